This design comes from an exercise in tuning for small area, a short achievable clock period and few clock cycles per item on the open sky130 flow, not from production work.
Function was checked by simulation only, so behaviour that the tests miss may differ from the original.
Order is by start time. A run may have started before the one above it ended, and the first run may already hold edits.
Not every run is shown, and edits may drop behaviour that the tests do not exercise.

==> design/flow/run.sh <==
#!/bin/bash
# synth_recipe.tcl (not shown) runs the flow's synth.tcl, then flattens the netlist and writes it again
# the make line also repeats each setting of config.mk as NAME=value (left out here)
make -C /OpenROAD-flow-scripts/flow DESIGN_CONFIG=/design/flow/config.mk WORK_HOME=/design/flow/orfs CLKGATE_MAP_FILE= SYNTH_SCRIPT=/design/flow/synth_recipe.tcl finish
==> design/flow/config.mk <==
export PLATFORM = sky130hd
export DESIGN_NAME = EC_TOP
export DESIGN_NICKNAME = EC_TOP
export VERILOG_FILES = /design/flow/design.v
export SDC_FILE = /design/flow/constraint.sdc
export NUM_CORES = 4
export LEC_CHECK = 0
export CAP_MARGIN = 20
export CORE_MARGIN = 2
export CORE_UTILIZATION = 40
export SLEW_MARGIN = 20
==> design/flow/constraint.sdc <==
create_clock -name core_clock -period 220.0 [get_ports {clk}]
set_input_delay 44.0000 -clock core_clock [delete_from_list [all_inputs] [get_ports {clk}]]
set_output_delay 44.0000 -clock core_clock [all_outputs]
set_load 0.01 [all_outputs]
==> design/flow/design.v <==
module INV_IP #(parameter IP_WIDTH = 6) (
    IN_1, IN_2,
    OUT_INV
);
input [IP_WIDTH-1:0] IN_1, IN_2;
output [IP_WIDTH-1:0] OUT_INV;
wire signed [IP_WIDTH:0]result;
wire [IP_WIDTH-1:0] IN1,IN2;
genvar i;
generate
	for(i=0; i<9; i=i+1) begin: ASSIGN_AB
		wire[IP_WIDTH-1:0] a,b,idx;
		if(i==0) begin
			assign b=(IN_1>=IN_2)? {1'b0,IN_1}: {1'b0,IN_2};
			assign a=(IN_1>=IN_2)? {1'b0,IN_2}: {1'b0,IN_1};
		end
		else begin
			assign a = ASSIGN_AB[i-1].b;	
			assign b = (ASSIGN_AB[i-1].a)%(ASSIGN_AB[i-1].b);
		end	
	end
endgenerate
genvar j;
generate
	for(j=0; j<9; j=j+1) begin: A_DIV_B
		wire signed [IP_WIDTH:0] div;
		assign div = (ASSIGN_AB[j].a)/(ASSIGN_AB[j].b);	
	end
endgenerate
genvar k;
generate
	for(k=8; k>=0; k=k-1) begin: EE
		wire signed [IP_WIDTH+1:0] s,t;
		if(k==8) begin
			assign s=1;
			assign t=0;
		end
		else if(k==0) begin
 			assign result = (EE[k+1].t+ASSIGN_AB[0].b)%ASSIGN_AB[0].b;
		end
		else begin
			assign s=(ASSIGN_AB[k].b==0)? 1: EE[k+1].t;
			assign t=(ASSIGN_AB[k].b==0)? 0: (EE[k+1].s)-(A_DIV_B[k].div)*EE[k+1].t;
		end
	end
endgenerate
assign OUT_INV = result[IP_WIDTH-1:0];
endmodule
module EC_TOP(
    clk, rst_n, in_valid,
    in_Px, in_Py, in_Qx, in_Qy, in_prime, in_a,
    out_valid, out_Rx, out_Ry
);
input clk, rst_n, in_valid;
input [6-1:0] in_Px, in_Py, in_Qx, in_Qy, in_prime, in_a;
output reg out_valid;
output reg [6-1:0] out_Rx, out_Ry;
reg [6-1:0] px, py, qx, qy, a, xr, yr;
reg [13:0] s_son;
reg [20:0]  s;
reg [6:0] p,s_mom;
reg [2:0] counter;
reg [11:0] first_sub;
wire [5:0] INV_IP6_out;
INV_IP #(.IP_WIDTH(6)) I_INV_IP6 ( .IN_1(p[5:0]), .IN_2(s_mom[5:0]), .OUT_INV(INV_IP6_out));
always@(posedge clk or negedge rst_n)begin
	if(!rst_n) begin
		counter<=0;
	end
	else begin
		if(in_valid==1 && counter<6) counter <= 1;
		else if (counter<6 && counter>0) counter <= counter+1;
		else counter<=0;
	end
end
always@(posedge clk or negedge rst_n)begin
	if(!rst_n) begin
		px <= 0;	
		py <= 0;
		qx <= 0;
		qy <= 0;
		p <= 0;
		a <= 0;
	end
	else begin		
		if (in_valid==1) begin				
			px <= in_Px;	
			py <= in_Py;
			qx <= in_Qx;
			qy <= in_Qy;
			p <= in_prime;
			a <= in_a;
		end	
		else begin
			px <= px;	
			py <= py;
			qx <= qx;
			qy <= qy;
			p <= p;
			a <= a;
		end
	end
end
always@(*)begin
		if ((px!=qx) || (py!=qy))begin
			if ((qy>=py) && (qx>=px))begin
				s_son = qy-py;
				s_mom = qx-px;
			end
			else if ((qy<=py) && (qx>=px))begin
				s_son = qy+p-py;    
				s_mom = qx-px;
			end	
			else if ((qy>=py) && (qx<=px))begin
				s_son = qy-py;    
				s_mom = qx+p-px;
			end
			else begin
				s_son = qy+p-py;    
				s_mom = qx+p-px;
			end
		end
		else begin
			s_son = 3*px*px + a;
			s_mom = (2*py)%p;
		end
end
always@(posedge clk or negedge rst_n)begin
	if(!rst_n) begin
		s <= 0;
	end
	else begin
		s <= (INV_IP6_out*s_son)%p;
	end
end
always@(posedge clk or negedge rst_n)begin
	if(!rst_n) begin
		first_sub <= 0;
	end
	else begin
		if (counter==2) begin
			if (s*s>=px) first_sub<= (s*s)-px;
			else first_sub<= (s*s)+p-px;
		end
		else if (counter==4) begin
			if (px>=xr) first_sub<= s*(px-xr);
			else first_sub<= s*(px+p-xr);
		end
		else first_sub<= first_sub;	
	end
end
always@(posedge clk or negedge rst_n)begin
	if(!rst_n) begin
		xr <= 0;
	end
	else begin
		if (counter==3) begin
			if (first_sub>=qx) xr <= (first_sub-qx)%p;
			else xr <= (first_sub+p-qx)%p;
		end
		else xr<=xr;
	end
end
always@(posedge clk or negedge rst_n)begin
	if(!rst_n) begin
		yr <= 0;
	end
	else begin
		if (counter==5) begin
			if (first_sub>=py) yr <= (first_sub-py)%p;
			else yr <= (first_sub+p-py)%p;
		end
		else yr<=yr;
	end
end		
always@(posedge clk or negedge rst_n)begin
	if(!rst_n) begin
		out_valid <= 0;
		out_Rx <= 0;
		out_Ry <= 0;
	end
	else begin
		if (counter==6) begin
			out_valid <= 1;
			out_Rx <= xr;
			out_Ry <= yr;
		end
		else begin
			out_valid <= 0;
			out_Rx <= 0;
			out_Ry <= 0;
		end
	end
end
endmodule
==> impl_metrics.py, run 1 <==
metrics = {
    "placement": {
        "dp_hpwl_mm": 191.9,
        "placed_area_sq_um": 78320,
        "port_buffers": 51,
        "globalplace.congestion": 0.9579,
    },
    "critical_path": {
        "crit_arrival_ns": 205.78,
        "r2r_slack_ns": 14.48,
        "timing.critical_path.from": "p[2]$_DFFE_PN0P_",
        "critPathMaxFanout": 29,
        "critPathCapture": "s[19]$_DFF_PN0_",
        "regToRegEndpoint": "s[19]$_DFF_PN0_",
        "worst_reg2reg_startpoint": "p[2]$_DFFE_PN0P_",
        "critical_path_required_ns": 220.26,
        "cp-end-kind": "flip-flop",
        "r2r_cells": 1005,
        "setup.worst_path.start_class": "flip-flop",
        "crit_path_max_cell_delay_ns": 0.65,
        "timing_worst_setup_path_type": "flip-flop to flip-flop",
        "critical_path_cell_count": 858,
        "cpMaxStageDelayCell": "sky130_fd_sc_hd__or4_4",
        "cp_top_family": "compound AO/OA/AOI/OAI gates",
        "buffer_and_inverter_count_on_the_worst_path": 58,
        "critical-path-top-cell-by-count": "sky130_fd_sc_hd__o21a_1",
    },
    "die": {
        "floorplan.core_area_sq_um": 185600,
        "overall_die_height_um": 436.6,
        "chipWidth_um": 436.6,
        "floorplan.rows": 158,
        "top_level_ports": 52,
        "initial_core_util_pct": 40.33,
        "design.die.area_sq_um": 190600,
    },
    "routing": {
        "drtAntennaViolNets": 0,
        "drt-total-wl_mm": 236.8,
        "detail_route.first_pass.iterations": 6,
        "drt-initial-drc-count": 5310,
        "drcViolationCount": 0,
        "detail_route.vias_per_cell": 5.920,
        "avgRoutedWirePerCell_um": 18.77,
        "num_vias": 74667,
    },
    "timing": {
        "fin_skew_ns": 0.02033,
        "tightestPinTransition_ns": 1.259,
        "period_share_pct": 93.42,
        "report.final.hold_viol_count": 0,
        "post_route_setup_tns_ns": 0,
        "timing.final.crit_period_ns": 205.52,
        "holdWs_ns": 0.4886,
        "max-slew-margin-rel_pct": 15.16,
        "setup_viol_count_final": 0,
        "final-max-slew-violation-count": 0,
        "max_freq_mhz": 4.866,
    },
    "global_routing": {
        "global_route.peak_usage_layer": "met2",
        "gr-usage-met2_pct": 41.52,
        "grt_pass1_vias": 72555,
        "global_route_wire_length_before_repair_mm": 381.9,
        "grt_antenna_before_repair": 0,
        "met3_usage_pct": 1.805,
        "grt_max_degree": 72,
        "globalRouteTotalUtil_pct": 23.88,
        "grt_remaining_overflow": 0,
        "grtUsageMet1_pct": 32.07,
    },
    "clocking": {
        "clock_tree_root": "sky130_fd_sc_hd__clkbuf_16",
        "cts_num_sinks": 96,
        "tritoncts": "done",
        "cts_buffers": 9,
        "max-clock-path-buffers": 2,
        "cts.reportedPaths.clkPinSlew_ns": 0.09,
        "cts_hold_buffers": 0,
        "htree_levels": 3,
        "worst_skew_pair.late_latency_ns": 0.41,
    },
    "yosys": {
        "yosys_warnings": 1,
        "portion_of_the_post_synthesis_area_used_by_sequential_elements_pct": 3.209,
        "ys_ff_latch": 96,
        "ys.flop_type": "sky130_fd_sc_hd__dfrtp_1",
        "synth_cells": 10085,
        "yosys.area.top_type": "sky130_fd_sc_hd__ha_1",
        "post_synthesis_mean_instance_area_sq_um": 7.423,
        "yosys.cell_types.count": 169,
        "synth-edff-count": 0,
        "synth.cell_area_sq_um": 74870,
        "synth_top_area_share_pct": 18.65,
        "postSynth.asyncResetShare_pct": 100.0,
        "synth_top_cells_by_area": "sky130_fd_sc_hd__ha_1 (19%), sky130_fd_sc_hd__fa_1 (11%), sky130_fd_sc_hd__xnor2_1 (5.3%), sky130_fd_sc_hd__nor2_1 (5.0%), sky130_fd_sc_hd__a21oi_1 (4.5%)",
    },
    "min_path": {
        "timing.hold.worst.class": "flip-flop to flip-flop",
        "whs_path_depth": 2,
        "hold_path_end": "yr[4]$_DFFE_PN0N_",
        "worstHoldStart": "yr[4]$_DFFE_PN0N_",
    },
    "finish": {
        "design.final.nets": 11682,
        "postLayoutCoreUtil_pct": 43.36,
        "finalInstanceArea_sq_um": 80490,
        "syn2layout_area_growth_pct": 7.516,
        "antenna_cells_inserted": 0,
        "layout-drive-gt1-share_pct": 8.369,
    },
    "run_status": {
        "outcome": "timing/DRC/antenna clean",
    },
    "flow_run": {
        "number_of_maximum_capacitance_violations": 0,
    },
}
## cells in the final DEF, fill, tap and decap left out, types with 27 or more instances in the layout
cell type / n
sky130_fd_sc_hd__nand3b_1: 27
sky130_fd_sc_hd__o31ai_1: 126
sky130_fd_sc_hd__clkdlybuf4s50_1: 49
sky130_fd_sc_hd__ha_1: 1116
sky130_fd_sc_hd__a31oi_1: 76
sky130_fd_sc_hd__nand4_1: 94
sky130_fd_sc_hd__and2_1: 202
sky130_fd_sc_hd__xnor2_1: 454
sky130_fd_sc_hd__and3_1: 86
sky130_fd_sc_hd__o21bai_1: 100
sky130_fd_sc_hd__inv_1: 803
sky130_fd_sc_hd__xor2_1: 244
sky130_fd_sc_hd__o211ai_1: 83
sky130_fd_sc_hd__fa_1: 399
sky130_fd_sc_hd__nand2_1: 852
sky130_fd_sc_hd__o22ai_1: 38
sky130_fd_sc_hd__mux2i_1: 108
sky130_fd_sc_hd__or3_1: 99
sky130_fd_sc_hd__a21o_1: 220
sky130_fd_sc_hd__nor2b_1: 131
sky130_fd_sc_hd__nand2b_1: 140
sky130_fd_sc_hd__mux2_2: 141
sky130_fd_sc_hd__buf_4: 194
sky130_fd_sc_hd__or2_2: 93
sky130_fd_sc_hd__a21oi_1: 629
sky130_fd_sc_hd__nor4_1: 51
sky130_fd_sc_hd__nor2_1: 976
sky130_fd_sc_hd__o21a_1: 354
sky130_fd_sc_hd__nand3_1: 169
sky130_fd_sc_hd__and4_1: 30
sky130_fd_sc_hd__o21ai_1: 76
sky130_fd_sc_hd__conb_1: 28
sky130_fd_sc_hd__dfrtp_1: 95
sky130_fd_sc_hd__a211oi_1: 60
sky130_fd_sc_hd__o21ai_0: 456
sky130_fd_sc_hd__a21oi_2: 34
sky130_fd_sc_hd__nor3_1: 391
sky130_fd_sc_hd__o31a_1: 27
## logic make-up (layout without fill, tap and decap cells)
| kind of cell | Yosys count | after routing | share of synthesized area, % |
|---|---|---|---|
| AND/OR/NAND/NOR | 3622 | 3624 | 24.07 |
| AO/OA/AOI/OAI | 2801 | 2801 | 25.31 |
| adder cells (fa/ha/maj) | 1519 | 1519 | 29.38 |
| buffers and inverters | 1069 | 1088 | 5.732 |
| XOR/XNOR | 710 | 710 | 8.438 |
| multiplexers | 267 | 267 | 3.861 |
| flip-flops | 96 | 96 | 3.209 |
| other | 1 | 28 | 0.005009 |
## registers in the layout, indices dropped and copies added (netlist names)
name and count:
a 6, counter 3, p 6, xr 6
qx 6, out_valid 1, first_sub 12, yr 6
py 6, px 6, out_Ry 6, s 20
out_Rx 6, qy 6
## routing by layer
metal	wire length, um	up-vias
li1	-	36444
met1	108200	36016
met2	112400	1883
met3	10560	324
met4	5654	0
met5	0	-
## through the flow
stage	std cells	setup WS, ns
6_report	12613	14.48
5_1_grt	12613	-0.8083
4_1_cts	12536	0.01721
3_5_place_dp	12515	-6.170
3_3_place_gp	12515	0.5416
2_1_floorplan	10112	17.53
## synth_stat cells (all sizes together) (20+ instances only)
library cell and number:
ha 1116, nor2 1003, nand2 865, inv 825
a21oi 676, o21ai 554, xnor2 457, nor3 418
fa 399, o21a 357, xor2 247, a21o 224
and2 206, nand3 181, clkbuf 156, mux2 152
nand2b 144, o31ai 134, nor2b 133, mux2i 115
or2 112, or3 106, o21bai 102, dfrtp 96
nand4 96, and3 92, o211ai 88, buf 87
a31oi 84, nor4 72, a211oi 68, o22ai 43
a21boi 41, a2111oi 36, and4 35, a31o 31
nand3b 28, o31a 28, or4 27, a41o 21
a211o 20, a22oi 20, o211a 20, o311ai 20
## final cells by class
type,count,area (sq um)
Tap cell,2480,3103
Fill cell,18927,105100
Clock buffer,9,225.2
Clock inverter,7,73.82
Multi-Input combinational cell,8949,69580
Sequential cell,96,2404
Timing Repair Buffer,246,1983
Inverter,826,3126
## what timing repair did
action / 4_1_cts / 5_1_grt
resized for setup: 39 / 241
pin swaps: 2 / 30
setup endpoints to repair: 20 / 20
cloned: 0 / 2
setup buffers: 5 / 75
Testbench counts, summed over its fixed seeds: cycles 22,408, items 3,200.
Power of run 1 is not shown: the default activity estimate is doubtful for this run.
==> inputs of run 2 (changes only) <==
==> design/flow/design.v (replaced) <==
module INV_IP(IN_1, IN_2, OUT_INV);
input [5:0] IN_1, IN_2;
output reg [5:0] OUT_INV;
always @* begin
  case ({IN_1[5:1], IN_2[4:0]})
    10'd33: OUT_INV = 6'd1;
    10'd65: OUT_INV = 6'd1;
    10'd66: OUT_INV = 6'd3;
    10'd97: OUT_INV = 6'd1;
    10'd98: OUT_INV = 6'd4;
    10'd99: OUT_INV = 6'd5;
    10'd161: OUT_INV = 6'd1;
    10'd162: OUT_INV = 6'd6;
    10'd163: OUT_INV = 6'd4;
    10'd164: OUT_INV = 6'd3;
    10'd165: OUT_INV = 6'd9;
    10'd193: OUT_INV = 6'd1;
    10'd194: OUT_INV = 6'd7;
    10'd195: OUT_INV = 6'd9;
    10'd196: OUT_INV = 6'd10;
    10'd197: OUT_INV = 6'd8;
    10'd198: OUT_INV = 6'd11;
    10'd257: OUT_INV = 6'd1;
    10'd258: OUT_INV = 6'd9;
    10'd259: OUT_INV = 6'd6;
    10'd260: OUT_INV = 6'd13;
    10'd261: OUT_INV = 6'd7;
    10'd262: OUT_INV = 6'd3;
    10'd263: OUT_INV = 6'd5;
    10'd264: OUT_INV = 6'd15;
    10'd289: OUT_INV = 6'd1;
    10'd290: OUT_INV = 6'd10;
    10'd291: OUT_INV = 6'd13;
    10'd292: OUT_INV = 6'd5;
    10'd293: OUT_INV = 6'd4;
    10'd294: OUT_INV = 6'd16;
    10'd295: OUT_INV = 6'd11;
    10'd296: OUT_INV = 6'd12;
    10'd297: OUT_INV = 6'd17;
    10'd353: OUT_INV = 6'd1;
    10'd354: OUT_INV = 6'd12;
    10'd355: OUT_INV = 6'd8;
    10'd356: OUT_INV = 6'd6;
    10'd357: OUT_INV = 6'd14;
    10'd358: OUT_INV = 6'd4;
    10'd359: OUT_INV = 6'd10;
    10'd360: OUT_INV = 6'd3;
    10'd361: OUT_INV = 6'd18;
    10'd362: OUT_INV = 6'd7;
    10'd363: OUT_INV = 6'd21;
    10'd449: OUT_INV = 6'd1;
    10'd450: OUT_INV = 6'd15;
    10'd451: OUT_INV = 6'd10;
    10'd452: OUT_INV = 6'd22;
    10'd453: OUT_INV = 6'd6;
    10'd454: OUT_INV = 6'd5;
    10'd455: OUT_INV = 6'd25;
    10'd456: OUT_INV = 6'd11;
    10'd457: OUT_INV = 6'd13;
    10'd458: OUT_INV = 6'd3;
    10'd459: OUT_INV = 6'd8;
    10'd460: OUT_INV = 6'd17;
    10'd461: OUT_INV = 6'd9;
    10'd462: OUT_INV = 6'd27;
    10'd481: OUT_INV = 6'd1;
    10'd482: OUT_INV = 6'd16;
    10'd483: OUT_INV = 6'd21;
    10'd484: OUT_INV = 6'd8;
    10'd485: OUT_INV = 6'd25;
    10'd486: OUT_INV = 6'd26;
    10'd487: OUT_INV = 6'd9;
    10'd488: OUT_INV = 6'd4;
    10'd489: OUT_INV = 6'd7;
    10'd490: OUT_INV = 6'd28;
    10'd491: OUT_INV = 6'd17;
    10'd492: OUT_INV = 6'd13;
    10'd493: OUT_INV = 6'd12;
    10'd494: OUT_INV = 6'd20;
    10'd495: OUT_INV = 6'd29;
    10'd577: OUT_INV = 6'd1;
    10'd578: OUT_INV = 6'd19;
    10'd579: OUT_INV = 6'd25;
    10'd580: OUT_INV = 6'd28;
    10'd581: OUT_INV = 6'd15;
    10'd582: OUT_INV = 6'd31;
    10'd583: OUT_INV = 6'd16;
    10'd584: OUT_INV = 6'd14;
    10'd585: OUT_INV = 6'd33;
    10'd586: OUT_INV = 6'd26;
    10'd587: OUT_INV = 6'd27;
    10'd588: OUT_INV = 6'd34;
    10'd589: OUT_INV = 6'd20;
    10'd590: OUT_INV = 6'd8;
    10'd591: OUT_INV = 6'd5;
    10'd592: OUT_INV = 6'd7;
    10'd593: OUT_INV = 6'd24;
    10'd594: OUT_INV = 6'd35;
    10'd641: OUT_INV = 6'd1;
    10'd642: OUT_INV = 6'd21;
    10'd643: OUT_INV = 6'd14;
    10'd644: OUT_INV = 6'd31;
    10'd645: OUT_INV = 6'd33;
    10'd646: OUT_INV = 6'd7;
    10'd647: OUT_INV = 6'd6;
    10'd648: OUT_INV = 6'd36;
    10'd649: OUT_INV = 6'd32;
    10'd650: OUT_INV = 6'd37;
    10'd651: OUT_INV = 6'd15;
    10'd652: OUT_INV = 6'd24;
    10'd653: OUT_INV = 6'd19;
    10'd654: OUT_INV = 6'd3;
    10'd655: OUT_INV = 6'd11;
    10'd656: OUT_INV = 6'd18;
    10'd657: OUT_INV = 6'd29;
    10'd658: OUT_INV = 6'd16;
    10'd659: OUT_INV = 6'd13;
    10'd660: OUT_INV = 6'd39;
    10'd673: OUT_INV = 6'd1;
    10'd674: OUT_INV = 6'd22;
    10'd675: OUT_INV = 6'd29;
    10'd676: OUT_INV = 6'd11;
    10'd677: OUT_INV = 6'd26;
    10'd678: OUT_INV = 6'd36;
    10'd679: OUT_INV = 6'd37;
    10'd680: OUT_INV = 6'd27;
    10'd681: OUT_INV = 6'd24;
    10'd682: OUT_INV = 6'd13;
    10'd683: OUT_INV = 6'd4;
    10'd684: OUT_INV = 6'd18;
    10'd685: OUT_INV = 6'd10;
    10'd686: OUT_INV = 6'd40;
    10'd687: OUT_INV = 6'd23;
    10'd688: OUT_INV = 6'd35;
    10'd689: OUT_INV = 6'd38;
    10'd690: OUT_INV = 6'd12;
    10'd691: OUT_INV = 6'd34;
    10'd692: OUT_INV = 6'd28;
    10'd693: OUT_INV = 6'd41;
    10'd737: OUT_INV = 6'd1;
    10'd738: OUT_INV = 6'd24;
    10'd739: OUT_INV = 6'd16;
    10'd740: OUT_INV = 6'd12;
    10'd741: OUT_INV = 6'd19;
    10'd742: OUT_INV = 6'd8;
    10'd743: OUT_INV = 6'd27;
    10'd744: OUT_INV = 6'd6;
    10'd745: OUT_INV = 6'd21;
    10'd746: OUT_INV = 6'd33;
    10'd747: OUT_INV = 6'd30;
    10'd748: OUT_INV = 6'd4;
    10'd749: OUT_INV = 6'd29;
    10'd750: OUT_INV = 6'd37;
    10'd751: OUT_INV = 6'd22;
    10'd752: OUT_INV = 6'd3;
    10'd753: OUT_INV = 6'd36;
    10'd754: OUT_INV = 6'd34;
    10'd755: OUT_INV = 6'd5;
    10'd756: OUT_INV = 6'd40;
    10'd757: OUT_INV = 6'd9;
    10'd758: OUT_INV = 6'd15;
    10'd759: OUT_INV = 6'd45;
    10'd833: OUT_INV = 6'd1;
    10'd834: OUT_INV = 6'd27;
    10'd835: OUT_INV = 6'd18;
    10'd836: OUT_INV = 6'd40;
    10'd837: OUT_INV = 6'd32;
    10'd838: OUT_INV = 6'd9;
    10'd839: OUT_INV = 6'd38;
    10'd840: OUT_INV = 6'd20;
    10'd841: OUT_INV = 6'd6;
    10'd842: OUT_INV = 6'd16;
    10'd843: OUT_INV = 6'd29;
    10'd844: OUT_INV = 6'd31;
    10'd845: OUT_INV = 6'd49;
    10'd846: OUT_INV = 6'd19;
    10'd847: OUT_INV = 6'd46;
    10'd848: OUT_INV = 6'd10;
    10'd849: OUT_INV = 6'd25;
    10'd850: OUT_INV = 6'd3;
    10'd851: OUT_INV = 6'd14;
    10'd852: OUT_INV = 6'd8;
    10'd853: OUT_INV = 6'd48;
    10'd854: OUT_INV = 6'd41;
    10'd855: OUT_INV = 6'd30;
    10'd856: OUT_INV = 6'd42;
    10'd857: OUT_INV = 6'd17;
    10'd858: OUT_INV = 6'd51;
    10'd929: OUT_INV = 6'd1;
    10'd930: OUT_INV = 6'd30;
    10'd931: OUT_INV = 6'd20;
    10'd932: OUT_INV = 6'd15;
    10'd933: OUT_INV = 6'd12;
    10'd934: OUT_INV = 6'd10;
    10'd935: OUT_INV = 6'd17;
    10'd936: OUT_INV = 6'd37;
    10'd937: OUT_INV = 6'd46;
    10'd938: OUT_INV = 6'd6;
    10'd939: OUT_INV = 6'd43;
    10'd940: OUT_INV = 6'd5;
    10'd941: OUT_INV = 6'd50;
    10'd942: OUT_INV = 6'd38;
    10'd943: OUT_INV = 6'd4;
    10'd944: OUT_INV = 6'd48;
    10'd945: OUT_INV = 6'd7;
    10'd946: OUT_INV = 6'd23;
    10'd947: OUT_INV = 6'd28;
    10'd948: OUT_INV = 6'd3;
    10'd949: OUT_INV = 6'd45;
    10'd950: OUT_INV = 6'd51;
    10'd951: OUT_INV = 6'd18;
    10'd952: OUT_INV = 6'd32;
    10'd953: OUT_INV = 6'd26;
    10'd954: OUT_INV = 6'd25;
    10'd955: OUT_INV = 6'd35;
    10'd956: OUT_INV = 6'd19;
    10'd957: OUT_INV = 6'd57;
    10'd961: OUT_INV = 6'd1;
    10'd962: OUT_INV = 6'd31;
    10'd963: OUT_INV = 6'd41;
    10'd964: OUT_INV = 6'd46;
    10'd965: OUT_INV = 6'd49;
    10'd966: OUT_INV = 6'd51;
    10'd967: OUT_INV = 6'd35;
    10'd968: OUT_INV = 6'd23;
    10'd969: OUT_INV = 6'd34;
    10'd970: OUT_INV = 6'd55;
    10'd971: OUT_INV = 6'd50;
    10'd972: OUT_INV = 6'd56;
    10'd973: OUT_INV = 6'd47;
    10'd974: OUT_INV = 6'd48;
    10'd975: OUT_INV = 6'd57;
    10'd976: OUT_INV = 6'd42;
    10'd977: OUT_INV = 6'd18;
    10'd978: OUT_INV = 6'd17;
    10'd979: OUT_INV = 6'd45;
    10'd980: OUT_INV = 6'd58;
    10'd981: OUT_INV = 6'd32;
    10'd982: OUT_INV = 6'd25;
    10'd983: OUT_INV = 6'd8;
    10'd984: OUT_INV = 6'd28;
    10'd985: OUT_INV = 6'd22;
    10'd986: OUT_INV = 6'd54;
    10'd987: OUT_INV = 6'd52;
    10'd988: OUT_INV = 6'd24;
    10'd989: OUT_INV = 6'd40;
    10'd990: OUT_INV = 6'd59;
    default: OUT_INV = 6'd0;
  endcase
end
endmodule
module EC_TOP(
    clk, rst_n, in_valid,
    in_Px, in_Py, in_Qx, in_Qy, in_prime, in_a,
    out_valid, out_Rx, out_Ry
);
input clk, rst_n, in_valid;
input [5:0] in_Px, in_Py, in_Qx, in_Qy, in_prime, in_a;
output out_valid;
output [5:0] out_Rx, out_Ry;
reg vld;
reg [5:0] s_q, w_q, u_q, pmy_q, p_q;
wire a0 = ~(in_Px[0] ^ in_Qx[0]);
wire a1 = ~(in_Px[1] ^ in_Qx[1]);
wire a2 = ~(in_Px[2] ^ in_Qx[2]);
wire a3 = ~(in_Px[3] ^ in_Qx[3]);
wire a4 = ~(in_Px[4] ^ in_Qx[4]);
wire a5 = ~(in_Px[5] ^ in_Qx[5]);
wire a6 = ~(in_Py[0] ^ in_Qy[0]);
wire a7 = ~(in_Py[1] ^ in_Qy[1]);
wire a8 = ~(in_Py[2] ^ in_Qy[2]);
wire a9 = ~(in_Py[3] ^ in_Qy[3]);
wire a10 = ~(in_Py[4] ^ in_Qy[4]);
wire a11 = ~(in_Py[5] ^ in_Qy[5]);
wire a12 = a0 & a1 & a2 & a3 & a4 & a5 & a6 & a7 & a8 & a9 & a10 & a11;
wire a13 = ~in_Py[0];
wire a14 = in_Qy[0] ^ a13;
wire a15 = ~a14;
wire a16 = in_Qy[0] | a13;
wire a17 = ~in_Py[1];
wire as18, ac18;
EC_FA u_afa18 (.a(in_Qy[1]), .b(a17), .c(a16), .s(as18), .co(ac18));
wire a19 = ~in_Py[2];
wire as20, ac20;
EC_FA u_afa20 (.a(in_Qy[2]), .b(a19), .c(ac18), .s(as20), .co(ac20));
wire a21 = ~in_Py[3];
wire as22, ac22;
EC_FA u_afa22 (.a(in_Qy[3]), .b(a21), .c(ac20), .s(as22), .co(ac22));
wire a23 = ~in_Py[4];
wire as24, ac24;
EC_FA u_afa24 (.a(in_Qy[4]), .b(a23), .c(ac22), .s(as24), .co(ac24));
wire a25 = ~in_Py[5];
wire as26, ac26;
EC_FA u_afa26 (.a(in_Qy[5]), .b(a25), .c(ac24), .s(as26), .co(ac26));
wire a27 = ~ac26;
wire as28, ac28;
EC_HA u_aha28 (.a(a15), .b(in_prime[0]), .s(as28), .co(ac28));
wire as29, ac29;
EC_FA u_afa29 (.a(as18), .b(in_prime[1]), .c(ac28), .s(as29), .co(ac29));
wire as30, ac30;
EC_FA u_afa30 (.a(as20), .b(in_prime[2]), .c(ac29), .s(as30), .co(ac30));
wire as31, ac31;
EC_FA u_afa31 (.a(as22), .b(in_prime[3]), .c(ac30), .s(as31), .co(ac31));
wire as32, ac32;
EC_FA u_afa32 (.a(as24), .b(in_prime[4]), .c(ac31), .s(as32), .co(ac32));
wire as33, ac33;
EC_FA u_afa33 (.a(as26), .b(in_prime[5]), .c(ac32), .s(as33), .co(ac33));
wire a34 = ac26 ? a15 : as28;
wire a35 = ac26 ? as18 : as29;
wire a36 = ac26 ? as20 : as30;
wire a37 = ac26 ? as22 : as31;
wire a38 = ac26 ? as24 : as32;
wire a39 = ac26 ? as26 : as33;
wire a40 = ~in_Px[0];
wire a41 = in_Qx[0] ^ a40;
wire a42 = ~a41;
wire a43 = in_Qx[0] | a40;
wire a44 = ~in_Px[1];
wire as45, ac45;
EC_FA u_afa45 (.a(in_Qx[1]), .b(a44), .c(a43), .s(as45), .co(ac45));
wire a46 = ~in_Px[2];
wire as47, ac47;
EC_FA u_afa47 (.a(in_Qx[2]), .b(a46), .c(ac45), .s(as47), .co(ac47));
wire a48 = ~in_Px[3];
wire as49, ac49;
EC_FA u_afa49 (.a(in_Qx[3]), .b(a48), .c(ac47), .s(as49), .co(ac49));
wire a50 = ~in_Px[4];
wire as51, ac51;
EC_FA u_afa51 (.a(in_Qx[4]), .b(a50), .c(ac49), .s(as51), .co(ac51));
wire a52 = ~in_Px[5];
wire as53, ac53;
EC_FA u_afa53 (.a(in_Qx[5]), .b(a52), .c(ac51), .s(as53), .co(ac53));
wire a54 = ~ac53;
wire as55, ac55;
EC_HA u_aha55 (.a(a42), .b(in_prime[0]), .s(as55), .co(ac55));
wire as56, ac56;
EC_FA u_afa56 (.a(as45), .b(in_prime[1]), .c(ac55), .s(as56), .co(ac56));
wire as57, ac57;
EC_FA u_afa57 (.a(as47), .b(in_prime[2]), .c(ac56), .s(as57), .co(ac57));
wire as58, ac58;
EC_FA u_afa58 (.a(as49), .b(in_prime[3]), .c(ac57), .s(as58), .co(ac58));
wire as59, ac59;
EC_FA u_afa59 (.a(as51), .b(in_prime[4]), .c(ac58), .s(as59), .co(ac59));
wire as60, ac60;
EC_FA u_afa60 (.a(as53), .b(in_prime[5]), .c(ac59), .s(as60), .co(ac60));
wire a61 = ac53 ? a42 : as55;
wire a62 = ac53 ? as45 : as56;
wire a63 = ac53 ? as47 : as57;
wire a64 = ac53 ? as49 : as58;
wire a65 = ac53 ? as51 : as59;
wire a66 = ac53 ? as53 : as60;
wire a67 = ~in_prime[0];
wire a68 = ~a67;
wire a69 = ~in_prime[1];
wire as70, ac70;
EC_FA u_afa70 (.a(in_Py[0]), .b(a69), .c(a67), .s(as70), .co(ac70));
wire a71 = ~in_prime[2];
wire as72, ac72;
EC_FA u_afa72 (.a(in_Py[1]), .b(a71), .c(ac70), .s(as72), .co(ac72));
wire a73 = ~in_prime[3];
wire as74, ac74;
EC_FA u_afa74 (.a(in_Py[2]), .b(a73), .c(ac72), .s(as74), .co(ac74));
wire a75 = ~in_prime[4];
wire as76, ac76;
EC_FA u_afa76 (.a(in_Py[3]), .b(a75), .c(ac74), .s(as76), .co(ac76));
wire a77 = ~in_prime[5];
wire as78, ac78;
EC_FA u_afa78 (.a(in_Py[4]), .b(a77), .c(ac76), .s(as78), .co(ac78));
wire a79 = in_Py[5] ^ ac78;
wire a80 = ~a79;
wire a81 = in_Py[5] | ac78;
wire a82 = a81 & a68;
wire a83 = a81 ? as70 : in_Py[0];
wire a84 = a81 ? as72 : in_Py[1];
wire a85 = a81 ? as74 : in_Py[2];
wire a86 = a81 ? as76 : in_Py[3];
wire a87 = a81 ? as78 : in_Py[4];
wire as88, ac88;
EC_HA u_aha88 (.a(in_Px[1]), .b(in_Px[0]), .s(as88), .co(ac88));
wire as89, ac89;
EC_FA u_afa89 (.a(in_Px[2]), .b(in_Px[1]), .c(ac88), .s(as89), .co(ac89));
wire as90, ac90;
EC_FA u_afa90 (.a(in_Px[3]), .b(in_Px[2]), .c(ac89), .s(as90), .co(ac90));
wire as91, ac91;
EC_FA u_afa91 (.a(in_Px[4]), .b(in_Px[3]), .c(ac90), .s(as91), .co(ac91));
wire as92, ac92;
EC_FA u_afa92 (.a(in_Px[5]), .b(in_Px[4]), .c(ac91), .s(as92), .co(ac92));
wire as93, ac93;
EC_HA u_aha93 (.a(in_Px[5]), .b(ac92), .s(as93), .co(ac93));
wire a94 = ~in_prime[0];
wire a95 = in_Px[0] ^ a94;
wire a96 = ~a95;
wire a97 = in_Px[0] | a94;
wire a98 = ~in_prime[1];
wire as99, ac99;
EC_FA u_afa99 (.a(as88), .b(a98), .c(a97), .s(as99), .co(ac99));
wire a100 = ~in_prime[2];
wire as101, ac101;
EC_FA u_afa101 (.a(as89), .b(a100), .c(ac99), .s(as101), .co(ac101));
wire a102 = ~in_prime[3];
wire as103, ac103;
EC_FA u_afa103 (.a(as90), .b(a102), .c(ac101), .s(as103), .co(ac103));
wire a104 = ~in_prime[4];
wire as105, ac105;
EC_FA u_afa105 (.a(as91), .b(a104), .c(ac103), .s(as105), .co(ac105));
wire a106 = ~in_prime[5];
wire as107, ac107;
EC_FA u_afa107 (.a(as92), .b(a106), .c(ac105), .s(as107), .co(ac107));
wire a108 = as93 ^ ac107;
wire a109 = ~a108;
wire a110 = as93 | ac107;
wire a111 = ac93 ^ a110;
wire a112 = ~a111;
wire a113 = ac93 | a110;
wire a114 = ~in_prime[0];
wire a115 = as88 ^ a114;
wire a116 = ~a115;
wire a117 = as88 | a114;
wire a118 = ~in_prime[1];
wire as119, ac119;
EC_FA u_afa119 (.a(as89), .b(a118), .c(a117), .s(as119), .co(ac119));
wire a120 = ~in_prime[2];
wire as121, ac121;
EC_FA u_afa121 (.a(as90), .b(a120), .c(ac119), .s(as121), .co(ac121));
wire a122 = ~in_prime[3];
wire as123, ac123;
EC_FA u_afa123 (.a(as91), .b(a122), .c(ac121), .s(as123), .co(ac123));
wire a124 = ~in_prime[4];
wire as125, ac125;
EC_FA u_afa125 (.a(as92), .b(a124), .c(ac123), .s(as125), .co(ac125));
wire a126 = ~in_prime[5];
wire as127, ac127;
EC_FA u_afa127 (.a(as93), .b(a126), .c(ac125), .s(as127), .co(ac127));
wire a128 = ac93 ^ ac127;
wire a129 = ~a128;
wire a130 = ac93 | ac127;
wire a131 = a113 ? a96 : in_Px[0];
wire a132 = a113 ? as99 : as88;
wire a133 = a113 ? as101 : as89;
wire a134 = a113 ? as103 : as90;
wire a135 = a113 ? as105 : as91;
wire a136 = a113 ? as107 : as92;
wire a137 = a130 ? in_Px[0] : a131;
wire a138 = a130 ? a116 : a132;
wire a139 = a130 ? as119 : a133;
wire a140 = a130 ? as121 : a134;
wire a141 = a130 ? as123 : a135;
wire a142 = a130 ? as125 : a136;
wire a143 = a12 ? a82 : a61;
wire a144 = a12 ? a83 : a62;
wire a145 = a12 ? a84 : a63;
wire a146 = a12 ? a85 : a64;
wire a147 = a12 ? a86 : a65;
wire a148 = a12 ? a87 : a66;
wire a149 = ~a143;
wire a150 = in_prime[1] ^ a149;
wire a151 = ~a150;
wire a152 = in_prime[1] | a149;
wire a153 = ~a144;
wire a154 = (in_prime[2] & a153) | (in_prime[2] & a152) | (a153 & a152);
wire a155 = ~a145;
wire a156 = (in_prime[3] & a155) | (in_prime[3] & a154) | (a155 & a154);
wire a157 = ~a146;
wire a158 = (in_prime[4] & a157) | (in_prime[4] & a156) | (a157 & a156);
wire a159 = ~a147;
wire a160 = (in_prime[5] & a159) | (in_prime[5] & a158) | (a159 & a158);
wire a161 = ~a148;
wire as162, ac162;
EC_HA u_aha162 (.a(a161), .b(a160), .s(as162), .co(ac162));
wire a163 = ~ac162;
wire a164 = ~a143;
wire a165 = in_prime[0] ^ a164;
wire a166 = ~a165;
wire a167 = in_prime[0] | a164;
wire a168 = ~a144;
wire as169, ac169;
EC_FA u_afa169 (.a(in_prime[1]), .b(a168), .c(a167), .s(as169), .co(ac169));
wire a170 = ~a145;
wire as171, ac171;
EC_FA u_afa171 (.a(in_prime[2]), .b(a170), .c(ac169), .s(as171), .co(ac171));
wire a172 = ~a146;
wire as173, ac173;
EC_FA u_afa173 (.a(in_prime[3]), .b(a172), .c(ac171), .s(as173), .co(ac173));
wire a174 = ~a147;
wire as175, ac175;
EC_FA u_afa175 (.a(in_prime[4]), .b(a174), .c(ac173), .s(as175), .co(ac175));
wire a176 = ~a148;
wire as177, ac177;
EC_FA u_afa177 (.a(in_prime[5]), .b(a176), .c(ac175), .s(as177), .co(ac177));
wire a178 = a163 ? a166 : a143;
wire a179 = a163 ? as169 : a144;
wire a180 = a163 ? as171 : a145;
wire a181 = a163 ? as173 : a146;
wire a182 = a163 ? as175 : a147;
wire [5:0] inv_y;
INV_IP u_inv(.IN_1(in_prime), .IN_2({1'b0, {a182, a181, a180, a179, a178}}), .OUT_INV(inv_y));
wire a183 = ~inv_y[0];
wire a184 = in_prime[0] ^ a183;
wire a185 = ~a184;
wire a186 = in_prime[0] | a183;
wire a187 = ~inv_y[1];
wire as188, ac188;
EC_FA u_afa188 (.a(in_prime[1]), .b(a187), .c(a186), .s(as188), .co(ac188));
wire a189 = ~inv_y[2];
wire as190, ac190;
EC_FA u_afa190 (.a(in_prime[2]), .b(a189), .c(ac188), .s(as190), .co(ac190));
wire a191 = ~inv_y[3];
wire as192, ac192;
EC_FA u_afa192 (.a(in_prime[3]), .b(a191), .c(ac190), .s(as192), .co(ac192));
wire a193 = ~inv_y[4];
wire as194, ac194;
EC_FA u_afa194 (.a(in_prime[4]), .b(a193), .c(ac192), .s(as194), .co(ac194));
wire a195 = ~inv_y[5];
wire as196, ac196;
EC_FA u_afa196 (.a(in_prime[5]), .b(a195), .c(ac194), .s(as196), .co(ac196));
wire a197 = a163 ? a185 : inv_y[0];
wire a198 = a163 ? as188 : inv_y[1];
wire a199 = a163 ? as190 : inv_y[2];
wire a200 = a163 ? as192 : inv_y[3];
wire a201 = a163 ? as194 : inv_y[4];
wire a202 = a163 ? as196 : inv_y[5];
wire a203 = a12 & a137;
wire a204 = a12 & a138;
wire a205 = a12 & a139;
wire a206 = a12 & a140;
wire a207 = a12 & a141;
wire a208 = a12 & a142;
wire a209 = a12 ? in_a[0] : a34;
wire a210 = a12 ? in_a[1] : a35;
wire a211 = a12 ? in_a[2] : a36;
wire a212 = a12 ? in_a[3] : a37;
wire a213 = a12 ? in_a[4] : a38;
wire a214 = a12 ? in_a[5] : a39;
wire a215 = a203 & in_Px[0];
wire a216 = a203 & in_Px[1];
wire a217 = a203 & in_Px[2];
wire a218 = a203 & in_Px[3];
wire a219 = a203 & in_Px[4];
wire a220 = a203 & in_Px[5];
wire a221 = a204 & in_Px[0];
wire a222 = a204 & in_Px[1];
wire a223 = a204 & in_Px[2];
wire a224 = a204 & in_Px[3];
wire a225 = a204 & in_Px[4];
wire a226 = a204 & in_Px[5];
wire a227 = a205 & in_Px[0];
wire a228 = a205 & in_Px[1];
wire a229 = a205 & in_Px[2];
wire a230 = a205 & in_Px[3];
wire a231 = a205 & in_Px[4];
wire a232 = a205 & in_Px[5];
wire a233 = a206 & in_Px[0];
wire a234 = a206 & in_Px[1];
wire a235 = a206 & in_Px[2];
wire a236 = a206 & in_Px[3];
wire a237 = a206 & in_Px[4];
wire a238 = a206 & in_Px[5];
wire a239 = a207 & in_Px[0];
wire a240 = a207 & in_Px[1];
wire a241 = a207 & in_Px[2];
wire a242 = a207 & in_Px[3];
wire a243 = a207 & in_Px[4];
wire a244 = a207 & in_Px[5];
wire a245 = a208 & in_Px[0];
wire a246 = a208 & in_Px[1];
wire a247 = a208 & in_Px[2];
wire a248 = a208 & in_Px[3];
wire a249 = a208 & in_Px[4];
wire a250 = a208 & in_Px[5];
wire as251, ac251;
EC_HA u_aha251 (.a(a209), .b(a215), .s(as251), .co(ac251));
wire as252, ac252;
EC_FA u_afa252 (.a(a210), .b(a216), .c(a221), .s(as252), .co(ac252));
wire as253, ac253;
EC_HA u_aha253 (.a(ac251), .b(as252), .s(as253), .co(ac253));
wire as254, ac254;
EC_FA u_afa254 (.a(a211), .b(a217), .c(a222), .s(as254), .co(ac254));
wire as255, ac255;
EC_FA u_afa255 (.a(a227), .b(ac252), .c(as254), .s(as255), .co(ac255));
wire as256, ac256;
EC_HA u_aha256 (.a(ac253), .b(as255), .s(as256), .co(ac256));
wire as257, ac257;
EC_FA u_afa257 (.a(a212), .b(a218), .c(a223), .s(as257), .co(ac257));
wire as258, ac258;
EC_FA u_afa258 (.a(a228), .b(a233), .c(ac254), .s(as258), .co(ac258));
wire as259, ac259;
EC_FA u_afa259 (.a(as257), .b(as258), .c(ac255), .s(as259), .co(ac259));
wire as260, ac260;
EC_HA u_aha260 (.a(ac256), .b(as259), .s(as260), .co(ac260));
wire as261, ac261;
EC_FA u_afa261 (.a(a213), .b(a219), .c(a224), .s(as261), .co(ac261));
wire as262, ac262;
EC_FA u_afa262 (.a(a229), .b(a234), .c(a239), .s(as262), .co(ac262));
wire as263, ac263;
EC_FA u_afa263 (.a(ac257), .b(as261), .c(as262), .s(as263), .co(ac263));
wire as264, ac264;
EC_FA u_afa264 (.a(ac258), .b(as263), .c(ac259), .s(as264), .co(ac264));
wire as265, ac265;
EC_HA u_aha265 (.a(ac260), .b(as264), .s(as265), .co(ac265));
wire as266, ac266;
EC_FA u_afa266 (.a(a214), .b(a220), .c(a225), .s(as266), .co(ac266));
wire as267, ac267;
EC_FA u_afa267 (.a(a230), .b(a235), .c(a240), .s(as267), .co(ac267));
wire as268, ac268;
EC_FA u_afa268 (.a(a245), .b(ac261), .c(ac262), .s(as268), .co(ac268));
wire as269, ac269;
EC_FA u_afa269 (.a(as266), .b(as267), .c(as268), .s(as269), .co(ac269));
wire as270, ac270;
EC_FA u_afa270 (.a(ac263), .b(as269), .c(ac264), .s(as270), .co(ac270));
wire as271, ac271;
EC_HA u_aha271 (.a(ac265), .b(as270), .s(as271), .co(ac271));
wire as272, ac272;
EC_FA u_afa272 (.a(a226), .b(a231), .c(a236), .s(as272), .co(ac272));
wire as273, ac273;
EC_FA u_afa273 (.a(a241), .b(a246), .c(ac266), .s(as273), .co(ac273));
wire as274, ac274;
EC_FA u_afa274 (.a(ac267), .b(as272), .c(ac268), .s(as274), .co(ac274));
wire as275, ac275;
EC_FA u_afa275 (.a(as273), .b(ac269), .c(as274), .s(as275), .co(ac275));
wire as276, ac276;
EC_FA u_afa276 (.a(as275), .b(ac270), .c(ac271), .s(as276), .co(ac276));
wire as277, ac277;
EC_FA u_afa277 (.a(a232), .b(a237), .c(a242), .s(as277), .co(ac277));
wire as278, ac278;
EC_FA u_afa278 (.a(a247), .b(ac272), .c(as277), .s(as278), .co(ac278));
wire as279, ac279;
EC_FA u_afa279 (.a(ac273), .b(as278), .c(ac274), .s(as279), .co(ac279));
wire as280, ac280;
EC_FA u_afa280 (.a(ac275), .b(as279), .c(ac276), .s(as280), .co(ac280));
wire as281, ac281;
EC_FA u_afa281 (.a(a238), .b(a243), .c(a248), .s(as281), .co(ac281));
wire as282, ac282;
EC_FA u_afa282 (.a(ac277), .b(as281), .c(ac278), .s(as282), .co(ac282));
wire as283, ac283;
EC_FA u_afa283 (.a(as282), .b(ac279), .c(ac280), .s(as283), .co(ac283));
wire as284, ac284;
EC_FA u_afa284 (.a(a244), .b(a249), .c(ac281), .s(as284), .co(ac284));
wire as285, ac285;
EC_FA u_afa285 (.a(as284), .b(ac282), .c(ac283), .s(as285), .co(ac285));
wire as286, ac286;
EC_FA u_afa286 (.a(a250), .b(ac284), .c(ac285), .s(as286), .co(ac286));
wire a287 = ~in_prime[0];
wire a288 = as271 ^ a287;
wire a289 = ~a288;
wire a290 = as271 | a287;
wire a291 = ~in_prime[1];
wire as292, ac292;
EC_FA u_afa292 (.a(as276), .b(a291), .c(a290), .s(as292), .co(ac292));
wire a293 = ~in_prime[2];
wire as294, ac294;
EC_FA u_afa294 (.a(as280), .b(a293), .c(ac292), .s(as294), .co(ac294));
wire a295 = ~in_prime[3];
wire as296, ac296;
EC_FA u_afa296 (.a(as283), .b(a295), .c(ac294), .s(as296), .co(ac296));
wire a297 = ~in_prime[4];
wire as298, ac298;
EC_FA u_afa298 (.a(as285), .b(a297), .c(ac296), .s(as298), .co(ac298));
wire a299 = ~in_prime[5];
wire as300, ac300;
EC_FA u_afa300 (.a(as286), .b(a299), .c(ac298), .s(as300), .co(ac300));
wire a301 = ac286 ^ ac300;
wire a302 = ~a301;
wire a303 = ac286 | ac300;
wire a304 = a303 ? a289 : as271;
wire a305 = a303 ? as292 : as276;
wire a306 = a303 ? as294 : as280;
wire a307 = a303 ? as296 : as283;
wire a308 = a303 ? as298 : as285;
wire a309 = a303 ? as300 : as286;
wire a310 = ~in_prime[0];
wire a311 = as265 ^ a310;
wire a312 = ~a311;
wire a313 = as265 | a310;
wire a314 = ~in_prime[1];
wire as315, ac315;
EC_FA u_afa315 (.a(a304), .b(a314), .c(a313), .s(as315), .co(ac315));
wire a316 = ~in_prime[2];
wire as317, ac317;
EC_FA u_afa317 (.a(a305), .b(a316), .c(ac315), .s(as317), .co(ac317));
wire a318 = ~in_prime[3];
wire as319, ac319;
EC_FA u_afa319 (.a(a306), .b(a318), .c(ac317), .s(as319), .co(ac319));
wire a320 = ~in_prime[4];
wire as321, ac321;
EC_FA u_afa321 (.a(a307), .b(a320), .c(ac319), .s(as321), .co(ac321));
wire a322 = ~in_prime[5];
wire as323, ac323;
EC_FA u_afa323 (.a(a308), .b(a322), .c(ac321), .s(as323), .co(ac323));
wire a324 = a309 ^ ac323;
wire a325 = ~a324;
wire a326 = a309 | ac323;
wire a327 = a326 ? a312 : as265;
wire a328 = a326 ? as315 : a304;
wire a329 = a326 ? as317 : a305;
wire a330 = a326 ? as319 : a306;
wire a331 = a326 ? as321 : a307;
wire a332 = a326 ? as323 : a308;
wire a333 = ~in_prime[0];
wire a334 = as260 ^ a333;
wire a335 = ~a334;
wire a336 = as260 | a333;
wire a337 = ~in_prime[1];
wire as338, ac338;
EC_FA u_afa338 (.a(a327), .b(a337), .c(a336), .s(as338), .co(ac338));
wire a339 = ~in_prime[2];
wire as340, ac340;
EC_FA u_afa340 (.a(a328), .b(a339), .c(ac338), .s(as340), .co(ac340));
wire a341 = ~in_prime[3];
wire as342, ac342;
EC_FA u_afa342 (.a(a329), .b(a341), .c(ac340), .s(as342), .co(ac342));
wire a343 = ~in_prime[4];
wire as344, ac344;
EC_FA u_afa344 (.a(a330), .b(a343), .c(ac342), .s(as344), .co(ac344));
wire a345 = ~in_prime[5];
wire as346, ac346;
EC_FA u_afa346 (.a(a331), .b(a345), .c(ac344), .s(as346), .co(ac346));
wire a347 = a332 ^ ac346;
wire a348 = ~a347;
wire a349 = a332 | ac346;
wire a350 = a349 ? a335 : as260;
wire a351 = a349 ? as338 : a327;
wire a352 = a349 ? as340 : a328;
wire a353 = a349 ? as342 : a329;
wire a354 = a349 ? as344 : a330;
wire a355 = a349 ? as346 : a331;
wire a356 = ~in_prime[0];
wire a357 = as256 ^ a356;
wire a358 = ~a357;
wire a359 = as256 | a356;
wire a360 = ~in_prime[1];
wire as361, ac361;
EC_FA u_afa361 (.a(a350), .b(a360), .c(a359), .s(as361), .co(ac361));
wire a362 = ~in_prime[2];
wire as363, ac363;
EC_FA u_afa363 (.a(a351), .b(a362), .c(ac361), .s(as363), .co(ac363));
wire a364 = ~in_prime[3];
wire as365, ac365;
EC_FA u_afa365 (.a(a352), .b(a364), .c(ac363), .s(as365), .co(ac365));
wire a366 = ~in_prime[4];
wire as367, ac367;
EC_FA u_afa367 (.a(a353), .b(a366), .c(ac365), .s(as367), .co(ac367));
wire a368 = ~in_prime[5];
wire as369, ac369;
EC_FA u_afa369 (.a(a354), .b(a368), .c(ac367), .s(as369), .co(ac369));
wire a370 = a355 ^ ac369;
wire a371 = ~a370;
wire a372 = a355 | ac369;
wire a373 = a372 ? a358 : as256;
wire a374 = a372 ? as361 : a350;
wire a375 = a372 ? as363 : a351;
wire a376 = a372 ? as365 : a352;
wire a377 = a372 ? as367 : a353;
wire a378 = a372 ? as369 : a354;
wire a379 = ~in_prime[0];
wire a380 = as253 ^ a379;
wire a381 = ~a380;
wire a382 = as253 | a379;
wire a383 = ~in_prime[1];
wire as384, ac384;
EC_FA u_afa384 (.a(a373), .b(a383), .c(a382), .s(as384), .co(ac384));
wire a385 = ~in_prime[2];
wire as386, ac386;
EC_FA u_afa386 (.a(a374), .b(a385), .c(ac384), .s(as386), .co(ac386));
wire a387 = ~in_prime[3];
wire as388, ac388;
EC_FA u_afa388 (.a(a375), .b(a387), .c(ac386), .s(as388), .co(ac388));
wire a389 = ~in_prime[4];
wire as390, ac390;
EC_FA u_afa390 (.a(a376), .b(a389), .c(ac388), .s(as390), .co(ac390));
wire a391 = ~in_prime[5];
wire as392, ac392;
EC_FA u_afa392 (.a(a377), .b(a391), .c(ac390), .s(as392), .co(ac392));
wire a393 = a378 ^ ac392;
wire a394 = ~a393;
wire a395 = a378 | ac392;
wire a396 = a395 ? a381 : as253;
wire a397 = a395 ? as384 : a373;
wire a398 = a395 ? as386 : a374;
wire a399 = a395 ? as388 : a375;
wire a400 = a395 ? as390 : a376;
wire a401 = a395 ? as392 : a377;
wire a402 = ~in_prime[0];
wire a403 = as251 ^ a402;
wire a404 = ~a403;
wire a405 = as251 | a402;
wire a406 = ~in_prime[1];
wire as407, ac407;
EC_FA u_afa407 (.a(a396), .b(a406), .c(a405), .s(as407), .co(ac407));
wire a408 = ~in_prime[2];
wire as409, ac409;
EC_FA u_afa409 (.a(a397), .b(a408), .c(ac407), .s(as409), .co(ac409));
wire a410 = ~in_prime[3];
wire as411, ac411;
EC_FA u_afa411 (.a(a398), .b(a410), .c(ac409), .s(as411), .co(ac411));
wire a412 = ~in_prime[4];
wire as413, ac413;
EC_FA u_afa413 (.a(a399), .b(a412), .c(ac411), .s(as413), .co(ac413));
wire a414 = ~in_prime[5];
wire as415, ac415;
EC_FA u_afa415 (.a(a400), .b(a414), .c(ac413), .s(as415), .co(ac415));
wire a416 = a401 ^ ac415;
wire a417 = ~a416;
wire a418 = a401 | ac415;
wire a419 = a418 ? a404 : as251;
wire a420 = a418 ? as407 : a396;
wire a421 = a418 ? as409 : a397;
wire a422 = a418 ? as411 : a398;
wire a423 = a418 ? as413 : a399;
wire a424 = a418 ? as415 : a400;
wire a425 = a419 & a197;
wire a426 = a419 & a198;
wire a427 = a419 & a199;
wire a428 = a419 & a200;
wire a429 = a419 & a201;
wire a430 = a419 & a202;
wire a431 = a420 & a197;
wire a432 = a420 & a198;
wire a433 = a420 & a199;
wire a434 = a420 & a200;
wire a435 = a420 & a201;
wire a436 = a420 & a202;
wire a437 = a421 & a197;
wire a438 = a421 & a198;
wire a439 = a421 & a199;
wire a440 = a421 & a200;
wire a441 = a421 & a201;
wire a442 = a421 & a202;
wire a443 = a422 & a197;
wire a444 = a422 & a198;
wire a445 = a422 & a199;
wire a446 = a422 & a200;
wire a447 = a422 & a201;
wire a448 = a422 & a202;
wire a449 = a423 & a197;
wire a450 = a423 & a198;
wire a451 = a423 & a199;
wire a452 = a423 & a200;
wire a453 = a423 & a201;
wire a454 = a423 & a202;
wire a455 = a424 & a197;
wire a456 = a424 & a198;
wire a457 = a424 & a199;
wire a458 = a424 & a200;
wire a459 = a424 & a201;
wire a460 = a424 & a202;
wire as461, ac461;
EC_HA u_aha461 (.a(a426), .b(a431), .s(as461), .co(ac461));
wire as462, ac462;
EC_FA u_afa462 (.a(a427), .b(a432), .c(a437), .s(as462), .co(ac462));
wire as463, ac463;
EC_HA u_aha463 (.a(ac461), .b(as462), .s(as463), .co(ac463));
wire as464, ac464;
EC_FA u_afa464 (.a(a428), .b(a433), .c(a438), .s(as464), .co(ac464));
wire as465, ac465;
EC_FA u_afa465 (.a(a443), .b(ac462), .c(as464), .s(as465), .co(ac465));
wire as466, ac466;
EC_HA u_aha466 (.a(ac463), .b(as465), .s(as466), .co(ac466));
wire as467, ac467;
EC_FA u_afa467 (.a(a429), .b(a434), .c(a439), .s(as467), .co(ac467));
wire as468, ac468;
EC_FA u_afa468 (.a(a444), .b(a449), .c(ac464), .s(as468), .co(ac468));
wire as469, ac469;
EC_FA u_afa469 (.a(as467), .b(ac465), .c(as468), .s(as469), .co(ac469));
wire as470, ac470;
EC_HA u_aha470 (.a(ac466), .b(as469), .s(as470), .co(ac470));
wire as471, ac471;
EC_FA u_afa471 (.a(a430), .b(a435), .c(a440), .s(as471), .co(ac471));
wire as472, ac472;
EC_FA u_afa472 (.a(a445), .b(a450), .c(a455), .s(as472), .co(ac472));
wire as473, ac473;
EC_FA u_afa473 (.a(ac467), .b(as471), .c(as472), .s(as473), .co(ac473));
wire as474, ac474;
EC_FA u_afa474 (.a(ac468), .b(as473), .c(ac469), .s(as474), .co(ac474));
wire as475, ac475;
EC_HA u_aha475 (.a(ac470), .b(as474), .s(as475), .co(ac475));
wire as476, ac476;
EC_FA u_afa476 (.a(a436), .b(a441), .c(a446), .s(as476), .co(ac476));
wire as477, ac477;
EC_FA u_afa477 (.a(a451), .b(a456), .c(ac471), .s(as477), .co(ac477));
wire as478, ac478;
EC_FA u_afa478 (.a(ac472), .b(as476), .c(ac473), .s(as478), .co(ac478));
wire as479, ac479;
EC_FA u_afa479 (.a(as477), .b(as478), .c(ac474), .s(as479), .co(ac479));
wire as480, ac480;
EC_HA u_aha480 (.a(ac475), .b(as479), .s(as480), .co(ac480));
wire as481, ac481;
EC_FA u_afa481 (.a(a442), .b(a447), .c(a452), .s(as481), .co(ac481));
wire as482, ac482;
EC_FA u_afa482 (.a(a457), .b(ac476), .c(as481), .s(as482), .co(ac482));
wire as483, ac483;
EC_FA u_afa483 (.a(ac477), .b(as482), .c(ac478), .s(as483), .co(ac483));
wire as484, ac484;
EC_FA u_afa484 (.a(as483), .b(ac479), .c(ac480), .s(as484), .co(ac484));
wire as485, ac485;
EC_FA u_afa485 (.a(a448), .b(a453), .c(a458), .s(as485), .co(ac485));
wire as486, ac486;
EC_FA u_afa486 (.a(ac481), .b(as485), .c(ac482), .s(as486), .co(ac486));
wire as487, ac487;
EC_FA u_afa487 (.a(as486), .b(ac483), .c(ac484), .s(as487), .co(ac487));
wire as488, ac488;
EC_FA u_afa488 (.a(a454), .b(a459), .c(ac485), .s(as488), .co(ac488));
wire as489, ac489;
EC_FA u_afa489 (.a(as488), .b(ac486), .c(ac487), .s(as489), .co(ac489));
wire as490, ac490;
EC_FA u_afa490 (.a(a460), .b(ac488), .c(ac489), .s(as490), .co(ac490));
wire a491 = ~in_prime[0];
wire a492 = as475 ^ a491;
wire a493 = ~a492;
wire a494 = as475 | a491;
wire a495 = ~in_prime[1];
wire as496, ac496;
EC_FA u_afa496 (.a(as480), .b(a495), .c(a494), .s(as496), .co(ac496));
wire a497 = ~in_prime[2];
wire as498, ac498;
EC_FA u_afa498 (.a(as484), .b(a497), .c(ac496), .s(as498), .co(ac498));
wire a499 = ~in_prime[3];
wire as500, ac500;
EC_FA u_afa500 (.a(as487), .b(a499), .c(ac498), .s(as500), .co(ac500));
wire a501 = ~in_prime[4];
wire as502, ac502;
EC_FA u_afa502 (.a(as489), .b(a501), .c(ac500), .s(as502), .co(ac502));
wire a503 = ~in_prime[5];
wire as504, ac504;
EC_FA u_afa504 (.a(as490), .b(a503), .c(ac502), .s(as504), .co(ac504));
wire a505 = ac490 ^ ac504;
wire a506 = ~a505;
wire a507 = ac490 | ac504;
wire a508 = a507 ? a493 : as475;
wire a509 = a507 ? as496 : as480;
wire a510 = a507 ? as498 : as484;
wire a511 = a507 ? as500 : as487;
wire a512 = a507 ? as502 : as489;
wire a513 = a507 ? as504 : as490;
wire a514 = ~in_prime[0];
wire a515 = as470 ^ a514;
wire a516 = ~a515;
wire a517 = as470 | a514;
wire a518 = ~in_prime[1];
wire as519, ac519;
EC_FA u_afa519 (.a(a508), .b(a518), .c(a517), .s(as519), .co(ac519));
wire a520 = ~in_prime[2];
wire as521, ac521;
EC_FA u_afa521 (.a(a509), .b(a520), .c(ac519), .s(as521), .co(ac521));
wire a522 = ~in_prime[3];
wire as523, ac523;
EC_FA u_afa523 (.a(a510), .b(a522), .c(ac521), .s(as523), .co(ac523));
wire a524 = ~in_prime[4];
wire as525, ac525;
EC_FA u_afa525 (.a(a511), .b(a524), .c(ac523), .s(as525), .co(ac525));
wire a526 = ~in_prime[5];
wire as527, ac527;
EC_FA u_afa527 (.a(a512), .b(a526), .c(ac525), .s(as527), .co(ac527));
wire a528 = a513 ^ ac527;
wire a529 = ~a528;
wire a530 = a513 | ac527;
wire a531 = a530 ? a516 : as470;
wire a532 = a530 ? as519 : a508;
wire a533 = a530 ? as521 : a509;
wire a534 = a530 ? as523 : a510;
wire a535 = a530 ? as525 : a511;
wire a536 = a530 ? as527 : a512;
wire a537 = ~in_prime[0];
wire a538 = as466 ^ a537;
wire a539 = ~a538;
wire a540 = as466 | a537;
wire a541 = ~in_prime[1];
wire as542, ac542;
EC_FA u_afa542 (.a(a531), .b(a541), .c(a540), .s(as542), .co(ac542));
wire a543 = ~in_prime[2];
wire as544, ac544;
EC_FA u_afa544 (.a(a532), .b(a543), .c(ac542), .s(as544), .co(ac544));
wire a545 = ~in_prime[3];
wire as546, ac546;
EC_FA u_afa546 (.a(a533), .b(a545), .c(ac544), .s(as546), .co(ac546));
wire a547 = ~in_prime[4];
wire as548, ac548;
EC_FA u_afa548 (.a(a534), .b(a547), .c(ac546), .s(as548), .co(ac548));
wire a549 = ~in_prime[5];
wire as550, ac550;
EC_FA u_afa550 (.a(a535), .b(a549), .c(ac548), .s(as550), .co(ac550));
wire a551 = a536 ^ ac550;
wire a552 = ~a551;
wire a553 = a536 | ac550;
wire a554 = a553 ? a539 : as466;
wire a555 = a553 ? as542 : a531;
wire a556 = a553 ? as544 : a532;
wire a557 = a553 ? as546 : a533;
wire a558 = a553 ? as548 : a534;
wire a559 = a553 ? as550 : a535;
wire a560 = ~in_prime[0];
wire a561 = as463 ^ a560;
wire a562 = ~a561;
wire a563 = as463 | a560;
wire a564 = ~in_prime[1];
wire as565, ac565;
EC_FA u_afa565 (.a(a554), .b(a564), .c(a563), .s(as565), .co(ac565));
wire a566 = ~in_prime[2];
wire as567, ac567;
EC_FA u_afa567 (.a(a555), .b(a566), .c(ac565), .s(as567), .co(ac567));
wire a568 = ~in_prime[3];
wire as569, ac569;
EC_FA u_afa569 (.a(a556), .b(a568), .c(ac567), .s(as569), .co(ac569));
wire a570 = ~in_prime[4];
wire as571, ac571;
EC_FA u_afa571 (.a(a557), .b(a570), .c(ac569), .s(as571), .co(ac571));
wire a572 = ~in_prime[5];
wire as573, ac573;
EC_FA u_afa573 (.a(a558), .b(a572), .c(ac571), .s(as573), .co(ac573));
wire a574 = a559 ^ ac573;
wire a575 = ~a574;
wire a576 = a559 | ac573;
wire a577 = a576 ? a562 : as463;
wire a578 = a576 ? as565 : a554;
wire a579 = a576 ? as567 : a555;
wire a580 = a576 ? as569 : a556;
wire a581 = a576 ? as571 : a557;
wire a582 = a576 ? as573 : a558;
wire a583 = ~in_prime[0];
wire a584 = as461 ^ a583;
wire a585 = ~a584;
wire a586 = as461 | a583;
wire a587 = ~in_prime[1];
wire as588, ac588;
EC_FA u_afa588 (.a(a577), .b(a587), .c(a586), .s(as588), .co(ac588));
wire a589 = ~in_prime[2];
wire as590, ac590;
EC_FA u_afa590 (.a(a578), .b(a589), .c(ac588), .s(as590), .co(ac590));
wire a591 = ~in_prime[3];
wire as592, ac592;
EC_FA u_afa592 (.a(a579), .b(a591), .c(ac590), .s(as592), .co(ac592));
wire a593 = ~in_prime[4];
wire as594, ac594;
EC_FA u_afa594 (.a(a580), .b(a593), .c(ac592), .s(as594), .co(ac594));
wire a595 = ~in_prime[5];
wire as596, ac596;
EC_FA u_afa596 (.a(a581), .b(a595), .c(ac594), .s(as596), .co(ac596));
wire a597 = a582 ^ ac596;
wire a598 = ~a597;
wire a599 = a582 | ac596;
wire a600 = a599 ? a585 : as461;
wire a601 = a599 ? as588 : a577;
wire a602 = a599 ? as590 : a578;
wire a603 = a599 ? as592 : a579;
wire a604 = a599 ? as594 : a580;
wire a605 = a599 ? as596 : a581;
wire a606 = ~in_prime[0];
wire a607 = a425 ^ a606;
wire a608 = ~a607;
wire a609 = a425 | a606;
wire a610 = ~in_prime[1];
wire as611, ac611;
EC_FA u_afa611 (.a(a600), .b(a610), .c(a609), .s(as611), .co(ac611));
wire a612 = ~in_prime[2];
wire as613, ac613;
EC_FA u_afa613 (.a(a601), .b(a612), .c(ac611), .s(as613), .co(ac613));
wire a614 = ~in_prime[3];
wire as615, ac615;
EC_FA u_afa615 (.a(a602), .b(a614), .c(ac613), .s(as615), .co(ac615));
wire a616 = ~in_prime[4];
wire as617, ac617;
EC_FA u_afa617 (.a(a603), .b(a616), .c(ac615), .s(as617), .co(ac617));
wire a618 = ~in_prime[5];
wire as619, ac619;
EC_FA u_afa619 (.a(a604), .b(a618), .c(ac617), .s(as619), .co(ac619));
wire a620 = a605 ^ ac619;
wire a621 = ~a620;
wire a622 = a605 | ac619;
wire a623 = a622 ? a608 : a425;
wire a624 = a622 ? as611 : a600;
wire a625 = a622 ? as613 : a601;
wire a626 = a622 ? as615 : a602;
wire a627 = a622 ? as617 : a603;
wire a628 = a622 ? as619 : a604;
wire as629, ac629;
EC_HA u_aha629 (.a(in_Px[0]), .b(in_Qx[1]), .s(as629), .co(ac629));
wire as630, ac630;
EC_FA u_afa630 (.a(in_Px[1]), .b(in_Qx[2]), .c(ac629), .s(as630), .co(ac630));
wire as631, ac631;
EC_FA u_afa631 (.a(in_Px[2]), .b(in_Qx[3]), .c(ac630), .s(as631), .co(ac631));
wire as632, ac632;
EC_FA u_afa632 (.a(in_Px[3]), .b(in_Qx[4]), .c(ac631), .s(as632), .co(ac632));
wire as633, ac633;
EC_FA u_afa633 (.a(in_Px[4]), .b(in_Qx[5]), .c(ac632), .s(as633), .co(ac633));
wire as634, ac634;
EC_HA u_aha634 (.a(in_Px[5]), .b(ac633), .s(as634), .co(ac634));
wire a635 = ~in_prime[0];
wire a636 = in_Qx[0] ^ a635;
wire a637 = ~a636;
wire a638 = in_Qx[0] | a635;
wire a639 = ~in_prime[1];
wire as640, ac640;
EC_FA u_afa640 (.a(as629), .b(a639), .c(a638), .s(as640), .co(ac640));
wire a641 = ~in_prime[2];
wire as642, ac642;
EC_FA u_afa642 (.a(as630), .b(a641), .c(ac640), .s(as642), .co(ac642));
wire a643 = ~in_prime[3];
wire as644, ac644;
EC_FA u_afa644 (.a(as631), .b(a643), .c(ac642), .s(as644), .co(ac644));
wire a645 = ~in_prime[4];
wire as646, ac646;
EC_FA u_afa646 (.a(as632), .b(a645), .c(ac644), .s(as646), .co(ac646));
wire a647 = ~in_prime[5];
wire as648, ac648;
EC_FA u_afa648 (.a(as633), .b(a647), .c(ac646), .s(as648), .co(ac648));
wire a649 = as634 ^ ac648;
wire a650 = ~a649;
wire a651 = as634 | ac648;
wire a652 = ac634 ^ a651;
wire a653 = ~a652;
wire a654 = ac634 | a651;
wire a655 = ~in_prime[0];
wire a656 = as629 ^ a655;
wire a657 = ~a656;
wire a658 = as629 | a655;
wire a659 = ~in_prime[1];
wire as660, ac660;
EC_FA u_afa660 (.a(as630), .b(a659), .c(a658), .s(as660), .co(ac660));
wire a661 = ~in_prime[2];
wire as662, ac662;
EC_FA u_afa662 (.a(as631), .b(a661), .c(ac660), .s(as662), .co(ac662));
wire a663 = ~in_prime[3];
wire as664, ac664;
EC_FA u_afa664 (.a(as632), .b(a663), .c(ac662), .s(as664), .co(ac664));
wire a665 = ~in_prime[4];
wire as666, ac666;
EC_FA u_afa666 (.a(as633), .b(a665), .c(ac664), .s(as666), .co(ac666));
wire a667 = ~in_prime[5];
wire as668, ac668;
EC_FA u_afa668 (.a(as634), .b(a667), .c(ac666), .s(as668), .co(ac668));
wire a669 = ac634 ^ ac668;
wire a670 = ~a669;
wire a671 = ac634 | ac668;
wire a672 = a654 ? a637 : in_Qx[0];
wire a673 = a654 ? as640 : as629;
wire a674 = a654 ? as642 : as630;
wire a675 = a654 ? as644 : as631;
wire a676 = a654 ? as646 : as632;
wire a677 = a654 ? as648 : as633;
wire a678 = a671 ? in_Qx[0] : a672;
wire a679 = a671 ? a657 : a673;
wire a680 = a671 ? as660 : a674;
wire a681 = a671 ? as662 : a675;
wire a682 = a671 ? as664 : a676;
wire a683 = a671 ? as666 : a677;
wire as684, ac684;
EC_HA u_aha684 (.a(in_Px[0]), .b(in_Qx[0]), .s(as684), .co(ac684));
wire as685, ac685;
EC_FA u_afa685 (.a(in_Px[1]), .b(in_Qx[1]), .c(ac684), .s(as685), .co(ac685));
wire as686, ac686;
EC_FA u_afa686 (.a(in_Px[2]), .b(in_Qx[2]), .c(ac685), .s(as686), .co(ac686));
wire as687, ac687;
EC_FA u_afa687 (.a(in_Px[3]), .b(in_Qx[3]), .c(ac686), .s(as687), .co(ac687));
wire as688, ac688;
EC_FA u_afa688 (.a(in_Px[4]), .b(in_Qx[4]), .c(ac687), .s(as688), .co(ac688));
wire as689, ac689;
EC_FA u_afa689 (.a(in_Px[5]), .b(in_Qx[5]), .c(ac688), .s(as689), .co(ac689));
wire a690 = ~in_prime[0];
wire a691 = as684 ^ a690;
wire a692 = ~a691;
wire a693 = as684 | a690;
wire a694 = ~in_prime[1];
wire as695, ac695;
EC_FA u_afa695 (.a(as685), .b(a694), .c(a693), .s(as695), .co(ac695));
wire a696 = ~in_prime[2];
wire as697, ac697;
EC_FA u_afa697 (.a(as686), .b(a696), .c(ac695), .s(as697), .co(ac697));
wire a698 = ~in_prime[3];
wire as699, ac699;
EC_FA u_afa699 (.a(as687), .b(a698), .c(ac697), .s(as699), .co(ac699));
wire a700 = ~in_prime[4];
wire as701, ac701;
EC_FA u_afa701 (.a(as688), .b(a700), .c(ac699), .s(as701), .co(ac701));
wire a702 = ~in_prime[5];
wire as703, ac703;
EC_FA u_afa703 (.a(as689), .b(a702), .c(ac701), .s(as703), .co(ac703));
wire a704 = ac689 ^ ac703;
wire a705 = ~a704;
wire a706 = ac689 | ac703;
wire a707 = a706 ? a692 : as684;
wire a708 = a706 ? as695 : as685;
wire a709 = a706 ? as697 : as686;
wire a710 = a706 ? as699 : as687;
wire a711 = a706 ? as701 : as688;
wire a712 = a706 ? as703 : as689;
wire a713 = ~in_Py[0];
wire a714 = in_prime[0] ^ a713;
wire a715 = ~a714;
wire a716 = in_prime[0] | a713;
wire a717 = ~in_Py[1];
wire as718, ac718;
EC_FA u_afa718 (.a(in_prime[1]), .b(a717), .c(a716), .s(as718), .co(ac718));
wire a719 = ~in_Py[2];
wire as720, ac720;
EC_FA u_afa720 (.a(in_prime[2]), .b(a719), .c(ac718), .s(as720), .co(ac720));
wire a721 = ~in_Py[3];
wire as722, ac722;
EC_FA u_afa722 (.a(in_prime[3]), .b(a721), .c(ac720), .s(as722), .co(ac722));
wire a723 = ~in_Py[4];
wire as724, ac724;
EC_FA u_afa724 (.a(in_prime[4]), .b(a723), .c(ac722), .s(as724), .co(ac724));
wire a725 = ~in_Py[5];
wire as726, ac726;
EC_FA u_afa726 (.a(in_prime[5]), .b(a725), .c(ac724), .s(as726), .co(ac726));
always @(posedge clk or negedge rst_n)
    if (!rst_n) vld <= 1'b0;
    else vld <= in_valid;
always @(posedge clk) begin
    s_q   <= {a628, a627, a626, a625, a624, a623};
    w_q   <= {a683, a682, a681, a680, a679, a678};
    u_q   <= {a712, a711, a710, a709, a708, a707};
    pmy_q <= {as726, as724, as722, as720, as718, a715};
    p_q   <= in_prime;
end
wire b0 = s_q[0] & s_q[1];
wire b1 = s_q[0] & s_q[2];
wire b2 = s_q[0] & s_q[3];
wire b3 = s_q[0] & s_q[4];
wire b4 = s_q[0] & s_q[5];
wire b5 = s_q[1] & s_q[2];
wire b6 = s_q[1] & s_q[3];
wire b7 = s_q[1] & s_q[4];
wire b8 = s_q[1] & s_q[5];
wire b9 = s_q[2] & s_q[3];
wire b10 = s_q[2] & s_q[4];
wire b11 = s_q[2] & s_q[5];
wire b12 = s_q[3] & s_q[4];
wire b13 = s_q[3] & s_q[5];
wire b14 = s_q[4] & s_q[5];
wire bs15, bc15;
EC_HA u_bha15 (.a(s_q[1]), .b(b0), .s(bs15), .co(bc15));
wire bs16, bc16;
EC_HA u_bha16 (.a(b1), .b(bc15), .s(bs16), .co(bc16));
wire bs17, bc17;
EC_FA u_bfa17 (.a(s_q[2]), .b(b2), .c(b5), .s(bs17), .co(bc17));
wire bs18, bc18;
EC_HA u_bha18 (.a(bc16), .b(bs17), .s(bs18), .co(bc18));
wire bs19, bc19;
EC_FA u_bfa19 (.a(b3), .b(b6), .c(bc17), .s(bs19), .co(bc19));
wire bs20, bc20;
EC_HA u_bha20 (.a(bc18), .b(bs19), .s(bs20), .co(bc20));
wire bs21, bc21;
EC_FA u_bfa21 (.a(s_q[3]), .b(b4), .c(b7), .s(bs21), .co(bc21));
wire bs22, bc22;
EC_FA u_bfa22 (.a(b9), .b(bs21), .c(bc19), .s(bs22), .co(bc22));
wire bs23, bc23;
EC_HA u_bha23 (.a(bc20), .b(bs22), .s(bs23), .co(bc23));
wire bs24, bc24;
EC_FA u_bfa24 (.a(b8), .b(b10), .c(bc21), .s(bs24), .co(bc24));
wire bs25, bc25;
EC_FA u_bfa25 (.a(bs24), .b(bc22), .c(bc23), .s(bs25), .co(bc25));
wire bs26, bc26;
EC_FA u_bfa26 (.a(s_q[4]), .b(b11), .c(b12), .s(bs26), .co(bc26));
wire bs27, bc27;
EC_FA u_bfa27 (.a(bs26), .b(bc24), .c(bc25), .s(bs27), .co(bc27));
wire bs28, bc28;
EC_FA u_bfa28 (.a(b13), .b(bc26), .c(bc27), .s(bs28), .co(bc28));
wire bs29, bc29;
EC_FA u_bfa29 (.a(s_q[5]), .b(b14), .c(bc28), .s(bs29), .co(bc29));
wire b30 = ~p_q[0];
wire b31 = bs20 ^ b30;
wire b32 = ~b31;
wire b33 = bs20 | b30;
wire b34 = ~p_q[1];
wire bs35, bc35;
EC_FA u_bfa35 (.a(bs23), .b(b34), .c(b33), .s(bs35), .co(bc35));
wire b36 = ~p_q[2];
wire bs37, bc37;
EC_FA u_bfa37 (.a(bs25), .b(b36), .c(bc35), .s(bs37), .co(bc37));
wire b38 = ~p_q[3];
wire bs39, bc39;
EC_FA u_bfa39 (.a(bs27), .b(b38), .c(bc37), .s(bs39), .co(bc39));
wire b40 = ~p_q[4];
wire bs41, bc41;
EC_FA u_bfa41 (.a(bs28), .b(b40), .c(bc39), .s(bs41), .co(bc41));
wire b42 = ~p_q[5];
wire bs43, bc43;
EC_FA u_bfa43 (.a(bs29), .b(b42), .c(bc41), .s(bs43), .co(bc43));
wire b44 = bc29 ^ bc43;
wire b45 = ~b44;
wire b46 = bc29 | bc43;
wire b47 = b46 ? b32 : bs20;
wire b48 = b46 ? bs35 : bs23;
wire b49 = b46 ? bs37 : bs25;
wire b50 = b46 ? bs39 : bs27;
wire b51 = b46 ? bs41 : bs28;
wire b52 = b46 ? bs43 : bs29;
wire b53 = ~p_q[0];
wire b54 = bs18 ^ b53;
wire b55 = ~b54;
wire b56 = bs18 | b53;
wire b57 = ~p_q[1];
wire bs58, bc58;
EC_FA u_bfa58 (.a(b47), .b(b57), .c(b56), .s(bs58), .co(bc58));
wire b59 = ~p_q[2];
wire bs60, bc60;
EC_FA u_bfa60 (.a(b48), .b(b59), .c(bc58), .s(bs60), .co(bc60));
wire b61 = ~p_q[3];
wire bs62, bc62;
EC_FA u_bfa62 (.a(b49), .b(b61), .c(bc60), .s(bs62), .co(bc62));
wire b63 = ~p_q[4];
wire bs64, bc64;
EC_FA u_bfa64 (.a(b50), .b(b63), .c(bc62), .s(bs64), .co(bc64));
wire b65 = ~p_q[5];
wire bs66, bc66;
EC_FA u_bfa66 (.a(b51), .b(b65), .c(bc64), .s(bs66), .co(bc66));
wire b67 = b52 ^ bc66;
wire b68 = ~b67;
wire b69 = b52 | bc66;
wire b70 = b69 ? b55 : bs18;
wire b71 = b69 ? bs58 : b47;
wire b72 = b69 ? bs60 : b48;
wire b73 = b69 ? bs62 : b49;
wire b74 = b69 ? bs64 : b50;
wire b75 = b69 ? bs66 : b51;
wire b76 = ~p_q[0];
wire b77 = bs16 ^ b76;
wire b78 = ~b77;
wire b79 = bs16 | b76;
wire b80 = ~p_q[1];
wire bs81, bc81;
EC_FA u_bfa81 (.a(b70), .b(b80), .c(b79), .s(bs81), .co(bc81));
wire b82 = ~p_q[2];
wire bs83, bc83;
EC_FA u_bfa83 (.a(b71), .b(b82), .c(bc81), .s(bs83), .co(bc83));
wire b84 = ~p_q[3];
wire bs85, bc85;
EC_FA u_bfa85 (.a(b72), .b(b84), .c(bc83), .s(bs85), .co(bc85));
wire b86 = ~p_q[4];
wire bs87, bc87;
EC_FA u_bfa87 (.a(b73), .b(b86), .c(bc85), .s(bs87), .co(bc87));
wire b88 = ~p_q[5];
wire bs89, bc89;
EC_FA u_bfa89 (.a(b74), .b(b88), .c(bc87), .s(bs89), .co(bc89));
wire b90 = b75 ^ bc89;
wire b91 = ~b90;
wire b92 = b75 | bc89;
wire b93 = b92 ? b78 : bs16;
wire b94 = b92 ? bs81 : b70;
wire b95 = b92 ? bs83 : b71;
wire b96 = b92 ? bs85 : b72;
wire b97 = b92 ? bs87 : b73;
wire b98 = b92 ? bs89 : b74;
wire b99 = ~p_q[0];
wire b100 = bs15 ^ b99;
wire b101 = ~b100;
wire b102 = bs15 | b99;
wire b103 = ~p_q[1];
wire bs104, bc104;
EC_FA u_bfa104 (.a(b93), .b(b103), .c(b102), .s(bs104), .co(bc104));
wire b105 = ~p_q[2];
wire bs106, bc106;
EC_FA u_bfa106 (.a(b94), .b(b105), .c(bc104), .s(bs106), .co(bc106));
wire b107 = ~p_q[3];
wire bs108, bc108;
EC_FA u_bfa108 (.a(b95), .b(b107), .c(bc106), .s(bs108), .co(bc108));
wire b109 = ~p_q[4];
wire bs110, bc110;
EC_FA u_bfa110 (.a(b96), .b(b109), .c(bc108), .s(bs110), .co(bc110));
wire b111 = ~p_q[5];
wire bs112, bc112;
EC_FA u_bfa112 (.a(b97), .b(b111), .c(bc110), .s(bs112), .co(bc112));
wire b113 = b98 ^ bc112;
wire b114 = ~b113;
wire b115 = b98 | bc112;
wire b116 = b115 ? b101 : bs15;
wire b117 = b115 ? bs104 : b93;
wire b118 = b115 ? bs106 : b94;
wire b119 = b115 ? bs108 : b95;
wire b120 = b115 ? bs110 : b96;
wire b121 = b115 ? bs112 : b97;
wire b122 = ~p_q[0];
wire b123 = ~b122;
wire b124 = ~p_q[1];
wire bs125, bc125;
EC_FA u_bfa125 (.a(b116), .b(b124), .c(b122), .s(bs125), .co(bc125));
wire b126 = ~p_q[2];
wire bs127, bc127;
EC_FA u_bfa127 (.a(b117), .b(b126), .c(bc125), .s(bs127), .co(bc127));
wire b128 = ~p_q[3];
wire bs129, bc129;
EC_FA u_bfa129 (.a(b118), .b(b128), .c(bc127), .s(bs129), .co(bc129));
wire b130 = ~p_q[4];
wire bs131, bc131;
EC_FA u_bfa131 (.a(b119), .b(b130), .c(bc129), .s(bs131), .co(bc131));
wire b132 = ~p_q[5];
wire bs133, bc133;
EC_FA u_bfa133 (.a(b120), .b(b132), .c(bc131), .s(bs133), .co(bc133));
wire b134 = b121 ^ bc133;
wire b135 = ~b134;
wire b136 = b121 | bc133;
wire b137 = b136 & b123;
wire b138 = b136 ? bs125 : b116;
wire b139 = b136 ? bs127 : b117;
wire b140 = b136 ? bs129 : b118;
wire b141 = b136 ? bs131 : b119;
wire b142 = b136 ? bs133 : b120;
wire b143 = ~p_q[0];
wire b144 = s_q[0] ^ b143;
wire b145 = ~b144;
wire b146 = s_q[0] | b143;
wire b147 = ~p_q[1];
wire bs148, bc148;
EC_FA u_bfa148 (.a(b137), .b(b147), .c(b146), .s(bs148), .co(bc148));
wire b149 = ~p_q[2];
wire bs150, bc150;
EC_FA u_bfa150 (.a(b138), .b(b149), .c(bc148), .s(bs150), .co(bc150));
wire b151 = ~p_q[3];
wire bs152, bc152;
EC_FA u_bfa152 (.a(b139), .b(b151), .c(bc150), .s(bs152), .co(bc152));
wire b153 = ~p_q[4];
wire bs154, bc154;
EC_FA u_bfa154 (.a(b140), .b(b153), .c(bc152), .s(bs154), .co(bc154));
wire b155 = ~p_q[5];
wire bs156, bc156;
EC_FA u_bfa156 (.a(b141), .b(b155), .c(bc154), .s(bs156), .co(bc156));
wire b157 = b142 ^ bc156;
wire b158 = ~b157;
wire b159 = b142 | bc156;
wire b160 = b159 ? b145 : s_q[0];
wire b161 = b159 ? bs148 : b137;
wire b162 = b159 ? bs150 : b138;
wire b163 = b159 ? bs152 : b139;
wire b164 = b159 ? bs154 : b140;
wire b165 = b159 ? bs156 : b141;
wire b166 = ~u_q[0];
wire b167 = b160 ^ b166;
wire b168 = ~b167;
wire b169 = b160 | b166;
wire b170 = ~u_q[1];
wire bs171, bc171;
EC_FA u_bfa171 (.a(b161), .b(b170), .c(b169), .s(bs171), .co(bc171));
wire b172 = ~u_q[2];
wire bs173, bc173;
EC_FA u_bfa173 (.a(b162), .b(b172), .c(bc171), .s(bs173), .co(bc173));
wire b174 = ~u_q[3];
wire bs175, bc175;
EC_FA u_bfa175 (.a(b163), .b(b174), .c(bc173), .s(bs175), .co(bc175));
wire b176 = ~u_q[4];
wire bs177, bc177;
EC_FA u_bfa177 (.a(b164), .b(b176), .c(bc175), .s(bs177), .co(bc177));
wire b178 = ~u_q[5];
wire bs179, bc179;
EC_FA u_bfa179 (.a(b165), .b(b178), .c(bc177), .s(bs179), .co(bc179));
wire b180 = ~bc179;
wire bs181, bc181;
EC_HA u_bha181 (.a(b168), .b(p_q[0]), .s(bs181), .co(bc181));
wire bs182, bc182;
EC_FA u_bfa182 (.a(bs171), .b(p_q[1]), .c(bc181), .s(bs182), .co(bc182));
wire bs183, bc183;
EC_FA u_bfa183 (.a(bs173), .b(p_q[2]), .c(bc182), .s(bs183), .co(bc183));
wire bs184, bc184;
EC_FA u_bfa184 (.a(bs175), .b(p_q[3]), .c(bc183), .s(bs184), .co(bc184));
wire bs185, bc185;
EC_FA u_bfa185 (.a(bs177), .b(p_q[4]), .c(bc184), .s(bs185), .co(bc185));
wire bs186, bc186;
EC_FA u_bfa186 (.a(bs179), .b(p_q[5]), .c(bc185), .s(bs186), .co(bc186));
wire b187 = bc179 ? b168 : bs181;
wire b188 = bc179 ? bs171 : bs182;
wire b189 = bc179 ? bs173 : bs183;
wire b190 = bc179 ? bs175 : bs184;
wire b191 = bc179 ? bs177 : bs185;
wire b192 = bc179 ? bs179 : bs186;
wire b193 = ~b160;
wire b194 = w_q[0] ^ b193;
wire b195 = ~b194;
wire b196 = w_q[0] | b193;
wire b197 = ~b161;
wire bs198, bc198;
EC_FA u_bfa198 (.a(w_q[1]), .b(b197), .c(b196), .s(bs198), .co(bc198));
wire b199 = ~b162;
wire bs200, bc200;
EC_FA u_bfa200 (.a(w_q[2]), .b(b199), .c(bc198), .s(bs200), .co(bc200));
wire b201 = ~b163;
wire bs202, bc202;
EC_FA u_bfa202 (.a(w_q[3]), .b(b201), .c(bc200), .s(bs202), .co(bc202));
wire b203 = ~b164;
wire bs204, bc204;
EC_FA u_bfa204 (.a(w_q[4]), .b(b203), .c(bc202), .s(bs204), .co(bc204));
wire b205 = ~b165;
wire bs206, bc206;
EC_FA u_bfa206 (.a(w_q[5]), .b(b205), .c(bc204), .s(bs206), .co(bc206));
wire b207 = ~bc206;
wire bs208, bc208;
EC_HA u_bha208 (.a(b195), .b(p_q[0]), .s(bs208), .co(bc208));
wire bs209, bc209;
EC_FA u_bfa209 (.a(bs198), .b(p_q[1]), .c(bc208), .s(bs209), .co(bc209));
wire bs210, bc210;
EC_FA u_bfa210 (.a(bs200), .b(p_q[2]), .c(bc209), .s(bs210), .co(bc210));
wire bs211, bc211;
EC_FA u_bfa211 (.a(bs202), .b(p_q[3]), .c(bc210), .s(bs211), .co(bc211));
wire bs212, bc212;
EC_FA u_bfa212 (.a(bs204), .b(p_q[4]), .c(bc211), .s(bs212), .co(bc212));
wire bs213, bc213;
EC_FA u_bfa213 (.a(bs206), .b(p_q[5]), .c(bc212), .s(bs213), .co(bc213));
wire b214 = bc206 ? b195 : bs208;
wire b215 = bc206 ? bs198 : bs209;
wire b216 = bc206 ? bs200 : bs210;
wire b217 = bc206 ? bs202 : bs211;
wire b218 = bc206 ? bs204 : bs212;
wire b219 = bc206 ? bs206 : bs213;
wire b220 = s_q[0] & b214;
wire b221 = s_q[0] & b215;
wire b222 = s_q[0] & b216;
wire b223 = s_q[0] & b217;
wire b224 = s_q[0] & b218;
wire b225 = s_q[0] & b219;
wire b226 = s_q[1] & b214;
wire b227 = s_q[1] & b215;
wire b228 = s_q[1] & b216;
wire b229 = s_q[1] & b217;
wire b230 = s_q[1] & b218;
wire b231 = s_q[1] & b219;
wire b232 = s_q[2] & b214;
wire b233 = s_q[2] & b215;
wire b234 = s_q[2] & b216;
wire b235 = s_q[2] & b217;
wire b236 = s_q[2] & b218;
wire b237 = s_q[2] & b219;
wire b238 = s_q[3] & b214;
wire b239 = s_q[3] & b215;
wire b240 = s_q[3] & b216;
wire b241 = s_q[3] & b217;
wire b242 = s_q[3] & b218;
wire b243 = s_q[3] & b219;
wire b244 = s_q[4] & b214;
wire b245 = s_q[4] & b215;
wire b246 = s_q[4] & b216;
wire b247 = s_q[4] & b217;
wire b248 = s_q[4] & b218;
wire b249 = s_q[4] & b219;
wire b250 = s_q[5] & b214;
wire b251 = s_q[5] & b215;
wire b252 = s_q[5] & b216;
wire b253 = s_q[5] & b217;
wire b254 = s_q[5] & b218;
wire b255 = s_q[5] & b219;
wire bs256, bc256;
EC_HA u_bha256 (.a(pmy_q[0]), .b(b220), .s(bs256), .co(bc256));
wire bs257, bc257;
EC_FA u_bfa257 (.a(pmy_q[1]), .b(b221), .c(b226), .s(bs257), .co(bc257));
wire bs258, bc258;
EC_HA u_bha258 (.a(bc256), .b(bs257), .s(bs258), .co(bc258));
wire bs259, bc259;
EC_FA u_bfa259 (.a(pmy_q[2]), .b(b222), .c(b227), .s(bs259), .co(bc259));
wire bs260, bc260;
EC_FA u_bfa260 (.a(b232), .b(bc257), .c(bs259), .s(bs260), .co(bc260));
wire bs261, bc261;
EC_HA u_bha261 (.a(bc258), .b(bs260), .s(bs261), .co(bc261));
wire bs262, bc262;
EC_FA u_bfa262 (.a(pmy_q[3]), .b(b223), .c(b228), .s(bs262), .co(bc262));
wire bs263, bc263;
EC_FA u_bfa263 (.a(b233), .b(b238), .c(bc259), .s(bs263), .co(bc263));
wire bs264, bc264;
EC_FA u_bfa264 (.a(bs262), .b(bc260), .c(bs263), .s(bs264), .co(bc264));
wire bs265, bc265;
EC_HA u_bha265 (.a(bc261), .b(bs264), .s(bs265), .co(bc265));
wire bs266, bc266;
EC_FA u_bfa266 (.a(pmy_q[4]), .b(b229), .c(b234), .s(bs266), .co(bc266));
wire bs267, bc267;
EC_FA u_bfa267 (.a(b239), .b(b244), .c(b224), .s(bs267), .co(bc267));
wire bs268, bc268;
EC_FA u_bfa268 (.a(bc262), .b(bs266), .c(bs267), .s(bs268), .co(bc268));
wire bs269, bc269;
EC_FA u_bfa269 (.a(bc263), .b(bs268), .c(bc264), .s(bs269), .co(bc269));
wire bs270, bc270;
EC_HA u_bha270 (.a(bc265), .b(bs269), .s(bs270), .co(bc270));
wire bs271, bc271;
EC_FA u_bfa271 (.a(pmy_q[5]), .b(b235), .c(b240), .s(bs271), .co(bc271));
wire bs272, bc272;
EC_FA u_bfa272 (.a(b245), .b(b250), .c(b230), .s(bs272), .co(bc272));
wire bs273, bc273;
EC_FA u_bfa273 (.a(bc266), .b(bs271), .c(b225), .s(bs273), .co(bc273));
wire bs274, bc274;
EC_FA u_bfa274 (.a(bc267), .b(bs272), .c(bc268), .s(bs274), .co(bc274));
wire bs275, bc275;
EC_FA u_bfa275 (.a(bs273), .b(bs274), .c(bc269), .s(bs275), .co(bc275));
wire bs276, bc276;
EC_HA u_bha276 (.a(bc270), .b(bs275), .s(bs276), .co(bc276));
wire bs277, bc277;
EC_FA u_bfa277 (.a(b241), .b(b246), .c(b251), .s(bs277), .co(bc277));
wire bs278, bc278;
EC_FA u_bfa278 (.a(b236), .b(bc271), .c(bs277), .s(bs278), .co(bc278));
wire bs279, bc279;
EC_FA u_bfa279 (.a(b231), .b(bc272), .c(bc273), .s(bs279), .co(bc279));
wire bs280, bc280;
EC_FA u_bfa280 (.a(bs278), .b(bc274), .c(bs279), .s(bs280), .co(bc280));
wire bs281, bc281;
EC_FA u_bfa281 (.a(bs280), .b(bc275), .c(bc276), .s(bs281), .co(bc281));
wire bs282, bc282;
EC_FA u_bfa282 (.a(b247), .b(b252), .c(b242), .s(bs282), .co(bc282));
wire bs283, bc283;
EC_FA u_bfa283 (.a(bc277), .b(b237), .c(bs282), .s(bs283), .co(bc283));
wire bs284, bc284;
EC_FA u_bfa284 (.a(bc278), .b(bs283), .c(bc279), .s(bs284), .co(bc284));
wire bs285, bc285;
EC_FA u_bfa285 (.a(bc280), .b(bs284), .c(bc281), .s(bs285), .co(bc285));
wire bs286, bc286;
EC_FA u_bfa286 (.a(b253), .b(b248), .c(b243), .s(bs286), .co(bc286));
wire bs287, bc287;
EC_FA u_bfa287 (.a(bc282), .b(bc283), .c(bs286), .s(bs287), .co(bc287));
wire bs288, bc288;
EC_FA u_bfa288 (.a(bs287), .b(bc284), .c(bc285), .s(bs288), .co(bc288));
wire bs289, bc289;
EC_FA u_bfa289 (.a(b254), .b(b249), .c(bc286), .s(bs289), .co(bc289));
wire bs290, bc290;
EC_FA u_bfa290 (.a(bc287), .b(bs289), .c(bc288), .s(bs290), .co(bc290));
wire bs291, bc291;
EC_FA u_bfa291 (.a(b255), .b(bc289), .c(bc290), .s(bs291), .co(bc291));
wire b292 = ~p_q[0];
wire b293 = bs276 ^ b292;
wire b294 = ~b293;
wire b295 = bs276 | b292;
wire b296 = ~p_q[1];
wire bs297, bc297;
EC_FA u_bfa297 (.a(bs281), .b(b296), .c(b295), .s(bs297), .co(bc297));
wire b298 = ~p_q[2];
wire bs299, bc299;
EC_FA u_bfa299 (.a(bs285), .b(b298), .c(bc297), .s(bs299), .co(bc299));
wire b300 = ~p_q[3];
wire bs301, bc301;
EC_FA u_bfa301 (.a(bs288), .b(b300), .c(bc299), .s(bs301), .co(bc301));
wire b302 = ~p_q[4];
wire bs303, bc303;
EC_FA u_bfa303 (.a(bs290), .b(b302), .c(bc301), .s(bs303), .co(bc303));
wire b304 = ~p_q[5];
wire bs305, bc305;
EC_FA u_bfa305 (.a(bs291), .b(b304), .c(bc303), .s(bs305), .co(bc305));
wire b306 = bc291 ^ bc305;
wire b307 = ~b306;
wire b308 = bc291 | bc305;
wire b309 = b308 ? b294 : bs276;
wire b310 = b308 ? bs297 : bs281;
wire b311 = b308 ? bs299 : bs285;
wire b312 = b308 ? bs301 : bs288;
wire b313 = b308 ? bs303 : bs290;
wire b314 = b308 ? bs305 : bs291;
wire b315 = ~p_q[0];
wire b316 = bs270 ^ b315;
wire b317 = ~b316;
wire b318 = bs270 | b315;
wire b319 = ~p_q[1];
wire bs320, bc320;
EC_FA u_bfa320 (.a(b309), .b(b319), .c(b318), .s(bs320), .co(bc320));
wire b321 = ~p_q[2];
wire bs322, bc322;
EC_FA u_bfa322 (.a(b310), .b(b321), .c(bc320), .s(bs322), .co(bc322));
wire b323 = ~p_q[3];
wire bs324, bc324;
EC_FA u_bfa324 (.a(b311), .b(b323), .c(bc322), .s(bs324), .co(bc324));
wire b325 = ~p_q[4];
wire bs326, bc326;
EC_FA u_bfa326 (.a(b312), .b(b325), .c(bc324), .s(bs326), .co(bc326));
wire b327 = ~p_q[5];
wire bs328, bc328;
EC_FA u_bfa328 (.a(b313), .b(b327), .c(bc326), .s(bs328), .co(bc328));
wire b329 = b314 ^ bc328;
wire b330 = ~b329;
wire b331 = b314 | bc328;
wire b332 = b331 ? b317 : bs270;
wire b333 = b331 ? bs320 : b309;
wire b334 = b331 ? bs322 : b310;
wire b335 = b331 ? bs324 : b311;
wire b336 = b331 ? bs326 : b312;
wire b337 = b331 ? bs328 : b313;
wire b338 = ~p_q[0];
wire b339 = bs265 ^ b338;
wire b340 = ~b339;
wire b341 = bs265 | b338;
wire b342 = ~p_q[1];
wire bs343, bc343;
EC_FA u_bfa343 (.a(b332), .b(b342), .c(b341), .s(bs343), .co(bc343));
wire b344 = ~p_q[2];
wire bs345, bc345;
EC_FA u_bfa345 (.a(b333), .b(b344), .c(bc343), .s(bs345), .co(bc345));
wire b346 = ~p_q[3];
wire bs347, bc347;
EC_FA u_bfa347 (.a(b334), .b(b346), .c(bc345), .s(bs347), .co(bc347));
wire b348 = ~p_q[4];
wire bs349, bc349;
EC_FA u_bfa349 (.a(b335), .b(b348), .c(bc347), .s(bs349), .co(bc349));
wire b350 = ~p_q[5];
wire bs351, bc351;
EC_FA u_bfa351 (.a(b336), .b(b350), .c(bc349), .s(bs351), .co(bc351));
wire b352 = b337 ^ bc351;
wire b353 = ~b352;
wire b354 = b337 | bc351;
wire b355 = b354 ? b340 : bs265;
wire b356 = b354 ? bs343 : b332;
wire b357 = b354 ? bs345 : b333;
wire b358 = b354 ? bs347 : b334;
wire b359 = b354 ? bs349 : b335;
wire b360 = b354 ? bs351 : b336;
wire b361 = ~p_q[0];
wire b362 = bs261 ^ b361;
wire b363 = ~b362;
wire b364 = bs261 | b361;
wire b365 = ~p_q[1];
wire bs366, bc366;
EC_FA u_bfa366 (.a(b355), .b(b365), .c(b364), .s(bs366), .co(bc366));
wire b367 = ~p_q[2];
wire bs368, bc368;
EC_FA u_bfa368 (.a(b356), .b(b367), .c(bc366), .s(bs368), .co(bc368));
wire b369 = ~p_q[3];
wire bs370, bc370;
EC_FA u_bfa370 (.a(b357), .b(b369), .c(bc368), .s(bs370), .co(bc370));
wire b371 = ~p_q[4];
wire bs372, bc372;
EC_FA u_bfa372 (.a(b358), .b(b371), .c(bc370), .s(bs372), .co(bc372));
wire b373 = ~p_q[5];
wire bs374, bc374;
EC_FA u_bfa374 (.a(b359), .b(b373), .c(bc372), .s(bs374), .co(bc374));
wire b375 = b360 ^ bc374;
wire b376 = ~b375;
wire b377 = b360 | bc374;
wire b378 = b377 ? b363 : bs261;
wire b379 = b377 ? bs366 : b355;
wire b380 = b377 ? bs368 : b356;
wire b381 = b377 ? bs370 : b357;
wire b382 = b377 ? bs372 : b358;
wire b383 = b377 ? bs374 : b359;
wire b384 = ~p_q[0];
wire b385 = bs258 ^ b384;
wire b386 = ~b385;
wire b387 = bs258 | b384;
wire b388 = ~p_q[1];
wire bs389, bc389;
EC_FA u_bfa389 (.a(b378), .b(b388), .c(b387), .s(bs389), .co(bc389));
wire b390 = ~p_q[2];
wire bs391, bc391;
EC_FA u_bfa391 (.a(b379), .b(b390), .c(bc389), .s(bs391), .co(bc391));
wire b392 = ~p_q[3];
wire bs393, bc393;
EC_FA u_bfa393 (.a(b380), .b(b392), .c(bc391), .s(bs393), .co(bc393));
wire b394 = ~p_q[4];
wire bs395, bc395;
EC_FA u_bfa395 (.a(b381), .b(b394), .c(bc393), .s(bs395), .co(bc395));
wire b396 = ~p_q[5];
wire bs397, bc397;
EC_FA u_bfa397 (.a(b382), .b(b396), .c(bc395), .s(bs397), .co(bc397));
wire b398 = b383 ^ bc397;
wire b399 = ~b398;
wire b400 = b383 | bc397;
wire b401 = b400 ? b386 : bs258;
wire b402 = b400 ? bs389 : b378;
wire b403 = b400 ? bs391 : b379;
wire b404 = b400 ? bs393 : b380;
wire b405 = b400 ? bs395 : b381;
wire b406 = b400 ? bs397 : b382;
wire b407 = ~p_q[0];
wire b408 = bs256 ^ b407;
wire b409 = ~b408;
wire b410 = bs256 | b407;
wire b411 = ~p_q[1];
wire bs412, bc412;
EC_FA u_bfa412 (.a(b401), .b(b411), .c(b410), .s(bs412), .co(bc412));
wire b413 = ~p_q[2];
wire bs414, bc414;
EC_FA u_bfa414 (.a(b402), .b(b413), .c(bc412), .s(bs414), .co(bc414));
wire b415 = ~p_q[3];
wire bs416, bc416;
EC_FA u_bfa416 (.a(b403), .b(b415), .c(bc414), .s(bs416), .co(bc416));
wire b417 = ~p_q[4];
wire bs418, bc418;
EC_FA u_bfa418 (.a(b404), .b(b417), .c(bc416), .s(bs418), .co(bc418));
wire b419 = ~p_q[5];
wire bs420, bc420;
EC_FA u_bfa420 (.a(b405), .b(b419), .c(bc418), .s(bs420), .co(bc420));
wire b421 = b406 ^ bc420;
wire b422 = ~b421;
wire b423 = b406 | bc420;
wire b424 = b423 ? b409 : bs256;
wire b425 = b423 ? bs412 : b401;
wire b426 = b423 ? bs414 : b402;
wire b427 = b423 ? bs416 : b403;
wire b428 = b423 ? bs418 : b404;
wire b429 = b423 ? bs420 : b405;
assign out_valid = vld;
assign out_Rx = {b192, b191, b190, b189, b188, b187} & {6{vld}};
assign out_Ry = {b429, b428, b427, b426, b425, b424} & {6{vld}};
endmodule
module EC_FA(a, b, c, s, co);
input a, b, c;
output s, co;
assign s = a ^ b ^ c;
assign co = (a & b) | (a & c) | (b & c);
endmodule
module EC_HA(a, b, s, co);
input a, b;
output s, co;
assign s = a ^ b;
assign co = a & b;
endmodule
--- a/design/flow/config.mk
+++ b/design/flow/config.mk
@@ -10,2 +10,4 @@
 export CORE_UTILIZATION = 40
 export SLEW_MARGIN = 20
+export SYNTH_HIERARCHICAL = 1
+export SYNTH_MEMORY_MAX_BITS = 16384
==> impl_metrics.py, run 2 <==
metrics = {
    "run_status": {
        "outcome": "timing/DRC/antenna clean",
    },
    "global_routing": {
        "grt_antenna_before_repair": 0,
        "grt_pass1_vias": 12743,
        "global_route_wire_length_before_repair_mm": 68.50,
        "grt_max_degree": 74,
        "grt_remaining_overflow": 0,
        "globalRouteTotalUtil_pct": 21.94,
    },
    "clocking": {
        "clock_tree_root": "sky130_fd_sc_hd__clkbuf_16",
        "cts_buffers": 5,
        "postCtsResizedCells": 0,
        "post_cts.repair.setup_buffers": 0,
        "htree_levels": 2,
        "max-clock-path-buffers": 2,
        "cts_hold_buffers": 0,
        "tritoncts": "done",
        "cts.reportedPaths.clkPinSlew_ns": 0.05,
        "cts_num_sinks": 31,
    },
    "yosys": {
        "synth.cell_area_sq_um": 15120,
        "synth_cells": 1584,
        "post_synthesis_mean_instance_area_sq_um": 9.546,
        "yosys_warnings": 8,
    },
    "finish": {
        "postLayoutCoreUtil_pct": 43.09,
        "antenna_cells_inserted": 0,
        "finalInstanceArea_sq_um": 16150,
        "final.fill_count": 3724,
        "final_common_cell": "sky130_fd_sc_hd__fa_1",
        "final_cell_mix": "sky130_fd_sc_hd__fa_1 (311), sky130_fd_sc_hd__inv_1 (137), sky130_fd_sc_hd__nor2_1 (132), sky130_fd_sc_hd__nand2_1 (86), sky130_fd_sc_hd__ha_1 (85)",
        "design.final.nets": 2016,
        "syn2layout_area_growth_pct": 6.835,
        "layout-drive-gt1-share_pct": 7.459,
    },
    "critical_path": {
        "cpMaxStageDelayCell": "sky130_fd_sc_hd__clkdlybuf4s50_1",
        "critical_path_required_ns": 220.16,
        "crit_path_max_cell_delay_ns": 0.71,
        "setup.worst_path.start_class": "input port",
        "cp-end-kind": "flip-flop",
        "crit_arrival_ns": 88.61,
        "timing.critical_path.from": "in_Px[1]",
        "critical-path-top-cell-by-count": "sky130_fd_sc_hd__fa_1",
        "timing_worst_setup_path_type": "input port to flip-flop",
        "critPathMaxFanout": 16,
    },
    "die": {
        "floorplan.core_area_sq_um": 37490,
        "chipWidth_um": 198.4,
        "design.die.area_sq_um": 39370,
        "top_level_ports": 52,
        "floorplan.rows": 71,
        "initial_core_util_pct": 40.33,
        "overall_die_height_um": 198.4,
    },
    "placement": {
        "dp_hpwl_mm": 32.41,
        "placed_area_sq_um": 15990,
        "port_buffers": 51,
        "globalplace.congestion": 0.9870,
    },
    "timing": {
        "final-max-slew-violation-count": 0,
        "post_route_setup_tns_ns": 0,
        "tightestPinTransition_ns": 0.9255,
        "grt_setup_unrepaired": "no",
        "report.final.hold_viol_count": 0,
        "period_share_pct": 40.20,
        "timing.final.crit_period_ns": 88.45,
        "setup_viol_count_final": 0,
        "max_freq_mhz": 11.31,
        "max-slew-margin-rel_pct": 38.17,
    },
    "routing": {
        "drt-initial-drc-count": 1179,
        "drt-total-wl_mm": 40.86,
        "detail_route.first_pass.iterations": 6,
        "drcViolationCount": 0,
        "num_vias": 11994,
        "drtAntennaViolNets": 0,
        "avgRoutedWirePerCell_um": 19.52,
        "detail_route.vias_per_cell": 5.731,
    },
    "flow_run": {
        "number_of_maximum_capacitance_violations": 0,
    },
    "min_path": {
        "timing.hold.worst.class": "input port to asynchronous set/reset pin",
    },
}
## run 2: worst paths after layout
check	slack, ns	end
max	131.55	s_q[1]$_DFF_P_
min	43.90	vld$_DFF_PN0_
max in group asynchronous	175.97	vld$_DFF_PN0_
min in group core_clock	44.25	vld$_DFF_PN0_
## run 2: area by class of cell
type | count | area [sq um] | area share (%)
Multi-Input combinational cell | 1332 | 13550 | 83.89
Tap cell | 511 | 639.4 | 3.958
Timing Repair Buffer | 69 | 635.6 | 3.935
Sequential cell | 31 | 625.6 | 3.873
Inverter | 142 | 533.0 | 3.300
Clock buffer | 5 | 125.1 | 0.7745
Clock inverter | 3 | 43.79 | 0.2711
## run 2: metal layers
metal	part of all wire, %	track usage (%)
met4	2.8	6.799
met2	47	35.96
met1	44	31.26
met3	5.9	1.356
met5	0	0
## run 2: stage by stage
stage | hold WS, ns | instances | setup WS (ns)
6_report | 43.90 | 2093 | 131.55
5_1_grt | 43.90 | 2093 | 129.17
4_1_cts | 43.89 | 2093 | 131.61
3_5_place_dp | 44.19 | 2085 | 131.29
3_3_place_gp | 44.19 | 2085 | 132.21
2_1_floorplan | 43.70 | 1584 | 134.67
## run 2: critical path, delay by kind of cell
kind	cells	cell delay, ns
adder cells (fa/ha/maj)	80	32.62
AO/OA/AOI/OAI	17	4.44
AND/OR/NAND/NOR	16	4.79
buffers and inverters	2	0.78
multiplexers	7	1.93
Testbench counts for the RTL of run 2, summed over its fixed seeds: cycles 3,208, items 3,200.
Power of run 2 is not shown: default switching activity piles up to over one toggle a cycle in this logic, so the estimate is an artifact.
## Run 3: large edit since run 2, in outline
design/flow/design.v: 1791 -> 1729 lines; modules unchanged: 3
  EC_TOP: edited, 1529 -> 1467 lines, shown in part
==> module EC_TOP, changes in run 3, first 52 of 1674 lines <==
@@ -23,23 +23,23 @@
 wire a11 = ~(in_Py[5] ^ in_Qy[5]);
 wire a12 = a0 & a1 & a2 & a3 & a4 & a5 & a6 & a7 & a8 & a9 & a10 & a11;
-wire a13 = ~in_Py[0];
-wire a14 = in_Qy[0] ^ a13;
+wire a13 = ~in_Px[0];
+wire a14 = in_Qx[0] ^ a13;
 wire a15 = ~a14;
-wire a16 = in_Qy[0] | a13;
-wire a17 = ~in_Py[1];
+wire a16 = in_Qx[0] | a13;
+wire a17 = ~in_Px[1];
 wire as18, ac18;
-EC_FA u_afa18 (.a(in_Qy[1]), .b(a17), .c(a16), .s(as18), .co(ac18));
-wire a19 = ~in_Py[2];
+EC_FA u_afa18 (.a(in_Qx[1]), .b(a17), .c(a16), .s(as18), .co(ac18));
+wire a19 = ~in_Px[2];
 wire as20, ac20;
-EC_FA u_afa20 (.a(in_Qy[2]), .b(a19), .c(ac18), .s(as20), .co(ac20));
-wire a21 = ~in_Py[3];
+EC_FA u_afa20 (.a(in_Qx[2]), .b(a19), .c(ac18), .s(as20), .co(ac20));
+wire a21 = ~in_Px[3];
 wire as22, ac22;
-EC_FA u_afa22 (.a(in_Qy[3]), .b(a21), .c(ac20), .s(as22), .co(ac22));
-wire a23 = ~in_Py[4];
+EC_FA u_afa22 (.a(in_Qx[3]), .b(a21), .c(ac20), .s(as22), .co(ac22));
+wire a23 = ~in_Px[4];
 wire as24, ac24;
-EC_FA u_afa24 (.a(in_Qy[4]), .b(a23), .c(ac22), .s(as24), .co(ac24));
-wire a25 = ~in_Py[5];
+EC_FA u_afa24 (.a(in_Qx[4]), .b(a23), .c(ac22), .s(as24), .co(ac24));
+wire a25 = ~in_Px[5];
 wire as26, ac26;
-EC_FA u_afa26 (.a(in_Qy[5]), .b(a25), .c(ac24), .s(as26), .co(ac26));
+EC_FA u_afa26 (.a(in_Qx[5]), .b(a25), .c(ac24), .s(as26), .co(ac26));
 wire a27 = ~ac26;
 wire as28, ac28;
@@ -61,902 +61,840 @@
 wire a38 = ac26 ? as24 : as32;
 wire a39 = ac26 ? as26 : as33;
-wire a40 = ~in_Px[0];
-wire a41 = in_Qx[0] ^ a40;
+wire a40 = ~in_Py[0];
+wire a41 = in_prime[0] ^ a40;
 wire a42 = ~a41;
-wire a43 = in_Qx[0] | a40;
-wire a44 = ~in_Px[1];
+wire a43 = in_prime[0] | a40;
+wire a44 = ~in_Py[1];
 wire as45, ac45;
-EC_FA u_afa45 (.a(in_Qx[1]), .b(a44), .c(a43), .s(as45), .co(ac45));
-wire a46 = ~in_Px[2];
--- a/design/flow/config.mk
+++ b/design/flow/config.mk
@@ -6,4 +6,5 @@
 export NUM_CORES = 4
 export LEC_CHECK = 0
+export ABC_AREA = 1
 export CAP_MARGIN = 20
 export CORE_MARGIN = 2
==> impl_metrics.py, run 3 <==
metrics = {
    "min_path": {
        "timing.hold.worst.class": "input port to asynchronous set/reset pin",
    },
    "critical_path": {
        "crit_arrival_ns": 84.39,
        "critical-path-top-cell-by-count": "sky130_fd_sc_hd__fa_1",
        "timing_worst_setup_path_type": "input port to flip-flop",
        "crit_path_max_cell_delay_ns": 0.60,
        "cp-end-kind": "flip-flop",
        "critical_path_required_ns": 220.16,
        "cpMaxStageDelayCell": "sky130_fd_sc_hd__clkdlybuf4s50_1",
        "setup.worst_path.start_class": "input port",
        "critPathMaxFanout": 12,
        "critPathCapture": "s_q[0]$_DFF_P_",
        "timing.critical_path.from": "in_Px[1]",
    },
    "die": {
        "overall_die_height_um": 194.6,
        "initial_core_util_pct": 40.74,
        "floorplan.core_area_sq_um": 35660,
        "design.die.area_sq_um": 37860,
        "top_level_ports": 52,
        "chipWidth_um": 194.6,
        "floorplan.rows": 69,
    },
    "finish": {
        "antenna_cells_inserted": 0,
        "design.final.nets": 2364,
        "layout-drive-gt1-share_pct": 6.674,
        "ff_latch_area_sq_um": 625.6,
        "syn2layout_area_growth_pct": 8.294,
        "layoutNonFillerInstCount": 2409,
        "final_common_cell": "sky130_fd_sc_hd__nand2_1",
        "multiInputGateArea_sq_um": 12610,
        "final.fill_count": 3662,
        "postLayoutCoreUtil_pct": 44.12,
        "final_cell_mix": "sky130_fd_sc_hd__nand2_1 (511), sky130_fd_sc_hd__fa_1 (303), sky130_fd_sc_hd__inv_1 (259), sky130_fd_sc_hd__nor2_1 (215), sky130_fd_sc_hd__nand3_1 (106)",
    },
    "routing": {
        "drtAntennaViolNets": 0,
        "detail_route.first_pass.iterations": 6,
        "avgRoutedWirePerCell_um": 17.03,
        "drcViolationCount": 0,
        "detail_route.vias_per_cell": 5.337,
        "num_vias": 12858,
        "drt-initial-drc-count": 994,
        "drt-total-wl_mm": 41.03,
    },
    "global_routing": {
        "global_route_wire_length_before_repair_mm": 69.27,
        "globalRouteTotalUtil_pct": 22.56,
        "grt_pass1_vias": 13261,
        "grt_antenna_before_repair": 0,
        "grt_remaining_overflow": 0,
        "grt_max_degree": 50,
    },
    "clocking": {
        "cts_num_sinks": 31,
        "cts_hold_buffers": 0,
        "tritoncts": "done",
        "htree_levels": 2,
        "max-clock-path-buffers": 2,
        "clock_tree_root": "sky130_fd_sc_hd__clkbuf_16",
        "post_cts.repair.setup_buffers": 0,
        "postCtsResizedCells": 0,
        "cts_buffers": 5,
        "cts.reportedPaths.clkPinSlew_ns": 0.05,
    },
    "timing": {
        "final-max-slew-violation-count": 0,
        "grt_setup_unrepaired": "no",
        "setup_viol_count_final": 0,
        "post_route_setup_tns_ns": 0,
        "timing.final.ws_setup_ns": 135.78,
        "report.final.hold_viol_count": 0,
        "tightestPinTransition_ns": 0.7803,
        "max_freq_mhz": 11.87,
        "timing.final.crit_period_ns": 84.22,
        "max-slew-margin-rel_pct": 47.91,
        "period_share_pct": 38.28,
    },
    "yosys": {
        "post_synthesis_mean_instance_area_sq_um": 7.621,
        "synth.cell_area_sq_um": 14530,
        "synth_cells": 1906,
        "yosys_warnings": 8,
    },
    "placement": {
        "placement.setup.worst_slack_ns": 135.38,
        "placedCellCount": 2401,
        "dp_hpwl_mm": 33.28,
        "port_buffers": 51,
        "globalplace.congestion": 0.9676,
    },
    "run_status": {
        "outcome": "timing/DRC/antenna clean",
    },
    "flow_run": {
        "number_of_maximum_capacitance_violations": 0,
    },
}
run 3: stage by stage:
stage / hold slack, ns / cell area, sq um
floorplan: 43.70 / 14530
global placement: 44.15 / 15540
detailed placement: 44.15 / 15540
CTS: 43.86 / 15730
global route: 43.86 / 15730
finish: 43.86 / 15730
run 3: area by class of cell:
| type | instances | share of cell area (%) |
|---|---|---|
| multi-input cells | 1557 | 80.18 |
| inverters | 278 | 6.633 |
| repair buffers | 74 | 4.343 |
| flip-flops and latches | 31 | 3.977 |
| well taps | 461 | 3.667 |
| clock buffers | 6 | 0.8192 |
| clock inverters | 2 | 0.3818 |
run 3: per-layer routing:
layer,global-route usage [%],vias to the layer above,part of all wire [%]
met4,6.638,0,2.8
li1,-,6045,-
met1,31.61,6151,44
met5,0,-,0
met2,37.18,562,47
met3,2.134,100,6.6
run 3: how the worst min path moves through the flow:
stage,start,to,slack [ns],depth (start not counted)
after global routing,rst_n,vld$_DFF_PN0_,43.86,1
after floorplan,rst_n,vld$_DFF_PN0_,43.70,0
after detailed placement,rst_n,vld$_DFF_PN0_,44.15,1
after global placement,rst_n,vld$_DFF_PN0_,44.15,1
after CTS,rst_n,vld$_DFF_PN0_,43.86,1
final,rst_n,vld$_DFF_PN0_,43.86,1
run 3: worst max-delay path, delay by kind of cell:
family | cells | cell delay (ns)
compound gates | 14 | 2.32
simple gates | 22 | 3.60
buf+inv | 13 | 1.85
fa+ha+maj | 80 | 32.57
Testbench counts for the RTL of run 3, summed over its fixed seeds: cycles 3,208, items 3,200.
Power of run 3 is left out for the same reason.
## Run 4: large edit since run 3, in outline
design/flow/design.v: 1729 -> 1659 lines; modules unchanged: 3
  EC_TOP: edited, 1467 -> 1397 lines, shown in part
==> module EC_TOP as of run 4, first 51 of 1397 lines <==
module EC_TOP(
    clk, rst_n, in_valid,
    in_Px, in_Py, in_Qx, in_Qy, in_prime, in_a,
    out_valid, out_Rx, out_Ry
);
input clk, rst_n, in_valid;
input [5:0] in_Px, in_Py, in_Qx, in_Qy, in_prime, in_a;
output out_valid;
output [5:0] out_Rx, out_Ry;
reg vld;
reg [5:0] s_q, w_q, u_q, pmy_q, p_q;
wire a0 = ~(in_Px[0] ^ in_Qx[0]);
wire a1 = ~(in_Px[1] ^ in_Qx[1]);
wire a2 = ~(in_Px[2] ^ in_Qx[2]);
wire a3 = ~(in_Px[3] ^ in_Qx[3]);
wire a4 = ~(in_Px[4] ^ in_Qx[4]);
wire a5 = ~(in_Px[5] ^ in_Qx[5]);
wire a6 = ~(in_Py[0] ^ in_Qy[0]);
wire a7 = ~(in_Py[1] ^ in_Qy[1]);
wire a8 = ~(in_Py[2] ^ in_Qy[2]);
wire a9 = ~(in_Py[3] ^ in_Qy[3]);
wire a10 = ~(in_Py[4] ^ in_Qy[4]);
wire a11 = ~(in_Py[5] ^ in_Qy[5]);
wire a12 = a0 & a1 & a2 & a3 & a4 & a5 & a6 & a7 & a8 & a9 & a10 & a11;
wire a13 = ~in_Px[0];
wire a14 = in_Qx[0] ^ a13;
wire a15 = ~a14;
wire a16 = in_Qx[0] | a13;
wire a17 = ~in_Px[1];
wire a18 = in_Qx[1] ^ a17 ^ a16;
wire a19 = (in_Qx[1] & a17) | (in_Qx[1] & a16) | (a17 & a16);
wire a20 = ~in_Px[2];
wire a21 = in_Qx[2] ^ a20 ^ a19;
wire a22 = (in_Qx[2] & a20) | (in_Qx[2] & a19) | (a20 & a19);
wire a23 = ~in_Px[3];
wire a24 = in_Qx[3] ^ a23 ^ a22;
wire a25 = (in_Qx[3] & a23) | (in_Qx[3] & a22) | (a23 & a22);
wire a26 = ~in_Px[4];
wire a27 = in_Qx[4] ^ a26 ^ a25;
wire a28 = (in_Qx[4] & a26) | (in_Qx[4] & a25) | (a26 & a25);
wire a29 = ~in_Px[5];
wire a30 = in_Qx[5] ^ a29 ^ a28;
wire a31 = (in_Qx[5] & a29) | (in_Qx[5] & a28) | (a29 & a28);
wire a32 = ~a31;
wire a33 = a15 ^ in_prime[0];
wire a34 = a15 & in_prime[0];
wire a35 = a18 ^ in_prime[1] ^ a34;
wire a36 = (a18 & in_prime[1]) | (a18 & a34) | (in_prime[1] & a34);
wire a37 = a21 ^ in_prime[2] ^ a36;
wire a38 = (a21 & in_prime[2]) | (a21 & a36) | (in_prime[2] & a36);
wire a39 = a24 ^ in_prime[3] ^ a38;
removed: design/flow/run.sh
==> design/flow/flow/run.sh (new file) <==
#!/bin/bash
# Own layout flow:
#  1. the standard synthesis (standard.sh synth), unchanged;
#  2. an area-oriented re-mapping (ABC amap) of the combinational standard
#     cells only: flip-flops, full/half adders and tie cells stay as they are,
#     so the registers keep their names and cell types;
#  3. the standard layout from floorplan to finish, with buf_1 port buffers.
# Each tool writes its full output to a log file in the work folder.
set -euo pipefail
W="$PWD"
RES="$W/orfs/results/$FLOW_PLATFORM/EC_TOP/base"
bash standard.sh synth > "$W/synth.log" 2>&1
cp "$RES/1_2_yosys.v" "$W/1_2_yosys_standard.v"
REMAP_IN="$W/1_2_yosys_standard.v" REMAP_OUT="$RES/1_2_yosys.v" \
  yosys -c flow/remap.tcl > "$W/remap.log" 2>&1
rm -f "$RES/1_synth.odb"
export BUFFER_PORTS_ARGS="-buffer_cell sky130_fd_sc_hd__buf_1"
bash standard.sh > "$W/layout.log" 2>&1
==> design/flow/flow/amap.abc (new file) <==
strash
dch
amap
topo
stime -c
==> design/flow/flow/remap.tcl (new file) <==
# Re-map the combinational cells of the standard synthesis for area.
# Flip-flops, full/half adders and tie cells are kept as they are.
yosys -import
set lib $::env(FLOW_HOME)/platforms/$::env(FLOW_PLATFORM)/lib/sky130_fd_sc_hd__tt_025C_1v80.lib
set top $::env(FLOW_TOP)
set flat $::env(PWD)/remap_flat.v
# 1. the other cells as their logic functions
read_liberty -ignore_miss_func $lib
read_verilog $::env(REMAP_IN)
hierarchy -check -top $top
blackbox sky130_fd_sc_hd__df* sky130_fd_sc_hd__fa_* sky130_fd_sc_hd__ha_* sky130_fd_sc_hd__conb_*
flatten
opt_clean -purge
select $top
write_verilog -noattr -selected $flat
select -clear
design -reset
# 2. map that logic again
read_liberty -lib $lib
read_verilog $flat
hierarchy -check -top $top
techmap
opt -fast
set dont {}
foreach c {probe_p_8 probec_p_8 lpflow_*} { lappend dont -dont_use sky130_fd_sc_hd__$c }
abc -liberty $lib {*}$dont -script [file dirname [info script]]/amap.abc
opt_clean -purge
setundef -zero
hilomap -singleton -hicell sky130_fd_sc_hd__conb_1 HI -locell sky130_fd_sc_hd__conb_1 LO
insbuf -buf sky130_fd_sc_hd__buf_4 A X
opt_clean -purge
check -assert
tee -o $::env(PWD)/remap_stat.txt stat -liberty $lib
write_verilog -noattr -nohex -nodec $::env(REMAP_OUT)
==> design/flow/standard.sh (new file) <==
#!/bin/bash
# synth_recipe.tcl (not shown) runs the flow's synth.tcl, then flattens the netlist and writes it again
# the make line also repeats each setting of config.mk as NAME=value (left out here)
make -C /OpenROAD-flow-scripts/flow DESIGN_CONFIG=/design/flow/config.mk WORK_HOME=/design/flow/orfs CLKGATE_MAP_FILE= SYNTH_SCRIPT=/design/flow/synth_recipe.tcl "${@:-finish}"
==> impl_metrics.py, run 4 <==
metrics = {
    "run_status": {
        "outcome": "timing/DRC/antenna clean",
    },
    "critical_path": {
        "cp-end-kind": "flip-flop",
        "critPathMaxFanout": 10,
        "timing.critical_path.from": "in_Px[2]",
        "crit_path_max_cell_delay_ns": 0.68,
        "critical-path-top-cell-by-count": "sky130_fd_sc_hd__fa_1",
        "cpMaxStageDelayCell": "sky130_fd_sc_hd__o21ai_0",
        "timing_worst_setup_path_type": "input port to flip-flop",
        "crit_arrival_ns": 85.02,
        "setup.worst_path.start_class": "input port",
        "critical_path_required_ns": 220.16,
    },
    "timing": {
        "timing.final.ws_setup_ns": 135.14,
        "tightestPinTransition_ns": 0.9090,
        "max_freq_mhz": 11.78,
        "max-slew-margin-rel_pct": 38.61,
        "setup_viol_count_final": 0,
        "post_route_setup_tns_ns": 0,
        "final-max-slew-violation-count": 0,
        "period_share_pct": 38.57,
        "timing.final.crit_period_ns": 84.86,
        "report.final.hold_viol_count": 0,
        "grt_setup_unrepaired": "no",
    },
    "routing": {
        "avgRoutedWirePerCell_um": 19.61,
        "drt-total-wl_mm": 38.30,
        "num_vias": 11684,
        "drt-initial-drc-count": 1277,
        "detail_route.first_pass.iterations": 6,
        "drcViolationCount": 0,
        "detail_route.vias_per_cell": 5.983,
        "drtAntennaViolNets": 0,
    },
    "die": {
        "design.die.area_sq_um": 33560,
        "top_level_ports": 52,
        "initial_core_util_pct": 40.70,
        "floorplan.core_area_sq_um": 31560,
        "overall_die_height_um": 183.2,
        "chipWidth_um": 183.2,
        "floorplan.rows": 65,
    },
    "clocking": {
        "max-clock-path-buffers": 2,
        "postCtsResizedCells": 0,
        "cts_buffers": 5,
        "cts_hold_buffers": 0,
        "tritoncts": "done",
        "cts.reportedPaths.clkPinSlew_ns": 0.05,
        "cts_num_sinks": 31,
        "post_cts.repair.setup_buffers": 0,
        "htree_levels": 2,
        "clock_tree_root": "sky130_fd_sc_hd__clkbuf_16",
    },
    "yosys": {
        "yosys_warnings": 8,
        "synth.cell_area_sq_um": 12840,
        "post_synthesis_mean_instance_area_sq_um": 8.690,
        "synth_cells": 1478,
    },
    "placement": {
        "dp_hpwl_mm": 30.69,
        "placement.setup.worst_slack_ns": 135.14,
        "placedCellCount": 1945,
        "port_buffers": 51,
        "globalplace.congestion": 0.9856,
    },
    "finish": {
        "design.final.nets": 1960,
        "antenna_cells_inserted": 0,
        "layout-drive-gt1-share_pct": 2.708,
        "final_cell_mix": "sky130_fd_sc_hd__nor2_1 (313), sky130_fd_sc_hd__fa_1 (288), sky130_fd_sc_hd__clkinv_1 (242), sky130_fd_sc_hd__o22ai_1 (97), sky130_fd_sc_hd__ha_1 (83)",
        "final_common_cell": "sky130_fd_sc_hd__nor2_1",
        "layoutNonFillerInstCount": 1953,
        "syn2layout_area_growth_pct": 7.550,
    },
    "global_routing": {
        "global_route_wire_length_before_repair_mm": 63.05,
        "grt_remaining_overflow": 0,
        "grt_max_degree": 41,
        "grt_antenna_before_repair": 0,
        "globalRouteTotalUtil_pct": 23.64,
        "grt_pass1_vias": 12023,
    },
    "flow_run": {
        "number_of_maximum_capacitance_violations": 0,
    },
    "min_path": {
        "timing.hold.worst.class": "input port to asynchronous set/reset pin",
    },
}
## run 4: final timing paths
check | end | slack (ns) | cells past startpoint
min | vld$_DFF_PN0_ | 43.47 | 1
max | s_q[3]$_DFF_P_ | 135.14 | 141
min in group core_clock | vld$_DFF_PN0_ | 43.82 | 1
max in group asynchronous | vld$_DFF_PN0_ | 176.43 | 1
## run 4: cell type report
class | count | area, sq um
Clock inverter | 3 | 20.02
Fill cell | 3148 | 17740
Sequential cell | 31 | 625.6
Inverter | 242 | 908.4
Multi-Input combinational cell | 1193 | 11240
Timing Repair Buffer | 77 | 391.6
Clock buffer | 5 | 125.1
Tap cell | 402 | 503.0
## run 4: layer usage
metal	global-route usage [%]	wire length (um)	vias to the layer above	share of wire (%)
met1	31.22	15660	5730	41
met2	40.74	18520	545	48
li1	-	-	5275	-
met4	8.832	1544	0	4.0
met3	1.827	2573	134	6.7
met5	0	0	-	0
## run 4: worst max-delay path, delay by kind of cell
family	cells	cell delay, ns
adders and majority gates	74	24.55
buffers and inverters	31	5.72
AOI/OAI and AO/OA	23	8.19
and+or+nand+nor	13	2.50
## run 4: through the flow
stage | cell area, sq um | hold slack (ns) | util [%]
2_1_floorplan | 12840 | 43.70 | -
3_3_place_gp | 13670 | 43.76 | 43.31
6_report | 13810 | 43.47 | 43.77
4_1_cts | 13810 | 43.46 | 43.77
5_1_grt | 13810 | 43.46 | 43.77
3_5_place_dp | 13670 | 43.76 | 43.31
Testbench counts for the RTL of run 4, summed over its fixed seeds: cycles 3,208, items 3,200.
Power of run 4 is left out for the same reason.
==> inputs of run 5 (changes only) <==
--- a/design/flow/flow/remap.tcl
+++ b/design/flow/flow/remap.tcl
@@ -9,5 +9,5 @@
 read_verilog $::env(REMAP_IN)
 hierarchy -check -top $top
-blackbox sky130_fd_sc_hd__df* sky130_fd_sc_hd__fa_* sky130_fd_sc_hd__ha_* sky130_fd_sc_hd__conb_*
+blackbox sky130_fd_sc_hd__df* sky130_fd_sc_hd__fa_* sky130_fd_sc_hd__ha_* sky130_fd_sc_hd__conb_* {*}[expr {[info exists ::env(REMAP_KEEP)] ? $::env(REMAP_KEEP) : ""}]
 flatten
 opt_clean -purge
==> impl_metrics.py, run 5 <==
metrics = {
    "routing": {
        "detail_route.first_pass.iterations": 6,
        "avgRoutedWirePerCell_um": 19.61,
        "detail_route.vias_per_cell": 5.983,
        "drt-initial-drc-count": 1277,
        "drt-total-wl_mm": 38.30,
        "num_vias": 11684,
        "drtAntennaViolNets": 0,
        "drcViolationCount": 0,
    },
    "critical_path": {
        "setup.worst_path.start_class": "input port",
        "critical_path_required_ns": 220.16,
        "crit_path_max_cell_delay_ns": 0.68,
        "critical-path-top-cell-by-count": "sky130_fd_sc_hd__fa_1",
        "cp-end-kind": "flip-flop",
        "timing.critical_path.from": "in_Px[2]",
        "critPathMaxFanout": 10,
        "crit_arrival_ns": 85.02,
        "timing_worst_setup_path_type": "input port to flip-flop",
        "buffer_and_inverter_count_on_the_worst_path": 31,
        "cp_top_family": "adder cells",
        "cpMaxStageDelayCell": "sky130_fd_sc_hd__o21ai_0",
    },
    "flow_run": {
        "number_of_maximum_capacitance_violations": 0,
    },
    "finish": {
        "antenna_cells_inserted": 0,
        "design.final.nets": 1960,
        "syn2layout_area_growth_pct": 7.550,
        "final_cell_mix": "sky130_fd_sc_hd__nor2_1 (313), sky130_fd_sc_hd__fa_1 (288), sky130_fd_sc_hd__clkinv_1 (242), sky130_fd_sc_hd__o22ai_1 (97), sky130_fd_sc_hd__ha_1 (83)",
        "layout-drive-gt1-share_pct": 2.708,
        "final_common_cell": "sky130_fd_sc_hd__nor2_1",
    },
    "die": {
        "floorplan.core_area_sq_um": 31560,
        "design.die.area_sq_um": 33560,
        "top_level_ports": 52,
        "overall_die_height_um": 183.2,
        "initial_core_util_pct": 40.70,
        "floorplan.rows": 65,
        "chipWidth_um": 183.2,
    },
    "timing": {
        "report.final.hold_viol_count": 0,
        "timing.final.crit_period_ns": 84.86,
        "period_share_pct": 38.57,
        "max-slew-margin-rel_pct": 38.61,
        "setup_viol_count_final": 0,
        "max_freq_mhz": 11.78,
        "final-max-slew-violation-count": 0,
        "grt_setup_unrepaired": "no",
        "post_route_setup_tns_ns": 0,
        "tightestPinTransition_ns": 0.9090,
    },
    "yosys": {
        "post_synthesis_mean_instance_area_sq_um": 8.690,
        "yosys_warnings": 8,
        "synth_cells": 1478,
        "synth.cell_area_sq_um": 12840,
    },
    "clocking": {
        "post_cts.repair.setup_buffers": 0,
        "max-clock-path-buffers": 2,
        "tritoncts": "done",
        "cts_num_sinks": 31,
        "clock_tree_root": "sky130_fd_sc_hd__clkbuf_16",
        "cts.reportedPaths.clkPinSlew_ns": 0.05,
        "cts_buffers": 5,
        "postCtsResizedCells": 0,
        "cts_hold_buffers": 0,
        "htree_levels": 2,
    },
    "min_path": {
        "timing.hold.worst.class": "input port to asynchronous set/reset pin",
    },
    "placement": {
        "globalplace.congestion": 0.9856,
        "dp_hpwl_mm": 30.69,
        "port_buffers": 51,
    },
    "global_routing": {
        "grt_pass1_vias": 12023,
        "global_route_wire_length_before_repair_mm": 63.05,
        "grt_antenna_before_repair": 0,
        "grt_max_degree": 41,
        "grt_remaining_overflow": 0,
        "globalRouteTotalUtil_pct": 23.64,
    },
    "run_status": {
        "outcome": "timing/DRC/antenna clean",
    },
}
==> run 5: cell counts in the layout (fill, tap and decap cells not counted) <==
No cell type changed its count.
==> run 5: metal layers <==
layer  up-vias  share of wire [%]  global-route usage (%)
met1      5730                 41                   31.22
met3       134                6.7                   1.827
met4         0                4.0                   8.832
met2       545                 48                   40.74
met5         -                  0                       0
li1       5275                  -                       -
==> run 5: per-stage QoR <==
| stage | util [%] | worst slack (ns) | cells | hold slack (ns) | cell area [sq um] |
|---|---|---|---|---|---|
| finish | 43.77 | 135.14 | 1953 | 43.47 | 13810 |
| detailed placement | 43.31 | 135.14 | 1945 | 43.76 | 13670 |
| global placement | 43.31 | 136.36 | 1945 | 43.76 | 13670 |
| CTS | 43.77 | 135.43 | 1953 | 43.46 | 13810 |
| floorplan | - | 139.10 | 1478 | 43.70 | 12840 |
| global route | 43.77 | 131.91 | 1953 | 43.46 | 13810 |
==> run 5: area by class of cell <==
cell class              instances  area, sq um
flip-flops and latches         31        625.6
clock buffers                   5        125.1
inverters                     242        908.4
fillers                      3148        17740
multi-input cells            1193        11240
well taps                     402        503.0
clock inverters                 3        20.02
repair buffers                 77        391.6
==> run 5: final timing paths <==
check	endpoint	slack [ns]	cells after the start
hold / removal	vld$_DFF_PN0_	43.47	1
setup / recovery	s_q[3]$_DFF_P_	135.14	141
min in group core_clock	vld$_DFF_PN0_	43.82	1
max in group asynchronous	vld$_DFF_PN0_	176.43	1
Power of run 5 is left out for the same reason.
==> inputs of run 6 (changes only) <==
--- a/design/flow/design.v
+++ b/design/flow/design.v
@@ -259,5 +259,6 @@
 output [5:0] out_Rx, out_Ry;
 reg vld;
-reg [5:0] s_q, w_q, u_q, pmy_q, p_q;
+reg [5:0] w_q, u_q, pmy_q, p_q;
+reg [6:0] s_q;
 wire a0 = ~(in_Px[0] ^ in_Qx[0]);
 wire a1 = ~(in_Px[1] ^ in_Qx[1]);
@@ -998,217 +999,192 @@
 wire a667 = a662 ? a657 : a641;
 wire a668 = a662 ? a660 : a642;
-wire a669 = ~in_prime[0];
-wire a670 = a478 ^ a669 ^ 1'b1;
-wire a671 = (a478 & a669) | (a478 & 1'b1) | (a669 & 1'b1);
-wire a672 = ~in_prime[1];
-wire a673 = a663 ^ a672 ^ a671;
-wire a674 = (a663 & a672) | (a663 & a671) | (a672 & a671);
-wire a675 = ~in_prime[2];
-wire a676 = a664 ^ a675 ^ a674;
-wire a677 = (a664 & a675) | (a664 & a674) | (a675 & a674);
-wire a678 = ~in_prime[3];
-wire a679 = a665 ^ a678 ^ a677;
-wire a680 = (a665 & a678) | (a665 & a677) | (a678 & a677);
-wire a681 = ~in_prime[4];
-wire a682 = a666 ^ a681 ^ a680;
-wire a683 = (a666 & a681) | (a666 & a680) | (a681 & a680);
-wire a684 = ~in_prime[5];
-wire a685 = a667 ^ a684 ^ a683;
-wire a686 = (a667 & a684) | (a667 & a683) | (a684 & a683);
-wire a687 = a668 | a686;
-wire a688 = a687 ? a670 : a478;
-wire a689 = a687 ? a673 : a663;
-wire a690 = a687 ? a676 : a664;
-wire a691 = a687 ? a679 : a665;
-wire a692 = a687 ? a682 : a666;
-wire a693 = a687 ? a685 : a667;
-wire a694 = in_Px[0] ^ in_Qx[0];
-wire a695 = in_Px[0] & in_Qx[0];
-wire a696 = in_Px[1] ^ in_Qx[1] ^ a695;
-wire a697 = (in_Px[1] & in_Qx[1]) | (in_Px[1] & a695) | (in_Qx[1] & a695);
-wire a698 = in_Px[2] ^ in_Qx[2] ^ a697;
-wire a699 = (in_Px[2] & in_Qx[2]) | (in_Px[2] & a697) | (in_Qx[2] & a697);
-wire a700 = in_Px[3] ^ in_Qx[3] ^ a699;
-wire a701 = (in_Px[3] & in_Qx[3]) | (in_Px[3] & a699) | (in_Qx[3] & a699);
-wire a702 = in_Px[4] ^ in_Qx[4] ^ a701;
-wire a703 = (in_Px[4] & in_Qx[4]) | (in_Px[4] & a701) | (in_Qx[4] & a701);
-wire a704 = in_Px[5] ^ in_Qx[5] ^ a703;
-wire a705 = (in_Px[5] & in_Qx[5]) | (in_Px[5] & a703) | (in_Qx[5] & a703);
-wire a706 = ~in_prime[0];
-wire a707 = a694 ^ a706;
-wire a708 = ~a707;
-wire a709 = a694 | a706;
-wire a710 = ~in_prime[1];
-wire a711 = a696 ^ a710 ^ a709;
-wire a712 = (a696 & a710) | (a696 & a709) | (a710 & a709);
-wire a713 = ~in_prime[2];
-wire a714 = a698 ^ a713 ^ a712;
-wire a715 = (a698 & a713) | (a698 & a712) | (a713 & a712);
-wire a716 = ~in_prime[3];
-wire a717 = a700 ^ a716 ^ a715;
-wire a718 = (a700 & a716) | (a700 & a715) | (a716 & a715);
-wire a719 = ~in_prime[4];
-wire a720 = a702 ^ a719 ^ a718;
-wire a721 = (a702 & a719) | (a702 & a718) | (a719 & a718);
-wire a722 = ~in_prime[5];
-wire a723 = a704 ^ a722 ^ a721;
-wire a724 = (a704 & a722) | (a704 & a721) | (a722 & a721);
-wire a725 = a705 ^ a724;
-wire a726 = ~a725;
-wire a727 = a705 | a724;
-wire a728 = a727 ? a708 : a694;
-wire a729 = a727 ? a711 : a696;
-wire a730 = a727 ? a714 : a698;
-wire a731 = a727 ? a717 : a700;
-wire a732 = a727 ? a720 : a702;
-wire a733 = a727 ? a723 : a704;
-wire a734 = in_Px[0] ^ a728;
-wire a735 = in_Px[0] & a728;
-wire a736 = in_Px[1] ^ a729 ^ a735;
-wire a737 = (in_Px[1] & a729) | (in_Px[1] & a735) | (a729 & a735);
-wire a738 = in_Px[2] ^ a730 ^ a737;
-wire a739 = (in_Px[2] & a730) | (in_Px[2] & a737) | (a730 & a737);
-wire a740 = in_Px[3] ^ a731 ^ a739;
-wire a741 = (in_Px[3] & a731) | (in_Px[3] & a739) | (a731 & a739);
-wire a742 = in_Px[4] ^ a732 ^ a741;
-wire a743 = (in_Px[4] & a732) | (in_Px[4] & a741) | (a732 & a741);
-wire a744 = in_Px[5] ^ a733 ^ a743;
-wire a745 = (in_Px[5] & a733) | (in_Px[5] & a743) | (a733 & a743);
-wire a746 = ~in_prime[0];
-wire a747 = a734 ^ a746;
-wire a748 = ~a747;
-wire a749 = a734 | a746;
-wire a750 = ~in_prime[1];
-wire a751 = a736 ^ a750 ^ a749;
-wire a752 = (a736 & a750) | (a736 & a749) | (a750 & a749);
-wire a753 = ~in_prime[2];
-wire a754 = a738 ^ a753 ^ a752;
-wire a755 = (a738 & a753) | (a738 & a752) | (a753 & a752);
-wire a756 = ~in_prime[3];
-wire a757 = a740 ^ a756 ^ a755;
-wire a758 = (a740 & a756) | (a740 & a755) | (a756 & a755);
-wire a759 = ~in_prime[4];
-wire a760 = a742 ^ a759 ^ a758;
-wire a761 = (a742 & a759) | (a742 & a758) | (a759 & a758);
-wire a762 = ~in_prime[5];
-wire a763 = a744 ^ a762 ^ a761;
-wire a764 = (a744 & a762) | (a744 & a761) | (a762 & a761);
-wire a765 = a745 ^ a764;
-wire a766 = ~a765;
-wire a767 = a745 | a764;
-wire a768 = a767 ? a748 : a734;
-wire a769 = a767 ? a751 : a736;
-wire a770 = a767 ? a754 : a738;
-wire a771 = a767 ? a757 : a740;
-wire a772 = a767 ? a760 : a742;
-wire a773 = a767 ? a763 : a744;
+wire a669 = in_Px[0] ^ in_Qx[0];
+wire a670 = in_Px[0] & in_Qx[0];
+wire a671 = in_Px[1] ^ in_Qx[1] ^ a670;
+wire a672 = (in_Px[1] & in_Qx[1]) | (in_Px[1] & a670) | (in_Qx[1] & a670);
+wire a673 = in_Px[2] ^ in_Qx[2] ^ a672;
+wire a674 = (in_Px[2] & in_Qx[2]) | (in_Px[2] & a672) | (in_Qx[2] & a672);
+wire a675 = in_Px[3] ^ in_Qx[3] ^ a674;
+wire a676 = (in_Px[3] & in_Qx[3]) | (in_Px[3] & a674) | (in_Qx[3] & a674);
+wire a677 = in_Px[4] ^ in_Qx[4] ^ a676;
+wire a678 = (in_Px[4] & in_Qx[4]) | (in_Px[4] & a676) | (in_Qx[4] & a676);
+wire a679 = in_Px[5] ^ in_Qx[5] ^ a678;
+wire a680 = (in_Px[5] & in_Qx[5]) | (in_Px[5] & a678) | (in_Qx[5] & a678);
+wire a681 = ~in_prime[0];
+wire a682 = a669 ^ a681;
+wire a683 = ~a682;
+wire a684 = a669 | a681;
+wire a685 = ~in_prime[1];
+wire a686 = a671 ^ a685 ^ a684;
+wire a687 = (a671 & a685) | (a671 & a684) | (a685 & a684);
+wire a688 = ~in_prime[2];
+wire a689 = a673 ^ a688 ^ a687;
+wire a690 = (a673 & a688) | (a673 & a687) | (a688 & a687);
+wire a691 = ~in_prime[3];
+wire a692 = a675 ^ a691 ^ a690;
+wire a693 = (a675 & a691) | (a675 & a690) | (a691 & a690);
+wire a694 = ~in_prime[4];
+wire a695 = a677 ^ a694 ^ a693;
+wire a696 = (a677 & a694) | (a677 & a693) | (a694 & a693);
+wire a697 = ~in_prime[5];
+wire a698 = a679 ^ a697 ^ a696;
+wire a699 = (a679 & a697) | (a679 & a696) | (a697 & a696);
+wire a700 = a680 ^ a699;
+wire a701 = ~a700;
+wire a702 = a680 | a699;
+wire a703 = a702 ? a683 : a669;
+wire a704 = a702 ? a686 : a671;
+wire a705 = a702 ? a689 : a673;
+wire a706 = a702 ? a692 : a675;
+wire a707 = a702 ? a695 : a677;
+wire a708 = a702 ? a698 : a679;
+wire a709 = in_Px[0] ^ a703;
+wire a710 = in_Px[0] & a703;
+wire a711 = in_Px[1] ^ a704 ^ a710;
+wire a712 = (in_Px[1] & a704) | (in_Px[1] & a710) | (a704 & a710);
+wire a713 = in_Px[2] ^ a705 ^ a712;
+wire a714 = (in_Px[2] & a705) | (in_Px[2] & a712) | (a705 & a712);
+wire a715 = in_Px[3] ^ a706 ^ a714;
+wire a716 = (in_Px[3] & a706) | (in_Px[3] & a714) | (a706 & a714);
+wire a717 = in_Px[4] ^ a707 ^ a716;
+wire a718 = (in_Px[4] & a707) | (in_Px[4] & a716) | (a707 & a716);
+wire a719 = in_Px[5] ^ a708 ^ a718;
+wire a720 = (in_Px[5] & a708) | (in_Px[5] & a718) | (a708 & a718);
+wire a721 = ~in_prime[0];
+wire a722 = a709 ^ a721;
+wire a723 = ~a722;
+wire a724 = a709 | a721;
+wire a725 = ~in_prime[1];
+wire a726 = a711 ^ a725 ^ a724;
+wire a727 = (a711 & a725) | (a711 & a724) | (a725 & a724);
+wire a728 = ~in_prime[2];
+wire a729 = a713 ^ a728 ^ a727;
+wire a730 = (a713 & a728) | (a713 & a727) | (a728 & a727);
+wire a731 = ~in_prime[3];
+wire a732 = a715 ^ a731 ^ a730;
+wire a733 = (a715 & a731) | (a715 & a730) | (a731 & a730);
+wire a734 = ~in_prime[4];
+wire a735 = a717 ^ a734 ^ a733;
+wire a736 = (a717 & a734) | (a717 & a733) | (a734 & a733);
+wire a737 = ~in_prime[5];
+wire a738 = a719 ^ a737 ^ a736;
+wire a739 = (a719 & a737) | (a719 & a736) | (a737 & a736);
+wire a740 = a720 ^ a739;
+wire a741 = ~a740;
+wire a742 = a720 | a739;
+wire a743 = a742 ? a723 : a709;
+wire a744 = a742 ? a726 : a711;
+wire a745 = a742 ? a729 : a713;
+wire a746 = a742 ? a732 : a715;
+wire a747 = a742 ? a735 : a717;
+wire a748 = a742 ? a738 : a719;
 always @(posedge clk or negedge rst_n)
     if (!rst_n) vld <= 1'b0;
     else vld <= in_valid;
 always @(posedge clk) begin
-    s_q   <= {a693, a692, a691, a690, a689, a688};
-    w_q   <= {a773, a772, a771, a770, a769, a768};
-    u_q   <= {a733, a732, a731, a730, a729, a728};
+    s_q   <= {a668, a667, a666, a665, a664, a663, a478};
+    w_q   <= {a748, a747, a746, a745, a744, a743};
+    u_q   <= {a708, a707, a706, a705, a704, a703};
     pmy_q <= {a68, a65, a62, a59, a56, a53};
     p_q   <= in_prime;
 end
-wire b0 = s_q[0] & s_q[1];
-wire b1 = s_q[0] & s_q[2];
-wire b2 = s_q[0] & s_q[3];
-wire b3 = s_q[0] & s_q[4];
-wire b4 = s_q[0] & s_q[5];
-wire b5 = s_q[1] & s_q[2];
-wire b6 = s_q[1] & s_q[3];
-wire b7 = s_q[1] & s_q[4];
-wire b8 = s_q[1] & s_q[5];
-wire b9 = s_q[2] & s_q[3];
-wire b10 = s_q[2] & s_q[4];
-wire b11 = s_q[2] & s_q[5];
-wire b12 = s_q[3] & s_q[4];
-wire b13 = s_q[3] & s_q[5];
-wire b14 = s_q[4] & s_q[5];
-wire bs15, bc15;
-EC_HA u_bha15 (.a(s_q[1]), .b(b0), .s(bs15), .co(bc15));
-wire bs16, bc16;
-EC_HA u_bha16 (.a(b1), .b(bc15), .s(bs16), .co(bc16));
-wire bs17, bc17;
-EC_FA u_bfa17 (.a(s_q[2]), .b(b2), .c(b5), .s(bs17), .co(bc17));
-wire bs18, bc18;
-EC_HA u_bha18 (.a(bc16), .b(bs17), .s(bs18), .co(bc18));
-wire bs19, bc19;
-EC_FA u_bfa19 (.a(b3), .b(b6), .c(bc17), .s(bs19), .co(bc19));
-wire bs20, bc20;
-EC_HA u_bha20 (.a(bc18), .b(bs19), .s(bs20), .co(bc20));
-wire bs21, bc21;
-EC_FA u_bfa21 (.a(s_q[3]), .b(b4), .c(b7), .s(bs21), .co(bc21));
-wire bs22, bc22;
-EC_FA u_bfa22 (.a(b9), .b(bs21), .c(bc19), .s(bs22), .co(bc22));
-wire bs23, bc23;
-EC_HA u_bha23 (.a(bc20), .b(bs22), .s(bs23), .co(bc23));
-wire bs24, bc24;
-EC_FA u_bfa24 (.a(b8), .b(b10), .c(bc21), .s(bs24), .co(bc24));
-wire bs25, bc25;
-EC_FA u_bfa25 (.a(bs24), .b(bc22), .c(bc23), .s(bs25), .co(bc25));
-wire bs26, bc26;
-EC_FA u_bfa26 (.a(s_q[4]), .b(b11), .c(b12), .s(bs26), .co(bc26));
-wire bs27, bc27;
-EC_FA u_bfa27 (.a(bs26), .b(bc24), .c(bc25), .s(bs27), .co(bc27));
-wire bs28, bc28;
-EC_FA u_bfa28 (.a(b13), .b(bc26), .c(bc27), .s(bs28), .co(bc28));
-wire bs29, bc29;
-EC_FA u_bfa29 (.a(s_q[5]), .b(b14), .c(bc28), .s(bs29), .co(bc29));
-wire b30 = ~p_q[0];
-wire b31 = bs20 ^ b30 ^ 1'b1;
-wire b32 = (bs20 & b30) | (bs20 & 1'b1) | (b30 & 1'b1);
-wire b33 = ~p_q[1];
-wire b34 = bs23 ^ b33 ^ b32;
-wire b35 = (bs23 & b33) | (bs23 & b32) | (b33 & b32);
-wire b36 = ~p_q[2];
-wire b37 = bs25 ^ b36 ^ b35;
-wire b38 = (bs25 & b36) | (bs25 & b35) | (b36 & b35);
-wire b39 = ~p_q[3];
-wire b40 = bs27 ^ b39 ^ b38;
-wire b41 = (bs27 & b39) | (bs27 & b38) | (b39 & b38);
-wire b42 = ~p_q[4];
-wire b43 = bs28 ^ b42 ^ b41;
-wire b44 = (bs28 & b42) | (bs28 & b41) | (b42 & b41);
-wire b45 = ~p_q[5];
-wire b46 = bs29 ^ b45 ^ b44;
-wire b47 = (bs29 & b45) | (bs29 & b44) | (b45 & b44);
-wire b48 = bc29 | b47;
-wire b49 = b48 ? b31 : bs20;
-wire b50 = b48 ? b34 : bs23;
-wire b51 = b48 ? b37 : bs25;
-wire b52 = b48 ? b40 : bs27;
-wire b53 = b48 ? b43 : bs28;
-wire b54 = b48 ? b46 : bs29;
+wire b0 = ~p_q[0];
+wire b1 = s_q[0] ^ b0 ^ 1'b1;
+wire b2 = (s_q[0] & b0) | (s_q[0] & 1'b1) | (b0 & 1'b1);
+wire b3 = ~p_q[1];
+wire b4 = s_q[1] ^ b3 ^ b2;
+wire b5 = (s_q[1] & b3) | (s_q[1] & b2) | (b3 & b2);
+wire b6 = ~p_q[2];
+wire b7 = s_q[2] ^ b6 ^ b5;
+wire b8 = (s_q[2] & b6) | (s_q[2] & b5) | (b6 & b5);
+wire b9 = ~p_q[3];
+wire b10 = s_q[3] ^ b9 ^ b8;
+wire b11 = (s_q[3] & b9) | (s_q[3] & b8) | (b9 & b8);
+wire b12 = ~p_q[4];
+wire b13 = s_q[4] ^ b12 ^ b11;
+wire b14 = (s_q[4] & b12) | (s_q[4] & b11) | (b12 & b11);
+wire b15 = ~p_q[5];
+wire b16 = s_q[5] ^ b15 ^ b14;
+wire b17 = (s_q[5] & b15) | (s_q[5] & b14) | (b15 & b14);
+wire b18 = s_q[6] | b17;
+wire b19 = b18 ? b1 : s_q[0];
+wire b20 = b18 ? b4 : s_q[1];
+wire b21 = b18 ? b7 : s_q[2];
+wire b22 = b18 ? b10 : s_q[3];
+wire b23 = b18 ? b13 : s_q[4];
+wire b24 = b18 ? b16 : s_q[5];
+wire b25 = b19 & b20;
+wire b26 = b19 & b21;
+wire b27 = b19 & b22;
+wire b28 = b19 & b23;
+wire b29 = b19 & b24;
+wire b30 = b20 & b21;
+wire b31 = b20 & b22;
+wire b32 = b20 & b23;
+wire b33 = b20 & b24;
+wire b34 = b21 & b22;
+wire b35 = b21 & b23;
+wire b36 = b21 & b24;
+wire b37 = b22 & b23;
+wire b38 = b22 & b24;
+wire b39 = b23 & b24;
+wire bs40, bc40;
+EC_HA u_bha40 (.a(b20), .b(b25), .s(bs40), .co(bc40));
+wire bs41, bc41;
+EC_HA u_bha41 (.a(b26), .b(bc40), .s(bs41), .co(bc41));
+wire bs42, bc42;
+EC_FA u_bfa42 (.a(b21), .b(b27), .c(b30), .s(bs42), .co(bc42));
+wire bs43, bc43;
+EC_HA u_bha43 (.a(bc41), .b(bs42), .s(bs43), .co(bc43));
+wire bs44, bc44;
+EC_FA u_bfa44 (.a(b28), .b(b31), .c(bc42), .s(bs44), .co(bc44));
+wire bs45, bc45;
+EC_HA u_bha45 (.a(bc43), .b(bs44), .s(bs45), .co(bc45));
+wire bs46, bc46;
+EC_FA u_bfa46 (.a(b22), .b(b29), .c(b32), .s(bs46), .co(bc46));
+wire bs47, bc47;
+EC_FA u_bfa47 (.a(b34), .b(bs46), .c(bc44), .s(bs47), .co(bc47));
+wire bs48, bc48;
+EC_HA u_bha48 (.a(bc45), .b(bs47), .s(bs48), .co(bc48));
+wire bs49, bc49;
+EC_FA u_bfa49 (.a(b33), .b(b35), .c(bc46), .s(bs49), .co(bc49));
+wire bs50, bc50;
+EC_FA u_bfa50 (.a(bs49), .b(bc47), .c(bc48), .s(bs50), .co(bc50));
+wire bs51, bc51;
+EC_FA u_bfa51 (.a(b23), .b(b36), .c(b37), .s(bs51), .co(bc51));
+wire bs52, bc52;
+EC_FA u_bfa52 (.a(bs51), .b(bc49), .c(bc50), .s(bs52), .co(bc52));
+wire bs53, bc53;
+EC_FA u_bfa53 (.a(b38), .b(bc51), .c(bc52), .s(bs53), .co(bc53));
+wire bs54, bc54;
+EC_FA u_bfa54 (.a(b24), .b(b39), .c(bc53), .s(bs54), .co(bc54));
 wire b55 = ~p_q[0];
-wire b56 = bs18 ^ b55 ^ 1'b1;
-wire b57 = (bs18 & b55) | (bs18 & 1'b1) | (b55 & 1'b1);
+wire b56 = bs45 ^ b55 ^ 1'b1;
+wire b57 = (bs45 & b55) | (bs45 & 1'b1) | (b55 & 1'b1);
 wire b58 = ~p_q[1];
-wire b59 = b49 ^ b58 ^ b57;
-wire b60 = (b49 & b58) | (b49 & b57) | (b58 & b57);
+wire b59 = bs48 ^ b58 ^ b57;
+wire b60 = (bs48 & b58) | (bs48 & b57) | (b58 & b57);
 wire b61 = ~p_q[2];
-wire b62 = b50 ^ b61 ^ b60;
-wire b63 = (b50 & b61) | (b50 & b60) | (b61 & b60);
+wire b62 = bs50 ^ b61 ^ b60;
+wire b63 = (bs50 & b61) | (bs50 & b60) | (b61 & b60);
 wire b64 = ~p_q[3];
-wire b65 = b51 ^ b64 ^ b63;
-wire b66 = (b51 & b64) | (b51 & b63) | (b64 & b63);
+wire b65 = bs52 ^ b64 ^ b63;
+wire b66 = (bs52 & b64) | (bs52 & b63) | (b64 & b63);
 wire b67 = ~p_q[4];
-wire b68 = b52 ^ b67 ^ b66;
-wire b69 = (b52 & b67) | (b52 & b66) | (b67 & b66);
+wire b68 = bs53 ^ b67 ^ b66;
+wire b69 = (bs53 & b67) | (bs53 & b66) | (b67 & b66);
 wire b70 = ~p_q[5];
-wire b71 = b53 ^ b70 ^ b69;
-wire b72 = (b53 & b70) | (b53 & b69) | (b70 & b69);
-wire b73 = b54 | b72;
-wire b74 = b73 ? b56 : bs18;
-wire b75 = b73 ? b59 : b49;
-wire b76 = b73 ? b62 : b50;
-wire b77 = b73 ? b65 : b51;
-wire b78 = b73 ? b68 : b52;
-wire b79 = b73 ? b71 : b53;
+wire b71 = bs54 ^ b70 ^ b69;
+wire b72 = (bs54 & b70) | (bs54 & b69) | (b70 & b69);
+wire b73 = bc54 | b72;
+wire b74 = b73 ? b56 : bs45;
+wire b75 = b73 ? b59 : bs48;
+wire b76 = b73 ? b62 : bs50;
+wire b77 = b73 ? b65 : bs52;
+wire b78 = b73 ? b68 : bs53;
+wire b79 = b73 ? b71 : bs54;
 wire b80 = ~p_q[0];
-wire b81 = bs16 ^ b80 ^ 1'b1;
-wire b82 = (bs16 & b80) | (bs16 & 1'b1) | (b80 & 1'b1);
+wire b81 = bs43 ^ b80 ^ 1'b1;
+wire b82 = (bs43 & b80) | (bs43 & 1'b1) | (b80 & 1'b1);
 wire b83 = ~p_q[1];
 wire b84 = b74 ^ b83 ^ b82;
@@ -1227,5 +1203,5 @@
 wire b97 = (b78 & b95) | (b78 & b94) | (b95 & b94);
 wire b98 = b79 | b97;
-wire b99 = b98 ? b81 : bs16;
+wire b99 = b98 ? b81 : bs43;
 wire b100 = b98 ? b84 : b74;
 wire b101 = b98 ? b87 : b75;
@@ -1234,6 +1210,6 @@
 wire b104 = b98 ? b96 : b78;
 wire b105 = ~p_q[0];
-wire b106 = bs15 ^ b105 ^ 1'b1;
-wire b107 = (bs15 & b105) | (bs15 & 1'b1) | (b105 & 1'b1);
+wire b106 = bs41 ^ b105 ^ 1'b1;
+wire b107 = (bs41 & b105) | (bs41 & 1'b1) | (b105 & 1'b1);
 wire b108 = ~p_q[1];
 wire b109 = b99 ^ b108 ^ b107;
@@ -1252,5 +1228,5 @@
 wire b122 = (b103 & b120) | (b103 & b119) | (b120 & b119);
 wire b123 = b104 | b122;
-wire b124 = b123 ? b106 : bs15;
+wire b124 = b123 ? b106 : bs41;
 wire b125 = b123 ? b109 : b99;
 wire b126 = b123 ? b112 : b100;
@@ -1259,6 +1235,6 @@
 wire b129 = b123 ? b121 : b103;
 wire b130 = ~p_q[0];
-wire b131 = 1'b0 ^ b130 ^ 1'b1;
-wire b132 = (1'b0 & b130) | (1'b0 & 1'b1) | (b130 & 1'b1);
+wire b131 = bs40 ^ b130 ^ 1'b1;
+wire b132 = (bs40 & b130) | (bs40 & 1'b1) | (b130 & 1'b1);
 wire b133 = ~p_q[1];
 wire b134 = b124 ^ b133 ^ b132;
@@ -1277,5 +1253,5 @@
 wire b147 = (b128 & b145) | (b128 & b144) | (b145 & b144);
 wire b148 = b129 | b147;
-wire b149 = b148 ? b131 : 1'b0;
+wire b149 = b148 ? b131 : bs40;
 wire b150 = b148 ? b134 : b124;
 wire b151 = b148 ? b137 : b125;
@@ -1284,6 +1260,6 @@
 wire b154 = b148 ? b146 : b128;
 wire b155 = ~p_q[0];
-wire b156 = s_q[0] ^ b155 ^ 1'b1;
-wire b157 = (s_q[0] & b155) | (s_q[0] & 1'b1) | (b155 & 1'b1);
+wire b156 = 1'b0 ^ b155 ^ 1'b1;
+wire b157 = (1'b0 & b155) | (1'b0 & 1'b1) | (b155 & 1'b1);
 wire b158 = ~p_q[1];
 wire b159 = b149 ^ b158 ^ b157;
@@ -1302,5 +1278,5 @@
 wire b172 = (b153 & b170) | (b153 & b169) | (b170 & b169);
 wire b173 = b154 | b172;
-wire b174 = b173 ? b156 : s_q[0];
+wire b174 = b173 ? b156 : 1'b0;
 wire b175 = b173 ? b159 : b149;
 wire b176 = b173 ? b162 : b150;
@@ -1308,341 +1284,421 @@
 wire b178 = b173 ? b168 : b152;
 wire b179 = b173 ? b171 : b153;
-wire b180 = ~u_q[0];
-wire b181 = b174 ^ b180;
-wire b182 = ~b181;
-wire b183 = b174 | b180;
-wire b184 = ~u_q[1];
-wire b185 = b175 ^ b184 ^ b183;
-wire b186 = (b175 & b184) | (b175 & b183) | (b184 & b183);
-wire b187 = ~u_q[2];
-wire b188 = b176 ^ b187 ^ b186;
-wire b189 = (b176 & b187) | (b176 & b186) | (b187 & b186);
-wire b190 = ~u_q[3];
-wire b191 = b177 ^ b190 ^ b189;
-wire b192 = (b177 & b190) | (b177 & b189) | (b190 & b189);
-wire b193 = ~u_q[4];
-wire b194 = b178 ^ b193 ^ b192;
-wire b195 = (b178 & b193) | (b178 & b192) | (b193 & b192);
-wire b196 = ~u_q[5];
-wire b197 = b179 ^ b196 ^ b195;
-wire b198 = (b179 & b196) | (b179 & b195) | (b196 & b195);
-wire b199 = ~b198;
-wire b200 = b182 ^ p_q[0];
-wire b201 = b182 & p_q[0];
-wire b202 = b185 ^ p_q[1] ^ b201;
-wire b203 = (b185 & p_q[1]) | (b185 & b201) | (p_q[1] & b201);
-wire b204 = b188 ^ p_q[2] ^ b203;
-wire b205 = (b188 & p_q[2]) | (b188 & b203) | (p_q[2] & b203);
-wire b206 = b191 ^ p_q[3] ^ b205;
-wire b207 = (b191 & p_q[3]) | (b191 & b205) | (p_q[3] & b205);
-wire b208 = b194 ^ p_q[4] ^ b207;
-wire b209 = (b194 & p_q[4]) | (b194 & b207) | (p_q[4] & b207);
-wire b210 = b197 ^ p_q[5] ^ b209;
-wire b211 = (b197 & p_q[5]) | (b197 & b209) | (p_q[5] & b209);
-wire b212 = b198 ? b182 : b200;
-wire b213 = b198 ? b185 : b202;
-wire b214 = b198 ? b188 : b204;
-wire b215 = b198 ? b191 : b206;
-wire b216 = b198 ? b194 : b208;
-wire b217 = b198 ? b197 : b210;
-wire b218 = ~b174;
-wire b219 = w_q[0] ^ b218;
-wire b220 = ~b219;
-wire b221 = w_q[0] | b218;
-wire b222 = ~b175;
-wire b223 = w_q[1] ^ b222 ^ b221;
-wire b224 = (w_q[1] & b222) | (w_q[1] & b221) | (b222 & b221);
-wire b225 = ~b176;
-wire b226 = w_q[2] ^ b225 ^ b224;
-wire b227 = (w_q[2] & b225) | (w_q[2] & b224) | (b225 & b224);
-wire b228 = ~b177;
-wire b229 = w_q[3] ^ b228 ^ b227;
-wire b230 = (w_q[3] & b228) | (w_q[3] & b227) | (b228 & b227);
-wire b231 = ~b178;
-wire b232 = w_q[4] ^ b231 ^ b230;
-wire b233 = (w_q[4] & b231) | (w_q[4] & b230) | (b231 & b230);
-wire b234 = ~b179;
-wire b235 = w_q[5] ^ b234 ^ b233;
-wire b236 = (w_q[5] & b234) | (w_q[5] & b233) | (b234 & b233);
-wire b237 = ~b236;
-wire b238 = b220 ^ p_q[0];
-wire b239 = b220 & p_q[0];
-wire b240 = b223 ^ p_q[1] ^ b239;
-wire b241 = (b223 & p_q[1]) | (b223 & b239) | (p_q[1] & b239);
-wire b242 = b226 ^ p_q[2] ^ b241;
-wire b243 = (b226 & p_q[2]) | (b226 & b241) | (p_q[2] & b241);
-wire b244 = b229 ^ p_q[3] ^ b243;
-wire b245 = (b229 & p_q[3]) | (b229 & b243) | (p_q[3] & b243);
-wire b246 = b232 ^ p_q[4] ^ b245;
-wire b247 = (b232 & p_q[4]) | (b232 & b245) | (p_q[4] & b245);
-wire b248 = b235 ^ p_q[5] ^ b247;
-wire b249 = (b235 & p_q[5]) | (b235 & b247) | (p_q[5] & b247);
-wire b250 = b236 ? b220 : b238;
-wire b251 = b236 ? b223 : b240;
-wire b252 = b236 ? b226 : b242;
-wire b253 = b236 ? b229 : b244;
-wire b254 = b236 ? b232 : b246;
-wire b255 = b236 ? b235 : b248;
-wire b256 = s_q[0] & b250;
-wire b257 = s_q[0] & b251;
-wire b258 = s_q[0] & b252;
-wire b259 = s_q[0] & b253;
-wire b260 = s_q[0] & b254;
-wire b261 = s_q[0] & b255;
-wire b262 = s_q[1] & b250;
-wire b263 = s_q[1] & b251;
-wire b264 = s_q[1] & b252;
-wire b265 = s_q[1] & b253;
-wire b266 = s_q[1] & b254;
-wire b267 = s_q[1] & b255;
-wire b268 = s_q[2] & b250;
-wire b269 = s_q[2] & b251;
-wire b270 = s_q[2] & b252;
-wire b271 = s_q[2] & b253;
-wire b272 = s_q[2] & b254;
-wire b273 = s_q[2] & b255;
-wire b274 = s_q[3] & b250;
-wire b275 = s_q[3] & b251;
-wire b276 = s_q[3] & b252;
-wire b277 = s_q[3] & b253;
-wire b278 = s_q[3] & b254;
-wire b279 = s_q[3] & b255;
-wire b280 = s_q[4] & b250;
-wire b281 = s_q[4] & b251;
-wire b282 = s_q[4] & b252;
-wire b283 = s_q[4] & b253;
-wire b284 = s_q[4] & b254;
-wire b285 = s_q[4] & b255;
-wire b286 = s_q[5] & b250;
-wire b287 = s_q[5] & b251;
-wire b288 = s_q[5] & b252;
-wire b289 = s_q[5] & b253;
-wire b290 = s_q[5] & b254;
-wire b291 = s_q[5] & b255;
-wire bs292, bc292;
-EC_HA u_bha292 (.a(pmy_q[0]), .b(b256), .s(bs292), .co(bc292));
-wire bs293, bc293;
-EC_FA u_bfa293 (.a(pmy_q[1]), .b(b257), .c(b262), .s(bs293), .co(bc293));
-wire bs294, bc294;
-EC_HA u_bha294 (.a(bc292), .b(bs293), .s(bs294), .co(bc294));
-wire bs295, bc295;
-EC_FA u_bfa295 (.a(pmy_q[2]), .b(b258), .c(b263), .s(bs295), .co(bc295));
-wire bs296, bc296;
-EC_FA u_bfa296 (.a(b268), .b(bc293), .c(bs295), .s(bs296), .co(bc296));
-wire bs297, bc297;
-EC_HA u_bha297 (.a(bc294), .b(bs296), .s(bs297), .co(bc297));
-wire bs298, bc298;
-EC_FA u_bfa298 (.a(pmy_q[3]), .b(b259), .c(b264), .s(bs298), .co(bc298));
-wire bs299, bc299;
-EC_FA u_bfa299 (.a(b269), .b(b274), .c(bc295), .s(bs299), .co(bc299));
-wire bs300, bc300;
-EC_FA u_bfa300 (.a(bs298), .b(bc296), .c(bs299), .s(bs300), .co(bc300));
-wire bs301, bc301;
-EC_HA u_bha301 (.a(bc297), .b(bs300), .s(bs301), .co(bc301));
-wire bs302, bc302;
-EC_FA u_bfa302 (.a(pmy_q[4]), .b(b265), .c(b270), .s(bs302), .co(bc302));
-wire bs303, bc303;
-EC_FA u_bfa303 (.a(b275), .b(b280), .c(b260), .s(bs303), .co(bc303));
-wire bs304, bc304;
-EC_FA u_bfa304 (.a(bc298), .b(bs302), .c(bs303), .s(bs304), .co(bc304));
-wire bs305, bc305;
-EC_FA u_bfa305 (.a(bc299), .b(bs304), .c(bc300), .s(bs305), .co(bc305));
-wire bs306, bc306;
-EC_HA u_bha306 (.a(bc301), .b(bs305), .s(bs306), .co(bc306));
-wire bs307, bc307;
-EC_FA u_bfa307 (.a(pmy_q[5]), .b(b271), .c(b276), .s(bs307), .co(bc307));
-wire bs308, bc308;
-EC_FA u_bfa308 (.a(b281), .b(b286), .c(b266), .s(bs308), .co(bc308));
-wire bs309, bc309;
-EC_FA u_bfa309 (.a(bc302), .b(bs307), .c(b261), .s(bs309), .co(bc309));
-wire bs310, bc310;
-EC_FA u_bfa310 (.a(bc303), .b(bs308), .c(bc304), .s(bs310), .co(bc310));
-wire bs311, bc311;
-EC_FA u_bfa311 (.a(bs309), .b(bs310), .c(bc305), .s(bs311), .co(bc311));
-wire bs312, bc312;
-EC_HA u_bha312 (.a(bc306), .b(bs311), .s(bs312), .co(bc312));
-wire bs313, bc313;
-EC_FA u_bfa313 (.a(b277), .b(b282), .c(b287), .s(bs313), .co(bc313));
-wire bs314, bc314;
-EC_FA u_bfa314 (.a(b272), .b(bc307), .c(bs313), .s(bs314), .co(bc314));
-wire bs315, bc315;
-EC_FA u_bfa315 (.a(b267), .b(bc308), .c(bc309), .s(bs315), .co(bc315));
-wire bs316, bc316;
-EC_FA u_bfa316 (.a(bs314), .b(bc310), .c(bs315), .s(bs316), .co(bc316));
-wire bs317, bc317;
-EC_FA u_bfa317 (.a(bs316), .b(bc311), .c(bc312), .s(bs317), .co(bc317));
-wire bs318, bc318;
-EC_FA u_bfa318 (.a(b283), .b(b288), .c(b278), .s(bs318), .co(bc318));
-wire bs319, bc319;
-EC_FA u_bfa319 (.a(bc313), .b(b273), .c(bs318), .s(bs319), .co(bc319));
-wire bs320, bc320;
-EC_FA u_bfa320 (.a(bc314), .b(bs319), .c(bc315), .s(bs320), .co(bc320));
-wire bs321, bc321;
-EC_FA u_bfa321 (.a(bc316), .b(bs320), .c(bc317), .s(bs321), .co(bc321));
-wire bs322, bc322;
-EC_FA u_bfa322 (.a(b289), .b(b284), .c(b279), .s(bs322), .co(bc322));
-wire bs323, bc323;
-EC_FA u_bfa323 (.a(bc318), .b(bc319), .c(bs322), .s(bs323), .co(bc323));
-wire bs324, bc324;
-EC_FA u_bfa324 (.a(bs323), .b(bc320), .c(bc321), .s(bs324), .co(bc324));
-wire bs325, bc325;
-EC_FA u_bfa325 (.a(b290), .b(b285), .c(bc322), .s(bs325), .co(bc325));
-wire bs326, bc326;
-EC_FA u_bfa326 (.a(bc323), .b(bs325), .c(bc324), .s(bs326), .co(bc326));
-wire bs327, bc327;
-EC_FA u_bfa327 (.a(b291), .b(bc325), .c(bc326), .s(bs327), .co(bc327));
-wire b328 = ~p_q[0];
-wire b329 = bs312 ^ b328 ^ 1'b1;
-wire b330 = (bs312 & b328) | (bs312 & 1'b1) | (b328 & 1'b1);
-wire b331 = ~p_q[1];
-wire b332 = bs317 ^ b331 ^ b330;
-wire b333 = (bs317 & b331) | (bs317 & b330) | (b331 & b330);
-wire b334 = ~p_q[2];
-wire b335 = bs321 ^ b334 ^ b333;
-wire b336 = (bs321 & b334) | (bs321 & b333) | (b334 & b333);
-wire b337 = ~p_q[3];
-wire b338 = bs324 ^ b337 ^ b336;
-wire b339 = (bs324 & b337) | (bs324 & b336) | (b337 & b336);
-wire b340 = ~p_q[4];
-wire b341 = bs326 ^ b340 ^ b339;
-wire b342 = (bs326 & b340) | (bs326 & b339) | (b340 & b339);
-wire b343 = ~p_q[5];
-wire b344 = bs327 ^ b343 ^ b342;
-wire b345 = (bs327 & b343) | (bs327 & b342) | (b343 & b342);
-wire b346 = bc327 | b345;
-wire b347 = b346 ? b329 : bs312;
-wire b348 = b346 ? b332 : bs317;
-wire b349 = b346 ? b335 : bs321;
-wire b350 = b346 ? b338 : bs324;
-wire b351 = b346 ? b341 : bs326;
-wire b352 = b346 ? b344 : bs327;
-wire b353 = ~p_q[0];
-wire b354 = bs306 ^ b353 ^ 1'b1;
-wire b355 = (bs306 & b353) | (bs306 & 1'b1) | (b353 & 1'b1);
-wire b356 = ~p_q[1];
-wire b357 = b347 ^ b356 ^ b355;
-wire b358 = (b347 & b356) | (b347 & b355) | (b356 & b355);
-wire b359 = ~p_q[2];
-wire b360 = b348 ^ b359 ^ b358;
-wire b361 = (b348 & b359) | (b348 & b358) | (b359 & b358);
-wire b362 = ~p_q[3];
-wire b363 = b349 ^ b362 ^ b361;
-wire b364 = (b349 & b362) | (b349 & b361) | (b362 & b361);
-wire b365 = ~p_q[4];
-wire b366 = b350 ^ b365 ^ b364;
-wire b367 = (b350 & b365) | (b350 & b364) | (b365 & b364);
-wire b368 = ~p_q[5];
-wire b369 = b351 ^ b368 ^ b367;
-wire b370 = (b351 & b368) | (b351 & b367) | (b368 & b367);
-wire b371 = b352 | b370;
-wire b372 = b371 ? b354 : bs306;
-wire b373 = b371 ? b357 : b347;
-wire b374 = b371 ? b360 : b348;
-wire b375 = b371 ? b363 : b349;
-wire b376 = b371 ? b366 : b350;
-wire b377 = b371 ? b369 : b351;
-wire b378 = ~p_q[0];
-wire b379 = bs301 ^ b378 ^ 1'b1;
-wire b380 = (bs301 & b378) | (bs301 & 1'b1) | (b378 & 1'b1);
-wire b381 = ~p_q[1];
-wire b382 = b372 ^ b381 ^ b380;
-wire b383 = (b372 & b381) | (b372 & b380) | (b381 & b380);
-wire b384 = ~p_q[2];
-wire b385 = b373 ^ b384 ^ b383;
-wire b386 = (b373 & b384) | (b373 & b383) | (b384 & b383);
-wire b387 = ~p_q[3];
-wire b388 = b374 ^ b387 ^ b386;
-wire b389 = (b374 & b387) | (b374 & b386) | (b387 & b386);
-wire b390 = ~p_q[4];
-wire b391 = b375 ^ b390 ^ b389;
-wire b392 = (b375 & b390) | (b375 & b389) | (b390 & b389);
-wire b393 = ~p_q[5];
-wire b394 = b376 ^ b393 ^ b392;
-wire b395 = (b376 & b393) | (b376 & b392) | (b393 & b392);
-wire b396 = b377 | b395;
-wire b397 = b396 ? b379 : bs301;
-wire b398 = b396 ? b382 : b372;
-wire b399 = b396 ? b385 : b373;
-wire b400 = b396 ? b388 : b374;
-wire b401 = b396 ? b391 : b375;
-wire b402 = b396 ? b394 : b376;
-wire b403 = ~p_q[0];
-wire b404 = bs297 ^ b403 ^ 1'b1;
-wire b405 = (bs297 & b403) | (bs297 & 1'b1) | (b403 & 1'b1);
-wire b406 = ~p_q[1];
-wire b407 = b397 ^ b406 ^ b405;
-wire b408 = (b397 & b406) | (b397 & b405) | (b406 & b405);
-wire b409 = ~p_q[2];
-wire b410 = b398 ^ b409 ^ b408;
-wire b411 = (b398 & b409) | (b398 & b408) | (b409 & b408);
-wire b412 = ~p_q[3];
-wire b413 = b399 ^ b412 ^ b411;
-wire b414 = (b399 & b412) | (b399 & b411) | (b412 & b411);
-wire b415 = ~p_q[4];
-wire b416 = b400 ^ b415 ^ b414;
-wire b417 = (b400 & b415) | (b400 & b414) | (b415 & b414);
-wire b418 = ~p_q[5];
-wire b419 = b401 ^ b418 ^ b417;
-wire b420 = (b401 & b418) | (b401 & b417) | (b418 & b417);
-wire b421 = b402 | b420;
-wire b422 = b421 ? b404 : bs297;
-wire b423 = b421 ? b407 : b397;
-wire b424 = b421 ? b410 : b398;
-wire b425 = b421 ? b413 : b399;
-wire b426 = b421 ? b416 : b400;
-wire b427 = b421 ? b419 : b401;
-wire b428 = ~p_q[0];
-wire b429 = bs294 ^ b428 ^ 1'b1;
-wire b430 = (bs294 & b428) | (bs294 & 1'b1) | (b428 & 1'b1);
-wire b431 = ~p_q[1];
-wire b432 = b422 ^ b431 ^ b430;
-wire b433 = (b422 & b431) | (b422 & b430) | (b431 & b430);
-wire b434 = ~p_q[2];
-wire b435 = b423 ^ b434 ^ b433;
-wire b436 = (b423 & b434) | (b423 & b433) | (b434 & b433);
-wire b437 = ~p_q[3];
-wire b438 = b424 ^ b437 ^ b436;
-wire b439 = (b424 & b437) | (b424 & b436) | (b437 & b436);
-wire b440 = ~p_q[4];
-wire b441 = b425 ^ b440 ^ b439;
-wire b442 = (b425 & b440) | (b425 & b439) | (b440 & b439);
-wire b443 = ~p_q[5];
-wire b444 = b426 ^ b443 ^ b442;
-wire b445 = (b426 & b443) | (b426 & b442) | (b443 & b442);
-wire b446 = b427 | b445;
-wire b447 = b446 ? b429 : bs294;
-wire b448 = b446 ? b432 : b422;
-wire b449 = b446 ? b435 : b423;
-wire b450 = b446 ? b438 : b424;
-wire b451 = b446 ? b441 : b425;
-wire b452 = b446 ? b444 : b426;
-wire b453 = ~p_q[0];
-wire b454 = bs292 ^ b453 ^ 1'b1;
-wire b455 = (bs292 & b453) | (bs292 & 1'b1) | (b453 & 1'b1);
-wire b456 = ~p_q[1];
-wire b457 = b447 ^ b456 ^ b455;
-wire b458 = (b447 & b456) | (b447 & b455) | (b456 & b455);
-wire b459 = ~p_q[2];
-wire b460 = b448 ^ b459 ^ b458;
-wire b461 = (b448 & b459) | (b448 & b458) | (b459 & b458);
-wire b462 = ~p_q[3];
-wire b463 = b449 ^ b462 ^ b461;
-wire b464 = (b449 & b462) | (b449 & b461) | (b462 & b461);
-wire b465 = ~p_q[4];
-wire b466 = b450 ^ b465 ^ b464;
-wire b467 = (b450 & b465) | (b450 & b464) | (b465 & b464);
-wire b468 = ~p_q[5];
-wire b469 = b451 ^ b468 ^ b467;
-wire b470 = (b451 & b468) | (b451 & b467) | (b468 & b467);
-wire b471 = b452 | b470;
-wire b472 = b471 ? b454 : bs292;
-wire b473 = b471 ? b457 : b447;
-wire b474 = b471 ? b460 : b448;
-wire b475 = b471 ? b463 : b449;
-wire b476 = b471 ? b466 : b450;
-wire b477 = b471 ? b469 : b451;
+wire b180 = ~p_q[0];
+wire b181 = b19 ^ b180 ^ 1'b1;
+wire b182 = (b19 & b180) | (b19 & 1'b1) | (b180 & 1'b1);
+wire b183 = ~p_q[1];
+wire b184 = b174 ^ b183 ^ b182;
+wire b185 = (b174 & b183) | (b174 & b182) | (b183 & b182);
+wire b186 = ~p_q[2];
+wire b187 = b175 ^ b186 ^ b185;
+wire b188 = (b175 & b186) | (b175 & b185) | (b186 & b185);
+wire b189 = ~p_q[3];
+wire b190 = b176 ^ b189 ^ b188;
+wire b191 = (b176 & b189) | (b176 & b188) | (b189 & b188);
+wire b192 = ~p_q[4];
+wire b193 = b177 ^ b192 ^ b191;
+wire b194 = (b177 & b192) | (b177 & b191) | (b192 & b191);
+wire b195 = ~p_q[5];
+wire b196 = b178 ^ b195 ^ b194;
+wire b197 = (b178 & b195) | (b178 & b194) | (b195 & b194);
+wire b198 = b179 | b197;
+wire b199 = b198 ? b181 : b19;
+wire b200 = b198 ? b184 : b174;
+wire b201 = b198 ? b187 : b175;
+wire b202 = b198 ? b190 : b176;
+wire b203 = b198 ? b193 : b177;
+wire b204 = b198 ? b196 : b178;
+wire b205 = ~u_q[0];
+wire b206 = b199 ^ b205;
+wire b207 = ~b206;
+wire b208 = b199 | b205;
+wire b209 = ~u_q[1];
+wire b210 = b200 ^ b209 ^ b208;
+wire b211 = (b200 & b209) | (b200 & b208) | (b209 & b208);
+wire b212 = ~u_q[2];
+wire b213 = b201 ^ b212 ^ b211;
+wire b214 = (b201 & b212) | (b201 & b211) | (b212 & b211);
+wire b215 = ~u_q[3];
+wire b216 = b202 ^ b215 ^ b214;
+wire b217 = (b202 & b215) | (b202 & b214) | (b215 & b214);
+wire b218 = ~u_q[4];
+wire b219 = b203 ^ b218 ^ b217;
+wire b220 = (b203 & b218) | (b203 & b217) | (b218 & b217);
+wire b221 = ~u_q[5];
+wire b222 = b204 ^ b221 ^ b220;
+wire b223 = (b204 & b221) | (b204 & b220) | (b221 & b220);
+wire b224 = ~b223;
+wire b225 = b207 ^ p_q[0];
+wire b226 = b207 & p_q[0];
+wire b227 = b210 ^ p_q[1] ^ b226;
+wire b228 = (b210 & p_q[1]) | (b210 & b226) | (p_q[1] & b226);
+wire b229 = b213 ^ p_q[2] ^ b228;
+wire b230 = (b213 & p_q[2]) | (b213 & b228) | (p_q[2] & b228);
+wire b231 = b216 ^ p_q[3] ^ b230;
+wire b232 = (b216 & p_q[3]) | (b216 & b230) | (p_q[3] & b230);
+wire b233 = b219 ^ p_q[4] ^ b232;
+wire b234 = (b219 & p_q[4]) | (b219 & b232) | (p_q[4] & b232);
+wire b235 = b222 ^ p_q[5] ^ b234;
+wire b236 = (b222 & p_q[5]) | (b222 & b234) | (p_q[5] & b234);
+wire b237 = b223 ? b207 : b225;
+wire b238 = b223 ? b210 : b227;
+wire b239 = b223 ? b213 : b229;
+wire b240 = b223 ? b216 : b231;
+wire b241 = b223 ? b219 : b233;
+wire b242 = b223 ? b222 : b235;
+wire b243 = ~b199;
+wire b244 = w_q[0] ^ b243;
+wire b245 = ~b244;
+wire b246 = w_q[0] | b243;
+wire b247 = ~b200;
+wire b248 = w_q[1] ^ b247 ^ b246;
+wire b249 = (w_q[1] & b247) | (w_q[1] & b246) | (b247 & b246);
+wire b250 = ~b201;
+wire b251 = w_q[2] ^ b250 ^ b249;
+wire b252 = (w_q[2] & b250) | (w_q[2] & b249) | (b250 & b249);
+wire b253 = ~b202;
+wire b254 = w_q[3] ^ b253 ^ b252;
+wire b255 = (w_q[3] & b253) | (w_q[3] & b252) | (b253 & b252);
+wire b256 = ~b203;
+wire b257 = w_q[4] ^ b256 ^ b255;
+wire b258 = (w_q[4] & b256) | (w_q[4] & b255) | (b256 & b255);
+wire b259 = ~b204;
+wire b260 = w_q[5] ^ b259 ^ b258;
+wire b261 = (w_q[5] & b259) | (w_q[5] & b258) | (b259 & b258);
+wire b262 = ~b261;
+wire b263 = b245 ^ p_q[0];
+wire b264 = b245 & p_q[0];
+wire b265 = b248 ^ p_q[1] ^ b264;
+wire b266 = (b248 & p_q[1]) | (b248 & b264) | (p_q[1] & b264);
+wire b267 = b251 ^ p_q[2] ^ b266;
+wire b268 = (b251 & p_q[2]) | (b251 & b266) | (p_q[2] & b266);
+wire b269 = b254 ^ p_q[3] ^ b268;
+wire b270 = (b254 & p_q[3]) | (b254 & b268) | (p_q[3] & b268);
+wire b271 = b257 ^ p_q[4] ^ b270;
+wire b272 = (b257 & p_q[4]) | (b257 & b270) | (p_q[4] & b270);
+wire b273 = b260 ^ p_q[5] ^ b272;
+wire b274 = (b260 & p_q[5]) | (b260 & b272) | (p_q[5] & b272);
+wire b275 = b261 ? b245 : b263;
+wire b276 = b261 ? b248 : b265;
+wire b277 = b261 ? b251 : b267;
+wire b278 = b261 ? b254 : b269;
+wire b279 = b261 ? b257 : b271;
+wire b280 = b261 ? b260 : b273;
+wire b281 = ~p_q[0];
+wire b282 = ~b281;
+wire b283 = ~p_q[1];
+wire b284 = b19 ^ b283 ^ b281;
+wire b285 = (b19 & b283) | (b19 & b281) | (b283 & b281);
+wire b286 = ~p_q[2];
+wire b287 = b20 ^ b286 ^ b285;
+wire b288 = (b20 & b286) | (b20 & b285) | (b286 & b285);
+wire b289 = ~p_q[3];
+wire b290 = b21 ^ b289 ^ b288;
+wire b291 = (b21 & b289) | (b21 & b288) | (b289 & b288);
+wire b292 = ~p_q[4];
+wire b293 = b22 ^ b292 ^ b291;
+wire b294 = (b22 & b292) | (b22 & b291) | (b292 & b291);
+wire b295 = ~p_q[5];
+wire b296 = b23 ^ b295 ^ b294;
+wire b297 = (b23 & b295) | (b23 & b294) | (b295 & b294);
+wire b298 = b24 ^ b297;
+wire b299 = ~b298;
+wire b300 = b24 | b297;
+wire b301 = b300 & b282;
+wire b302 = b300 ? b284 : b19;
+wire b303 = b300 ? b287 : b20;
+wire b304 = b300 ? b290 : b21;
+wire b305 = b300 ? b293 : b22;
+wire b306 = b300 ? b296 : b23;
+wire b307 = ~p_q[0];
+wire b308 = ~b307;
+wire b309 = ~p_q[1];
+wire b310 = b301 ^ b309 ^ b307;
+wire b311 = (b301 & b309) | (b301 & b307) | (b309 & b307);
+wire b312 = ~p_q[2];
+wire b313 = b302 ^ b312 ^ b311;
+wire b314 = (b302 & b312) | (b302 & b311) | (b312 & b311);
+wire b315 = ~p_q[3];
+wire b316 = b303 ^ b315 ^ b314;
+wire b317 = (b303 & b315) | (b303 & b314) | (b315 & b314);
+wire b318 = ~p_q[4];
+wire b319 = b304 ^ b318 ^ b317;
+wire b320 = (b304 & b318) | (b304 & b317) | (b318 & b317);
+wire b321 = ~p_q[5];
+wire b322 = b305 ^ b321 ^ b320;
+wire b323 = (b305 & b321) | (b305 & b320) | (b321 & b320);
+wire b324 = b306 ^ b323;
+wire b325 = ~b324;
+wire b326 = b306 | b323;
+wire b327 = b326 & b308;
+wire b328 = b326 ? b310 : b301;
+wire b329 = b326 ? b313 : b302;
+wire b330 = b326 ? b316 : b303;
+wire b331 = b326 ? b319 : b304;
+wire b332 = b326 ? b322 : b305;
+wire b333 = ~p_q[0];
+wire b334 = ~b333;
+wire b335 = ~p_q[1];
+wire b336 = b327 ^ b335 ^ b333;
+wire b337 = (b327 & b335) | (b327 & b333) | (b335 & b333);
+wire b338 = ~p_q[2];
+wire b339 = b328 ^ b338 ^ b337;
+wire b340 = (b328 & b338) | (b328 & b337) | (b338 & b337);
+wire b341 = ~p_q[3];
+wire b342 = b329 ^ b341 ^ b340;
+wire b343 = (b329 & b341) | (b329 & b340) | (b341 & b340);
+wire b344 = ~p_q[4];
+wire b345 = b330 ^ b344 ^ b343;
+wire b346 = (b330 & b344) | (b330 & b343) | (b344 & b343);
+wire b347 = ~p_q[5];
+wire b348 = b331 ^ b347 ^ b346;
+wire b349 = (b331 & b347) | (b331 & b346) | (b347 & b346);
+wire b350 = b332 ^ b349;
+wire b351 = ~b350;
+wire b352 = b332 | b349;
+wire b353 = b352 & b334;
+wire b354 = b352 ? b336 : b327;
+wire b355 = b352 ? b339 : b328;
+wire b356 = b352 ? b342 : b329;
+wire b357 = b352 ? b345 : b330;
+wire b358 = b352 ? b348 : b331;
+wire b359 = ~p_q[0];
+wire b360 = ~b359;
+wire b361 = ~p_q[1];
+wire b362 = b353 ^ b361 ^ b359;
+wire b363 = (b353 & b361) | (b353 & b359) | (b361 & b359);
+wire b364 = ~p_q[2];
+wire b365 = b354 ^ b364 ^ b363;
+wire b366 = (b354 & b364) | (b354 & b363) | (b364 & b363);
+wire b367 = ~p_q[3];
+wire b368 = b355 ^ b367 ^ b366;
+wire b369 = (b355 & b367) | (b355 & b366) | (b367 & b366);
+wire b370 = ~p_q[4];
+wire b371 = b356 ^ b370 ^ b369;
+wire b372 = (b356 & b370) | (b356 & b369) | (b370 & b369);
+wire b373 = ~p_q[5];
+wire b374 = b357 ^ b373 ^ b372;
+wire b375 = (b357 & b373) | (b357 & b372) | (b373 & b372);
+wire b376 = b358 ^ b375;
+wire b377 = ~b376;
+wire b378 = b358 | b375;
+wire b379 = b378 & b360;
+wire b380 = b378 ? b362 : b353;
+wire b381 = b378 ? b365 : b354;
+wire b382 = b378 ? b368 : b355;
+wire b383 = b378 ? b371 : b356;
+wire b384 = b378 ? b374 : b357;
+wire b385 = ~p_q[0];
+wire b386 = ~b385;
+wire b387 = ~p_q[1];
+wire b388 = b379 ^ b387 ^ b385;
+wire b389 = (b379 & b387) | (b379 & b385) | (b387 & b385);
+wire b390 = ~p_q[2];
+wire b391 = b380 ^ b390 ^ b389;
+wire b392 = (b380 & b390) | (b380 & b389) | (b390 & b389);
+wire b393 = ~p_q[3];
+wire b394 = b381 ^ b393 ^ b392;
+wire b395 = (b381 & b393) | (b381 & b392) | (b393 & b392);
+wire b396 = ~p_q[4];
+wire b397 = b382 ^ b396 ^ b395;
+wire b398 = (b382 & b396) | (b382 & b395) | (b396 & b395);
+wire b399 = ~p_q[5];
+wire b400 = b383 ^ b399 ^ b398;
+wire b401 = (b383 & b399) | (b383 & b398) | (b399 & b398);
+wire b402 = b384 ^ b401;
+wire b403 = ~b402;
+wire b404 = b384 | b401;
+wire b405 = b404 & b386;
+wire b406 = b404 ? b388 : b379;
+wire b407 = b404 ? b391 : b380;
+wire b408 = b404 ? b394 : b381;
+wire b409 = b404 ? b397 : b382;
+wire b410 = b404 ? b400 : b383;
+wire b411 = b275 & b19;
+wire b412 = b275 & b20;
+wire b413 = b275 & b21;
+wire b414 = b275 & b22;
+wire b415 = b275 & b23;
+wire b416 = b275 & b24;
+wire b417 = b276 & b301;
+wire b418 = b276 & b302;
+wire b419 = b276 & b303;
+wire b420 = b276 & b304;
+wire b421 = b276 & b305;
+wire b422 = b276 & b306;
+wire b423 = b277 & b327;
+wire b424 = b277 & b328;
+wire b425 = b277 & b329;
+wire b426 = b277 & b330;
+wire b427 = b277 & b331;
+wire b428 = b277 & b332;
+wire b429 = b278 & b353;
+wire b430 = b278 & b354;
+wire b431 = b278 & b355;
+wire b432 = b278 & b356;
+wire b433 = b278 & b357;
+wire b434 = b278 & b358;
+wire b435 = b279 & b379;
+wire b436 = b279 & b380;
+wire b437 = b279 & b381;
+wire b438 = b279 & b382;
+wire b439 = b279 & b383;
+wire b440 = b279 & b384;
+wire b441 = b280 & b405;
+wire b442 = b280 & b406;
+wire b443 = b280 & b407;
+wire b444 = b280 & b408;
+wire b445 = b280 & b409;
+wire b446 = b280 & b410;
+wire bs447, bc447;
+EC_FA u_bfa447 (.a(pmy_q[0]), .b(b411), .c(b417), .s(bs447), .co(bc447));
+wire bs448, bc448;
+EC_FA u_bfa448 (.a(bs447), .b(b423), .c(b429), .s(bs448), .co(bc448));
+wire bs449, bc449;
+EC_FA u_bfa449 (.a(bs448), .b(b435), .c(b441), .s(bs449), .co(bc449));
+wire bs450, bc450;
+EC_FA u_bfa450 (.a(pmy_q[1]), .b(b412), .c(b418), .s(bs450), .co(bc450));
+wire bs451, bc451;
+EC_FA u_bfa451 (.a(bc447), .b(bs450), .c(b424), .s(bs451), .co(bc451));
+wire bs452, bc452;
+EC_FA u_bfa452 (.a(bs451), .b(b430), .c(bc448), .s(bs452), .co(bc452));
+wire bs453, bc453;
+EC_FA u_bfa453 (.a(bs452), .b(b436), .c(b442), .s(bs453), .co(bc453));
+wire bs454, bc454;
+EC_HA u_bha454 (.a(bc449), .b(bs453), .s(bs454), .co(bc454));
+wire bs455, bc455;
+EC_FA u_bfa455 (.a(pmy_q[2]), .b(b413), .c(b419), .s(bs455), .co(bc455));
+wire bs456, bc456;
+EC_FA u_bfa456 (.a(bc450), .b(bs455), .c(b425), .s(bs456), .co(bc456));
+wire bs457, bc457;
+EC_FA u_bfa457 (.a(bc451), .b(bs456), .c(b431), .s(bs457), .co(bc457));
+wire bs458, bc458;
+EC_FA u_bfa458 (.a(bs457), .b(bc452), .c(b437), .s(bs458), .co(bc458));
+wire bs459, bc459;
+EC_FA u_bfa459 (.a(bs458), .b(b443), .c(bc453), .s(bs459), .co(bc459));
+wire bs460, bc460;
+EC_HA u_bha460 (.a(bc454), .b(bs459), .s(bs460), .co(bc460));
+wire bs461, bc461;
+EC_FA u_bfa461 (.a(pmy_q[3]), .b(b414), .c(b420), .s(bs461), .co(bc461));
+wire bs462, bc462;
+EC_FA u_bfa462 (.a(bc455), .b(bs461), .c(b426), .s(bs462), .co(bc462));
+wire bs463, bc463;
+EC_FA u_bfa463 (.a(bc456), .b(bs462), .c(b432), .s(bs463), .co(bc463));
+wire bs464, bc464;
+EC_FA u_bfa464 (.a(bc457), .b(bs463), .c(b438), .s(bs464), .co(bc464));
+wire bs465, bc465;
+EC_FA u_bfa465 (.a(bc458), .b(bs464), .c(b444), .s(bs465), .co(bc465));
+wire bs466, bc466;
+EC_FA u_bfa466 (.a(bs465), .b(bc459), .c(bc460), .s(bs466), .co(bc466));
+wire bs467, bc467;
+EC_FA u_bfa467 (.a(pmy_q[4]), .b(b415), .c(b421), .s(bs467), .co(bc467));
+wire bs468, bc468;
+EC_FA u_bfa468 (.a(bc461), .b(bs467), .c(b427), .s(bs468), .co(bc468));
+wire bs469, bc469;
+EC_FA u_bfa469 (.a(bc462), .b(bs468), .c(b433), .s(bs469), .co(bc469));
+wire bs470, bc470;
+EC_FA u_bfa470 (.a(bc463), .b(bs469), .c(b439), .s(bs470), .co(bc470));
+wire bs471, bc471;
+EC_FA u_bfa471 (.a(bc464), .b(bs470), .c(b445), .s(bs471), .co(bc471));
+wire bs472, bc472;
+EC_FA u_bfa472 (.a(bc465), .b(bs471), .c(bc466), .s(bs472), .co(bc472));
+wire bs473, bc473;
+EC_FA u_bfa473 (.a(pmy_q[5]), .b(b416), .c(b422), .s(bs473), .co(bc473));
+wire bs474, bc474;
+EC_FA u_bfa474 (.a(bc467), .b(bs473), .c(b428), .s(bs474), .co(bc474));
+wire bs475, bc475;
+EC_FA u_bfa475 (.a(bc468), .b(bs474), .c(b434), .s(bs475), .co(bc475));
+wire bs476, bc476;
+EC_FA u_bfa476 (.a(bc469), .b(bs475), .c(b440), .s(bs476), .co(bc476));
+wire bs477, bc477;
+EC_FA u_bfa477 (.a(bc470), .b(bs476), .c(b446), .s(bs477), .co(bc477));
+wire bs478, bc478;
+EC_FA u_bfa478 (.a(bc471), .b(bs477), .c(bc472), .s(bs478), .co(bc478));
+wire bs479, bc479;
+EC_FA u_bfa479 (.a(bc473), .b(bc474), .c(bc475), .s(bs479), .co(bc479));
+wire bs480, bc480;
+EC_FA u_bfa480 (.a(bs479), .b(bc476), .c(bc477), .s(bs480), .co(bc480));
+wire bs481, bc481;
+EC_HA u_bha481 (.a(bs480), .b(bc478), .s(bs481), .co(bc481));
+wire bs482, bc482;
+EC_FA u_bfa482 (.a(bc479), .b(bc480), .c(bc481), .s(bs482), .co(bc482));
+wire b483 = ~p_q[0];
+wire b484 = bs460 ^ b483 ^ 1'b1;
+wire b485 = (bs460 & b483) | (bs460 & 1'b1) | (b483 & 1'b1);
+wire b486 = ~p_q[1];
+wire b487 = bs466 ^ b486 ^ b485;
+wire b488 = (bs466 & b486) | (bs466 & b485) | (b486 & b485);
+wire b489 = ~p_q[2];
+wire b490 = bs472 ^ b489 ^ b488;
+wire b491 = (bs472 & b489) | (bs472 & b488) | (b489 & b488);
+wire b492 = ~p_q[3];
+wire b493 = bs478 ^ b492 ^ b491;
+wire b494 = (bs478 & b492) | (bs478 & b491) | (b492 & b491);
+wire b495 = ~p_q[4];
+wire b496 = bs481 ^ b495 ^ b494;
+wire b497 = (bs481 & b495) | (bs481 & b494) | (b495 & b494);
+wire b498 = ~p_q[5];
+wire b499 = bs482 ^ b498 ^ b497;
+wire b500 = (bs482 & b498) | (bs482 & b497) | (b498 & b497);
+wire b501 = bc482 | b500;
+wire b502 = b501 ? b484 : bs460;
+wire b503 = b501 ? b487 : bs466;
+wire b504 = b501 ? b490 : bs472;
+wire b505 = b501 ? b493 : bs478;
+wire b506 = b501 ? b496 : bs481;
+wire b507 = b501 ? b499 : bs482;
+wire b508 = ~p_q[0];
+wire b509 = bs454 ^ b508 ^ 1'b1;
+wire b510 = (bs454 & b508) | (bs454 & 1'b1) | (b508 & 1'b1);
+wire b511 = ~p_q[1];
+wire b512 = b502 ^ b511 ^ b510;
+wire b513 = (b502 & b511) | (b502 & b510) | (b511 & b510);
+wire b514 = ~p_q[2];
+wire b515 = b503 ^ b514 ^ b513;
+wire b516 = (b503 & b514) | (b503 & b513) | (b514 & b513);
+wire b517 = ~p_q[3];
+wire b518 = b504 ^ b517 ^ b516;
+wire b519 = (b504 & b517) | (b504 & b516) | (b517 & b516);
+wire b520 = ~p_q[4];
+wire b521 = b505 ^ b520 ^ b519;
+wire b522 = (b505 & b520) | (b505 & b519) | (b520 & b519);
+wire b523 = ~p_q[5];
+wire b524 = b506 ^ b523 ^ b522;
+wire b525 = (b506 & b523) | (b506 & b522) | (b523 & b522);
+wire b526 = b507 | b525;
+wire b527 = b526 ? b509 : bs454;
+wire b528 = b526 ? b512 : b502;
+wire b529 = b526 ? b515 : b503;
+wire b530 = b526 ? b518 : b504;
+wire b531 = b526 ? b521 : b505;
+wire b532 = b526 ? b524 : b506;
+wire b533 = ~p_q[0];
+wire b534 = bs449 ^ b533 ^ 1'b1;
+wire b535 = (bs449 & b533) | (bs449 & 1'b1) | (b533 & 1'b1);
+wire b536 = ~p_q[1];
+wire b537 = b527 ^ b536 ^ b535;
+wire b538 = (b527 & b536) | (b527 & b535) | (b536 & b535);
+wire b539 = ~p_q[2];
+wire b540 = b528 ^ b539 ^ b538;
+wire b541 = (b528 & b539) | (b528 & b538) | (b539 & b538);
+wire b542 = ~p_q[3];
+wire b543 = b529 ^ b542 ^ b541;
+wire b544 = (b529 & b542) | (b529 & b541) | (b542 & b541);
+wire b545 = ~p_q[4];
+wire b546 = b530 ^ b545 ^ b544;
+wire b547 = (b530 & b545) | (b530 & b544) | (b545 & b544);
+wire b548 = ~p_q[5];
+wire b549 = b531 ^ b548 ^ b547;
+wire b550 = (b531 & b548) | (b531 & b547) | (b548 & b547);
+wire b551 = b532 | b550;
+wire b552 = b551 ? b534 : bs449;
+wire b553 = b551 ? b537 : b527;
+wire b554 = b551 ? b540 : b528;
+wire b555 = b551 ? b543 : b529;
+wire b556 = b551 ? b546 : b530;
+wire b557 = b551 ? b549 : b531;
 assign out_valid = vld;
-assign out_Rx = {b217, b216, b215, b214, b213, b212} & {6{vld}};
-assign out_Ry = {b477, b476, b475, b474, b473, b472} & {6{vld}};
+assign out_Rx = {b242, b241, b240, b239, b238, b237} & {6{vld}};
+assign out_Ry = {b557, b556, b555, b554, b553, b552} & {6{vld}};
 endmodule
 module EC_FA(a, b, c, s, co);
@@ -1652,4 +1708,9 @@
 assign co = (a & b) | (a & c) | (b & c);
 endmodule
+module EC_MUX(s, a, b, y);
+input s, a, b;
+output y;
+assign y = s ? a : b;
+endmodule
 module EC_HA(a, b, s, co);
 input a, b;
==> impl_metrics.py, run 6 <==
metrics = {
    "run_status": {
        "outcome": "timing/DRC/antenna clean",
    },
    "timing": {
        "grt_setup_unrepaired": "no",
        "final-max-slew-violation-count": 0,
        "post_route_setup_tns_ns": 0,
        "setup_viol_count_final": 0,
        "period_share_pct": 37.14,
        "timing.final.ws_setup_ns": 138.30,
        "report.final.hold_viol_count": 0,
        "max_freq_mhz": 12.24,
        "timing.final.crit_period_ns": 81.70,
        "tightestPinTransition_ns": 0.9262,
        "max-slew-margin-rel_pct": 37.87,
    },
    "die": {
        "chipWidth_um": 184.9,
        "floorplan.rows": 66,
        "initial_core_util_pct": 40.46,
        "top_level_ports": 52,
        "floorplan.core_area_sq_um": 32370,
        "overall_die_height_um": 184.9,
        "design.die.area_sq_um": 34200,
    },
    "placement": {
        "dp_hpwl_mm": 31.33,
        "globalplace.congestion": 1.022,
        "placed_area_sq_um": 13980,
        "port_buffers": 51,
        "placement.setup.worst_slack_ns": 138.30,
    },
    "finish": {
        "final.fill_count": 3313,
        "layout-drive-gt1-share_pct": 2.715,
        "design.final.nets": 2000,
        "finalInstanceArea_sq_um": 14160,
        "final_cell_mix": "sky130_fd_sc_hd__fa_1 (297), sky130_fd_sc_hd__nor2_1 (296), sky130_fd_sc_hd__clkinv_1 (239), sky130_fd_sc_hd__o22ai_1 (120), sky130_fd_sc_hd__ha_1 (81)",
        "antenna_cells_inserted": 0,
        "max_reg_flops": 7,
        "largest-register": "s_q",
        "syn2layout_area_growth_pct": 8.140,
        "final_common_cell": "sky130_fd_sc_hd__fa_1",
    },
    "clocking": {
        "cts_hold_buffers": 0,
        "tritoncts": "done",
        "max-clock-path-buffers": 2,
        "cts_num_sinks": 32,
        "cts_buffers": 5,
        "cts.reportedPaths.clkPinSlew_ns": 0.05,
        "clock_tree_root": "sky130_fd_sc_hd__clkbuf_16",
        "post_cts.repair.setup_buffers": 0,
        "postCtsResizedCells": 0,
        "htree_levels": 2,
    },
    "routing": {
        "drt-total-wl_mm": 39.10,
        "drcViolationCount": 0,
        "drtAntennaViolNets": 0,
        "detail_route.vias_per_cell": 5.830,
        "avgRoutedWirePerCell_um": 19.30,
        "num_vias": 11812,
        "drt-initial-drc-count": 1158,
        "detail_route.first_pass.iterations": 6,
    },
    "flow_run": {
        "number_of_maximum_capacitance_violations": 0,
    },
    "min_path": {
        "timing.hold.worst.class": "input port to asynchronous set/reset pin",
    },
    "critical_path": {
        "critical-path-top-cell-by-count": "sky130_fd_sc_hd__fa_1",
        "crit_arrival_ns": 81.86,
        "critPathMaxFanout": 10,
        "critical_path_required_ns": 220.16,
        "crit_path_max_cell_delay_ns": 0.70,
        "setup.worst_path.start_class": "input port",
        "cpMaxStageDelayCell": "sky130_fd_sc_hd__nor3_1",
        "timing_worst_setup_path_type": "input port to flip-flop",
        "cp-end-kind": "flip-flop",
    },
    "global_routing": {
        "grt_max_degree": 39,
        "globalRouteTotalUtil_pct": 23.79,
        "global_route_wire_length_before_repair_mm": 63.89,
        "grt_antenna_before_repair": 0,
        "grt_remaining_overflow": 0,
        "grt_pass1_vias": 12012,
    },
    "yosys": {
        "synth_cells": 1509,
        "post_synthesis_mean_instance_area_sq_um": 8.679,
        "yosys_warnings": 8,
        "synth.cell_area_sq_um": 13100,
    },
}
run 6: metal layers:
| layer | GRT usage, % | wire, um | vias to the layer above |
|---|---|---|---|
| li1 | - | - | 5347 |
| met1 | 32.07 | 16360 | 5813 |
| met2 | 40.90 | 18870 | 535 |
| met3 | 2.438 | 2671 | 117 |
| met4 | 6.349 | 1196 | 0 |
| met5 | 0 | 0 | - |
run 6: cell type report:
type	instances	area (sq um)	share of cell area, %
multi-input cells	1226	11480	81.04
inverters	239	897.1	6.334
flip-flops and latches	32	645.6	4.559
well taps	442	553.0	3.905
repair buffers	79	406.6	2.871
clock buffers	7	152.6	1.078
clock inverters	1	30.03	0.2120
run 6: critical path: cells and delay by family:
family	cells	cell delay [ns]
and+or+nand+nor	8	2.18
buffers and inverters	32	5.01
AOI/OAI and AO/OA	19	6.12
adders and majority gates	73	24.42
run 6: metrics by stage:
| stage | cells | hold WS, ns | util, % |
|---|---|---|---|
| after floorplan | 1509 | 43.70 | - |
| after global placement | 2018 | 43.76 | 43.19 |
| after detailed placement | 2018 | 43.77 | 43.19 |
| after CTS | 2026 | 43.48 | 43.75 |
| after global routing | 2026 | 43.47 | 43.75 |
| final | 2026 | 43.48 | 43.75 |
run 6: how the worst max path moves through the flow:
stage	from	endpoint	slack, ns
final	in_Px[2]	s_q[4]$_DFF_P_	138.30
after global placement	in_Px[3]	s_q[5]$_DFF_P_	139.59
after CTS	in_Px[2]	s_q[4]$_DFF_P_	138.57
after global routing	in_Px[2]	s_q[5]$_DFF_P_	135.85
after floorplan	in_Px[4]	s_q[4]$_DFF_P_	141.11
after detailed placement	in_Px[2]	s_q[4]$_DFF_P_	138.30
Testbench counts for the RTL of run 6, summed over its fixed seeds: cycles 3,208, items 3,200.
Power of run 6 is left out for the same reason.
==> inputs of run 7 (changes only) <==
--- a/design/flow/design.v
+++ b/design/flow/design.v
@@ -1039,44 +1039,4 @@
 wire a707 = a702 ? a695 : a677;
 wire a708 = a702 ? a698 : a679;
-wire a709 = in_Px[0] ^ a703;
-wire a710 = in_Px[0] & a703;
-wire a711 = in_Px[1] ^ a704 ^ a710;
-wire a712 = (in_Px[1] & a704) | (in_Px[1] & a710) | (a704 & a710);
-wire a713 = in_Px[2] ^ a705 ^ a712;
-wire a714 = (in_Px[2] & a705) | (in_Px[2] & a712) | (a705 & a712);
-wire a715 = in_Px[3] ^ a706 ^ a714;
-wire a716 = (in_Px[3] & a706) | (in_Px[3] & a714) | (a706 & a714);
-wire a717 = in_Px[4] ^ a707 ^ a716;
-wire a718 = (in_Px[4] & a707) | (in_Px[4] & a716) | (a707 & a716);
-wire a719 = in_Px[5] ^ a708 ^ a718;
-wire a720 = (in_Px[5] & a708) | (in_Px[5] & a718) | (a708 & a718);
-wire a721 = ~in_prime[0];
-wire a722 = a709 ^ a721;
-wire a723 = ~a722;
-wire a724 = a709 | a721;
-wire a725 = ~in_prime[1];
-wire a726 = a711 ^ a725 ^ a724;
-wire a727 = (a711 & a725) | (a711 & a724) | (a725 & a724);
-wire a728 = ~in_prime[2];
-wire a729 = a713 ^ a728 ^ a727;
-wire a730 = (a713 & a728) | (a713 & a727) | (a728 & a727);
-wire a731 = ~in_prime[3];
-wire a732 = a715 ^ a731 ^ a730;
-wire a733 = (a715 & a731) | (a715 & a730) | (a731 & a730);
-wire a734 = ~in_prime[4];
-wire a735 = a717 ^ a734 ^ a733;
-wire a736 = (a717 & a734) | (a717 & a733) | (a734 & a733);
-wire a737 = ~in_prime[5];
-wire a738 = a719 ^ a737 ^ a736;
-wire a739 = (a719 & a737) | (a719 & a736) | (a737 & a736);
-wire a740 = a720 ^ a739;
-wire a741 = ~a740;
-wire a742 = a720 | a739;
-wire a743 = a742 ? a723 : a709;
-wire a744 = a742 ? a726 : a711;
-wire a745 = a742 ? a729 : a713;
-wire a746 = a742 ? a732 : a715;
-wire a747 = a742 ? a735 : a717;
-wire a748 = a742 ? a738 : a719;
 always @(posedge clk or negedge rst_n)
     if (!rst_n) vld <= 1'b0;
@@ -1084,5 +1044,5 @@
 always @(posedge clk) begin
     s_q   <= {a668, a667, a666, a665, a664, a663, a478};
-    w_q   <= {a748, a747, a746, a745, a744, a743};
+    w_q   <= {in_Px[5], in_Px[4], in_Px[3], in_Px[2], in_Px[1], in_Px[0]};
     u_q   <= {a708, a707, a706, a705, a704, a703};
     pmy_q <= {a68, a65, a62, a59, a56, a53};
@@ -1347,21 +1307,21 @@
 wire b241 = b223 ? b219 : b233;
 wire b242 = b223 ? b222 : b235;
-wire b243 = ~b199;
+wire b243 = ~b237;
 wire b244 = w_q[0] ^ b243;
 wire b245 = ~b244;
 wire b246 = w_q[0] | b243;
-wire b247 = ~b200;
+wire b247 = ~b238;
 wire b248 = w_q[1] ^ b247 ^ b246;
 wire b249 = (w_q[1] & b247) | (w_q[1] & b246) | (b247 & b246);
-wire b250 = ~b201;
+wire b250 = ~b239;
 wire b251 = w_q[2] ^ b250 ^ b249;
 wire b252 = (w_q[2] & b250) | (w_q[2] & b249) | (b250 & b249);
-wire b253 = ~b202;
+wire b253 = ~b240;
 wire b254 = w_q[3] ^ b253 ^ b252;
 wire b255 = (w_q[3] & b253) | (w_q[3] & b252) | (b253 & b252);
-wire b256 = ~b203;
+wire b256 = ~b241;
 wire b257 = w_q[4] ^ b256 ^ b255;
 wire b258 = (w_q[4] & b256) | (w_q[4] & b255) | (b256 & b255);
-wire b259 = ~b204;
+wire b259 = ~b242;
 wire b260 = w_q[5] ^ b259 ^ b258;
 wire b261 = (w_q[5] & b259) | (w_q[5] & b258) | (b259 & b258);
@@ -1554,5 +1514,5 @@
 EC_FA u_bfa447 (.a(pmy_q[0]), .b(b411), .c(b417), .s(bs447), .co(bc447));
 wire bs448, bc448;
-EC_FA u_bfa448 (.a(bs447), .b(b423), .c(b429), .s(bs448), .co(bc448));
+EC_FA u_bfa448 (.a(b423), .b(bs447), .c(b429), .s(bs448), .co(bc448));
 wire bs449, bc449;
 EC_FA u_bfa449 (.a(bs448), .b(b435), .c(b441), .s(bs449), .co(bc449));
@@ -1560,5 +1520,5 @@
 EC_FA u_bfa450 (.a(pmy_q[1]), .b(b412), .c(b418), .s(bs450), .co(bc450));
 wire bs451, bc451;
-EC_FA u_bfa451 (.a(bc447), .b(bs450), .c(b424), .s(bs451), .co(bc451));
+EC_FA u_bfa451 (.a(b424), .b(bc447), .c(bs450), .s(bs451), .co(bc451));
 wire bs452, bc452;
 EC_FA u_bfa452 (.a(bs451), .b(b430), .c(bc448), .s(bs452), .co(bc452));
@@ -1570,5 +1530,5 @@
 EC_FA u_bfa455 (.a(pmy_q[2]), .b(b413), .c(b419), .s(bs455), .co(bc455));
 wire bs456, bc456;
-EC_FA u_bfa456 (.a(bc450), .b(bs455), .c(b425), .s(bs456), .co(bc456));
+EC_FA u_bfa456 (.a(b425), .b(bc450), .c(bs455), .s(bs456), .co(bc456));
 wire bs457, bc457;
 EC_FA u_bfa457 (.a(bc451), .b(bs456), .c(b431), .s(bs457), .co(bc457));
@@ -1582,5 +1542,5 @@
 EC_FA u_bfa461 (.a(pmy_q[3]), .b(b414), .c(b420), .s(bs461), .co(bc461));
 wire bs462, bc462;
-EC_FA u_bfa462 (.a(bc455), .b(bs461), .c(b426), .s(bs462), .co(bc462));
+EC_FA u_bfa462 (.a(b426), .b(bc455), .c(bs461), .s(bs462), .co(bc462));
 wire bs463, bc463;
 EC_FA u_bfa463 (.a(bc456), .b(bs462), .c(b432), .s(bs463), .co(bc463));
@@ -1594,5 +1554,5 @@
 EC_FA u_bfa467 (.a(pmy_q[4]), .b(b415), .c(b421), .s(bs467), .co(bc467));
 wire bs468, bc468;
-EC_FA u_bfa468 (.a(bc461), .b(bs467), .c(b427), .s(bs468), .co(bc468));
+EC_FA u_bfa468 (.a(b427), .b(bc461), .c(bs467), .s(bs468), .co(bc468));
 wire bs469, bc469;
 EC_FA u_bfa469 (.a(bc462), .b(bs468), .c(b433), .s(bs469), .co(bc469));
@@ -1606,5 +1566,5 @@
 EC_FA u_bfa473 (.a(pmy_q[5]), .b(b416), .c(b422), .s(bs473), .co(bc473));
 wire bs474, bc474;
-EC_FA u_bfa474 (.a(bc467), .b(bs473), .c(b428), .s(bs474), .co(bc474));
+EC_FA u_bfa474 (.a(b428), .b(bc467), .c(bs473), .s(bs474), .co(bc474));
 wire bs475, bc475;
 EC_FA u_bfa475 (.a(bc468), .b(bs474), .c(b434), .s(bs475), .co(bc475));
--- a/design/flow/config.mk
+++ b/design/flow/config.mk
@@ -9,5 +9,7 @@
 export CAP_MARGIN = 20
 export CORE_MARGIN = 2
-export CORE_UTILIZATION = 40
+export CORE_UTILIZATION = 60
+export CTS_BUF_LIST = sky130_fd_sc_hd__clkbuf_4 sky130_fd_sc_hd__clkbuf_8
+export GPL_TIMING_DRIVEN = 0
 export SLEW_MARGIN = 20
 export SYNTH_HIERARCHICAL = 1
==> impl_metrics.py, run 7 <==
metrics = {
    "run_status": {
        "outcome": "timing/DRC/antenna clean",
    },
    "finish": {
        "syn2layout_area_growth_pct": 6.585,
        "design.final.nets": 1946,
        "finalInstanceArea_sq_um": 13610,
        "max_reg_flops": 7,
        "layout-drive-gt1-share_pct": 2.855,
        "final_cell_mix": "sky130_fd_sc_hd__nor2_1 (298), sky130_fd_sc_hd__fa_1 (291), sky130_fd_sc_hd__clkinv_1 (245), sky130_fd_sc_hd__o22ai_1 (105), sky130_fd_sc_hd__ha_1 (76)",
        "largest-register": "s_q",
        "final_common_cell": "sky130_fd_sc_hd__nor2_1",
        "final.fill_count": 1811,
        "antenna_cells_inserted": 0,
    },
    "timing": {
        "timing.final.crit_period_ns": 83.79,
        "final-max-slew-violation-count": 0,
        "tightestPinTransition_ns": 1.149,
        "max-slew-margin-rel_pct": 23.41,
        "max_freq_mhz": 11.93,
        "timing.final.ws_setup_ns": 136.21,
        "report.final.hold_viol_count": 0,
        "period_share_pct": 38.09,
        "setup_viol_count_final": 0,
        "grt_setup_unrepaired": "no",
        "post_route_setup_tns_ns": 0,
    },
    "critical_path": {
        "critical-path-top-cell-by-count": "sky130_fd_sc_hd__fa_1",
        "crit_arrival_ns": 39.79,
        "timing_worst_setup_path_type": "flip-flop to output port",
        "cp-end-kind": "output port",
        "timing.critical_path.from": "p_q[1]$_DFF_P_",
        "setup.worst_path.start_class": "flip-flop",
        "crit_path_max_cell_delay_ns": 0.83,
        "critPathMaxFanout": 12,
        "critical_path_required_ns": 176.00,
        "cpMaxStageDelayCell": "sky130_fd_sc_hd__clkinv_1",
    },
    "die": {
        "design.die.area_sq_um": 22460,
        "floorplan.rows": 53,
        "overall_die_height_um": 149.9,
        "top_level_ports": 52,
        "chipWidth_um": 149.9,
        "initial_core_util_pct": 60.93,
        "floorplan.core_area_sq_um": 20960,
    },
    "placement": {
        "port_buffers": 51,
        "dp_hpwl_mm": 31.05,
        "placed_area_sq_um": 13510,
        "globalplace.congestion": 1.065,
        "placement.setup.worst_slack_ns": 136.79,
    },
    "clocking": {
        "cts_buffers": 5,
        "post_cts.repair.setup_buffers": 0,
        "htree_levels": 2,
        "cts_hold_buffers": 0,
        "max-clock-path-buffers": 2,
        "postCtsResizedCells": 0,
        "cts_num_sinks": 32,
        "clock_tree_root": "sky130_fd_sc_hd__clkbuf_8",
        "tritoncts": "done",
        "cts.reportedPaths.clkPinSlew_ns": 0.07,
    },
    "routing": {
        "drtAntennaViolNets": 0,
        "detail_route.first_pass.iterations": 9,
        "avgRoutedWirePerCell_um": 21.23,
        "drt-total-wl_mm": 38.56,
        "num_vias": 11696,
        "drt-initial-drc-count": 1128,
        "drcViolationCount": 0,
        "detail_route.vias_per_cell": 6.441,
    },
    "global_routing": {
        "globalRouteTotalUtil_pct": 35.72,
        "global_route_wire_length_before_repair_mm": 61.82,
        "grt_pass1_vias": 11727,
        "grt_antenna_before_repair": 0,
        "grt_remaining_overflow": 0,
        "grt_max_degree": 36,
    },
    "yosys": {
        "post_synthesis_mean_instance_area_sq_um": 8.668,
        "synth_cells": 1473,
        "synth.cell_area_sq_um": 12770,
        "yosys_warnings": 8,
    },
    "min_path": {
        "timing.hold.worst.class": "input port to asynchronous set/reset pin",
    },
    "flow_run": {
        "number_of_maximum_capacitance_violations": 0,
    },
}
[run 7: layout make-up]
cell class / count / area [sq um] / share of cell area, %
multi-input cells: 1183 / 11160 / 81.98
well taps: 275 / 344.1 / 2.528
inverters: 246 / 924.6 / 6.794
repair buffers: 60 / 346.6 / 2.547
plain buffers: 12 / 90.09 / 0.6619
clock buffers: 8 / 97.59 / 0.7171
flip-flops and latches: 32 / 649.4 / 4.772
[run 7: metrics by stage]
step	hold WS, ns	util (%)	std cells
floorplan	43.70	-	1473
global placement	43.76	63.49	1799
detailed placement	43.77	64.48	1808
CTS	43.45	64.95	1816
global route	43.46	64.95	1816
finish	43.46	64.95	1816
[run 7: how the worst max path moves through the flow]
stage,endpoint,slack [ns],cells after the start
2_1_floorplan,s_q[4]$_DFF_P_,140.88,130
3_5_place_dp,out_Ry[0],136.79,122
5_1_grt,out_Ry[1],133.88,122
4_1_cts,out_Ry[0],136.39,122
3_3_place_gp,s_q[4]$_DFF_P_,135.24,131
6_report,out_Ry[0],136.21,121
[run 7: per-layer routing]
layer  routed length (um)  track usage (%)  share of wire [%]  up-vias
li1                     -                -                  -     5193
met1                15030            47.96                 39     5745
met2                18640            60.05                 48      626
met3                 3333            4.390                8.6      132
met4                 1555            12.83                4.0        0
met5                    0                0                  0        -
[run 7: worst max-delay path, delay by kind of cell, from the launching register on]
| kind | cells | cell delay (ns) |
|---|---|---|
| flops | 1 | 0.78 |
| compound gates | 18 | 6.03 |
| simple gates | 9 | 1.95 |
| buf+inv | 23 | 4.55 |
| fa+ha+maj | 71 | 26.12 |
Testbench counts for the RTL of run 7, summed over its fixed seeds: cycles 3,208, items 3,200.
Power of run 7 is left out for the same reason.
==> inputs of run 8 (changes only) <==
--- a/design/flow/config.mk
+++ b/design/flow/config.mk
@@ -9,7 +9,5 @@
 export CAP_MARGIN = 20
 export CORE_MARGIN = 2
-export CORE_UTILIZATION = 60
-export CTS_BUF_LIST = sky130_fd_sc_hd__clkbuf_4 sky130_fd_sc_hd__clkbuf_8
-export GPL_TIMING_DRIVEN = 0
+export CORE_UTILIZATION = 40
 export SLEW_MARGIN = 20
 export SYNTH_HIERARCHICAL = 1
==> impl_metrics.py, run 8 <==
metrics = {
    "flow_run": {
        "number_of_maximum_capacitance_violations": 0,
    },
    "routing": {
        "num_vias": 11641,
        "avgRoutedWirePerCell_um": 20.72,
        "drt-total-wl_mm": 40.37,
        "drtAntennaViolNets": 0,
        "detail_route.first_pass.iterations": 5,
        "drt-initial-drc-count": 1006,
        "drcViolationCount": 0,
        "detail_route.vias_per_cell": 5.973,
    },
    "die": {
        "floorplan.rows": 65,
        "overall_die_height_um": 182.7,
        "floorplan.core_area_sq_um": 31470,
        "chipWidth_um": 182.7,
        "design.die.area_sq_um": 33370,
        "top_level_ports": 52,
        "initial_core_util_pct": 40.57,
    },
    "clocking": {
        "htree_levels": 2,
        "tritoncts": "done",
        "cts_num_sinks": 32,
        "cts_buffers": 5,
        "postCtsResizedCells": 0,
        "clock_tree_root": "sky130_fd_sc_hd__clkbuf_16",
        "cts.reportedPaths.clkPinSlew_ns": 0.06,
        "cts_hold_buffers": 0,
        "max-clock-path-buffers": 2,
        "post_cts.repair.setup_buffers": 0,
    },
    "timing": {
        "grt_setup_unrepaired": "no",
        "final-max-slew-violation-count": 0,
        "max_freq_mhz": 12.04,
        "post_route_setup_tns_ns": 0,
        "report.final.hold_viol_count": 0,
        "setup_viol_count_final": 0,
        "timing.final.crit_period_ns": 83.08,
        "max-slew-margin-rel_pct": 35.19,
        "period_share_pct": 37.77,
        "tightestPinTransition_ns": 0.9691,
    },
    "critical_path": {
        "timing_worst_setup_path_type": "flip-flop to output port",
        "crit_path_max_cell_delay_ns": 0.79,
        "critical-path-top-cell-by-count": "sky130_fd_sc_hd__fa_1",
        "cp_top_family": "adder cells",
        "cp-end-kind": "output port",
        "crit_arrival_ns": 39.08,
        "setup.worst_path.start_class": "flip-flop",
        "buffer_and_inverter_count_on_the_worst_path": 23,
        "cpMaxStageDelayCell": "sky130_fd_sc_hd__dfxtp_1",
        "critPathMaxFanout": 9,
        "critical_path_required_ns": 176.00,
    },
    "finish": {
        "final.fill_count": 3187,
        "final_common_cell": "sky130_fd_sc_hd__nor2_1",
        "multiInputGateArea_sq_um": 11120,
        "max_reg_flops": 7,
        "final_cell_mix": "sky130_fd_sc_hd__nor2_1 (298), sky130_fd_sc_hd__fa_1 (291), sky130_fd_sc_hd__clkinv_1 (246), sky130_fd_sc_hd__o22ai_1 (107), sky130_fd_sc_hd__ha_1 (76)",
        "largest-register": "s_q",
        "layout-drive-gt1-share_pct": 2.521,
        "ff_latch_area_sq_um": 645.6,
        "antenna_cells_inserted": 0,
        "design.final.nets": 1952,
        "syn2layout_area_growth_pct": 7.536,
    },
    "global_routing": {
        "globalRouteTotalUtil_pct": 25.04,
        "grt_max_degree": 37,
        "grt_remaining_overflow": 0,
        "grt_pass1_vias": 11965,
        "grt_antenna_before_repair": 0,
        "global_route_wire_length_before_repair_mm": 65.25,
    },
    "yosys": {
        "synth.cell_area_sq_um": 12770,
        "yosys_warnings": 8,
        "synth_cells": 1473,
        "post_synthesis_mean_instance_area_sq_um": 8.668,
    },
    "placement": {
        "dp_hpwl_mm": 32.95,
        "globalplace.congestion": 1.073,
        "port_buffers": 51,
    },
    "min_path": {
        "timing.hold.worst.class": "input port to asynchronous set/reset pin",
    },
    "run_status": {
        "outcome": "timing/DRC/antenna clean",
    },
}
[run 8: worst max path at each step]
| stage | from | depth (start not counted) | endpoint |
|---|---|---|---|
| global placement | p_q[1]$_DFF_P_ | 122 | out_Ry[0] |
| finish | p_q[1]$_DFF_P_ | 122 | out_Ry[0] |
| global route | p_q[1]$_DFF_P_ | 122 | out_Ry[0] |
| detailed placement | p_q[1]$_DFF_P_ | 122 | out_Ry[0] |
| CTS | p_q[1]$_DFF_P_ | 122 | out_Ry[0] |
| floorplan | in_Px[3] | 130 | s_q[4]$_DFF_P_ |
[run 8: stage by stage]
stage / area [sq um] / utilization (%) / hold slack, ns / std cells / setup WS, ns
floorplan: 12770 / - / 43.70 / 1473 / 140.88
global placement: 13590 / 43.19 / 43.76 / 1941 / 137.52
detailed placement: 13590 / 43.19 / 43.77 / 1941 / 137.08
CTS: 13730 / 43.63 / 43.47 / 1949 / 136.79
global route: 13730 / 43.63 / 43.47 / 1949 / 134.18
finish: 13730 / 43.63 / 43.47 / 1949 / 136.92
[run 8: final cells by class]
type / count / share of cell area (%)
repair buffers: 78 / 2.907
inverters: 246 / 6.725
flip-flops and latches: 32 / 4.702
multi-input cells: 1183 / 81.00
clock inverters: 1 / 0.03645
clock buffers: 7 / 0.9659
well taps: 402 / 3.663
[run 8: layer usage]
metal | part of all wire, % | vias to the layer above | GRT usage, %
li1 | - | 5214 | -
met1 | 40 | 5791 | 32.53
met2 | 49 | 512 | 43.29
met3 | 6.0 | 124 | 1.836
met4 | 4.9 | 0 | 10.55
met5 | 0 | - | 0
Power of run 8 is left out for the same reason.
==> inputs of run 9 (changes only) <==
--- a/design/flow/config.mk
+++ b/design/flow/config.mk
@@ -9,5 +9,6 @@
 export CAP_MARGIN = 20
 export CORE_MARGIN = 2
-export CORE_UTILIZATION = 40
+export CORE_UTILIZATION = 50
+export CTS_BUF_LIST = sky130_fd_sc_hd__clkbuf_4 sky130_fd_sc_hd__clkbuf_8
 export SLEW_MARGIN = 20
 export SYNTH_HIERARCHICAL = 1
==> impl_metrics.py, run 9 <==
metrics = {
    "critical_path": {
        "crit_arrival_ns": 38.85,
        "critical_path_required_ns": 176.00,
        "critPathMaxFanout": 10,
        "cpMaxStageDelayCell": "sky130_fd_sc_hd__dfxtp_1",
        "timing_worst_setup_path_type": "flip-flop to output port",
        "cp-end-kind": "output port",
        "crit_path_max_cell_delay_ns": 0.75,
        "critical-path-top-cell-by-count": "sky130_fd_sc_hd__fa_1",
        "setup.worst_path.start_class": "flip-flop",
    },
    "timing": {
        "post_route_setup_tns_ns": 0,
        "grt_setup_unrepaired": "no",
        "report.final.hold_viol_count": 0,
        "max_freq_mhz": 12.07,
        "timing.final.crit_period_ns": 82.85,
        "setup_viol_count_final": 0,
        "tightestPinTransition_ns": 1.177,
        "max-slew-margin-rel_pct": 20.68,
        "period_share_pct": 37.66,
        "final-max-slew-violation-count": 0,
    },
    "clocking": {
        "postCtsResizedCells": 0,
        "post_cts.repair.setup_buffers": 0,
        "cts_buffers": 5,
        "cts_hold_buffers": 0,
        "tritoncts": "done",
        "clock_tree_root": "sky130_fd_sc_hd__clkbuf_8",
        "cts.reportedPaths.clkPinSlew_ns": 0.08,
        "cts_num_sinks": 32,
        "htree_levels": 2,
        "max-clock-path-buffers": 2,
    },
    "routing": {
        "drt-total-wl_mm": 40.26,
        "num_vias": 11454,
        "detail_route.vias_per_cell": 6.112,
        "detail_route.first_pass.iterations": 6,
        "drcViolationCount": 0,
        "avgRoutedWirePerCell_um": 21.48,
        "drtAntennaViolNets": 0,
        "drt-initial-drc-count": 1032,
    },
    "yosys": {
        "post_synthesis_mean_instance_area_sq_um": 8.668,
        "synth_cells": 1473,
        "yosys_warnings": 8,
        "synth.cell_area_sq_um": 12770,
    },
    "die": {
        "floorplan.core_area_sq_um": 25110,
        "initial_core_util_pct": 50.85,
        "design.die.area_sq_um": 26830,
        "chipWidth_um": 163.8,
        "overall_die_height_um": 163.8,
        "floorplan.rows": 58,
        "top_level_ports": 52,
    },
    "finish": {
        "design.final.nets": 1949,
        "layout-drive-gt1-share_pct": 2.396,
        "final_common_cell": "sky130_fd_sc_hd__nor2_1",
        "syn2layout_area_growth_pct": 6.555,
        "postLayoutCoreUtil_pct": 54.19,
        "antenna_cells_inserted": 0,
        "final_cell_mix": "sky130_fd_sc_hd__nor2_1 (298), sky130_fd_sc_hd__fa_1 (291), sky130_fd_sc_hd__clkinv_1 (246), sky130_fd_sc_hd__o22ai_1 (107), sky130_fd_sc_hd__ha_1 (76)",
        "layoutNonFillerInstCount": 1874,
        "max_reg_flops": 7,
        "largest-register": "s_q",
        "final.fill_count": 2433,
    },
    "placement": {
        "globalplace.congestion": 1.029,
        "dp_hpwl_mm": 32.83,
        "port_buffers": 51,
        "placedCellCount": 1866,
    },
    "run_status": {
        "outcome": "timing/DRC/antenna clean",
    },
    "global_routing": {
        "grt_pass1_vias": 11953,
        "global_route_wire_length_before_repair_mm": 65.49,
        "grt_remaining_overflow": 0,
        "globalRouteTotalUtil_pct": 31.66,
        "grt_max_degree": 37,
        "grt_antenna_before_repair": 0,
    },
    "flow_run": {
        "number_of_maximum_capacitance_violations": 0,
    },
    "min_path": {
        "timing.hold.worst.class": "input port to asynchronous set/reset pin",
    },
}
run 9: per-stage QoR:
stage	hold WS [ns]	area (sq um)	setup slack, ns
after floorplan	43.70	12770	140.88
after global placement	43.76	13480	137.36
after detailed placement	43.76	13480	137.29
after CTS	43.43	13610	136.96
after global routing	43.44	13610	134.71
final	43.44	13610	137.15
run 9: worst max-delay path: cells and delay by family, from the launching register on:
kind            cells  cell delay (ns)
simple gates        9             1.93
flops               1             0.75
compound gates     18             5.75
buf+inv            23             4.26
fa+ha+maj          72            25.83
run 9: path summary, 6_finish.rpt:
kind,startpoint,to,slack (ns),cells past startpoint
max,p_q[1]$_DFF_P_,out_Ry[0],137.15,122
min,rst_n,vld$_DFF_PN0_,43.44,1
max in group asynchronous,rst_n,vld$_DFF_PN0_,176.46,1
min in group core_clock,in_valid,vld$_DFF_PN0_,43.79,1
run 9: per-layer routing:
| layer | vias to the layer above | global-route usage [%] | share of wire (%) |
|---|---|---|---|
| li1 | 5192 | - | - |
| met1 | 5625 | 42.98 | 41 |
| met4 | 0 | 9.569 | 3.1 |
| met3 | 121 | 3.687 | 7.4 |
| met2 | 516 | 53.51 | 48 |
| met5 | - | 0 | 0 |
run 9: area by class of cell:
type	instances	area (sq um)	area share [%]
multi-input cells	1183	11120	81.75
clock buffers	7	96.34	0.7081
inverters	246	923.4	6.787
clock inverters	1	30.03	0.2207
repair buffers	75	375.4	2.759
flip-flops and latches	32	645.6	4.745
well taps	330	412.9	3.035
Power of run 9 is left out for the same reason.
==> inputs of run 10 (changes only) <==
--- a/design/flow/config.mk
+++ b/design/flow/config.mk
@@ -7,9 +7,9 @@
 export LEC_CHECK = 0
 export ABC_AREA = 1
-export CAP_MARGIN = 20
+export CAP_MARGIN = 0
 export CORE_MARGIN = 2
 export CORE_UTILIZATION = 50
 export CTS_BUF_LIST = sky130_fd_sc_hd__clkbuf_4 sky130_fd_sc_hd__clkbuf_8
-export SLEW_MARGIN = 20
+export SLEW_MARGIN = 0
 export SYNTH_HIERARCHICAL = 1
 export SYNTH_MEMORY_MAX_BITS = 16384
==> impl_metrics.py, run 10 <==
metrics = {
    "run_status": {
        "outcome": "timing/DRC/antenna clean",
    },
    "die": {
        "design.die.area_sq_um": 26830,
        "overall_die_height_um": 163.8,
        "floorplan.rows": 58,
        "floorplan.core_area_sq_um": 25110,
        "top_level_ports": 52,
        "initial_core_util_pct": 50.85,
        "chipWidth_um": 163.8,
    },
    "routing": {
        "detail_route.vias_per_cell": 6.109,
        "drtAntennaViolNets": 0,
        "drt-initial-drc-count": 1032,
        "drcViolationCount": 0,
        "drt-total-wl_mm": 40.27,
        "detail_route.first_pass.iterations": 7,
        "avgRoutedWirePerCell_um": 21.49,
        "num_vias": 11448,
    },
    "timing": {
        "final-max-slew-violation-count": 0,
        "post_route_setup_tns_ns": 0,
        "max_freq_mhz": 12.07,
        "report.final.hold_viol_count": 0,
        "tightestPinTransition_ns": 1.177,
        "setup_viol_count_final": 0,
        "period_share_pct": 37.66,
        "timing.final.crit_period_ns": 82.85,
        "grt_setup_unrepaired": "no",
        "max-slew-margin-rel_pct": 20.68,
    },
    "finish": {
        "design.final.nets": 1949,
        "largest-register": "s_q",
        "syn2layout_area_growth_pct": 6.555,
        "final_common_cell": "sky130_fd_sc_hd__nor2_1",
        "max_reg_flops": 7,
        "layout-drive-gt1-share_pct": 2.396,
        "final_cell_mix": "sky130_fd_sc_hd__nor2_1 (298), sky130_fd_sc_hd__fa_1 (291), sky130_fd_sc_hd__clkinv_1 (246), sky130_fd_sc_hd__o22ai_1 (107), sky130_fd_sc_hd__ha_1 (76)",
        "antenna_cells_inserted": 0,
        "final.fill_count": 2433,
    },
    "clocking": {
        "tritoncts": "done",
        "cts_buffers": 5,
        "cts.reportedPaths.clkPinSlew_ns": 0.08,
        "postCtsResizedCells": 0,
        "max-clock-path-buffers": 2,
        "cts_num_sinks": 32,
        "post_cts.repair.setup_buffers": 0,
        "cts_hold_buffers": 0,
        "htree_levels": 2,
        "clock_tree_root": "sky130_fd_sc_hd__clkbuf_8",
    },
    "critical_path": {
        "timing_worst_setup_path_type": "flip-flop to output port",
        "setup.worst_path.start_class": "flip-flop",
        "critPathMaxFanout": 10,
        "buffer_and_inverter_count_on_the_worst_path": 23,
        "cpMaxStageDelayCell": "sky130_fd_sc_hd__dfxtp_1",
        "crit_arrival_ns": 38.85,
        "crit_path_max_cell_delay_ns": 0.75,
        "cp-end-kind": "output port",
        "cp_top_family": "adder cells",
        "critical_path_required_ns": 176.00,
        "critical-path-top-cell-by-count": "sky130_fd_sc_hd__fa_1",
    },
    "global_routing": {
        "grt_remaining_overflow": 0,
        "grtUsageMet1_pct": 42.98,
        "global_route.peak_usage_layer": "met2",
        "globalRouteTotalUtil_pct": 31.66,
        "global_route_wire_length_before_repair_mm": 65.49,
        "grt_pass1_vias": 11953,
        "grt_max_degree": 37,
        "gr-usage-met2_pct": 53.51,
        "grt_antenna_before_repair": 0,
        "met3_usage_pct": 3.687,
    },
    "yosys": {
        "post_synthesis_mean_instance_area_sq_um": 8.668,
        "synth.cell_area_sq_um": 12770,
        "synth_cells": 1473,
        "yosys_warnings": 8,
    },
    "min_path": {
        "timing.hold.worst.class": "input port to asynchronous set/reset pin",
    },
    "placement": {
        "port_buffers": 51,
        "globalplace.congestion": 1.029,
        "dp_hpwl_mm": 32.83,
    },
    "flow_run": {
        "number_of_maximum_capacitance_violations": 0,
    },
}
[run 10: metrics by stage]
step	setup slack (ns)	utilization [%]	cells	hold WS (ns)	area, sq um
after floorplan	140.88	-	1473	43.70	12770
after global placement	137.36	53.68	1866	43.76	13480
after detailed placement	137.29	53.68	1866	43.76	13480
after CTS	136.96	54.19	1874	43.43	13610
after global routing	134.71	54.19	1874	43.44	13610
final	137.15	54.19	1874	43.44	13610
[run 10: area by class of cell]
class	instances	area, sq um	share of cell area, %
Clock buffer	7	96.34	0.7081
Clock inverter	1	30.03	0.2207
Sequential cell	32	645.6	4.745
Inverter	246	923.4	6.787
Multi-Input combinational cell	1183	11120	81.75
Timing Repair Buffer	75	375.4	2.759
Tap cell	330	412.9	3.035
[run 10: layer usage]
metal | routed length, um | share of wire, %
met4 | 1227 | 3.0
met1 | 16600 | 41
met3 | 3027 | 7.5
met5 | 0 | 0
met2 | 19410 | 48
[run 10: worst max path at each step]
stage              startpoint        endpoint  slack [ns]  cells after the start
3_5_place_dp   p_q[1]$_DFF_P_       out_Ry[0]      137.29                    122
4_1_cts        p_q[1]$_DFF_P_       out_Ry[0]      136.96                    122
6_report       p_q[1]$_DFF_P_       out_Ry[0]      137.15                    122
2_1_floorplan        in_Px[3]  s_q[4]$_DFF_P_      140.88                    130
3_3_place_gp   p_q[1]$_DFF_P_       out_Ry[0]      137.36                    122
5_1_grt        p_q[1]$_DFF_P_       out_Ry[0]      134.71                    122
Power of run 10 is left out for the same reason.
## Run 11: large edit since run 10, in outline
design/flow/design.v: 1680 -> 1611 lines; modules unchanged: 4
  EC_TOP: edited, 1413 -> 1344 lines, shown in part
==> module EC_TOP as of run 11, first 52 of 1344 lines <==
module EC_TOP(
    clk, rst_n, in_valid,
    in_Px, in_Py, in_Qx, in_Qy, in_prime, in_a,
    out_valid, out_Rx, out_Ry
);
input clk, rst_n, in_valid;
input [5:0] in_Px, in_Py, in_Qx, in_Qy, in_prime, in_a;
output out_valid;
output [5:0] out_Rx, out_Ry;
reg vld;
reg [5:0] w_q, u_q, pmy_q, p_q;
reg [6:0] s_q;
wire a0 = ~(in_Px[0] ^ in_Qx[0]);
wire a1 = ~(in_Px[1] ^ in_Qx[1]);
wire a2 = ~(in_Px[2] ^ in_Qx[2]);
wire a3 = ~(in_Px[3] ^ in_Qx[3]);
wire a4 = ~(in_Px[4] ^ in_Qx[4]);
wire a5 = ~(in_Px[5] ^ in_Qx[5]);
wire a6 = ~(in_Py[0] ^ in_Qy[0]);
wire a7 = ~(in_Py[1] ^ in_Qy[1]);
wire a8 = ~(in_Py[2] ^ in_Qy[2]);
wire a9 = ~(in_Py[3] ^ in_Qy[3]);
wire a10 = ~(in_Py[4] ^ in_Qy[4]);
wire a11 = ~(in_Py[5] ^ in_Qy[5]);
wire a12 = a0 & a1 & a2 & a3 & a4 & a5 & a6 & a7 & a8 & a9 & a10 & a11;
wire a13 = ~in_Px[0];
wire a14 = in_Qx[0] ^ a13;
wire a15 = ~a14;
wire a16 = in_Qx[0] | a13;
wire a17 = ~in_Px[1];
wire a18 = in_Qx[1] ^ a17 ^ a16;
wire a19 = (in_Qx[1] & a17) | (in_Qx[1] & a16) | (a17 & a16);
wire a20 = ~in_Px[2];
wire a21 = in_Qx[2] ^ a20 ^ a19;
wire a22 = (in_Qx[2] & a20) | (in_Qx[2] & a19) | (a20 & a19);
wire a23 = ~in_Px[3];
wire a24 = in_Qx[3] ^ a23 ^ a22;
wire a25 = (in_Qx[3] & a23) | (in_Qx[3] & a22) | (a23 & a22);
wire a26 = ~in_Px[4];
wire a27 = in_Qx[4] ^ a26 ^ a25;
wire a28 = (in_Qx[4] & a26) | (in_Qx[4] & a25) | (a26 & a25);
wire a29 = ~in_Px[5];
wire a30 = in_Qx[5] ^ a29 ^ a28;
wire a31 = (in_Qx[5] & a29) | (in_Qx[5] & a28) | (a29 & a28);
wire a32 = ~a31;
wire a33 = a15 ^ in_prime[0];
wire a34 = a15 & in_prime[0];
wire a35 = a18 ^ in_prime[1] ^ a34;
wire a36 = (a18 & in_prime[1]) | (a18 & a34) | (in_prime[1] & a34);
wire a37 = a21 ^ in_prime[2] ^ a36;
wire a38 = (a21 & in_prime[2]) | (a21 & a36) | (in_prime[2] & a36);
wire a39 = a24 ^ in_prime[3] ^ a38;
--- a/design/flow/config.mk
+++ b/design/flow/config.mk
@@ -7,9 +7,9 @@
 export LEC_CHECK = 0
 export ABC_AREA = 1
-export CAP_MARGIN = 0
+export CAP_MARGIN = 20
 export CORE_MARGIN = 2
 export CORE_UTILIZATION = 50
 export CTS_BUF_LIST = sky130_fd_sc_hd__clkbuf_4 sky130_fd_sc_hd__clkbuf_8
-export SLEW_MARGIN = 0
+export SLEW_MARGIN = 20
 export SYNTH_HIERARCHICAL = 1
 export SYNTH_MEMORY_MAX_BITS = 16384
==> impl_metrics.py, run 11 <==
metrics = {
    "run_status": {
        "outcome": "timing/DRC/antenna clean",
    },
    "finish": {
        "design.final.nets": 1919,
        "max_reg_flops": 7,
        "finalInstanceArea_sq_um": 13500,
        "layout-drive-gt1-share_pct": 3.104,
        "largest-register": "s_q",
        "antenna_cells_inserted": 0,
        "postLayoutCoreUtil_pct": 54.06,
        "final_common_cell": "sky130_fd_sc_hd__nor2_1",
        "final_cell_mix": "sky130_fd_sc_hd__nor2_1 (316), sky130_fd_sc_hd__fa_1 (297), sky130_fd_sc_hd__clkinv_1 (196), sky130_fd_sc_hd__o22ai_1 (121), sky130_fd_sc_hd__ha_1 (70)",
        "syn2layout_area_growth_pct": 6.961,
    },
    "critical_path": {
        "timing_worst_setup_path_type": "input port to flip-flop",
        "crit_path_max_cell_delay_ns": 0.68,
        "cp-end-kind": "flip-flop",
        "critical-path-top-cell-by-count": "sky130_fd_sc_hd__fa_1",
        "cpMaxStageDelayCell": "sky130_fd_sc_hd__nor3_1",
        "setup.worst_path.start_class": "input port",
        "crit_arrival_ns": 83.15,
        "critPathMaxFanout": 11,
        "critical_path_required_ns": 220.19,
    },
    "die": {
        "initial_core_util_pct": 50.54,
        "floorplan.core_area_sq_um": 24960,
        "design.die.area_sq_um": 26520,
        "floorplan.rows": 58,
        "overall_die_height_um": 162.9,
        "chipWidth_um": 162.9,
        "top_level_ports": 52,
    },
    "clocking": {
        "cts_buffers": 5,
        "postCtsResizedCells": 0,
        "max-clock-path-buffers": 2,
        "post_cts.repair.setup_buffers": 0,
        "cts_hold_buffers": 0,
        "tritoncts": "done",
        "cts.reportedPaths.clkPinSlew_ns": 0.07,
        "cts_num_sinks": 32,
        "htree_levels": 2,
        "clock_tree_root": "sky130_fd_sc_hd__clkbuf_8",
    },
    "routing": {
        "num_vias": 11291,
        "detail_route.vias_per_cell": 6.123,
        "drt-initial-drc-count": 1096,
        "avgRoutedWirePerCell_um": 21.43,
        "drcViolationCount": 0,
        "drtAntennaViolNets": 0,
        "drt-total-wl_mm": 39.53,
        "detail_route.first_pass.iterations": 5,
    },
    "placement": {
        "dp_hpwl_mm": 31.87,
        "placed_area_sq_um": 13380,
        "port_buffers": 51,
        "globalplace.congestion": 0.9786,
    },
    "yosys": {
        "synth.cell_area_sq_um": 12620,
        "post_synthesis_mean_instance_area_sq_um": 8.786,
        "synth_cells": 1436,
        "yosys_warnings": 8,
    },
    "timing": {
        "post_route_setup_tns_ns": 0,
        "tightestPinTransition_ns": 0.8434,
        "period_share_pct": 37.71,
        "setup_viol_count_final": 0,
        "max-slew-margin-rel_pct": 43.18,
        "grt_setup_unrepaired": "no",
        "timing.final.crit_period_ns": 82.96,
        "max_freq_mhz": 12.05,
        "final-max-slew-violation-count": 0,
        "holdWs_ns": 43.46,
        "report.final.hold_viol_count": 0,
    },
    "global_routing": {
        "global_route_wire_length_before_repair_mm": 65.32,
        "grt_pass1_vias": 11961,
        "grt_remaining_overflow": 0,
        "grt_max_degree": 42,
        "globalRouteTotalUtil_pct": 31.87,
        "grt_antenna_before_repair": 0,
    },
    "min_path": {
        "timing.hold.worst.class": "input port to asynchronous set/reset pin",
    },
    "flow_run": {
        "number_of_maximum_capacitance_violations": 0,
    },
}
[run 11: worst max-delay path, delay by kind of cell]
kind / cells / cell delay, ns
buffers and inverters: 13 / 2.89
and+or+nand+nor: 18 / 4.12
adders and majority gates: 71 / 28.84
AOI/OAI and AO/OA: 16 / 3.26
[run 11: layout make-up]
type | instances | area (sq um)
Clock inverter | 3 | 42.54
Fill cell | 2382 | 11470
Clock buffer | 5 | 68.82
Tap cell | 330 | 412.9
Multi-Input combinational cell | 1196 | 11160
Timing Repair Buffer | 82 | 430.4
Sequential cell | 32 | 645.6
Inverter | 196 | 735.7
[run 11: layer usage]
| metal | routed length (um) | vias up | global-route usage (%) | share of wire, % |
|---|---|---|---|---|
| met2 | 18960 | 484 | 53.35 | 48 |
| li1 | - | 5128 | - | - |
| met3 | 2464 | 143 | 2.878 | 6.2 |
| met5 | 0 | - | 0 | 0 |
| met1 | 16000 | 5536 | 41.94 | 40 |
| met4 | 2101 | 0 | 15.45 | 5.3 |
[run 11: per-stage QoR]
step           setup WS (ns)  cells
6_report              137.04   1844
5_1_grt               134.70   1844
4_1_cts               137.11   1844
3_5_place_dp          136.85   1836
3_3_place_gp          137.74   1836
2_1_floorplan         139.66   1436
[run 11: worst paths after layout]
check | from | slack (ns) | end
max in group asynchronous | rst_n | 176.44 | vld$_DFF_PN0_
hold / removal | rst_n | 43.46 | vld$_DFF_PN0_
min in group core_clock | in_Px[3] | 43.82 | w_q[3]$_DFF_P_
setup / recovery | in_Px[3] | 137.04 | s_q[6]$_DFF_P_
Testbench counts for the RTL of run 11, summed over its fixed seeds: cycles 3,208, items 3,200.
Power of run 11 is left out for the same reason.
==> inputs of run 12 (changes only) <==
==> design/flow/design.v (replaced) <==
module INV_IP(IN_1, IN_2, OUT_INV);
input [5:0] IN_1, IN_2;
output [5:0] OUT_INV;
reg [5:0] lo, hi;
always @* begin
  case ({IN_1[5:1], IN_2[3:0]})
    9'd17: lo = 6'd1;
    9'd33: lo = 6'd1;
    9'd34: lo = 6'd3;
    9'd49: lo = 6'd1;
    9'd50: lo = 6'd4;
    9'd51: lo = 6'd5;
    9'd81: lo = 6'd1;
    9'd82: lo = 6'd6;
    9'd83: lo = 6'd4;
    9'd84: lo = 6'd3;
    9'd85: lo = 6'd9;
    9'd97: lo = 6'd1;
    9'd98: lo = 6'd7;
    9'd99: lo = 6'd9;
    9'd100: lo = 6'd10;
    9'd101: lo = 6'd8;
    9'd102: lo = 6'd11;
    9'd129: lo = 6'd1;
    9'd130: lo = 6'd9;
    9'd131: lo = 6'd6;
    9'd132: lo = 6'd13;
    9'd133: lo = 6'd7;
    9'd134: lo = 6'd3;
    9'd135: lo = 6'd5;
    9'd136: lo = 6'd15;
    9'd145: lo = 6'd1;
    9'd146: lo = 6'd10;
    9'd147: lo = 6'd13;
    9'd148: lo = 6'd5;
    9'd149: lo = 6'd4;
    9'd150: lo = 6'd16;
    9'd151: lo = 6'd11;
    9'd152: lo = 6'd12;
    9'd153: lo = 6'd17;
    9'd177: lo = 6'd1;
    9'd178: lo = 6'd12;
    9'd179: lo = 6'd8;
    9'd180: lo = 6'd6;
    9'd181: lo = 6'd14;
    9'd182: lo = 6'd4;
    9'd183: lo = 6'd10;
    9'd184: lo = 6'd3;
    9'd185: lo = 6'd18;
    9'd186: lo = 6'd7;
    9'd187: lo = 6'd21;
    9'd225: lo = 6'd1;
    9'd226: lo = 6'd15;
    9'd227: lo = 6'd10;
    9'd228: lo = 6'd22;
    9'd229: lo = 6'd6;
    9'd230: lo = 6'd5;
    9'd231: lo = 6'd25;
    9'd232: lo = 6'd11;
    9'd233: lo = 6'd13;
    9'd234: lo = 6'd3;
    9'd235: lo = 6'd8;
    9'd236: lo = 6'd17;
    9'd237: lo = 6'd9;
    9'd238: lo = 6'd27;
    9'd241: lo = 6'd1;
    9'd242: lo = 6'd16;
    9'd243: lo = 6'd21;
    9'd244: lo = 6'd8;
    9'd245: lo = 6'd25;
    9'd246: lo = 6'd26;
    9'd247: lo = 6'd9;
    9'd248: lo = 6'd4;
    9'd249: lo = 6'd7;
    9'd250: lo = 6'd28;
    9'd251: lo = 6'd17;
    9'd252: lo = 6'd13;
    9'd253: lo = 6'd12;
    9'd254: lo = 6'd20;
    9'd255: lo = 6'd29;
    9'd289: lo = 6'd1;
    9'd290: lo = 6'd19;
    9'd291: lo = 6'd25;
    9'd292: lo = 6'd28;
    9'd293: lo = 6'd15;
    9'd294: lo = 6'd31;
    9'd295: lo = 6'd16;
    9'd296: lo = 6'd14;
    9'd297: lo = 6'd33;
    9'd298: lo = 6'd26;
    9'd299: lo = 6'd27;
    9'd300: lo = 6'd34;
    9'd301: lo = 6'd20;
    9'd302: lo = 6'd8;
    9'd303: lo = 6'd5;
    9'd321: lo = 6'd1;
    9'd322: lo = 6'd21;
    9'd323: lo = 6'd14;
    9'd324: lo = 6'd31;
    9'd325: lo = 6'd33;
    9'd326: lo = 6'd7;
    9'd327: lo = 6'd6;
    9'd328: lo = 6'd36;
    9'd329: lo = 6'd32;
    9'd330: lo = 6'd37;
    9'd331: lo = 6'd15;
    9'd332: lo = 6'd24;
    9'd333: lo = 6'd19;
    9'd334: lo = 6'd3;
    9'd335: lo = 6'd11;
    9'd337: lo = 6'd1;
    9'd338: lo = 6'd22;
    9'd339: lo = 6'd29;
    9'd340: lo = 6'd11;
    9'd341: lo = 6'd26;
    9'd342: lo = 6'd36;
    9'd343: lo = 6'd37;
    9'd344: lo = 6'd27;
    9'd345: lo = 6'd24;
    9'd346: lo = 6'd13;
    9'd347: lo = 6'd4;
    9'd348: lo = 6'd18;
    9'd349: lo = 6'd10;
    9'd350: lo = 6'd40;
    9'd351: lo = 6'd23;
    9'd369: lo = 6'd1;
    9'd370: lo = 6'd24;
    9'd371: lo = 6'd16;
    9'd372: lo = 6'd12;
    9'd373: lo = 6'd19;
    9'd374: lo = 6'd8;
    9'd375: lo = 6'd27;
    9'd376: lo = 6'd6;
    9'd377: lo = 6'd21;
    9'd378: lo = 6'd33;
    9'd379: lo = 6'd30;
    9'd380: lo = 6'd4;
    9'd381: lo = 6'd29;
    9'd382: lo = 6'd37;
    9'd383: lo = 6'd22;
    9'd417: lo = 6'd1;
    9'd418: lo = 6'd27;
    9'd419: lo = 6'd18;
    9'd420: lo = 6'd40;
    9'd421: lo = 6'd32;
    9'd422: lo = 6'd9;
    9'd423: lo = 6'd38;
    9'd424: lo = 6'd20;
    9'd425: lo = 6'd6;
    9'd426: lo = 6'd16;
    9'd427: lo = 6'd29;
    9'd428: lo = 6'd31;
    9'd429: lo = 6'd49;
    9'd430: lo = 6'd19;
    9'd431: lo = 6'd46;
    9'd465: lo = 6'd1;
    9'd466: lo = 6'd30;
    9'd467: lo = 6'd20;
    9'd468: lo = 6'd15;
    9'd469: lo = 6'd12;
    9'd470: lo = 6'd10;
    9'd471: lo = 6'd17;
    9'd472: lo = 6'd37;
    9'd473: lo = 6'd46;
    9'd474: lo = 6'd6;
    9'd475: lo = 6'd43;
    9'd476: lo = 6'd5;
    9'd477: lo = 6'd50;
    9'd478: lo = 6'd38;
    9'd479: lo = 6'd4;
    9'd481: lo = 6'd1;
    9'd482: lo = 6'd31;
    9'd483: lo = 6'd41;
    9'd484: lo = 6'd46;
    9'd485: lo = 6'd49;
    9'd486: lo = 6'd51;
    9'd487: lo = 6'd35;
    9'd488: lo = 6'd23;
    9'd489: lo = 6'd34;
    9'd490: lo = 6'd55;
    9'd491: lo = 6'd50;
    9'd492: lo = 6'd56;
    9'd493: lo = 6'd47;
    9'd494: lo = 6'd48;
    9'd495: lo = 6'd57;
    default: lo = 6'd0;
  endcase
end
always @* begin
  case ({IN_1[5:1], IN_2[3:0]})
    9'd288: hi = 6'd7;
    9'd289: hi = 6'd24;
    9'd290: hi = 6'd35;
    9'd320: hi = 6'd18;
    9'd321: hi = 6'd29;
    9'd322: hi = 6'd16;
    9'd323: hi = 6'd13;
    9'd324: hi = 6'd39;
    9'd336: hi = 6'd35;
    9'd337: hi = 6'd38;
    9'd338: hi = 6'd12;
    9'd339: hi = 6'd34;
    9'd340: hi = 6'd28;
    9'd341: hi = 6'd41;
    9'd368: hi = 6'd3;
    9'd369: hi = 6'd36;
    9'd370: hi = 6'd34;
    9'd371: hi = 6'd5;
    9'd372: hi = 6'd40;
    9'd373: hi = 6'd9;
    9'd374: hi = 6'd15;
    9'd375: hi = 6'd45;
    9'd416: hi = 6'd10;
    9'd417: hi = 6'd25;
    9'd418: hi = 6'd3;
    9'd419: hi = 6'd14;
    9'd420: hi = 6'd8;
    9'd421: hi = 6'd48;
    9'd422: hi = 6'd41;
    9'd423: hi = 6'd30;
    9'd424: hi = 6'd42;
    9'd425: hi = 6'd17;
    9'd426: hi = 6'd51;
    9'd464: hi = 6'd48;
    9'd465: hi = 6'd7;
    9'd466: hi = 6'd23;
    9'd467: hi = 6'd28;
    9'd468: hi = 6'd3;
    9'd469: hi = 6'd45;
    9'd470: hi = 6'd51;
    9'd471: hi = 6'd18;
    9'd472: hi = 6'd32;
    9'd473: hi = 6'd26;
    9'd474: hi = 6'd25;
    9'd475: hi = 6'd35;
    9'd476: hi = 6'd19;
    9'd477: hi = 6'd57;
    9'd480: hi = 6'd42;
    9'd481: hi = 6'd18;
    9'd482: hi = 6'd17;
    9'd483: hi = 6'd45;
    9'd484: hi = 6'd58;
    9'd485: hi = 6'd32;
    9'd486: hi = 6'd25;
    9'd487: hi = 6'd8;
    9'd488: hi = 6'd28;
    9'd489: hi = 6'd22;
    9'd490: hi = 6'd54;
    9'd491: hi = 6'd52;
    9'd492: hi = 6'd24;
    9'd493: hi = 6'd40;
    9'd494: hi = 6'd59;
    default: hi = 6'd0;
  endcase
end
assign OUT_INV = IN_2[4] ? hi : lo;
endmodule
module SQ3_IP(IN_1, IN_2, OUT_SQ);
input [5:0] IN_1, IN_2;
output [5:0] OUT_SQ;
reg [5:0] lo, hi;
always @* begin
  case ({IN_1[5:1], IN_2[3:0]})
    9'd16: lo = 6'd0;
    9'd17: lo = 6'd0;
    9'd32: lo = 6'd0;
    9'd33: lo = 6'd3;
    9'd34: lo = 6'd2;
    9'd48: lo = 6'd0;
    9'd49: lo = 6'd3;
    9'd50: lo = 6'd5;
    9'd51: lo = 6'd6;
    9'd80: lo = 6'd0;
    9'd81: lo = 6'd3;
    9'd82: lo = 6'd1;
    9'd83: lo = 6'd5;
    9'd84: lo = 6'd4;
    9'd85: lo = 6'd9;
    9'd96: lo = 6'd0;
    9'd97: lo = 6'd3;
    9'd98: lo = 6'd12;
    9'd99: lo = 6'd1;
    9'd100: lo = 6'd9;
    9'd101: lo = 6'd10;
    9'd102: lo = 6'd4;
    9'd128: lo = 6'd0;
    9'd129: lo = 6'd3;
    9'd130: lo = 6'd12;
    9'd131: lo = 6'd10;
    9'd132: lo = 6'd14;
    9'd133: lo = 6'd7;
    9'd134: lo = 6'd6;
    9'd135: lo = 6'd11;
    9'd136: lo = 6'd5;
    9'd144: lo = 6'd0;
    9'd145: lo = 6'd3;
    9'd146: lo = 6'd12;
    9'd147: lo = 6'd8;
    9'd148: lo = 6'd10;
    9'd149: lo = 6'd18;
    9'd150: lo = 6'd13;
    9'd151: lo = 6'd14;
    9'd152: lo = 6'd2;
    9'd153: lo = 6'd15;
    9'd176: lo = 6'd0;
    9'd177: lo = 6'd3;
    9'd178: lo = 6'd12;
    9'd179: lo = 6'd4;
    9'd180: lo = 6'd2;
    9'd181: lo = 6'd6;
    9'd182: lo = 6'd16;
    9'd183: lo = 6'd9;
    9'd184: lo = 6'd8;
    9'd185: lo = 6'd13;
    9'd186: lo = 6'd1;
    9'd187: lo = 6'd18;
    9'd224: lo = 6'd0;
    9'd225: lo = 6'd3;
    9'd226: lo = 6'd12;
    9'd227: lo = 6'd27;
    9'd228: lo = 6'd19;
    9'd229: lo = 6'd17;
    9'd230: lo = 6'd21;
    9'd231: lo = 6'd2;
    9'd232: lo = 6'd18;
    9'd233: lo = 6'd11;
    9'd234: lo = 6'd10;
    9'd235: lo = 6'd15;
    9'd236: lo = 6'd26;
    9'd237: lo = 6'd14;
    9'd238: lo = 6'd8;
    9'd240: lo = 6'd0;
    9'd241: lo = 6'd3;
    9'd242: lo = 6'd12;
    9'd243: lo = 6'd27;
    9'd244: lo = 6'd17;
    9'd245: lo = 6'd13;
    9'd246: lo = 6'd15;
    9'd247: lo = 6'd23;
    9'd248: lo = 6'd6;
    9'd249: lo = 6'd26;
    9'd250: lo = 6'd21;
    9'd251: lo = 6'd22;
    9'd252: lo = 6'd29;
    9'd253: lo = 6'd11;
    9'd254: lo = 6'd30;
    9'd255: lo = 6'd24;
    9'd288: lo = 6'd0;
    9'd289: lo = 6'd3;
    9'd290: lo = 6'd12;
    9'd291: lo = 6'd27;
    9'd292: lo = 6'd11;
    9'd293: lo = 6'd1;
    9'd294: lo = 6'd34;
    9'd295: lo = 6'd36;
    9'd296: lo = 6'd7;
    9'd297: lo = 6'd21;
    9'd298: lo = 6'd4;
    9'd299: lo = 6'd30;
    9'd300: lo = 6'd25;
    9'd301: lo = 6'd26;
    9'd302: lo = 6'd33;
    9'd303: lo = 6'd9;
    9'd320: lo = 6'd0;
    9'd321: lo = 6'd3;
    9'd322: lo = 6'd12;
    9'd323: lo = 6'd27;
    9'd324: lo = 6'd7;
    9'd325: lo = 6'd34;
    9'd326: lo = 6'd26;
    9'd327: lo = 6'd24;
    9'd328: lo = 6'd28;
    9'd329: lo = 6'd38;
    9'd330: lo = 6'd13;
    9'd331: lo = 6'd35;
    9'd332: lo = 6'd22;
    9'd333: lo = 6'd15;
    9'd334: lo = 6'd14;
    9'd335: lo = 6'd19;
    9'd336: lo = 6'd0;
    9'd337: lo = 6'd3;
    9'd338: lo = 6'd12;
    9'd339: lo = 6'd27;
    9'd340: lo = 6'd5;
    9'd341: lo = 6'd32;
    9'd342: lo = 6'd22;
    9'd343: lo = 6'd18;
    9'd344: lo = 6'd20;
    9'd345: lo = 6'd28;
    9'd346: lo = 6'd42;
    9'd347: lo = 6'd19;
    9'd348: lo = 6'd2;
    9'd349: lo = 6'd34;
    9'd350: lo = 6'd29;
    9'd351: lo = 6'd30;
    9'd368: lo = 6'd0;
    9'd369: lo = 6'd3;
    9'd370: lo = 6'd12;
    9'd371: lo = 6'd27;
    9'd372: lo = 6'd1;
    9'd373: lo = 6'd28;
    9'd374: lo = 6'd14;
    9'd375: lo = 6'd6;
    9'd376: lo = 6'd4;
    9'd377: lo = 6'd8;
    9'd378: lo = 6'd18;
    9'd379: lo = 6'd34;
    9'd380: lo = 6'd9;
    9'd381: lo = 6'd37;
    9'd382: lo = 6'd24;
    9'd383: lo = 6'd17;
    9'd416: lo = 6'd0;
    9'd417: lo = 6'd3;
    9'd418: lo = 6'd12;
    9'd419: lo = 6'd27;
    9'd420: lo = 6'd48;
    9'd421: lo = 6'd22;
    9'd422: lo = 6'd2;
    9'd423: lo = 6'd41;
    9'd424: lo = 6'd33;
    9'd425: lo = 6'd31;
    9'd426: lo = 6'd35;
    9'd427: lo = 6'd45;
    9'd428: lo = 6'd8;
    9'd429: lo = 6'd30;
    9'd430: lo = 6'd5;
    9'd431: lo = 6'd39;
    9'd464: lo = 6'd0;
    9'd465: lo = 6'd3;
    9'd466: lo = 6'd12;
    9'd467: lo = 6'd27;
    9'd468: lo = 6'd48;
    9'd469: lo = 6'd16;
    9'd470: lo = 6'd49;
    9'd471: lo = 6'd29;
    9'd472: lo = 6'd15;
    9'd473: lo = 6'd7;
    9'd474: lo = 6'd5;
    9'd475: lo = 6'd9;
    9'd476: lo = 6'd19;
    9'd477: lo = 6'd35;
    9'd478: lo = 6'd57;
    9'd479: lo = 6'd26;
    9'd480: lo = 6'd0;
    9'd481: lo = 6'd3;
    9'd482: lo = 6'd12;
    9'd483: lo = 6'd27;
    9'd484: lo = 6'd48;
    9'd485: lo = 6'd14;
    9'd486: lo = 6'd47;
    9'd487: lo = 6'd25;
    9'd488: lo = 6'd9;
    9'd489: lo = 6'd60;
    9'd490: lo = 6'd56;
    9'd491: lo = 6'd58;
    9'd492: lo = 6'd5;
    9'd493: lo = 6'd19;
    9'd494: lo = 6'd39;
    9'd495: lo = 6'd4;
    default: lo = 6'd0;
  endcase
end
always @* begin
  case ({IN_1[5:1], IN_2[3:0]})
    9'd288: hi = 6'd28;
    9'd289: hi = 6'd16;
    9'd290: hi = 6'd10;
    9'd320: hi = 6'd30;
    9'd321: hi = 6'd6;
    9'd322: hi = 6'd29;
    9'd323: hi = 6'd17;
    9'd324: hi = 6'd11;
    9'd336: hi = 6'd37;
    9'd337: hi = 6'd7;
    9'd338: hi = 6'd26;
    9'd339: hi = 6'd8;
    9'd340: hi = 6'd39;
    9'd341: hi = 6'd33;
    9'd368: hi = 6'd16;
    9'd369: hi = 6'd21;
    9'd370: hi = 6'd32;
    9'd371: hi = 6'd2;
    9'd372: hi = 6'd25;
    9'd373: hi = 6'd7;
    9'd374: hi = 6'd42;
    9'd375: hi = 6'd36;
    9'd416: hi = 6'd26;
    9'd417: hi = 6'd19;
    9'd418: hi = 6'd18;
    9'd419: hi = 6'd23;
    9'd420: hi = 6'd34;
    9'd421: hi = 6'd51;
    9'd422: hi = 6'd21;
    9'd423: hi = 6'd50;
    9'd424: hi = 6'd32;
    9'd425: hi = 6'd20;
    9'd426: hi = 6'd14;
    9'd464: hi = 6'd1;
    9'd465: hi = 6'd41;
    9'd466: hi = 6'd28;
    9'd467: hi = 6'd21;
    9'd468: hi = 6'd20;
    9'd469: hi = 6'd25;
    9'd470: hi = 6'd36;
    9'd471: hi = 6'd53;
    9'd472: hi = 6'd17;
    9'd473: hi = 6'd46;
    9'd474: hi = 6'd22;
    9'd475: hi = 6'd4;
    9'd476: hi = 6'd51;
    9'd477: hi = 6'd45;
    9'd480: hi = 6'd36;
    9'd481: hi = 6'd13;
    9'd482: hi = 6'd57;
    9'd483: hi = 6'd46;
    9'd484: hi = 6'd41;
    9'd485: hi = 6'd42;
    9'd486: hi = 6'd49;
    9'd487: hi = 6'd1;
    9'd488: hi = 6'd20;
    9'd489: hi = 6'd45;
    9'd490: hi = 6'd15;
    9'd491: hi = 6'd52;
    9'd492: hi = 6'd34;
    9'd493: hi = 6'd22;
    9'd494: hi = 6'd16;
    default: hi = 6'd0;
  endcase
end
assign OUT_SQ = IN_2[4] ? hi : lo;
endmodule
module SQ_IP(IN_1, IN_2, OUT_SQ);
input [5:0] IN_1, IN_2;
output [5:0] OUT_SQ;
reg [5:0] lo, hi;
always @* begin
  case ({IN_1[5:1], IN_2[3:0]})
    9'd16: lo = 6'd0;
    9'd17: lo = 6'd1;
    9'd32: lo = 6'd0;
    9'd33: lo = 6'd1;
    9'd34: lo = 6'd4;
    9'd48: lo = 6'd0;
    9'd49: lo = 6'd1;
    9'd50: lo = 6'd4;
    9'd51: lo = 6'd2;
    9'd80: lo = 6'd0;
    9'd81: lo = 6'd1;
    9'd82: lo = 6'd4;
    9'd83: lo = 6'd9;
    9'd84: lo = 6'd5;
    9'd85: lo = 6'd3;
    9'd96: lo = 6'd0;
    9'd97: lo = 6'd1;
    9'd98: lo = 6'd4;
    9'd99: lo = 6'd9;
    9'd100: lo = 6'd3;
    9'd101: lo = 6'd12;
    9'd102: lo = 6'd10;
    9'd128: lo = 6'd0;
    9'd129: lo = 6'd1;
    9'd130: lo = 6'd4;
    9'd131: lo = 6'd9;
    9'd132: lo = 6'd16;
    9'd133: lo = 6'd8;
    9'd134: lo = 6'd2;
    9'd135: lo = 6'd15;
    9'd136: lo = 6'd13;
    9'd144: lo = 6'd0;
    9'd145: lo = 6'd1;
    9'd146: lo = 6'd4;
    9'd147: lo = 6'd9;
    9'd148: lo = 6'd16;
    9'd149: lo = 6'd6;
    9'd150: lo = 6'd17;
    9'd151: lo = 6'd11;
    9'd152: lo = 6'd7;
    9'd153: lo = 6'd5;
    9'd176: lo = 6'd0;
    9'd177: lo = 6'd1;
    9'd178: lo = 6'd4;
    9'd179: lo = 6'd9;
    9'd180: lo = 6'd16;
    9'd181: lo = 6'd2;
    9'd182: lo = 6'd13;
    9'd183: lo = 6'd3;
    9'd184: lo = 6'd18;
    9'd185: lo = 6'd12;
    9'd186: lo = 6'd8;
    9'd187: lo = 6'd6;
    9'd224: lo = 6'd0;
    9'd225: lo = 6'd1;
    9'd226: lo = 6'd4;
    9'd227: lo = 6'd9;
    9'd228: lo = 6'd16;
    9'd229: lo = 6'd25;
    9'd230: lo = 6'd7;
    9'd231: lo = 6'd20;
    9'd232: lo = 6'd6;
    9'd233: lo = 6'd23;
    9'd234: lo = 6'd13;
    9'd235: lo = 6'd5;
    9'd236: lo = 6'd28;
    9'd237: lo = 6'd24;
    9'd238: lo = 6'd22;
    9'd240: lo = 6'd0;
    9'd241: lo = 6'd1;
    9'd242: lo = 6'd4;
    9'd243: lo = 6'd9;
    9'd244: lo = 6'd16;
    9'd245: lo = 6'd25;
    9'd246: lo = 6'd5;
    9'd247: lo = 6'd18;
    9'd248: lo = 6'd2;
    9'd249: lo = 6'd19;
    9'd250: lo = 6'd7;
    9'd251: lo = 6'd28;
    9'd252: lo = 6'd20;
    9'd253: lo = 6'd14;
    9'd254: lo = 6'd10;
    9'd255: lo = 6'd8;
    9'd288: lo = 6'd0;
    9'd289: lo = 6'd1;
    9'd290: lo = 6'd4;
    9'd291: lo = 6'd9;
    9'd292: lo = 6'd16;
    9'd293: lo = 6'd25;
    9'd294: lo = 6'd36;
    9'd295: lo = 6'd12;
    9'd296: lo = 6'd27;
    9'd297: lo = 6'd7;
    9'd298: lo = 6'd26;
    9'd299: lo = 6'd10;
    9'd300: lo = 6'd33;
    9'd301: lo = 6'd21;
    9'd302: lo = 6'd11;
    9'd303: lo = 6'd3;
    9'd320: lo = 6'd0;
    9'd321: lo = 6'd1;
    9'd322: lo = 6'd4;
    9'd323: lo = 6'd9;
    9'd324: lo = 6'd16;
    9'd325: lo = 6'd25;
    9'd326: lo = 6'd36;
    9'd327: lo = 6'd8;
    9'd328: lo = 6'd23;
    9'd329: lo = 6'd40;
    9'd330: lo = 6'd18;
    9'd331: lo = 6'd39;
    9'd332: lo = 6'd21;
    9'd333: lo = 6'd5;
    9'd334: lo = 6'd32;
    9'd335: lo = 6'd20;
    9'd336: lo = 6'd0;
    9'd337: lo = 6'd1;
    9'd338: lo = 6'd4;
    9'd339: lo = 6'd9;
    9'd340: lo = 6'd16;
    9'd341: lo = 6'd25;
    9'd342: lo = 6'd36;
    9'd343: lo = 6'd6;
    9'd344: lo = 6'd21;
    9'd345: lo = 6'd38;
    9'd346: lo = 6'd14;
    9'd347: lo = 6'd35;
    9'd348: lo = 6'd15;
    9'd349: lo = 6'd40;
    9'd350: lo = 6'd24;
    9'd351: lo = 6'd10;
    9'd368: lo = 6'd0;
    9'd369: lo = 6'd1;
    9'd370: lo = 6'd4;
    9'd371: lo = 6'd9;
    9'd372: lo = 6'd16;
    9'd373: lo = 6'd25;
    9'd374: lo = 6'd36;
    9'd375: lo = 6'd2;
    9'd376: lo = 6'd17;
    9'd377: lo = 6'd34;
    9'd378: lo = 6'd6;
    9'd379: lo = 6'd27;
    9'd380: lo = 6'd3;
    9'd381: lo = 6'd28;
    9'd382: lo = 6'd8;
    9'd383: lo = 6'd37;
    9'd416: lo = 6'd0;
    9'd417: lo = 6'd1;
    9'd418: lo = 6'd4;
    9'd419: lo = 6'd9;
    9'd420: lo = 6'd16;
    9'd421: lo = 6'd25;
    9'd422: lo = 6'd36;
    9'd423: lo = 6'd49;
    9'd424: lo = 6'd11;
    9'd425: lo = 6'd28;
    9'd426: lo = 6'd47;
    9'd427: lo = 6'd15;
    9'd428: lo = 6'd38;
    9'd429: lo = 6'd10;
    9'd430: lo = 6'd37;
    9'd431: lo = 6'd13;
    9'd464: lo = 6'd0;
    9'd465: lo = 6'd1;
    9'd466: lo = 6'd4;
    9'd467: lo = 6'd9;
    9'd468: lo = 6'd16;
    9'd469: lo = 6'd25;
    9'd470: lo = 6'd36;
    9'd471: lo = 6'd49;
    9'd472: lo = 6'd5;
    9'd473: lo = 6'd22;
    9'd474: lo = 6'd41;
    9'd475: lo = 6'd3;
    9'd476: lo = 6'd26;
    9'd477: lo = 6'd51;
    9'd478: lo = 6'd19;
    9'd479: lo = 6'd48;
    9'd480: lo = 6'd0;
    9'd481: lo = 6'd1;
    9'd482: lo = 6'd4;
    9'd483: lo = 6'd9;
    9'd484: lo = 6'd16;
    9'd485: lo = 6'd25;
    9'd486: lo = 6'd36;
    9'd487: lo = 6'd49;
    9'd488: lo = 6'd3;
    9'd489: lo = 6'd20;
    9'd490: lo = 6'd39;
    9'd491: lo = 6'd60;
    9'd492: lo = 6'd22;
    9'd493: lo = 6'd47;
    9'd494: lo = 6'd13;
    9'd495: lo = 6'd42;
    default: lo = 6'd0;
  endcase
end
always @* begin
  case ({IN_1[5:1], IN_2[3:0]})
    9'd288: hi = 6'd34;
    9'd289: hi = 6'd30;
    9'd290: hi = 6'd28;
    9'd320: hi = 6'd10;
    9'd321: hi = 6'd2;
    9'd322: hi = 6'd37;
    9'd323: hi = 6'd33;
    9'd324: hi = 6'd31;
    9'd336: hi = 6'd41;
    9'd337: hi = 6'd31;
    9'd338: hi = 6'd23;
    9'd339: hi = 6'd17;
    9'd340: hi = 6'd13;
    9'd341: hi = 6'd11;
    9'd368: hi = 6'd21;
    9'd369: hi = 6'd7;
    9'd370: hi = 6'd42;
    9'd371: hi = 6'd32;
    9'd372: hi = 6'd24;
    9'd373: hi = 6'd18;
    9'd374: hi = 6'd14;
    9'd375: hi = 6'd12;
    9'd416: hi = 6'd44;
    9'd417: hi = 6'd24;
    9'd418: hi = 6'd6;
    9'd419: hi = 6'd43;
    9'd420: hi = 6'd29;
    9'd421: hi = 6'd17;
    9'd422: hi = 6'd7;
    9'd423: hi = 6'd52;
    9'd424: hi = 6'd46;
    9'd425: hi = 6'd42;
    9'd426: hi = 6'd40;
    9'd464: hi = 6'd20;
    9'd465: hi = 6'd53;
    9'd466: hi = 6'd29;
    9'd467: hi = 6'd7;
    9'd468: hi = 6'd46;
    9'd469: hi = 6'd28;
    9'd470: hi = 6'd12;
    9'd471: hi = 6'd57;
    9'd472: hi = 6'd45;
    9'd473: hi = 6'd35;
    9'd474: hi = 6'd27;
    9'd475: hi = 6'd21;
    9'd476: hi = 6'd17;
    9'd477: hi = 6'd15;
    9'd480: hi = 6'd12;
    9'd481: hi = 6'd45;
    9'd482: hi = 6'd19;
    9'd483: hi = 6'd56;
    9'd484: hi = 6'd34;
    9'd485: hi = 6'd14;
    9'd486: hi = 6'd57;
    9'd487: hi = 6'd41;
    9'd488: hi = 6'd27;
    9'd489: hi = 6'd15;
    9'd490: hi = 6'd5;
    9'd491: hi = 6'd58;
    9'd492: hi = 6'd52;
    9'd493: hi = 6'd48;
    9'd494: hi = 6'd46;
    default: hi = 6'd0;
  endcase
end
assign OUT_SQ = IN_2[4] ? hi : lo;
endmodule
module EC_TOP(
    clk, rst_n, in_valid,
    in_Px, in_Py, in_Qx, in_Qy, in_prime, in_a,
    out_valid, out_Rx, out_Ry
);
input clk, rst_n, in_valid;
input [5:0] in_Px, in_Py, in_Qx, in_Qy, in_prime, in_a;
output out_valid;
output [5:0] out_Rx, out_Ry;
reg vld;
reg [5:0] w_q, u_q, pmy_q, p_q;
reg [6:0] s_q;
wire a0 = ~(in_Px[0] ^ in_Qx[0]);
wire a1 = ~(in_Px[1] ^ in_Qx[1]);
wire a2 = ~(in_Px[2] ^ in_Qx[2]);
wire a3 = ~(in_Px[3] ^ in_Qx[3]);
wire a4 = ~(in_Px[4] ^ in_Qx[4]);
wire a5 = ~(in_Px[5] ^ in_Qx[5]);
wire a6 = ~(in_Py[0] ^ in_Qy[0]);
wire a7 = ~(in_Py[1] ^ in_Qy[1]);
wire a8 = ~(in_Py[2] ^ in_Qy[2]);
wire a9 = ~(in_Py[3] ^ in_Qy[3]);
wire a10 = ~(in_Py[4] ^ in_Qy[4]);
wire a11 = ~(in_Py[5] ^ in_Qy[5]);
wire a12 = a0 & a1 & a2 & a3 & a4 & a5 & a6 & a7 & a8 & a9 & a10 & a11;
wire a13 = ~in_Px[0];
wire a14 = in_Qx[0] ^ a13;
wire a15 = ~a14;
wire a16 = in_Qx[0] | a13;
wire a17 = ~in_Px[1];
wire a18 = in_Qx[1] ^ a17 ^ a16;
wire a19 = (in_Qx[1] & a17) | (in_Qx[1] & a16) | (a17 & a16);
wire a20 = ~in_Px[2];
wire a21 = in_Qx[2] ^ a20 ^ a19;
wire a22 = (in_Qx[2] & a20) | (in_Qx[2] & a19) | (a20 & a19);
wire a23 = ~in_Px[3];
wire a24 = in_Qx[3] ^ a23 ^ a22;
wire a25 = (in_Qx[3] & a23) | (in_Qx[3] & a22) | (a23 & a22);
wire a26 = ~in_Px[4];
wire a27 = in_Qx[4] ^ a26 ^ a25;
wire a28 = (in_Qx[4] & a26) | (in_Qx[4] & a25) | (a26 & a25);
wire a29 = ~in_Px[5];
wire a30 = in_Qx[5] ^ a29 ^ a28;
wire a31 = (in_Qx[5] & a29) | (in_Qx[5] & a28) | (a29 & a28);
wire a32 = ~a31;
wire a33 = a15 ^ in_prime[0];
wire a34 = a15 & in_prime[0];
wire a35 = a18 ^ in_prime[1] ^ a34;
wire a36 = (a18 & in_prime[1]) | (a18 & a34) | (in_prime[1] & a34);
wire a37 = a21 ^ in_prime[2] ^ a36;
wire a38 = (a21 & in_prime[2]) | (a21 & a36) | (in_prime[2] & a36);
wire a39 = a24 ^ in_prime[3] ^ a38;
wire a40 = (a24 & in_prime[3]) | (a24 & a38) | (in_prime[3] & a38);
wire a41 = a27 ^ in_prime[4] ^ a40;
wire a42 = (a27 & in_prime[4]) | (a27 & a40) | (in_prime[4] & a40);
wire a43 = a30 ^ in_prime[5] ^ a42;
wire a44 = (a30 & in_prime[5]) | (a30 & a42) | (in_prime[5] & a42);
wire a45 = a31 ? a15 : a33;
wire a46 = a31 ? a18 : a35;
wire a47 = a31 ? a21 : a37;
wire a48 = a31 ? a24 : a39;
wire a49 = a31 ? a27 : a41;
wire a50 = a31 ? a30 : a43;
wire a51 = ~in_Py[0];
wire a52 = in_prime[0] ^ a51;
wire a53 = ~a52;
wire a54 = in_prime[0] | a51;
wire a55 = ~in_Py[1];
wire a56 = in_prime[1] ^ a55 ^ a54;
wire a57 = (in_prime[1] & a55) | (in_prime[1] & a54) | (a55 & a54);
wire a58 = ~in_Py[2];
wire a59 = in_prime[2] ^ a58 ^ a57;
wire a60 = (in_prime[2] & a58) | (in_prime[2] & a57) | (a58 & a57);
wire a61 = ~in_Py[3];
wire a62 = in_prime[3] ^ a61 ^ a60;
wire a63 = (in_prime[3] & a61) | (in_prime[3] & a60) | (a61 & a60);
wire a64 = ~in_Py[4];
wire a65 = in_prime[4] ^ a64 ^ a63;
wire a66 = (in_prime[4] & a64) | (in_prime[4] & a63) | (a64 & a63);
wire a67 = ~in_Py[5];
wire a68 = in_prime[5] ^ a67 ^ a66;
wire a69 = (in_prime[5] & a67) | (in_prime[5] & a66) | (a67 & a66);
wire a70 = ~in_prime[0];
wire a71 = ~a70;
wire a72 = ~in_prime[1];
wire a73 = in_Py[0] ^ a72 ^ a70;
wire a74 = (in_Py[0] & a72) | (in_Py[0] & a70) | (a72 & a70);
wire a75 = ~in_prime[2];
wire a76 = in_Py[1] ^ a75 ^ a74;
wire a77 = (in_Py[1] & a75) | (in_Py[1] & a74) | (a75 & a74);
wire a78 = ~in_prime[3];
wire a79 = in_Py[2] ^ a78 ^ a77;
wire a80 = (in_Py[2] & a78) | (in_Py[2] & a77) | (a78 & a77);
wire a81 = ~in_prime[4];
wire a82 = in_Py[3] ^ a81 ^ a80;
wire a83 = (in_Py[3] & a81) | (in_Py[3] & a80) | (a81 & a80);
wire a84 = ~in_prime[5];
wire a85 = in_Py[4] ^ a84 ^ a83;
wire a86 = (in_Py[4] & a84) | (in_Py[4] & a83) | (a84 & a83);
wire a87 = in_Py[5] ^ a86;
wire a88 = ~a87;
wire a89 = in_Py[5] | a86;
wire a90 = a89 & a71;
wire a91 = a89 ? a73 : in_Py[0];
wire a92 = a89 ? a76 : in_Py[1];
wire a93 = a89 ? a79 : in_Py[2];
wire a94 = a89 ? a82 : in_Py[3];
wire a95 = a89 ? a85 : in_Py[4];
wire a96 = a12 ? a90 : a45;
wire a97 = a12 ? a91 : a46;
wire a98 = a12 ? a92 : a47;
wire a99 = a12 ? a93 : a48;
wire a100 = a12 ? a94 : a49;
wire a101 = a12 ? a95 : a50;
wire a102 = ~a96;
wire a103 = in_prime[1] ^ a102;
wire a104 = ~a103;
wire a105 = in_prime[1] | a102;
wire a106 = ~a97;
wire a107 = (in_prime[2] & a106) | (in_prime[2] & a105) | (a106 & a105);
wire a108 = ~a98;
wire a109 = (in_prime[3] & a108) | (in_prime[3] & a107) | (a108 & a107);
wire a110 = ~a99;
wire a111 = (in_prime[4] & a110) | (in_prime[4] & a109) | (a110 & a109);
wire a112 = ~a100;
wire a113 = (in_prime[5] & a112) | (in_prime[5] & a111) | (a112 & a111);
wire a114 = ~a101;
wire as115, ac115;
EC_HA u_aha115 (.a(a114), .b(a113), .s(as115), .co(ac115));
wire a116 = ~ac115;
wire a117 = ~a96;
wire a118 = in_prime[0] ^ a117;
wire a119 = ~a118;
wire a120 = in_prime[0] | a117;
wire a121 = ~a97;
wire a122 = in_prime[1] ^ a121 ^ a120;
wire a123 = (in_prime[1] & a121) | (in_prime[1] & a120) | (a121 & a120);
wire a124 = ~a98;
wire a125 = in_prime[2] ^ a124 ^ a123;
wire a126 = (in_prime[2] & a124) | (in_prime[2] & a123) | (a124 & a123);
wire a127 = ~a99;
wire a128 = in_prime[3] ^ a127 ^ a126;
wire a129 = (in_prime[3] & a127) | (in_prime[3] & a126) | (a127 & a126);
wire a130 = ~a100;
wire a131 = in_prime[4] ^ a130 ^ a129;
wire a132 = (in_prime[4] & a130) | (in_prime[4] & a129) | (a130 & a129);
wire a133 = ~a101;
wire a134 = in_prime[5] ^ a133 ^ a132;
wire a135 = (in_prime[5] & a133) | (in_prime[5] & a132) | (a133 & a132);
wire a136 = a116 ? a119 : a96;
wire a137 = a116 ? a122 : a97;
wire a138 = a116 ? a125 : a98;
wire a139 = a116 ? a128 : a99;
wire a140 = a116 ? a131 : a100;
wire [5:0] inv_y;
INV_IP u_inv(.IN_1(in_prime), .IN_2({1'b0, {a140, a139, a138, a137, a136}}), .OUT_INV(inv_y));
wire a141 = ~inv_y[0];
wire a142 = in_prime[0] ^ a141;
wire a143 = ~a142;
wire a144 = in_prime[0] | a141;
wire a145 = ~inv_y[1];
wire a146 = in_prime[1] ^ a145 ^ a144;
wire a147 = (in_prime[1] & a145) | (in_prime[1] & a144) | (a145 & a144);
wire a148 = ~inv_y[2];
wire a149 = in_prime[2] ^ a148 ^ a147;
wire a150 = (in_prime[2] & a148) | (in_prime[2] & a147) | (a148 & a147);
wire a151 = ~inv_y[3];
wire a152 = in_prime[3] ^ a151 ^ a150;
wire a153 = (in_prime[3] & a151) | (in_prime[3] & a150) | (a151 & a150);
wire a154 = ~inv_y[4];
wire a155 = in_prime[4] ^ a154 ^ a153;
wire a156 = (in_prime[4] & a154) | (in_prime[4] & a153) | (a154 & a153);
wire a157 = ~inv_y[5];
wire a158 = in_prime[5] ^ a157 ^ a156;
wire a159 = (in_prime[5] & a157) | (in_prime[5] & a156) | (a157 & a156);
wire a160 = a116 ? a143 : inv_y[0];
wire a161 = a116 ? a146 : inv_y[1];
wire a162 = a116 ? a149 : inv_y[2];
wire a163 = a116 ? a152 : inv_y[3];
wire a164 = a116 ? a155 : inv_y[4];
wire a165 = a116 ? a158 : inv_y[5];
wire a166 = ~in_Px[0];
wire a167 = in_prime[1] ^ a166;
wire a168 = ~a167;
wire a169 = in_prime[1] | a166;
wire a170 = ~in_Px[1];
wire a171 = (in_prime[2] & a170) | (in_prime[2] & a169) | (a170 & a169);
wire a172 = ~in_Px[2];
wire a173 = (in_prime[3] & a172) | (in_prime[3] & a171) | (a172 & a171);
wire a174 = ~in_Px[3];
wire a175 = (in_prime[4] & a174) | (in_prime[4] & a173) | (a174 & a173);
wire a176 = ~in_Px[4];
wire a177 = (in_prime[5] & a176) | (in_prime[5] & a175) | (a176 & a175);
wire a178 = ~in_Px[5];
wire as179, ac179;
EC_HA u_aha179 (.a(a178), .b(a177), .s(as179), .co(ac179));
wire a180 = ~ac179;
wire a181 = ~in_Px[0];
wire a182 = in_prime[0] ^ a181;
wire a183 = ~a182;
wire a184 = in_prime[0] | a181;
wire a185 = ~in_Px[1];
wire a186 = in_prime[1] ^ a185 ^ a184;
wire a187 = (in_prime[1] & a185) | (in_prime[1] & a184) | (a185 & a184);
wire a188 = ~in_Px[2];
wire a189 = in_prime[2] ^ a188 ^ a187;
wire a190 = (in_prime[2] & a188) | (in_prime[2] & a187) | (a188 & a187);
wire a191 = ~in_Px[3];
wire a192 = in_prime[3] ^ a191 ^ a190;
wire a193 = (in_prime[3] & a191) | (in_prime[3] & a190) | (a191 & a190);
wire a194 = ~in_Px[4];
wire a195 = in_prime[4] ^ a194 ^ a193;
wire a196 = (in_prime[4] & a194) | (in_prime[4] & a193) | (a194 & a193);
wire a197 = ~in_Px[5];
wire a198 = in_prime[5] ^ a197 ^ a196;
wire a199 = (in_prime[5] & a197) | (in_prime[5] & a196) | (a197 & a196);
wire a200 = a180 ? a183 : in_Px[0];
wire a201 = a180 ? a186 : in_Px[1];
wire a202 = a180 ? a189 : in_Px[2];
wire a203 = a180 ? a192 : in_Px[3];
wire a204 = a180 ? a195 : in_Px[4];
wire [5:0] sq3_y;
SQ3_IP u_sq3_y(.IN_1({in_prime[5], in_prime[4], in_prime[3], in_prime[2], in_prime[1], in_prime[0]}), .IN_2({1'b0, {a204, a203, a202, a201, a200}}), .OUT_SQ(sq3_y));
wire a205 = a12 ? sq3_y[0] : in_Qy[0];
wire a206 = a12 ? sq3_y[1] : in_Qy[1];
wire a207 = a12 ? sq3_y[2] : in_Qy[2];
wire a208 = a12 ? sq3_y[3] : in_Qy[3];
wire a209 = a12 ? sq3_y[4] : in_Qy[4];
wire a210 = a12 ? sq3_y[5] : in_Qy[5];
wire a211 = a12 ? in_a[0] : a53;
wire a212 = a12 ? in_a[1] : a56;
wire a213 = a12 ? in_a[2] : a59;
wire a214 = a12 ? in_a[3] : a62;
wire a215 = a12 ? in_a[4] : a65;
wire a216 = a12 ? in_a[5] : a68;
wire a217 = a205 ^ a211;
wire a218 = a205 & a211;
wire a219 = a206 ^ a212 ^ a218;
wire a220 = (a206 & a212) | (a206 & a218) | (a212 & a218);
wire a221 = a207 ^ a213 ^ a220;
wire a222 = (a207 & a213) | (a207 & a220) | (a213 & a220);
wire a223 = a208 ^ a214 ^ a222;
wire a224 = (a208 & a214) | (a208 & a222) | (a214 & a222);
wire a225 = a209 ^ a215 ^ a224;
wire a226 = (a209 & a215) | (a209 & a224) | (a215 & a224);
wire a227 = a210 ^ a216 ^ a226;
wire a228 = (a210 & a216) | (a210 & a226) | (a216 & a226);
wire a229 = ~in_prime[0];
wire a230 = a217 ^ a229;
wire a231 = ~a230;
wire a232 = a217 | a229;
wire a233 = ~in_prime[1];
wire a234 = a219 ^ a233 ^ a232;
wire a235 = (a219 & a233) | (a219 & a232) | (a233 & a232);
wire a236 = ~in_prime[2];
wire a237 = a221 ^ a236 ^ a235;
wire a238 = (a221 & a236) | (a221 & a235) | (a236 & a235);
wire a239 = ~in_prime[3];
wire a240 = a223 ^ a239 ^ a238;
wire a241 = (a223 & a239) | (a223 & a238) | (a239 & a238);
wire a242 = ~in_prime[4];
wire a243 = a225 ^ a242 ^ a241;
wire a244 = (a225 & a242) | (a225 & a241) | (a242 & a241);
wire a245 = ~in_prime[5];
wire a246 = a227 ^ a245 ^ a244;
wire a247 = (a227 & a245) | (a227 & a244) | (a245 & a244);
wire a248 = a228 ^ a247;
wire a249 = ~a248;
wire a250 = a228 | a247;
wire a251 = a250 ? a231 : a217;
wire a252 = a250 ? a234 : a219;
wire a253 = a250 ? a237 : a221;
wire a254 = a250 ? a240 : a223;
wire a255 = a250 ? a243 : a225;
wire a256 = a250 ? a246 : a227;
wire a257 = a251 & a160;
wire a258 = a251 & a161;
wire a259 = a251 & a162;
wire a260 = a251 & a163;
wire a261 = a251 & a164;
wire a262 = a251 & a165;
wire a263 = a252 & a160;
wire a264 = a252 & a161;
wire a265 = a252 & a162;
wire a266 = a252 & a163;
wire a267 = a252 & a164;
wire a268 = a252 & a165;
wire a269 = a253 & a160;
wire a270 = a253 & a161;
wire a271 = a253 & a162;
wire a272 = a253 & a163;
wire a273 = a253 & a164;
wire a274 = a253 & a165;
wire a275 = a254 & a160;
wire a276 = a254 & a161;
wire a277 = a254 & a162;
wire a278 = a254 & a163;
wire a279 = a254 & a164;
wire a280 = a254 & a165;
wire a281 = a255 & a160;
wire a282 = a255 & a161;
wire a283 = a255 & a162;
wire a284 = a255 & a163;
wire a285 = a255 & a164;
wire a286 = a255 & a165;
wire a287 = a256 & a160;
wire a288 = a256 & a161;
wire a289 = a256 & a162;
wire a290 = a256 & a163;
wire a291 = a256 & a164;
wire a292 = a256 & a165;
wire as293, ac293;
EC_HA u_aha293 (.a(a263), .b(a258), .s(as293), .co(ac293));
wire as294, ac294;
EC_FA u_afa294 (.a(a269), .b(a264), .c(ac293), .s(as294), .co(ac294));
wire as295, ac295;
EC_HA u_aha295 (.a(a259), .b(as294), .s(as295), .co(ac295));
wire as296, ac296;
EC_FA u_afa296 (.a(a275), .b(a270), .c(a265), .s(as296), .co(ac296));
wire as297, ac297;
EC_FA u_afa297 (.a(ac294), .b(a260), .c(ac295), .s(as297), .co(ac297));
wire as298, ac298;
EC_HA u_aha298 (.a(as296), .b(as297), .s(as298), .co(ac298));
wire as299, ac299;
EC_FA u_afa299 (.a(a281), .b(a276), .c(a271), .s(as299), .co(ac299));
wire as300, ac300;
EC_FA u_afa300 (.a(a266), .b(ac296), .c(as299), .s(as300), .co(ac300));
wire as301, ac301;
EC_FA u_afa301 (.a(a261), .b(ac297), .c(as300), .s(as301), .co(ac301));
wire as302, ac302;
EC_HA u_aha302 (.a(ac298), .b(as301), .s(as302), .co(ac302));
wire as303, ac303;
EC_FA u_afa303 (.a(a287), .b(a282), .c(a277), .s(as303), .co(ac303));
wire as304, ac304;
EC_FA u_afa304 (.a(a272), .b(ac299), .c(as303), .s(as304), .co(ac304));
wire as305, ac305;
EC_FA u_afa305 (.a(a267), .b(ac300), .c(as304), .s(as305), .co(ac305));
wire as306, ac306;
EC_FA u_afa306 (.a(a262), .b(ac301), .c(as305), .s(as306), .co(ac306));
wire as307, ac307;
EC_HA u_aha307 (.a(ac302), .b(as306), .s(as307), .co(ac307));
wire as308, ac308;
EC_FA u_afa308 (.a(a288), .b(a283), .c(a278), .s(as308), .co(ac308));
wire as309, ac309;
EC_FA u_afa309 (.a(ac303), .b(a273), .c(ac304), .s(as309), .co(ac309));
wire as310, ac310;
EC_FA u_afa310 (.a(as308), .b(a268), .c(ac305), .s(as310), .co(ac310));
wire as311, ac311;
EC_FA u_afa311 (.a(as309), .b(ac306), .c(as310), .s(as311), .co(ac311));
wire as312, ac312;
EC_HA u_aha312 (.a(ac307), .b(as311), .s(as312), .co(ac312));
wire as313, ac313;
EC_FA u_afa313 (.a(a289), .b(a284), .c(a279), .s(as313), .co(ac313));
wire as314, ac314;
EC_FA u_afa314 (.a(ac308), .b(a274), .c(ac309), .s(as314), .co(ac314));
wire as315, ac315;
EC_FA u_afa315 (.a(as313), .b(ac310), .c(as314), .s(as315), .co(ac315));
wire as316, ac316;
EC_FA u_afa316 (.a(ac311), .b(as315), .c(ac312), .s(as316), .co(ac316));
wire as317, ac317;
EC_FA u_afa317 (.a(a290), .b(a285), .c(a280), .s(as317), .co(ac317));
wire as318, ac318;
EC_FA u_afa318 (.a(ac313), .b(ac314), .c(as317), .s(as318), .co(ac318));
wire as319, ac319;
EC_FA u_afa319 (.a(as318), .b(ac315), .c(ac316), .s(as319), .co(ac319));
wire as320, ac320;
EC_FA u_afa320 (.a(a291), .b(a286), .c(ac317), .s(as320), .co(ac320));
wire as321, ac321;
EC_FA u_afa321 (.a(ac318), .b(as320), .c(ac319), .s(as321), .co(ac321));
wire as322, ac322;
EC_FA u_afa322 (.a(a292), .b(ac320), .c(ac321), .s(as322), .co(ac322));
wire a323 = ~in_prime[0];
wire a324 = ~in_prime[1];
wire a325 = ~in_prime[2];
wire a326 = ~in_prime[3];
wire a327 = ~in_prime[4];
wire a328 = ~in_prime[5];
wire a329 = ~(as307 ^ a323);
wire a330 = as307 | a323;
wire as331, ac331;
EC_FA u_afa331 (.a(as312), .b(a324), .c(a330), .s(as331), .co(ac331));
wire as332, ac332;
EC_FA u_afa332 (.a(as316), .b(a325), .c(ac331), .s(as332), .co(ac332));
wire as333, ac333;
EC_FA u_afa333 (.a(as319), .b(a326), .c(ac332), .s(as333), .co(ac333));
wire as334, ac334;
EC_FA u_afa334 (.a(as321), .b(a327), .c(ac333), .s(as334), .co(ac334));
wire as335, ac335;
EC_FA u_afa335 (.a(as322), .b(a328), .c(ac334), .s(as335), .co(ac335));
wire a336 = ac322 | ac335;
wire a337 = ~(a336 ? a329 : as307);
wire a338 = ~(a336 ? as331 : as312);
wire a339 = ~(a336 ? as332 : as316);
wire a340 = ~(a336 ? as333 : as319);
wire a341 = ~(a336 ? as334 : as321);
wire a342 = ~(a336 ? as335 : as322);
wire a343 = ~as302;
wire a344 = a343 ^ in_prime[0];
wire a345 = a343 & in_prime[0];
wire as346, ac346;
EC_FA u_afa346 (.a(a337), .b(in_prime[1]), .c(a345), .s(as346), .co(ac346));
wire as347, ac347;
EC_FA u_afa347 (.a(a338), .b(in_prime[2]), .c(ac346), .s(as347), .co(ac347));
wire as348, ac348;
EC_FA u_afa348 (.a(a339), .b(in_prime[3]), .c(ac347), .s(as348), .co(ac348));
wire as349, ac349;
EC_FA u_afa349 (.a(a340), .b(in_prime[4]), .c(ac348), .s(as349), .co(ac349));
wire as350, ac350;
EC_FA u_afa350 (.a(a341), .b(in_prime[5]), .c(ac349), .s(as350), .co(ac350));
wire a351 = ~(a342 & ac350);
wire a352 = ~(a351 ? a344 : a343);
wire a353 = ~(a351 ? as346 : a337);
wire a354 = ~(a351 ? as347 : a338);
wire a355 = ~(a351 ? as348 : a339);
wire a356 = ~(a351 ? as349 : a340);
wire a357 = ~(a351 ? as350 : a341);
wire a358 = ~(as298 ^ a323);
wire a359 = as298 | a323;
wire as360, ac360;
EC_FA u_afa360 (.a(a352), .b(a324), .c(a359), .s(as360), .co(ac360));
wire as361, ac361;
EC_FA u_afa361 (.a(a353), .b(a325), .c(ac360), .s(as361), .co(ac361));
wire as362, ac362;
EC_FA u_afa362 (.a(a354), .b(a326), .c(ac361), .s(as362), .co(ac362));
wire as363, ac363;
EC_FA u_afa363 (.a(a355), .b(a327), .c(ac362), .s(as363), .co(ac363));
wire as364, ac364;
EC_FA u_afa364 (.a(a356), .b(a328), .c(ac363), .s(as364), .co(ac364));
wire a365 = a357 | ac364;
wire a366 = ~(a365 ? a358 : as298);
wire a367 = ~(a365 ? as360 : a352);
wire a368 = ~(a365 ? as361 : a353);
wire a369 = ~(a365 ? as362 : a354);
wire a370 = ~(a365 ? as363 : a355);
wire a371 = ~(a365 ? as364 : a356);
wire a372 = ~as295;
wire a373 = a372 ^ in_prime[0];
wire a374 = a372 & in_prime[0];
wire as375, ac375;
EC_FA u_afa375 (.a(a366), .b(in_prime[1]), .c(a374), .s(as375), .co(ac375));
wire as376, ac376;
EC_FA u_afa376 (.a(a367), .b(in_prime[2]), .c(ac375), .s(as376), .co(ac376));
wire as377, ac377;
EC_FA u_afa377 (.a(a368), .b(in_prime[3]), .c(ac376), .s(as377), .co(ac377));
wire as378, ac378;
EC_FA u_afa378 (.a(a369), .b(in_prime[4]), .c(ac377), .s(as378), .co(ac378));
wire as379, ac379;
EC_FA u_afa379 (.a(a370), .b(in_prime[5]), .c(ac378), .s(as379), .co(ac379));
wire a380 = ~(a371 & ac379);
wire a381 = ~(a380 ? a373 : a372);
wire a382 = ~(a380 ? as375 : a366);
wire a383 = ~(a380 ? as376 : a367);
wire a384 = ~(a380 ? as377 : a368);
wire a385 = ~(a380 ? as378 : a369);
wire a386 = ~(a380 ? as379 : a370);
wire a387 = ~(as293 ^ a323);
wire a388 = as293 | a323;
wire as389, ac389;
EC_FA u_afa389 (.a(a381), .b(a324), .c(a388), .s(as389), .co(ac389));
wire as390, ac390;
EC_FA u_afa390 (.a(a382), .b(a325), .c(ac389), .s(as390), .co(ac390));
wire as391, ac391;
EC_FA u_afa391 (.a(a383), .b(a326), .c(ac390), .s(as391), .co(ac391));
wire as392, ac392;
EC_FA u_afa392 (.a(a384), .b(a327), .c(ac391), .s(as392), .co(ac392));
wire as393, ac393;
EC_FA u_afa393 (.a(a385), .b(a328), .c(ac392), .s(as393), .co(ac393));
wire a394 = a386 | ac393;
wire a395 = ~(a394 ? a387 : as293);
wire a396 = ~(a394 ? as389 : a381);
wire a397 = ~(a394 ? as390 : a382);
wire a398 = ~(a394 ? as391 : a383);
wire a399 = ~(a394 ? as392 : a384);
wire a400 = ~(a394 ? as393 : a385);
wire a401 = ~a395;
wire a402 = ~a396;
wire a403 = ~a397;
wire a404 = ~a398;
wire a405 = ~a399;
wire a406 = ~a400;
wire a407 = in_Px[0] ^ in_Qx[0];
wire a408 = in_Px[0] & in_Qx[0];
wire a409 = in_Px[1] ^ in_Qx[1] ^ a408;
wire a410 = (in_Px[1] & in_Qx[1]) | (in_Px[1] & a408) | (in_Qx[1] & a408);
wire a411 = in_Px[2] ^ in_Qx[2] ^ a410;
wire a412 = (in_Px[2] & in_Qx[2]) | (in_Px[2] & a410) | (in_Qx[2] & a410);
wire a413 = in_Px[3] ^ in_Qx[3] ^ a412;
wire a414 = (in_Px[3] & in_Qx[3]) | (in_Px[3] & a412) | (in_Qx[3] & a412);
wire a415 = in_Px[4] ^ in_Qx[4] ^ a414;
wire a416 = (in_Px[4] & in_Qx[4]) | (in_Px[4] & a414) | (in_Qx[4] & a414);
wire a417 = in_Px[5] ^ in_Qx[5] ^ a416;
wire a418 = (in_Px[5] & in_Qx[5]) | (in_Px[5] & a416) | (in_Qx[5] & a416);
wire a419 = ~in_prime[0];
wire a420 = a407 ^ a419;
wire a421 = ~a420;
wire a422 = a407 | a419;
wire a423 = ~in_prime[1];
wire a424 = a409 ^ a423 ^ a422;
wire a425 = (a409 & a423) | (a409 & a422) | (a423 & a422);
wire a426 = ~in_prime[2];
wire a427 = a411 ^ a426 ^ a425;
wire a428 = (a411 & a426) | (a411 & a425) | (a426 & a425);
wire a429 = ~in_prime[3];
wire a430 = a413 ^ a429 ^ a428;
wire a431 = (a413 & a429) | (a413 & a428) | (a429 & a428);
wire a432 = ~in_prime[4];
wire a433 = a415 ^ a432 ^ a431;
wire a434 = (a415 & a432) | (a415 & a431) | (a432 & a431);
wire a435 = ~in_prime[5];
wire a436 = a417 ^ a435 ^ a434;
wire a437 = (a417 & a435) | (a417 & a434) | (a435 & a434);
wire a438 = a418 ^ a437;
wire a439 = ~a438;
wire a440 = a418 | a437;
wire a441 = a440 ? a421 : a407;
wire a442 = a440 ? a424 : a409;
wire a443 = a440 ? a427 : a411;
wire a444 = a440 ? a430 : a413;
wire a445 = a440 ? a433 : a415;
wire a446 = a440 ? a436 : a417;
always @(posedge clk or negedge rst_n)
    if (!rst_n) vld <= 1'b0;
    else vld <= in_valid;
always @(posedge clk) begin
    s_q   <= {a406, a405, a404, a403, a402, a401, a257};
    w_q   <= {in_Px[5], in_Px[4], in_Px[3], in_Px[2], in_Px[1], in_Px[0]};
    u_q   <= {a446, a445, a444, a443, a442, a441};
    pmy_q <= {a68, a65, a62, a59, a56, a53};
    p_q   <= in_prime;
end
wire b0 = ~p_q[0];
wire b1 = ~p_q[1];
wire b2 = ~p_q[2];
wire b3 = ~p_q[3];
wire b4 = ~p_q[4];
wire b5 = ~p_q[5];
wire b6 = ~(s_q[0] ^ b0);
wire b7 = s_q[0] | b0;
wire bs8, bc8;
EC_FA u_bfa8 (.a(s_q[1]), .b(b1), .c(b7), .s(bs8), .co(bc8));
wire bs9, bc9;
EC_FA u_bfa9 (.a(s_q[2]), .b(b2), .c(bc8), .s(bs9), .co(bc9));
wire bs10, bc10;
EC_FA u_bfa10 (.a(s_q[3]), .b(b3), .c(bc9), .s(bs10), .co(bc10));
wire bs11, bc11;
EC_FA u_bfa11 (.a(s_q[4]), .b(b4), .c(bc10), .s(bs11), .co(bc11));
wire bs12, bc12;
EC_FA u_bfa12 (.a(s_q[5]), .b(b5), .c(bc11), .s(bs12), .co(bc12));
wire b13 = s_q[6] | bc12;
wire b14 = ~(b13 ? b6 : s_q[0]);
wire b15 = ~(b13 ? bs8 : s_q[1]);
wire b16 = ~(b13 ? bs9 : s_q[2]);
wire b17 = ~(b13 ? bs10 : s_q[3]);
wire b18 = ~(b13 ? bs11 : s_q[4]);
wire b19 = ~(b13 ? bs12 : s_q[5]);
wire b20 = ~b14;
wire b21 = ~b15;
wire b22 = ~b16;
wire b23 = ~b17;
wire b24 = ~b18;
wire b25 = ~b19;
wire b26 = ~b20;
wire b27 = p_q[1] ^ b26;
wire b28 = ~b27;
wire b29 = p_q[1] | b26;
wire b30 = ~b21;
wire b31 = (p_q[2] & b30) | (p_q[2] & b29) | (b30 & b29);
wire b32 = ~b22;
wire b33 = (p_q[3] & b32) | (p_q[3] & b31) | (b32 & b31);
wire b34 = ~b23;
wire b35 = (p_q[4] & b34) | (p_q[4] & b33) | (b34 & b33);
wire b36 = ~b24;
wire b37 = (p_q[5] & b36) | (p_q[5] & b35) | (b36 & b35);
wire b38 = ~b25;
wire bs39, bc39;
EC_HA u_bha39 (.a(b38), .b(b37), .s(bs39), .co(bc39));
wire b40 = ~bc39;
wire b41 = ~b20;
wire b42 = p_q[0] ^ b41;
wire b43 = ~b42;
wire b44 = p_q[0] | b41;
wire b45 = ~b21;
wire b46 = p_q[1] ^ b45 ^ b44;
wire b47 = (p_q[1] & b45) | (p_q[1] & b44) | (b45 & b44);
wire b48 = ~b22;
wire b49 = p_q[2] ^ b48 ^ b47;
wire b50 = (p_q[2] & b48) | (p_q[2] & b47) | (b48 & b47);
wire b51 = ~b23;
wire b52 = p_q[3] ^ b51 ^ b50;
wire b53 = (p_q[3] & b51) | (p_q[3] & b50) | (b51 & b50);
wire b54 = ~b24;
wire b55 = p_q[4] ^ b54 ^ b53;
wire b56 = (p_q[4] & b54) | (p_q[4] & b53) | (b54 & b53);
wire b57 = ~b25;
wire b58 = p_q[5] ^ b57 ^ b56;
wire b59 = (p_q[5] & b57) | (p_q[5] & b56) | (b57 & b56);
wire b60 = b40 ? b43 : b20;
wire b61 = b40 ? b46 : b21;
wire b62 = b40 ? b49 : b22;
wire b63 = b40 ? b52 : b23;
wire b64 = b40 ? b55 : b24;
wire [5:0] sq_s;
SQ_IP u_sq_s(.IN_1({p_q[5], p_q[4], p_q[3], p_q[2], p_q[1], p_q[0]}), .IN_2({1'b0, {b64, b63, b62, b61, b60}}), .OUT_SQ(sq_s));
wire b65 = ~u_q[0];
wire b66 = sq_s[0] ^ b65;
wire b67 = ~b66;
wire b68 = sq_s[0] | b65;
wire b69 = ~u_q[1];
wire b70 = sq_s[1] ^ b69 ^ b68;
wire b71 = (sq_s[1] & b69) | (sq_s[1] & b68) | (b69 & b68);
wire b72 = ~u_q[2];
wire b73 = sq_s[2] ^ b72 ^ b71;
wire b74 = (sq_s[2] & b72) | (sq_s[2] & b71) | (b72 & b71);
wire b75 = ~u_q[3];
wire b76 = sq_s[3] ^ b75 ^ b74;
wire b77 = (sq_s[3] & b75) | (sq_s[3] & b74) | (b75 & b74);
wire b78 = ~u_q[4];
wire b79 = sq_s[4] ^ b78 ^ b77;
wire b80 = (sq_s[4] & b78) | (sq_s[4] & b77) | (b78 & b77);
wire b81 = ~u_q[5];
wire b82 = sq_s[5] ^ b81 ^ b80;
wire b83 = (sq_s[5] & b81) | (sq_s[5] & b80) | (b81 & b80);
wire b84 = ~b83;
wire b85 = b67 ^ p_q[0];
wire b86 = b67 & p_q[0];
wire b87 = b70 ^ p_q[1] ^ b86;
wire b88 = (b70 & p_q[1]) | (b70 & b86) | (p_q[1] & b86);
wire b89 = b73 ^ p_q[2] ^ b88;
wire b90 = (b73 & p_q[2]) | (b73 & b88) | (p_q[2] & b88);
wire b91 = b76 ^ p_q[3] ^ b90;
wire b92 = (b76 & p_q[3]) | (b76 & b90) | (p_q[3] & b90);
wire b93 = b79 ^ p_q[4] ^ b92;
wire b94 = (b79 & p_q[4]) | (b79 & b92) | (p_q[4] & b92);
wire b95 = b82 ^ p_q[5] ^ b94;
wire b96 = (b82 & p_q[5]) | (b82 & b94) | (p_q[5] & b94);
wire b97 = b83 ? b67 : b85;
wire b98 = b83 ? b70 : b87;
wire b99 = b83 ? b73 : b89;
wire b100 = b83 ? b76 : b91;
wire b101 = b83 ? b79 : b93;
wire b102 = b83 ? b82 : b95;
wire b103 = ~b97;
wire b104 = w_q[0] ^ b103;
wire b105 = ~b104;
wire b106 = w_q[0] | b103;
wire b107 = ~b98;
wire b108 = w_q[1] ^ b107 ^ b106;
wire b109 = (w_q[1] & b107) | (w_q[1] & b106) | (b107 & b106);
wire b110 = ~b99;
wire b111 = w_q[2] ^ b110 ^ b109;
wire b112 = (w_q[2] & b110) | (w_q[2] & b109) | (b110 & b109);
wire b113 = ~b100;
wire b114 = w_q[3] ^ b113 ^ b112;
wire b115 = (w_q[3] & b113) | (w_q[3] & b112) | (b113 & b112);
wire b116 = ~b101;
wire b117 = w_q[4] ^ b116 ^ b115;
wire b118 = (w_q[4] & b116) | (w_q[4] & b115) | (b116 & b115);
wire b119 = ~b102;
wire b120 = w_q[5] ^ b119 ^ b118;
wire b121 = (w_q[5] & b119) | (w_q[5] & b118) | (b119 & b118);
wire b122 = ~b121;
wire b123 = b105 ^ p_q[0];
wire b124 = b105 & p_q[0];
wire b125 = b108 ^ p_q[1] ^ b124;
wire b126 = (b108 & p_q[1]) | (b108 & b124) | (p_q[1] & b124);
wire b127 = b111 ^ p_q[2] ^ b126;
wire b128 = (b111 & p_q[2]) | (b111 & b126) | (p_q[2] & b126);
wire b129 = b114 ^ p_q[3] ^ b128;
wire b130 = (b114 & p_q[3]) | (b114 & b128) | (p_q[3] & b128);
wire b131 = b117 ^ p_q[4] ^ b130;
wire b132 = (b117 & p_q[4]) | (b117 & b130) | (p_q[4] & b130);
wire b133 = b120 ^ p_q[5] ^ b132;
wire b134 = (b120 & p_q[5]) | (b120 & b132) | (p_q[5] & b132);
wire b135 = b121 ? b105 : b123;
wire b136 = b121 ? b108 : b125;
wire b137 = b121 ? b111 : b127;
wire b138 = b121 ? b114 : b129;
wire b139 = b121 ? b117 : b131;
wire b140 = b121 ? b120 : b133;
wire b141 = ~p_q[0];
wire b142 = ~b141;
wire b143 = ~p_q[1];
wire b144 = b20 ^ b143 ^ b141;
wire b145 = (b20 & b143) | (b20 & b141) | (b143 & b141);
wire b146 = ~p_q[2];
wire b147 = b21 ^ b146 ^ b145;
wire b148 = (b21 & b146) | (b21 & b145) | (b146 & b145);
wire b149 = ~p_q[3];
wire b150 = b22 ^ b149 ^ b148;
wire b151 = (b22 & b149) | (b22 & b148) | (b149 & b148);
wire b152 = ~p_q[4];
wire b153 = b23 ^ b152 ^ b151;
wire b154 = (b23 & b152) | (b23 & b151) | (b152 & b151);
wire b155 = ~p_q[5];
wire b156 = b24 ^ b155 ^ b154;
wire b157 = (b24 & b155) | (b24 & b154) | (b155 & b154);
wire b158 = b25 ^ b157;
wire b159 = ~b158;
wire b160 = b25 | b157;
wire b161 = b160 & b142;
wire b162 = b160 ? b144 : b20;
wire b163 = b160 ? b147 : b21;
wire b164 = b160 ? b150 : b22;
wire b165 = b160 ? b153 : b23;
wire b166 = b160 ? b156 : b24;
wire b167 = ~p_q[0];
wire b168 = ~b167;
wire b169 = ~p_q[1];
wire b170 = b161 ^ b169 ^ b167;
wire b171 = (b161 & b169) | (b161 & b167) | (b169 & b167);
wire b172 = ~p_q[2];
wire b173 = b162 ^ b172 ^ b171;
wire b174 = (b162 & b172) | (b162 & b171) | (b172 & b171);
wire b175 = ~p_q[3];
wire b176 = b163 ^ b175 ^ b174;
wire b177 = (b163 & b175) | (b163 & b174) | (b175 & b174);
wire b178 = ~p_q[4];
wire b179 = b164 ^ b178 ^ b177;
wire b180 = (b164 & b178) | (b164 & b177) | (b178 & b177);
wire b181 = ~p_q[5];
wire b182 = b165 ^ b181 ^ b180;
wire b183 = (b165 & b181) | (b165 & b180) | (b181 & b180);
wire b184 = b166 ^ b183;
wire b185 = ~b184;
wire b186 = b166 | b183;
wire b187 = b186 & b168;
wire b188 = b186 ? b170 : b161;
wire b189 = b186 ? b173 : b162;
wire b190 = b186 ? b176 : b163;
wire b191 = b186 ? b179 : b164;
wire b192 = b186 ? b182 : b165;
wire b193 = ~p_q[0];
wire b194 = ~b193;
wire b195 = ~p_q[1];
wire b196 = b187 ^ b195 ^ b193;
wire b197 = (b187 & b195) | (b187 & b193) | (b195 & b193);
wire b198 = ~p_q[2];
wire b199 = b188 ^ b198 ^ b197;
wire b200 = (b188 & b198) | (b188 & b197) | (b198 & b197);
wire b201 = ~p_q[3];
wire b202 = b189 ^ b201 ^ b200;
wire b203 = (b189 & b201) | (b189 & b200) | (b201 & b200);
wire b204 = ~p_q[4];
wire b205 = b190 ^ b204 ^ b203;
wire b206 = (b190 & b204) | (b190 & b203) | (b204 & b203);
wire b207 = ~p_q[5];
wire b208 = b191 ^ b207 ^ b206;
wire b209 = (b191 & b207) | (b191 & b206) | (b207 & b206);
wire b210 = b192 ^ b209;
wire b211 = ~b210;
wire b212 = b192 | b209;
wire b213 = b212 & b194;
wire b214 = b212 ? b196 : b187;
wire b215 = b212 ? b199 : b188;
wire b216 = b212 ? b202 : b189;
wire b217 = b212 ? b205 : b190;
wire b218 = b212 ? b208 : b191;
wire b219 = ~p_q[0];
wire b220 = ~b219;
wire b221 = ~p_q[1];
wire b222 = b213 ^ b221 ^ b219;
wire b223 = (b213 & b221) | (b213 & b219) | (b221 & b219);
wire b224 = ~p_q[2];
wire b225 = b214 ^ b224 ^ b223;
wire b226 = (b214 & b224) | (b214 & b223) | (b224 & b223);
wire b227 = ~p_q[3];
wire b228 = b215 ^ b227 ^ b226;
wire b229 = (b215 & b227) | (b215 & b226) | (b227 & b226);
wire b230 = ~p_q[4];
wire b231 = b216 ^ b230 ^ b229;
wire b232 = (b216 & b230) | (b216 & b229) | (b230 & b229);
wire b233 = ~p_q[5];
wire b234 = b217 ^ b233 ^ b232;
wire b235 = (b217 & b233) | (b217 & b232) | (b233 & b232);
wire b236 = b218 ^ b235;
wire b237 = ~b236;
wire b238 = b218 | b235;
wire b239 = b238 & b220;
wire b240 = b238 ? b222 : b213;
wire b241 = b238 ? b225 : b214;
wire b242 = b238 ? b228 : b215;
wire b243 = b238 ? b231 : b216;
wire b244 = b238 ? b234 : b217;
wire b245 = ~p_q[0];
wire b246 = ~b245;
wire b247 = ~p_q[1];
wire b248 = b239 ^ b247 ^ b245;
wire b249 = (b239 & b247) | (b239 & b245) | (b247 & b245);
wire b250 = ~p_q[2];
wire b251 = b240 ^ b250 ^ b249;
wire b252 = (b240 & b250) | (b240 & b249) | (b250 & b249);
wire b253 = ~p_q[3];
wire b254 = b241 ^ b253 ^ b252;
wire b255 = (b241 & b253) | (b241 & b252) | (b253 & b252);
wire b256 = ~p_q[4];
wire b257 = b242 ^ b256 ^ b255;
wire b258 = (b242 & b256) | (b242 & b255) | (b256 & b255);
wire b259 = ~p_q[5];
wire b260 = b243 ^ b259 ^ b258;
wire b261 = (b243 & b259) | (b243 & b258) | (b259 & b258);
wire b262 = b244 ^ b261;
wire b263 = ~b262;
wire b264 = b244 | b261;
wire b265 = b264 & b246;
wire b266 = b264 ? b248 : b239;
wire b267 = b264 ? b251 : b240;
wire b268 = b264 ? b254 : b241;
wire b269 = b264 ? b257 : b242;
wire b270 = b264 ? b260 : b243;
wire b271 = b135 & b20;
wire b272 = b135 & b21;
wire b273 = b135 & b22;
wire b274 = b135 & b23;
wire b275 = b135 & b24;
wire b276 = b135 & b25;
wire b277 = b136 & b161;
wire b278 = b136 & b162;
wire b279 = b136 & b163;
wire b280 = b136 & b164;
wire b281 = b136 & b165;
wire b282 = b136 & b166;
wire b283 = b137 & b187;
wire b284 = b137 & b188;
wire b285 = b137 & b189;
wire b286 = b137 & b190;
wire b287 = b137 & b191;
wire b288 = b137 & b192;
wire b289 = b138 & b213;
wire b290 = b138 & b214;
wire b291 = b138 & b215;
wire b292 = b138 & b216;
wire b293 = b138 & b217;
wire b294 = b138 & b218;
wire b295 = b139 & b239;
wire b296 = b139 & b240;
wire b297 = b139 & b241;
wire b298 = b139 & b242;
wire b299 = b139 & b243;
wire b300 = b139 & b244;
wire b301 = b140 & b265;
wire b302 = b140 & b266;
wire b303 = b140 & b267;
wire b304 = b140 & b268;
wire b305 = b140 & b269;
wire b306 = b140 & b270;
wire bs307, bc307;
EC_FA u_bfa307 (.a(pmy_q[0]), .b(b271), .c(b277), .s(bs307), .co(bc307));
wire bs308, bc308;
EC_FA u_bfa308 (.a(b283), .b(b289), .c(b295), .s(bs308), .co(bc308));
wire bs309, bc309;
EC_FA u_bfa309 (.a(bs307), .b(b301), .c(bs308), .s(bs309), .co(bc309));
wire bs310, bc310;
EC_FA u_bfa310 (.a(pmy_q[1]), .b(b272), .c(b278), .s(bs310), .co(bc310));
wire bs311, bc311;
EC_FA u_bfa311 (.a(b284), .b(b290), .c(b296), .s(bs311), .co(bc311));
wire bs312, bc312;
EC_FA u_bfa312 (.a(bc307), .b(bs310), .c(b302), .s(bs312), .co(bc312));
wire bs313, bc313;
EC_FA u_bfa313 (.a(bc308), .b(bs311), .c(bc309), .s(bs313), .co(bc313));
wire bs314, bc314;
EC_HA u_bha314 (.a(bs312), .b(bs313), .s(bs314), .co(bc314));
wire bs315, bc315;
EC_FA u_bfa315 (.a(pmy_q[2]), .b(b273), .c(b279), .s(bs315), .co(bc315));
wire bs316, bc316;
EC_FA u_bfa316 (.a(b285), .b(b291), .c(b297), .s(bs316), .co(bc316));
wire bs317, bc317;
EC_FA u_bfa317 (.a(bc310), .b(bs315), .c(b303), .s(bs317), .co(bc317));
wire bs318, bc318;
EC_FA u_bfa318 (.a(bc311), .b(bs316), .c(bc312), .s(bs318), .co(bc318));
wire bs319, bc319;
EC_FA u_bfa319 (.a(bs317), .b(bc313), .c(bs318), .s(bs319), .co(bc319));
wire bs320, bc320;
EC_HA u_bha320 (.a(bc314), .b(bs319), .s(bs320), .co(bc320));
wire bs321, bc321;
EC_FA u_bfa321 (.a(pmy_q[3]), .b(b274), .c(b280), .s(bs321), .co(bc321));
wire bs322, bc322;
EC_FA u_bfa322 (.a(b286), .b(b292), .c(b298), .s(bs322), .co(bc322));
wire bs323, bc323;
EC_FA u_bfa323 (.a(bc315), .b(bs321), .c(b304), .s(bs323), .co(bc323));
wire bs324, bc324;
EC_FA u_bfa324 (.a(bc316), .b(bs322), .c(bc317), .s(bs324), .co(bc324));
wire bs325, bc325;
EC_FA u_bfa325 (.a(bs323), .b(bc318), .c(bs324), .s(bs325), .co(bc325));
wire bs326, bc326;
EC_FA u_bfa326 (.a(bc319), .b(bs325), .c(bc320), .s(bs326), .co(bc326));
wire bs327, bc327;
EC_FA u_bfa327 (.a(pmy_q[4]), .b(b275), .c(b281), .s(bs327), .co(bc327));
wire bs328, bc328;
EC_FA u_bfa328 (.a(b287), .b(b293), .c(b299), .s(bs328), .co(bc328));
wire bs329, bc329;
EC_FA u_bfa329 (.a(bc321), .b(bs327), .c(b305), .s(bs329), .co(bc329));
wire bs330, bc330;
EC_FA u_bfa330 (.a(bc322), .b(bs328), .c(bc323), .s(bs330), .co(bc330));
wire bs331, bc331;
EC_FA u_bfa331 (.a(bs329), .b(bc324), .c(bs330), .s(bs331), .co(bc331));
wire bs332, bc332;
EC_FA u_bfa332 (.a(bc325), .b(bs331), .c(bc326), .s(bs332), .co(bc332));
wire bs333, bc333;
EC_FA u_bfa333 (.a(pmy_q[5]), .b(b276), .c(b282), .s(bs333), .co(bc333));
wire bs334, bc334;
EC_FA u_bfa334 (.a(b288), .b(b294), .c(b300), .s(bs334), .co(bc334));
wire bs335, bc335;
EC_FA u_bfa335 (.a(bc327), .b(bs333), .c(b306), .s(bs335), .co(bc335));
wire bs336, bc336;
EC_FA u_bfa336 (.a(bc328), .b(bs334), .c(bc329), .s(bs336), .co(bc336));
wire bs337, bc337;
EC_FA u_bfa337 (.a(bs335), .b(bc330), .c(bs336), .s(bs337), .co(bc337));
wire bs338, bc338;
EC_FA u_bfa338 (.a(bc331), .b(bs337), .c(bc332), .s(bs338), .co(bc338));
wire bs339, bc339;
EC_FA u_bfa339 (.a(bc333), .b(bc334), .c(bc335), .s(bs339), .co(bc339));
wire bs340, bc340;
EC_FA u_bfa340 (.a(bc336), .b(bs339), .c(bc337), .s(bs340), .co(bc340));
wire bs341, bc341;
EC_HA u_bha341 (.a(bs340), .b(bc338), .s(bs341), .co(bc341));
wire bs342, bc342;
EC_FA u_bfa342 (.a(bc339), .b(bc340), .c(bc341), .s(bs342), .co(bc342));
wire b343 = ~p_q[0];
wire b344 = ~p_q[1];
wire b345 = ~p_q[2];
wire b346 = ~p_q[3];
wire b347 = ~p_q[4];
wire b348 = ~p_q[5];
wire b349 = ~(bs320 ^ b343);
wire b350 = bs320 | b343;
wire bs351, bc351;
EC_FA u_bfa351 (.a(bs326), .b(b344), .c(b350), .s(bs351), .co(bc351));
wire bs352, bc352;
EC_FA u_bfa352 (.a(bs332), .b(b345), .c(bc351), .s(bs352), .co(bc352));
wire bs353, bc353;
EC_FA u_bfa353 (.a(bs338), .b(b346), .c(bc352), .s(bs353), .co(bc353));
wire bs354, bc354;
EC_FA u_bfa354 (.a(bs341), .b(b347), .c(bc353), .s(bs354), .co(bc354));
wire bs355, bc355;
EC_FA u_bfa355 (.a(bs342), .b(b348), .c(bc354), .s(bs355), .co(bc355));
wire b356 = bc342 | bc355;
wire b357 = ~(b356 ? b349 : bs320);
wire b358 = ~(b356 ? bs351 : bs326);
wire b359 = ~(b356 ? bs352 : bs332);
wire b360 = ~(b356 ? bs353 : bs338);
wire b361 = ~(b356 ? bs354 : bs341);
wire b362 = ~(b356 ? bs355 : bs342);
wire b363 = ~bs314;
wire b364 = b363 ^ p_q[0];
wire b365 = b363 & p_q[0];
wire bs366, bc366;
EC_FA u_bfa366 (.a(b357), .b(p_q[1]), .c(b365), .s(bs366), .co(bc366));
wire bs367, bc367;
EC_FA u_bfa367 (.a(b358), .b(p_q[2]), .c(bc366), .s(bs367), .co(bc367));
wire bs368, bc368;
EC_FA u_bfa368 (.a(b359), .b(p_q[3]), .c(bc367), .s(bs368), .co(bc368));
wire bs369, bc369;
EC_FA u_bfa369 (.a(b360), .b(p_q[4]), .c(bc368), .s(bs369), .co(bc369));
wire bs370, bc370;
EC_FA u_bfa370 (.a(b361), .b(p_q[5]), .c(bc369), .s(bs370), .co(bc370));
wire b371 = ~(b362 & bc370);
wire b372 = ~(b371 ? b364 : b363);
wire b373 = ~(b371 ? bs366 : b357);
wire b374 = ~(b371 ? bs367 : b358);
wire b375 = ~(b371 ? bs368 : b359);
wire b376 = ~(b371 ? bs369 : b360);
wire b377 = ~(b371 ? bs370 : b361);
wire b378 = ~(bs309 ^ b343);
wire b379 = bs309 | b343;
wire bs380, bc380;
EC_FA u_bfa380 (.a(b372), .b(b344), .c(b379), .s(bs380), .co(bc380));
wire bs381, bc381;
EC_FA u_bfa381 (.a(b373), .b(b345), .c(bc380), .s(bs381), .co(bc381));
wire bs382, bc382;
EC_FA u_bfa382 (.a(b374), .b(b346), .c(bc381), .s(bs382), .co(bc382));
wire bs383, bc383;
EC_FA u_bfa383 (.a(b375), .b(b347), .c(bc382), .s(bs383), .co(bc383));
wire bs384, bc384;
EC_FA u_bfa384 (.a(b376), .b(b348), .c(bc383), .s(bs384), .co(bc384));
wire b385 = b377 | bc384;
wire b386 = ~(b385 ? b378 : bs309);
wire b387 = ~(b385 ? bs380 : b372);
wire b388 = ~(b385 ? bs381 : b373);
wire b389 = ~(b385 ? bs382 : b374);
wire b390 = ~(b385 ? bs383 : b375);
wire b391 = ~(b385 ? bs384 : b376);
wire b392 = ~b386;
wire b393 = ~b387;
wire b394 = ~b388;
wire b395 = ~b389;
wire b396 = ~b390;
wire b397 = ~b391;
assign out_valid = vld;
assign out_Rx = {b102, b101, b100, b99, b98, b97} & {6{vld}};
assign out_Ry = {b397, b396, b395, b394, b393, b392} & {6{vld}};
endmodule
module EC_FA(a, b, c, s, co);
input a, b, c;
output s, co;
assign s = a ^ b ^ c;
assign co = (a & b) | (a & c) | (b & c);
endmodule
module EC_MUX(s, a, b, y);
input s, a, b;
output y;
assign y = s ? a : b;
endmodule
module EC_HA(a, b, s, co);
input a, b;
output s, co;
assign s = a ^ b;
assign co = a & b;
endmodule
--- a/design/flow/flow/remap.tcl
+++ b/design/flow/flow/remap.tcl
@@ -9,5 +9,5 @@
 read_verilog $::env(REMAP_IN)
 hierarchy -check -top $top
-blackbox sky130_fd_sc_hd__df* sky130_fd_sc_hd__fa_* sky130_fd_sc_hd__ha_* sky130_fd_sc_hd__conb_* {*}[expr {[info exists ::env(REMAP_KEEP)] ? $::env(REMAP_KEEP) : ""}]
+blackbox sky130_fd_sc_hd__df* sky130_fd_sc_hd__fa_* sky130_fd_sc_hd__ha_* sky130_fd_sc_hd__conb_*
 flatten
 opt_clean -purge
--- a/design/flow/config.mk
+++ b/design/flow/config.mk
@@ -13,3 +13,2 @@
 export SLEW_MARGIN = 20
 export SYNTH_HIERARCHICAL = 1
-export SYNTH_MEMORY_MAX_BITS = 16384
==> impl_metrics.py, run 12 <==
metrics = {
    "critical_path": {
        "critical_path_required_ns": 176.00,
        "critPathMaxFanout": 15,
        "cpMaxStageDelayCell": "sky130_fd_sc_hd__fa_1",
        "cp_top_family": "adder cells",
        "cp-end-kind": "output port",
        "critical-path-top-cell-by-count": "sky130_fd_sc_hd__fa_1",
        "crit_path_max_cell_delay_ns": 0.70,
        "timing_worst_setup_path_type": "flip-flop to output port",
        "buffer_and_inverter_count_on_the_worst_path": 17,
        "crit_arrival_ns": 26.58,
        "setup.worst_path.start_class": "flip-flop",
    },
    "clocking": {
        "htree_levels": 2,
        "cts.reportedPaths.clkPinSlew_ns": 0.07,
        "post_cts.repair.setup_buffers": 0,
        "cts_num_sinks": 32,
        "postCtsResizedCells": 0,
        "tritoncts": "done",
        "cts_hold_buffers": 0,
        "clock_tree_root": "sky130_fd_sc_hd__clkbuf_8",
        "max-clock-path-buffers": 2,
        "cts_buffers": 5,
    },
    "routing": {
        "wl_met3_mm": 6.991,
        "num_vias": 16488,
        "highest-signal-layer": "met4",
        "avgRoutedWirePerCell_um": 24.85,
        "drcViolationCount": 0,
        "drt-total-wl_mm": 58.64,
        "drt-initial-drc-count": 2744,
        "detail_route.first_pass.iterations": 9,
        "detail_route.wirelength.met1_mm": 21.99,
        "met2_length_mm": 25.38,
        "detail_route.vias_per_cell": 6.986,
        "drtAntennaViolNets": 0,
    },
    "timing": {
        "max_freq_mhz": 14.17,
        "report.final.hold_viol_count": 0,
        "final-max-slew-violation-count": 0,
        "period_share_pct": 32.08,
        "timing.final.crit_period_ns": 70.58,
        "post_route_setup_tns_ns": 0,
        "tightestPinTransition_ns": 1.129,
        "holdWs_ns": 43.45,
        "max-slew-margin-rel_pct": 22.76,
        "grt_setup_unrepaired": "no",
        "setup_viol_count_final": 0,
    },
    "global_routing": {
        "globalRouteTotalUtil_pct": 40.77,
        "grt_max_degree": 40,
        "grt_remaining_overflow": 0,
        "global_route_wire_length_before_repair_mm": 91.77,
        "grt_antenna_before_repair": 0,
        "grt_pass1_vias": 16363,
    },
    "run_status": {
        "outcome": "timing/DRC/antenna clean",
    },
    "placement": {
        "globalplace.congestion": 1.090,
        "dp_hpwl_mm": 45.11,
        "port_buffers": 51,
    },
    "yosys": {
        "synth.cell_area_sq_um": 13750,
        "post_synthesis_mean_instance_area_sq_um": 7.115,
        "synth_cells": 1932,
        "yosys_warnings": 10,
    },
    "min_path": {
        "timing.hold.worst.class": "input port to asynchronous set/reset pin",
    },
    "die": {
        "floorplan.rows": 60,
        "top_level_ports": 52,
        "overall_die_height_um": 169.8,
        "chipWidth_um": 169.8,
        "initial_core_util_pct": 51.01,
        "floorplan.core_area_sq_um": 26950,
        "design.die.area_sq_um": 28840,
    },
    "finish": {
        "design.final.nets": 2336,
        "final_common_cell": "sky130_fd_sc_hd__nor2_1",
        "antenna_cells_inserted": 0,
        "multiInputGateArea_sq_um": 12100,
        "layout-drive-gt1-share_pct": 2.724,
        "syn2layout_area_growth_pct": 7.100,
        "final_cell_mix": "sky130_fd_sc_hd__nor2_1 (468), sky130_fd_sc_hd__clkinv_1 (255), sky130_fd_sc_hd__fa_1 (195), sky130_fd_sc_hd__nand2_1 (123), sky130_fd_sc_hd__o22ai_1 (120)",
        "final.fill_count": 2641,
        "ff_latch_area_sq_um": 645.6,
        "max_reg_flops": 7,
        "largest-register": "s_q",
    },
    "flow_run": {
        "number_of_maximum_capacitance_violations": 0,
    },
}
## run 12: layout make-up
class,count,area share (%)
inverter,255,6.501
multi-input combinational,1633,82.17
clock buffer,8,0.7054
sequential,32,4.385
tap,341,2.898
timing repair buffer,91,3.340
## run 12: stage by stage
stage | util (%) | area (sq um) | instances | setup slack, ns
after floorplan | - | 13750 | 1932 | 151.10
after global placement | 54.24 | 14620 | 2352 | 150.72
after detailed placement | 54.24 | 14620 | 2352 | 149.87
after CTS | 54.63 | 14720 | 2360 | 149.94
after global routing | 54.63 | 14720 | 2360 | 147.91
final | 54.63 | 14720 | 2360 | 149.42
## run 12: worst paths after layout
path,start,end,slack (ns),cells after the start
max,p_q[1]$_DFF_P_,out_Ry[5],149.42,87
min in group core_clock,in_valid,vld$_DFF_PN0_,43.81,1
min,rst_n,vld$_DFF_PN0_,43.45,1
max in group asynchronous,rst_n,vld$_DFF_PN0_,176.45,1
## run 12: layer usage
layer,GRT usage (%),vias to the layer above
met5,0,-
met1,51.74,7623
met2,64.81,1393
met3,8.767,386
li1,-,7086
met4,22.78,0
Testbench counts for the RTL of run 12, summed over its fixed seeds: cycles 3,208, items 3,200.
Power of run 12 is left out for the same reason.
==> inputs of run 13 (changes only) <==
--- a/design/flow/config.mk
+++ b/design/flow/config.mk
@@ -9,5 +9,5 @@
 export CAP_MARGIN = 20
 export CORE_MARGIN = 2
-export CORE_UTILIZATION = 50
+export CORE_UTILIZATION = 40
 export CTS_BUF_LIST = sky130_fd_sc_hd__clkbuf_4 sky130_fd_sc_hd__clkbuf_8
 export SLEW_MARGIN = 20
==> impl_metrics.py, run 13 <==
metrics = {
    "global_routing": {
        "globalRouteTotalUtil_pct": 35.26,
        "grt_remaining_overflow": 0,
        "grt_max_degree": 45,
        "grt_pass1_vias": 16005,
        "global_route_wire_length_before_repair_mm": 96.69,
        "grt_antenna_before_repair": 5,
    },
    "clocking": {
        "max-clock-path-buffers": 2,
        "tritoncts": "done",
        "post_cts.repair.setup_buffers": 0,
        "htree_levels": 2,
        "clock_tree_root": "sky130_fd_sc_hd__clkbuf_8",
        "cts_num_sinks": 32,
        "cts_hold_buffers": 0,
        "cts_buffers": 5,
        "cts.reportedPaths.clkPinSlew_ns": 0.07,
        "postCtsResizedCells": 0,
    },
    "timing": {
        "grt_setup_unrepaired": "no",
        "timing.final.crit_period_ns": 70.60,
        "period_share_pct": 32.09,
        "setup_viol_count_final": 0,
        "max-slew-margin-rel_pct": 29.67,
        "report.final.hold_viol_count": 0,
        "max_freq_mhz": 14.17,
        "tightestPinTransition_ns": 1.028,
        "final-max-slew-violation-count": 0,
        "post_route_setup_tns_ns": 0,
    },
    "flow_run": {
        "number_of_maximum_capacitance_violations": 0,
    },
    "critical_path": {
        "crit_path_max_cell_delay_ns": 0.75,
        "critPathMaxFanout": 30,
        "cp_top_family": "adder cells",
        "setup.worst_path.start_class": "input port",
        "cp-end-kind": "flip-flop",
        "timing_worst_setup_path_type": "input port to flip-flop",
        "crit_arrival_ns": 70.77,
        "cpMaxStageDelayCell": "sky130_fd_sc_hd__nor2_1",
        "critical-path-top-cell-by-count": "sky130_fd_sc_hd__fa_1",
        "critical_path_required_ns": 220.18,
        "buffer_and_inverter_count_on_the_worst_path": 14,
    },
    "routing": {
        "drcViolationCount": 0,
        "detail_route.first_pass.iterations": 6,
        "drt-initial-drc-count": 2010,
        "avgRoutedWirePerCell_um": 25.73,
        "drtAntennaViolNets": 0,
        "drt-total-wl_mm": 63.70,
        "detail_route.vias_per_cell": 6.550,
        "num_vias": 16217,
    },
    "yosys": {
        "yosys_warnings": 10,
        "synth.cell_area_sq_um": 13750,
        "synth_cells": 1932,
        "post_synthesis_mean_instance_area_sq_um": 7.115,
    },
    "finish": {
        "design.final.nets": 2340,
        "largest-register": "s_q",
        "layout-drive-gt1-share_pct": 2.916,
        "max_reg_flops": 7,
        "syn2layout_area_growth_pct": 8.301,
        "final_cell_mix": "sky130_fd_sc_hd__nor2_1 (468), sky130_fd_sc_hd__clkinv_1 (255), sky130_fd_sc_hd__fa_1 (195), sky130_fd_sc_hd__nand2_1 (123), sky130_fd_sc_hd__o22ai_1 (120)",
        "final.fill_count": 3584,
        "final_common_cell": "sky130_fd_sc_hd__nor2_1",
    },
    "placement": {
        "globalplace.congestion": 1.053,
        "port_buffers": 51,
        "dp_hpwl_mm": 50.41,
    },
    "die": {
        "chipWidth_um": 189.4,
        "floorplan.core_area_sq_um": 33700,
        "design.die.area_sq_um": 35870,
        "floorplan.rows": 67,
        "top_level_ports": 52,
        "overall_die_height_um": 189.4,
        "initial_core_util_pct": 40.79,
    },
    "min_path": {
        "timing.hold.worst.class": "input port to asynchronous set/reset pin",
    },
    "run_status": {
        "outcome": "timing/DRC/antenna clean",
    },
}
==> run 13: path summary, 6_finish.rpt <==
path | depth (start not counted) | startpoint | end
worst min-delay path | 1 | rst_n | vld$_DFF_PN0_
min in group core_clock | 1 | in_valid | vld$_DFF_PN0_
worst max-delay path | 89 | in_prime[0] | s_q[5]$_DFF_P_
max in group asynchronous | 1 | rst_n | vld$_DFF_PN0_
==> run 13: final cells by class <==
cell class	count	area, sq um	share of cell area, %
sequential	32	645.6	4.337
antenna	5	12.51	0.08404
clock inverter	2	10.01	0.06723
inverter	255	957.2	6.429
tap	448	560.5	3.765
timing repair buffer	95	521.8	3.505
clock buffer	6	82.58	0.5547
multi-input combinational	1633	12100	81.26
==> run 13: metal layers <==
| metal | vias to the layer above | track usage [%] | routed length, um |
|---|---|---|---|
| met4 | 0 | 18.93 | 4202 |
| met2 | 1068 | 60.26 | 30000 |
| met5 | - | 0 | 0 |
| met3 | 308 | 6.302 | 5893 |
| met1 | 7746 | 42.17 | 23610 |
| li1 | 7095 | - | - |
==> run 13: through the flow <==
stage	hold slack (ns)	setup WS [ns]	std cells	util, %	cell area, sq um
final	43.46	149.41	2476	44.18	14890
after global routing	43.45	147.84	2473	44.16	14880
after CTS	43.45	149.60	2471	44.14	14880
after detailed placement	43.77	149.40	2463	43.87	14780
after global placement	43.76	149.71	2463	43.87	14780
after floorplan	43.70	151.10	1932	-	13750
Power of run 13 is left out for the same reason.

port drivers added, routing unchanged:
The flow's constraints put no driver on any port. The routed layouts listed below were extracted and timed again, unchanged, in two steps. Step 1 sets driving cells, clkbuf_16 on the clock port and buf_2 on the other inputs (assumed; they add their load-dependent delay and slew). Step 2 also shifts input and output timing later by t, the mid clock arrival at the registers, as if the neighbouring blocks saw the same clock. Three values: no drivers, after step 1, after step 2; two values: the first two.
| run | shift t [ns] | setup WS [ns] | clock arrival spread, ns | slew at the worst register clock pin (ns) | cell pins on the clock port's net |
|---|---|---|---|---|---|
| run 1 | 0.447 | 14.476 / 14.476 / 14.476 | 0.020 / 0.020 | 0.09 / 0.09 | 1 |
| run 2 | 0.312 | 131.550 / 131.559 / 131.246 | 0.005 / 0.005 | 0.05 / 0.05 | 1 |
| run 3 | 0.306 | 135.776 / 135.783 / 135.477 | 0.006 / 0.007 | 0.05 / 0.05 | 1 |
| run 4 | 0.308 | 135.140 / 135.145 / 134.837 | 0.005 / 0.004 | 0.05 / 0.05 | 1 |
| run 5 | 0.308 | 135.140 / 135.145 / 134.837 | 0.005 / 0.004 | 0.05 / 0.05 | 1 |
| run 6 | 0.302 | 138.299 / 138.312 / 138.010 | 0.002 / 0.003 | 0.05 / 0.05 | 1 |
| run 7 | 0.321 | 136.208 / 136.176 / 136.497 | 0.007 / 0.008 | 0.07 / 0.07 | 1 |
| run 8 | 0.308 | 136.916 / 136.882 / 137.190 | 0.012 / 0.013 | 0.06 / 0.06 | 1 |
| run 9 | 0.322 | 137.149 / 137.117 / 137.439 | 0.017 / 0.017 | 0.08 / 0.08 | 1 |
| run 10 | 0.322 | 137.149 / 137.117 / 137.439 | 0.017 / 0.017 | 0.08 / 0.08 | 1 |
| run 11 | 0.329 | 137.038 / 137.052 / 136.723 | 0.011 / 0.010 | 0.09 / 0.09 | 1 |
| run 12 | 0.321 | 149.420 / 149.390 / 149.476 | 0.009 / 0.009 | 0.07 / 0.07 | 1 |
| run 13 | 0.314 | 149.405 / 149.410 / 149.096 | 0.012 / 0.012 | 0.07 / 0.07 | 1 |
After both steps setup and hold are still met in every run listed. For run 11, which loses most, drivers alone change the setup slack by +0.014 ns; drivers and shift together by -0.315 ns.
